This design comes from an exercise in tuning for small area and a short achievable clock period on the open sky130 flow, not from production work.
At most, simulation tests tie the RTL to the original design; equivalence was not proved.
The runs stand in the order in which they began. Some may have run side by side, so a run need not build on the results above it, and the first need not be the original design.
The series may have gaps, and a smaller design here may also do less where the tests do not look.
No functional check of the RTL was part of runs 16, 22 to 24, 31, 32, 37 and 40 to 42.
Power and IR drop assume default switching activity.

--- flow/design.v ---
module FIR(Dout,
           Din,
           clk,
           reset);
    parameter b0 = 7;
    parameter b1 = 17;
    parameter b2 = 32;
    parameter b3 = 46;
    parameter b4 = 52;
    parameter b5 = 46;
    parameter b6 = 32;
    parameter b7 = 17;
    parameter b8 = 7;
    output	[17:0]	Dout;
    input 	[7:0] 	Din;
    input 		clk, reset;
    reg[17:0] cal_out[0:8];
    reg[7:0] shift_regs[0:7];
    integer reg_index;
    always @(posedge clk)
    begin
        for(reg_index = 0;reg_index < 8 ; reg_index = reg_index + 1)
        begin
            if (reset)
            begin
                shift_regs[reg_index] <= 'd0;
            end
            else
            begin
                if(reg_index == 0)
                    shift_regs[reg_index] <= Din;
                else
                    shift_regs[reg_index] <= shift_regs[reg_index-1];
            end
        end
    end
    assign Dout = (((Din * b0 + 'd0) + (shift_regs[0] * b1)) + (shift_regs[1] * b2) + (shift_regs[2] * b3)+(shift_regs[3]*b4)+
        (shift_regs[4]*b5)+(shift_regs[5]*b6) + (shift_regs[6]*b7) + (shift_regs[7]*b8));
endmodule
--- flow/config.mk ---
export PLATFORM = sky130hd
export DESIGN_NAME = FIR
export DESIGN_NICKNAME = FIR
export VERILOG_FILES = /design/flow/design.v
export SDC_FILE = /design/flow/constraint.sdc
export NUM_CORES = 4
export LEC_CHECK = 0
export CAP_MARGIN = 20
export CORE_MARGIN = 2
export CORE_UTILIZATION = 40
export SLEW_MARGIN = 20
--- flow/run.sh ---
#!/bin/bash
# synth_recipe.tcl (not shown) runs the flow's synth.tcl, then flattens the netlist and writes it again
# the make line also repeats each setting of config.mk as NAME=value (left out here)
make -C /OpenROAD-flow-scripts/flow DESIGN_CONFIG=/design/flow/config.mk WORK_HOME=/design/flow/orfs CLKGATE_MAP_FILE= SYNTH_SCRIPT=/design/flow/synth_recipe.tcl finish
--- flow/constraint.sdc ---
create_clock -name core_clock -period 12.0 [get_ports {clk}]
set_input_delay 2.4000 -clock core_clock [delete_from_list [all_inputs] [get_ports {clk}]]
set_output_delay 2.4000 -clock core_clock [all_outputs]
set_load 0.01 [all_outputs]
==> impl_metrics.csv, run 1 <==
group,metric,value,unit
outcome,outcome,"timing/DRC/antenna clean",
cells_and_area,diodes,0,
grt,grt_overflow,0,
setup_path,cp_slowest_cell,"clkdlybuf4s50_1",
synthesis,synth_warnings,2,
cells_and_area,nFillCells,1983,
clock_network,clock_latency,0.34,ns
timing,hold_violations,0,
clock_network,cts_resized,0,
cells_and_area,final_nets,1151,
clock_network,cts_tree,"built",
timing,max_freq,87.99,MHz
placed_design,dpl.hpwl,13830,um
placed_design,placed_area,8806,um2
drt,drtPass1Iterations,4,
grt,grt_util_met3,3.117,%
timing,drv_slew,0,
placed_design,place_inst,1114,
timing,finalClockSkew,0.005510,ns
setup_path,critPathMaxFanout,5,
floorplanning,rows,52,
setup_path,path_common_cell,"inv_1",
timing,post-route-period-util,94.71,%
clock_network,h-tree-depth,3,
timing,slew_headroom,55.65,%
drt,post_drt_wl_per_cell,13.91,um
timing,setup_viol,0,
placed_design,place_congestion,0.7689,
synthesis,synth_edf_count,0,
cells_and_area,reg_top3,"shift_regs (64)",
synthesis,ys_ff_latch,64,
synthesis,ys_types,46,
synthesis,syn_area_per_cell,9.975,um2
cells_and_area,stdcell_area,9110,um2
grt,grt_pass1_wl,26660,um
grt,grt_pass1_vias,5266,
floorplanning,initial_core_util,40.67,%
placed_design,io_buffers,27,
setup_path,critPathKind,"reg -> out",
clock_network,path_clk_slew,0.06,ns
timing,period_needed,11.37,ns
drt,drt_iter0_drc,163,
floorplanning,dieArea,21740,um2
clock_network,numClockSinks,64,
setup_path,cp-end-kind,"primary output",
flow_run,max_cap_violations,0,
grt,grt_antenna_before_repair,0,
grt,grt_most_used_layer,"met2",
setup_path,max_stage_delay,0.58,ns
timing,setup_tns,0,ns
grt,use_met2,25.91,%
clock_network,clockBufferDepth,2,
cells_and_area,drive_gt1_share,2.907,%
grt,grt_max_degree,65,
power_and_ir_drop,power.density,151.6,nW/um2
clock_network,post_cts_buffers,0,
floorplanning,ioPinCount,28,
power_and_ir_drop,finalPower,1.381,mW
floorplanning,die_y,147.4,um
grt,grtUsageTotal,15.88,%
setup_path,worstSetupStartpointType,"flip-flop",
drt,avgViaCountPerCell,4.578,
setup_path,crit_family,"adder cells",
cells_and_area,largest_register_ffs,64,
power_and_ir_drop,ir_drop,0.0002394,V
cells_and_area,final_cell_count_no_fill,1130,
clock_network,root_buffer,"clkbuf_16",
timing,hold_ws,0.4794,ns
floorplanning,die_x,147.4,um
drt,wl,15720,um
drt,remaining_drc_errors,0,
synthesis,synth_async_sr_flop_share,0,%
synthesis,synth_cells,825,
timing,tightestPinTransition,0.6549,ns
floorplanning,core,20230,um2
drt,ant_nets,0,
timing,rsz0062_at_grt,"no",
power_and_ir_drop,p_leak,4.911,nW
synthesis,ys.flop_type,"dfxtp_1",
setup_path,path_buf_inv,9,
setup_path,cp.required,9.60,ns
drt,num_vias,5173,
min_path,worstHoldPathType,"reg -> reg",
synthesis,yosysSeqAreaShare,15.57,%
clock_network,hold_buffers,0,
clock_network,cts_buffers,9,
setup_path,arrival,8.97,ns
cells_and_area,regMostFlops,"shift_regs",
cells_and_area,areaGrowthSynthToFinish,10.70,%
grt,use_met1,22.87,%
synthesis,syn-cell-area,8229,um2
-- worst min-delay path: cells and delay by family (launching register included) --
kind | cells | cell delay, ns
buf+inv | 1 | 0.08
flops | 1 | 0.30
simple gates | 1 | 0.05
-- stage by stage --
stage | setup slack [ns] | util, %
after floorplan | 2.095 | -
after detailed placement | 0.7990 | 43.52
after global routing | 0.04891 | 45.02
final | 0.6346 | 45.02
after CTS | 0.5596 | 45.02
after global placement | 0.8153 | 43.52
-- cells in the final DEF, fill, tap and decap left out, types with 2 or more instances in the layout --
cell               n
nand4_1            2
o21bai_1           5
a221o_1            2
nand2_1            9
xnor2_1           20
and3_1             5
a31oi_1            3
nand3_1            3
or2_2              3
a221oi_1           2
o211ai_1           2
fa_1             132
nand2b_1           2
and4_1             2
o31ai_1            2
inv_1            238
clkdlybuf4s50_1   26
a211oi_1           2
xor2_1            14
a21oi_1           22
ha_1             154
o21ai_1            5
dfxtp_1           64
inv_6              3
nor2b_1           47
o21ai_0            6
and2_1             4
nor2_1            33
clkbuf_16          9
nor3_1             6
o21a_1             3
a21o_1             8
-- path summary, 6_finish.rpt --
kind | start | to | slack (ns) | depth (start not counted)
setup / recovery | shift_regs[4][3] | Dout[15] | 0.63 | 31
hold / removal | shift_regs[1][4] | shift_regs[2][4] | 0.48 | 2
setup reg to reg | shift_regs[4][6] | shift_regs[5][6] | 11.21 | 2
hold reg to reg | shift_regs[1][4] | shift_regs[2][4] | 0.48 | 2
-- cell usage after synthesis, types with 6 or more instances --
cell / n / area [um2]
a21o_1: 8 / 60.06
nor3_1: 6 / 30.03
fa_1: 132 / 2643
xor2_1: 14 / 122.6
dfxtp_1: 64 / 1281
xnor2_1: 20 / 175.2
nor2_1: 33 / 123.9
ha_1: 154 / 1927
nand2_1: 9 / 33.78
inv_1: 238 / 893.4
o21ai_0: 6 / 30.03
a21oi_1: 22 / 110.1
nor2b_1: 47 / 294.0
clkbuf_1: 8 / 30.03
-- area by class of cell --
type	count	area (um2)	share of cell area, %
Multi-Input combinational cell	514	6022	66.10
Clock buffer	9	225.2	2.472
Inverter	238	893.4	9.806
Clock inverter	7	77.57	0.8515
Tap cell	270	337.8	3.708
Timing Repair Buffer	28	272.8	2.994
Sequential cell	64	1281	14.06
-- power breakdown --
group / internal (mW) / total, mW / switching, mW
logic: 0.442 / 0.888 / 0.446
registers: 0.217 / 0.223 / 0.00577
clock network: 0.163 / 0.270 / 0.107
total: 0.822 / 1.38 / 0.559
-- cell families (layout without fill, tap and decap cells) --
| logic type | count (synthesis) | count (layout) | synth area share, % |
|---|---|---|---|
| XOR/XNOR | 34 | 34 | 3.619 |
| AO/OA/AOI/OAI | 75 | 75 | 6.249 |
| buffers and inverters | 247 | 282 | 11.27 |
| multiplexers | 1 | 1 | 0.1216 |
| adder cells (fa/ha/maj) | 286 | 286 | 55.53 |
| flip-flops | 64 | 64 | 15.57 |
| AND/OR/NAND/NOR | 118 | 118 | 7.648 |
-- layer usage --
layer  up-vias  wire length, um
met5         -                0
met4         0               57
met3         6              405
met2        50             7540
met1      2516             7719
li1       2601                -
==> run 2, diff against run 1 <==
==> flow/design.v (replaced) <==
module FIR(Dout,
           Din,
           clk,
           reset);
    output  [17:0]  Dout;
    input   [7:0]   Din;
    input           clk, reset;
    reg [7:0]  x1, x2, x3, x4, x5, x6, x7;
    reg [15:0] acc;
    wire [15:0] acc_next = 17*Din + 32*x1 + 46*x2 + 52*x3 + 46*x4 + 32*x5 + 17*x6 + 7*x7;
    always @(posedge clk) begin
        if (reset) begin
            x1 <= 0; x2 <= 0; x3 <= 0; x4 <= 0; x5 <= 0; x6 <= 0; x7 <= 0;
            acc <= 0;
        end else begin
            x1 <= Din; x2 <= x1; x3 <= x2; x4 <= x3; x5 <= x4; x6 <= x5; x7 <= x6;
            acc <= acc_next;
        end
    end
    assign Dout = {2'b00, acc + 16'd7*Din};
endmodule
==> impl_metrics.csv, run 2 <==
group,metric,value,unit
outcome,outcome,"timing/DRC/antenna clean",
synthesis,ys_ff_latch,72,
clock_network,numClockSinks,72,
floorplanning,die_x,150.7,um
power_and_ir_drop,ir_drop,0.00007675,V
power_and_ir_drop,p_leak,4.960,nW
cells_and_area,regMostFlops,"acc",
min_path,holdPathEnd,"x6[0]",
clock_network,hold_buffers,0,
cells_and_area,largest_register_ffs,16,
placed_design,place_congestion,0.8055,
cells_and_area,final_common_cell,"inv_1",
synthesis,synth_edf_count,0,
timing,hold_ws,0.4666,ns
timing,period_needed,8.580,ns
cells_and_area,mostFrequentLayoutCells,"inv_1 (219), ha_1 (151), fa_1 (121)",
setup_path,cp_slowest_cell,"clkdlybuf4s50_1",
drt,met2WireLength,8380,um
min_path,worstHoldPathType,"reg -> reg",
cells_and_area,areaGrowthSynthToFinish,9.811,%
floorplanning,die_y,150.7,um
timing,tightestPinTransition,0.9020,ns
synthesis,synth_warnings,1,
synthesis,synth_most_common_cell,"inv_1",
flow_run,max_cap_violations,0,
setup_path,cp.required,9.60,ns
cells_and_area,drive_gt1_share,3.152,%
placed_design,dpl.hpwl,14880,um
synthesis,synth_async_sr_flop_share,0,%
synthesis,ys_types,54,
clock_network,path_clk_slew,0.06,ns
setup_path,arrival,6.18,ns
floorplanning,ioPinCount,28,
min_path,worstHoldPathCells,2,
drt,drt_iter0_drc,187,
cells_and_area,fin_util,44.83,%
clock_network,cts_tree,"built",
floorplanning,rows,53,
drt,drtPass1Iterations,4,
timing,rsz0062_at_grt,"no",
clock_network,clockBufferDepth,2,
cells_and_area,diodes,0,
synthesis,synthTopCellsByCount,"inv_1 (219), ha_1 (151), fa_1 (121)",
clock_network,cts_resized,0,
clock_network,post_cts_buffers,0,
synthesis,yosysSeqAreaShare,16.74,%
synthesis,synth_top_area_cell,"fa_1",
timing,slew_headroom,39.87,%
setup_path,path_common_cell,"fa_1",
drt,ant_nets,0,
cells_and_area,final_nets,1197,
synthesis,synth_area_leaders,"fa_1 (28%), ha_1 (22%), dfxtp_1 (17%), inv_1 (9.5%), nor2b_1 (3.7%)",
synthesis,syn_area_per_cell,9.683,um2
min_path,hp-start,"x5[0]",
drt,wl,17800,um
grt,grt_max_degree,82,
timing,setup_tns,0,ns
timing,fin_ws,3.420,ns
synthesis,syn-cell-area,8608,um2
floorplanning,core,21090,um2
timing,hold_violations,0,
grt,grt_antenna_before_repair,0,
timing,drv_slew,0,
drt,drt-met1-wl,8663,um
timing,finalClockSkew,0.005299,ns
power_and_ir_drop,power.density,149.2,nW/um2
placed_design,dpl_worst_slack,3.366,ns
drt,remaining_drc_errors,0,
setup_path,cp-end-kind,"primary output",
drt,post_drt_wl_per_cell,14.90,um
setup_path,critPathMaxFanout,6,
clock_network,h-tree-depth,3,
synthesis,synth_cells,889,
timing,post-route-period-util,71.50,%
clock_network,cts_buffers,9,
drt,met3_length,513,um
setup_path,worstSetupStartpointType,"primary input",
clock_network,clock_latency,0.35,ns
grt,grt_overflow,0,
setup_path,worst-r2r-cell-count,23,
setup_path,r2r_start,"x4[3]",
drt,top_layer,"met4",
drt,num_vias,5675,
synthesis,yosysTopAreaCellShare,28.14,%
grt,grtUsageTotal,16.83,%
drt,avgViaCountPerCell,4.749,
timing,max_freq,116.5,MHz
placed_design,io_buffers,25,
setup_path,r2r_setup_slack,4.70,ns
clock_network,root_buffer,"clkbuf_16",
setup_path,critPathKind,"in -> out",
setup_path,crit_chain,"clkdlybuf4s50_1 -> fa_1 -> inv_1 -> fa_1 -> inv_1 -> fa_1 -> a21o_2 -> a221oi_4 -> a2111oi_0 -> nor2_1 -> xnor2_1 -> clkdlybuf4s50_1",
timing,setup_viol,0,
floorplanning,initial_core_util,40.82,%
setup_path,max_stage_delay,0.60,ns
synthesis,ys.flop_type,"dfxtp_1",
grt,grt_pass1_wl,29110,um
setup_path,r2r_end,"acc[15]",
floorplanning,dieArea,22710,um2
grt,grt_pass1_vias,5824,
[run 2: cell types whose count changed after synthesis, moves of 4 or more]
cell,previous run,this run
xnor2_1,20,27
fa_1,132,121
nor3b_1,0,4
o21bai_1,5,1
nor2b_1,47,51
inv_1,238,219
a211oi_1,2,11
nor2_1,33,51
a21o_1,8,12
dfxtp_1,64,72
o21ai_0,6,24
a21oi_1,22,35
[run 2: cell families (layout without fill, tap and decap cells)]
group | Yosys count | in the layout | share of synthesized area (%)
compound gates | 119 | 119 | 9.434
fa+ha+maj | 272 | 272 | 50.09
buf+inv | 231 | 261 | 10.19
other cells | 1 | 2 | 0.04356
xor+xnor | 38 | 38 | 3.866
simple gates | 156 | 156 | 9.637
flops | 72 | 72 | 16.74
[run 2: area by class of cell]
cell class	instances	area, um2
Clock buffer	11	242.7
Clock inverter	5	56.30
Fill cell	2041	11630
Inverter	219	822.0
Multi-Input combinational cell	587	6294
Sequential cell	72	1441
Tap cell	275	344.1
Timing Repair Buffer	26	252.7
[run 2: worst max-delay path by stage]
stage | cells after the start | endpoint | startpoint | slack, ns
4_1_cts | 12 | Dout[13] | Din[1] | 3.37
5_1_grt | 12 | Dout[13] | Din[1] | 3.21
3_5_place_dp | 12 | Dout[13] | Din[1] | 3.37
2_1_floorplan | 10 | Dout[11] | Din[0] | 4.68
3_3_place_gp | 12 | Dout[13] | Din[1] | 3.39
6_report | 12 | Dout[13] | Din[1] | 3.42
[run 2: worst max-delay path: cells and delay by family]
family                     cells  cell delay, ns
adders and majority gates      3            1.47
and+or+nand+nor                1            0.17
AOI/OAI and AO/OA              3            0.73
buffers and inverters          4            1.27
xor gates and xnor gates       1            0.13
[run 2: layer usage]
layer / up-vias / global-route usage (%)
met1: 2724 / 22.72
met5: - / 0
met2: 72 / 28.43
met4: 0 / 4.159
li1: 2867 / -
met3: 12 / 2.515
[run 2: metrics by stage]
stage	std cells	total power, mW	instance area (um2)
floorplan	890	0.8966	8612
global placement	1179	1.140	9154
detailed placement	1179	1.147	9154
CTS	1195	1.436	9453
global route	1195	1.542	9453
finish	1195	1.410	9453
[run 2: report_power, final]
part	internal (mW)	leakage, nW	total (mW)	switching (mW)
clock network	0.166	0.145	0.276	0.110
logic	0.389	4.23	0.855	0.466
registers	0.262	0.589	0.279	0.0173
==> run 3, diff against run 2 <==
--- a/flow/config.mk
+++ b/flow/config.mk
@@ -8,4 +8,5 @@
 export CAP_MARGIN = 20
 export CORE_MARGIN = 2
 export CORE_UTILIZATION = 40
+export SETUP_SLACK_MARGIN = 5
 export SLEW_MARGIN = 20
==> impl_metrics.csv, run 3 <==
group,metric,value,unit
setup_path,r2r_setup_slack,5.25,ns
floorplanning,die_x,150.7,um
grt,grt_pass1_wl,30540,um
synthesis,synth_area_leaders,"fa_1 (28%), ha_1 (22%), dfxtp_1 (17%), inv_1 (9.5%), nor2b_1 (3.7%)",
clock_network,path_clk_slew,0.06,ns
min_path,holdPathEnd,"x6[2]",
timing,slew_headroom,40.42,%
clock_network,numClockSinks,72,
floorplanning,core,21090,um2
floorplanning,die_y,150.7,um
synthesis,yosysSeqAreaShare,16.74,%
timing,max_freq,132.1,MHz
synthesis,ys_types,54,
clock_network,cts_buffers,9,
drt,remaining_drc_errors,0,
timing,setup_viol,0,
synthesis,synth_cells,889,
cells_and_area,areaGrowthSynthToFinish,16.15,%
grt,grtUsageTotal,17.46,%
placed_design,placed_area,9169,um2
synthesis,synth_most_common_cell,"inv_1",
setup_path,worst-r2r-cell-count,22,
synthesis,synth_top_area_cell,"fa_1",
cells_and_area,fin_util,47.41,%
drt,ant_nets,0,
setup_path,worstSetupStartpointType,"primary input",
flow_run,max_cap_violations,0,
clock_network,root_buffer,"clkbuf_16",
clock_network,cts_tree,"built",
cells_and_area,largest_register_ffs,16,
power_and_ir_drop,p_leak,5.118,nW
floorplanning,dieArea,22710,um2
power_and_ir_drop,power.density,162.1,nW/um2
drt,num_vias,5791,
cells_and_area,regMostFlops,"acc",
timing,tightestPinTransition,0.8937,ns
grt,grt_antenna_before_repair,0,
setup_path,critPathMaxFanout,3,
synthesis,ys_ff_latch,72,
timing,period_needed,7.569,ns
floorplanning,rows,53,
synthesis,yosysTopAreaCellShare,28.14,%
placed_design,dpl_worst_slack,3.415,ns
synthesis,synth_edf_count,0,
placed_design,io_buffers,25,
cells_and_area,mostFrequentLayoutCells,"inv_1 (213), ha_1 (133), fa_1 (119)",
placed_design,place_congestion,0.8293,
grt,grt_max_degree,82,
timing,rsz0062_at_grt,"yes",
min_path,worstHoldPathCells,1,
setup_path,cp-end-kind,"primary output",
outcome,outcome,"timing/DRC/antenna clean",
grt,grt_overflow,0,
grt,grt_pass1_vias,6024,
synthesis,syn-cell-area,8608,um2
clock_network,clock_latency,0.34,ns
drt,avgViaCountPerCell,4.755,
timing,setup_tns,0,ns
setup_path,r2r_start,"x4[3]",
setup_path,critPathKind,"in -> out",
drt,wl,18420,um
floorplanning,ioPinCount,28,
power_and_ir_drop,finalPower,1.621,mW
timing,hold_violations,0,
timing,drv_slew,0,
setup_path,arrival,5.17,ns
cells_and_area,stdcell_area,9998,um2
synthesis,ys.flop_type,"dfxtp_1",
clock_network,hold_buffers,0,
synthesis,synth_async_sr_flop_share,0,%
placed_design,dpl.hpwl,14780,um
drt,post_drt_wl_per_cell,15.12,um
clock_network,clockBufferDepth,2,
timing,fin_ws,4.431,ns
timing,post-route-period-util,63.07,%
timing,finalClockSkew,0.007721,ns
power_and_ir_drop,ir_drop,0.00008018,V
drt,drt_iter0_drc,175,
cells_and_area,final_nets,1220,
setup_path,r2r_end,"acc[15]",
setup_path,cp.required,9.60,ns
min_path,hp-start,"x5[2]",
synthesis,syn_area_per_cell,9.683,um2
synthesis,synthTopCellsByCount,"inv_1 (219), ha_1 (151), fa_1 (121)",
cells_and_area,diodes,0,
cells_and_area,final_common_cell,"inv_1",
clock_network,h-tree-depth,3,
cells_and_area,drive_gt1_share,14.00,%
min_path,worstHoldPathType,"reg -> reg",
drt,drtPass1Iterations,4,
floorplanning,initial_core_util,40.82,%
synthesis,synth_warnings,1,
==> run 3: cell count changes in the layout (fill, tap and decap cells not counted), moves of 5 or more <==
cell	previous run	this run
dfxtp_4	0	5
a21oi_1	35	30
ha_1	151	133
inv_1	219	213
clkdlybuf4s50_1	24	2
buf_6	0	8
o21ai_2	1	6
inv_2	0	6
ha_4	0	15
buf_4	1	22
o21ai_0	24	19
buf_2	1	13
dfxtp_1	72	66
==> run 3: metal layers <==
layer  global-route usage, %  wire [um]  share of wire (%)
met1                   23.86       8815                 48
met2                   29.43       8890                 48
met3                   2.303        412                2.2
met4                   4.252        297                1.6
met5                       0          0                  0
==> run 3: worst max-delay path: stages <==
cell and delay (ns):
buf_12 0.10, fa_1 0.52, inv_1 0.05, fa_1 0.49
inv_2 0.05, fa_2 0.37, a21o_4 0.24, a221oi_4 0.29
buf_6 0.16, a2111oi_2 0.06, nor2_1 0.15, xnor2_1 0.13
buf_2 0.16
==> run 3: report_power, final <==
part / leakage (nW) / switching, mW / internal [mW] / total (mW)
clock network: 0.134 / 0.106 / 0.161 / 0.267
registers: 0.593 / 0.0182 / 0.261 / 0.279
logic: 4.39 / 0.567 / 0.508 / 1.07
total: 5.12 / 0.691 / 0.930 / 1.62
==> run 3: how the worst max path moves through the flow <==
stage           start       end  slack, ns  depth (start not counted)
5_1_grt        Din[1]  Dout[13]       4.30                         13
3_3_place_gp   Din[1]  Dout[15]       3.45                         12
2_1_floorplan  Din[0]  Dout[11]       4.75                         10
3_5_place_dp   Din[1]  Dout[15]       3.41                         12
6_report       Din[1]  Dout[13]       4.43                         13
4_1_cts        Din[1]  Dout[15]       4.42                         13
==> run 3: final cells by class <==
type	instances	area, um2
Multi-Input combinational cell	587	6694
Fill cell	1958	11090
Tap cell	275	344.1
Clock buffer	13	240.2
Sequential cell	72	1461
Timing Repair Buffer	49	394.1
Inverter	219	822.0
Clock inverter	3	42.54
==> run 3: per-stage QoR <==
stage | hold slack, ns | instances
floorplan | 0.4476 | 890
global placement | 0.4820 | 1179
detailed placement | 0.4855 | 1179
CTS | 0.4902 | 1210
global route | 0.5023 | 1218
finish | 0.4902 | 1218
==> run 3: timing repair <==
action,4_1_cts,5_1_grt
endpoints found under the setup margin,23,19
resized for setup,158,42
buffers inserted,15,8
pin swaps,42,35
==> run 3: cells by family (layout without fill, tap and decap cells) <==
family          after synthesis  after routing  synth area share [%]
other cells                   1              2               0.04356
fa+ha+maj                   272            272                 50.09
compound gates              119            119                 9.434
buf+inv                     231            284                 10.19
flops                        72             72                 16.74
simple gates                156            156                 9.637
xor+xnor                     38             38                 3.866
==> run 4, diff against run 3 <==
==> flow/design.v (replaced) <==
module FIR(Dout,
           Din,
           clk,
           reset);
    output  [17:0]  Dout;
    input   [7:0]   Din;
    input           clk, reset;
    reg [7:0]  x1, x2, x3, x4, x5, x6, x7;
    reg [15:0] S;
    wire s1, c2;
    ha u2 (x2[0], x4[0], s1, c2);
    wire s3, c4;
    fa u4 (x2[1], x4[1], c2, s3, c4);
    wire s5, c6;
    fa u6 (x2[2], x4[2], c4, s5, c6);
    wire s7, c8;
    fa u8 (x2[3], x4[3], c6, s7, c8);
    wire s9, c10;
    fa u10 (x2[4], x4[4], c8, s9, c10);
    wire s11, c12;
    fa u12 (x2[5], x4[5], c10, s11, c12);
    wire s13, c14;
    fa u14 (x2[6], x4[6], c12, s13, c14);
    wire s15, c16;
    fa u16 (x2[7], x4[7], c14, s15, c16);
    wire n17 = ~s1;
    wire n18 = ~s3;
    wire n19 = ~s5;
    wire n20 = ~s7;
    wire n21 = ~s9;
    wire n22 = ~s11;
    wire n23 = ~s13;
    wire n24 = ~s15;
    wire n25 = ~c16;
    wire n26 = ~x7[0];
    wire n27 = ~x7[1];
    wire n28 = ~x7[2];
    wire n29 = ~x7[3];
    wire n30 = ~x7[4];
    wire n31 = ~x7[5];
    wire n32 = ~x7[6];
    wire n33 = ~x7[7];
    wire s34, c35;
    fa u35 (x6[0], n26, Din[0], s34, c35);
    wire s36, c37;
    fa u37 (x6[1], n27, n17, s36, c37);
    wire s38, c39;
    fa u39 (s36, Din[1], c35, s38, c39);
    wire s40, c41;
    fa u41 (x6[2], x3[0], n28, s40, c41);
    wire s42, c43;
    fa u43 (s40, n18, c37, s42, c43);
    wire s44, c45;
    fa u45 (s42, Din[2], c39, s44, c45);
    wire n46 = ~s44;
    wire s47, c48;
    fa u48 (x6[3], x3[1], x7[0], s47, c48);
    wire s49, c50;
    fa u50 (n29, c41, s47, s49, c50);
    wire s51, c52;
    fa u52 (s49, n19, c43, s51, c52);
    wire s53, c54;
    fa u54 (s51, Din[3], c45, s53, c54);
    wire s55, c56;
    ha u56 (s44, s53, s55, c56);
    wire s57, c58;
    fa u58 (x6[0], x6[4], x3[0], s57, c58);
    wire s59, c60;
    fa u60 (x3[2], x7[1], n30, s59, c60);
    wire s61, c62;
    fa u62 (s1, c48, s57, s61, c62);
    wire s63, c64;
    fa u64 (s59, c50, s61, s63, c64);
    wire s65, c66;
    fa u66 (s63, n20, c52, s65, c66);
    wire s67, c68;
    fa u68 (Din[0], Din[4], s65, s67, c68);
    wire s69, c70;
    fa u70 (s67, c54, c56, s69, c70);
    wire s71, c72;
    fa u72 (x6[1], x6[5], x1[0], s71, c72);
    wire s73, c74;
    fa u74 (x5[0], x3[0], x3[1], s73, c74);
    wire s75, c76;
    fa u76 (x3[3], x7[2], n31, s75, c76);
    wire s77, c78;
    fa u78 (s1, c58, c60, s77, c78);
    wire s79, c80;
    fa u80 (s71, s73, s75, s79, c80);
    wire s81, c82;
    fa u82 (s3, c62, s77, s81, c82);
    wire s83, c84;
    fa u84 (s79, c64, s81, s83, c84);
    wire s85, c86;
    fa u86 (Din[1], Din[5], n21, s85, c86);
    wire s87, c88;
    fa u88 (c66, s83, s85, s87, c88);
    wire s89, c90;
    fa u90 (c68, s87, c70, s89, c90);
    wire s91, c92;
    fa u92 (x6[2], x6[6], x1[1], s91, c92);
    wire s93, c94;
    fa u94 (x5[1], x3[1], x3[2], s93, c94);
    wire s95, c96;
    fa u96 (x3[4], x7[3], n32, s95, c96);
    wire s97, c98;
    fa u98 (c72, c74, c76, s97, c98);
    wire s99, c100;
    fa u100 (s91, s93, s95, s99, c100);
    wire s101, c102;
    fa u102 (s3, c78, c80, s101, c102);
    wire s103, c104;
    fa u104 (s97, s99, s5, s103, c104);
    wire s105, c106;
    fa u106 (c82, s101, s103, s105, c106);
    wire s107, c108;
    fa u108 (c84, Din[2], Din[6], s107, c108);
    wire s109, c110;
    fa u110 (s105, n22, c86, s109, c110);
    wire s111, c112;
    fa u112 (s107, c88, s109, s111, c112);
    wire s113, c114;
    ha u114 (s111, c90, s113, c114);
    wire s115, c116;
    fa u116 (x6[3], x6[7], x1[2], s115, c116);
    wire s117, c118;
    fa u118 (x5[2], x3[2], x3[3], s117, c118);
    wire s119, c120;
    fa u120 (x3[5], x7[4], n33, s119, c120);
    wire s121, c122;
    fa u122 (c92, c94, c96, s121, c122);
    wire s123, c124;
    fa u124 (s115, s117, s119, s123, c124);
    wire s125, c126;
    fa u126 (c98, c100, s121, s125, c126);
    wire s127, c128;
    fa u128 (s123, s5, c102, s127, c128);
    wire s129, c130;
    fa u130 (s125, s7, c104, s129, c130);
    wire s131, c132;
    fa u132 (s127, Din[3], Din[7], s131, c132);
    wire s133, c134;
    fa u134 (c106, s129, c108, s133, c134);
    wire s135, c136;
    fa u136 (s131, n23, c110, s135, c136);
    wire s137, c138;
    fa u138 (s133, c112, s135, s137, c138);
    wire s139, c140;
    ha u140 (s137, c114, s139, c140);
    wire s141, c142;
    fa u142 (x6[4], x1[3], x5[3], s141, c142);
    wire s143, c144;
    fa u144 (x3[3], x3[4], x3[6], s143, c144);
    wire s145, c146;
    fa u146 (x7[5], c116, c118, s145, c146);
    wire s147, c148;
    fa u148 (c120, s141, s143, s147, c148);
    wire s149, c150;
    fa u150 (c122, s145, c124, s149, c150);
    wire s151, c152;
    fa u152 (s147, c126, s149, s151, c152);
    wire s153, c154;
    fa u154 (s7, c128, s9, s153, c154);
    wire s155, c156;
    fa u156 (c130, Din[4], s151, s155, c156);
    wire s157, c158;
    fa u158 (c132, s153, s155, s157, c158);
    wire s159, c160;
    fa u160 (c134, s157, n24, s159, c160);
    wire s161, c162;
    fa u162 (c136, c138, s159, s161, c162);
    wire s163, c164;
    ha u164 (s161, c140, s163, c164);
    wire s165, c166;
    fa u166 (x6[5], x1[4], x5[4], s165, c166);
    wire s167, c168;
    fa u168 (x3[4], x3[5], x3[7], s167, c168);
    wire s169, c170;
    fa u170 (x7[6], c142, c144, s169, c170);
    wire s171, c172;
    fa u172 (s165, s167, c146, s171, c172);
    wire s173, c174;
    fa u174 (c148, s169, s171, s173, c174);
    wire s175, c176;
    fa u176 (c150, s173, c152, s175, c176);
    wire s177, c178;
    fa u178 (s9, Din[5], s11, s177, c178);
    wire s179, c180;
    fa u180 (c154, c156, s175, s179, c180);
    wire s181, c182;
    fa u182 (s177, c158, s179, s181, c182);
    wire s183, c184;
    fa u184 (n25, s181, c160, s183, c184);
    wire s185, c186;
    fa u186 (s183, c162, c164, s185, c186);
    wire n187 = ~s185;
    wire s188, c189;
    fa u189 (x6[6], x1[5], x5[5], s188, c189);
    wire s190, c191;
    fa u191 (x3[5], x3[6], x7[7], s190, c191);
    wire s192, c193;
    fa u193 (c166, c168, s188, s192, c193);
    wire s194, c195;
    fa u195 (s190, c170, s192, s194, c195);
    wire s196, c197;
    fa u197 (c172, s194, c174, s196, c197);
    wire s198, c199;
    fa u199 (Din[6], s196, c176, s198, c199);
    wire s200, c201;
    fa u201 (s11, s13, c178, s200, c201);
    wire s202, c203;
    fa u203 (c180, s198, s200, s202, c203);
    wire s204, c205;
    fa u205 (c182, s202, c184, s204, c205);
    wire s206, c207;
    fa u207 (s204, c186, s185, s206, c207);
    wire s208, c209;
    fa u209 (x6[7], x1[6], x5[6], s208, c209);
    wire s210, c211;
    fa u211 (x3[6], x3[7], c189, s210, c211);
    wire s212, c213;
    fa u213 (c191, s208, c193, s212, c213);
    wire s214, c215;
    fa u215 (s210, c195, s212, s214, c215);
    wire s216, c217;
    fa u217 (Din[7], s214, c197, s216, c217);
    wire s218, c219;
    fa u219 (s216, c199, s13, s218, c219);
    wire s220, c221;
    fa u221 (s15, c201, s218, s220, c221);
    wire s222, c223;
    fa u223 (c203, s220, c205, s222, c223);
    wire s224 = ~(s222 ^ c207);
    wire c225 = s222 | c207;
    wire s226, c227;
    fa u227 (x1[7], x5[7], x3[7], s226, c227);
    wire s228, c229;
    fa u229 (c209, s226, c211, s228, c229);
    wire s230, c231;
    fa u231 (c213, s228, c215, s230, c231);
    wire s232, c233;
    fa u233 (s230, c217, c16, s232, c233);
    wire s234, c235;
    fa u235 (s15, c219, s232, s234, c235);
    wire s236, c237;
    fa u237 (c221, s234, c223, s236, c237);
    wire s238 = ~(s236 ^ c225);
    wire c239 = s236 | c225;
    wire s240, c241;
    fa u241 (c227, c229, c231, s240, c241);
    wire s242, c243;
    fa u243 (s240, c16, c233, s242, c243);
    wire s244, c245;
    fa u245 (c235, s242, c237, s244, c245);
    wire s246 = ~(s244 ^ c239);
    wire c247 = s244 | c239;
    wire s248, c249;
    fa u249 (c241, c243, c245, s248, c249);
    wire s250 = ~(s248 ^ c247);
    wire c251 = s248 | c247;
    wire s252 = ~(c249 ^ c251);
    wire c253 = c249 | c251;
    wire [15:0] S_next = {s252, s250, s246, s238, s224, s206, n187, s163, s139, s113, s89, s69, s55, n46, s38, s34};
    always @(posedge clk) begin
        if (reset) begin
            x1 <= 8'd0; x2 <= 8'd0; x3 <= 8'd0; x4 <= 8'd0;
            x5 <= 8'd0; x6 <= 8'd0; x7 <= 8'd0;
            S  <= 16'hFF01;
        end else begin
            x1 <= Din; x2 <= x1; x3 <= x2; x4 <= x3;
            x5 <= x4; x6 <= x5; x7 <= x6;
            S  <= S_next;
        end
    end
    wire [15:0] y;
    outadd ua (S, Din, 1'b0, y);
    assign Dout = {2'b00, y};
endmodule
module outadd(input [15:0] s, input [7:0] d, input [0:0] k, output [15:0] y);
    assign y = s + {5'd0, d, 3'd0} + {8'd0, ~d};
endmodule
module fa(input a, input b, input c, output s, output co);
    assign s = a ^ b ^ c;
    assign co = (a & b) | (a & c) | (b & c);
endmodule
module ha(input a, input b, output s, output co);
    assign s = a ^ b;
    assign co = a & b;
endmodule
--- a/flow/config.mk
+++ b/flow/config.mk
@@ -8,5 +8,7 @@
 export CAP_MARGIN = 20
 export CORE_MARGIN = 2
 export CORE_UTILIZATION = 40
-export SETUP_SLACK_MARGIN = 5
+export SETUP_SLACK_MARGIN = 3
 export SLEW_MARGIN = 20
+export SYNTH_HIERARCHICAL = 1
+export SYNTH_MINIMUM_KEEP_SIZE = 0
==> impl_metrics.csv, run 4 <==
group,metric,value,unit
setup_path,critPathKind,"in -> out",
power_and_ir_drop,switchingPower,0.4599,mW
synthesis,synth_area_leaders,"fa_1 (44%), dfxtp_1 (28%), nor2b_1 (7.7%), ha_1 (6.3%), inv_1 (2.3%)",
clock_network,root_buffer,"clkbuf_16",
synthesis,synth_most_common_cell,"fa_1",
setup_path,cp.required,9.60,ns
synthesis,synth_warnings,7,
drt,post_drt_wl_per_cell,14.71,um
synthesis,synthTopCellsByCount,"fa_1 (113), dfxtp_1 (72), nor2b_1 (63)",
placed_design,io_buffers,25,
placed_design,place_inst,589,
setup_path,arrival,5.66,ns
timing,hold_violations,0,
grt,grtUsageTotal,14.84,%
clock_network,clockBufferDepth,2,
cells_and_area,mostFrequentLayoutCells,"fa_1 (113), dfxtp_1 (72), nor2b_1 (63)",
power_and_ir_drop,power.density,211.2,nW/um2
timing,period_needed,8.057,ns
timing,max_freq,124.1,MHz
cells_and_area,drive_gt1_share,4.388,%
cells_and_area,largest_register_ffs,16,
drt,ant_nets,0,
cells_and_area,final_nets,577,
synthesis,syn_area_per_cell,12.79,um2
cells_and_area,diodes,0,
power_and_ir_drop,finalPower,1.226,mW
synthesis,synth_cells,402,
clock_network,clock_latency,0.34,ns
drt,drtPass1Iterations,4,
min_path,worstHoldPathType,"reg -> reg",
clock_network,numClockSinks,72,
power_and_ir_drop,p_int,0.7658,mW
timing,finalClockSkew,0.002081,ns
timing,slew_headroom,55.36,%
power_and_ir_drop,switching_share,37.52,%
timing,setup_viol,0,
outcome,outcome,"timing/DRC/antenna clean",
synthesis,yosysTopAreaCellShare,44.00,%
floorplanning,initial_core_util,40.91,%
timing,drv_slew,0,
cells_and_area,final_cell_count_no_fill,605,
timing,setup_tns,0,ns
cells_and_area,areaGrowthSynthToFinish,12.87,%
power_and_ir_drop,p_leak,2.523,nW
flow_run,max_cap_violations,0,
drt,avgViaCountPerCell,4.681,
timing,tightestPinTransition,0.6696,ns
synthesis,yosysSeqAreaShare,28.04,%
setup_path,worstSetupStartpointType,"primary input",
synthesis,ys_ff_latch,72,
power_and_ir_drop,p_comb_share,56.7,%
drt,drt_iter0_drc,158,
power_and_ir_drop,p_clk_share,19.9,%
synthesis,synth_edf_count,0,
synthesis,ys_types,38,
floorplanning,die_y,117.4,um
grt,grt_overflow,0,
cells_and_area,final_common_cell,"fa_1",
synthesis,synth_async_sr_flop_share,0,%
drt,wl,8902,um
clock_network,cts_resized,0,
grt,grt_pass1_vias,3125,
power_and_ir_drop,ir_drop,0.0001281,V
grt,grt_antenna_before_repair,0,
cells_and_area,regMostFlops,"S",
floorplanning,die_x,117.4,um
clock_network,path_clk_slew,0.05,ns
clock_network,cts_tree,"built",
grt,grt_max_degree,73,
power_and_ir_drop,seq_power_share,23.3,%
placed_design,place_congestion,0.8479,
placed_design,dpl.hpwl,7396,um
setup_path,critPathMaxFanout,6,
floorplanning,rows,41,
clock_network,h-tree-depth,3,
synthesis,ys.flop_type,"dfxtp_1",
clock_network,post_cts_buffers,0,
floorplanning,core,12570,um2
synthesis,synth_top_area_cell,"fa_1",
synthesis,syn-cell-area,5141,um2
grt,grt_pass1_wl,15700,um
setup_path,cp-end-kind,"primary output",
timing,post-route-period-util,67.14,%
floorplanning,ioPinCount,28,
drt,remaining_drc_errors,0,
floorplanning,dieArea,13780,um2
drt,num_vias,2832,
clock_network,hold_buffers,0,
clock_network,cts_buffers,9,
timing,rsz0062_at_grt,"no",
## run 4: cell count changes after synthesis, moves of 12 or more
cell | previous run | this run
inv_1 | 219 | 32
ha_1 | 151 | 26
nor2_1 | 51 | 7
a21oi_1 | 35 | 11
o21ai_0 | 24 | 1
xnor2_1 | 27 | 7
nor2b_1 | 51 | 63
## run 4: Yosys stat by module, one instance, submodules excluded
module	cells inside	copies in the design	flops+latches	area [um2]
FIR	182	1	72	2102
outadd	108	1	0	834.6
ha	1	5	0	12.51
fa	1	107	0	20.02
## run 4: metrics by stage
step | worst slack [ns] | cell area (um2) | util, % | hold slack (ns)
after global routing | 3.665 | 5803 | 46.17 | 0.4883
final | 3.943 | 5803 | 46.17 | 0.4740
after floorplan | 4.859 | 5145 | - | 0.4422
after detailed placement | 3.915 | 5530 | 44.00 | 0.4677
after CTS | 3.908 | 5803 | 46.17 | 0.4783
after global placement | 3.911 | 5530 | 44.00 | 0.4532
## run 4: final cells by class
| type | instances | area, um2 |
|---|---|---|
| Sequential cell | 72 | 1441 |
| Tap cell | 172 | 215.2 |
| Multi-Input combinational cell | 287 | 3501 |
| Inverter | 32 | 120.1 |
| Clock inverter | 7 | 47.55 |
| Fill cell | 1165 | 6765 |
| Clock buffer | 9 | 225.2 |
| Timing Repair Buffer | 26 | 252.7 |
## run 4: worst max-delay path: stages
cell             delay (ns)
clkdlybuf4s50_1        0.69
inv_1                  0.10
fa_1                   0.45
ha_1                   0.41
a21o_1                 0.14
a21oi_1                0.09
a21oi_1                0.42
nor3_1                 0.12
a211oi_1               0.24
clkdlybuf4s50_1        0.60
## run 4: power by group through the flow
stage | clock network (mW) | logic, mW | registers, mW
floorplan | 0 | 0.499 | 0.288
global placement | 0 | 0.695 | 0.292
detailed placement | 0 | 0.708 | 0.292
CTS | 0.252 | 0.713 | 0.287
global route | 0.262 | 0.804 | 0.290
finish | 0.244 | 0.696 | 0.286
## run 4: path summary, 6_finish.rpt
| path | from | to | slack (ns) | cells past startpoint |
|---|---|---|---|---|
| worst min-delay path | x4[0] | x5[0] | 0.47 | 1 |
| worst max register to register | x2[0] | S[15] | 4.95 | 20 |
| worst min register to register | x4[0] | x5[0] | 0.47 | 1 |
| worst max-delay path | Din[4] | Dout[12] | 3.94 | 10 |
## run 4: logic make-up after synthesis
family                     count (synthesis)  share of synthesized area, %
other                                      1                       0.07294
muxes                                      1                        0.1947
AOI/OAI and AO/OA                         29                         3.846
DFF                                       72                         28.04
xor gates and xnor gates                  10                         1.704
adders and majority gates                139                         50.33
buffers and inverters                     44                         3.942
and+or+nand+nor                          106                         11.88
## run 4: layer usage
metal  track usage, %  wire [um]  vias up
met5                0          0        -
met4            4.066         99        0
met3            5.058        376        8
met2            23.14       4382       40
met1            19.87       4042     1471
li1                 -          -     1313
==> run 5, diff against run 4 <==
--- a/flow/config.mk
+++ b/flow/config.mk
@@ -8,7 +8,7 @@
 export CAP_MARGIN = 20
 export CORE_MARGIN = 2
 export CORE_UTILIZATION = 40
-export SETUP_SLACK_MARGIN = 3
+export SETUP_SLACK_MARGIN = 5
 export SLEW_MARGIN = 20
 export SYNTH_HIERARCHICAL = 1
 export SYNTH_MINIMUM_KEEP_SIZE = 0
==> impl_metrics.csv, run 5 <==
group,metric,value,unit
outcome,outcome,"timing/DRC/antenna clean",
placed_design,dpl_worst_slack,3.941,ns
grt,grt_antenna_before_repair,0,
setup_path,arrival,4.56,ns
clock_network,h-tree-depth,3,
drt,avgViaCountPerCell,4.659,
cells_and_area,mostFrequentLayoutCells,"fa_1 (102), dfxtp_1 (72), nor2b_1 (63)",
setup_path,worst-r2r-cell-count,20,
grt,grt_max_degree,73,
placed_design,io_buffers,25,
power_and_ir_drop,finalPower,1.407,mW
drt,ant_nets,0,
power_and_ir_drop,power.density,231.6,nW/um2
clock_network,cts_buffers,9,
synthesis,synth_top_area_cell,"fa_1",
power_and_ir_drop,ir_drop,0.0001462,V
placed_design,place_congestion,0.8178,
timing,max_freq,143.7,MHz
drt,drtPass1Iterations,4,
min_path,worstHoldPathCells,1,
synthesis,yosysSeqAreaShare,28.04,%
timing,finalClockSkew,0.009873,ns
power_and_ir_drop,seq_power_share,20.3,%
cells_and_area,areaGrowthSynthToFinish,18.18,%
timing,setup_tns,0,ns
timing,drv_slew,0,
drt,wl,9030,um
power_and_ir_drop,switching_share,37.50,%
setup_path,critPathKind,"in -> out",
synthesis,ys_types,38,
floorplanning,rows,41,
synthesis,synth_edf_count,0,
floorplanning,die_y,117.4,um
synthesis,synth_most_common_cell,"fa_1",
power_and_ir_drop,p_comb_share,61.2,%
floorplanning,ioPinCount,28,
cells_and_area,multiInputGateArea,3711,um2
synthesis,syn_area_per_cell,12.79,um2
synthesis,ys.flop_type,"dfxtp_1",
synthesis,synthTopCellsByCount,"fa_1 (113), dfxtp_1 (72), nor2b_1 (63)",
timing,post-route-period-util,57.98,%
clock_network,clockBufferDepth,2,
floorplanning,initial_core_util,40.91,%
placed_design,dpl.hpwl,7313,um
power_and_ir_drop,p_int,0.8793,mW
flow_run,max_cap_violations,0,
floorplanning,core,12570,um2
timing,fin_ws,5.043,ns
clock_network,clock_latency,0.33,ns
grt,grt_pass1_wl,15290,um
setup_path,worstSetupStartpointType,"primary input",
timing,rsz0062_at_grt,"yes",
power_and_ir_drop,p_leak,2.600,nW
synthesis,synth_area_leaders,"fa_1 (44%), dfxtp_1 (28%), nor2b_1 (7.7%), ha_1 (6.3%), inv_1 (2.3%)",
floorplanning,die_x,117.4,um
setup_path,cp.required,9.60,ns
grt,grt_overflow,0,
synthesis,synth_cells,402,
drt,post_drt_wl_per_cell,14.68,um
cells_and_area,final_nets,587,
cells_and_area,final_common_cell,"fa_1",
drt,remaining_drc_errors,0,
grt,grtUsageTotal,14.26,%
timing,setup_viol,0,
min_path,worstHoldPathType,"reg -> reg",
timing,tightestPinTransition,0.6959,ns
clock_network,cts_tree,"built",
clock_network,root_buffer,"clkbuf_16",
cells_and_area,regArea,1441,um2
synthesis,synth_warnings,7,
grt,grt_pass1_vias,3038,
power_and_ir_drop,switchingPower,0.5275,mW
setup_path,cp-end-kind,"primary output",
cells_and_area,largest_register_ffs,16,
synthesis,synth_async_sr_flop_share,0,%
clock_network,path_clk_slew,0.06,ns
drt,drt_iter0_drc,133,
cells_and_area,regMostFlops,"S",
power_and_ir_drop,p_clk_share,18.5,%
timing,hold_violations,0,
setup_path,critPathMaxFanout,5,
synthesis,ys_ff_latch,72,
cells_and_area,drive_gt1_share,16.03,%
cells_and_area,nFillCells,1115,
synthesis,syn-cell-area,5141,um2
cells_and_area,diodes,0,
floorplanning,dieArea,13780,um2
synthesis,yosysTopAreaCellShare,44.00,%
drt,num_vias,2865,
timing,period_needed,6.957,ns
timing,slew_headroom,53.60,%
clock_network,numClockSinks,72,
[run 5: cell counts after synthesis]
Identical to the previous run, type by type.
[run 5: cell families (layout without fill, tap and decap cells)]
kind of cell | after synthesis | after routing | share of synthesized area, %
multiplexers | 1 | 1 | 0.1947
buffers and inverters | 44 | 84 | 3.942
other | 1 | 2 | 0.07294
XOR/XNOR | 10 | 10 | 1.704
AND/OR/NAND/NOR | 106 | 106 | 11.88
flip-flops | 72 | 72 | 28.04
AO/OA/AOI/OAI | 29 | 29 | 3.846
adder cells (fa/ha/maj) | 139 | 139 | 50.33
[run 5: timing repair]
action                     in CTS  in global routing
pin swaps                      12                 22
setup endpoints to repair      18                 11
cloned                          0                  0
setup buffers                   3                  7
gates resized for setup        76                 34
hold buffers                    0                  0
[run 5: layout make-up]
class | instances | share of cell area, %
well taps | 172 | 3.542
clock inverters | 4 | 0.9061
flip-flops and latches | 72 | 23.72
multi-input cells | 287 | 61.08
inverters | 32 | 1.977
repair buffers | 36 | 4.881
clock buffers | 12 | 3.892
[run 5: stage by stage]
stage | util [%] | std cells | cell area [um2] | hold WS (ns)
after global placement | 44.12 | 589 | 5545 | 0.4545
after detailed placement | 44.12 | 589 | 5545 | 0.4677
after CTS | 47.07 | 608 | 5916 | 0.4760
after floorplan | - | 403 | 5160 | 0.4422
after global routing | 48.34 | 615 | 6076 | 0.4893
final | 48.34 | 615 | 6076 | 0.4734
[run 5: layer usage]
layer,wire (um),global-route usage (%),vias up,part of all wire [%]
met1,4181,19.85,1484,46
met3,312,3.988,5,3.5
met5,0,0,-,0
met4,50,3.163,0,0.55
met2,4485,22.40,36,50
li1,-,-,1340,-
[run 5: path summary, 6_finish.rpt]
check,startpoint,endpoint,slack (ns)
max,Din[1],Dout[15],5.04
min,x2[0],x3[0],0.47
max reg2reg,x2[0],S[15],5.19
min reg2reg,x2[0],x3[0],0.47
[run 5: worst max-delay path: stages]
cell	delay (ns)
buf_4	0.14
inv_1	0.05
ha_1	0.27
ha_1	0.23
fa_2	0.36
a21o_1	0.21
a31o_4	0.25
and3_1	0.16
nor3_2	0.20
xnor2_1	0.14
clkbuf_2	0.15
[run 5: power groups by stage]
| stage | Clock [mW] | Combinational (mW) | Sequential, mW |
|---|---|---|---|
| 2_1_floorplan | 0 | 0.501 | 0.288 |
| 3_3_place_gp | 0 | 0.700 | 0.292 |
| 3_5_place_dp | 0 | 0.706 | 0.292 |
| 4_1_cts | 0.268 | 0.746 | 0.287 |
| 5_1_grt | 0.279 | 0.993 | 0.290 |
| 6_report | 0.260 | 0.861 | 0.286 |
[run 5: modules after synthesis, one instance, submodules excluded]
module | cell area [um2] | flops+latches
outadd | 834.6 | 0
ha | 12.51 | 0
FIR | 2102 | 72
fa | 20.02 | 0
==> run 6, diff against run 5 <==
==> flow/flow/run.sh (new file) <==
#!/bin/bash
set -euo pipefail
MARGIN=$(cat flow/margin.txt)
MAKELINE=$(grep '^make ' standard.sh | sed 's/"\${@:-finish}"//')
eval "$MAKELINE SETUP_SLACK_MARGIN=$MARGIN finish" > make_finish.log 2>&1
# everything is built: this only writes out/final.def from the final layout
bash standard.sh finish > make_def.log 2>&1
==> flow/flow/margin.txt (new file) <==
7
==> flow/standard.sh (new file) <==
#!/bin/bash
# synth_recipe.tcl (not shown) runs the flow's synth.tcl, then flattens the netlist and writes it again
# the make line also repeats each setting of config.mk as NAME=value (left out here)
make -C /OpenROAD-flow-scripts/flow DESIGN_CONFIG=/design/flow/config.mk WORK_HOME=/design/flow/orfs CLKGATE_MAP_FILE= SYNTH_SCRIPT=/design/flow/synth_recipe.tcl "${@:-finish}"
removed: flow/run.sh
==> impl_metrics.csv, run 6 <==
group,metric,value,unit
floorplanning,rows,41,
power_and_ir_drop,switchingPower,0.5624,mW
drt,post_drt_wl_per_cell,15.39,um
setup_path,crit_chain,"buf_12 -> fa_2 -> ha_4 -> a211o_1 -> a31o_4 -> and3_4 -> nor3_4 -> xnor2_1 -> buf_2",
drt,drt_iter0_drc,89,
clock_network,numClockSinks,72,
timing,post-route-period-util,56.86,%
synthesis,synth_warnings,7,
cells_and_area,regMostFlops,"S",
setup_path,max_stage_delay,0.59,ns
synthesis,synth_async_sr_flop_share,0,%
cells_and_area,largest_register_ffs,16,
floorplanning,die_x,117.4,um
power_and_ir_drop,ir_drop,0.0001301,V
floorplanning,core,12570,um2
synthesis,syn_area_per_cell,12.79,um2
timing,rsz0062_at_grt,"yes",
cells_and_area,diodes,0,
floorplanning,initial_core_util,40.91,%
timing,period_needed,6.823,ns
timing,hold_violations,0,
placed_design,place_congestion,0.8379,
timing,drv_slew,0,
synthesis,yosysSeqAreaShare,28.04,%
setup_path,arrival,4.42,ns
setup_path,cp_slowest_cell,"fa_2",
cells_and_area,final_nets,607,
timing,tightestPinTransition,0.6834,ns
clock_network,cts_tree,"built",
cells_and_area,areaGrowthSynthToFinish,29.52,%
synthesis,synth_cells,402,
drt,remaining_drc_errors,0,
setup_path,worstSetupStartpointType,"primary input",
timing,slew_headroom,54.44,%
setup_path,path_buf_inv,2,
clock_network,cts_buffers,9,
synthesis,synth_most_common_cell,"fa_1",
outcome,outcome,"timing/DRC/antenna clean",
placed_design,io_buffers,25,
timing,finalClockSkew,0.005695,ns
power_and_ir_drop,switching_share,36.56,%
clock_network,root_buffer,"clkbuf_16",
clock_network,path_clk_slew,0.06,ns
power_and_ir_drop,power.density,231.0,nW/um2
synthesis,synth_top_area_cell,"fa_1",
placed_design,dpl.hpwl,7650,um
floorplanning,dieArea,13780,um2
clock_network,clock_latency,0.34,ns
power_and_ir_drop,seq_power_share,18.7,%
cells_and_area,drive_gt1_share,32.18,%
timing,setup_tns,0,ns
synthesis,ys_ff_latch,72,
power_and_ir_drop,p_leak,2.811,nW
timing,setup_viol,0,
setup_path,crit_family,"adder cells",
power_and_ir_drop,p_clk_share,21.5,%
cells_and_area,final_common_cell,"fa_1",
synthesis,ys.flop_type,"dfxtp_1",
timing,max_freq,146.6,MHz
synthesis,synth_area_leaders,"fa_1 (44%), dfxtp_1 (28%), nor2b_1 (7.7%), ha_1 (6.3%), inv_1 (2.3%)",
floorplanning,ioPinCount,28,
drt,drtPass1Iterations,6,
drt,ant_nets,0,
synthesis,syn-cell-area,5141,um2
drt,num_vias,3009,
grt,grt_pass1_vias,3278,
grt,grt_pass1_wl,16620,um
setup_path,cp-end-kind,"primary output",
drt,wl,9770,um
grt,grt_antenna_before_repair,0,
synthesis,synthTopCellsByCount,"fa_1 (113), dfxtp_1 (72), nor2b_1 (63)",
grt,grt_max_degree,73,
synthesis,ys_types,38,
cells_and_area,fin_util,52.98,%
clock_network,h-tree-depth,3,
floorplanning,die_y,117.4,um
setup_path,critPathMaxFanout,3,
grt,grtUsageTotal,15.70,%
synthesis,yosysTopAreaCellShare,44.00,%
clock_network,clockBufferDepth,2,
min_path,worstHoldPathType,"reg -> reg",
flow_run,max_cap_violations,0,
grt,grt_overflow,0,
setup_path,critPathKind,"in -> out",
synthesis,synth_edf_count,0,
cells_and_area,mostFrequentLayoutCells,"fa_1 (97), nor2b_1 (63), dfxtp_1 (60)",
setup_path,cp.required,9.60,ns
power_and_ir_drop,p_comb_share,59.8,%
power_and_ir_drop,p_int,0.9757,mW
drt,avgViaCountPerCell,4.739,
==> run 6: cell counts after synthesis <==
No cell type changed its count.
==> run 6: path summary, 6_finish.rpt <==
| path | startpoint | endpoint | slack [ns] | cells after the start |
|---|---|---|---|---|
| max | Din[2] | Dout[15] | 5.18 | 9 |
| min | x4[0] | x5[0] | 0.46 | 1 |
| max reg2reg | x2[0] | S[15] | 5.34 | 20 |
| min reg2reg | x4[0] | x5[0] | 0.46 | 1 |
==> run 6: final cells by class <==
class | instances | area [um2]
clock buffer | 9 | 225.2
clock inverter | 7 | 142.6
fill | 1066 | 5909
inverter | 32 | 167.7
multi-input combinational | 287 | 3920
sequential | 72 | 1456
tap | 172 | 215.2
timing repair buffer | 56 | 531.8
==> run 6: per-layer routing <==
metal  track usage (%)  vias to the layer above  share of wire (%)
li1                  -                     1375                  -
met1             21.47                     1577                 44
met2             24.96                       46                 51
met3             4.280                       11                3.7
met4             3.991                        0                1.0
met5                 0                        -                  0
==> run 6: kinds of logic after synthesis <==
| family | count (synthesis) | synth area share (%) |
|---|---|---|
| adders and majority gates | 139 | 50.33 |
| and+or+nand+nor | 106 | 11.88 |
| DFF | 72 | 28.04 |
| buffers and inverters | 44 | 3.942 |
| AOI/OAI and AO/OA | 29 | 3.846 |
| xor gates and xnor gates | 10 | 1.704 |
| other | 1 | 0.07294 |
| muxes | 1 | 0.1947 |
==> run 6: stage by stage <==
| stage | setup slack, ns | power, mW | std cells | hold WS [ns] | area [um2] |
|---|---|---|---|---|---|
| after global routing | 5.144 | 1.704 | 635 | 0.4857 | 6659 |
| after CTS | 5.138 | 1.525 | 624 | 0.4690 | 6472 |
| after detailed placement | 3.925 | 1.176 | 589 | 0.4606 | 5869 |
| after global placement | 3.946 | 1.161 | 589 | 0.4616 | 5869 |
| final | 5.177 | 1.538 | 635 | 0.4649 | 6659 |
| after floorplan | 5.141 | 0.9461 | 403 | 0.4422 | 5484 |
==> run 6: power by group through the flow <==
stage                     registers, mW  clock network, mW  logic [mW]
after floorplan                   0.288                  0       0.658
after global placement            0.293                  0       0.869
after detailed placement          0.293                  0       0.883
after CTS                         0.288              0.338       0.900
after global routing              0.291              0.348        1.06
final                             0.288              0.330       0.921
==> run 6: Yosys stat by module, one instance, submodules excluded <==
module / cell area [um2] / cells inside / times used
outadd: 834.6 / 108 / 1
ha: 12.51 / 1 / 5
FIR: 2102 / 182 / 1
fa: 20.02 / 1 / 107
==> run 6: repair_timing <==
| item | CTS | global route |
|---|---|---|
| gates resized for setup | 157 | 20 |
| endpoints found under the setup margin | 29 | 26 |
| setup buffers | 19 | 11 |
| pin swaps | 28 | 18 |
| hold buffers | 0 | 0 |
==> run 7, diff against run 6 <==
==> flow/flow/margin.txt (replaced) <==
6
==> impl_metrics.csv, run 7 <==
group,metric,value,unit
setup_path,r2r_start,"x6[6]",
grt,grt_overflow,0,
floorplanning,core,12570,um2
synthesis,synth_top_area_cell,"fa_1",
drt,wl,9818,um
clock_network,numClockSinks,72,
placed_design,place_inst,589,
cells_and_area,final_cell_count_no_fill,630,
cells_and_area,diodes,0,
placed_design,io_buffers,25,
grt,grt_pass1_wl,16660,um
cells_and_area,mostFrequentLayoutCells,"fa_1 (94), dfxtp_1 (71), nor2b_1 (63)",
cells_and_area,largest_register_ffs,16,
outcome,outcome,"timing/DRC/antenna clean",
synthesis,syn_area_per_cell,12.79,um2
synthesis,synth_most_common_cell,"fa_1",
setup_path,arrival,4.38,ns
clock_network,cts_tree,"built",
drt,ant_nets,0,
cells_and_area,regMostFlops,"S",
clock_network,path_clk_slew,0.05,ns
clock_network,root_buffer,"clkbuf_16",
cells_and_area,areaGrowthSynthToFinish,25.87,%
drt,avgViaCountPerCell,4.671,
grt,grt_antenna_before_repair,0,
timing,finalClockSkew,0.007128,ns
setup_path,r2r_setup_slack,5.38,ns
timing,drv_slew,0,
synthesis,yosysSeqAreaShare,28.04,%
flow_run,max_cap_violations,0,
setup_path,worst-r2r-cell-count,17,
timing,tightestPinTransition,0.7048,ns
synthesis,ys_types,38,
grt,grt_max_degree,73,
clock_network,cts_buffers,9,
power_and_ir_drop,p_leak,2.720,nW
floorplanning,die_y,117.4,um
placed_design,place_congestion,0.8529,
synthesis,synth_cells,402,
timing,max_freq,147.6,MHz
min_path,worstHoldPathType,"reg -> reg",
setup_path,worstSetupStartpointType,"primary input",
clock_network,h-tree-depth,3,
cells_and_area,final_common_cell,"fa_1",
setup_path,crit_end,"Dout[15]",
synthesis,ys_ff_latch,72,
power_and_ir_drop,power.density,229.6,nW/um2
setup_path,cp.required,9.60,ns
synthesis,synth_async_sr_flop_share,0,%
grt,grt_pass1_vias,3212,
power_and_ir_drop,finalPower,1.486,mW
clock_network,clockBufferDepth,2,
timing,setup_viol,0,
drt,drt_iter0_drc,80,
setup_path,crit_start,"Din[3]",
power_and_ir_drop,ir_drop,0.0001355,V
placed_design,dpl.hpwl,7558,um
synthesis,syn-cell-area,5141,um2
setup_path,r2r_end,"S[15]",
drt,drtPass1Iterations,4,
grt,grtUsageTotal,15.67,%
floorplanning,rows,41,
timing,hold_violations,0,
floorplanning,ioPinCount,28,
floorplanning,dieArea,13780,um2
synthesis,yosysTopAreaCellShare,44.00,%
floorplanning,initial_core_util,40.91,%
timing,rsz0062_at_grt,"yes",
cells_and_area,drive_gt1_share,29.26,%
cells_and_area,final_nets,602,
setup_path,critPathMaxFanout,4,
setup_path,critPathKind,"in -> out",
drt,remaining_drc_errors,0,
floorplanning,die_x,117.4,um
setup_path,cp-end-kind,"primary output",
drt,num_vias,2943,
synthesis,synth_warnings,7,
timing,setup_tns,0,ns
drt,post_drt_wl_per_cell,15.58,um
synthesis,synthTopCellsByCount,"fa_1 (113), dfxtp_1 (72), nor2b_1 (63)",
timing,post-route-period-util,56.46,%
timing,period_needed,6.776,ns
synthesis,synth_edf_count,0,
timing,slew_headroom,53.01,%
synthesis,ys.flop_type,"dfxtp_1",
synthesis,synth_area_leaders,"fa_1 (44%), dfxtp_1 (28%), nor2b_1 (7.7%), ha_1 (6.3%), inv_1 (2.3%)",
clock_network,clock_latency,0.34,ns
[run 7: cell count changes in the layout (fill, tap and decap cells not counted), sizes merged]
cell / change
buf: -8
clkinvlp: +1
clkbuf: +3
clkdlybuf4s50: +2
bufinv: -3
inv: -1
clkinv: +1
[run 7: metrics by stage]
step / setup slack (ns) / area (um2) / util [%] / hold slack [ns]
floorplan: 5.141 / 5413 / - / 0.4422
global placement: 3.949 / 5798 / 46.13 / 0.4571
detailed placement: 3.890 / 5798 / 46.13 / 0.4607
CTS: 5.149 / 6307 / 50.18 / 0.4750
global route: 5.131 / 6471 / 51.49 / 0.4925
finish: 5.224 / 6471 / 51.49 / 0.4728
[run 7: timing repair]
item                       CTS  global route
setup buffers               13            12
pin swaps                   24            31
setup endpoints to repair   23            20
hold buffers                 0             0
cloned                       0             0
gates resized for setup    139            31
[run 7: power breakdown]
group / leakage, nW / switching [mW] / internal [mW]
logic: 1.98 / 0.446 / 0.482
registers: 0.590 / 0.0172 / 0.269
clock network: 0.145 / 0.105 / 0.166
total: 2.72 / 0.568 / 0.918
[run 7: routing by layer]
metal	wire [um]	part of all wire [%]	track usage, %	vias to the layer above
li1	-	-	-	1359
met1	4416	45	21.69	1540
met2	5006	51	24.85	36
met3	299	3.0	4.086	8
met4	96	0.98	3.765	0
met5	0	0	0	-
[run 7: cell type report]
| type | count | area, um2 |
|---|---|---|
| sequential | 72 | 1443 |
| tap | 172 | 215.2 |
| clock inverter | 5 | 56.30 |
| inverter | 32 | 150.1 |
| timing repair buffer | 51 | 459.2 |
| clock buffer | 11 | 242.7 |
| multi-input combinational | 287 | 3905 |
| fill | 1100 | 6097 |
[run 7: worst min path at each step]
| stage | slack, ns | startpoint | depth (start not counted) | endpoint |
|---|---|---|---|---|
| after floorplan | 0.44 | x4[0] | 1 | x5[0] |
| after global placement | 0.46 | x2[0] | 1 | x3[0] |
| after detailed placement | 0.46 | x2[0] | 1 | x3[0] |
| after CTS | 0.48 | x2[0] | 1 | x3[0] |
| after global routing | 0.49 | x2[5] | 1 | x3[5] |
| final | 0.47 | x4[0] | 1 | x5[0] |
[run 7: critical path, cell delays in order]
cell	delay, ns
buf_12	0.09
inv_4	0.03
fa_2	0.59
ha_4	0.22
a21o_1	0.21
a31o_4	0.28
and3_4	0.16
nor3_4	0.12
xnor2_1	0.13
buf_2	0.15
[run 7: cells by family after synthesis]
kind of cell               share of synthesized area [%]
buffers and inverters                              3.942
DFF                                                28.04
other                                            0.07294
adders and majority gates                          50.33
xor gates and xnor gates                           1.704
muxes                                             0.1947
AOI/OAI and AO/OA                                  3.846
and+or+nand+nor                                    11.88
[run 7: Yosys stat by module, one instance, submodules excluded]
module	flops+latches	times used
FIR	72	1
outadd	0	1
fa	0	107
ha	0	5
==> run 8, diff against run 7 <==
--- a/flow/design.v
+++ b/flow/design.v
@@ -58,7 +58,7 @@
     wire s49, c50;
     fa u50 (n29, c41, s47, s49, c50);
     wire s51, c52;
-    fa u52 (s49, n19, c43, s51, c52);
+    fa u52 (s49, c43, n19, s51, c52);
     wire s53, c54;
     fa u54 (s51, Din[3], c45, s53, c54);
     wire s55, c56;
@@ -114,7 +114,7 @@
     wire s105, c106;
     fa u106 (c82, s101, s103, s105, c106);
     wire s107, c108;
-    fa u108 (c84, Din[2], Din[6], s107, c108);
+    fa u108 (Din[2], Din[6], c84, s107, c108);
     wire s109, c110;
     fa u110 (s105, n22, c86, s109, c110);
     wire s111, c112;
@@ -138,7 +138,7 @@
     wire s129, c130;
     fa u130 (s125, s7, c104, s129, c130);
     wire s131, c132;
-    fa u132 (s127, Din[3], Din[7], s131, c132);
+    fa u132 (Din[3], Din[7], s127, s131, c132);
     wire s133, c134;
     fa u134 (c106, s129, c108, s133, c134);
     wire s135, c136;
@@ -160,9 +160,9 @@
     wire s151, c152;
     fa u152 (s147, c126, s149, s151, c152);
     wire s153, c154;
-    fa u154 (s7, c128, s9, s153, c154);
+    fa u154 (s7, c128, Din[4], s153, c154);
     wire s155, c156;
-    fa u156 (c130, Din[4], s151, s155, c156);
+    fa u156 (s9, c130, s151, s155, c156);
     wire s157, c158;
     fa u158 (c132, s153, s155, s157, c158);
     wire s159, c160;
@@ -182,17 +182,17 @@
     wire s173, c174;
     fa u174 (c148, s169, s171, s173, c174);
     wire s175, c176;
-    fa u176 (c150, s173, c152, s175, c176);
+    fa u176 (c150, s173, Din[5], s175, c176);
     wire s177, c178;
-    fa u178 (s9, Din[5], s11, s177, c178);
+    fa u178 (c152, s9, c154, s177, c178);
     wire s179, c180;
-    fa u180 (c154, c156, s175, s179, c180);
+    fa u180 (s11, c156, s175, s179, c180);
     wire s181, c182;
     fa u182 (s177, c158, s179, s181, c182);
     wire s183, c184;
     fa u184 (n25, s181, c160, s183, c184);
     wire s185, c186;
-    fa u186 (s183, c162, c164, s185, c186);
+    fa u186 (c162, s183, c164, s185, c186);
     wire n187 = ~s185;
     wire s188, c189;
     fa u189 (x6[6], x1[5], x5[5], s188, c189);
@@ -207,7 +207,7 @@
     wire s198, c199;
     fa u199 (Din[6], s196, c176, s198, c199);
     wire s200, c201;
-    fa u201 (s11, s13, c178, s200, c201);
+    fa u201 (s11, c178, s13, s200, c201);
     wire s202, c203;
     fa u203 (c180, s198, s200, s202, c203);
     wire s204, c205;
@@ -230,8 +230,8 @@
     fa u221 (s15, c201, s218, s220, c221);
     wire s222, c223;
     fa u223 (c203, s220, c205, s222, c223);
-    wire s224 = ~(s222 ^ c207);
-    wire c225 = s222 | c207;
+    wire w224 = ~(s222 ^ c207);
+    wire w225 = s222 | c207;
     wire s226, c227;
     fa u227 (x1[7], x5[7], x3[7], s226, c227);
     wire s228, c229;
@@ -244,23 +244,23 @@
     fa u235 (s15, c219, s232, s234, c235);
     wire s236, c237;
     fa u237 (c221, s234, c223, s236, c237);
-    wire s238 = ~(s236 ^ c225);
-    wire c239 = s236 | c225;
+    wire w238 = ~(s236 ^ w225);
+    wire w239 = s236 | w225;
     wire s240, c241;
     fa u241 (c227, c229, c231, s240, c241);
     wire s242, c243;
     fa u243 (s240, c16, c233, s242, c243);
     wire s244, c245;
-    fa u245 (c235, s242, c237, s244, c245);
-    wire s246 = ~(s244 ^ c239);
-    wire c247 = s244 | c239;
+    fa u245 (s242, c235, c237, s244, c245);
+    wire w246 = ~(s244 ^ w239);
+    wire w247 = s244 | w239;
     wire s248, c249;
     fa u249 (c241, c243, c245, s248, c249);
-    wire s250 = ~(s248 ^ c247);
-    wire c251 = s248 | c247;
-    wire s252 = ~(c249 ^ c251);
-    wire c253 = c249 | c251;
-    wire [15:0] S_next = {s252, s250, s246, s238, s224, s206, n187, s163, s139, s113, s89, s69, s55, n46, s38, s34};
+    wire w250 = ~(s248 ^ w247);
+    wire w251 = s248 | w247;
+    wire w252 = ~(c249 ^ w251);
+    wire w253 = c249 | w251;
+    wire [15:0] S_next = {w252, w250, w246, w238, w224, s206, n187, s163, s139, s113, s89, s69, s55, n46, s38, s34};
     always @(posedge clk) begin
         if (reset) begin
             x1 <= 8'd0; x2 <= 8'd0; x3 <= 8'd0; x4 <= 8'd0;
@@ -277,7 +277,128 @@
     assign Dout = {2'b00, y};
 endmodule
 module outadd(input [15:0] s, input [7:0] d, input [0:0] k, output [15:0] y);
-    assign y = s + {5'd0, d, 3'd0} + {8'd0, ~d};
+    wire o_w1 = ~d[0];
+    wire o_w2 = ~d[1];
+    wire o_w3 = ~d[2];
+    wire o_w4 = ~d[3];
+    wire o_w5 = ~d[4];
+    wire o_w6 = ~d[5];
+    wire o_w7 = ~d[6];
+    wire o_w8 = ~d[7];
+    wire o_s9, o_c10;
+    fa o_u10 (s[3], d[0], o_w4, o_s9, o_c10);
+    wire o_s11, o_c12;
+    fa o_u12 (s[4], d[1], o_w5, o_s11, o_c12);
+    wire o_s13, o_c14;
+    fa o_u14 (s[5], d[2], o_w6, o_s13, o_c14);
+    wire o_s15, o_c16;
+    fa o_u16 (s[6], d[3], o_w7, o_s15, o_c16);
+    wire o_s17, o_c18;
+    fa o_u18 (s[7], d[4], o_w8, o_s17, o_c18);
+    wire o_s19, o_c20;
+    ha o_u20 (s[8], d[5], o_s19, o_c20);
+    wire o_s21, o_c22;
+    ha o_u22 (s[9], d[6], o_s21, o_c22);
+    wire o_s23, o_c24;
+    ha o_u24 (s[10], d[7], o_s23, o_c24);
+    wire o_s25, o_c26;
+    ha o_u26 (s[0], o_w1, o_s25, o_c26);
+    wire o_s27, o_c28;
+    ha o_u28 (s[1], o_w2, o_s27, o_c28);
+    wire o_s29, o_c30;
+    ha o_u30 (s[2], o_w3, o_s29, o_c30);
+    wire o_s31, o_c32;
+    ha o_u32 (o_s11, o_c10, o_s31, o_c32);
+    wire o_s33, o_c34;
+    ha o_u34 (o_s13, o_c12, o_s33, o_c34);
+    wire o_s35, o_c36;
+    ha o_u36 (o_s15, o_c14, o_s35, o_c36);
+    wire o_s37, o_c38;
+    ha o_u38 (o_s17, o_c16, o_s37, o_c38);
+    wire o_s39, o_c40;
+    ha o_u40 (o_s19, o_c18, o_s39, o_c40);
+    wire o_s41, o_c42;
+    ha o_u42 (o_s21, o_c20, o_s41, o_c42);
+    wire o_s43, o_c44;
+    ha o_u44 (o_s23, o_c22, o_s43, o_c44);
+    wire o_s45, o_c46;
+    ha o_u46 (s[11], o_c24, o_s45, o_c46);
+    wire o_w47 = o_c28 | (o_s27 & o_c26);
+    wire o_w48 = o_s27 & o_s25;
+    wire o_w49 = (o_s9 & o_c30);
+    wire o_w50 = o_s9 & o_s29;
+    wire o_w51 = o_c34 | (o_s33 & o_c32);
+    wire o_w52 = o_s33 & o_s31;
+    wire o_w53 = o_c38 | (o_s37 & o_c36);
+    wire o_w54 = o_s37 & o_s35;
+    wire o_w55 = o_c42 | (o_s41 & o_c40);
+    wire o_w56 = o_s41 & o_s39;
+    wire o_w57 = o_c46 | (o_s45 & o_c44);
+    wire o_w58 = o_s45 & o_s43;
+    wire o_w59 = s[13] & s[12];
+    wire o_w60 = s[15] & s[14];
+    wire o_w61 = o_c30 | (o_s29 & o_w47);
+    wire o_w62 = o_s29 & o_w48;
+    wire o_w63 = o_w49 | (o_w50 & o_w47);
+    wire o_w64 = o_w50 & o_w48;
+    wire o_w65 = o_c36 | (o_s35 & o_w51);
+    wire o_w66 = o_s35 & o_w52;
+    wire o_w67 = o_w53 | (o_w54 & o_w51);
+    wire o_w68 = o_w54 & o_w52;
+    wire o_w69 = o_c44 | (o_s43 & o_w55);
+    wire o_w70 = o_s43 & o_w56;
+    wire o_w71 = o_w57 | (o_w58 & o_w55);
+    wire o_w72 = o_w58 & o_w56;
+    wire o_w73 = s[14] & o_w59;
+    wire o_w74 = o_w60 & o_w59;
+    wire o_w75 = o_c32 | (o_s31 & o_w63);
+    wire o_w76 = o_s31 & o_w64;
+    wire o_w77 = o_w51 | (o_w52 & o_w63);
+    wire o_w78 = o_w52 & o_w64;
+    wire o_w79 = o_w65 | (o_w66 & o_w63);
+    wire o_w80 = o_w66 & o_w64;
+    wire o_w81 = o_w67 | (o_w68 & o_w63);
+    wire o_w82 = o_w68 & o_w64;
+    wire o_w83 = (s[12] & o_w71);
+    wire o_w84 = s[12] & o_w72;
+    wire o_w85 = (o_w59 & o_w71);
+    wire o_w86 = o_w59 & o_w72;
+    wire o_w87 = (o_w73 & o_w71);
+    wire o_w88 = o_w73 & o_w72;
+    wire o_w89 = (o_w74 & o_w71);
+    wire o_w90 = o_w74 & o_w72;
+    wire o_w91 = o_c40 | (o_s39 & o_w81);
+    wire o_w92 = o_s39 & o_w82;
+    wire o_w93 = o_w55 | (o_w56 & o_w81);
+    wire o_w94 = o_w56 & o_w82;
+    wire o_w95 = o_w69 | (o_w70 & o_w81);
+    wire o_w96 = o_w70 & o_w82;
+    wire o_w97 = o_w71 | (o_w72 & o_w81);
+    wire o_w98 = o_w72 & o_w82;
+    wire o_w99 = o_w83 | (o_w84 & o_w81);
+    wire o_w100 = o_w84 & o_w82;
+    wire o_w101 = o_w85 | (o_w86 & o_w81);
+    wire o_w102 = o_w86 & o_w82;
+    wire o_w103 = o_w87 | (o_w88 & o_w81);
+    wire o_w104 = o_w88 & o_w82;
+    wire o_w105 = o_w89 | (o_w90 & o_w81);
+    wire o_w106 = o_w90 & o_w82;
+    wire o_w107 = o_s27 ^ o_c26;
+    wire o_w108 = o_s29 ^ o_w47;
+    wire o_w109 = o_s9 ^ o_w61;
+    wire o_w110 = o_s31 ^ o_w63;
+    wire o_w111 = o_s33 ^ o_w75;
+    wire o_w112 = o_s35 ^ o_w77;
+    wire o_w113 = o_s37 ^ o_w79;
+    wire o_w114 = o_s39 ^ o_w81;
+    wire o_w115 = o_s41 ^ o_w91;
+    wire o_w116 = o_s43 ^ o_w93;
+    wire o_w117 = o_s45 ^ o_w95;
+    wire o_w118 = s[12] ^ o_w97;
+    wire o_w119 = s[13] ^ o_w99;
+    wire o_w120 = s[14] ^ o_w101;
+    wire o_w121 = s[15] ^ o_w103;
+    assign y = {o_w121, o_w120, o_w119, o_w118, o_w117, o_w116, o_w115, o_w114, o_w113, o_w112, o_w111, o_w110, o_w109, o_w108, o_w107, o_s25};
 endmodule
 module fa(input a, input b, input c, output s, output co);
     assign s = a ^ b ^ c;
==> flow/run.sh (new file) <==
#!/bin/bash
# synth_recipe.tcl (not shown) runs the flow's synth.tcl, then flattens the netlist and writes it again
# the make line also repeats each setting of config.mk as NAME=value (left out here)
make -C /OpenROAD-flow-scripts/flow DESIGN_CONFIG=/design/flow/config.mk WORK_HOME=/design/flow/orfs CLKGATE_MAP_FILE= SYNTH_SCRIPT=/design/flow/synth_recipe.tcl finish
removed: flow/flow/run.sh
removed: flow/flow/margin.txt
removed: flow/standard.sh
==> impl_metrics.csv, run 8 <==
group,metric,value,unit
drt,remaining_drc_errors,0,
power_and_ir_drop,p_int,0.8828,mW
setup_path,cp.required,9.60,ns
synthesis,ys_ff_latch,72,
floorplanning,dieArea,13710,um2
grt,grt_max_degree,73,
setup_path,r2r_start,"x2[0]",
clock_network,clockBufferDepth,2,
drt,ant_nets,0,
synthesis,synth_cells,387,
grt,grt_pass1_vias,2917,
timing,hold_violations,0,
cells_and_area,drive_gt1_share,17.76,%
timing,slew_headroom,54.40,%
cells_and_area,final_nets,556,
clock_network,clock_latency,0.34,ns
timing,post-route-period-util,58.10,%
power_and_ir_drop,p_clk_share,20.2,%
flow_run,max_cap_violations,0,
timing,rsz0062_at_grt,"yes",
clock_network,cts_tree,"built",
drt,wl,8394,um
setup_path,worstSetupStartpointType,"primary input",
synthesis,ys_types,30,
clock_network,root_buffer,"clkbuf_16",
drt,drt_iter0_drc,106,
power_and_ir_drop,seq_power_share,20.9,%
setup_path,worst-r2r-cell-count,20,
synthesis,syn_area_per_cell,13.22,um2
grt,grt_antenna_before_repair,0,
clock_network,path_clk_slew,0.05,ns
setup_path,r2r_setup_slack,5.26,ns
grt,grt_overflow,0,
power_and_ir_drop,p_leak,2.527,nW
setup_path,crit_chain,"buf_4 -> fa_1 -> ha_4 -> a211oi_2 -> nor2_2 -> a21boi_4 -> a21oi_2 -> o21bai_1 -> ha_2 -> nor2_1 -> xnor2_1 -> buf_2",
cells_and_area,areaGrowthSynthToFinish,16.19,%
power_and_ir_drop,power.density,229.0,nW/um2
placed_design,dpl_worst_slack,3.900,ns
cells_and_area,final_cell_count_no_fill,583,
clock_network,numClockSinks,72,
clock_network,h-tree-depth,3,
timing,tightestPinTransition,0.6839,ns
floorplanning,die_y,117.1,um
timing,max_freq,143.4,MHz
timing,setup_viol,0,
synthesis,synth_top_area_cell,"fa_1",
synthesis,synth_edf_count,0,
power_and_ir_drop,switchingPower,0.4785,mW
drt,drtPass1Iterations,3,
floorplanning,die_x,117.1,um
timing,hold_ws,0.4737,ns
min_path,holdPathEnd,"x3[0]",
drt,avgViaCountPerCell,4.487,
min_path,worstHoldPathType,"reg -> reg",
synthesis,synth_warnings,7,
placed_design,place_congestion,0.8322,
drt,num_vias,2616,
timing,fin_ws,5.028,ns
setup_path,cp-end-kind,"primary output",
grt,grtUsageTotal,14.38,%
min_path,worstHoldPathCells,1,
floorplanning,initial_core_util,40.72,%
cells_and_area,mostFrequentLayoutCells,"fa_1 (103), dfxtp_1 (72), nor2b_1 (62)",
grt,grt_pass1_wl,14440,um
floorplanning,core,12570,um2
floorplanning,ioPinCount,28,
drt,post_drt_wl_per_cell,14.40,um
cells_and_area,regMostFlops,"S",
setup_path,cp_slowest_cell,"fa_1",
placed_design,io_buffers,25,
timing,period_needed,6.972,ns
setup_path,r2r_end,"S[15]",
synthesis,ys.flop_type,"dfxtp_1",
placed_design,place_inst,560,
timing,finalClockSkew,0.006549,ns
synthesis,syn-cell-area,5117,um2
synthesis,synthTopCellsByCount,"fa_1 (112), dfxtp_1 (72), nor2b_1 (62)",
power_and_ir_drop,ir_drop,0.0001159,V
clock_network,cts_buffers,9,
setup_path,critPathMaxFanout,5,
synthesis,synth_most_common_cell,"fa_1",
cells_and_area,stdcell_area,5946,um2
setup_path,arrival,4.57,ns
cells_and_area,final_common_cell,"fa_1",
outcome,outcome,"timing/DRC/antenna clean",
timing,drv_slew,0,
synthesis,synth_async_sr_flop_share,0,%
placed_design,dpl.hpwl,6838,um
power_and_ir_drop,switching_share,35.15,%
floorplanning,rows,41,
cells_and_area,diodes,0,
cells_and_area,largest_register_ffs,16,
synthesis,yosysTopAreaCellShare,43.81,%
timing,setup_tns,0,ns
placed_design,placed_area,5416,um2
clock_network,hold_buffers,0,
synthesis,yosysSeqAreaShare,28.17,%
min_path,hp-start,"x2[0]",
synthesis,synth_area_leaders,"fa_1 (44%), dfxtp_1 (28%), nor2b_1 (7.6%), ha_1 (6.6%), buf_4 (2.6%)",
setup_path,critPathKind,"in -> out",
power_and_ir_drop,p_comb_share,58.9,%
setup_path,max_stage_delay,0.55,ns
-- run 8: changes by cell type in the layout (fill, tap and decap cells not counted), moves of 6 or more --
cell | previous run | this run
buf_2 | 14 | 3
fa_2 | 19 | 9
fa_1 | 94 | 103
nand2_1 | 10 | 2
buf_4 | 20 | 14
buf_6 | 7 | 1
xnor2_1 | 3 | 9
-- run 8: per-stage QoR --
stage               utilization [%]  total power, mW
floorplan                         -           0.8220
global placement              43.10           0.9449
detailed placement            43.10           0.9542
CTS                           45.83            1.257
global route                  47.31            1.501
finish                        47.31            1.361
-- run 8: repair_timing --
action / in CTS / in global routing
buffers inserted: 3 / 5
gates resized for setup: 64 / 47
pin swaps: 7 / 25
endpoints found under the setup margin: 18 / 11
-- run 8: how the worst max path moves through the flow --
stage / startpoint / to / slack, ns / cells past startpoint
floorplan: Din[0] / S[15] / 5.00 / 19
finish: Din[1] / Dout[9] / 5.03 / 12
global placement: Din[5] / Dout[9] / 3.94 / 13
detailed placement: Din[4] / Dout[9] / 3.90 / 13
global route: Din[5] / Dout[9] / 4.87 / 13
CTS: Din[4] / Dout[9] / 4.82 / 13
-- run 8: cells by family (layout without fill, tap and decap cells) --
kind of cell | Yosys count | count (layout) | synth area share [%]
fa+ha+maj | 139 | 139 | 50.42
buf+inv | 59 | 82 | 6.088
flops | 72 | 72 | 28.17
simple gates | 85 | 85 | 10.12
compound gates | 19 | 19 | 3.080
xor+xnor | 12 | 12 | 2.054
other cells | 1 | 2 | 0.07328
-- run 8: power by group through the flow --
stage	Sequential [mW]	Clock, mW	Combinational [mW]
floorplan	0.286	0	0.536
global placement	0.289	0	0.656
detailed placement	0.290	0	0.665
CTS	0.284	0.284	0.689
global route	0.287	0.294	0.921
finish	0.284	0.276	0.802
-- run 8: metal layers --
layer / GRT usage, % / routed length, um / vias up / part of all wire (%)
li1: - / - / 1204 / -
met1: 19.10 / 3702 / 1366 / 44
met2: 22.89 / 4255 / 33 / 51
met3: 4.222 / 310 / 13 / 3.7
met4: 4.706 / 126 / 0 / 1.5
met5: 0 / 0 / - / 0
-- run 8: final cells by class --
class                           instances  area [um2]
Clock inverter                          4       70.07
Inverter                               33       123.9
Timing Repair Buffer                   34       299.0
Multi-Input combinational cell        257        3563
Sequential cell                        72        1441
Fill cell                            1126        6623
Clock buffer                           11       232.7
Tap cell                              172       215.2
-- run 8: Yosys stat by module (local to each module, per instance) --
module  times used  area [um2]  cells  flops+latches
outadd           1       535.5     74              0
ha              19       12.51      1              0
FIR              1        2102    182             72
fa             112       20.02      1              0
-- run 8: critical path, delay by kind of cell --
family	cells	cell delay, ns
XOR/XNOR	1	0.12
AND/OR/NAND/NOR	2	0.19
adder cells (fa/ha/maj)	3	0.93
AO/OA/AOI/OAI	4	0.64
buffers and inverters	2	0.29
==> run 9, diff against run 8 <==
--- a/flow/config.mk
+++ b/flow/config.mk
@@ -8,6 +8,9 @@
 export CAP_MARGIN = 20
 export CORE_MARGIN = 2
 export CORE_UTILIZATION = 40
+export CTS_BUF_LIST = sky130_fd_sc_hd__clkbuf_4
+export CTS_CLUSTER_DIAMETER = 60
+export CTS_CLUSTER_SIZE = 20
 export SETUP_SLACK_MARGIN = 5
 export SLEW_MARGIN = 20
 export SYNTH_HIERARCHICAL = 1
==> impl_metrics.csv, run 9 <==
group,metric,value,unit
grt,grt_pass1_vias,2907,
cells_and_area,nFillCells,1165,
power_and_ir_drop,ir_drop,0.00008036,V
clock_network,clockBufferDepth,2,
drt,avgViaCountPerCell,4.479,
timing,period_needed,6.956,ns
setup_path,cp_slowest_cell,"fa_1",
synthesis,ys_ff_latch,72,
synthesis,synth_warnings,7,
timing,setup_tns,0,ns
cells_and_area,final_common_cell,"fa_1",
cells_and_area,final_cell_count_no_fill,583,
setup_path,crit_family,"adder cells",
drt,num_vias,2611,
clock_network,numClockSinks,72,
setup_path,worstSetupStartpointType,"primary input",
synthesis,ys_types,30,
floorplanning,die_y,117.1,um
clock_network,cts_tree,"built",
clock_network,root_buffer,"clkbuf_4",
synthesis,syn_area_per_cell,13.22,um2
floorplanning,initial_core_util,40.72,%
synthesis,synth_cells,387,
grt,grt_overflow,0,
setup_path,critPathMaxFanout,4,
cells_and_area,diodes,0,
cells_and_area,regArea,1444,um2
synthesis,ys.flop_type,"dfxtp_1",
timing,drv_slew,0,
placed_design,dpl.hpwl,6838,um
grt,grtUsageTotal,14.08,%
drt,drt_iter0_drc,74,
cells_and_area,areaGrowthSynthToFinish,12.00,%
cells_and_area,regMostFlops,"S",
floorplanning,ioPinCount,28,
drt,ant_nets,0,
power_and_ir_drop,power.density,198.5,nW/um2
drt,wl,8233,um
floorplanning,die_x,117.1,um
setup_path,crit_chain,"buf_12 -> inv_4 -> fa_1 -> ha_4 -> a211oi_4 -> nor2_4 -> a21boi_4 -> a21oi_2 -> o21bai_1 -> ha_2 -> nor2_2 -> xnor2_1 -> buf_2",
synthesis,synth_area_leaders,"fa_1 (44%), dfxtp_1 (28%), nor2b_1 (7.6%), ha_1 (6.6%), buf_4 (2.6%)",
drt,remaining_drc_errors,0,
drt,drtPass1Iterations,4,
grt,grt_antenna_before_repair,0,
setup_path,cp.required,9.60,ns
synthesis,synthTopCellsByCount,"fa_1 (112), dfxtp_1 (72), nor2b_1 (62)",
timing,finalClockSkew,0.01637,ns
clock_network,cts_buffers,9,
drt,post_drt_wl_per_cell,14.12,um
synthesis,synth_async_sr_flop_share,0,%
synthesis,syn-cell-area,5117,um2
clock_network,clock_latency,0.43,ns
cells_and_area,drive_gt1_share,18.49,%
synthesis,synth_most_common_cell,"fa_1",
timing,post-route-period-util,57.96,%
timing,hold_violations,0,
timing,setup_viol,0,
setup_path,max_stage_delay,0.58,ns
clock_network,h-tree-depth,3,
power_and_ir_drop,p_leak,2.447,nW
timing,slew_headroom,54.17,%
cells_and_area,largest_register_ffs,16,
setup_path,path_buf_inv,3,
flow_run,max_cap_violations,0,
timing,rsz0062_at_grt,"yes",
clock_network,path_clk_slew,0.10,ns
timing,max_freq,143.8,MHz
synthesis,synth_edf_count,0,
placed_design,place_inst,560,
min_path,worstHoldPathType,"reg -> reg",
cells_and_area,final_nets,556,
grt,grt_pass1_wl,14250,um
floorplanning,dieArea,13710,um2
setup_path,cp-end-kind,"primary output",
floorplanning,core,12570,um2
setup_path,critPathKind,"in -> out",
synthesis,yosysTopAreaCellShare,43.81,%
grt,grt_max_degree,73,
synthesis,synth_top_area_cell,"fa_1",
setup_path,arrival,4.56,ns
cells_and_area,multiInputGateArea,3506,um2
floorplanning,rows,41,
timing,tightestPinTransition,0.6875,ns
synthesis,yosysSeqAreaShare,28.17,%
placed_design,place_congestion,0.8322,
cells_and_area,mostFrequentLayoutCells,"fa_1 (101), dfxtp_1 (70), nor2b_1 (62)",
placed_design,io_buffers,25,
outcome,outcome,"timing/DRC/antenna clean",
==> run 9: cell counts after synthesis <==
No cell type changed its count.
==> run 9: layout make-up <==
cell class | instances | share of cell area (%)
clock buffer | 11 | 1.441
clock inverter | 4 | 1.222
inverter | 33 | 2.205
multi-input combinational | 257 | 61.17
sequential | 72 | 25.19
tap | 172 | 3.755
timing repair buffer | 34 | 5.021
==> run 9: cell families after synthesis <==
logic type | share of synthesized area, %
DFF | 28.17
other | 0.07328
buffers and inverters | 6.088
adders and majority gates | 50.42
xor gates and xnor gates | 2.054
AOI/OAI and AO/OA | 3.080
and+or+nand+nor | 10.12
==> run 9: where the power goes <==
part	internal, mW	switching (mW)
combinational	0.361	0.324
clock	0.0875	0.0817
sequential	0.269	0.0144
total	0.717	0.420
==> run 9: worst reg2reg max path: stages, from the launching register on <==
cell      delay, ns
dfxtp_1        0.54
fa_1           0.51
fa_1           0.42
fa_1           0.51
fa_1           0.43
fa_1           0.40
fa_1           0.53
fa_1           0.43
fa_1           0.41
fa_1           0.38
fa_1           0.38
fa_1           0.38
fa_1           0.38
fa_1           0.48
inv_1          0.04
ha_2           0.17
xnor2_1        0.12
nand2b_1       0.06
==> run 9: final timing paths <==
path | start | to | slack, ns | cells past startpoint
max | Din[4] | Dout[9] | 5.04 | 13
min | x4[0] | x5[0] | 0.48 | 1
max reg2reg | x3[3] | S[15] | 5.31 | 17
min reg2reg | x4[0] | x5[0] | 0.48 | 1
==> run 9: layer usage <==
layer	routed length, um	vias to the layer above	GRT usage [%]
met2	4216	36	22.89
met4	110	0	4.235
li1	-	1203	-
met5	0	-	0
met3	262	9	3.708
met1	3644	1363	18.71
==> run 9: metrics by stage <==
step | cell area, um2 | total power [mW] | hold slack [ns] | util (%) | setup WS, ns
floorplan | 5136 | 0.8220 | 0.4422 | - | 5.001
global placement | 5416 | 0.9449 | 0.4582 | 43.10 | 3.936
detailed placement | 5416 | 0.9542 | 0.4645 | 43.10 | 3.900
CTS | 5600 | 1.132 | 0.4858 | 44.56 | 4.821
global route | 5732 | 1.269 | 0.5040 | 45.60 | 4.940
finish | 5732 | 1.138 | 0.4815 | 45.60 | 5.044
==> run 9: what timing repair did <==
action	CTS	global route
resized for setup	63	42
pin swaps	5	14
setup buffers	2	6
endpoints found under the setup margin	18	12
hold buffers	0	0
==> run 9: modules after synthesis, one instance, submodules excluded <==
module | cells | copies in the design | area (um2) | flops+latches
FIR | 182 | 1 | 2102 | 72
fa | 1 | 112 | 20.02 | 0
ha | 1 | 19 | 12.51 | 0
outadd | 74 | 1 | 535.5 | 0
==> run 10, diff against run 9 <==
==> flow/flow/run.sh (new file) <==
#!/bin/bash
# Own layout flow: the standard ORFS flow (standard.sh's make command and
# synthesis, unchanged), with these changes after synthesis:
#  - timing repair aims at a setup slack margin of $MARGIN ns,
#  - port buffers are buf_2 cells (ORFS's default pick is a delay cell),
#  - clock tree: clkbuf_8 buffers, larger sink clusters, no dummy loads.
# ORFS writes each tool's log under orfs/logs/; make's output goes to
# make_*.log in this folder.
set -euo pipefail
MARGIN=5
MAKELINE=$(grep '^make ' standard.sh | sed 's/"\${@:-finish}"//')
run_make() { eval "$MAKELINE"' "$@"'; }
run_make synth > make_synth.log 2>&1
run_make "SETUP_SLACK_MARGIN=$MARGIN" \
  "BUFFER_PORTS_ARGS=-buffer_cell sky130_fd_sc_hd__buf_2" \
  "CTS_ARGS=-sink_clustering_enable -repair_clock_nets -dont_use_dummy_load -buf_list sky130_fd_sc_hd__clkbuf_8 -sink_clustering_size 30 -sink_clustering_max_diameter 100" \
  finish > make_finish.log 2>&1
# everything is built: this only writes out/final.def from the final layout
bash standard.sh finish > make_def.log 2>&1
==> flow/standard.sh (new file) <==
#!/bin/bash
# synth_recipe.tcl (not shown) runs the flow's synth.tcl, then flattens the netlist and writes it again
# the make line also repeats each setting of config.mk as NAME=value (left out here)
make -C /OpenROAD-flow-scripts/flow DESIGN_CONFIG=/design/flow/config.mk WORK_HOME=/design/flow/orfs CLKGATE_MAP_FILE= SYNTH_SCRIPT=/design/flow/synth_recipe.tcl "${@:-finish}"
--- a/flow/config.mk
+++ b/flow/config.mk
@@ -8,9 +8,6 @@
 export CAP_MARGIN = 20
 export CORE_MARGIN = 2
 export CORE_UTILIZATION = 40
-export CTS_BUF_LIST = sky130_fd_sc_hd__clkbuf_4
-export CTS_CLUSTER_DIAMETER = 60
-export CTS_CLUSTER_SIZE = 20
 export SETUP_SLACK_MARGIN = 5
 export SLEW_MARGIN = 20
 export SYNTH_HIERARCHICAL = 1
removed: flow/run.sh
==> impl_metrics.csv, run 10 <==
group,metric,value,unit
outcome,outcome,"timing/DRC/antenna clean",
cells_and_area,final_cell_count_no_fill,575,
power_and_ir_drop,ir_drop,0.0001221,V
setup_path,path_buf_inv,2,
grt,grt_overflow,0,
synthesis,ys_ff_latch,72,
placed_design,place_congestion,0.8097,
drt,num_vias,2582,
setup_path,critPathMaxFanout,4,
timing,setup_tns,0,ns
setup_path,r2r_start,"x2[0]",
timing,fin_ws,5.022,ns
min_path,hp-start,"x5[5]",
placed_design,dpl.hpwl,6731,um
synthesis,yosysTopAreaCellShare,43.81,%
floorplanning,rows,41,
timing,setup_viol,0,
clock_network,cts_buffers,9,
grt,grt_pass1_vias,2862,
synthesis,synth_top_area_cell,"fa_1",
clock_network,h-tree-depth,3,
placed_design,io_buffers,25,
min_path,holdPathEnd,"x6[5]",
synthesis,synth_area_leaders,"fa_1 (44%), dfxtp_1 (28%), nor2b_1 (7.6%), ha_1 (6.6%), buf_4 (2.6%)",
cells_and_area,fin_util,45.04,%
setup_path,worst-r2r-cell-count,20,
grt,grt_most_used_layer,"met2",
synthesis,ys.flop_type,"dfxtp_1",
synthesis,yosysSeqAreaShare,28.17,%
cells_and_area,final_nets,554,
synthesis,synth_warnings,7,
clock_network,root_buffer,"clkbuf_8",
synthesis,synthAdderAreaFrac,50.42,%
synthesis,synth_async_sr_flop_share,0,%
drt,drtPass1Iterations,4,
setup_path,r2r_setup_slack,5.19,ns
placed_design,place_inst,560,
floorplanning,core,12570,um2
synthesis,ys_types,30,
timing,tightestPinTransition,0.6729,ns
drt,drt_iter0_drc,92,
drt,remaining_drc_errors,0,
setup_path,crit_chain,"buf_12 -> fa_2 -> fa_2 -> fa_2 -> fa_1 -> ha_2 -> fa_2 -> fa_2 -> ha_4 -> ha_4 -> ha_4 -> fa_1 -> fa_2 -> inv_2 -> ha_4 -> ha_4 -> ha_4 -> ha_4 -> xnor2_2 -> nand2b_1",
setup_path,max_stage_delay,0.49,ns
setup_path,r2r_end,"S[15]",
grt,use_met2,22.27,%
clock_network,numClockSinks,72,
drt,post_drt_wl_per_cell,14.03,um
synthesis,syn-cell-area,5117,um2
synthesis,synth_xor_area_share,2.054,%
timing,hold_violations,0,
synthesis,synth.area.mux_share,0,%
grt,grt_pass1_wl,13760,um
synthesis,synthTopCellsByCount,"fa_1 (112), dfxtp_1 (72), nor2b_1 (62)",
setup_path,worstSetupStartpointType,"primary input",
drt,wl,8070,um
setup_path,cp-end-kind,"flip-flop",
flow_run,max_cap_violations,0,
power_and_ir_drop,p_leak,2.405,nW
min_path,worstHoldPathCells,1,
floorplanning,ioPinCount,28,
grt,grt_antenna_before_repair,0,
setup_path,arrival,7.21,ns
timing,period_needed,6.978,ns
grt,grt_util_met3,3.296,%
timing,max_freq,143.3,MHz
timing,drv_slew,0,
clock_network,path_clk_slew,0.07,ns
cells_and_area,diodes,0,
floorplanning,initial_core_util,40.72,%
drt,ant_nets,0,
timing,slew_headroom,55.14,%
drt,avgViaCountPerCell,4.490,
cells_and_area,regMostFlops,"S",
clock_network,clockBufferDepth,2,
setup_path,cp_slowest_cell,"fa_1",
setup_path,path_common_cell,"ha_4",
synthesis,syn_area_per_cell,13.22,um2
floorplanning,die_y,117.1,um
synthesis,synthSimpleGateAreaFrac,10.12,%
grt,grtUsageTotal,13.66,%
cells_and_area,areaGrowthSynthToFinish,10.61,%
timing,post-route-period-util,58.15,%
synthesis,synth_top_family_by_area,"adder cells",
synthesis,synth_edf_count,0,
cells_and_area,drive_gt1_share,18.86,%
clock_network,cts_tree,"built",
cells_and_area,largest_register_ffs,16,
setup_path,critPathKind,"in -> reg",
setup_path,cp.required,12.23,ns
synthesis,synth_compound_area_share,3.081,%
cells_and_area,mostFrequentLayoutCells,"fa_1 (103), dfxtp_1 (72), nor2b_1 (62)",
power_and_ir_drop,power.density,205.4,nW/um2
floorplanning,dieArea,13710,um2
cells_and_area,final_common_cell,"fa_1",
placed_design,dpl_worst_slack,4.665,ns
clock_network,clock_latency,0.36,ns
min_path,worstHoldPathType,"reg -> reg",
synthesis,synth_cells,387,
timing,finalClockSkew,0.01741,ns
grt,grt_max_degree,73,
setup_path,crit_family,"adder cells",
grt,use_met1,17.86,%
synthesis,synth_most_common_cell,"fa_1",
floorplanning,die_x,117.1,um
timing,rsz0062_at_grt,"yes",
run 10: cell counts after synthesis:
No cell type changed its count.
run 10: final cells by class:
class / instances / area (um2)
Inverter: 33 / 123.9
Fill cell: 1151 / 6908
Multi-Input combinational cell: 257 / 3538
Sequential cell: 72 / 1441
Clock buffer: 9 / 123.9
Timing Repair Buffer: 32 / 217.7
Tap cell: 172 / 215.2
run 10: how the worst max path moves through the flow:
stage                      start  endpoint  cells past startpoint
after floorplan           Din[0]     S[15]                     19
after global placement    Din[0]     S[15]                     20
after detailed placement  Din[0]     S[15]                     20
after CTS                 Din[4]   Dout[9]                     13
after global routing      Din[5]   Dout[9]                     13
final                     Din[0]     S[15]                     20
run 10: where the power goes:
group	total [mW]	switching [mW]	internal, mW
clock	0.143	0.0767	0.0668
combinational	0.736	0.354	0.382
sequential	0.283	0.0142	0.269
total	1.16	0.445	0.718
run 10: logic make-up after synthesis:
group	Yosys count
buf+inv	59
other cells	1
fa+ha+maj	139
xor+xnor	12
simple gates	85
flops	72
compound gates	19
run 10: layer usage:
layer | share of wire, % | wire length [um]
met3 | 3.1 | 254
met1 | 45 | 3596
met4 | 1.3 | 104
met2 | 51 | 4116
met5 | 0 | 0
run 10: Yosys stat by module (local to each module, per instance):
module  cell area (um2)  flip-flops and latches
outadd            535.5                       0
FIR                2102                      72
ha                12.51                       0
fa                20.02                       0
run 10: through the flow:
stage                     instance area (um2)  total power, mW  hold slack [ns]
after floorplan                          5136           0.8220           0.4422
after global placement                   5296           0.8885           0.4565
after detailed placement                 5296           0.8960           0.4611
after CTS                                5463            1.055           0.4705
after global routing                     5660            1.307           0.4847
final                                    5660            1.163           0.4649
run 10: timing repair:
action / in CTS / in global routing
buffers inserted: 2 / 4
gates resized for setup: 7 / 35
pin swaps: 4 / 26
hold buffers: 0 / 0
endpoints found under the setup margin: 3 / 5
==> run 11, diff against run 10 <==
==> flow/run.sh (new file) <==
#!/bin/bash
# synth_recipe.tcl (not shown) runs the flow's synth.tcl, then flattens the netlist and writes it again
# the make line also repeats each setting of config.mk as NAME=value (left out here)
make -C /OpenROAD-flow-scripts/flow DESIGN_CONFIG=/design/flow/config.mk WORK_HOME=/design/flow/orfs CLKGATE_MAP_FILE= SYNTH_SCRIPT=/design/flow/synth_recipe.tcl finish
--- a/flow/config.mk
+++ b/flow/config.mk
@@ -8,6 +8,9 @@
 export CAP_MARGIN = 20
 export CORE_MARGIN = 2
 export CORE_UTILIZATION = 40
+export CTS_BUF_LIST = sky130_fd_sc_hd__clkbuf_8
+export CTS_CLUSTER_DIAMETER = 100
+export CTS_CLUSTER_SIZE = 30
 export SETUP_SLACK_MARGIN = 5
 export SLEW_MARGIN = 20
 export SYNTH_HIERARCHICAL = 1
removed: flow/flow/run.sh
removed: flow/standard.sh
==> impl_metrics.csv, run 11 <==
group,metric,value,unit
setup_path,arrival,4.59,ns
drt,ant_nets,0,
clock_network,clockBufferDepth,2,
setup_path,cp.required,9.60,ns
grt,grt_util_met3,3.862,%
grt,grt_pass1_wl,14280,um
synthesis,syn_area_per_cell,13.22,um2
timing,post-route-period-util,58.24,%
cells_and_area,largest_register_ffs,16,
setup_path,critPathKind,"in -> out",
synthesis,synth_xor_area_share,2.054,%
timing,tightestPinTransition,0.6739,ns
synthesis,synth_top_family_by_area,"adder cells",
synthesis,synthAdderAreaFrac,50.42,%
cells_and_area,mostFrequentLayoutCells,"fa_1 (103), dfxtp_1 (71), nor2b_1 (62)",
timing,rsz0062_at_grt,"yes",
setup_path,max_stage_delay,0.54,ns
setup_path,cp-end-kind,"primary output",
grt,use_met2,22.85,%
floorplanning,die_x,117.1,um
setup_path,path_buf_inv,2,
placed_design,io_buffers,25,
outcome,outcome,"timing/DRC/antenna clean",
clock_network,h-tree-depth,3,
grt,grt_pass1_vias,2904,
timing,hold_ws,0.4771,ns
cells_and_area,nFillCells,1159,
synthesis,synth_warnings,7,
timing,hold_violations,0,
synthesis,synth_area_leaders,"fa_1 (44%), dfxtp_1 (28%), nor2b_1 (7.6%), ha_1 (6.6%), buf_4 (2.6%)",
cells_and_area,multiInputGateArea,3506,um2
synthesis,synth_top_area_cell,"fa_1",
cells_and_area,regArea,1443,um2
synthesis,synthTopCellsByCount,"fa_1 (112), dfxtp_1 (72), nor2b_1 (62)",
timing,drv_slew,0,
floorplanning,die_y,117.1,um
cells_and_area,final_nets,555,
timing,finalClockSkew,0.01040,ns
clock_network,path_clk_slew,0.07,ns
drt,drt_iter0_drc,89,
min_path,worstHoldPathType,"reg -> reg",
drt,avgViaCountPerCell,4.471,
setup_path,crit_chain,"buf_4 -> fa_1 -> ha_4 -> a211oi_2 -> nor2_2 -> a21boi_4 -> a21oi_2 -> o21bai_1 -> ha_1 -> nor2_1 -> xnor2_1 -> buf_2",
synthesis,yosysTopAreaCellShare,43.81,%
synthesis,synth_compound_area_share,3.081,%
drt,drtPass1Iterations,4,
setup_path,cp_slowest_cell,"fa_1",
timing,max_freq,143.1,MHz
flow_run,max_cap_violations,0,
synthesis,ys_types,30,
floorplanning,dieArea,13710,um2
synthesis,ys_ff_latch,72,
setup_path,worstSetupStartpointType,"primary input",
synthesis,yosysSeqAreaShare,28.17,%
setup_path,critPathMaxFanout,5,
synthesis,synth_most_common_cell,"fa_1",
grt,grt_antenna_before_repair,0,
timing,fin_ws,5.011,ns
grt,grtUsageTotal,14.15,%
synthesis,synthSimpleGateAreaFrac,10.12,%
cells_and_area,drive_gt1_share,16.59,%
cells_and_area,diodes,0,
synthesis,synth_cells,387,
placed_design,place_congestion,0.8322,
power_and_ir_drop,ir_drop,0.00009445,V
cells_and_area,final_common_cell,"fa_1",
floorplanning,rows,41,
synthesis,synth_edf_count,0,
floorplanning,initial_core_util,40.72,%
clock_network,clock_latency,0.35,ns
grt,grt_most_used_layer,"met2",
placed_design,dpl_worst_slack,3.900,ns
clock_network,cts_buffers,9,
drt,post_drt_wl_per_cell,14.06,um
grt,grt_max_degree,73,
clock_network,numClockSinks,72,
clock_network,cts_tree,"built",
synthesis,syn-cell-area,5117,um2
drt,remaining_drc_errors,0,
setup_path,crit_family,"adder cells",
synthesis,synth.area.mux_share,0,%
grt,use_met1,18.88,%
placed_design,dpl.hpwl,6838,um
timing,slew_headroom,55.07,%
drt,num_vias,2602,
clock_network,root_buffer,"clkbuf_8",
floorplanning,core,12570,um2
power_and_ir_drop,power.density,209.1,nW/um2
cells_and_area,areaGrowthSynthToFinish,12.54,%
cells_and_area,regMostFlops,"S",
synthesis,synth_async_sr_flop_share,0,%
drt,wl,8182,um
power_and_ir_drop,p_leak,2.477,nW
clock_network,hold_buffers,0,
floorplanning,ioPinCount,28,
timing,setup_viol,0,
synthesis,ys.flop_type,"dfxtp_1",
timing,period_needed,6.989,ns
timing,setup_tns,0,ns
grt,grt_overflow,0,
==> run 11: cell counts after synthesis <==
Identical to the previous run, type by type.
==> run 11: metrics by stage <==
| stage | total power [mW] | cell area [um2] | std cells | utilization [%] |
|---|---|---|---|---|
| after floorplan | 0.8220 | 5136 | 388 | - |
| after global placement | 0.9449 | 5416 | 560 | 43.10 |
| after detailed placement | 0.9542 | 5416 | 560 | 43.10 |
| after CTS | 1.163 | 5652 | 577 | 44.97 |
| after global routing | 1.339 | 5759 | 582 | 45.82 |
| final | 1.204 | 5759 | 582 | 45.82 |
==> run 11: report_power, final <==
| part | switching (mW) | internal (mW) | total, mW |
|---|---|---|---|
| Clock | 0.0867 | 0.114 | 0.200 |
| Sequential | 0.0145 | 0.269 | 0.284 |
| Combinational | 0.333 | 0.387 | 0.720 |
==> run 11: area by class of cell <==
type                    instances  share of cell area [%]
clock inverters                 6                   1.347
clock buffers                   9                   2.151
flip-flops and latches         72                   25.05
repair buffers                 33                   4.693
inverters                      33                   2.151
multi-input cells             257                   60.87
well taps                     172                   3.737
==> run 11: layer usage <==
metal	part of all wire [%]	vias to the layer above
li1	-	1201
met1	44	1354
met2	51	37
met3	3.7	10
met4	1.3	0
met5	0	-
==> run 11: worst reg2reg max path: stages, from the launching register on <==
cell	delay, ns
dfxtp_1	0.31
ha_1	0.21
fa_1	0.39
fa_1	0.39
fa_1	0.39
fa_1	0.39
fa_2	0.36
fa_2	0.36
fa_2	0.57
inv_1	0.07
fa_1	0.38
fa_1	0.39
fa_1	0.38
fa_1	0.38
fa_1	0.38
fa_1	0.38
fa_1	0.48
inv_1	0.06
ha_4	0.16
xnor2_2	0.11
nand2b_1	0.06
==> run 11: kinds of logic after synthesis <==
kind of cell               count (synthesis)
xor gates and xnor gates                  12
adders and majority gates                139
buffers and inverters                     59
AOI/OAI and AO/OA                         19
and+or+nand+nor                           85
DFF                                       72
other                                      1
==> run 11: modules after synthesis, one instance, submodules excluded <==
| module | cells | area, um2 | times used |
|---|---|---|---|
| FIR | 182 | 2102 | 1 |
| ha | 1 | 12.51 | 19 |
| fa | 1 | 20.02 | 112 |
| outadd | 74 | 535.5 | 1 |
==> run 11: final timing paths <==
| path | from | to | slack, ns | cells after the start |
|---|---|---|---|---|
| min | x2[0] | x3[0] | 0.48 | 1 |
| max reg2reg | x2[0] | S[15] | 5.27 | 20 |
| min reg2reg | x2[0] | x3[0] | 0.48 | 1 |
| max | Din[1] | Dout[9] | 5.01 | 12 |
==> run 11: what timing repair did <==
item	4_1_cts	5_1_grt
endpoints found under the setup margin	18	11
pin swaps	6	13
buffers inserted	2	5
resized for setup	64	32
==> run 12, diff against run 11 <==
==> flow/flow/run.sh (new file) <==
#!/bin/bash
# Own layout flow: the standard ORFS flow (standard.sh's make command and
# synthesis, unchanged), with these changes after synthesis:
#  - timing repair aims at a setup slack margin of $MARGIN ns,
#  - port buffers are buf_2 cells (ORFS's default pick is a delay cell),
#  - clock tree: clkbuf_8 buffers, larger sink clusters, no dummy loads.
# ORFS writes each tool's log under orfs/logs/; make's output goes to
# make_*.log in this folder.
set -euo pipefail
MARGIN=5.5
MAKELINE=$(grep '^make ' standard.sh | sed 's/"\${@:-finish}"//')
run_make() { eval "$MAKELINE"' "$@"'; }
run_make synth > make_synth.log 2>&1
run_make "SETUP_SLACK_MARGIN=$MARGIN" \
  "BUFFER_PORTS_ARGS=-buffer_cell sky130_fd_sc_hd__buf_2" \
  "CTS_ARGS=-sink_clustering_enable -repair_clock_nets -dont_use_dummy_load -buf_list sky130_fd_sc_hd__clkbuf_8 -sink_clustering_size 30 -sink_clustering_max_diameter 100" \
  finish > make_finish.log 2>&1
# everything is built: this only writes out/final.def from the final layout
bash standard.sh finish > make_def.log 2>&1
==> flow/standard.sh (new file) <==
#!/bin/bash
# synth_recipe.tcl (not shown) runs the flow's synth.tcl, then flattens the netlist and writes it again
# the make line also repeats each setting of config.mk as NAME=value (left out here)
make -C /OpenROAD-flow-scripts/flow DESIGN_CONFIG=/design/flow/config.mk WORK_HOME=/design/flow/orfs CLKGATE_MAP_FILE= SYNTH_SCRIPT=/design/flow/synth_recipe.tcl "${@:-finish}"
--- a/flow/config.mk
+++ b/flow/config.mk
@@ -8,9 +8,6 @@
 export CAP_MARGIN = 20
 export CORE_MARGIN = 2
 export CORE_UTILIZATION = 40
-export CTS_BUF_LIST = sky130_fd_sc_hd__clkbuf_8
-export CTS_CLUSTER_DIAMETER = 100
-export CTS_CLUSTER_SIZE = 30
 export SETUP_SLACK_MARGIN = 5
 export SLEW_MARGIN = 20
 export SYNTH_HIERARCHICAL = 1
removed: flow/run.sh
==> impl_metrics.csv, run 12 <==
group,metric,value,unit
cells_and_area,mostFrequentLayoutCells,"fa_1 (94), dfxtp_1 (68), nor2b_1 (62)",
timing,period_needed,6.898,ns
setup_path,worstSetupStartpointType,"primary input",
drt,ant_nets,0,
clock_network,root_buffer,"clkbuf_8",
floorplanning,die_x,117.1,um
drt,wl,8366,um
timing,finalClockSkew,0.01384,ns
setup_path,crit_chain,"buf_12 -> buf_4 -> fa_1 -> ha_4 -> nand4_1 -> a21oi_2 -> a21oi_4 -> a211o_1 -> xnor2_2 -> buf_2",
power_and_ir_drop,ir_drop,0.0001062,V
cells_and_area,largest_register_ffs,16,
floorplanning,die_y,117.1,um
placed_design,dpl.hpwl,6953,um
cells_and_area,final_nets,562,
cells_and_area,diodes,0,
grt,grt_pass1_vias,2847,
timing,hold_ws,0.4695,ns
grt,grtUsageTotal,14.10,%
grt,grt_antenna_before_repair,0,
cells_and_area,regArea,1446,um2
synthesis,synth_most_common_cell,"fa_1",
synthesis,synth_edf_count,0,
clock_network,numClockSinks,72,
drt,drtPass1Iterations,4,
cells_and_area,nFillCells,1154,
floorplanning,core,12570,um2
placed_design,dpl_worst_slack,4.832,ns
grt,use_met2,22.43,%
power_and_ir_drop,power.density,209.6,nW/um2
grt,grt_most_used_layer,"met2",
setup_path,critPathKind,"in -> out",
clock_network,cts_buffers,9,
synthesis,synth_area_leaders,"fa_1 (44%), dfxtp_1 (28%), nor2b_1 (7.6%), ha_1 (6.6%), buf_4 (2.6%)",
min_path,hp-start,"x2[0]",
grt,grt_max_degree,73,
synthesis,synth_top_area_cell,"fa_1",
cells_and_area,regMostFlops,"S",
synthesis,ys_ff_latch,72,
clock_network,path_clk_slew,0.06,ns
setup_path,cp-end-kind,"primary output",
outcome,outcome,"timing/DRC/antenna clean",
timing,setup_tns,0,ns
timing,slew_headroom,53.17,%
timing,fin_ws,5.102,ns
timing,hold_violations,0,
cells_and_area,areaGrowthSynthToFinish,14.30,%
cells_and_area,multiInputGateArea,3618,um2
floorplanning,initial_core_util,40.72,%
placed_design,io_buffers,25,
setup_path,arrival,4.50,ns
synthesis,synth_warnings,7,
cells_and_area,drive_gt1_share,25.30,%
flow_run,max_cap_violations,0,
synthesis,synth_cells,387,
timing,setup_viol,0,
drt,remaining_drc_errors,0,
clock_network,clockBufferDepth,2,
setup_path,critPathMaxFanout,4,
synthesis,yosysTopAreaCellShare,43.81,%
floorplanning,rows,41,
drt,drt_iter0_drc,69,
synthesis,syn_area_per_cell,13.22,um2
placed_design,placed_area,5399,um2
synthesis,yosysSeqAreaShare,28.17,%
drt,avgViaCountPerCell,4.489,
timing,post-route-period-util,57.48,%
setup_path,cp_slowest_cell,"fa_1",
timing,drv_slew,0,
drt,post_drt_wl_per_cell,14.35,um
cells_and_area,stdcell_area,5849,um2
synthesis,synthTopCellsByCount,"fa_1 (112), dfxtp_1 (72), nor2b_1 (62)",
floorplanning,ioPinCount,28,
drt,num_vias,2617,
cells_and_area,final_common_cell,"fa_1",
grt,use_met1,18.54,%
synthesis,syn-cell-area,5117,um2
synthesis,ys.flop_type,"dfxtp_1",
grt,grt_util_met3,4.068,%
timing,max_freq,145.0,MHz
timing,tightestPinTransition,0.7025,ns
grt,grt_pass1_wl,14030,um
synthesis,ys_types,30,
grt,grt_overflow,0,
clock_network,clock_latency,0.35,ns
placed_design,place_congestion,0.8401,
power_and_ir_drop,finalPower,1.226,mW
min_path,worstHoldPathType,"reg -> reg",
clock_network,cts_tree,"built",
power_and_ir_drop,p_leak,2.456,nW
setup_path,max_stage_delay,0.50,ns
timing,rsz0062_at_grt,"yes",
clock_network,h-tree-depth,3,
setup_path,cp.required,9.60,ns
setup_path,crit_start,"Din[4]",
setup_path,r2r_start,"x2[0]",
floorplanning,dieArea,13710,um2
setup_path,r2r_setup_slack,5.44,ns
synthesis,synth_async_sr_flop_share,0,%
-- run 12: cell counts after synthesis --
No cell type changed its count.
-- run 12: path summary, 6_finish.rpt --
kind                                 end  cells after the start
worst max register to register     S[15]                     20
worst min-delay path               x3[0]                      1
worst max-delay path            Dout[15]                     10
worst min register to register     x3[0]                      1
-- run 12: area by class of cell --
class	count	area share [%]
repair buffers	40	5.326
flip-flops and latches	72	24.73
clock buffers	9	2.118
inverters	33	2.289
multi-input cells	257	61.86
well taps	172	3.679
-- run 12: per-layer routing --
layer / vias up / wire length, um
met2: 41 / 4198
li1: 1211 / -
met4: 0 / 154
met3: 12 / 245
met1: 1353 / 3767
met5: - / 0
-- run 12: power breakdown --
| part | internal (mW) | leakage [nW] | total [mW] | switching [mW] |
|---|---|---|---|---|
| clock network | 0.0668 | 0.0647 | 0.145 | 0.0781 |
| logic | 0.427 | 1.80 | 0.797 | 0.370 |
| registers | 0.269 | 0.591 | 0.284 | 0.0145 |
| total | 0.763 | 2.46 | 1.23 | 0.463 |
-- run 12: cells by family (layout without fill, tap and decap cells) --
logic type	count (synthesis)	in the layout	synth area share, %
DFF	72	72	28.17
and+or+nand+nor	85	85	10.12
xor gates and xnor gates	12	12	2.054
AOI/OAI and AO/OA	19	19	3.080
other	1	2	0.07328
adders and majority gates	139	139	50.42
buffers and inverters	59	82	6.088
-- run 12: repair_timing --
| item | 4_1_cts | 5_1_grt |
|---|---|---|
| buffers inserted | 6 | 8 |
| hold buffers | 0 | 0 |
| pin swaps | 15 | 20 |
| gates resized for setup | 41 | 12 |
| endpoints found under the setup margin | 14 | 14 |
-- run 12: stage by stage --
step | instances | utilization, %
floorplan | 388 | -
global placement | 560 | 42.96
detailed placement | 560 | 42.96
CTS | 575 | 45.59
global route | 583 | 46.54
finish | 583 | 46.54
-- run 12: critical path, delay by kind of cell --
family | cells | cell delay, ns
fa+ha+maj | 2 | 0.80
compound gates | 3 | 0.61
buf+inv | 3 | 0.42
xor+xnor | 1 | 0.15
simple gates | 1 | 0.11
-- run 12: Yosys stat by module (local to each module, per instance) --
module  times used  cells inside
FIR              1           182
fa             112             1
ha              19             1
outadd           1            74
==> run 13, diff against run 12 <==
--- a/flow/flow/run.sh
+++ b/flow/flow/run.sh
@@ -7,7 +7,7 @@
 # ORFS writes each tool's log under orfs/logs/; make's output goes to
 # make_*.log in this folder.
 set -euo pipefail
-MARGIN=5.5
+MARGIN=6
 MAKELINE=$(grep '^make ' standard.sh | sed 's/"\${@:-finish}"//')
 run_make() { eval "$MAKELINE"' "$@"'; }
 run_make synth > make_synth.log 2>&1
==> impl_metrics.csv, run 13 <==
group,metric,value,unit
drt,avgViaCountPerCell,4.509,
timing,period_needed,6.851,ns
floorplanning,dieArea,13710,um2
cells_and_area,nFillCells,1107,
power_and_ir_drop,p_clk_share,11.8,%
clock_network,cts_tree,"built",
synthesis,synth_most_common_cell,"fa_1",
synthesis,ys_types,30,
grt,grt_pass1_vias,2983,
synthesis,synth_top_area_cell,"fa_1",
placed_design,place_congestion,0.8021,
drt,remaining_drc_errors,0,
cells_and_area,regMostFlops,"S",
floorplanning,die_x,117.1,um
setup_path,worstSetupStartpointType,"primary input",
synthesis,synthAdderAreaFrac,50.42,%
timing,finalClockSkew,0.01331,ns
power_and_ir_drop,p_leak,2.505,nW
setup_path,cp.required,9.60,ns
setup_path,max_stage_delay,0.54,ns
clock_network,cts_buffers,9,
setup_path,critPathKind,"in -> out",
power_and_ir_drop,switchingPower,0.4646,mW
synthesis,ys_ff_latch,72,
floorplanning,rows,41,
synthesis,synth_top_family_by_area,"adder cells",
power_and_ir_drop,ir_drop,0.00008790,V
floorplanning,core,12570,um2
grt,grt_pass1_wl,14700,um
synthesis,synth_compound_area_share,3.081,%
floorplanning,ioPinCount,28,
synthesis,yosysTopAreaCellShare,43.81,%
timing,rsz0062_at_grt,"yes",
cells_and_area,final_common_cell,"fa_1",
drt,ant_nets,0,
clock_network,numClockSinks,72,
synthesis,synth_async_sr_flop_share,0,%
power_and_ir_drop,p_int,0.7606,mW
synthesis,synth_cells,387,
setup_path,critPathMaxFanout,3,
grt,grt_antenna_before_repair,0,
setup_path,cp_slowest_cell,"fa_1",
drt,drtPass1Iterations,4,
synthesis,synth_edf_count,0,
timing,setup_viol,0,
cells_and_area,diodes,0,
clock_network,clock_latency,0.34,ns
timing,hold_violations,0,
timing,post-route-period-util,57.09,%
cells_and_area,areaGrowthSynthToFinish,17.38,%
cells_and_area,drive_gt1_share,28.67,%
synthesis,ys.flop_type,"dfxtp_1",
synthesis,synth.area.mux_share,0,%
cells_and_area,regArea,1453,um2
setup_path,cp-end-kind,"primary output",
outcome,outcome,"timing/DRC/antenna clean",
cells_and_area,mostFrequentLayoutCells,"fa_1 (96), dfxtp_1 (63), nor2b_1 (62)",
timing,max_freq,146.0,MHz
synthesis,yosysSeqAreaShare,28.17,%
floorplanning,die_y,117.1,um
clock_network,hold_buffers,0,
power_and_ir_drop,seq_power_share,23.3,%
synthesis,synthSimpleGateAreaFrac,10.12,%
drt,wl,8588,um
synthesis,synthTopCellsByCount,"fa_1 (112), dfxtp_1 (72), nor2b_1 (62)",
setup_path,crit_chain,"buf_12 -> inv_8 -> fa_1 -> ha_4 -> a211oi_2 -> nor2_2 -> a21boi_4 -> a21oi_2 -> o21bai_1 -> ha_2 -> nor2_2 -> xnor2_1 -> buf_2",
synthesis,synth_xor_area_share,2.054,%
synthesis,synth_area_leaders,"fa_1 (44%), dfxtp_1 (28%), nor2b_1 (7.6%), ha_1 (6.6%), buf_4 (2.6%)",
synthesis,syn-cell-area,5117,um2
synthesis,synth_warnings,7,
timing,slew_headroom,54.81,%
timing,tightestPinTransition,0.6779,ns
drt,post_drt_wl_per_cell,14.63,um
timing,drv_slew,0,
cells_and_area,multiInputGateArea,3682,um2
clock_network,path_clk_slew,0.07,ns
setup_path,arrival,4.45,ns
clock_network,root_buffer,"clkbuf_8",
cells_and_area,largest_register_ffs,16,
drt,num_vias,2647,
cells_and_area,final_nets,566,
setup_path,path_common_cell,"nor2_2",
grt,grt_overflow,0,
drt,drt_iter0_drc,73,
timing,setup_tns,0,ns
synthesis,syn_area_per_cell,13.22,um2
min_path,worstHoldPathType,"reg -> reg",
placed_design,io_buffers,25,
power_and_ir_drop,finalPower,1.225,mW
placed_design,dpl.hpwl,6946,um
power_and_ir_drop,power.density,204.0,nW/um2
grt,grtUsageTotal,14.52,%
power_and_ir_drop,switching_share,37.92,%
power_and_ir_drop,p_comb_share,64.9,%
floorplanning,initial_core_util,40.72,%
cells_and_area,fin_util,47.79,%
setup_path,r2r_setup_slack,5.43,ns
flow_run,max_cap_violations,0,
clock_network,h-tree-depth,3,
clock_network,clockBufferDepth,2,
grt,grt_max_degree,73,
run 13: cell count changes in the layout (fill, tap and decap cells not counted), moves of 3 or more:
cell / before / now
buf_12: 2 / 5
ha_4: 12 / 16
ha_1: 13 / 9
dfxtp_2: 4 / 9
dfxtp_1: 68 / 63
buf_6: 5 / 9
run 13: path summary, 6_finish.rpt:
| check | from | end | cells past startpoint |
|---|---|---|---|
| worst max-delay path | Din[4] | Dout[9] | 13 |
| worst min-delay path | x4[0] | x5[0] | 1 |
| worst max register to register | x6[2] | S[15] | 17 |
| worst min register to register | x4[0] | x5[0] | 1 |
run 13: area by class of cell:
type	instances	area share (%)
multi-input cells	257	61.30
flip-flops and latches	72	24.18
repair buffers	44	6.644
inverters	33	2.229
well taps	172	3.583
clock buffers	9	2.062
run 13: repair_timing:
item	in CTS	in global routing
endpoints found under the setup margin	20	20
setup buffers	11	7
pin swaps	13	11
gates cloned	0	0
resized for setup	54	13
run 13: metrics by stage:
| stage | instance area (um2) | setup WS (ns) | instances | hold slack, ns |
|---|---|---|---|---|
| after floorplan | 5326 | 5.141 | 388 | 0.4422 |
| after global placement | 5483 | 4.905 | 560 | 0.4520 |
| after detailed placement | 5483 | 4.837 | 560 | 0.4618 |
| after CTS | 5908 | 5.139 | 580 | 0.4720 |
| after global routing | 6007 | 5.008 | 587 | 0.4925 |
| final | 6007 | 5.149 | 587 | 0.4706 |
run 13: modules after synthesis (local to each module, per instance):
module | flops+latches | times used
FIR | 72 | 1
outadd | 0 | 1
fa | 0 | 112
ha | 0 | 19
run 13: worst max-delay path: cells and delay by family:
kind                     cells  cell delay (ns)
adder cells (fa/ha/maj)      3             0.92
buffers and inverters        3             0.26
AO/OA/AOI/OAI                4             0.59
XOR/XNOR                     1             0.11
AND/OR/NAND/NOR              2             0.15
run 13: cell families (layout without fill, tap and decap cells):
family	count (synthesis)	count (layout)
flip-flops	72	72
XOR/XNOR	12	12
adder cells (fa/ha/maj)	139	139
AND/OR/NAND/NOR	85	85
other	1	2
buffers and inverters	59	86
AO/OA/AOI/OAI	19	19
run 13: metal layers:
metal / up-vias / share of wire (%) / GRT usage (%)
met5: - / 0 / 0
met4: 0 / 1.2 / 4.235
met3: 10 / 3.0 / 3.605
met2: 28 / 51 / 23.39
met1: 1395 / 45 / 19.70
li1: 1214 / - / -
run 13: power groups by stage:
stage               combinational (mW)  clock, mW  sequential [mW]
detailed placement               0.742          0            0.290
CTS                              0.798      0.152            0.285
global route                     0.917      0.162            0.289
global placement                 0.729          0            0.289
floorplan                        0.659          0            0.286
finish                           0.796      0.144            0.285
==> run 14, diff against run 13 <==
--- a/flow/flow/run.sh
+++ b/flow/flow/run.sh
@@ -7,7 +7,7 @@
 # ORFS writes each tool's log under orfs/logs/; make's output goes to
 # make_*.log in this folder.
 set -euo pipefail
-MARGIN=6
+MARGIN=5
 MAKELINE=$(grep '^make ' standard.sh | sed 's/"\${@:-finish}"//')
 run_make() { eval "$MAKELINE"' "$@"'; }
 run_make synth > make_synth.log 2>&1
--- a/flow/config.mk
+++ b/flow/config.mk
@@ -7,7 +7,8 @@
 export LEC_CHECK = 0
 export CAP_MARGIN = 20
 export CORE_MARGIN = 2
-export CORE_UTILIZATION = 40
+export CORE_UTILIZATION = 60
+export PLACE_DENSITY = 0.7
 export SETUP_SLACK_MARGIN = 5
 export SLEW_MARGIN = 20
 export SYNTH_HIERARCHICAL = 1
==> impl_metrics.csv, run 14 <==
group,metric,value,unit
outcome,outcome,"timing/DRC/antenna clean",
placed_design,io_buffers,25,
clock_network,clockBufferDepth,2,
synthesis,synth_warnings,7,
grt,grt_pass1_wl,14150,um
power_and_ir_drop,ir_drop,0.0002229,V
grt,grt_max_degree,73,
synthesis,synth_top_family_by_area,"adder cells",
cells_and_area,nFillCells,637,
timing,setup_viol,0,
synthesis,syn_area_per_cell,13.22,um2
floorplanning,core,8258,um2
synthesis,syn-cell-area,5117,um2
grt,grt_overflow,0,
drt,ant_nets,0,
setup_path,arrival,4.53,ns
setup_path,cp.required,9.60,ns
power_and_ir_drop,p_leak,2.442,nW
timing,rsz0062_at_grt,"yes",
floorplanning,dieArea,9283,um2
clock_network,h-tree-depth,3,
synthesis,ys.flop_type,"dfxtp_1",
synthesis,synth_edf_count,0,
power_and_ir_drop,power.density,210.5,nW/um2
setup_path,r2r_end,"S[15]",
floorplanning,rows,33,
placed_design,dpl.hpwl,6739,um
synthesis,synth_area_leaders,"fa_1 (44%), dfxtp_1 (28%), nor2b_1 (7.6%), ha_1 (6.6%), buf_4 (2.6%)",
placed_design,place_congestion,0.8090,
drt,post_drt_wl_per_cell,16.23,um
setup_path,critPathMaxFanout,5,
cells_and_area,fin_util,67.97,%
drt,avgViaCountPerCell,5.194,
synthesis,synth.area.mux_share,0,%
synthesis,ys_ff_latch,72,
setup_path,max_stage_delay,0.43,ns
synthesis,synthTopCellsByCount,"fa_1 (112), dfxtp_1 (72), nor2b_1 (62)",
setup_path,crit_family,"adder cells",
setup_path,crit_chain,"buf_2 -> inv_1 -> fa_1 -> ha_1 -> nand4_1 -> a21oi_2 -> a21oi_4 -> a211o_1 -> xnor2_1 -> buf_2",
floorplanning,die_y,96.35,um
cells_and_area,regMostFlops,"S",
synthesis,synthSimpleGateAreaFrac,10.12,%
timing,max_freq,144.3,MHz
synthesis,yosysSeqAreaShare,28.17,%
setup_path,cp-end-kind,"primary output",
timing,finalClockSkew,0.01875,ns
drt,num_vias,2675,
setup_path,worst-path-stages,10,
setup_path,path_common_cell,"buf_2",
timing,setup_tns,0,ns
synthesis,synth_most_common_cell,"fa_1",
setup_path,worstSetupStartpointType,"primary input",
timing,drv_slew,0,
clock_network,numClockSinks,72,
floorplanning,die_x,96.35,um
drt,remaining_drc_errors,0,
setup_path,crit_start,"Din[7]",
clock_network,root_buffer,"clkbuf_8",
setup_path,path_buf_inv,3,
cells_and_area,mostFrequentLayoutCells,"fa_1 (102), dfxtp_1 (72), nor2b_1 (62)",
cells_and_area,regArea,1441,um2
cells_and_area,drive_gt1_share,20.24,%
drt,drtPass1Iterations,4,
timing,post-route-period-util,57.74,%
setup_path,worst-r2r-cell-count,20,
synthesis,synth_top_area_cell,"fa_1",
grt,grt_pass1_vias,2918,
timing,hold_violations,0,
setup_path,crit_end,"Dout[15]",
flow_run,max_cap_violations,0,
drt,wl,8359,um
min_path,worstHoldPathType,"reg -> reg",
cells_and_area,final_nets,561,
timing,period_needed,6.929,ns
clock_network,cts_buffers,9,
floorplanning,initial_core_util,61.97,%
synthesis,synth_cells,387,
clock_network,cts_tree,"built",
drt,drt_iter0_drc,41,
placed_design,dpl_worst_slack,4.626,ns
synthesis,ys_types,30,
cells_and_area,areaGrowthSynthToFinish,9.682,%
cells_and_area,largest_register_ffs,16,
clock_network,clock_latency,0.34,ns
setup_path,r2r_start,"x2[0]",
grt,grtUsageTotal,21.22,%
clock_network,path_clk_slew,0.07,ns
floorplanning,ioPinCount,28,
grt,grt_antenna_before_repair,0,
timing,hold_ws,0.4761,ns
clock_network,hold_buffers,0,
synthesis,synthAdderAreaFrac,50.42,%
setup_path,cp_slowest_cell,"fa_1",
synthesis,yosysTopAreaCellShare,43.81,%
synthesis,synth_xor_area_share,2.054,%
setup_path,critPathKind,"in -> out",
timing,slew_headroom,53.90,%
setup_path,r2r_setup_slack,5.24,ns
synthesis,synth_async_sr_flop_share,0,%
cells_and_area,multiInputGateArea,3518,um2
timing,tightestPinTransition,0.6915,ns
cells_and_area,diodes,0,
timing,fin_ws,5.071,ns
synthesis,synth_compound_area_share,3.081,%
cells_and_area,final_common_cell,"fa_1",
-- run 14: cell types whose count changed in the layout (fill, tap and decap cells not counted), moves of 5 or more --
cell,previous run,this run
buf_2,14,19
buf_6,9,1
dfxtp_1,63,72
dfxtp_2,9,0
fa_1,96,102
fa_2,16,10
ha_1,9,16
ha_4,16,6
-- run 14: cell type report --
cell class,count,area share (%)
inverters,33,2.207
repair buffers,39,4.882
clock buffers,9,2.207
multi-input cells,257,62.68
flip-flops and latches,72,25.68
well taps,105,2.341
-- run 14: per-module statistics from Yosys (local to each module, per instance) --
| module | cells inside | flops+latches | area, um2 | copies in the design |
|---|---|---|---|---|
| ha | 1 | 0 | 12.51 | 19 |
| fa | 1 | 0 | 20.02 | 112 |
| outadd | 74 | 0 | 535.5 | 1 |
| FIR | 182 | 72 | 2102 | 1 |
-- run 14: how the worst min path moves through the flow --
stage	start	to	slack (ns)	depth (start not counted)
2_1_floorplan	x4[0]	x5[0]	0.44	1
3_3_place_gp	x4[0]	x5[0]	0.45	1
3_5_place_dp	x4[0]	x5[0]	0.47	1
4_1_cts	x4[0]	x5[0]	0.48	1
5_1_grt	x2[0]	x3[0]	0.49	1
6_report	x1[6]	x2[6]	0.48	1
-- run 14: power breakdown --
group          switching, mW  internal [mW]  total (mW)
combinational          0.365          0.389       0.754
clock                 0.0763         0.0669       0.143
sequential            0.0154          0.269       0.285
total                  0.457          0.725        1.18
-- run 14: worst reg2reg max path: cells and delay by family, from the launching register on --
family,cells,cell delay [ns]
xor gates and xnor gates,1,0.11
buffers and inverters,2,0.12
adders and majority gates,16,6.02
DFF,1,0.31
and+or+nand+nor,1,0.06
-- run 14: layer usage --
metal | part of all wire (%) | global-route usage, % | wire, um
met1 | 43 | 27.87 | 3592
met2 | 54 | 36.34 | 4520
met3 | 2.1 | 3.524 | 173
met4 | 0.86 | 6.690 | 72
met5 | 0 | 0 | 0
-- run 14: per-stage QoR --
step                      power (mW)  cell area (um2)  instances
after CTS                      1.068             5396        506
after detailed placement      0.8973             5213        493
after global placement        0.8829             5213        493
after global routing           1.307             5613        515
after floorplan               0.8220             5136        388
final                          1.181             5613        515
-- run 14: what timing repair did --
| action | CTS | global route |
|---|---|---|
| buffers inserted | 4 | 9 |
| pin swaps | 8 | 20 |
| setup endpoints to repair | 3 | 7 |
| gates resized for setup | 7 | 36 |
-- run 14: cell families after synthesis --
logic type                 Yosys count
and+or+nand+nor                     85
xor gates and xnor gates            12
buffers and inverters               59
adders and majority gates          139
DFF                                 72
AOI/OAI and AO/OA                   19
other                                1
==> run 15, diff against run 14 <==
--- a/flow/config.mk
+++ b/flow/config.mk
@@ -7,8 +7,8 @@
 export LEC_CHECK = 0
 export CAP_MARGIN = 20
 export CORE_MARGIN = 2
-export CORE_UTILIZATION = 60
-export PLACE_DENSITY = 0.7
+export CORE_UTILIZATION = 75
+export PLACE_DENSITY = 0.85
 export SETUP_SLACK_MARGIN = 5
 export SLEW_MARGIN = 20
 export SYNTH_HIERARCHICAL = 1
==> impl_metrics.csv, run 15 <==
group,metric,value,unit
outcome,outcome,"timing/DRC/antenna clean",
clock_network,cts_tree,"built",
clock_network,path_clk_slew,0.08,ns
synthesis,yosysTopAreaCellShare,43.81,%
cells_and_area,stdcell_area,5538,um2
timing,post-route-period-util,58.79,%
cells_and_area,final_nets,553,
floorplanning,rows,30,
cells_and_area,final_common_cell,"fa_1",
drt,avgViaCountPerCell,5.627,
grt,grtUsageTotal,28.20,%
timing,rsz0062_at_grt,"yes",
placed_design,place_inst,467,
synthesis,ys_ff_latch,72,
cells_and_area,drive_gt1_share,18.66,%
clock_network,cts_buffers,9,
flow_run,max_cap_violations,0,
floorplanning,initial_core_util,76.59,%
cells_and_area,regMostFlops,"S",
timing,tightestPinTransition,0.6948,ns
setup_path,max_stage_delay,0.52,ns
setup_path,crit_family,"adder cells",
timing,drv_slew,0,
grt,grt_antenna_before_repair,0,
floorplanning,die_x,86.60,um
setup_path,critPathKind,"in -> reg",
grt,grt_overflow,0,
floorplanning,dieArea,7500,um2
drt,ant_nets,0,
timing,setup_viol,0,
synthesis,ys_types,30,
cells_and_area,mostFrequentLayoutCells,"fa_1 (102), dfxtp_1 (72), nor2b_1 (62)",
grt,grt_max_degree,73,
synthesis,syn-cell-area,5117,um2
setup_path,cp.required,12.25,ns
timing,period_needed,7.055,ns
clock_network,numClockSinks,72,
placed_design,io_buffers,25,
clock_network,clock_latency,0.35,ns
setup_path,critPathMaxFanout,5,
setup_path,cp_slowest_cell,"fa_1",
timing,hold_violations,0,
power_and_ir_drop,p_leak,2.396,nW
drt,post_drt_wl_per_cell,19.37,um
timing,finalClockSkew,0.02136,ns
synthesis,syn_area_per_cell,13.22,um2
synthesis,synth_cells,387,
synthesis,yosysSeqAreaShare,28.17,%
placed_design,place_congestion,0.8597,
timing,setup_tns,0,ns
power_and_ir_drop,power.density,229.3,nW/um2
min_path,worstHoldPathType,"reg -> reg",
clock_network,clockBufferDepth,2,
drt,remaining_drc_errors,0,
synthesis,synth_edf_count,0,
floorplanning,core,6681,um2
synthesis,ys.flop_type,"dfxtp_1",
timing,max_freq,141.8,MHz
setup_path,crit_chain,"buf_12 -> fa_2 -> fa_2 -> fa_2 -> fa_1 -> ha_2 -> fa_2 -> fa_2 -> ha_4 -> ha_4 -> ha_4 -> fa_1 -> fa_2 -> inv_2 -> ha_4 -> ha_4 -> ha_4 -> ha_4 -> xnor2_2 -> nand2b_1",
power_and_ir_drop,ir_drop,0.0002802,V
clock_network,hold_buffers,0,
synthesis,synthTopCellsByCount,"fa_1 (112), dfxtp_1 (72), nor2b_1 (62)",
cells_and_area,largest_register_ffs,16,
grt,grt_pass1_wl,15400,um
cells_and_area,nFillCells,350,
floorplanning,die_y,86.60,um
synthesis,synth_warnings,7,
drt,num_vias,2712,
setup_path,arrival,7.31,ns
cells_and_area,final_cell_count_no_fill,482,
clock_network,h-tree-depth,3,
clock_network,root_buffer,"clkbuf_8",
placed_design,placed_area,5174,um2
grt,grt_pass1_vias,3231,
cells_and_area,diodes,0,
drt,drt_iter0_drc,86,
setup_path,path_common_cell,"ha_4",
placed_design,dpl.hpwl,6960,um
synthesis,synth_most_common_cell,"fa_1",
drt,wl,9336,um
floorplanning,ioPinCount,28,
drt,drtPass1Iterations,4,
synthesis,synth_top_area_cell,"fa_1",
synthesis,synth_area_leaders,"fa_1 (44%), dfxtp_1 (28%), nor2b_1 (7.6%), ha_1 (6.6%), buf_4 (2.6%)",
setup_path,path_buf_inv,2,
cells_and_area,areaGrowthSynthToFinish,8.215,%
synthesis,synth_async_sr_flop_share,0,%
setup_path,cp-end-kind,"flip-flop",
timing,slew_headroom,53.68,%
setup_path,worstSetupStartpointType,"primary input",
## run 15: cells by family (layout without fill, tap and decap cells)
logic type,Yosys count,in the layout,synth area share [%]
flops,72,72,28.17
other cells,1,2,0.07328
simple gates,85,85,10.12
buf+inv,59,73,6.088
compound gates,19,19,3.080
xor+xnor,12,12,2.054
fa+ha+maj,139,139,50.42
## run 15: area by class of cell
cell class | instances | area, um2 | area share, %
multi-input combinational | 257 | 3541 | 63.94
sequential | 72 | 1441 | 26.03
timing repair buffer | 31 | 207.7 | 3.751
clock buffer | 9 | 123.9 | 2.237
inverter | 33 | 123.9 | 2.237
tap | 80 | 100.1 | 1.808
## run 15: modules after synthesis, one instance, submodules excluded
module	area (um2)	flip-flops and latches
fa	20.02	0
ha	12.51	0
FIR	2102	72
outadd	535.5	0
## run 15: worst paths after layout
path,to,slack [ns],cells after the start,start
hold reg to reg,x3[0],0.47,1,x2[0]
hold / removal,x3[0],0.47,1,x2[0]
setup / recovery,S[15],4.95,20,Din[0]
setup reg to reg,S[15],5.11,20,x4[0]
## run 15: per-stage QoR
step / power (mW) / setup slack [ns] / hold WS, ns / util [%]
after global routing: 1.387 / 4.807 / 0.4821 / 82.88
final: 1.270 / 4.945 / 0.4730 / 82.88
after CTS: 1.081 / 4.985 / 0.4745 / 80.21
after detailed placement: 0.9103 / 4.586 / 0.4668 / 77.43
after floorplan: 0.8220 / 5.001 / 0.4422 / -
after global placement: 0.8782 / 4.710 / 0.4460 / 77.43
## run 15: timing repair
| action | 4_1_cts | 5_1_grt |
|---|---|---|
| buffers inserted | 3 | 3 |
| pin swaps | 8 | 22 |
| resized for setup | 11 | 30 |
| endpoints found under the setup margin | 4 | 7 |
## run 15: routing by layer
metal / share of wire, % / global-route usage (%)
met4: 3.4 / 12.50
met3: 2.7 / 5.238
met2: 55 / 48.04
met1: 39 / 35.55
met5: 0 / 0
## run 15: worst reg2reg max path, delay by kind of cell, from the launching register on
kind / cells / cell delay (ns)
buffers and inverters: 2 / 0.12
flip-flops: 1 / 0.31
XOR/XNOR: 1 / 0.14
AND/OR/NAND/NOR: 1 / 0.06
adder cells (fa/ha/maj): 16 / 6.14
## run 15: power by group
part | switching [mW] | internal [mW]
Clock | 0.0805 | 0.0669
Sequential | 0.0163 | 0.269
Combinational | 0.411 | 0.427
==> run 16, diff against run 15 <==
--- a/flow/design.v
+++ b/flow/design.v
@@ -277,6 +277,9 @@
     assign Dout = {2'b00, y};
 endmodule
 module outadd(input [15:0] s, input [7:0] d, input [0:0] k, output [15:0] y);
+    wire [4:0] px, po, pn;
+    dpx upx (d, px);
+    dpon upo (d, po, pn);
     wire o_w1 = ~d[0];
     wire o_w2 = ~d[1];
     wire o_w3 = ~d[2];
@@ -285,16 +288,16 @@
     wire o_w6 = ~d[5];
     wire o_w7 = ~d[6];
     wire o_w8 = ~d[7];
-    wire o_s9, o_c10;
-    fa o_u10 (s[3], d[0], o_w4, o_s9, o_c10);
-    wire o_s11, o_c12;
-    fa o_u12 (s[4], d[1], o_w5, o_s11, o_c12);
-    wire o_s13, o_c14;
-    fa o_u14 (s[5], d[2], o_w6, o_s13, o_c14);
-    wire o_s15, o_c16;
-    fa o_u16 (s[6], d[3], o_w7, o_s15, o_c16);
-    wire o_s17, o_c18;
-    fa o_u18 (s[7], d[4], o_w8, o_s17, o_c18);
+    wire o_w9 = s[3] ^ px[0];
+    wire o_w10 = s[3] ? po[0] : pn[0];
+    wire o_w11 = s[4] ^ px[1];
+    wire o_w12 = s[4] ? po[1] : pn[1];
+    wire o_w13 = s[5] ^ px[2];
+    wire o_w14 = s[5] ? po[2] : pn[2];
+    wire o_w15 = s[6] ^ px[3];
+    wire o_w16 = s[6] ? po[3] : pn[3];
+    wire o_w17 = s[7] ^ px[4];
+    wire o_w18 = s[7] ? po[4] : pn[4];
     wire o_s19, o_c20;
     ha o_u20 (s[8], d[5], o_s19, o_c20);
     wire o_s21, o_c22;
@@ -308,15 +311,15 @@
     wire o_s29, o_c30;
     ha o_u30 (s[2], o_w3, o_s29, o_c30);
     wire o_s31, o_c32;
-    ha o_u32 (o_s11, o_c10, o_s31, o_c32);
+    ha o_u32 (o_w11, o_w10, o_s31, o_c32);
     wire o_s33, o_c34;
-    ha o_u34 (o_s13, o_c12, o_s33, o_c34);
+    ha o_u34 (o_w13, o_w12, o_s33, o_c34);
     wire o_s35, o_c36;
-    ha o_u36 (o_s15, o_c14, o_s35, o_c36);
+    ha o_u36 (o_w15, o_w14, o_s35, o_c36);
     wire o_s37, o_c38;
-    ha o_u38 (o_s17, o_c16, o_s37, o_c38);
+    ha o_u38 (o_w17, o_w16, o_s37, o_c38);
     wire o_s39, o_c40;
-    ha o_u40 (o_s19, o_c18, o_s39, o_c40);
+    ha o_u40 (o_s19, o_w18, o_s39, o_c40);
     wire o_s41, o_c42;
     ha o_u42 (o_s21, o_c20, o_s41, o_c42);
     wire o_s43, o_c44;
@@ -325,8 +328,8 @@
     ha o_u46 (s[11], o_c24, o_s45, o_c46);
     wire o_w47 = o_c28 | (o_s27 & o_c26);
     wire o_w48 = o_s27 & o_s25;
-    wire o_w49 = (o_s9 & o_c30);
-    wire o_w50 = o_s9 & o_s29;
+    wire o_w49 = (o_w9 & o_c30);
+    wire o_w50 = o_w9 & o_s29;
     wire o_w51 = o_c34 | (o_s33 & o_c32);
     wire o_w52 = o_s33 & o_s31;
     wire o_w53 = o_c38 | (o_s37 & o_c36);
@@ -385,7 +388,7 @@
     wire o_w106 = o_w90 & o_w82;
     wire o_w107 = o_s27 ^ o_c26;
     wire o_w108 = o_s29 ^ o_w47;
-    wire o_w109 = o_s9 ^ o_w61;
+    wire o_w109 = o_w9 ^ o_w61;
     wire o_w110 = o_s31 ^ o_w63;
     wire o_w111 = o_s33 ^ o_w75;
     wire o_w112 = o_s35 ^ o_w77;
@@ -400,6 +403,25 @@
     wire o_w121 = s[15] ^ o_w103;
     assign y = {o_w121, o_w120, o_w119, o_w118, o_w117, o_w116, o_w115, o_w114, o_w113, o_w112, o_w111, o_w110, o_w109, o_w108, o_w107, o_s25};
 endmodule
+module dpx(input [7:0] d, output [4:0] x);
+    assign x[0] = ~(d[0] ^ d[3]);   
+    assign x[1] = ~(d[1] ^ d[4]);   
+    assign x[2] = ~(d[2] ^ d[5]);   
+    assign x[3] = ~(d[3] ^ d[6]);   
+    assign x[4] = ~(d[4] ^ d[7]);   
+endmodule
+module dpon(input [7:0] d, output [4:0] o, output [4:0] n);
+    assign o[0] = d[0] | ~d[3];   
+    assign n[0] = d[0] & ~d[3];
+    assign o[1] = d[1] | ~d[4];   
+    assign n[1] = d[1] & ~d[4];
+    assign o[2] = d[2] | ~d[5];   
+    assign n[2] = d[2] & ~d[5];
+    assign o[3] = d[3] | ~d[6];   
+    assign n[3] = d[3] & ~d[6];
+    assign o[4] = d[4] | ~d[7];   
+    assign n[4] = d[4] & ~d[7];
+endmodule
 module fa(input a, input b, input c, output s, output co);
     assign s = a ^ b ^ c;
     assign co = (a & b) | (a & c) | (b & c);
--- a/flow/config.mk
+++ b/flow/config.mk
@@ -7,8 +7,7 @@
 export LEC_CHECK = 0
 export CAP_MARGIN = 20
 export CORE_MARGIN = 2
-export CORE_UTILIZATION = 75
-export PLACE_DENSITY = 0.85
+export CORE_UTILIZATION = 40
 export SETUP_SLACK_MARGIN = 5
 export SLEW_MARGIN = 20
 export SYNTH_HIERARCHICAL = 1
==> impl_metrics.csv, run 16 <==
group,metric,value,unit
outcome,outcome,"timing/DRC/antenna clean",
cells_and_area,mostFrequentLayoutCells,"fa_1 (96), dfxtp_1 (71), nor2b_1 (65)",
synthesis,ys_ff_latch,72,
timing,post-route-period-util,57.64,%
timing,max_freq,144.6,MHz
cells_and_area,drive_gt1_share,21.40,%
grt,grt_pass1_wl,15460,um
timing,hold_violations,0,
drt,avgViaCountPerCell,4.643,
synthesis,yosysTopAreaCellShare,40.94,%
synthesis,synthAdderAreaFrac,47.39,%
synthesis,synth_async_sr_flop_share,0,%
grt,grt_antenna_before_repair,0,
synthesis,ys_types,33,
synthesis,syn-cell-area,5233,um2
setup_path,crit_chain,"buf_4 -> nand2b_1 -> mux2_2 -> ha_4 -> a21oi_4 -> o21ai_2 -> a41oi_4 -> nor3_2 -> or4b_1 -> buf_2",
drt,remaining_drc_errors,0,
floorplanning,ioPinCount,28,
synthesis,yosysSeqAreaShare,27.55,%
setup_path,arrival,4.52,ns
synthesis,synthTopCellsByCount,"fa_1 (107), dfxtp_1 (72), nor2b_1 (66)",
drt,ant_nets,0,
setup_path,cp-end-kind,"primary output",
power_and_ir_drop,p_clk_share,11.8,%
cells_and_area,regMostFlops,"S",
timing,slew_headroom,54.62,%
timing,period_needed,6.916,ns
power_and_ir_drop,p_leak,2.467,nW
min_path,worstHoldPathType,"reg -> reg",
timing,rsz0062_at_grt,"no",
synthesis,ys.flop_type,"dfxtp_1",
floorplanning,rows,41,
synthesis,synth.area.mux_share,1.076,%
grt,grt_pass1_vias,3089,
placed_design,io_buffers,25,
clock_network,h-tree-depth,3,
power_and_ir_drop,finalPower,1.214,mW
floorplanning,core,12670,um2
clock_network,clock_latency,0.35,ns
power_and_ir_drop,switching_share,39.87,%
power_and_ir_drop,switchingPower,0.4839,mW
synthesis,synth_most_common_cell,"fa_1",
floorplanning,dieArea,14010,um2
placed_design,place_congestion,0.8311,
setup_path,worstSetupStartpointType,"primary input",
timing,setup_viol,0,
drt,drt_iter0_drc,91,
floorplanning,initial_core_util,41.30,%
timing,drv_slew,0,
synthesis,synth_xor_area_share,3.348,%
drt,post_drt_wl_per_cell,14.99,um
drt,num_vias,2795,
synthesis,syn_area_per_cell,12.64,um2
synthesis,synth_area_leaders,"fa_1 (41%), dfxtp_1 (28%), nor2b_1 (7.9%), ha_1 (6.5%), buf_4 (2.6%)",
synthesis,synth_warnings,7,
cells_and_area,final_common_cell,"fa_1",
grt,grt_max_degree,73,
floorplanning,die_y,118.4,um
timing,finalClockSkew,0.01977,ns
synthesis,synth_top_area_cell,"fa_1",
clock_network,numClockSinks,72,
clock_network,cts_tree,"built",
power_and_ir_drop,p_comb_share,64.3,%
power_and_ir_drop,p_int,0.7296,mW
power_and_ir_drop,ir_drop,0.0001057,V
setup_path,critPathKind,"in -> out",
synthesis,synth_cells,414,
synthesis,synthSimpleGateAreaFrac,11.98,%
cells_and_area,largest_register_ffs,16,
power_and_ir_drop,seq_power_share,23.9,%
synthesis,synth_edf_count,0,
clock_network,cts_buffers,9,
grt,grt_overflow,0,
setup_path,cp_slowest_cell,"or4b_1",
setup_path,cp.required,9.60,ns
cells_and_area,diodes,0,
clock_network,path_clk_slew,0.06,ns
clock_network,hold_buffers,0,
synthesis,synth_compound_area_share,2.846,%
cells_and_area,areaGrowthSynthToFinish,12.08,%
timing,tightestPinTransition,0.6806,ns
clock_network,clockBufferDepth,2,
floorplanning,die_x,118.4,um
power_and_ir_drop,power.density,206.9,nW/um2
cells_and_area,final_nets,576,
clock_network,root_buffer,"clkbuf_8",
timing,setup_tns,0,ns
flow_run,max_cap_violations,0,
synthesis,synth_top_family_by_area,"adder cells",
drt,wl,9025,um
setup_path,max_stage_delay,0.50,ns
grt,grtUsageTotal,14.22,%
placed_design,dpl.hpwl,7226,um
setup_path,critPathMaxFanout,7,
drt,drtPass1Iterations,4,
[run 16: metrics by stage]
stage / util [%] / instances / setup WS [ns] / hold WS (ns) / area (um2)
after CTS: 44.58 / 599 / 5.004 / 0.4755 / 5649
final: 46.28 / 602 / 5.084 / 0.4754 / 5864
after floorplan: - / 415 / 5.001 / 0.4422 / 5251
after global routing: 46.28 / 602 / 4.980 / 0.4772 / 5864
after detailed placement: 42.71 / 587 / 4.567 / 0.4685 / 5411
after global placement: 42.71 / 587 / 4.708 / 0.4577 / 5411
[run 16: final timing paths]
| check | from | to | slack [ns] | depth (start not counted) |
|---|---|---|---|---|
| worst max-delay path | Din[1] | Dout[11] | 5.08 | 10 |
| worst min-delay path | x2[0] | x3[0] | 0.48 | 1 |
| worst max register to register | x2[0] | S[15] | 5.22 | 20 |
| worst min register to register | x2[0] | x3[0] | 0.48 | 1 |
[run 16: power by group through the flow]
stage / Sequential, mW / Combinational [mW] / Clock [mW]
after global routing: 0.293 / 0.903 / 0.160
after floorplan: 0.288 / 0.550 / 0
after CTS: 0.288 / 0.664 / 0.152
after global placement: 0.292 / 0.613 / 0
after detailed placement: 0.294 / 0.634 / 0
final: 0.290 / 0.781 / 0.143
[run 16: repair_timing]
| action | CTS | global route |
|---|---|---|
| setup endpoints to repair | 8 | 9 |
| pin swaps | 10 | 16 |
| setup buffers | 3 | 3 |
| resized for setup | 21 | 36 |
[run 16: logic make-up (layout without fill, tap and decap cells)]
| logic type | after synthesis | after routing |
|---|---|---|
| adders and majority gates | 134 | 134 |
| and+or+nand+nor | 105 | 105 |
| DFF | 72 | 72 |
| buffers and inverters | 56 | 71 |
| AOI/OAI and AO/OA | 21 | 21 |
| xor gates and xnor gates | 20 | 20 |
| muxes | 5 | 5 |
| other | 1 | 2 |
[run 16: per-module statistics from Yosys, one instance, submodules excluded]
module	times used	flip-flops and latches	cells
FIR	1	72	182
outadd	1	0	91
dpon	1	0	10
dpx	1	0	5
fa	107	0	1
ha	19	0	1
[run 16: metal layers]
layer | GRT usage (%) | routed length (um) | vias up
li1 | - | - | 1288
met5 | 0 | 0 | -
met3 | 4.006 | 320 | 8
met1 | 18.20 | 3878 | 1453
met2 | 23.52 | 4699 | 46
met4 | 4.315 | 127 | 0
[run 16: area by class of cell]
cell class / count / area [um2]
fillers: 1178 / 6807
well taps: 172 / 215.2
repair buffers: 32 / 205.2
clock buffers: 9 / 123.9
flip-flops and latches: 72 / 1443
inverters: 30 / 112.6
multi-input cells: 287 / 3765
[run 16: critical path, delay by kind of cell]
| kind | cells | cell delay (ns) |
|---|---|---|
| fa+ha+maj | 1 | 0.27 |
| compound gates | 3 | 0.54 |
| buf+inv | 2 | 0.30 |
| mux | 1 | 0.29 |
| simple gates | 3 | 0.71 |
==> run 17, diff against run 16 <==
==> flow/design.v: back to that of run 8 <==
--- a/flow/flow/run.sh
+++ b/flow/flow/run.sh
@@ -13,7 +13,7 @@
 run_make synth > make_synth.log 2>&1
 run_make "SETUP_SLACK_MARGIN=$MARGIN" \
   "BUFFER_PORTS_ARGS=-buffer_cell sky130_fd_sc_hd__buf_2" \
-  "CTS_ARGS=-sink_clustering_enable -repair_clock_nets -dont_use_dummy_load -buf_list sky130_fd_sc_hd__clkbuf_8 -sink_clustering_size 30 -sink_clustering_max_diameter 100" \
+  "CTS_ARGS=-sink_clustering_enable -repair_clock_nets -dont_use_dummy_load -buf_list sky130_fd_sc_hd__clkbuf_16 -sink_clustering_size 40 -sink_clustering_max_diameter 300 -distance_between_buffers 200" \
   finish > make_finish.log 2>&1
 # everything is built: this only writes out/final.def from the final layout
 bash standard.sh finish > make_def.log 2>&1
==> impl_metrics.csv, run 17 <==
group,metric,value,unit
timing,post-route-period-util,58.25,%
synthesis,yosysSeqAreaShare,28.17,%
timing,fin_ws,5.010,ns
floorplanning,core,12570,um2
cells_and_area,nFillCells,1135,
synthesis,synth_top_family_by_area,"adder cells",
clock_network,h-tree-depth,3,
drt,remaining_drc_errors,0,
synthesis,synth_area_leaders,"fa_1 (44%), dfxtp_1 (28%), nor2b_1 (7.6%), ha_1 (6.6%), buf_4 (2.6%)",
timing,setup_viol,0,
setup_path,critPathMaxFanout,4,
outcome,outcome,"timing/DRC/antenna clean",
synthesis,yosysTopAreaCellShare,43.81,%
grt,grt_pass1_vias,2846,
setup_path,cp_slowest_cell,"fa_1",
placed_design,dpl.hpwl,6731,um
setup_path,worstSetupStartpointType,"primary input",
cells_and_area,mostFrequentLayoutCells,"fa_1 (104), dfxtp_1 (72), nor2b_1 (62)",
timing,rsz0062_at_grt,"yes",
synthesis,syn-cell-area,5117,um2
synthesis,synthSimpleGateAreaFrac,10.12,%
setup_path,arrival,7.20,ns
timing,slew_headroom,55.37,%
setup_path,cp-end-kind,"flip-flop",
cells_and_area,diodes,0,
clock_network,numClockSinks,72,
grt,grtUsageTotal,13.61,%
cells_and_area,drive_gt1_share,18.61,%
synthesis,synth_edf_count,0,
placed_design,dpl_worst_slack,4.665,ns
grt,grt_overflow,0,
synthesis,synth_async_sr_flop_share,0,%
drt,wl,8090,um
power_and_ir_drop,p_leak,2.454,nW
synthesis,ys.flop_type,"dfxtp_1",
cells_and_area,regMostFlops,"S",
placed_design,placed_area,5296,um2
drt,ant_nets,0,
placed_design,place_congestion,0.8097,
synthesis,synth.area.mux_share,0,%
flow_run,max_cap_violations,0,
drt,post_drt_wl_per_cell,14.07,um
synthesis,synth_warnings,7,
floorplanning,dieArea,13710,um2
grt,grt_antenna_before_repair,0,
drt,drtPass1Iterations,4,
min_path,hp-start,"x5[5]",
timing,drv_slew,0,
cells_and_area,final_common_cell,"fa_1",
placed_design,place_inst,560,
setup_path,crit_chain,"buf_12 -> fa_2 -> fa_2 -> fa_2 -> fa_1 -> ha_2 -> fa_2 -> fa_2 -> ha_4 -> ha_4 -> ha_4 -> fa_1 -> fa_2 -> inv_2 -> ha_4 -> ha_4 -> ha_4 -> ha_4 -> xnor2_2 -> nand2b_1",
synthesis,synthTopCellsByCount,"fa_1 (112), dfxtp_1 (72), nor2b_1 (62)",
setup_path,cp.required,12.21,ns
synthesis,synth_most_common_cell,"fa_1",
synthesis,synth_cells,387,
clock_network,clock_latency,0.33,ns
setup_path,r2r_start,"x2[0]",
synthesis,syn_area_per_cell,13.22,um2
synthesis,synthAdderAreaFrac,50.42,%
cells_and_area,final_nets,554,
cells_and_area,largest_register_ffs,16,
synthesis,ys_ff_latch,72,
timing,hold_violations,0,
cells_and_area,stdcell_area,5759,um2
grt,grt_max_degree,73,
clock_network,path_clk_slew,0.05,ns
synthesis,ys_types,30,
floorplanning,rows,41,
timing,period_needed,6.990,ns
synthesis,synth_top_area_cell,"fa_1",
cells_and_area,areaGrowthSynthToFinish,12.54,%
power_and_ir_drop,power.density,214.4,nW/um2
drt,drt_iter0_drc,85,
floorplanning,die_y,117.1,um
setup_path,r2r_setup_slack,5.13,ns
floorplanning,initial_core_util,40.72,%
timing,max_freq,143.1,MHz
setup_path,critPathKind,"in -> reg",
cells_and_area,final_cell_count_no_fill,575,
timing,finalClockSkew,0.01028,ns
power_and_ir_drop,finalPower,1.235,mW
setup_path,max_stage_delay,0.55,ns
placed_design,io_buffers,25,
min_path,worstHoldPathType,"reg -> reg",
synthesis,synth_compound_area_share,3.081,%
timing,tightestPinTransition,0.6694,ns
clock_network,cts_buffers,9,
cells_and_area,multiInputGateArea,3536,um2
floorplanning,ioPinCount,28,
floorplanning,die_x,117.1,um
cells_and_area,regArea,1441,um2
synthesis,synth_xor_area_share,2.054,%
setup_path,path_common_cell,"ha_4",
drt,num_vias,2601,
clock_network,cts_tree,"built",
timing,setup_tns,0,ns
drt,avgViaCountPerCell,4.523,
setup_path,crit_start,"Din[0]",
clock_network,clockBufferDepth,2,
grt,grt_pass1_wl,13770,um
clock_network,root_buffer,"clkbuf_16",
power_and_ir_drop,ir_drop,0.0001122,V
==> run 17: changes by cell type in the layout (fill, tap and decap cells not counted), sizes merged, moves of 5 or more <==
cell    before  now
nor2b       68   62
xor2         8    2
mux2         5    0
o21ai        6    1
nand2        7    2
fa         107  112
nand2b      12    6
==> run 17: power breakdown <==
| group | switching (mW) | leakage (nW) | internal, mW | total (mW) |
|---|---|---|---|---|
| logic | 0.354 | 1.75 | 0.380 | 0.734 |
| clock network | 0.0859 | 0.111 | 0.131 | 0.217 |
| registers | 0.0142 | 0.590 | 0.270 | 0.284 |
==> run 17: metrics by stage <==
stage	utilization, %	hold slack, ns
global placement	42.14	0.4565
CTS	44.27	0.4685
floorplan	-	0.4422
global route	45.82	0.4821
detailed placement	42.14	0.4611
finish	45.82	0.4666
==> run 17: path summary, 6_finish.rpt <==
path / endpoint / depth (start not counted)
worst min register to register: x6[5] / 1
worst min-delay path: x6[5] / 1
worst max-delay path: S[15] / 20
worst max register to register: S[15] / 20
==> run 17: timing repair <==
item                       4_1_cts  5_1_grt
setup endpoints to repair        3        5
hold buffers                     0        0
buffers inserted                 2        4
resized for setup                7       34
pin swaps                        6       23
==> run 17: final cells by class <==
| cell class | count | area share, % |
|---|---|---|
| multi-input cells | 257 | 61.39 |
| flip-flops and latches | 72 | 25.03 |
| clock buffers | 9 | 3.910 |
| repair buffers | 32 | 3.780 |
| well taps | 172 | 3.737 |
| inverters | 33 | 2.151 |
==> run 17: per-layer routing <==
metal / global-route usage [%] / vias to the layer above / part of all wire (%)
li1: - / 1189 / -
met1: 17.93 / 1368 / 45
met2: 22.24 / 36 / 51
met3: 3.605 / 8 / 3.2
met4: 4.235 / 0 / 1.3
met5: 0 / - / 0
==> run 17: kinds of logic after synthesis <==
| family | count (synthesis) |
|---|---|
| AOI/OAI and AO/OA | 19 |
| xor gates and xnor gates | 12 |
| adders and majority gates | 139 |
| buffers and inverters | 59 |
| DFF | 72 |
| other | 1 |
| and+or+nand+nor | 85 |
==> run 17: modules after synthesis (local to each module, per instance) <==
module,flip-flops and latches,area (um2),cells inside,copies in the design
outadd,0,535.5,74,1
FIR,72,2102,182,1
ha,0,12.51,1,19
fa,0,20.02,1,112
==> run 17: critical path: cells and delay by family <==
kind / cells / cell delay [ns]
fa+ha+maj: 16 / 4.44
buf+inv: 2 / 0.15
xor+xnor: 1 / 0.14
simple gates: 1 / 0.06
==> run 18, diff against run 17 <==
--- a/flow/flow/run.sh
+++ b/flow/flow/run.sh
@@ -13,7 +13,7 @@
 run_make synth > make_synth.log 2>&1
 run_make "SETUP_SLACK_MARGIN=$MARGIN" \
   "BUFFER_PORTS_ARGS=-buffer_cell sky130_fd_sc_hd__buf_2" \
-  "CTS_ARGS=-sink_clustering_enable -repair_clock_nets -dont_use_dummy_load -buf_list sky130_fd_sc_hd__clkbuf_16 -sink_clustering_size 40 -sink_clustering_max_diameter 300 -distance_between_buffers 200" \
+  "CTS_ARGS=-sink_clustering_enable -repair_clock_nets -dont_use_dummy_load -buf_list sky130_fd_sc_hd__clkbuf_8 -sink_clustering_size 36 -sink_clustering_max_diameter 300 -sink_clustering_levels 1" \
   finish > make_finish.log 2>&1
 # everything is built: this only writes out/final.def from the final layout
 bash standard.sh finish > make_def.log 2>&1
==> impl_metrics.csv, run 18 <==
group,metric,value,unit
synthesis,synth_async_sr_flop_share,0,%
power_and_ir_drop,p_leak,2.405,nW
power_and_ir_drop,ir_drop,0.0001221,V
timing,max_freq,143.3,MHz
setup_path,cp-end-kind,"flip-flop",
floorplanning,dieArea,13710,um2
setup_path,critPathKind,"in -> reg",
setup_path,worst-r2r-cell-count,20,
drt,num_vias,2582,
grt,grt_pass1_wl,13760,um
clock_network,hold_buffers,0,
setup_path,arrival,7.21,ns
clock_network,cts_buffers,9,
synthesis,synth_top_family_by_area,"adder cells",
power_and_ir_drop,finalPower,1.163,mW
clock_network,numClockSinks,72,
placed_design,dpl.hpwl,6731,um
synthesis,ys_types,30,
grt,grt_pass1_vias,2862,
cells_and_area,regMostFlops,"S",
drt,drt_iter0_drc,92,
min_path,worstHoldPathCells,1,
setup_path,r2r_start,"x2[0]",
drt,avgViaCountPerCell,4.490,
clock_network,root_buffer,"clkbuf_8",
cells_and_area,stdcell_area,5660,um2
min_path,holdPathEnd,"x6[5]",
placed_design,place_congestion,0.8097,
timing,tightestPinTransition,0.6729,ns
placed_design,io_buffers,25,
drt,drtPass1Iterations,4,
timing,setup_tns,0,ns
cells_and_area,areaGrowthSynthToFinish,10.61,%
power_and_ir_drop,power.density,205.4,nW/um2
synthesis,synth_area_leaders,"fa_1 (44%), dfxtp_1 (28%), nor2b_1 (7.6%), ha_1 (6.6%), buf_4 (2.6%)",
placed_design,placed_area,5296,um2
timing,period_needed,6.978,ns
floorplanning,die_x,117.1,um
setup_path,worstSetupStartpointType,"primary input",
synthesis,synthTopCellsByCount,"fa_1 (112), dfxtp_1 (72), nor2b_1 (62)",
synthesis,synth_top_area_cell,"fa_1",
grt,grt_max_degree,73,
floorplanning,die_y,117.1,um
synthesis,syn_area_per_cell,13.22,um2
clock_network,clock_latency,0.36,ns
synthesis,yosysSeqAreaShare,28.17,%
synthesis,yosysTopAreaCellShare,43.81,%
floorplanning,ioPinCount,28,
synthesis,synth_most_common_cell,"fa_1",
clock_network,clockBufferDepth,2,
synthesis,ys_ff_latch,72,
timing,hold_violations,0,
synthesis,synth.area.mux_share,0,%
timing,post-route-period-util,58.15,%
floorplanning,initial_core_util,40.72,%
cells_and_area,mostFrequentLayoutCells,"fa_1 (103), dfxtp_1 (72), nor2b_1 (62)",
timing,drv_slew,0,
floorplanning,rows,41,
clock_network,cts_tree,"built",
cells_and_area,final_common_cell,"fa_1",
grt,grtUsageTotal,13.66,%
drt,wl,8070,um
synthesis,synth_warnings,7,
cells_and_area,fin_util,45.04,%
timing,rsz0062_at_grt,"yes",
timing,setup_viol,0,
cells_and_area,drive_gt1_share,18.86,%
synthesis,ys.flop_type,"dfxtp_1",
setup_path,r2r_setup_slack,5.19,ns
clock_network,h-tree-depth,3,
timing,finalClockSkew,0.01741,ns
grt,grt_antenna_before_repair,0,
flow_run,max_cap_violations,0,
synthesis,synthAdderAreaFrac,50.42,%
clock_network,path_clk_slew,0.07,ns
outcome,outcome,"timing/DRC/antenna clean",
synthesis,synth_compound_area_share,3.081,%
setup_path,cp.required,12.23,ns
drt,post_drt_wl_per_cell,14.03,um
cells_and_area,diodes,0,
drt,ant_nets,0,
setup_path,critPathMaxFanout,4,
min_path,worstHoldPathType,"reg -> reg",
floorplanning,core,12570,um2
cells_and_area,final_nets,554,
synthesis,synthSimpleGateAreaFrac,10.12,%
setup_path,r2r_end,"S[15]",
min_path,hp-start,"x5[5]",
synthesis,syn-cell-area,5117,um2
grt,grt_overflow,0,
drt,remaining_drc_errors,0,
synthesis,synth_edf_count,0,
synthesis,synth_cells,387,
timing,slew_headroom,55.14,%
cells_and_area,largest_register_ffs,16,
synthesis,synth_xor_area_share,2.054,%
run 18: cell types whose count changed in the layout (fill, tap and decap cells not counted):
cell       before  now
fa_1          104  103
clkbuf_16       9    0
fa_2            8    9
clkbuf_8        0    9
run 18: routing by layer:
layer | wire, um | global-route usage, % | part of all wire, %
met4 | 104 | 5.176 | 1.3
met3 | 254 | 3.296 | 3.1
met2 | 4116 | 22.27 | 51
met5 | 0 | 0 | 0
met1 | 3596 | 17.86 | 45
run 18: logic make-up (layout without fill, tap and decap cells):
group                      count (synthesis)  after routing
adders and majority gates                139            139
and+or+nand+nor                           85             85
DFF                                       72             72
buffers and inverters                     59             74
AOI/OAI and AO/OA                         19             19
xor gates and xnor gates                  12             12
other                                      1              2
run 18: power breakdown:
group | leakage [nW] | internal [mW] | total, mW | switching, mW
clock network | 0.0647 | 0.0668 | 0.143 | 0.0767
logic | 1.75 | 0.382 | 0.736 | 0.354
registers | 0.590 | 0.269 | 0.283 | 0.0142
run 18: stage by stage:
stage / cells / hold WS [ns] / worst slack, ns
after global routing: 575 / 0.4847 / 4.870
final: 575 / 0.4649 / 5.022
after detailed placement: 560 / 0.4611 / 4.665
after global placement: 560 / 0.4565 / 4.716
after CTS: 571 / 0.4705 / 4.978
after floorplan: 388 / 0.4422 / 5.001
run 18: worst max-delay path, stage by stage:
cell and delay [ns]:
buf_12 0.11, fa_2 0.36, fa_2 0.40, fa_2 0.40
fa_1 0.49, ha_2 0.20, fa_2 0.36, fa_2 0.38
ha_4 0.18, ha_4 0.16, ha_4 0.15, fa_1 0.48
fa_2 0.37, inv_2 0.07, ha_4 0.13, ha_4 0.13
ha_4 0.14, ha_4 0.13, xnor2_2 0.10, nand2b_1 0.06
run 18: area by class of cell:
class	instances	area [um2]
clock buffers	9	123.9
fillers	1151	6908
inverters	33	123.9
multi-input cells	257	3538
flip-flops and latches	72	1441
well taps	172	215.2
repair buffers	32	217.7
run 18: Yosys stat by module (local to each module, per instance):
module,cell area (um2),cells inside
fa,20.02,1
outadd,535.5,74
FIR,2102,182
ha,12.51,1
run 18: what timing repair did:
action	4_1_cts	5_1_grt
endpoints found under the setup margin	3	5
buffers inserted	2	4
endpoints found under the hold margin	0	0
gates resized for setup	7	35
gates cloned	0	0
pin swaps	4	26
run 18: worst max path at each step:
stage                          to  slack [ns]   start  cells after the start
after floorplan             S[15]        5.00  Din[0]                     19
after global placement      S[15]        4.72  Din[0]                     20
after detailed placement    S[15]        4.67  Din[0]                     20
after CTS                 Dout[9]        4.98  Din[4]                     13
after global routing      Dout[9]        4.87  Din[5]                     13
final                       S[15]        5.02  Din[0]                     20
==> run 19, diff against run 18 <==
==> flow/design.v (replaced) <==
module FIR(Dout,
           Din,
           clk,
           reset);
    output  [17:0]  Dout;
    input   [7:0]   Din;
    input           clk, reset;
    reg [7:0]  x1, x2n, x3, x4n, x5, x6n, x7;
    reg [15:0] S;
    wire       rn;       
    rinv ur (reset, rn);
    wire s1, c2;
    fa u2 (x2n[0], x4n[0], 1'b1, s1, c2);
    wire s3, c4;
    fa u4 (x2n[1], x4n[1], c2, s3, c4);
    wire s5, c6;
    fa u6 (x2n[2], x4n[2], c4, s5, c6);
    wire s7, c8;
    fa u8 (x2n[3], x4n[3], c6, s7, c8);
    wire s9, c10;
    fa u10 (x2n[4], x4n[4], c8, s9, c10);
    wire s11, c12;
    fa u12 (x2n[5], x4n[5], c10, s11, c12);
    wire s13, c14;
    fa u14 (x2n[6], x4n[6], c12, s13, c14);
    wire s15, c16;
    fa u16 (x2n[7], x4n[7], c14, s15, c16);
    wire n17 = ~x6n[0];
    wire n18 = ~x6n[1];
    wire n19 = ~x6n[2];
    wire n20 = ~x6n[3];
    wire n21 = ~x6n[4];
    wire n22 = ~x6n[5];
    wire n23 = ~x6n[6];
    wire n24 = ~x6n[7];
    wire n25 = ~s1;
    wire n26 = ~s3;
    wire n27 = ~s5;
    wire n28 = ~s7;
    wire n29 = ~s9;
    wire n30 = ~s11;
    wire n31 = ~s13;
    wire n32 = ~s15;
    wire n33 = ~c16;
    wire n34 = ~x7[0];
    wire n35 = ~x7[1];
    wire n36 = ~x7[2];
    wire n37 = ~x7[3];
    wire n38 = ~x7[4];
    wire n39 = ~x7[5];
    wire n40 = ~x7[6];
    wire n41 = ~x7[7];
    wire s42, c43;
    fa u43 (n17, n34, Din[0], s42, c43);
    wire s44, c45;
    fa u45 (n18, n35, s1, s44, c45);
    wire s46, c47;
    fa u47 (s44, Din[1], c43, s46, c47);
    wire s48, c49;
    fa u49 (x3[0], n19, n36, s48, c49);
    wire s50, c51;
    fa u51 (s48, s3, c45, s50, c51);
    wire s52, c53;
    fa u53 (s50, Din[2], c47, s52, c53);
    wire n54 = ~s52;
    wire s55, c56;
    fa u56 (x3[1], x7[0], n20, s55, c56);
    wire s57, c58;
    fa u58 (n37, c49, s55, s57, c58);
    wire s59, c60;
    fa u60 (s57, s5, c51, s59, c60);
    wire s61, c62;
    fa u62 (s59, Din[3], c53, s61, c62);
    wire s63, c64;
    ha u64 (s52, s61, s63, c64);
    wire s65, c66;
    fa u66 (x3[0], x3[2], x7[1], s65, c66);
    wire s67, c68;
    fa u68 (n17, n21, n38, s67, c68);
    wire s69, c70;
    fa u70 (c56, s65, n25, s69, c70);
    wire s71, c72;
    fa u72 (s67, c58, s69, s71, c72);
    wire s73, c74;
    fa u74 (s71, s7, c60, s73, c74);
    wire s75, c76;
    fa u76 (Din[0], Din[4], s73, s75, c76);
    wire s77, c78;
    fa u78 (s75, c62, c64, s77, c78);
    wire s79, c80;
    fa u80 (x1[0], x5[0], x3[0], s79, c80);
    wire s81, c82;
    fa u82 (x3[1], x3[3], x7[2], s81, c82);
    wire s83, c84;
    fa u84 (n18, n22, n39, s83, c84);
    wire s85, c86;
    fa u86 (c66, c68, s79, s85, c86);
    wire s87, c88;
    fa u88 (s81, n25, s83, s87, c88);
    wire s89, c90;
    fa u90 (n26, c70, s85, s89, c90);
    wire s91, c92;
    fa u92 (s87, c72, s89, s91, c92);
    wire s93, c94;
    fa u94 (Din[1], Din[5], s91, s93, c94);
    wire s95, c96;
    fa u96 (s9, c74, s93, s95, c96);
    wire s97, c98;
    fa u98 (c76, s95, c78, s97, c98);
    wire s99, c100;
    fa u100 (x1[1], x5[1], x3[1], s99, c100);
    wire s101, c102;
    fa u102 (x3[2], x3[4], x7[3], s101, c102);
    wire s103, c104;
    fa u104 (n19, n23, n40, s103, c104);
    wire s105, c106;
    fa u106 (c80, c82, c84, s105, c106);
    wire s107, c108;
    fa u108 (s99, s101, s103, s107, c108);
    wire s109, c110;
    fa u110 (c86, n26, c88, s109, c110);
    wire s111, c112;
    fa u112 (s105, s107, n27, s111, c112);
    wire s113, c114;
    fa u114 (c90, s109, s111, s113, c114);
    wire s115, c116;
    fa u116 (Din[2], Din[6], c92, s115, c116);
    wire s117, c118;
    fa u118 (s113, c94, s115, s117, c118);
    wire s119, c120;
    fa u120 (s11, c96, s117, s119, c120);
    wire s121, c122;
    ha u122 (s119, c98, s121, c122);
    wire s123, c124;
    fa u124 (x1[2], x5[2], x3[2], s123, c124);
    wire s125, c126;
    fa u126 (x3[3], x3[5], x7[4], s125, c126);
    wire s127, c128;
    fa u128 (n20, n24, n41, s127, c128);
    wire s129, c130;
    fa u130 (c100, c102, c104, s129, c130);
    wire s131, c132;
    fa u132 (s123, s125, s127, s131, c132);
    wire s133, c134;
    fa u134 (c106, c108, s129, s133, c134);
    wire s135, c136;
    fa u136 (s131, n27, c110, s135, c136);
    wire s137, c138;
    fa u138 (s133, n28, c112, s137, c138);
    wire s139, c140;
    fa u140 (Din[3], Din[7], s135, s139, c140);
    wire s141, c142;
    fa u142 (c114, s137, c116, s141, c142);
    wire s143, c144;
    fa u144 (s139, c118, s141, s143, c144);
    wire s145, c146;
    fa u146 (s13, c120, s143, s145, c146);
    wire s147, c148;
    ha u148 (s145, c122, s147, c148);
    wire s149, c150;
    fa u150 (x1[3], x5[3], x3[3], s149, c150);
    wire s151, c152;
    fa u152 (x3[4], x3[6], x7[5], s151, c152);
    wire s153, c154;
    fa u154 (n21, c124, c126, s153, c154);
    wire s155, c156;
    fa u156 (c128, s149, s151, s155, c156);
    wire s157, c158;
    fa u158 (c130, s153, c132, s157, c158);
    wire s159, c160;
    fa u160 (s155, c134, s157, s159, c160);
    wire s161, c162;
    fa u162 (n28, c136, Din[4], s161, c162);
    wire s163, c164;
    fa u164 (s159, n29, c138, s163, c164);
    wire s165, c166;
    fa u166 (c140, s161, s163, s165, c166);
    wire s167, c168;
    fa u168 (c142, s165, c144, s167, c168);
    wire s169, c170;
    fa u170 (s15, s167, c146, s169, c170);
    wire s171, c172;
    ha u172 (s169, c148, s171, c172);
    wire s173, c174;
    fa u174 (x1[4], x5[4], x3[4], s173, c174);
    wire s175, c176;
    fa u176 (x3[5], x3[7], x7[6], s175, c176);
    wire s177, c178;
    fa u178 (n22, c150, c152, s177, c178);
    wire s179, c180;
    fa u180 (s173, s175, c154, s179, c180);
    wire s181, c182;
    fa u182 (c156, s177, s179, s181, c182);
    wire s183, c184;
    fa u184 (c158, s181, Din[5], s183, c184);
    wire s185, c186;
    fa u186 (c160, n29, c162, s185, c186);
    wire s187, c188;
    fa u188 (s183, n30, c164, s187, c188);
    wire s189, c190;
    fa u190 (s185, c166, s187, s189, c190);
    wire s191, c192;
    fa u192 (c16, s189, c168, s191, c192);
    wire s193, c194;
    fa u194 (s191, c170, c172, s193, c194);
    wire n195 = ~s193;
    wire s196, c197;
    fa u197 (x1[5], x5[5], x3[5], s196, c197);
    wire s198, c199;
    fa u199 (x3[6], x7[7], n23, s198, c199);
    wire s200, c201;
    fa u201 (c174, c176, s196, s200, c201);
    wire s202, c203;
    fa u203 (s198, c178, s200, s202, c203);
    wire s204, c205;
    fa u205 (c180, s202, c182, s204, c205);
    wire s206, c207;
    fa u207 (Din[6], s204, c184, s206, c207);
    wire s208, c209;
    fa u209 (n30, c186, s206, s208, c209);
    wire s210, c211;
    fa u211 (n31, c188, s208, s210, c211);
    wire s212, c213;
    fa u213 (c190, s210, c192, s212, c213);
    wire s214, c215;
    fa u215 (s212, c194, s193, s214, c215);
    wire s216, c217;
    fa u217 (x1[6], x5[6], x3[6], s216, c217);
    wire s218, c219;
    fa u219 (x3[7], n24, c197, s218, c219);
    wire s220, c221;
    fa u221 (c199, s216, c201, s220, c221);
    wire s222, c223;
    fa u223 (s218, c203, s220, s222, c223);
    wire s224, c225;
    fa u225 (Din[7], s222, c205, s224, c225);
    wire s226, c227;
    fa u227 (s224, c207, n31, s226, c227);
    wire s228, c229;
    fa u229 (c209, n32, s226, s228, c229);
    wire s230, c231;
    fa u231 (c211, s228, c213, s230, c231);
    wire w232 = ~(s230 ^ c215);
    wire w233 = s230 | c215;
    wire s234, c235;
    fa u235 (x1[7], x5[7], x3[7], s234, c235);
    wire s236, c237;
    fa u237 (c217, s234, c219, s236, c237);
    wire s238, c239;
    fa u239 (c221, s236, c223, s238, c239);
    wire s240, c241;
    fa u241 (s238, c225, n33, s240, c241);
    wire s242, c243;
    fa u243 (n32, c227, s240, s242, c243);
    wire s244, c245;
    fa u245 (c229, s242, c231, s244, c245);
    wire w246 = ~(s244 ^ w233);
    wire w247 = s244 | w233;
    wire s248, c249;
    fa u249 (c235, c237, c239, s248, c249);
    wire s250, c251;
    fa u251 (s248, n33, c241, s250, c251);
    wire s252, c253;
    fa u253 (c243, s250, c245, s252, c253);
    wire w254 = ~(s252 ^ w247);
    wire w255 = s252 | w247;
    wire s256, c257;
    fa u257 (c249, c251, c253, s256, c257);
    wire w258 = ~(s256 ^ w255);
    wire w259 = s256 | w255;
    wire w260 = ~(c257 ^ w259);
    wire w261 = c257 | w259;
    wire [15:0] S_next = {w260, w258, w254, w246, w232, s214, n195, s171, s147, s121, s97, s77, s63, n54, s46, s42};
    always @(posedge clk) begin
        x1  <= Din & {8{rn}};
        x2n <= ~(x1 & {8{rn}});
        x3  <= ~(x2n | {8{reset}});
        x4n <= ~(x3 & {8{rn}});
        x5  <= ~(x4n | {8{reset}});
        x6n <= ~(x5 & {8{rn}});
        x7  <= ~(x6n | {8{reset}});
    end
    always @(posedge clk) begin
        if (reset) begin
            S  <= 16'hFF01;
        end else begin
            S  <= S_next;
        end
    end
    wire [15:0] y;
    outadd ua (S, Din, 1'b0, y);
    assign Dout = {2'b00, y};
endmodule
module outadd(input [15:0] s, input [7:0] d, input [0:0] k, output [15:0] y);
    wire o_w1 = ~d[0];
    wire o_w2 = ~d[1];
    wire o_w3 = ~d[2];
    wire o_w4 = ~d[3];
    wire o_w5 = ~d[4];
    wire o_w6 = ~d[5];
    wire o_w7 = ~d[6];
    wire o_w8 = ~d[7];
    wire o_s9, o_c10;
    fa o_u10 (s[3], d[0], o_w4, o_s9, o_c10);
    wire o_s11, o_c12;
    fa o_u12 (s[4], d[1], o_w5, o_s11, o_c12);
    wire o_s13, o_c14;
    fa o_u14 (s[5], d[2], o_w6, o_s13, o_c14);
    wire o_s15, o_c16;
    fa o_u16 (s[6], d[3], o_w7, o_s15, o_c16);
    wire o_s17, o_c18;
    fa o_u18 (s[7], d[4], o_w8, o_s17, o_c18);
    wire o_s19, o_c20;
    ha o_u20 (s[8], d[5], o_s19, o_c20);
    wire o_s21, o_c22;
    ha o_u22 (s[9], d[6], o_s21, o_c22);
    wire o_s23, o_c24;
    ha o_u24 (s[10], d[7], o_s23, o_c24);
    wire o_s25, o_c26;
    ha o_u26 (s[0], o_w1, o_s25, o_c26);
    wire o_s27, o_c28;
    ha o_u28 (s[1], o_w2, o_s27, o_c28);
    wire o_s29, o_c30;
    ha o_u30 (s[2], o_w3, o_s29, o_c30);
    wire o_s31, o_c32;
    ha o_u32 (o_s11, o_c10, o_s31, o_c32);
    wire o_s33, o_c34;
    ha o_u34 (o_s13, o_c12, o_s33, o_c34);
    wire o_s35, o_c36;
    ha o_u36 (o_s15, o_c14, o_s35, o_c36);
    wire o_s37, o_c38;
    ha o_u38 (o_s17, o_c16, o_s37, o_c38);
    wire o_s39, o_c40;
    ha o_u40 (o_s19, o_c18, o_s39, o_c40);
    wire o_s41, o_c42;
    ha o_u42 (o_s21, o_c20, o_s41, o_c42);
    wire o_s43, o_c44;
    ha o_u44 (o_s23, o_c22, o_s43, o_c44);
    wire o_s45, o_c46;
    ha o_u46 (s[11], o_c24, o_s45, o_c46);
    wire o_w47 = o_c28 | (o_s27 & o_c26);
    wire o_w48 = o_s27 & o_s25;
    wire o_w49 = (o_s9 & o_c30);
    wire o_w50 = o_s9 & o_s29;
    wire o_w51 = o_c34 | (o_s33 & o_c32);
    wire o_w52 = o_s33 & o_s31;
    wire o_w53 = o_c38 | (o_s37 & o_c36);
    wire o_w54 = o_s37 & o_s35;
    wire o_w55 = o_c42 | (o_s41 & o_c40);
    wire o_w56 = o_s41 & o_s39;
    wire o_w57 = o_c46 | (o_s45 & o_c44);
    wire o_w58 = o_s45 & o_s43;
    wire o_w59 = s[13] & s[12];
    wire o_w60 = s[15] & s[14];
    wire o_w61 = o_c30 | (o_s29 & o_w47);
    wire o_w62 = o_s29 & o_w48;
    wire o_w63 = o_w49 | (o_w50 & o_w47);
    wire o_w64 = o_w50 & o_w48;
    wire o_w65 = o_c36 | (o_s35 & o_w51);
    wire o_w66 = o_s35 & o_w52;
    wire o_w67 = o_w53 | (o_w54 & o_w51);
    wire o_w68 = o_w54 & o_w52;
    wire o_w69 = o_c44 | (o_s43 & o_w55);
    wire o_w70 = o_s43 & o_w56;
    wire o_w71 = o_w57 | (o_w58 & o_w55);
    wire o_w72 = o_w58 & o_w56;
    wire o_w73 = s[14] & o_w59;
    wire o_w74 = o_w60 & o_w59;
    wire o_w75 = o_c32 | (o_s31 & o_w63);
    wire o_w76 = o_s31 & o_w64;
    wire o_w77 = o_w51 | (o_w52 & o_w63);
    wire o_w78 = o_w52 & o_w64;
    wire o_w79 = o_w65 | (o_w66 & o_w63);
    wire o_w80 = o_w66 & o_w64;
    wire o_w81 = o_w67 | (o_w68 & o_w63);
    wire o_w82 = o_w68 & o_w64;
    wire o_w83 = (s[12] & o_w71);
    wire o_w84 = s[12] & o_w72;
    wire o_w85 = (o_w59 & o_w71);
    wire o_w86 = o_w59 & o_w72;
    wire o_w87 = (o_w73 & o_w71);
    wire o_w88 = o_w73 & o_w72;
    wire o_w89 = (o_w74 & o_w71);
    wire o_w90 = o_w74 & o_w72;
    wire o_w91 = o_c40 | (o_s39 & o_w81);
    wire o_w92 = o_s39 & o_w82;
    wire o_w93 = o_w55 | (o_w56 & o_w81);
    wire o_w94 = o_w56 & o_w82;
    wire o_w95 = o_w69 | (o_w70 & o_w81);
    wire o_w96 = o_w70 & o_w82;
    wire o_w97 = o_w71 | (o_w72 & o_w81);
    wire o_w98 = o_w72 & o_w82;
    wire o_w99 = o_w83 | (o_w84 & o_w81);
    wire o_w100 = o_w84 & o_w82;
    wire o_w101 = o_w85 | (o_w86 & o_w81);
    wire o_w102 = o_w86 & o_w82;
    wire o_w103 = o_w87 | (o_w88 & o_w81);
    wire o_w104 = o_w88 & o_w82;
    wire o_w105 = o_w89 | (o_w90 & o_w81);
    wire o_w106 = o_w90 & o_w82;
    wire o_w107 = o_s27 ^ o_c26;
    wire o_w108 = o_s29 ^ o_w47;
    wire o_w109 = o_s9 ^ o_w61;
    wire o_w110 = o_s31 ^ o_w63;
    wire o_w111 = o_s33 ^ o_w75;
    wire o_w112 = o_s35 ^ o_w77;
    wire o_w113 = o_s37 ^ o_w79;
    wire o_w114 = o_s39 ^ o_w81;
    wire o_w115 = o_s41 ^ o_w91;
    wire o_w116 = o_s43 ^ o_w93;
    wire o_w117 = o_s45 ^ o_w95;
    wire o_w118 = s[12] ^ o_w97;
    wire o_w119 = s[13] ^ o_w99;
    wire o_w120 = s[14] ^ o_w101;
    wire o_w121 = s[15] ^ o_w103;
    assign y = {o_w121, o_w120, o_w119, o_w118, o_w117, o_w116, o_w115, o_w114, o_w113, o_w112, o_w111, o_w110, o_w109, o_w108, o_w107, o_s25};
endmodule
module rinv(input r, output rn);
    assign rn = ~r;
endmodule
module fa(input a, input b, input c, output s, output co);
    assign s = a ^ b ^ c;
    assign co = (a & b) | (a & c) | (b & c);
endmodule
module ha(input a, input b, output s, output co);
    assign s = a ^ b;
    assign co = a & b;
endmodule
--- a/flow/flow/run.sh
+++ b/flow/flow/run.sh
@@ -13,7 +13,7 @@
 run_make synth > make_synth.log 2>&1
 run_make "SETUP_SLACK_MARGIN=$MARGIN" \
   "BUFFER_PORTS_ARGS=-buffer_cell sky130_fd_sc_hd__buf_2" \
-  "CTS_ARGS=-sink_clustering_enable -repair_clock_nets -dont_use_dummy_load -buf_list sky130_fd_sc_hd__clkbuf_8 -sink_clustering_size 36 -sink_clustering_max_diameter 300 -sink_clustering_levels 1" \
+  "CTS_ARGS=-sink_clustering_enable -repair_clock_nets -dont_use_dummy_load -buf_list sky130_fd_sc_hd__clkbuf_8 -sink_clustering_size 30 -sink_clustering_max_diameter 100" \
   finish > make_finish.log 2>&1
 # everything is built: this only writes out/final.def from the final layout
 bash standard.sh finish > make_def.log 2>&1
==> impl_metrics.csv, run 19 <==
group,metric,value,unit
floorplanning,dieArea,13470,um2
synthesis,synth_cells,396,
setup_path,critPathKind,"in -> out",
cells_and_area,final_common_cell,"fa_1",
drt,drt_iter0_drc,46,
synthesis,syn_area_per_cell,12.69,um2
synthesis,ys_types,30,
timing,finalClockSkew,0.02360,ns
cells_and_area,regMostFlops,"S",
grt,grt_pass1_wl,14500,um
grt,grtUsageTotal,14.70,%
synthesis,synth_edf_count,0,
clock_network,clock_latency,0.35,ns
timing,hold_violations,0,
synthesis,synthTopCellsByCount,"fa_1 (113), dfxtp_1 (72), inv_1 (42)",
setup_path,cp-end-kind,"primary output",
drt,avgViaCountPerCell,4.611,
placed_design,io_buffers,25,
clock_network,hold_buffers,0,
synthesis,ys_ff_latch,72,
clock_network,clockBufferDepth,2,
synthesis,ys.flop_type,"dfxtp_1",
cells_and_area,diodes,0,
cells_and_area,drive_gt1_share,22.09,%
outcome,outcome,"timing/DRC/antenna clean",
floorplanning,die_y,116.1,um
synthesis,yosysSeqAreaShare,28.69,%
power_and_ir_drop,finalPower,1.289,mW
placed_design,dpl_worst_slack,4.669,ns
timing,rsz0062_at_grt,"yes",
clock_network,cts_tree,"built",
cells_and_area,largest_register_ffs,16,
floorplanning,core,12160,um2
cells_and_area,mostFrequentLayoutCells,"fa_1 (96), dfxtp_1 (72), inv_1 (39)",
clock_network,h-tree-depth,3,
setup_path,worstSetupStartpointType,"primary input",
grt,grt_max_degree,42,
synthesis,synth_top_area_cell,"fa_1",
drt,ant_nets,0,
drt,remaining_drc_errors,0,
timing,period_needed,6.990,ns
placed_design,dpl.hpwl,7118,um
drt,drtPass1Iterations,4,
floorplanning,initial_core_util,41.32,%
flow_run,max_cap_violations,0,
timing,setup_tns,0,ns
grt,grt_overflow,0,
timing,fin_ws,5.010,ns
synthesis,synth_async_sr_flop_share,0,%
timing,max_freq,143.1,MHz
power_and_ir_drop,p_leak,2.486,nW
cells_and_area,final_nets,572,
min_path,worstHoldPathType,"reg -> reg",
setup_path,critPathMaxFanout,5,
timing,setup_viol,0,
synthesis,synth_warnings,7,
floorplanning,rows,40,
cells_and_area,areaGrowthSynthToFinish,12.33,%
drt,post_drt_wl_per_cell,14.71,um
drt,wl,8662,um
clock_network,numClockSinks,72,
timing,drv_slew,0,
grt,grt_antenna_before_repair,0,
grt,grt_pass1_vias,2989,
clock_network,root_buffer,"clkbuf_8",
power_and_ir_drop,power.density,228.4,nW/um2
synthesis,synth_area_leaders,"fa_1 (45%), dfxtp_1 (29%), ha_1 (6.5%), inv_1 (3.1%), buf_4 (2.7%)",
cells_and_area,final_cell_count_no_fill,589,
clock_network,path_clk_slew,0.07,ns
drt,num_vias,2716,
timing,post-route-period-util,58.25,%
synthesis,synth_most_common_cell,"fa_1",
setup_path,cp.required,9.60,ns
floorplanning,die_x,116.1,um
power_and_ir_drop,ir_drop,0.0001384,V
synthesis,syn-cell-area,5025,um2
floorplanning,ioPinCount,28,
placed_design,place_inst,567,
clock_network,cts_buffers,9,
synthesis,yosysTopAreaCellShare,45.02,%
setup_path,arrival,4.59,ns
placed_design,place_congestion,0.8593,
## run 19: cell families after synthesis
kind of cell / count (synthesis) / synth area share (%)
xor gates and xnor gates: 12 / 2.092
AOI/OAI and AO/OA: 19 / 3.137
adders and majority gates: 139 / 51.49
buffers and inverters: 67 / 6.524
other: 2 / 0.1495
and+or+nand+nor: 85 / 7.919
DFF: 72 / 28.69
## run 19: power by group
part	switching [mW]	total, mW	internal, mW
logic	0.411	0.862	0.451
registers	0.0150	0.286	0.271
clock network	0.0745	0.141	0.0666
## run 19: repair_timing
action                                  in CTS  in global routing
gates resized for setup                     16                 32
pin swaps                                   13                 24
setup buffers                                7                  6
endpoints found under the setup margin       4                  6
## run 19: final timing paths
check,start,end,slack (ns),depth (start not counted)
worst max register to register,x3[0],S[15],5.14,18
worst min register to register,x6n[2],x7[2],0.41,1
worst max-delay path,Din[4],Dout[9],5.01,13
worst min-delay path,x6n[2],x7[2],0.41,1
## run 19: cell type report
class	count	area (um2)
inverter	42	160.2
tap	168	210.2
multi-input combinational	258	3440
clock buffer	9	123.9
fill	1134	6518
timing repair buffer	40	269.0
sequential	72	1441
## run 19: routing by layer
| layer | up-vias | global-route usage (%) | share of wire, % |
|---|---|---|---|
| li1 | 1231 | - | - |
| met1 | 1441 | 19.20 | 45 |
| met2 | 36 | 24.17 | 51 |
| met3 | 8 | 4.079 | 2.5 |
| met4 | 0 | 4.286 | 1.2 |
| met5 | - | 0 | 0 |
## run 19: modules after synthesis (local to each module, per instance)
module	flip-flops and latches	area [um2]	cells inside	times used
rinv	0	3.754	1	1
fa	0	20.02	1	113
ha	0	12.51	1	18
FIR	72	1998	190	1
outadd	0	535.5	74	1
## run 19: stage by stage
stage	hold slack (ns)	utilization, %	instance area (um2)
detailed placement	0.3948	42.95	5224
finish	0.4058	46.41	5644
global route	0.4053	46.41	5644
CTS	0.4028	44.80	5449
floorplan	0.3856	-	5044
global placement	0.3926	42.95	5224
## run 19: critical path, cell delays in order
cell	delay (ns)
buf_12	0.10
inv_4	0.03
fa_1	0.58
ha_4	0.22
a211oi_2	0.23
nor2_2	0.07
a21boi_4	0.14
a21oi_2	0.18
o21bai_1	0.10
ha_2	0.18
nor2_2	0.11
xnor2_1	0.11
buf_2	0.14
==> run 20, diff against run 19 <==
--- a/flow/config.mk
+++ b/flow/config.mk
@@ -5,10 +5,10 @@
 export SDC_FILE = /design/flow/constraint.sdc
 export NUM_CORES = 4
 export LEC_CHECK = 0
-export CAP_MARGIN = 20
+export CAP_MARGIN = 0
 export CORE_MARGIN = 2
 export CORE_UTILIZATION = 40
 export SETUP_SLACK_MARGIN = 5
-export SLEW_MARGIN = 20
+export SLEW_MARGIN = 0
 export SYNTH_HIERARCHICAL = 1
 export SYNTH_MINIMUM_KEEP_SIZE = 0
==> impl_metrics.csv, run 20 <==
group,metric,value,unit
outcome,outcome,"timing/DRC/antenna clean",
drt,num_vias,2716,
clock_network,numClockSinks,72,
clock_network,cts_buffers,9,
synthesis,synth_async_sr_flop_share,0,%
cells_and_area,diodes,0,
floorplanning,core,12160,um2
synthesis,synth_area_leaders,"fa_1 (45%), dfxtp_1 (29%), ha_1 (6.5%), inv_1 (3.1%), buf_4 (2.7%)",
drt,ant_nets,0,
setup_path,critPathMaxFanout,5,
synthesis,syn-cell-area,5025,um2
grt,grt_pass1_vias,2989,
placed_design,place_congestion,0.8593,
placed_design,dpl.hpwl,7118,um
cells_and_area,final_common_cell,"fa_1",
floorplanning,die_x,116.1,um
power_and_ir_drop,p_leak,2.486,nW
setup_path,cp-end-kind,"primary output",
synthesis,synthTopCellsByCount,"fa_1 (113), dfxtp_1 (72), inv_1 (42)",
timing,setup_viol,0,
synthesis,synth_most_common_cell,"fa_1",
setup_path,max_stage_delay,0.58,ns
setup_path,worstSetupStartpointType,"primary input",
drt,avgViaCountPerCell,4.611,
clock_network,h-tree-depth,3,
clock_network,cts_tree,"built",
min_path,holdPathEnd,"x7[2]",
clock_network,clockBufferDepth,2,
flow_run,max_cap_violations,0,
setup_path,r2r_setup_slack,5.14,ns
cells_and_area,mostFrequentLayoutCells,"fa_1 (96), dfxtp_1 (72), inv_1 (39)",
placed_design,io_buffers,25,
min_path,worstHoldPathCells,1,
drt,remaining_drc_errors,0,
timing,setup_tns,0,ns
timing,fin_ws,5.010,ns
synthesis,ys_ff_latch,72,
synthesis,synth_cells,396,
setup_path,r2r_end,"S[15]",
synthesis,synth_top_area_cell,"fa_1",
cells_and_area,fin_util,46.41,%
synthesis,ys_types,30,
grt,grtUsageTotal,14.70,%
drt,wl,8662,um
floorplanning,ioPinCount,28,
cells_and_area,areaGrowthSynthToFinish,12.33,%
floorplanning,initial_core_util,41.32,%
cells_and_area,drive_gt1_share,22.09,%
setup_path,path_buf_inv,3,
setup_path,crit_family,"adder cells",
synthesis,synth_edf_count,0,
floorplanning,dieArea,13470,um2
synthesis,yosysSeqAreaShare,28.69,%
grt,grt_overflow,0,
clock_network,clock_latency,0.35,ns
timing,max_freq,143.1,MHz
setup_path,r2r_start,"x3[0]",
setup_path,worst-r2r-cell-count,18,
cells_and_area,largest_register_ffs,16,
cells_and_area,regMostFlops,"S",
synthesis,synth_warnings,7,
placed_design,dpl_worst_slack,4.669,ns
min_path,hp-start,"x6n[2]",
timing,rsz0062_at_grt,"yes",
grt,grt_pass1_wl,14500,um
clock_network,root_buffer,"clkbuf_8",
floorplanning,die_y,116.1,um
setup_path,critPathKind,"in -> out",
setup_path,arrival,4.59,ns
timing,drv_slew,0,
min_path,worstHoldPathType,"reg -> reg",
timing,finalClockSkew,0.02360,ns
setup_path,cp.required,9.60,ns
grt,grt_antenna_before_repair,0,
drt,drt_iter0_drc,46,
setup_path,path_common_cell,"nor2_2",
timing,post-route-period-util,58.25,%
setup_path,cp_slowest_cell,"fa_1",
drt,drtPass1Iterations,4,
grt,grt_max_degree,42,
synthesis,syn_area_per_cell,12.69,um2
drt,post_drt_wl_per_cell,14.71,um
timing,hold_violations,0,
power_and_ir_drop,power.density,228.4,nW/um2
setup_path,crit_chain,"buf_12 -> inv_4 -> fa_1 -> ha_4 -> a211oi_2 -> nor2_2 -> a21boi_4 -> a21oi_2 -> o21bai_1 -> ha_2 -> nor2_2 -> xnor2_1 -> buf_2",
floorplanning,rows,40,
power_and_ir_drop,ir_drop,0.0001384,V
clock_network,path_clk_slew,0.07,ns
synthesis,ys.flop_type,"dfxtp_1",
timing,period_needed,6.990,ns
synthesis,yosysTopAreaCellShare,45.02,%
cells_and_area,final_nets,572,
==> run 20: Yosys stat by module, one instance, submodules excluded <==
| module | cell area (um2) | flops+latches | cells inside |
|---|---|---|---|
| outadd | 535.5 | 0 | 74 |
| fa | 20.02 | 0 | 1 |
| rinv | 3.754 | 0 | 1 |
| ha | 12.51 | 0 | 1 |
| FIR | 1998 | 72 | 190 |
==> run 20: cell type report <==
class,count,area [um2]
fillers,1134,6518
multi-input cells,258,3440
flip-flops and latches,72,1441
repair buffers,40,269.0
well taps,168,210.2
inverters,42,160.2
clock buffers,9,123.9
==> run 20: per-stage QoR <==
stage / std cells / hold WS [ns] / cell area (um2) / power, mW
floorplan: 397 / 0.3856 / 5044 / 0.8761
global placement: 567 / 0.3926 / 5224 / 0.9629
detailed placement: 567 / 0.3948 / 5224 / 0.9661
CTS: 583 / 0.4028 / 5449 / 1.135
global route: 589 / 0.4053 / 5644 / 1.450
finish: 589 / 0.4058 / 5644 / 1.289
==> run 20: worst max-delay path by stage <==
| stage | to | depth (start not counted) | slack (ns) | from |
|---|---|---|---|---|
| after floorplan | S[15] | 19 | 5.00 | Din[0] |
| after global placement | S[15] | 20 | 4.72 | Din[0] |
| after detailed placement | S[15] | 20 | 4.67 | Din[0] |
| after CTS | Dout[9] | 13 | 5.01 | Din[4] |
| after global routing | Dout[9] | 13 | 4.86 | Din[4] |
| final | Dout[9] | 13 | 5.01 | Din[4] |
==> run 20: kinds of logic after synthesis <==
logic type      count (synthesis)  synth area share (%)
fa+ha+maj                     139                 51.49
simple gates                   85                 7.919
flops                          72                 28.69
buf+inv                        67                 6.524
compound gates                 19                 3.137
xor+xnor                       12                 2.092
other cells                     2                0.1495
==> run 20: routing by layer <==
metal | wire length [um] | global-route usage, % | vias to the layer above
li1 | - | - | 1231
met1 | 3935 | 19.20 | 1441
met2 | 4401 | 24.17 | 36
met3 | 219 | 4.079 | 8
met4 | 105 | 4.286 | 0
met5 | 0 | 0 | -
==> run 20: where the power goes <==
| part | leakage (nW) | internal, mW | switching [mW] |
|---|---|---|---|
| registers | 0.591 | 0.271 | 0.0150 |
| logic | 1.83 | 0.451 | 0.411 |
| clock network | 0.0647 | 0.0666 | 0.0745 |
==> run 20: timing repair <==
action                     in CTS  in global routing
buffers inserted                7                  6
gates cloned                    0                  0
setup endpoints to repair       4                  6
resized for setup              16                 32
pin swaps                      13                 24
hold buffers                    0                  0
==> run 21, diff against run 20 <==
==> flow/design.v (replaced) <==
module FIR(Dout,
           Din,
           clk,
           reset);
    output  [17:0]  Dout;
    input   [7:0]   Din;
    input           clk, reset;
    reg [7:0]  x1, x2n, x3, x4n, x5, x6n, x7;
    reg [15:0] S;
    wire       rn;       
    rinv ur (reset, rn);
    wire s1, c2;
    fa u2 (x2n[0], x4n[0], 1'b1, s1, c2);
    wire s3, c4;
    fa u4 (x2n[1], x4n[1], c2, s3, c4);
    wire s5, c6;
    fa u6 (x2n[2], x4n[2], c4, s5, c6);
    wire s7, c8;
    fa u8 (x2n[3], x4n[3], c6, s7, c8);
    wire s9, c10;
    fa u10 (x2n[4], x4n[4], c8, s9, c10);
    wire s11, c12;
    fa u12 (x2n[5], x4n[5], c10, s11, c12);
    wire s13, c14;
    fa u14 (x2n[6], x4n[6], c12, s13, c14);
    wire s15, c16;
    fa u16 (x2n[7], x4n[7], c14, s15, c16);
    wire n17 = ~x6n[0];
    wire n18 = ~x6n[1];
    wire n19 = ~x6n[2];
    wire n20 = ~x6n[3];
    wire n21 = ~x6n[4];
    wire n22 = ~x6n[5];
    wire n23 = ~x6n[6];
    wire n24 = ~x6n[7];
    wire n25 = ~s1;
    wire n26 = ~s3;
    wire n27 = ~s5;
    wire n28 = ~s7;
    wire n29 = ~s9;
    wire n30 = ~s11;
    wire n31 = ~s13;
    wire n32 = ~s15;
    wire n33 = ~c16;
    wire n34 = ~x7[0];
    wire n35 = ~x7[1];
    wire n36 = ~x7[2];
    wire n37 = ~x7[3];
    wire n38 = ~x7[4];
    wire n39 = ~x7[5];
    wire n40 = ~x7[6];
    wire n41 = ~x7[7];
    wire s42, c43;
    fa u43 (n17, n34, Din[0], s42, c43);
    wire s44, c45;
    fa u45 (n18, n35, s1, s44, c45);
    wire s46, c47;
    fa u47 (s44, Din[1], c43, s46, c47);
    wire s48, c49;
    fa u49 (x3[0], n19, n36, s48, c49);
    wire s50, c51;
    fa u51 (s48, s3, c45, s50, c51);
    wire s52, c53;
    fa u53 (s50, Din[2], c47, s52, c53);
    wire s54, c55;
    fa u55 (x3[1], x7[0], n20, s54, c55);
    wire s56, c57;
    fa u57 (n37, c49, s54, s56, c57);
    wire s58, c59;
    fa u59 (s56, s5, c51, s58, c59);
    wire s60, c61;
    fa u61 (s58, Din[3], c53, s60, c61);
    wire s62, c63;
    fa u63 (x3[0], x3[2], x7[1], s62, c63);
    wire s64, c65;
    fa u65 (n17, n21, n38, s64, c65);
    wire s66, c67;
    fa u67 (c55, s62, n25, s66, c67);
    wire s68, c69;
    fa u69 (s64, c57, s66, s68, c69);
    wire s70, c71;
    fa u71 (s68, s7, c59, s70, c71);
    wire s72, c73;
    fa u73 (Din[0], Din[4], s70, s72, c73);
    wire s74, c75;
    fa u75 (x1[0], x5[0], x3[0], s74, c75);
    wire s76, c77;
    fa u77 (x3[1], x3[3], x7[2], s76, c77);
    wire s78, c79;
    fa u79 (n18, n22, n39, s78, c79);
    wire s80, c81;
    fa u81 (c63, c65, s74, s80, c81);
    wire s82, c83;
    fa u83 (s76, n25, s78, s82, c83);
    wire s84, c85;
    fa u85 (n26, c67, s80, s84, c85);
    wire s86, c87;
    fa u87 (s82, c69, s84, s86, c87);
    wire s88, c89;
    fa u89 (Din[1], Din[5], s86, s88, c89);
    wire s90, c91;
    fa u91 (s9, c71, s88, s90, c91);
    wire s92, c93;
    fa u93 (x1[1], x5[1], x3[1], s92, c93);
    wire s94, c95;
    fa u95 (x3[2], x3[4], x7[3], s94, c95);
    wire s96, c97;
    fa u97 (n19, n23, n40, s96, c97);
    wire s98, c99;
    fa u99 (c75, c77, c79, s98, c99);
    wire s100, c101;
    fa u101 (s92, s94, s96, s100, c101);
    wire s102, c103;
    fa u103 (c81, n26, c83, s102, c103);
    wire s104, c105;
    fa u105 (s98, s100, n27, s104, c105);
    wire s106, c107;
    fa u107 (c85, s102, s104, s106, c107);
    wire s108, c109;
    fa u109 (Din[2], Din[6], c87, s108, c109);
    wire s110, c111;
    fa u111 (s106, c89, s108, s110, c111);
    wire s112, c113;
    fa u113 (s11, c91, s110, s112, c113);
    wire s114, c115;
    fa u115 (x1[2], x5[2], x3[2], s114, c115);
    wire s116, c117;
    fa u117 (x3[3], x3[5], x7[4], s116, c117);
    wire s118, c119;
    fa u119 (n20, n24, n41, s118, c119);
    wire s120, c121;
    fa u121 (c93, c95, c97, s120, c121);
    wire s122, c123;
    fa u123 (s114, s116, s118, s122, c123);
    wire s124, c125;
    fa u125 (c99, c101, s120, s124, c125);
    wire s126, c127;
    fa u127 (s122, n27, c103, s126, c127);
    wire s128, c129;
    fa u129 (s124, n28, c105, s128, c129);
    wire s130, c131;
    fa u131 (Din[3], Din[7], s126, s130, c131);
    wire s132, c133;
    fa u133 (c107, s128, c109, s132, c133);
    wire s134, c135;
    fa u135 (s130, c111, s132, s134, c135);
    wire s136, c137;
    fa u137 (s13, c113, s134, s136, c137);
    wire s138, c139;
    fa u139 (x1[3], x5[3], x3[3], s138, c139);
    wire s140, c141;
    fa u141 (x3[4], x3[6], x7[5], s140, c141);
    wire s142, c143;
    fa u143 (n21, c115, c117, s142, c143);
    wire s144, c145;
    fa u145 (c119, s138, s140, s144, c145);
    wire s146, c147;
    fa u147 (c121, s142, c123, s146, c147);
    wire s148, c149;
    fa u149 (s144, c125, s146, s148, c149);
    wire s150, c151;
    fa u151 (n28, c127, Din[4], s150, c151);
    wire s152, c153;
    fa u153 (s148, n29, c129, s152, c153);
    wire s154, c155;
    fa u155 (c131, s150, s152, s154, c155);
    wire s156, c157;
    fa u157 (c133, s154, c135, s156, c157);
    wire s158, c159;
    fa u159 (s15, s156, c137, s158, c159);
    wire s160, c161;
    fa u161 (x1[4], x5[4], x3[4], s160, c161);
    wire s162, c163;
    fa u163 (x3[5], x3[7], x7[6], s162, c163);
    wire s164, c165;
    fa u165 (n22, c139, c141, s164, c165);
    wire s166, c167;
    fa u167 (s160, s162, c143, s166, c167);
    wire s168, c169;
    fa u169 (c145, s164, s166, s168, c169);
    wire s170, c171;
    fa u171 (c147, s168, Din[5], s170, c171);
    wire s172, c173;
    fa u173 (c149, n29, c151, s172, c173);
    wire s174, c175;
    fa u175 (s170, n30, c153, s174, c175);
    wire s176, c177;
    fa u177 (s172, c155, s174, s176, c177);
    wire s178, c179;
    fa u179 (c16, s176, c157, s178, c179);
    wire w180 = ~(s178 ^ c159);
    wire w181 = s178 | c159;
    wire s182, c183;
    fa u183 (x1[5], x5[5], x3[5], s182, c183);
    wire s184, c185;
    fa u185 (x3[6], x7[7], n23, s184, c185);
    wire s186, c187;
    fa u187 (c161, c163, s182, s186, c187);
    wire s188, c189;
    fa u189 (s184, c165, s186, s188, c189);
    wire s190, c191;
    fa u191 (c167, s188, c169, s190, c191);
    wire s192, c193;
    fa u193 (Din[6], s190, c171, s192, c193);
    wire s194, c195;
    fa u195 (n30, c173, s192, s194, c195);
    wire s196, c197;
    fa u197 (n31, c175, s194, s196, c197);
    wire s198, c199;
    fa u199 (c177, s196, c179, s198, c199);
    wire s200, c201;
    fa u201 (x1[6], x5[6], x3[6], s200, c201);
    wire s202, c203;
    fa u203 (x3[7], n24, c183, s202, c203);
    wire s204, c205;
    fa u205 (c185, s200, c187, s204, c205);
    wire s206, c207;
    fa u207 (s202, c189, s204, s206, c207);
    wire s208, c209;
    fa u209 (Din[7], s206, c191, s208, c209);
    wire s210, c211;
    fa u211 (s208, c193, n31, s210, c211);
    wire s212, c213;
    fa u213 (c195, n32, s210, s212, c213);
    wire s214, c215;
    fa u215 (c197, s212, c199, s214, c215);
    wire s216, c217;
    fa u217 (x1[7], x5[7], x3[7], s216, c217);
    wire s218, c219;
    fa u219 (c201, s216, c203, s218, c219);
    wire s220, c221;
    fa u221 (c205, s218, c207, s220, c221);
    wire s222, c223;
    fa u223 (s220, c209, n33, s222, c223);
    wire s224, c225;
    fa u225 (n32, c211, s222, s224, c225);
    wire s226, c227;
    fa u227 (c213, s224, c215, s226, c227);
    wire s228, c229;
    fa u229 (c217, c219, c221, s228, c229);
    wire s230, c231;
    fa u231 (s228, n33, c223, s230, c231);
    wire s232, c233;
    fa u233 (c225, s230, c227, s232, c233);
    wire s234, c235;
    fa u235 (c229, c231, c233, s234, c235);
    wire n236 = ~s52;
    wire s237, c238;
    ha u238 (s60, s52, s237, c238);
    wire s239, c240;
    fa u240 (c61, s72, c238, s239, c240);
    wire s241, c242;
    fa u242 (c73, s90, c240, s241, c242);
    wire s243, c244;
    ha u244 (s112, c242, s243, c244);
    wire s245, c246;
    ha u246 (s136, c244, s245, c246);
    wire s247, c248;
    ha u248 (s158, c246, s247, c248);
    wire s249, c250;
    ha u250 (w180, c248, s249, c250);
    wire s251, c252;
    fa u252 (w181, s198, c250, s251, c252);
    wire w253 = ~(s214 ^ c252);
    wire w254 = s214 | c252;
    wire w255 = ~(s226 ^ w254);
    wire w256 = s226 | w254;
    wire w257 = ~(s232 ^ w256);
    wire w258 = s232 | w256;
    wire w259 = ~(s234 ^ w258);
    wire w260 = s234 | w258;
    wire w261 = ~(c235 ^ w260);
    wire w262 = c235 | w260;
    wire [15:0] S_next = {w261, w259, w257, w255, w253, s251, s249, s247, s245, s243, s241, s239, s237, n236, s46, s42};
    always @(posedge clk) begin
        x1  <= Din & {8{rn}};
        x2n <= ~(x1 & {8{rn}});
        x3  <= ~(x2n | {8{reset}});
        x4n <= ~(x3 & {8{rn}});
        x5  <= ~(x4n | {8{reset}});
        x6n <= ~(x5 & {8{rn}});
        x7  <= ~(x6n | {8{reset}});
    end
    always @(posedge clk) begin
        if (reset) begin
            S  <= 16'hFF01;
        end else begin
            S  <= S_next;
        end
    end
    wire [15:0] y;
    outadd ua (S, Din, 1'b0, y);
    assign Dout = {2'b00, y};
endmodule
module outadd(input [15:0] s, input [7:0] d, input [0:0] k, output [15:0] y);
    wire o_w1 = ~d[0];
    wire o_w2 = ~d[1];
    wire o_w3 = ~d[2];
    wire o_w4 = ~d[3];
    wire o_w5 = ~d[4];
    wire o_w6 = ~d[5];
    wire o_w7 = ~d[6];
    wire o_w8 = ~d[7];
    wire o_s9, o_c10;
    fa o_u10 (s[3], d[0], o_w4, o_s9, o_c10);
    wire o_s11, o_c12;
    fa o_u12 (s[4], d[1], o_w5, o_s11, o_c12);
    wire o_s13, o_c14;
    fa o_u14 (s[5], d[2], o_w6, o_s13, o_c14);
    wire o_s15, o_c16;
    fa o_u16 (s[6], d[3], o_w7, o_s15, o_c16);
    wire o_s17, o_c18;
    fa o_u18 (s[7], d[4], o_w8, o_s17, o_c18);
    wire o_s19, o_c20;
    ha o_u20 (s[8], d[5], o_s19, o_c20);
    wire o_s21, o_c22;
    ha o_u22 (s[9], d[6], o_s21, o_c22);
    wire o_s23, o_c24;
    ha o_u24 (s[10], d[7], o_s23, o_c24);
    wire o_s25, o_c26;
    ha o_u26 (s[0], o_w1, o_s25, o_c26);
    wire o_s27, o_c28;
    ha o_u28 (s[1], o_w2, o_s27, o_c28);
    wire o_s29, o_c30;
    ha o_u30 (s[2], o_w3, o_s29, o_c30);
    wire o_s31, o_c32;
    ha o_u32 (o_s11, o_c10, o_s31, o_c32);
    wire o_s33, o_c34;
    ha o_u34 (o_s13, o_c12, o_s33, o_c34);
    wire o_s35, o_c36;
    ha o_u36 (o_s15, o_c14, o_s35, o_c36);
    wire o_s37, o_c38;
    ha o_u38 (o_s17, o_c16, o_s37, o_c38);
    wire o_s39, o_c40;
    ha o_u40 (o_s19, o_c18, o_s39, o_c40);
    wire o_s41, o_c42;
    ha o_u42 (o_s21, o_c20, o_s41, o_c42);
    wire o_s43, o_c44;
    ha o_u44 (o_s23, o_c22, o_s43, o_c44);
    wire o_s45, o_c46;
    ha o_u46 (s[11], o_c24, o_s45, o_c46);
    wire o_w47 = o_c28 | (o_s27 & o_c26);
    wire o_w48 = o_s27 & o_s25;
    wire o_w49 = (o_s9 & o_c30);
    wire o_w50 = o_s9 & o_s29;
    wire o_w51 = o_c34 | (o_s33 & o_c32);
    wire o_w52 = o_s33 & o_s31;
    wire o_w53 = o_c38 | (o_s37 & o_c36);
    wire o_w54 = o_s37 & o_s35;
    wire o_w55 = o_c42 | (o_s41 & o_c40);
    wire o_w56 = o_s41 & o_s39;
    wire o_w57 = o_c46 | (o_s45 & o_c44);
    wire o_w58 = o_s45 & o_s43;
    wire o_w59 = s[13] & s[12];
    wire o_w60 = s[15] & s[14];
    wire o_w61 = o_c30 | (o_s29 & o_w47);
    wire o_w62 = o_s29 & o_w48;
    wire o_w63 = o_w49 | (o_w50 & o_w47);
    wire o_w64 = o_w50 & o_w48;
    wire o_w65 = o_c36 | (o_s35 & o_w51);
    wire o_w66 = o_s35 & o_w52;
    wire o_w67 = o_w53 | (o_w54 & o_w51);
    wire o_w68 = o_w54 & o_w52;
    wire o_w69 = o_c44 | (o_s43 & o_w55);
    wire o_w70 = o_s43 & o_w56;
    wire o_w71 = o_w57 | (o_w58 & o_w55);
    wire o_w72 = o_w58 & o_w56;
    wire o_w73 = s[14] & o_w59;
    wire o_w74 = o_w60 & o_w59;
    wire o_w75 = o_c32 | (o_s31 & o_w63);
    wire o_w76 = o_s31 & o_w64;
    wire o_w77 = o_w51 | (o_w52 & o_w63);
    wire o_w78 = o_w52 & o_w64;
    wire o_w79 = o_w65 | (o_w66 & o_w63);
    wire o_w80 = o_w66 & o_w64;
    wire o_w81 = o_w67 | (o_w68 & o_w63);
    wire o_w82 = o_w68 & o_w64;
    wire o_w83 = (s[12] & o_w71);
    wire o_w84 = s[12] & o_w72;
    wire o_w85 = (o_w59 & o_w71);
    wire o_w86 = o_w59 & o_w72;
    wire o_w87 = (o_w73 & o_w71);
    wire o_w88 = o_w73 & o_w72;
    wire o_w89 = (o_w74 & o_w71);
    wire o_w90 = o_w74 & o_w72;
    wire o_w91 = o_c40 | (o_s39 & o_w81);
    wire o_w92 = o_s39 & o_w82;
    wire o_w93 = o_w55 | (o_w56 & o_w81);
    wire o_w94 = o_w56 & o_w82;
    wire o_w95 = o_w69 | (o_w70 & o_w81);
    wire o_w96 = o_w70 & o_w82;
    wire o_w97 = o_w71 | (o_w72 & o_w81);
    wire o_w98 = o_w72 & o_w82;
    wire o_w99 = o_w83 | (o_w84 & o_w81);
    wire o_w100 = o_w84 & o_w82;
    wire o_w101 = o_w85 | (o_w86 & o_w81);
    wire o_w102 = o_w86 & o_w82;
    wire o_w103 = o_w87 | (o_w88 & o_w81);
    wire o_w104 = o_w88 & o_w82;
    wire o_w105 = o_w89 | (o_w90 & o_w81);
    wire o_w106 = o_w90 & o_w82;
    wire o_w107 = o_s27 ^ o_c26;
    wire o_w108 = o_s29 ^ o_w47;
    wire o_w109 = o_s9 ^ o_w61;
    wire o_w110 = o_s31 ^ o_w63;
    wire o_w111 = o_s33 ^ o_w75;
    wire o_w112 = o_s35 ^ o_w77;
    wire o_w113 = o_s37 ^ o_w79;
    wire o_w114 = o_s39 ^ o_w81;
    wire o_w115 = o_s41 ^ o_w91;
    wire o_w116 = o_s43 ^ o_w93;
    wire o_w117 = o_s45 ^ o_w95;
    wire o_w118 = s[12] ^ o_w97;
    wire o_w119 = s[13] ^ o_w99;
    wire o_w120 = s[14] ^ o_w101;
    wire o_w121 = s[15] ^ o_w103;
    assign y = {o_w121, o_w120, o_w119, o_w118, o_w117, o_w116, o_w115, o_w114, o_w113, o_w112, o_w111, o_w110, o_w109, o_w108, o_w107, o_s25};
endmodule
module rinv(input r, output rn);
    assign rn = ~r;
endmodule
module fa(input a, input b, input c, output s, output co);
    assign s = a ^ b ^ c;
    assign co = (a & b) | (a & c) | (b & c);
endmodule
module ha(input a, input b, output s, output co);
    assign s = a ^ b;
    assign co = a & b;
endmodule
--- a/flow/config.mk
+++ b/flow/config.mk
@@ -5,10 +5,10 @@
 export SDC_FILE = /design/flow/constraint.sdc
 export NUM_CORES = 4
 export LEC_CHECK = 0
-export CAP_MARGIN = 0
+export CAP_MARGIN = 20
 export CORE_MARGIN = 2
 export CORE_UTILIZATION = 40
 export SETUP_SLACK_MARGIN = 5
-export SLEW_MARGIN = 0
+export SLEW_MARGIN = 20
 export SYNTH_HIERARCHICAL = 1
 export SYNTH_MINIMUM_KEEP_SIZE = 0
==> impl_metrics.csv, run 21 <==
group,metric,value,unit
outcome,outcome,"timing/DRC/antenna clean",
cells_and_area,nFillCells,1165,
setup_path,worst-r2r-cell-count,19,
synthesis,synthTopCellsByCount,"fa_1 (112), dfxtp_1 (72), inv_1 (46)",
clock_network,numClockSinks,72,
cells_and_area,final_nets,574,
timing,setup_tns,0,ns
power_and_ir_drop,p_int,0.6661,mW
drt,avgViaCountPerCell,4.483,
drt,num_vias,2663,
timing,slew_headroom,35.96,%
cells_and_area,diodes,0,
synthesis,yosysTopAreaCellShare,44.44,%
timing,max_freq,143.7,MHz
floorplanning,rows,41,
power_and_ir_drop,p_comb_share,60.6,%
synthesis,synth_area_leaders,"fa_1 (44%), dfxtp_1 (29%), ha_1 (6.9%), inv_1 (3.4%), buf_4 (2.7%)",
setup_path,r2r_end,"S[15]",
setup_path,crit_end,"Dout[9]",
synthesis,synth_cells,401,
placed_design,io_buffers,25,
drt,drtPass1Iterations,4,
timing,fin_ws,5.040,ns
placed_design,place_inst,574,
synthesis,synth_most_common_cell,"fa_1",
clock_network,path_clk_slew,0.07,ns
synthesis,syn_area_per_cell,12.58,um2
setup_path,critPathMaxFanout,3,
setup_path,cp.required,9.60,ns
timing,rsz0062_at_grt,"yes",
setup_path,critPathKind,"in -> out",
setup_path,cp_slowest_cell,"fa_1",
setup_path,crit_chain,"buf_12 -> fa_1 -> ha_4 -> a211oi_2 -> nor2_2 -> a21boi_4 -> a21oi_2 -> o21bai_1 -> ha_2 -> nor2_2 -> xnor2_1 -> buf_2",
grt,grt_pass1_vias,2970,
floorplanning,dieArea,13530,um2
synthesis,ys.flop_type,"dfxtp_1",
floorplanning,die_y,116.3,um
synthesis,syn-cell-area,5045,um2
cells_and_area,regMostFlops,"S",
synthesis,yosysSeqAreaShare,28.57,%
power_and_ir_drop,power.density,195.3,nW/um2
synthesis,synth_async_sr_flop_share,0,%
flow_run,max_cap_violations,0,
setup_path,max_stage_delay,0.55,ns
grt,grtUsageTotal,13.73,%
floorplanning,initial_core_util,40.47,%
timing,setup_viol,0,
power_and_ir_drop,seq_power_share,26.2,%
setup_path,r2r_setup_slack,5.22,ns
placed_design,place_congestion,0.8478,
power_and_ir_drop,p_leak,2.507,nW
timing,post-route-period-util,58.00,%
cells_and_area,stdcell_area,5553,um2
cells_and_area,mostFrequentLayoutCells,"fa_1 (94), dfxtp_1 (72), inv_1 (45)",
cells_and_area,final_cell_count_no_fill,594,
setup_path,worstSetupStartpointType,"primary input",
floorplanning,core,12470,um2
grt,grt_overflow,0,
cells_and_area,final_common_cell,"fa_1",
timing,drv_slew,0,
setup_path,cp-end-kind,"primary output",
timing,finalClockSkew,0.02824,ns
clock_network,h-tree-depth,3,
placed_design,dpl_worst_slack,4.722,ns
setup_path,r2r_start,"x2n[0]",
placed_design,dpl.hpwl,7029,um
timing,period_needed,6.960,ns
power_and_ir_drop,switchingPower,0.4186,mW
drt,drt_iter0_drc,69,
timing,tightestPinTransition,0.9595,ns
drt,post_drt_wl_per_cell,14.09,um
synthesis,synth_warnings,7,
grt,grt_pass1_wl,13900,um
setup_path,crit_start,"Din[1]",
setup_path,arrival,4.56,ns
cells_and_area,largest_register_ffs,16,
min_path,worstHoldPathType,"reg -> reg",
setup_path,path_common_cell,"nor2_2",
synthesis,synth_edf_count,0,
clock_network,cts_buffers,9,
clock_network,clockBufferDepth,2,
clock_network,cts_tree,"built",
timing,hold_violations,0,
grt,grt_max_degree,42,
cells_and_area,areaGrowthSynthToFinish,10.07,%
drt,remaining_drc_errors,0,
drt,wl,8372,um
clock_network,clock_latency,0.35,ns
cells_and_area,drive_gt1_share,18.48,%
drt,ant_nets,0,
power_and_ir_drop,ir_drop,0.00007891,V
floorplanning,die_x,116.3,um
synthesis,ys_ff_latch,72,
synthesis,synth_top_area_cell,"fa_1",
grt,grt_antenna_before_repair,0,
synthesis,ys_types,30,
clock_network,root_buffer,"clkbuf_8",
power_and_ir_drop,p_clk_share,13.2,%
placed_design,placed_area,5219,um2
clock_network,hold_buffers,0,
power_and_ir_drop,switching_share,38.59,%
floorplanning,ioPinCount,28,
[run 21: changes by cell type in the layout (fill, tap and decap cells not counted), moves of 2 or more]
| cell | before | now |
|---|---|---|
| buf_4 | 17 | 12 |
| inv_2 | 2 | 0 |
| clkbuf_4 | 2 | 0 |
| ha_2 | 3 | 1 |
| fa_1 | 96 | 94 |
| inv_1 | 39 | 45 |
| ha_4 | 9 | 2 |
| ha_1 | 14 | 25 |
| buf_2 | 19 | 21 |
[run 21: cell type report]
class	instances	area (um2)	share of cell area, %
Tap cell	172	215.2	3.876
Clock buffer	9	123.9	2.231
Timing Repair Buffer	36	250.2	4.507
Sequential cell	72	1441	25.96
Inverter	46	175.2	3.155
Multi-Input combinational cell	259	3347	60.27
[run 21: kinds of logic after synthesis]
group	after synthesis	share of synthesized area (%)
simple gates	85	7.887
compound gates	19	3.125
xor+xnor	12	2.083
fa+ha+maj	140	51.39
flops	72	28.57
other cells	2	0.1489
buf+inv	71	6.796
[run 21: critical path: cells and delay by family]
kind	cells	cell delay (ns)
AOI/OAI and AO/OA	4	0.66
xor gates and xnor gates	1	0.12
adders and majority gates	3	0.96
buffers and inverters	2	0.25
and+or+nand+nor	2	0.18
[run 21: power by group through the flow]
| stage | sequential [mW] | clock, mW | combinational, mW |
|---|---|---|---|
| 2_1_floorplan | 0.287 | 0 | 0.549 |
| 3_3_place_gp | 0.289 | 0 | 0.622 |
| 3_5_place_dp | 0.290 | 0 | 0.623 |
| 4_1_cts | 0.284 | 0.149 | 0.650 |
| 5_1_grt | 0.287 | 0.160 | 0.771 |
| 6_report | 0.284 | 0.144 | 0.657 |
[run 21: per-stage QoR]
step / util [%] / power, mW / hold WS, ns
2_1_floorplan: - / 0.8351 / 0.3856
3_3_place_gp: 41.86 / 0.9110 / 0.3899
3_5_place_dp: 41.86 / 0.9128 / 0.3928
4_1_cts: 43.43 / 1.083 / 0.3905
5_1_grt: 44.54 / 1.218 / 0.4139
6_report: 44.54 / 1.085 / 0.3858
[run 21: how the worst min path moves through the flow]
stage,start,depth (start not counted),slack (ns),to
floorplan,x6n[0],1,0.39,x7[0]
global route,x6n[0],1,0.41,x7[0]
finish,x6n[0],1,0.39,x7[0]
global placement,x6n[2],1,0.39,x7[2]
detailed placement,x6n[3],1,0.39,x7[3]
CTS,x6n[0],1,0.39,x7[0]
[run 21: what timing repair did]
item / in CTS / in global routing
resized for setup: 12 / 27
endpoints found under the setup margin: 4 / 3
setup buffers: 4 / 7
pin swaps: 8 / 19
[run 21: Yosys stat by module (local to each module, per instance)]
module | cells | flops+latches | times used | area, um2
ha | 1 | 0 | 19 | 12.51
outadd | 74 | 0 | 1 | 535.5
FIR | 195 | 72 | 1 | 2026
fa | 1 | 0 | 112 | 20.02
rinv | 1 | 0 | 1 | 3.754
[run 21: layer usage]
metal	GRT usage (%)	up-vias	part of all wire [%]
li1	-	1229	-
met1	18.35	1381	46
met2	22.71	42	49
met3	2.802	11	3.7
met4	4.286	0	1.4
met5	0	-	0
==> run 22, diff against run 21 <==
--- a/flow/design.v
+++ b/flow/design.v
@@ -293,6 +293,9 @@
     assign Dout = {2'b00, y};
 endmodule
 module outadd(input [15:0] s, input [7:0] d, input [0:0] k, output [15:0] y);
+    wire [4:0] px, po, pn;
+    dpx upx (d, px);
+    dpon upo (d, po, pn);
     wire o_w1 = ~d[0];
     wire o_w2 = ~d[1];
     wire o_w3 = ~d[2];
@@ -301,16 +304,16 @@
     wire o_w6 = ~d[5];
     wire o_w7 = ~d[6];
     wire o_w8 = ~d[7];
-    wire o_s9, o_c10;
-    fa o_u10 (s[3], d[0], o_w4, o_s9, o_c10);
-    wire o_s11, o_c12;
-    fa o_u12 (s[4], d[1], o_w5, o_s11, o_c12);
-    wire o_s13, o_c14;
-    fa o_u14 (s[5], d[2], o_w6, o_s13, o_c14);
-    wire o_s15, o_c16;
-    fa o_u16 (s[6], d[3], o_w7, o_s15, o_c16);
-    wire o_s17, o_c18;
-    fa o_u18 (s[7], d[4], o_w8, o_s17, o_c18);
+    wire o_w9 = s[3] ^ px[0];
+    wire o_w10 = s[3] ? po[0] : pn[0];
+    wire o_w11 = s[4] ^ px[1];
+    wire o_w12 = s[4] ? po[1] : pn[1];
+    wire o_w13 = s[5] ^ px[2];
+    wire o_w14 = s[5] ? po[2] : pn[2];
+    wire o_w15 = s[6] ^ px[3];
+    wire o_w16 = s[6] ? po[3] : pn[3];
+    wire o_w17 = s[7] ^ px[4];
+    wire o_w18 = s[7] ? po[4] : pn[4];
     wire o_s19, o_c20;
     ha o_u20 (s[8], d[5], o_s19, o_c20);
     wire o_s21, o_c22;
@@ -324,15 +327,15 @@
     wire o_s29, o_c30;
     ha o_u30 (s[2], o_w3, o_s29, o_c30);
     wire o_s31, o_c32;
-    ha o_u32 (o_s11, o_c10, o_s31, o_c32);
+    ha o_u32 (o_w11, o_w10, o_s31, o_c32);
     wire o_s33, o_c34;
-    ha o_u34 (o_s13, o_c12, o_s33, o_c34);
+    ha o_u34 (o_w13, o_w12, o_s33, o_c34);
     wire o_s35, o_c36;
-    ha o_u36 (o_s15, o_c14, o_s35, o_c36);
+    ha o_u36 (o_w15, o_w14, o_s35, o_c36);
     wire o_s37, o_c38;
-    ha o_u38 (o_s17, o_c16, o_s37, o_c38);
+    ha o_u38 (o_w17, o_w16, o_s37, o_c38);
     wire o_s39, o_c40;
-    ha o_u40 (o_s19, o_c18, o_s39, o_c40);
+    ha o_u40 (o_s19, o_w18, o_s39, o_c40);
     wire o_s41, o_c42;
     ha o_u42 (o_s21, o_c20, o_s41, o_c42);
     wire o_s43, o_c44;
@@ -341,8 +344,8 @@
     ha o_u46 (s[11], o_c24, o_s45, o_c46);
     wire o_w47 = o_c28 | (o_s27 & o_c26);
     wire o_w48 = o_s27 & o_s25;
-    wire o_w49 = (o_s9 & o_c30);
-    wire o_w50 = o_s9 & o_s29;
+    wire o_w49 = (o_w9 & o_c30);
+    wire o_w50 = o_w9 & o_s29;
     wire o_w51 = o_c34 | (o_s33 & o_c32);
     wire o_w52 = o_s33 & o_s31;
     wire o_w53 = o_c38 | (o_s37 & o_c36);
@@ -401,7 +404,7 @@
     wire o_w106 = o_w90 & o_w82;
     wire o_w107 = o_s27 ^ o_c26;
     wire o_w108 = o_s29 ^ o_w47;
-    wire o_w109 = o_s9 ^ o_w61;
+    wire o_w109 = o_w9 ^ o_w61;
     wire o_w110 = o_s31 ^ o_w63;
     wire o_w111 = o_s33 ^ o_w75;
     wire o_w112 = o_s35 ^ o_w77;
@@ -416,6 +419,25 @@
     wire o_w121 = s[15] ^ o_w103;
     assign y = {o_w121, o_w120, o_w119, o_w118, o_w117, o_w116, o_w115, o_w114, o_w113, o_w112, o_w111, o_w110, o_w109, o_w108, o_w107, o_s25};
 endmodule
+module dpx(input [7:0] d, output [4:0] x);
+    assign x[0] = ~(d[0] ^ d[3]);   
+    assign x[1] = ~(d[1] ^ d[4]);   
+    assign x[2] = ~(d[2] ^ d[5]);   
+    assign x[3] = ~(d[3] ^ d[6]);   
+    assign x[4] = ~(d[4] ^ d[7]);   
+endmodule
+module dpon(input [7:0] d, output [4:0] o, output [4:0] n);
+    assign o[0] = d[0] | ~d[3];   
+    assign n[0] = d[0] & ~d[3];
+    assign o[1] = d[1] | ~d[4];   
+    assign n[1] = d[1] & ~d[4];
+    assign o[2] = d[2] | ~d[5];   
+    assign n[2] = d[2] & ~d[5];
+    assign o[3] = d[3] | ~d[6];   
+    assign n[3] = d[3] & ~d[6];
+    assign o[4] = d[4] | ~d[7];   
+    assign n[4] = d[4] & ~d[7];
+endmodule
 module rinv(input r, output rn);
     assign rn = ~r;
 endmodule
==> impl_metrics.csv, run 22 <==
group,metric,value,unit
outcome,outcome,"timing/DRC/antenna clean",
placed_design,place_congestion,0.8225,
timing,period_needed,6.949,ns
cells_and_area,multiInputGateArea,3585,um2
cells_and_area,diodes,0,
drt,drt_iter0_drc,80,
clock_network,clock_latency,0.35,ns
synthesis,ys.flop_type,"dfxtp_1",
drt,ant_nets,0,
cells_and_area,regArea,1444,um2
timing,finalClockSkew,0.01408,ns
floorplanning,core,12620,um2
cells_and_area,drive_gt1_share,19.46,%
timing,drv_slew,0,
timing,rsz0062_at_grt,"no",
power_and_ir_drop,power.density,199.3,nW/um2
clock_network,cts_buffers,9,
timing,setup_viol,0,
setup_path,path_buf_inv,2,
grt,grtUsageTotal,14.27,%
setup_path,max_stage_delay,0.55,ns
flow_run,max_cap_violations,0,
synthesis,syn_area_per_cell,12.06,um2
synthesis,synth_edf_count,0,
drt,num_vias,2889,
cells_and_area,largest_register_ffs,16,
grt,grt_pass1_wl,15310,um
drt,wl,8877,um
cells_and_area,fin_util,45.58,%
cells_and_area,areaGrowthSynthToFinish,11.47,%
floorplanning,rows,41,
floorplanning,initial_core_util,40.89,%
synthesis,yosysTopAreaCellShare,41.51,%
synthesis,synth_async_sr_flop_share,0,%
clock_network,path_clk_slew,0.06,ns
timing,max_freq,143.9,MHz
synthesis,synth_most_common_cell,"fa_1",
grt,grt_max_degree,42,
clock_network,root_buffer,"clkbuf_8",
floorplanning,ioPinCount,28,
grt,grt_pass1_vias,3138,
synthesis,yosysSeqAreaShare,27.93,%
clock_network,h-tree-depth,3,
synthesis,synth_warnings,7,
setup_path,critPathMaxFanout,7,
setup_path,worstSetupStartpointType,"primary input",
setup_path,cp_slowest_cell,"or4b_4",
synthesis,synth_cells,428,
placed_design,io_buffers,25,
drt,drtPass1Iterations,4,
floorplanning,die_x,117.6,um
drt,avgViaCountPerCell,4.667,
setup_path,crit_chain,"buf_4 -> xnor2_1 -> xor2_1 -> ha_4 -> a21oi_2 -> o21ai_2 -> a41oi_4 -> nor3_1 -> or4b_4 -> buf_6",
floorplanning,dieArea,13820,um2
drt,remaining_drc_errors,0,
synthesis,synth_top_area_cell,"fa_1",
floorplanning,die_y,117.6,um
timing,tightestPinTransition,0.9933,ns
cells_and_area,nFillCells,1179,
setup_path,critPathKind,"in -> out",
clock_network,numClockSinks,72,
setup_path,arrival,4.55,ns
cells_and_area,regMostFlops,"S",
synthesis,synth_area_leaders,"fa_1 (42%), dfxtp_1 (28%), ha_1 (6.8%), inv_1 (3.1%), buf_4 (2.6%)",
synthesis,synthTopCellsByCount,"fa_1 (107), dfxtp_1 (72), inv_1 (43)",
setup_path,cp-end-kind,"primary output",
drt,post_drt_wl_per_cell,14.34,um
synthesis,ys_types,33,
clock_network,cts_tree,"built",
setup_path,cp.required,9.60,ns
placed_design,dpl.hpwl,7197,um
timing,hold_violations,0,
setup_path,crit_family,"simple AND/OR/NAND/NOR gates",
cells_and_area,final_common_cell,"fa_1",
synthesis,ys_ff_latch,72,
power_and_ir_drop,p_leak,2.552,nW
synthesis,syn-cell-area,5160,um2
cells_and_area,mostFrequentLayoutCells,"fa_1 (91), dfxtp_1 (70), inv_1 (41)",
timing,post-route-period-util,57.91,%
power_and_ir_drop,ir_drop,0.00008895,V
timing,setup_tns,0,ns
min_path,worstHoldPathType,"reg -> reg",
clock_network,clockBufferDepth,2,
grt,grt_overflow,0,
timing,slew_headroom,33.71,%
grt,grt_antenna_before_repair,0,
cells_and_area,final_nets,594,
[run 22: path summary, 6_finish.rpt]
path          start  endpoint  slack, ns  cells after the start
max          Din[7]  Dout[11]       5.05                     10
min          x6n[3]     x7[3]       0.40                      1
max reg2reg  x2n[0]     S[15]       5.20                     19
min reg2reg  x6n[3]     x7[3]       0.40                      1
[run 22: power breakdown]
part,total [mW],internal (mW),switching (mW)
clock network,0.142,0.0667,0.0755
logic,0.716,0.353,0.364
registers,0.288,0.269,0.0191
[run 22: timing repair]
action,in CTS,in global routing
pin swaps,12,12
hold buffers,0,0
endpoints found under the hold margin,0,0
endpoints found under the setup margin,8,9
setup buffers,6,2
gates resized for setup,24,32
[run 22: cell families after synthesis]
kind of cell               after synthesis  share of synthesized area [%]
muxes                                    5                          1.091
adders and majority gates              135                          48.30
buffers and inverters                   68                          6.426
xor gates and xnor gates                20                          3.395
and+or+nand+nor                        105                          9.821
DFF                                     72                          27.93
AOI/OAI and AO/OA                       21                          2.886
other                                    2                         0.1455
[run 22: modules after synthesis, one instance, submodules excluded]
| module | area, um2 | copies in the design | cells |
|---|---|---|---|
| fa | 20.02 | 107 | 1 |
| ha | 12.51 | 19 | 1 |
| dpon | 67.56 | 1 | 10 |
| outadd | 639.4 | 1 | 91 |
| FIR | 2026 | 1 | 195 |
| rinv | 3.754 | 1 | 1 |
| dpx | 43.79 | 1 | 5 |
[run 22: per-stage QoR]
stage | std cells | hold slack (ns) | cell area (um2) | setup slack (ns) | power [mW]
after floorplan | 429 | 0.3856 | 5164 | 5.025 | 0.8505
after detailed placement | 602 | 0.3909 | 5341 | 4.666 | 0.9399
after CTS | 617 | 0.3985 | 5618 | 4.977 | 1.122
after global routing | 619 | 0.4098 | 5752 | 4.976 | 1.289
final | 619 | 0.3995 | 5752 | 5.051 | 1.147
after global placement | 602 | 0.3904 | 5341 | 4.722 | 0.9226
[run 22: final cells by class]
cell class	instances	area share (%)
clock buffers	9	2.154
inverters	43	2.806
multi-input cells	289	62.32
flip-flops and latches	72	25.10
well taps	172	3.742
repair buffers	34	3.872
[run 22: routing by layer]
layer / global-route usage [%] / share of wire [%]
met5: 0 / 0
met4: 3.840 / 1.2
met3: 4.070 / 3.8
met2: 22.55 / 50
met1: 19.41 / 45
==> run 23, diff against run 22 <==
--- a/flow/flow/run.sh
+++ b/flow/flow/run.sh
@@ -7,7 +7,7 @@
 # ORFS writes each tool's log under orfs/logs/; make's output goes to
 # make_*.log in this folder.
 set -euo pipefail
-MARGIN=5
+MARGIN=5.5
 MAKELINE=$(grep '^make ' standard.sh | sed 's/"\${@:-finish}"//')
 run_make() { eval "$MAKELINE"' "$@"'; }
 run_make synth > make_synth.log 2>&1
==> impl_metrics.csv, run 23 <==
group,metric,value,unit
outcome,outcome,"timing/DRC/antenna clean",
setup_path,worst-r2r-cell-count,19,
synthesis,synth_top_area_cell,"fa_1",
min_path,worstHoldPathType,"reg -> reg",
setup_path,cp.required,9.60,ns
clock_network,hold_buffers,0,
floorplanning,rows,41,
timing,finalClockSkew,0.01676,ns
cells_and_area,mostFrequentLayoutCells,"fa_1 (78), dfxtp_1 (68), inv_1 (34)",
cells_and_area,drive_gt1_share,31.51,%
cells_and_area,final_cell_count_no_fill,629,
drt,remaining_drc_errors,0,
floorplanning,dieArea,13820,um2
cells_and_area,areaGrowthSynthToFinish,19.25,%
min_path,hp-start,"x6n[1]",
floorplanning,core,12620,um2
setup_path,arrival,4.39,ns
cells_and_area,largest_register_ffs,16,
timing,setup_viol,0,
drt,post_drt_wl_per_cell,14.80,um
setup_path,critPathKind,"in -> out",
placed_design,place_congestion,0.8141,
min_path,holdPathEnd,"x7[1]",
clock_network,clock_latency,0.36,ns
synthesis,ys.flop_type,"dfxtp_1",
synthesis,syn_area_per_cell,12.06,um2
drt,drt_iter0_drc,79,
drt,ant_nets,0,
setup_path,cp_slowest_cell,"or4b_1",
drt,wl,9307,um
synthesis,syn-cell-area,5160,um2
synthesis,synth_cells,428,
grt,grt_antenna_before_repair,0,
cells_and_area,fin_util,48.76,%
clock_network,cts_buffers,9,
floorplanning,die_x,117.6,um
placed_design,io_buffers,25,
synthesis,yosysTopAreaCellShare,41.51,%
timing,max_freq,147.2,MHz
setup_path,crit_start,"Din[0]",
grt,grt_pass1_vias,3156,
power_and_ir_drop,p_leak,2.630,nW
synthesis,synth_edf_count,0,
synthesis,ys_ff_latch,72,
clock_network,numClockSinks,72,
clock_network,path_clk_slew,0.07,ns
power_and_ir_drop,ir_drop,0.00009701,V
synthesis,synth_most_common_cell,"fa_1",
synthesis,ys_types,33,
grt,grt_pass1_wl,15720,um
cells_and_area,regMostFlops,"S",
timing,post-route-period-util,56.61,%
timing,setup_tns,0,ns
timing,rsz0062_at_grt,"yes",
timing,drv_slew,0,
clock_network,root_buffer,"clkbuf_8",
timing,hold_violations,0,
cells_and_area,final_common_cell,"fa_1",
synthesis,yosysSeqAreaShare,27.93,%
min_path,worstHoldPathCells,1,
synthesis,synthTopCellsByCount,"fa_1 (107), dfxtp_1 (72), inv_1 (43)",
grt,grt_max_degree,42,
floorplanning,die_y,117.6,um
timing,tightestPinTransition,1.010,ns
drt,avgViaCountPerCell,4.652,
floorplanning,initial_core_util,40.89,%
timing,period_needed,6.793,ns
clock_network,h-tree-depth,3,
grt,grtUsageTotal,14.65,%
setup_path,r2r_setup_slack,5.49,ns
floorplanning,ioPinCount,28,
placed_design,place_inst,602,
setup_path,cp-end-kind,"primary output",
flow_run,max_cap_violations,0,
clock_network,clockBufferDepth,2,
timing,slew_headroom,32.56,%
synthesis,synth_area_leaders,"fa_1 (42%), dfxtp_1 (28%), ha_1 (6.8%), inv_1 (3.1%), buf_4 (2.6%)",
grt,grt_overflow,0,
timing,hold_ws,0.3848,ns
placed_design,dpl.hpwl,7323,um
setup_path,r2r_end,"S[15]",
synthesis,synth_async_sr_flop_share,0,%
setup_path,r2r_start,"x2n[0]",
cells_and_area,final_nets,604,
drt,num_vias,2926,
setup_path,crit_chain,"buf_12 -> nor2b_1 -> mux2_4 -> ha_4 -> inv_4 -> a211oi_4 -> a41oi_4 -> o2111ai_1 -> or4b_1 -> buf_2",
setup_path,critPathMaxFanout,5,
setup_path,max_stage_delay,0.43,ns
clock_network,cts_tree,"built",
setup_path,worstSetupStartpointType,"primary input",
power_and_ir_drop,power.density,214.8,nW/um2
cells_and_area,diodes,0,
drt,drtPass1Iterations,4,
synthesis,synth_warnings,7,
==> run 23: cell counts after synthesis <==
Identical to the previous run, type by type.
==> run 23: worst max-delay path, delay by kind of cell <==
family                     cells  cell delay [ns]
AOI/OAI and AO/OA              3             0.60
muxes                          1             0.28
and+or+nand+nor                2             0.55
adders and majority gates      1             0.28
buffers and inverters          3             0.28
==> run 23: metrics by stage <==
step           setup slack (ns)  area, um2  power, mW
4_1_cts                   5.160       5943      1.207
5_1_grt                   5.117       6153      1.464
2_1_floorplan             5.322       5248     0.8787
3_3_place_gp              4.977       5425     0.9614
6_report                  5.207       6153      1.322
3_5_place_dp              4.873       5425     0.9720
==> run 23: layer usage <==
metal | up-vias | wire, um | GRT usage [%]
met5 | - | 0 | 0
met4 | 0 | 126 | 4.744
met3 | 11 | 247 | 3.488
met2 | 34 | 4842 | 23.87
met1 | 1531 | 4091 | 19.41
li1 | 1350 | - | -
==> run 23: cells by family (layout without fill, tap and decap cells) <==
kind of cell	after synthesis	after routing	share of synthesized area [%]
muxes	5	5	1.091
and+or+nand+nor	105	105	9.821
adders and majority gates	135	135	48.30
DFF	72	72	27.93
AOI/OAI and AO/OA	21	21	2.886
other	2	3	0.1455
buffers and inverters	68	96	6.426
xor gates and xnor gates	20	20	3.395
==> run 23: area by class of cell <==
type                       instances  area, um2
sequential                        72       1446
multi-input combinational        289       3831
fill                            1166       6466
inverter                          43      166.4
clock buffer                       9      123.9
tap                              172      215.2
timing repair buffer              44      370.4
==> run 23: how the worst max path moves through the flow <==
stage,to,slack (ns),depth (start not counted)
after global placement,Dout[11],4.98,10
after detailed placement,Dout[11],4.87,10
after floorplan,Dout[11],5.32,9
final,Dout[11],5.21,10
after global routing,Dout[11],5.12,10
after CTS,Dout[11],5.16,10
==> run 23: Yosys stat by module, one instance, submodules excluded <==
module / copies in the design / cells inside / cell area (um2)
fa: 107 / 1 / 20.02
outadd: 1 / 91 / 639.4
rinv: 1 / 1 / 3.754
dpon: 1 / 10 / 67.56
FIR: 1 / 195 / 2026
ha: 19 / 1 / 12.51
dpx: 1 / 5 / 43.79
==> run 23: power breakdown <==
group          leakage (nW)  total (mW)  internal [mW]  switching (mW)
sequential            0.592       0.289          0.269          0.0202
clock                0.0647       0.146         0.0668          0.0787
combinational          1.97       0.887          0.454           0.433
total                  2.63        1.32          0.790           0.532
==> run 23: repair_timing <==
item / in CTS / in global routing
pin swaps: 34 / 25
setup buffers: 15 / 3
resized for setup: 73 / 41
endpoints found under the setup margin: 14 / 13
==> run 24, diff against run 23 <==
--- a/flow/design.v
+++ b/flow/design.v
@@ -9,6 +9,7 @@
     reg [15:0] S;
     wire       rn;       
     rinv ur (reset, rn);
+    reg [3:0] K;    
     wire s1, c2;
     fa u2 (x2n[0], x4n[0], 1'b1, s1, c2);
     wire s3, c4;
@@ -258,20 +259,16 @@
     wire s247, c248;
     ha u248 (s158, c246, s247, c248);
     wire s249, c250;
-    ha u250 (w180, c248, s249, c250);
-    wire s251, c252;
-    fa u252 (w181, s198, c250, s251, c252);
-    wire w253 = ~(s214 ^ c252);
-    wire w254 = s214 | c252;
-    wire w255 = ~(s226 ^ w254);
-    wire w256 = s226 | w254;
-    wire w257 = ~(s232 ^ w256);
-    wire w258 = s232 | w256;
-    wire w259 = ~(s234 ^ w258);
-    wire w260 = s234 | w258;
-    wire w261 = ~(c235 ^ w260);
-    wire w262 = c235 | w260;
-    wire [15:0] S_next = {w261, w259, w257, w255, w253, s251, s249, s247, s245, s243, s241, s239, s237, n236, s46, s42};
+    ha u250 (w181, s198, s249, c250);
+    wire n251 = ~s214;
+    wire w252 = ~(s226 ^ s214);
+    wire w253 = s226 | s214;
+    wire n254 = ~s232;
+    wire w255 = ~(s234 ^ s232);
+    wire w256 = s234 | s232;
+    wire n257 = ~c235;
+    wire [15:0] S_next = {n257, w255, n254, w252, n251, s249, w180, s247, s245, s243, s241, s239, s237, n236, s46, s42};
+    wire [3:0] K_next = {w256, w253, c250, c248};
     always @(posedge clk) begin
         x1  <= Din & {8{rn}};
         x2n <= ~(x1 & {8{rn}});
@@ -284,18 +281,17 @@
     always @(posedge clk) begin
         if (reset) begin
             S  <= 16'hFF01;
+            K  <= 4'd0;
         end else begin
             S  <= S_next;
+            K  <= K_next;
         end
     end
     wire [15:0] y;
-    outadd ua (S, Din, 1'b0, y);
+    outadd ua (S, Din, K, y);
     assign Dout = {2'b00, y};
 endmodule
-module outadd(input [15:0] s, input [7:0] d, input [0:0] k, output [15:0] y);
-    wire [4:0] px, po, pn;
-    dpx upx (d, px);
-    dpon upo (d, po, pn);
+module outadd(input [15:0] s, input [7:0] d, input [3:0] k, output [15:0] y);
     wire o_w1 = ~d[0];
     wire o_w2 = ~d[1];
     wire o_w3 = ~d[2];
@@ -304,139 +300,131 @@
     wire o_w6 = ~d[5];
     wire o_w7 = ~d[6];
     wire o_w8 = ~d[7];
-    wire o_w9 = s[3] ^ px[0];
-    wire o_w10 = s[3] ? po[0] : pn[0];
-    wire o_w11 = s[4] ^ px[1];
-    wire o_w12 = s[4] ? po[1] : pn[1];
-    wire o_w13 = s[5] ^ px[2];
-    wire o_w14 = s[5] ? po[2] : pn[2];
-    wire o_w15 = s[6] ^ px[3];
-    wire o_w16 = s[6] ? po[3] : pn[3];
-    wire o_w17 = s[7] ^ px[4];
-    wire o_w18 = s[7] ? po[4] : pn[4];
+    wire o_s9, o_c10;
+    fa o_u10 (s[3], d[0], o_w4, o_s9, o_c10);
+    wire o_s11, o_c12;
+    fa o_u12 (s[4], d[1], o_w5, o_s11, o_c12);
+    wire o_s13, o_c14;
+    fa o_u14 (s[5], d[2], o_w6, o_s13, o_c14);
+    wire o_s15, o_c16;
+    fa o_u16 (s[6], d[3], o_w7, o_s15, o_c16);
+    wire o_s17, o_c18;
+    fa o_u18 (s[7], d[4], o_w8, o_s17, o_c18);
     wire o_s19, o_c20;
     ha o_u20 (s[8], d[5], o_s19, o_c20);
     wire o_s21, o_c22;
-    ha o_u22 (s[9], d[6], o_s21, o_c22);
+    fa o_u22 (s[9], d[6], k[0], o_s21, o_c22);
     wire o_s23, o_c24;
     ha o_u24 (s[10], d[7], o_s23, o_c24);
     wire o_s25, o_c26;
-    ha o_u26 (s[0], o_w1, o_s25, o_c26);
+    ha o_u26 (s[11], k[1], o_s25, o_c26);
     wire o_s27, o_c28;
-    ha o_u28 (s[1], o_w2, o_s27, o_c28);
+    ha o_u28 (s[0], o_w1, o_s27, o_c28);
     wire o_s29, o_c30;
-    ha o_u30 (s[2], o_w3, o_s29, o_c30);
+    ha o_u30 (s[1], o_w2, o_s29, o_c30);
     wire o_s31, o_c32;
-    ha o_u32 (o_w11, o_w10, o_s31, o_c32);
+    ha o_u32 (s[2], o_w3, o_s31, o_c32);
     wire o_s33, o_c34;
-    ha o_u34 (o_w13, o_w12, o_s33, o_c34);
+    ha o_u34 (o_s11, o_c10, o_s33, o_c34);
     wire o_s35, o_c36;
-    ha o_u36 (o_w15, o_w14, o_s35, o_c36);
+    ha o_u36 (o_s13, o_c12, o_s35, o_c36);
     wire o_s37, o_c38;
-    ha o_u38 (o_w17, o_w16, o_s37, o_c38);
+    ha o_u38 (o_s15, o_c14, o_s37, o_c38);
     wire o_s39, o_c40;
-    ha o_u40 (o_s19, o_w18, o_s39, o_c40);
+    ha o_u40 (o_s17, o_c16, o_s39, o_c40);
     wire o_s41, o_c42;
-    ha o_u42 (o_s21, o_c20, o_s41, o_c42);
+    ha o_u42 (o_s19, o_c18, o_s41, o_c42);
     wire o_s43, o_c44;
-    ha o_u44 (o_s23, o_c22, o_s43, o_c44);
+    ha o_u44 (o_s21, o_c20, o_s43, o_c44);
     wire o_s45, o_c46;
-    ha o_u46 (s[11], o_c24, o_s45, o_c46);
-    wire o_w47 = o_c28 | (o_s27 & o_c26);
-    wire o_w48 = o_s27 & o_s25;
-    wire o_w49 = (o_w9 & o_c30);
-    wire o_w50 = o_w9 & o_s29;
-    wire o_w51 = o_c34 | (o_s33 & o_c32);
-    wire o_w52 = o_s33 & o_s31;
-    wire o_w53 = o_c38 | (o_s37 & o_c36);
-    wire o_w54 = o_s37 & o_s35;
-    wire o_w55 = o_c42 | (o_s41 & o_c40);
-    wire o_w56 = o_s41 & o_s39;
-    wire o_w57 = o_c46 | (o_s45 & o_c44);
-    wire o_w58 = o_s45 & o_s43;
-    wire o_w59 = s[13] & s[12];
-    wire o_w60 = s[15] & s[14];
-    wire o_w61 = o_c30 | (o_s29 & o_w47);
-    wire o_w62 = o_s29 & o_w48;
-    wire o_w63 = o_w49 | (o_w50 & o_w47);
-    wire o_w64 = o_w50 & o_w48;
-    wire o_w65 = o_c36 | (o_s35 & o_w51);
-    wire o_w66 = o_s35 & o_w52;
-    wire o_w67 = o_w53 | (o_w54 & o_w51);
-    wire o_w68 = o_w54 & o_w52;
-    wire o_w69 = o_c44 | (o_s43 & o_w55);
-    wire o_w70 = o_s43 & o_w56;
-    wire o_w71 = o_w57 | (o_w58 & o_w55);
-    wire o_w72 = o_w58 & o_w56;
-    wire o_w73 = s[14] & o_w59;
-    wire o_w74 = o_w60 & o_w59;
-    wire o_w75 = o_c32 | (o_s31 & o_w63);
-    wire o_w76 = o_s31 & o_w64;
-    wire o_w77 = o_w51 | (o_w52 & o_w63);
-    wire o_w78 = o_w52 & o_w64;
-    wire o_w79 = o_w65 | (o_w66 & o_w63);
-    wire o_w80 = o_w66 & o_w64;
-    wire o_w81 = o_w67 | (o_w68 & o_w63);
-    wire o_w82 = o_w68 & o_w64;
-    wire o_w83 = (s[12] & o_w71);
-    wire o_w84 = s[12] & o_w72;
-    wire o_w85 = (o_w59 & o_w71);
-    wire o_w86 = o_w59 & o_w72;
-    wire o_w87 = (o_w73 & o_w71);
-    wire o_w88 = o_w73 & o_w72;
-    wire o_w89 = (o_w74 & o_w71);
-    wire o_w90 = o_w74 & o_w72;
-    wire o_w91 = o_c40 | (o_s39 & o_w81);
-    wire o_w92 = o_s39 & o_w82;
-    wire o_w93 = o_w55 | (o_w56 & o_w81);
-    wire o_w94 = o_w56 & o_w82;
-    wire o_w95 = o_w69 | (o_w70 & o_w81);
-    wire o_w96 = o_w70 & o_w82;
-    wire o_w97 = o_w71 | (o_w72 & o_w81);
-    wire o_w98 = o_w72 & o_w82;
-    wire o_w99 = o_w83 | (o_w84 & o_w81);
-    wire o_w100 = o_w84 & o_w82;
-    wire o_w101 = o_w85 | (o_w86 & o_w81);
-    wire o_w102 = o_w86 & o_w82;
-    wire o_w103 = o_w87 | (o_w88 & o_w81);
-    wire o_w104 = o_w88 & o_w82;
-    wire o_w105 = o_w89 | (o_w90 & o_w81);
-    wire o_w106 = o_w90 & o_w82;
-    wire o_w107 = o_s27 ^ o_c26;
-    wire o_w108 = o_s29 ^ o_w47;
-    wire o_w109 = o_w9 ^ o_w61;
-    wire o_w110 = o_s31 ^ o_w63;
-    wire o_w111 = o_s33 ^ o_w75;
-    wire o_w112 = o_s35 ^ o_w77;
-    wire o_w113 = o_s37 ^ o_w79;
-    wire o_w114 = o_s39 ^ o_w81;
-    wire o_w115 = o_s41 ^ o_w91;
-    wire o_w116 = o_s43 ^ o_w93;
-    wire o_w117 = o_s45 ^ o_w95;
-    wire o_w118 = s[12] ^ o_w97;
-    wire o_w119 = s[13] ^ o_w99;
-    wire o_w120 = s[14] ^ o_w101;
-    wire o_w121 = s[15] ^ o_w103;
-    assign y = {o_w121, o_w120, o_w119, o_w118, o_w117, o_w116, o_w115, o_w114, o_w113, o_w112, o_w111, o_w110, o_w109, o_w108, o_w107, o_s25};
-endmodule
-module dpx(input [7:0] d, output [4:0] x);
-    assign x[0] = ~(d[0] ^ d[3]);   
-    assign x[1] = ~(d[1] ^ d[4]);   
-    assign x[2] = ~(d[2] ^ d[5]);   
-    assign x[3] = ~(d[3] ^ d[6]);   
-    assign x[4] = ~(d[4] ^ d[7]);   
-endmodule
-module dpon(input [7:0] d, output [4:0] o, output [4:0] n);
-    assign o[0] = d[0] | ~d[3];   
-    assign n[0] = d[0] & ~d[3];
-    assign o[1] = d[1] | ~d[4];   
-    assign n[1] = d[1] & ~d[4];
-    assign o[2] = d[2] | ~d[5];   
-    assign n[2] = d[2] & ~d[5];
-    assign o[3] = d[3] | ~d[6];   
-    assign n[3] = d[3] & ~d[6];
-    assign o[4] = d[4] | ~d[7];   
-    assign n[4] = d[4] & ~d[7];
+    ha o_u46 (o_s23, o_c22, o_s45, o_c46);
+    wire o_s47, o_c48;
+    ha o_u48 (o_s25, o_c24, o_s47, o_c48);
+    wire o_s49, o_c50;
+    ha o_u50 (s[12], o_c26, o_s49, o_c50);
+    wire o_s51, o_c52;
+    ha o_u52 (s[13], k[2], o_s51, o_c52);
+    wire o_s53, o_c54;
+    ha o_u54 (s[15], k[3], o_s53, o_c54);
+    wire o_w55 = o_c30 | (o_s29 & o_c28);
+    wire o_w56 = o_s29 & o_s27;
+    wire o_w57 = (o_s9 & o_c32);
+    wire o_w58 = o_s9 & o_s31;
+    wire o_w59 = o_c36 | (o_s35 & o_c34);
+    wire o_w60 = o_s35 & o_s33;
+    wire o_w61 = o_c40 | (o_s39 & o_c38);
+    wire o_w62 = o_s39 & o_s37;
+    wire o_w63 = o_c44 | (o_s43 & o_c42);
+    wire o_w64 = o_s43 & o_s41;
+    wire o_w65 = o_c48 | (o_s47 & o_c46);
+    wire o_w66 = o_s47 & o_s45;
+    wire o_w67 = o_c52 | (o_s51 & o_c50);
+    wire o_w68 = o_s51 & o_s49;
+    wire o_w69 = o_s53 & s[14];
+    wire o_w70 = o_c32 | (o_s31 & o_w55);
+    wire o_w71 = o_s31 & o_w56;
+    wire o_w72 = o_w57 | (o_w58 & o_w55);
+    wire o_w73 = o_w58 & o_w56;
+    wire o_w74 = o_c38 | (o_s37 & o_w59);
+    wire o_w75 = o_s37 & o_w60;
+    wire o_w76 = o_w61 | (o_w62 & o_w59);
+    wire o_w77 = o_w62 & o_w60;
+    wire o_w78 = o_c46 | (o_s45 & o_w63);
+    wire o_w79 = o_s45 & o_w64;
+    wire o_w80 = o_w65 | (o_w66 & o_w63);
+    wire o_w81 = o_w66 & o_w64;
+    wire o_w82 = (s[14] & o_w67);
+    wire o_w83 = s[14] & o_w68;
+    wire o_w84 = o_c54 | (o_w69 & o_w67);
+    wire o_w85 = o_w69 & o_w68;
+    wire o_w86 = o_c34 | (o_s33 & o_w72);
+    wire o_w87 = o_s33 & o_w73;
+    wire o_w88 = o_w59 | (o_w60 & o_w72);
+    wire o_w89 = o_w60 & o_w73;
+    wire o_w90 = o_w74 | (o_w75 & o_w72);
+    wire o_w91 = o_w75 & o_w73;
+    wire o_w92 = o_w76 | (o_w77 & o_w72);
+    wire o_w93 = o_w77 & o_w73;
+    wire o_w94 = o_c50 | (o_s49 & o_w80);
+    wire o_w95 = o_s49 & o_w81;
+    wire o_w96 = o_w67 | (o_w68 & o_w80);
+    wire o_w97 = o_w68 & o_w81;
+    wire o_w98 = o_w82 | (o_w83 & o_w80);
+    wire o_w99 = o_w83 & o_w81;
+    wire o_w100 = o_w84 | (o_w85 & o_w80);
+    wire o_w101 = o_w85 & o_w81;
+    wire o_w102 = o_c42 | (o_s41 & o_w92);
+    wire o_w103 = o_s41 & o_w93;
+    wire o_w104 = o_w63 | (o_w64 & o_w92);
+    wire o_w105 = o_w64 & o_w93;
+    wire o_w106 = o_w78 | (o_w79 & o_w92);
+    wire o_w107 = o_w79 & o_w93;
+    wire o_w108 = o_w80 | (o_w81 & o_w92);
+    wire o_w109 = o_w81 & o_w93;
+    wire o_w110 = o_w94 | (o_w95 & o_w92);
+    wire o_w111 = o_w95 & o_w93;
+    wire o_w112 = o_w96 | (o_w97 & o_w92);
+    wire o_w113 = o_w97 & o_w93;
+    wire o_w114 = o_w98 | (o_w99 & o_w92);
+    wire o_w115 = o_w99 & o_w93;
+    wire o_w116 = o_w100 | (o_w101 & o_w92);
+    wire o_w117 = o_w101 & o_w93;
+    wire o_w118 = o_s29 ^ o_c28;
+    wire o_w119 = o_s31 ^ o_w55;
+    wire o_w120 = o_s9 ^ o_w70;
+    wire o_w121 = o_s33 ^ o_w72;
+    wire o_w122 = o_s35 ^ o_w86;
+    wire o_w123 = o_s37 ^ o_w88;
+    wire o_w124 = o_s39 ^ o_w90;
+    wire o_w125 = o_s41 ^ o_w92;
+    wire o_w126 = o_s43 ^ o_w102;
+    wire o_w127 = o_s45 ^ o_w104;
+    wire o_w128 = o_s47 ^ o_w106;
+    wire o_w129 = o_s49 ^ o_w108;
+    wire o_w130 = o_s51 ^ o_w110;
+    wire o_w131 = s[14] ^ o_w112;
+    wire o_w132 = o_s53 ^ o_w114;
+    assign y = {o_w132, o_w131, o_w130, o_w129, o_w128, o_w127, o_w126, o_w125, o_w124, o_w123, o_w122, o_w121, o_w120, o_w119, o_w118, o_s27};
 endmodule
 module rinv(input r, output rn);
     assign rn = ~r;
--- a/flow/flow/run.sh
+++ b/flow/flow/run.sh
@@ -7,7 +7,7 @@
 # ORFS writes each tool's log under orfs/logs/; make's output goes to
 # make_*.log in this folder.
 set -euo pipefail
-MARGIN=5.5
+MARGIN=5
 MAKELINE=$(grep '^make ' standard.sh | sed 's/"\${@:-finish}"//')
 run_make() { eval "$MAKELINE"' "$@"'; }
 run_make synth > make_synth.log 2>&1
==> impl_metrics.csv, run 24 <==
group,metric,value,unit
cells_and_area,areaGrowthSynthToFinish,10.19,%
clock_network,root_buffer,"clkbuf_8",
cells_and_area,diodes,0,
floorplanning,rows,41,
timing,period_needed,6.921,ns
timing,setup_viol,0,
floorplanning,core,12670,um2
synthesis,synthTopCellsByCount,"fa_1 (112), dfxtp_1 (76), inv_1 (43)",
setup_path,worstSetupStartpointType,"primary input",
setup_path,cp_slowest_cell,"fa_1",
grt,grt_pass1_wl,14970,um
clock_network,path_clk_slew,0.08,ns
flow_run,max_cap_violations,0,
synthesis,synth_warnings,7,
clock_network,cts_tree,"built",
clock_network,clock_latency,0.36,ns
timing,max_freq,144.5,MHz
timing,hold_violations,0,
synthesis,synth_top_area_cell,"fa_1",
min_path,worstHoldPathType,"reg -> reg",
synthesis,syn-cell-area,5204,um2
drt,num_vias,2767,
timing,fin_ws,5.079,ns
placed_design,io_buffers,25,
floorplanning,dieArea,13940,um2
setup_path,max_stage_delay,0.48,ns
clock_network,clockBufferDepth,2,
timing,drv_slew,0,
timing,tightestPinTransition,0.9227,ns
grt,grt_overflow,0,
synthesis,ys_types,36,
power_and_ir_drop,power.density,206.4,nW/um2
synthesis,synth_edf_count,0,
cells_and_area,final_nets,588,
synthesis,syn_area_per_cell,12.48,um2
grt,grt_max_degree,46,
drt,ant_nets,0,
cells_and_area,multiInputGateArea,3502,um2
cells_and_area,regMostFlops,"S",
grt,grt_antenna_before_repair,0,
clock_network,numClockSinks,76,
timing,slew_headroom,38.42,%
floorplanning,die_y,118.1,um
setup_path,critPathKind,"in -> out",
synthesis,yosysSeqAreaShare,29.24,%
power_and_ir_drop,ir_drop,0.00006905,V
drt,post_drt_wl_per_cell,14.33,um
grt,grt_pass1_vias,3141,
synthesis,synth_cells,417,
floorplanning,die_x,118.1,um
synthesis,ys.flop_type,"dfxtp_1",
drt,remaining_drc_errors,0,
placed_design,dpl_worst_slack,4.787,ns
setup_path,crit_chain,"buf_4 -> inv_1 -> fa_1 -> ha_4 -> a21o_1 -> a21oi_4 -> or3_1 -> a31o_1 -> xnor2_1 -> buf_2",
timing,rsz0062_at_grt,"yes",
synthesis,synth_async_sr_flop_share,0,%
drt,drt_iter0_drc,70,
cells_and_area,largest_register_ffs,16,
placed_design,dpl.hpwl,7226,um
setup_path,critPathMaxFanout,5,
synthesis,yosysTopAreaCellShare,43.09,%
clock_network,hold_buffers,0,
synthesis,synth_area_leaders,"fa_1 (43%), dfxtp_1 (29%), ha_1 (7.0%), inv_1 (3.1%), buf_4 (2.6%)",
drt,wl,8701,um
timing,setup_tns,0,ns
cells_and_area,drive_gt1_share,17.24,%
floorplanning,initial_core_util,41.07,%
cells_and_area,mostFrequentLayoutCells,"fa_1 (99), dfxtp_1 (75), inv_1 (43)",
placed_design,place_congestion,0.8336,
cells_and_area,nFillCells,1208,
drt,drtPass1Iterations,4,
setup_path,cp.required,9.60,ns
cells_and_area,final_common_cell,"fa_1",
cells_and_area,regArea,1523,um2
floorplanning,ioPinCount,28,
timing,post-route-period-util,57.68,%
synthesis,ys_ff_latch,76,
outcome,outcome,"timing/DRC/antenna clean",
setup_path,cp-end-kind,"primary output",
drt,avgViaCountPerCell,4.558,
synthesis,synth_most_common_cell,"fa_1",
timing,finalClockSkew,0.02313,ns
clock_network,cts_buffers,9,
grt,grtUsageTotal,13.97,%
setup_path,arrival,4.52,ns
clock_network,h-tree-depth,3,
power_and_ir_drop,p_leak,2.556,nW
==> run 24: cell types whose count changed in the layout (fill, tap and decap cells not counted), sizes merged, moves of 5 or more <==
cell	before	now
mux2	5	0
fa	107	112
xor2	8	1
o21ai	6	0
buf	44	32
a21o	0	5
==> run 24: logic make-up (layout without fill, tap and decap cells) <==
group | after synthesis | after routing | synth area share, %
and+or+nand+nor | 101 | 101 | 9.377
DFF | 76 | 76 | 29.24
buffers and inverters | 69 | 86 | 6.708
xor gates and xnor gates | 10 | 10 | 1.683
adders and majority gates | 141 | 141 | 50.06
other | 2 | 3 | 0.1443
AOI/OAI and AO/OA | 18 | 18 | 2.789
==> run 24: metal layers <==
metal / vias to the layer above / wire (um) / global-route usage, %
li1: 1288 / - / -
met1: 1436 / 3996 / 17.84
met5: - / 0 / 0
met3: 8 / 363 / 4.554
met2: 35 / 4230 / 22.83
met4: 0 / 111 / 3.840
==> run 24: critical path, delay by kind of cell <==
family	cells	cell delay, ns
buffers and inverters	3	0.37
AOI/OAI and AO/OA	3	0.46
adders and majority gates	2	0.78
xor gates and xnor gates	1	0.12
and+or+nand+nor	1	0.37
==> run 24: layout make-up <==
cell class	instances	share of cell area [%]
multi-input cells	273	61.07
flip-flops and latches	76	26.55
well taps	172	3.753
repair buffers	34	3.644
inverters	43	2.815
clock buffers	9	2.160
==> run 24: timing repair <==
action | in CTS | in global routing
gates resized for setup | 13 | 25
endpoints found under the hold margin | 0 | 0
pin swaps | 4 | 17
setup buffers | 3 | 5
endpoints found under the setup margin | 10 | 9
==> run 24: path summary, 6_finish.rpt <==
kind / slack, ns / endpoint / from / depth (start not counted)
hold reg to reg: 0.38 / x7[5] / x6n[5] / 1
setup reg to reg: 5.25 / S[14] / x2n[0] / 18
setup / recovery: 5.08 / Dout[13] / Din[4] / 10
hold / removal: 0.38 / x7[5] / x6n[5] / 1
==> run 24: stage by stage <==
step,power [mW],cell area (um2),utilization [%],cells,hold WS (ns)
after floorplan,0.8917,5207,-,418,0.3856
after global placement,0.9525,5368,42.36,590,0.3909
after detailed placement,0.9703,5368,42.36,590,0.3941
after CTS,1.152,5577,44.01,602,0.3861
after global routing,1.310,5734,45.26,607,0.4047
final,1.183,5734,45.26,607,0.3829
==> run 24: Yosys stat by module (local to each module, per instance) <==
module,cells,flops+latches,copies in the design,area (um2)
fa,1,0,112,20.02
outadd,83,0,1,580.6
FIR,199,76,1,2102
rinv,1,0,1,3.754
ha,1,0,22,12.51
==> run 24: report_power, final <==
part           internal (mW)  switching, mW
combinational          0.373          0.365
clock                 0.0668         0.0799
sequential             0.284         0.0148
total                  0.724          0.459
==> run 25, diff against run 24 <==
==> flow/design.v: back to that of run 21 <==
--- a/flow/flow/run.sh
+++ b/flow/flow/run.sh
@@ -7,7 +7,7 @@
 # ORFS writes each tool's log under orfs/logs/; make's output goes to
 # make_*.log in this folder.
 set -euo pipefail
-MARGIN=5
+MARGIN=5.3
 MAKELINE=$(grep '^make ' standard.sh | sed 's/"\${@:-finish}"//')
 run_make() { eval "$MAKELINE"' "$@"'; }
 run_make synth > make_synth.log 2>&1
--- a/flow/config.mk
+++ b/flow/config.mk
@@ -5,6 +5,7 @@
 export SDC_FILE = /design/flow/constraint.sdc
 export NUM_CORES = 4
 export LEC_CHECK = 0
+export ABC_AREA = 1
 export CAP_MARGIN = 20
 export CORE_MARGIN = 2
 export CORE_UTILIZATION = 40
==> impl_metrics.csv, run 25 <==
group,metric,value,unit
synthesis,synth_area_leaders,"fa_1 (43%), dfxtp_1 (28%), ha_1 (6.8%), inv_1 (5.7%), nand2_1 (5.1%)",
synthesis,yosysTopAreaCellShare,43.20,%
timing,finalClockSkew,0.02435,ns
setup_path,arrival,4.24,ns
min_path,worstHoldPathType,"reg -> reg",
timing,setup_tns,0,ns
setup_path,path_common_cell,"nand2_4",
grt,grt_max_degree,38,
synthesis,synthSimpleGateAreaFrac,10.46,%
timing,hold_violations,0,
setup_path,crit_end,"Dout[9]",
clock_network,path_clk_slew,0.07,ns
timing,slew_headroom,33.44,%
clock_network,clock_latency,0.36,ns
clock_network,numClockSinks,72,
setup_path,r2r_end,"S[14]",
floorplanning,initial_core_util,41.13,%
synthesis,synth_edf_count,0,
timing,max_freq,150.6,MHz
synthesis,yosysSeqAreaShare,27.77,%
clock_network,hold_buffers,0,
setup_path,r2r_setup_slack,5.49,ns
setup_path,worst-path-stages,12,
setup_path,critPathKind,"in -> out",
timing,tightestPinTransition,0.9973,ns
synthesis,synth.area.mux_share,0,%
synthesis,synthAdderAreaFrac,49.95,%
synthesis,ys_ff_latch,72,
clock_network,clockBufferDepth,2,
setup_path,cp.required,9.60,ns
drt,post_drt_wl_per_cell,13.82,um
timing,hold_ws,0.4011,ns
cells_and_area,drive_gt1_share,24.02,%
drt,avgViaCountPerCell,4.466,
synthesis,synth_cells,464,
setup_path,max_stage_delay,0.59,ns
synthesis,synth_compound_area_share,1.061,%
cells_and_area,diodes,0,
floorplanning,core,12620,um2
cells_and_area,nFillCells,1177,
floorplanning,die_y,117.9,um
setup_path,crit_family,"adder cells",
flow_run,max_cap_violations,0,
clock_network,h-tree-depth,3,
drt,drtPass1Iterations,4,
synthesis,ys_types,21,
setup_path,worstSetupStartpointType,"primary input",
grt,use_met1,18.40,%
floorplanning,die_x,117.9,um
placed_design,io_buffers,25,
drt,ant_nets,0,
synthesis,syn_area_per_cell,11.19,um2
outcome,outcome,"timing/DRC/antenna clean",
setup_path,crit_chain,"buf_12 -> clkinv_4 -> fa_2 -> ha_4 -> nand2_4 -> nand2_4 -> a21oi_4 -> nand2_4 -> ha_4 -> nor2_4 -> xnor2_2 -> buf_2",
power_and_ir_drop,ir_drop,0.00006940,V
synthesis,synth_async_sr_flop_share,0,%
setup_path,crit_start,"Din[5]",
power_and_ir_drop,power.density,203.7,nW/um2
drt,num_vias,2943,
setup_path,path_buf_inv,3,
timing,period_needed,6.641,ns
synthesis,synthTopCellsByCount,"fa_1 (112), inv_1 (79), dfxtp_1 (72)",
cells_and_area,largest_register_ffs,16,
timing,drv_slew,0,
setup_path,r2r_start,"x6n[0]",
setup_path,cp_slowest_cell,"fa_2",
drt,wl,9105,um
placed_design,dpl.hpwl,7441,um
grt,grt_pass1_wl,15910,um
synthesis,synth_top_family_by_area,"adder cells",
grt,grt_antenna_before_repair,0,
cells_and_area,mostFrequentLayoutCells,"fa_1 (84), inv_1 (72), dfxtp_1 (69)",
clock_network,cts_tree,"built",
drt,drt_iter0_drc,138,
grt,grt_util_met3,4.118,%
synthesis,synth_warnings,7,
grt,use_met2,24.96,%
synthesis,synth_xor_area_share,0.8438,%
cells_and_area,areaGrowthSynthToFinish,12.39,%
drt,remaining_drc_errors,0,
floorplanning,dieArea,13900,um2
cells_and_area,final_nets,639,
timing,post-route-period-util,55.34,%
setup_path,cp-end-kind,"primary output",
synthesis,synth_most_common_cell,"fa_1",
placed_design,place_congestion,0.8614,
power_and_ir_drop,p_leak,2.778,nW
setup_path,worst-r2r-cell-count,18,
grt,grt_overflow,0,
setup_path,critPathMaxFanout,5,
floorplanning,ioPinCount,28,
timing,rsz0062_at_grt,"yes",
synthesis,syn-cell-area,5190,um2
clock_network,root_buffer,"clkbuf_8",
clock_network,cts_buffers,9,
synthesis,ys.flop_type,"dfxtp_1",
synthesis,synth_top_area_cell,"fa_1",
cells_and_area,final_common_cell,"fa_1",
grt,grt_pass1_vias,3348,
timing,setup_viol,0,
grt,grtUsageTotal,14.86,%
cells_and_area,regMostFlops,"S",
floorplanning,rows,41,
grt,grt_most_used_layer,"met2",
## run 25: how the worst min path moves through the flow
stage | start | endpoint | slack [ns] | cells past startpoint
2_1_floorplan | x6n[0] | x7[0] | 0.39 | 1
3_3_place_gp | x6n[2] | x7[2] | 0.39 | 1
3_5_place_dp | x6n[2] | x7[2] | 0.39 | 1
4_1_cts | x6n[2] | x7[2] | 0.41 | 1
5_1_grt | x6n[3] | x7[3] | 0.42 | 1
6_report | x6n[4] | x7[4] | 0.40 | 1
## run 25: worst reg2reg max path: stages (launching register included)
cell	delay, ns
dfxtp_1	0.33
inv_1	0.10
fa_1	0.47
fa_1	0.55
fa_1	0.45
fa_1	0.39
fa_1	0.38
fa_1	0.46
fa_2	0.35
fa_2	0.35
fa_2	0.36
fa_2	0.34
fa_2	0.34
fa_2	0.34
fa_2	0.34
fa_1	0.48
inv_1	0.07
ha_4	0.25
nand2_1	0.04
## run 25: cell families (layout without fill, tap and decap cells)
| family | Yosys count | after routing |
|---|---|---|
| adders and majority gates | 140 | 140 |
| and+or+nand+nor | 133 | 133 |
| buffers and inverters | 104 | 126 |
| DFF | 72 | 72 |
| AOI/OAI and AO/OA | 8 | 8 |
| xor gates and xnor gates | 5 | 5 |
| other | 2 | 3 |
## run 25: stage by stage
step / area, um2 / worst slack (ns) / power (mW) / std cells / utilization, %
floorplan: 5219 / 5.312 / 0.8473 / 465 / -
global placement: 5349 / 4.979 / 0.9189 / 637 / 42.39
detailed placement: 5349 / 4.922 / 0.9342 / 637 / 42.39
CTS: 5607 / 5.305 / 1.111 / 651 / 44.43
global route: 5833 / 5.279 / 1.336 / 659 / 46.22
finish: 5833 / 5.359 / 1.188 / 659 / 46.22
## run 25: per-module statistics from Yosys, one instance, submodules excluded
module / flops+latches / cells / times used
FIR: 72 / 213 / 1
fa: 0 / 1 / 112
outadd: 0 / 119 / 1
rinv: 0 / 1 / 1
ha: 0 / 1 / 19
## run 25: repair_timing
action,in CTS,in global routing
pin swaps,18,29
gates resized for setup,26,53
setup endpoints to repair,10,9
buffers inserted,5,8
endpoints found under the hold margin,0,0
## run 25: routing by layer
layer	vias to the layer above	wire length (um)
met4	0	227
li1	1377	-
met1	1506	3845
met3	19	347
met2	41	4685
met5	-	0
## run 25: area by class of cell
class,count,area (um2),share of cell area (%)
Tap cell,172,215.2,3.689
Clock buffer,9,123.9,2.124
Multi-Input combinational cell,289,3468,59.46
Timing Repair Buffer,38,279.0,4.783
Sequential cell,72,1445,24.77
Inverter,79,301.5,5.169
## run 25: power by group
| part | internal (mW) | switching [mW] | total [mW] |
|---|---|---|---|
| Clock | 0.0668 | 0.0789 | 0.146 |
| Sequential | 0.269 | 0.0150 | 0.284 |
| Combinational | 0.369 | 0.390 | 0.759 |
| Total | 0.705 | 0.484 | 1.19 |
==> run 26, diff against run 25 <==
--- a/flow/flow/run.sh
+++ b/flow/flow/run.sh
@@ -7,7 +7,7 @@
 # ORFS writes each tool's log under orfs/logs/; make's output goes to
 # make_*.log in this folder.
 set -euo pipefail
-MARGIN=5.3
+MARGIN=5.6
 MAKELINE=$(grep '^make ' standard.sh | sed 's/"\${@:-finish}"//')
 run_make() { eval "$MAKELINE"' "$@"'; }
 run_make synth > make_synth.log 2>&1
==> impl_metrics.csv, run 26 <==
group,metric,value,unit
outcome,outcome,"timing/DRC/antenna clean",
drt,met2WireLength,4879,um
synthesis,synth_most_common_cell,"fa_1",
floorplanning,core,12620,um2
setup_path,crit_start,"Din[4]",
synthesis,synth_top_area_cell,"fa_1",
power_and_ir_drop,ir_drop,0.0001113,V
timing,drv_slew,0,
synthesis,synth_async_sr_flop_share,0,%
cells_and_area,final_nets,650,
drt,post_drt_wl_per_cell,14.16,um
setup_path,critPathKind,"in -> out",
cells_and_area,largest_register_ffs,16,
synthesis,yosysTopAreaCellShare,43.20,%
clock_network,path_clk_slew,0.08,ns
timing,finalClockSkew,0.02659,ns
timing,tightestPinTransition,0.7319,ns
clock_network,cts_tree,"built",
setup_path,cp-end-kind,"primary output",
drt,ant_nets,0,
drt,wl,9484,um
clock_network,clockBufferDepth,2,
min_path,hp-start,"x5[4]",
timing,post-route-period-util,55.02,%
drt,avgViaCountPerCell,4.464,
clock_network,cts_buffers,9,
setup_path,arrival,4.20,ns
synthesis,ys.flop_type,"dfxtp_1",
timing,setup_viol,0,
clock_network,h-tree-depth,3,
synthesis,yosysSeqAreaShare,27.77,%
drt,drtPass1Iterations,4,
drt,drt_iter0_drc,116,
timing,setup_tns,0,ns
timing,hold_violations,0,
synthesis,ys_ff_latch,72,
floorplanning,die_y,117.9,um
timing,slew_headroom,51.21,%
placed_design,dpl.hpwl,7399,um
floorplanning,initial_core_util,41.13,%
cells_and_area,areaGrowthSynthToFinish,18.78,%
cells_and_area,mostFrequentLayoutCells,"fa_1 (81), dfxtp_1 (68), inv_1 (68)",
cells_and_area,diodes,0,
cells_and_area,final_common_cell,"fa_1",
grt,grtUsageTotal,15.10,%
synthesis,syn-cell-area,5190,um2
placed_design,placed_area,5431,um2
min_path,worstHoldPathType,"reg -> reg",
power_and_ir_drop,finalPower,1.328,mW
power_and_ir_drop,power.density,215.5,nW/um2
synthesis,syn_area_per_cell,11.19,um2
setup_path,critPathMaxFanout,4,
synthesis,ys_types,21,
clock_network,numClockSinks,72,
grt,grt_pass1_vias,3340,
cells_and_area,regMostFlops,"S",
drt,top_layer,"met4",
drt,met3_length,272,um
synthesis,synth_area_leaders,"fa_1 (43%), dfxtp_1 (28%), ha_1 (6.8%), inv_1 (5.7%), nand2_1 (5.1%)",
grt,grt_pass1_wl,16100,um
setup_path,cp.required,9.60,ns
setup_path,r2r_start,"x6n[0]",
grt,grt_max_degree,38,
cells_and_area,drive_gt1_share,30.32,%
synthesis,synth_warnings,7,
power_and_ir_drop,p_leak,2.901,nW
cells_and_area,stdcell_area,6165,um2
floorplanning,die_x,117.9,um
placed_design,place_congestion,0.8448,
clock_network,root_buffer,"clkbuf_8",
setup_path,worstSetupStartpointType,"primary input",
clock_network,clock_latency,0.36,ns
flow_run,max_cap_violations,0,
placed_design,io_buffers,25,
drt,remaining_drc_errors,0,
synthesis,synth_cells,464,
synthesis,synthTopCellsByCount,"fa_1 (112), inv_1 (79), dfxtp_1 (72)",
timing,max_freq,151.5,MHz
synthesis,synth_edf_count,0,
timing,period_needed,6.602,ns
timing,rsz0062_at_grt,"yes",
floorplanning,rows,41,
floorplanning,dieArea,13900,um2
grt,grt_overflow,0,
drt,num_vias,2991,
cells_and_area,nFillCells,1148,
drt,drt-met1-wl,4286,um
grt,grt_antenna_before_repair,0,
floorplanning,ioPinCount,28,
==> run 26: cell types whose count changed in the layout (fill, tap and decap cells not counted), sizes merged <==
| cell | previous run | this run |
|---|---|---|
| buf | 36 | 49 |
| clkbuf | 11 | 9 |
| clkinv | 1 | 0 |
| inv | 78 | 79 |
==> run 26: kinds of logic (layout without fill, tap and decap cells) <==
group                      count (synthesis)  count (layout)  share of synthesized area, %
AOI/OAI and AO/OA                          8               8                         1.061
xor gates and xnor gates                   5               5                        0.8437
adders and majority gates                140             140                         49.95
buffers and inverters                    104             137                         9.764
DFF                                       72              72                         27.77
other                                      2               3                        0.1447
and+or+nand+nor                          133             133                         10.46
==> run 26: worst paths after layout <==
path                                 to  slack (ns)  cells past startpoint
worst max register to register    S[14]        5.48                     18
worst min-delay path             x6n[4]        0.40                      1
worst min register to register   x6n[4]        0.40                      1
worst max-delay path            Dout[9]        5.40                     11
==> run 26: repair_timing <==
action,4_1_cts,5_1_grt
hold buffers,0,0
setup endpoints to repair,14,14
setup buffers,13,10
resized for setup,61,55
pin swaps,28,46
==> run 26: metal layers <==
metal	vias up	track usage, %
met5	-	0
met2	37	25.84
met3	5	3.682
met4	0	3.389
li1	1404	-
met1	1545	19.43
==> run 26: layout make-up <==
| type | instances | area (um2) | area share, % |
|---|---|---|---|
| inverter | 79 | 309.0 | 5.013 |
| multi-input combinational | 289 | 3617 | 58.68 |
| sequential | 72 | 1446 | 23.46 |
| timing repair buffer | 49 | 452.9 | 7.347 |
| clock buffer | 9 | 123.9 | 2.009 |
| tap | 172 | 215.2 | 3.491 |
==> run 26: power breakdown <==
part           switching (mW)  internal [mW]
Clock                  0.0787         0.0668
Sequential             0.0146          0.269
Combinational           0.447          0.452
==> run 26: worst max-delay path, stage by stage <==
cell and delay, ns:
buf_12 0.11, fa_1 0.57, ha_4 0.23, nand2_4 0.09
inv_2 0.04, a21oi_4 0.13, nand2_4 0.11, ha_4 0.18
nor2_4 0.07, xnor2_1 0.11, buf_2 0.15
==> run 26: per-module statistics from Yosys, one instance, submodules excluded <==
module / cell area (um2) / cells / flops+latches
FIR: 2082 / 213 / 72
rinv: 3.754 / 1 / 0
ha: 12.51 / 1 / 0
fa: 20.02 / 1 / 0
outadd: 624.3 / 119 / 0
==> run 26: per-stage QoR <==
| stage | utilization [%] | cells | hold slack, ns | worst slack (ns) |
|---|---|---|---|---|
| 2_1_floorplan | - | 465 | 0.3856 | 5.387 |
| 3_3_place_gp | 43.04 | 637 | 0.3930 | 5.055 |
| 3_5_place_dp | 43.04 | 637 | 0.3943 | 5.026 |
| 4_1_cts | 46.41 | 659 | 0.4000 | 5.323 |
| 5_1_grt | 48.85 | 670 | 0.4110 | 5.314 |
| 6_report | 48.85 | 670 | 0.3963 | 5.398 |
==> run 27, diff against run 26 <==
--- a/flow/flow/run.sh
+++ b/flow/flow/run.sh
@@ -7,7 +7,7 @@
 # ORFS writes each tool's log under orfs/logs/; make's output goes to
 # make_*.log in this folder.
 set -euo pipefail
-MARGIN=5.6
+MARGIN=5
 MAKELINE=$(grep '^make ' standard.sh | sed 's/"\${@:-finish}"//')
 run_make() { eval "$MAKELINE"' "$@"'; }
 run_make synth > make_synth.log 2>&1
--- a/flow/config.mk
+++ b/flow/config.mk
@@ -5,7 +5,7 @@
 export SDC_FILE = /design/flow/constraint.sdc
 export NUM_CORES = 4
 export LEC_CHECK = 0
-export ABC_AREA = 1
+export ABC_CLOCK_PERIOD_IN_PS = 1500
 export CAP_MARGIN = 20
 export CORE_MARGIN = 2
 export CORE_UTILIZATION = 40
==> impl_metrics.csv, run 27 <==
group,metric,value,unit
outcome,outcome,"timing/DRC/antenna clean",
clock_network,cts_tree,"built",
floorplanning,die_x,116.3,um
synthesis,ys_ff_latch,72,
floorplanning,dieArea,13530,um2
floorplanning,ioPinCount,28,
cells_and_area,mostFrequentLayoutCells,"fa_1 (94), dfxtp_1 (72), inv_1 (45)",
cells_and_area,final_nets,574,
floorplanning,die_y,116.3,um
setup_path,worstSetupStartpointType,"primary input",
min_path,worstHoldPathType,"reg -> reg",
placed_design,place_inst,574,
timing,max_freq,143.7,MHz
setup_path,critPathKind,"in -> out",
power_and_ir_drop,ir_drop,0.00007891,V
clock_network,clock_latency,0.35,ns
flow_run,max_cap_violations,0,
synthesis,synth_cells,401,
cells_and_area,final_cell_count_no_fill,594,
timing,setup_tns,0,ns
drt,drt_iter0_drc,69,
power_and_ir_drop,p_int,0.6661,mW
timing,post-route-period-util,58.00,%
floorplanning,initial_core_util,40.47,%
synthesis,synthTopCellsByCount,"fa_1 (112), dfxtp_1 (72), inv_1 (46)",
drt,drtPass1Iterations,4,
power_and_ir_drop,power.density,195.3,nW/um2
synthesis,synth_async_sr_flop_share,0,%
clock_network,root_buffer,"clkbuf_8",
setup_path,cp.required,9.60,ns
synthesis,synth_most_common_cell,"fa_1",
clock_network,h-tree-depth,3,
timing,slew_headroom,35.96,%
setup_path,worst-r2r-cell-count,19,
drt,post_drt_wl_per_cell,14.09,um
setup_path,critPathMaxFanout,3,
cells_and_area,final_common_cell,"fa_1",
cells_and_area,diodes,0,
timing,drv_slew,0,
timing,tightestPinTransition,0.9595,ns
power_and_ir_drop,p_leak,2.507,nW
clock_network,hold_buffers,0,
clock_network,path_clk_slew,0.07,ns
floorplanning,rows,41,
setup_path,crit_chain,"buf_12 -> fa_1 -> ha_4 -> a211oi_2 -> nor2_2 -> a21boi_4 -> a21oi_2 -> o21bai_1 -> ha_2 -> nor2_2 -> xnor2_1 -> buf_2",
timing,setup_viol,0,
drt,remaining_drc_errors,0,
cells_and_area,largest_register_ffs,16,
timing,hold_violations,0,
power_and_ir_drop,switchingPower,0.4186,mW
power_and_ir_drop,p_clk_share,13.2,%
synthesis,ys.flop_type,"dfxtp_1",
timing,period_needed,6.960,ns
synthesis,syn_area_per_cell,12.58,um2
power_and_ir_drop,seq_power_share,26.2,%
setup_path,cp_slowest_cell,"fa_1",
placed_design,io_buffers,25,
synthesis,yosysSeqAreaShare,28.57,%
clock_network,clockBufferDepth,2,
cells_and_area,regMostFlops,"S",
power_and_ir_drop,switching_share,38.59,%
drt,num_vias,2663,
setup_path,max_stage_delay,0.55,ns
placed_design,dpl.hpwl,7029,um
grt,grt_pass1_vias,2970,
synthesis,synth_warnings,7,
timing,rsz0062_at_grt,"yes",
clock_network,cts_buffers,9,
grt,grt_antenna_before_repair,0,
setup_path,arrival,4.56,ns
drt,wl,8372,um
synthesis,syn-cell-area,5045,um2
cells_and_area,drive_gt1_share,18.48,%
power_and_ir_drop,p_comb_share,60.6,%
grt,grtUsageTotal,13.73,%
power_and_ir_drop,finalPower,1.085,mW
grt,grt_pass1_wl,13900,um
synthesis,synth_area_leaders,"fa_1 (44%), dfxtp_1 (29%), ha_1 (6.9%), inv_1 (3.4%), buf_4 (2.7%)",
grt,grt_overflow,0,
synthesis,yosysTopAreaCellShare,44.44,%
placed_design,place_congestion,0.8478,
drt,avgViaCountPerCell,4.483,
drt,ant_nets,0,
cells_and_area,areaGrowthSynthToFinish,10.07,%
grt,grt_max_degree,42,
cells_and_area,nFillCells,1165,
setup_path,cp-end-kind,"primary output",
min_path,worstHoldPathCells,1,
floorplanning,core,12470,um2
synthesis,synth_top_area_cell,"fa_1",
synthesis,ys_types,30,
synthesis,synth_edf_count,0,
setup_path,path_common_cell,"nor2_2",
clock_network,numClockSinks,72,
timing,finalClockSkew,0.02824,ns
-- run 27: changes by cell type after synthesis, sizes merged, moves of 3 or more --
cell	change
nor2	-11
a211o	+3
inv	-33
nor2b	+6
xnor2	+6
nand2	-52
clkbuf	-3
nand2b	+4
nand3	-6
and2	+8
buf	+3
-- run 27: final timing paths --
check	from	to	slack [ns]
worst max-delay path	Din[1]	Dout[9]	5.04
worst min-delay path	x6n[0]	x7[0]	0.39
worst min register to register	x6n[0]	x7[0]	0.39
worst max register to register	x2n[0]	S[15]	5.22
-- run 27: final cells by class --
class / count / area, um2 / area share (%)
inverter: 46 / 175.2 / 3.155
tap: 172 / 215.2 / 3.876
multi-input combinational: 259 / 3347 / 60.27
timing repair buffer: 36 / 250.2 / 4.507
sequential: 72 / 1441 / 25.96
clock buffer: 9 / 123.9 / 2.231
-- run 27: Yosys stat by module, one instance, submodules excluded --
module | flops+latches | times used
FIR | 72 | 1
outadd | 0 | 1
fa | 0 | 112
ha | 0 | 19
rinv | 0 | 1
-- run 27: logic make-up (layout without fill, tap and decap cells) --
family	count (synthesis)	after routing	synth area share, %
buffers and inverters	71	91	6.796
AND/OR/NAND/NOR	85	85	7.887
adder cells (fa/ha/maj)	140	140	51.39
other	2	3	0.1489
flip-flops	72	72	28.57
AO/OA/AOI/OAI	19	19	3.125
XOR/XNOR	12	12	2.083
-- run 27: repair_timing --
action	4_1_cts	5_1_grt
endpoints found under the setup margin	4	3
setup buffers	4	7
gates resized for setup	12	27
hold endpoints to repair	0	0
pin swaps	8	19
-- run 27: critical path, delay by kind of cell --
kind,cells,cell delay (ns)
simple gates,2,0.18
buf+inv,2,0.25
xor+xnor,1,0.12
compound gates,4,0.66
fa+ha+maj,3,0.96
-- run 27: metrics by stage --
stage               setup slack, ns  util, %  hold WS (ns)  area (um2)
global route                  4.946    44.54        0.4139        5553
global placement              4.779    41.86        0.3899        5219
detailed placement            4.722    41.86        0.3928        5219
CTS                           4.986    43.43        0.3905        5414
floorplan                     5.025        -        0.3856        5049
finish                        5.040    44.54        0.3858        5553
-- run 27: power by group through the flow --
| stage | Clock (mW) | Combinational [mW] | Sequential [mW] |
|---|---|---|---|
| 3_5_place_dp | 0 | 0.623 | 0.290 |
| 3_3_place_gp | 0 | 0.622 | 0.289 |
| 2_1_floorplan | 0 | 0.549 | 0.287 |
| 6_report | 0.144 | 0.657 | 0.284 |
| 5_1_grt | 0.160 | 0.771 | 0.287 |
| 4_1_cts | 0.149 | 0.650 | 0.284 |
-- run 27: routing by layer --
metal / part of all wire [%] / GRT usage (%) / vias up
li1: - / - / 1229
met1: 46 / 18.35 / 1381
met2: 49 / 22.71 / 42
met3: 3.7 / 2.802 / 11
met4: 1.4 / 4.286 / 0
met5: 0 / 0 / -
==> run 28, diff against run 27 <==
--- a/flow/config.mk
+++ b/flow/config.mk
@@ -5,7 +5,7 @@
 export SDC_FILE = /design/flow/constraint.sdc
 export NUM_CORES = 4
 export LEC_CHECK = 0
-export ABC_CLOCK_PERIOD_IN_PS = 1500
+export ABC_AREA = 1
 export CAP_MARGIN = 20
 export CORE_MARGIN = 2
 export CORE_UTILIZATION = 40
==> impl_metrics.csv, run 28 <==
group,metric,value,unit
synthesis,synth_async_sr_flop_share,0,%
drt,avgViaCountPerCell,4.440,
cells_and_area,drive_gt1_share,14.37,%
synthesis,ys_types,21,
drt,wl,8729,um
timing,setup_tns,0,ns
floorplanning,core,12620,um2
timing,hold_violations,0,
grt,grtUsageTotal,14.53,%
drt,num_vias,2895,
clock_network,root_buffer,"clkbuf_8",
clock_network,cts_tree,"built",
clock_network,clockBufferDepth,2,
power_and_ir_drop,p_leak,2.735,nW
synthesis,yosysSeqAreaShare,27.77,%
cells_and_area,largest_register_ffs,16,
synthesis,syn_area_per_cell,11.19,um2
drt,drtPass1Iterations,4,
floorplanning,initial_core_util,41.13,%
cells_and_area,nFillCells,1234,
setup_path,cp-end-kind,"primary output",
placed_design,io_buffers,25,
floorplanning,die_y,117.9,um
setup_path,max_stage_delay,0.59,ns
setup_path,crit_chain,"buf_4 -> inv_1 -> fa_1 -> ha_4 -> nand2_1 -> nand2_2 -> a21oi_4 -> nand2_4 -> ha_1 -> nor2_2 -> xnor2_1 -> buf_2",
setup_path,arrival,4.47,ns
setup_path,cp_slowest_cell,"fa_1",
grt,grt_max_degree,38,
timing,period_needed,6.867,ns
power_and_ir_drop,ir_drop,0.00006921,V
timing,rsz0062_at_grt,"no",
synthesis,synthTopCellsByCount,"fa_1 (112), inv_1 (79), dfxtp_1 (72)",
clock_network,path_clk_slew,0.07,ns
floorplanning,die_x,117.9,um
synthesis,ys_ff_latch,72,
cells_and_area,final_common_cell,"fa_1",
timing,finalClockSkew,0.01116,ns
power_and_ir_drop,power.density,193.7,nW/um2
timing,max_freq,145.6,MHz
setup_path,critPathMaxFanout,7,
synthesis,synth_warnings,7,
timing,tightestPinTransition,1.014,ns
floorplanning,rows,41,
synthesis,yosysTopAreaCellShare,43.20,%
synthesis,synth_cells,464,
setup_path,critPathKind,"in -> out",
clock_network,cts_buffers,9,
cells_and_area,final_cell_count_no_fill,652,
floorplanning,dieArea,13900,um2
drt,remaining_drc_errors,0,
synthesis,synth_most_common_cell,"fa_1",
setup_path,cp.required,9.60,ns
min_path,worstHoldPathType,"reg -> reg",
synthesis,ys.flop_type,"dfxtp_1",
placed_design,dpl.hpwl,7284,um
floorplanning,ioPinCount,28,
cells_and_area,areaGrowthSynthToFinish,7.425,%
grt,grt_antenna_before_repair,0,
synthesis,syn-cell-area,5190,um2
cells_and_area,mostFrequentLayoutCells,"fa_1 (99), inv_1 (77), dfxtp_1 (72)",
timing,post-route-period-util,57.23,%
timing,drv_slew,0,
grt,grt_overflow,0,
setup_path,worstSetupStartpointType,"primary input",
grt,grt_pass1_wl,15620,um
drt,ant_nets,0,
synthesis,synth_top_area_cell,"fa_1",
clock_network,h-tree-depth,3,
placed_design,place_inst,638,
clock_network,numClockSinks,72,
timing,setup_viol,0,
grt,grt_pass1_vias,3279,
timing,slew_headroom,32.33,%
drt,drt_iter0_drc,112,
outcome,outcome,"timing/DRC/antenna clean",
clock_network,clock_latency,0.36,ns
synthesis,synth_area_leaders,"fa_1 (43%), dfxtp_1 (28%), ha_1 (6.8%), inv_1 (5.7%), nand2_1 (5.1%)",
synthesis,synth_edf_count,0,
flow_run,max_cap_violations,0,
cells_and_area,diodes,0,
placed_design,place_congestion,0.8381,
cells_and_area,final_nets,632,
cells_and_area,regMostFlops,"S",
drt,post_drt_wl_per_cell,13.39,um
[run 28: cell types whose count changed after synthesis, sizes merged, moves of 3 or more]
cell and change:
nand2 +52, inv +33, nor2 +11, and2 -8, nand3 +6, nor2b -6, xnor2 -6, nand2b -4
a211o -3, buf -3, clkbuf +3
[run 28: routing by layer]
layer	track usage, %	part of all wire, %
met1	18.78	46
met2	24.53	50
met3	3.924	3.6
met4	3.163	0.68
met5	0	0
[run 28: cell type report]
| class | count | area, um2 | share of cell area (%) |
|---|---|---|---|
| inverters | 79 | 296.5 | 5.319 |
| well taps | 172 | 215.2 | 3.860 |
| repair buffers | 31 | 177.7 | 3.187 |
| multi-input cells | 289 | 3321 | 59.56 |
| clock buffers | 9 | 123.9 | 2.222 |
| flip-flops and latches | 72 | 1441 | 25.85 |
[run 28: final timing paths]
check / start / to / slack (ns) / depth (start not counted)
min reg2reg: x6n[4] / x7[4] / 0.40 / 1
max: Din[5] / Dout[9] / 5.13 / 12
min: x6n[4] / x7[4] / 0.40 / 1
max reg2reg: x2n[0] / S[15] / 5.23 / 19
[run 28: worst max-delay path, delay by kind of cell]
kind	cells	cell delay, ns
fa+ha+maj	3	1.02
buf+inv	3	0.38
simple gates	4	0.37
compound gates	1	0.17
xor+xnor	1	0.11
[run 28: logic make-up after synthesis]
group                    after synthesis  share of synthesized area, %
adder cells (fa/ha/maj)              140                         49.95
AND/OR/NAND/NOR                      133                         10.46
buffers and inverters                104                         9.764
flip-flops                            72                         27.77
AO/OA/AOI/OAI                          8                         1.061
XOR/XNOR                               5                        0.8437
other                                  2                        0.1447
[run 28: per-module statistics from Yosys (local to each module, per instance)]
module	flip-flops and latches	cell area [um2]	times used	cells
FIR	72	2082	1	213
outadd	0	624.3	1	119
rinv	0	3.754	1	1
ha	0	12.51	19	1
fa	0	20.02	112	1
[run 28: what timing repair did]
action / 4_1_cts / 5_1_grt
buffers inserted: 3 / 2
pin swaps: 3 / 9
gates resized for setup: 6 / 18
hold endpoints to repair: 0 / 0
hold buffers: 0 / 0
endpoints found under the setup margin: 2 / 3
[run 28: where the power goes]
part	total, mW	internal (mW)	leakage, nW	switching [mW]
Combinational	0.648	0.300	2.08	0.348
Sequential	0.284	0.269	0.591	0.0146
Clock	0.148	0.0669	0.0647	0.0814
[run 28: metrics by stage]
stage	utilization [%]	instance area [um2]	total power, mW	setup slack [ns]	hold slack, ns
5_1_grt	44.18	5575	1.229	4.982	0.4167
2_1_floorplan	-	5194	0.8390	5.110	0.3856
6_report	44.18	5575	1.080	5.133	0.4023
3_3_place_gp	42.25	5331	0.9146	4.851	0.3917
4_1_cts	43.53	5493	1.084	5.043	0.4001
3_5_place_dp	42.25	5331	0.9310	4.783	0.3935
==> run 29, diff against run 28 <==
--- a/flow/flow/run.sh
+++ b/flow/flow/run.sh
@@ -11,7 +11,7 @@
 MAKELINE=$(grep '^make ' standard.sh | sed 's/"\${@:-finish}"//')
 run_make() { eval "$MAKELINE"' "$@"'; }
 run_make synth > make_synth.log 2>&1
-run_make "SETUP_SLACK_MARGIN=$MARGIN" \
+run_make "SETUP_SLACK_MARGIN=$MARGIN" "MATCH_CELL_FOOTPRINT=0" \
   "BUFFER_PORTS_ARGS=-buffer_cell sky130_fd_sc_hd__buf_2" \
   "CTS_ARGS=-sink_clustering_enable -repair_clock_nets -dont_use_dummy_load -buf_list sky130_fd_sc_hd__clkbuf_8 -sink_clustering_size 30 -sink_clustering_max_diameter 100" \
   finish > make_finish.log 2>&1
==> impl_metrics.csv, run 29 <==
group,metric,value,unit
clock_network,path_clk_slew,0.07,ns
grt,grtUsageTotal,14.53,%
cells_and_area,fin_util,44.18,%
grt,grt_max_degree,38,
timing,slew_headroom,32.33,%
cells_and_area,mostFrequentLayoutCells,"fa_1 (99), inv_1 (77), dfxtp_1 (72)",
timing,rsz0062_at_grt,"no",
drt,drtPass1Iterations,4,
synthesis,synth_async_sr_flop_share,0,%
synthesis,yosysTopAreaCellShare,43.20,%
cells_and_area,final_common_cell,"fa_1",
timing,max_freq,145.6,MHz
setup_path,max_stage_delay,0.59,ns
clock_network,hold_buffers,0,
timing,hold_violations,0,
synthesis,ys_types,21,
power_and_ir_drop,power.density,193.7,nW/um2
setup_path,arrival,4.47,ns
drt,post_drt_wl_per_cell,13.39,um
drt,avgViaCountPerCell,4.440,
setup_path,worstSetupStartpointType,"primary input",
placed_design,io_buffers,25,
drt,wl,8729,um
drt,ant_nets,0,
timing,setup_viol,0,
synthesis,synth_warnings,7,
synthesis,synth_cells,464,
clock_network,clockBufferDepth,2,
timing,hold_ws,0.4023,ns
synthesis,syn-cell-area,5190,um2
floorplanning,rows,41,
timing,finalClockSkew,0.01116,ns
placed_design,place_inst,638,
setup_path,cp.required,9.60,ns
clock_network,numClockSinks,72,
flow_run,max_cap_violations,0,
drt,num_vias,2895,
power_and_ir_drop,finalPower,1.080,mW
setup_path,crit_family,"adder cells",
timing,post-route-period-util,57.23,%
timing,period_needed,6.867,ns
synthesis,synth_edf_count,0,
cells_and_area,largest_register_ffs,16,
cells_and_area,final_nets,632,
placed_design,dpl.hpwl,7284,um
setup_path,cp_slowest_cell,"fa_1",
clock_network,h-tree-depth,3,
floorplanning,die_y,117.9,um
floorplanning,dieArea,13900,um2
clock_network,clock_latency,0.36,ns
grt,grt_antenna_before_repair,0,
synthesis,synth_area_leaders,"fa_1 (43%), dfxtp_1 (28%), ha_1 (6.8%), inv_1 (5.7%), nand2_1 (5.1%)",
grt,grt_pass1_vias,3279,
synthesis,synth_top_area_cell,"fa_1",
cells_and_area,regMostFlops,"S",
setup_path,cp-end-kind,"primary output",
floorplanning,die_x,117.9,um
setup_path,critPathKind,"in -> out",
cells_and_area,final_cell_count_no_fill,652,
clock_network,cts_tree,"built",
synthesis,syn_area_per_cell,11.19,um2
clock_network,cts_buffers,9,
grt,grt_pass1_wl,15620,um
power_and_ir_drop,ir_drop,0.00006921,V
min_path,worstHoldPathType,"reg -> reg",
setup_path,path_buf_inv,3,
timing,drv_slew,0,
setup_path,crit_chain,"buf_4 -> inv_1 -> fa_1 -> ha_4 -> nand2_1 -> nand2_2 -> a21oi_4 -> nand2_4 -> ha_1 -> nor2_2 -> xnor2_1 -> buf_2",
timing,tightestPinTransition,1.014,ns
synthesis,yosysSeqAreaShare,27.77,%
floorplanning,ioPinCount,28,
floorplanning,core,12620,um2
synthesis,ys_ff_latch,72,
synthesis,synthTopCellsByCount,"fa_1 (112), inv_1 (79), dfxtp_1 (72)",
placed_design,place_congestion,0.8381,
synthesis,synth_most_common_cell,"fa_1",
floorplanning,initial_core_util,41.13,%
grt,grt_overflow,0,
timing,setup_tns,0,ns
cells_and_area,multiInputGateArea,3321,um2
cells_and_area,diodes,0,
drt,remaining_drc_errors,0,
cells_and_area,areaGrowthSynthToFinish,7.425,%
setup_path,critPathMaxFanout,7,
drt,drt_iter0_drc,112,
power_and_ir_drop,p_leak,2.735,nW
cells_and_area,regArea,1441,um2
synthesis,ys.flop_type,"dfxtp_1",
cells_and_area,drive_gt1_share,14.37,%
cells_and_area,nFillCells,1234,
outcome,outcome,"timing/DRC/antenna clean",
clock_network,root_buffer,"clkbuf_8",
-- run 29: kinds of logic after synthesis --
| kind of cell | after synthesis | share of synthesized area, % |
|---|---|---|
| flops | 72 | 27.77 |
| buf+inv | 104 | 9.764 |
| simple gates | 133 | 10.46 |
| compound gates | 8 | 1.061 |
| xor+xnor | 5 | 0.8437 |
| other cells | 2 | 0.1447 |
| fa+ha+maj | 140 | 49.95 |
-- run 29: report_power, final --
part | internal (mW) | switching (mW) | total [mW]
clock network | 0.0669 | 0.0814 | 0.148
registers | 0.269 | 0.0146 | 0.284
logic | 0.300 | 0.348 | 0.648
-- run 29: what timing repair did --
action	in CTS	in global routing
pin swaps	3	9
endpoints found under the setup margin	2	3
setup buffers	3	2
cloned	0	0
hold endpoints to repair	0	0
resized for setup	6	18
-- run 29: per-stage QoR --
stage / instance area (um2) / setup WS, ns
5_1_grt: 5575 / 4.982
3_5_place_dp: 5331 / 4.783
4_1_cts: 5493 / 5.043
3_3_place_gp: 5331 / 4.851
2_1_floorplan: 5194 / 5.110
6_report: 5575 / 5.133
-- run 29: cell type report --
type                       instances  share of cell area [%]
tap                              172                   3.860
clock buffer                       9                   2.222
multi-input combinational        289                   59.56
timing repair buffer              31                   3.187
inverter                          79                   5.319
sequential                        72                   25.85
-- run 29: worst register-to-register path, delay by kind of cell, from the launching register on --
| family | cells | cell delay, ns |
|---|---|---|
| AND/OR/NAND/NOR | 2 | 0.12 |
| adder cells (fa/ha/maj) | 15 | 6.07 |
| buffers and inverters | 2 | 0.12 |
| flip-flops | 1 | 0.33 |
-- run 29: final timing paths --
path	startpoint	endpoint	slack [ns]	cells past startpoint
setup / recovery	Din[5]	Dout[9]	5.13	12
hold / removal	x6n[4]	x7[4]	0.40	1
setup reg to reg	x2n[0]	S[15]	5.23	19
hold reg to reg	x6n[4]	x7[4]	0.40	1
-- run 29: metal layers --
layer  vias to the layer above  GRT usage (%)  wire length [um]
li1                       1364              -                 -
met1                      1484          18.78              3973
met2                        41          24.53              4381
met3                         6          3.924               314
met4                         0          3.163                59
met5                         -              0                 0
-- run 29: per-module statistics from Yosys (local to each module, per instance) --
module	flip-flops and latches	cells inside	cell area (um2)
fa	0	1	20.02
outadd	0	119	624.3
FIR	72	213	2082
rinv	0	1	3.754
ha	0	1	12.51
==> run 30, diff against run 29 <==
--- a/flow/flow/run.sh
+++ b/flow/flow/run.sh
@@ -11,7 +11,7 @@
 MAKELINE=$(grep '^make ' standard.sh | sed 's/"\${@:-finish}"//')
 run_make() { eval "$MAKELINE"' "$@"'; }
 run_make synth > make_synth.log 2>&1
-run_make "SETUP_SLACK_MARGIN=$MARGIN" "MATCH_CELL_FOOTPRINT=0" \
+run_make "SETUP_SLACK_MARGIN=$MARGIN" "RECOVER_POWER=100" \
   "BUFFER_PORTS_ARGS=-buffer_cell sky130_fd_sc_hd__buf_2" \
   "CTS_ARGS=-sink_clustering_enable -repair_clock_nets -dont_use_dummy_load -buf_list sky130_fd_sc_hd__clkbuf_8 -sink_clustering_size 30 -sink_clustering_max_diameter 100" \
   finish > make_finish.log 2>&1
==> impl_metrics.csv, run 30 <==
group,metric,value,unit
cells_and_area,nFillCells,1248,
min_path,hp-start,"x6n[4]",
grt,grt_overflow,0,
clock_network,cts_tree,"built",
power_and_ir_drop,switching_share,41.47,%
synthesis,syn-cell-area,5190,um2
drt,avgViaCountPerCell,4.429,
setup_path,path_buf_inv,3,
placed_design,io_buffers,25,
setup_path,r2r_setup_slack,5.23,ns
power_and_ir_drop,seq_power_share,26.6,%
power_and_ir_drop,p_comb_share,59.5,%
timing,fin_ws,4.929,ns
floorplanning,initial_core_util,41.13,%
timing,rsz0062_at_grt,"no",
grt,grt_most_used_layer,"met2",
grt,grt_util_met3,3.924,%
placed_design,dpl.hpwl,7284,um
power_and_ir_drop,finalPower,1.065,mW
setup_path,arrival,4.67,ns
grt,use_met1,18.78,%
clock_network,path_clk_slew,0.07,ns
timing,slew_headroom,-13.25,%
power_and_ir_drop,p_int,0.6236,mW
synthesis,yosysSeqAreaShare,27.77,%
grt,grtUsageTotal,14.53,%
setup_path,max_stage_delay,0.54,ns
placed_design,place_congestion,0.8381,
power_and_ir_drop,p_clk_share,13.9,%
synthesis,syn_area_per_cell,11.19,um2
setup_path,r2r_start,"x2n[0]",
timing,period_needed,7.071,ns
cells_and_area,diodes,0,
drt,remaining_drc_errors,0,
clock_network,clock_latency,0.36,ns
cells_and_area,regMostFlops,"S",
synthesis,synth_cells,464,
synthesis,synth_top_area_cell,"fa_1",
power_and_ir_drop,power.density,192.4,nW/um2
setup_path,cp-end-kind,"primary output",
synthesis,synth_area_leaders,"fa_1 (43%), dfxtp_1 (28%), ha_1 (6.8%), inv_1 (5.7%), nand2_1 (5.1%)",
min_path,worstHoldPathType,"reg -> reg",
setup_path,cp_slowest_cell,"fa_1",
timing,post-route-period-util,58.93,%
floorplanning,die_y,117.9,um
synthesis,synth_most_common_cell,"fa_1",
synthesis,synthTopCellsByCount,"fa_1 (112), inv_1 (79), dfxtp_1 (72)",
outcome,outcome,"finished with violations",
grt,grt_max_degree,38,
drt,drtPass1Iterations,4,
floorplanning,dieArea,13900,um2
grt,use_met2,24.53,%
grt,grt_antenna_before_repair,0,
synthesis,synth_edf_count,0,
setup_path,cp.required,9.60,ns
cells_and_area,fin_util,43.88,%
drt,num_vias,2888,
outcome,so_faults,"max-capacitance violations, max-slew violations",
placed_design,dpl_worst_slack,4.783,ns
timing,tightestPinTransition,1.699,ns
floorplanning,ioPinCount,28,
setup_path,worst-r2r-cell-count,19,
floorplanning,core,12620,um2
timing,hold_ws,0.4038,ns
timing,setup_viol,0,
clock_network,root_buffer,"clkbuf_8",
synthesis,synth_async_sr_flop_share,0,%
timing,hold_violations,0,
setup_path,crit_family,"adder cells",
timing,finalClockSkew,0.01088,ns
power_and_ir_drop,ir_drop,0.00006893,V
min_path,worstHoldPathCells,1,
cells_and_area,final_common_cell,"fa_1",
cells_and_area,regArea,1441,um2
timing,setup_tns,0,ns
clock_network,clockBufferDepth,2,
cells_and_area,drive_gt1_share,10.42,%
grt,grt_pass1_wl,15620,um
floorplanning,die_x,117.9,um
setup_path,r2r_end,"S[15]",
setup_path,critPathMaxFanout,7,
synthesis,ys_ff_latch,72,
cells_and_area,mostFrequentLayoutCells,"fa_1 (100), inv_1 (77), nand2_1 (74)",
grt,grt_pass1_vias,3279,
timing,drv_slew,38,
cells_and_area,largest_register_ffs,16,
cells_and_area,final_nets,632,
drt,drt_iter0_drc,108,
setup_path,worstSetupStartpointType,"primary input",
cells_and_area,areaGrowthSynthToFinish,6.702,%
drt,post_drt_wl_per_cell,13.40,um
min_path,holdPathEnd,"x7[4]",
drt,wl,8737,um
floorplanning,rows,41,
clock_network,numClockSinks,72,
clock_network,h-tree-depth,3,
drt,ant_nets,0,
synthesis,ys.flop_type,"dfxtp_1",
setup_path,critPathKind,"in -> out",
synthesis,yosysTopAreaCellShare,43.20,%
power_and_ir_drop,switchingPower,0.4418,mW
power_and_ir_drop,p_leak,2.695,nW
flow_run,max_cap_violations,1,
clock_network,cts_buffers,9,
synthesis,synth_warnings,7,
timing,max_freq,141.4,MHz
synthesis,ys_types,21,
setup_path,crit_chain,"clkbuf_1 -> fa_1 -> ha_4 -> nand2_1 -> inv_1 -> a21oi_4 -> nand2_1 -> ha_1 -> nor2_2 -> xnor2_1 -> clkbuf_1",
cells_and_area,multiInputGateArea,3303,um2
==> run 30: cell counts after synthesis <==
No cell type changed its count.
==> run 30: how the worst max path moves through the flow <==
stage	start	end	slack, ns	cells past startpoint
final	Din[3]	Dout[9]	4.93	11
after global routing	Din[3]	Dout[9]	4.70	11
after floorplan	Din[2]	S[15]	5.11	14
after detailed placement	Din[2]	S[15]	4.78	15
after global placement	Din[2]	S[15]	4.85	15
after CTS	Din[5]	Dout[9]	5.04	12
==> run 30: cell type report <==
class                   count  share of cell area [%]
well taps                 172                   3.886
inverters                  79                   5.355
flip-flops and latches     72                   26.03
repair buffers             31                   2.847
multi-input cells         289                   59.65
clock buffers               9                   2.237
==> run 30: per-layer routing <==
metal | wire length (um) | vias up | part of all wire (%)
met5 | 0 | - | 0
met4 | 59 | 0 | 0.68
met3 | 316 | 6 | 3.6
met2 | 4361 | 43 | 50
met1 | 3999 | 1475 | 46
li1 | - | 1364 | -
==> run 30: kinds of logic (layout without fill, tap and decap cells) <==
family                     after synthesis  count (layout)  synth area share, %
DFF                                     72              72                27.77
AOI/OAI and AO/OA                        8               8                1.061
xor gates and xnor gates                 5               5               0.8437
and+or+nand+nor                        133             133                10.46
adders and majority gates              140             140                49.95
buffers and inverters                  104             119                9.764
other                                    2               3               0.1447
==> run 30: worst reg2reg max path, cell delays in order (launching register included) <==
cell     delay [ns]
dfxtp_1        0.33
fa_2           0.39
fa_2           0.36
fa_2           0.61
inv_1          0.08
fa_1           0.46
fa_1           0.44
fa_1           0.50
fa_1           0.40
fa_1           0.39
fa_1           0.39
fa_2           0.35
fa_2           0.34
fa_1           0.38
fa_1           0.38
fa_1           0.49
inv_1          0.04
ha_1           0.20
nand2_1        0.07
nand3_1        0.05
==> run 30: Yosys stat by module, one instance, submodules excluded <==
module / cells / times used / area, um2
ha: 1 / 19 / 12.51
fa: 1 / 112 / 20.02
outadd: 119 / 1 / 624.3
FIR: 213 / 1 / 2082
rinv: 1 / 1 / 3.754
==> run 30: what timing repair did <==
item                                    in CTS  in global routing
hold buffers                                 0                  0
gates cloned                                 0                  0
endpoints found under the setup margin       2                  3
gates resized for setup                      6                 18
hold endpoints to repair                     0                  0
buffers inserted                             3                  2
pin swaps                                    3                  9
==> run 30: power groups by stage <==
stage | clock network (mW) | logic, mW | registers, mW
global placement | 0 | 0.626 | 0.289
detailed placement | 0 | 0.641 | 0.290
floorplan | 0 | 0.553 | 0.286
global route | 0.163 | 0.764 | 0.287
CTS | 0.155 | 0.645 | 0.284
finish | 0.148 | 0.633 | 0.284
==> run 30: per-stage QoR <==
stage | instance area, um2 | instances
floorplan | 5194 | 465
global placement | 5331 | 638
detailed placement | 5331 | 638
CTS | 5493 | 650
global route | 5538 | 652
finish | 5538 | 652
==> run 31, diff against run 30 <==
--- a/flow/design.v
+++ b/flow/design.v
@@ -188,8 +188,9 @@
     fa u177 (s172, c155, s174, s176, c177);
     wire s178, c179;
     fa u179 (c16, s176, c157, s178, c179);
-    wire w180 = ~(s178 ^ c159);
-    wire w181 = s178 | c159;
+    wire s180, c181;
+    xnor1 x181 (s178, c159, s180);
+    or1 o181 (s178, c159, c181);
     wire s182, c183;
     fa u183 (x1[5], x5[5], x3[5], s182, c183);
     wire s184, c185;
@@ -258,20 +259,25 @@
     wire s247, c248;
     ha u248 (s158, c246, s247, c248);
     wire s249, c250;
-    ha u250 (w180, c248, s249, c250);
+    ha u250 (s180, c248, s249, c250);
     wire s251, c252;
-    fa u252 (w181, s198, c250, s251, c252);
-    wire w253 = ~(s214 ^ c252);
-    wire w254 = s214 | c252;
-    wire w255 = ~(s226 ^ w254);
-    wire w256 = s226 | w254;
-    wire w257 = ~(s232 ^ w256);
-    wire w258 = s232 | w256;
-    wire w259 = ~(s234 ^ w258);
-    wire w260 = s234 | w258;
-    wire w261 = ~(c235 ^ w260);
-    wire w262 = c235 | w260;
-    wire [15:0] S_next = {w261, w259, w257, w255, w253, s251, s249, s247, s245, s243, s241, s239, s237, n236, s46, s42};
+    fa u252 (c181, s198, c250, s251, c252);
+    wire s253, c254;
+    xnor1 x254 (s214, c252, s253);
+    or1 o254 (s214, c252, c254);
+    wire s255, c256;
+    xnor1 x256 (s226, c254, s255);
+    or1 o256 (s226, c254, c256);
+    wire s257, c258;
+    xnor1 x258 (s232, c256, s257);
+    or1 o258 (s232, c256, c258);
+    wire s259, c260;
+    xnor1 x260 (s234, c258, s259);
+    or1 o260 (s234, c258, c260);
+    wire s261, c262;
+    xnor1 x262 (c235, c260, s261);
+    or1 o262 (c235, c260, c262);
+    wire [15:0] S_next = {s261, s259, s257, s255, s253, s251, s249, s247, s245, s243, s241, s239, s237, n236, s46, s42};
     always @(posedge clk) begin
         x1  <= Din & {8{rn}};
         x2n <= ~(x1 & {8{rn}});
@@ -419,6 +425,12 @@
 module rinv(input r, output rn);
     assign rn = ~r;
 endmodule
+module xnor1(input a, input b, output y);
+    assign y = ~(a ^ b);
+endmodule
+module or1(input a, input b, output y);
+    assign y = a | b;
+endmodule
 module fa(input a, input b, input c, output s, output co);
     assign s = a ^ b ^ c;
     assign co = (a & b) | (a & c) | (b & c);
--- a/flow/flow/run.sh
+++ b/flow/flow/run.sh
@@ -11,7 +11,7 @@
 MAKELINE=$(grep '^make ' standard.sh | sed 's/"\${@:-finish}"//')
 run_make() { eval "$MAKELINE"' "$@"'; }
 run_make synth > make_synth.log 2>&1
-run_make "SETUP_SLACK_MARGIN=$MARGIN" "RECOVER_POWER=100" \
+run_make "SETUP_SLACK_MARGIN=$MARGIN" \
   "BUFFER_PORTS_ARGS=-buffer_cell sky130_fd_sc_hd__buf_2" \
   "CTS_ARGS=-sink_clustering_enable -repair_clock_nets -dont_use_dummy_load -buf_list sky130_fd_sc_hd__clkbuf_8 -sink_clustering_size 30 -sink_clustering_max_diameter 100" \
   finish > make_finish.log 2>&1
--- a/flow/config.mk
+++ b/flow/config.mk
@@ -5,7 +5,7 @@
 export SDC_FILE = /design/flow/constraint.sdc
 export NUM_CORES = 4
 export LEC_CHECK = 0
-export ABC_AREA = 1
+export ABC_AREA = 0
 export CAP_MARGIN = 20
 export CORE_MARGIN = 2
 export CORE_UTILIZATION = 40
==> impl_metrics.csv, run 31 <==
group,metric,value,unit
clock_network,clock_latency,0.34,ns
cells_and_area,final_cell_count_no_fill,592,
timing,setup_tns,0,ns
synthesis,synth_most_common_cell,"fa_1",
timing,setup_viol,0,
setup_path,worstSetupStartpointType,"flip-flop",
drt,ant_nets,0,
grt,grt_overflow,0,
setup_path,cp.required,12.22,ns
cells_and_area,regMostFlops,"S",
synthesis,synth_edf_count,0,
drt,drt_iter0_drc,57,
placed_design,io_buffers,25,
placed_design,place_congestion,0.8316,
synthesis,synth_warnings,7,
synthesis,synth_top_area_cell,"fa_1",
clock_network,h-tree-depth,3,
synthesis,yosysTopAreaCellShare,44.63,%
grt,grt_max_degree,42,
floorplanning,core,12110,um2
setup_path,critPathKind,"reg -> reg",
power_and_ir_drop,p_int,0.7263,mW
power_and_ir_drop,seq_power_share,24.7,%
setup_path,cp-end-kind,"flip-flop",
clock_network,path_clk_slew,0.07,ns
drt,remaining_drc_errors,0,
timing,rsz0062_at_grt,"yes",
drt,post_drt_wl_per_cell,14.44,um
synthesis,ys.flop_type,"dfxtp_1",
placed_design,place_inst,567,
drt,avgViaCountPerCell,4.481,
grt,grt_pass1_wl,14180,um
clock_network,clockBufferDepth,2,
power_and_ir_drop,switchingPower,0.4259,mW
setup_path,r2r_start,"x3[2]",
setup_path,critPathMaxFanout,4,
cells_and_area,final_common_cell,"fa_1",
synthesis,yosysSeqAreaShare,28.69,%
synthesis,synthTopCellsByCount,"fa_1 (112), dfxtp_1 (72), inv_1 (37)",
timing,hold_violations,0,
outcome,outcome,"timing/DRC/antenna clean",
power_and_ir_drop,p_comb_share,62.9,%
timing,drv_slew,0,
floorplanning,die_y,116.1,um
synthesis,ys_types,29,
cells_and_area,areaGrowthSynthToFinish,11.61,%
setup_path,r2r_end,"S[15]",
timing,tightestPinTransition,0.7299,ns
drt,drtPass1Iterations,4,
clock_network,cts_buffers,9,
grt,grt_pass1_vias,2970,
timing,finalClockSkew,0.01530,ns
synthesis,synth_cells,397,
cells_and_area,drive_gt1_share,22.17,%
drt,wl,8548,um
min_path,worstHoldPathCells,1,
clock_network,hold_buffers,0,
timing,hold_ws,0.3965,ns
flow_run,max_cap_violations,0,
clock_network,cts_tree,"built",
power_and_ir_drop,ir_drop,0.0001075,V
timing,post-route-period-util,58.05,%
clock_network,root_buffer,"clkbuf_8",
placed_design,dpl.hpwl,7084,um
cells_and_area,fin_util,46.29,%
cells_and_area,final_nets,571,
cells_and_area,mostFrequentLayoutCells,"fa_1 (92), dfxtp_1 (71), inv_1 (35)",
power_and_ir_drop,power.density,205.5,nW/um2
power_and_ir_drop,switching_share,36.96,%
floorplanning,ioPinCount,28,
floorplanning,die_x,116.1,um
min_path,hp-start,"x5[6]",
timing,max_freq,143.5,MHz
grt,grtUsageTotal,14.19,%
timing,slew_headroom,51.34,%
setup_path,r2r_setup_slack,5.03,ns
grt,grt_antenna_before_repair,0,
floorplanning,initial_core_util,41.48,%
power_and_ir_drop,p_leak,2.459,nW
power_and_ir_drop,p_clk_share,12.4,%
min_path,worstHoldPathType,"reg -> reg",
floorplanning,dieArea,13470,um2
drt,num_vias,2653,
synthesis,ys_ff_latch,72,
synthesis,synth_area_leaders,"fa_1 (45%), dfxtp_1 (29%), ha_1 (5.7%), inv_1 (2.8%), buf_4 (2.7%)",
clock_network,numClockSinks,72,
floorplanning,rows,40,
min_path,holdPathEnd,"x6n[6]",
setup_path,arrival,7.19,ns
synthesis,synth_async_sr_flop_share,0,%
synthesis,syn-cell-area,5024,um2
timing,period_needed,6.966,ns
setup_path,worst-r2r-cell-count,17,
synthesis,syn_area_per_cell,12.65,um2
cells_and_area,largest_register_ffs,16,
cells_and_area,diodes,0,
==> run 31: kinds of logic after synthesis <==
logic type | synth area share (%)
fa+ha+maj | 50.36
simple gates | 8.543
flops | 28.69
buf+inv | 6.152
compound gates | 3.138
xor+xnor | 2.964
other cells | 0.1495
==> run 31: power groups by stage <==
stage / logic, mW / clock network (mW) / registers [mW]
detailed placement: 0.660 / 0 / 0.290
floorplan: 0.590 / 0 / 0.287
global route: 0.832 / 0.160 / 0.287
finish: 0.725 / 0.143 / 0.284
CTS: 0.699 / 0.150 / 0.284
global placement: 0.656 / 0 / 0.289
==> run 31: critical path: stages (launching register included) <==
cell     delay (ns)
dfxtp_1        0.49
fa_1           0.49
fa_1           0.43
fa_1           0.54
fa_1           0.43
fa_2           0.36
fa_1           0.42
fa_1           0.42
fa_2           0.35
fa_2           0.34
fa_1           0.38
fa_1           0.39
fa_1           0.39
fa_2           0.35
fa_1           0.49
or2_1          0.25
xnor2_1        0.12
or2_1          0.20
==> run 31: through the flow <==
stage          area (um2)  total power [mW]  setup WS, ns
3_5_place_dp         5220            0.9501         4.590
6_report             5607             1.152         5.034
5_1_grt              5607             1.280         4.856
3_3_place_gp         5220            0.9458         4.623
4_1_cts              5454             1.134         4.947
2_1_floorplan        5047            0.8769         4.898
==> run 31: repair_timing <==
item | CTS | global route
resized for setup | 19 | 24
pin swaps | 19 | 20
buffers inserted | 7 | 9
endpoints found under the hold margin | 0 | 0
endpoints found under the setup margin | 4 | 6
==> run 31: routing by layer <==
metal	part of all wire, %	global-route usage, %
met1	46	19.00
met2	49	23.39
met3	4.1	3.504
met4	0.77	3.571
met5	0	0
==> run 31: worst max path at each step <==
stage            from  depth (start not counted)  slack, ns     to
2_1_floorplan  Din[0]                         18       4.90  S[15]
3_3_place_gp   Din[0]                         19       4.62  S[15]
3_5_place_dp   Din[0]                         19       4.59  S[15]
4_1_cts        Din[0]                         19       4.95  S[15]
5_1_grt         x3[2]                         17       4.86  S[15]
6_report        x3[2]                         17       5.03  S[15]
==> run 31: layout make-up <==
class                           count  area (um2)
Timing Repair Buffer               42       299.0
Clock buffer                        9       123.9
Inverter                           37       141.4
Fill cell                        1151        6505
Sequential cell                    72        1443
Multi-Input combinational cell    264        3390
Tap cell                          168       210.2
==> run 31: modules after synthesis (local to each module, per instance) <==
module	times used	cells inside	flops+latches
FIR	1	180	72
fa	112	1	0
ha	19	1	0
or1	5	1	0
outadd	1	74	0
rinv	1	1	0
xnor1	6	1	0
==> run 32, diff against run 31 <==
--- a/flow/config.mk
+++ b/flow/config.mk
@@ -5,7 +5,7 @@
 export SDC_FILE = /design/flow/constraint.sdc
 export NUM_CORES = 4
 export LEC_CHECK = 0
-export ABC_AREA = 0
+export ABC_AREA = 1
 export CAP_MARGIN = 20
 export CORE_MARGIN = 2
 export CORE_UTILIZATION = 40
==> impl_metrics.csv, run 32 <==
group,metric,value,unit
synthesis,synth_edf_count,0,
cells_and_area,final_common_cell,"nand2_1",
cells_and_area,mostFrequentLayoutCells,"nand2_1 (97), fa_1 (96), inv_1 (95)",
synthesis,ys_types,20,
synthesis,synth_most_common_cell,"fa_1",
drt,avgViaCountPerCell,4.459,
drt,drt_iter0_drc,129,
power_and_ir_drop,power.density,209.0,nW/um2
clock_network,hold_buffers,0,
drt,ant_nets,0,
cells_and_area,multiInputGateArea,3328,um2
clock_network,h-tree-depth,3,
drt,post_drt_wl_per_cell,13.37,um
grt,grt_pass1_wl,15410,um
setup_path,arrival,4.47,ns
floorplanning,core,12720,um2
placed_design,dpl_worst_slack,4.774,ns
setup_path,critPathKind,"in -> out",
setup_path,max_stage_delay,0.55,ns
setup_path,crit_family,"adder cells",
floorplanning,ioPinCount,28,
floorplanning,die_x,118.6,um
floorplanning,rows,41,
clock_network,clock_latency,0.35,ns
synthesis,yosysTopAreaCellShare,42.70,%
setup_path,cp.required,9.60,ns
grt,grt_pass1_vias,3173,
timing,tightestPinTransition,1.014,ns
timing,rsz0062_at_grt,"yes",
cells_and_area,diodes,0,
synthesis,synthTopCellsByCount,"fa_1 (112), inv_1 (98), nand2_1 (97)",
timing,setup_viol,0,
setup_path,cp-end-kind,"primary output",
setup_path,cp_slowest_cell,"fa_1",
synthesis,synth_warnings,7,
synthesis,synth_cells,499,
clock_network,cts_tree,"built",
drt,remaining_drc_errors,0,
placed_design,dpl.hpwl,7633,um
timing,fin_ws,5.129,ns
timing,drv_slew,0,
cells_and_area,areaGrowthSynthToFinish,7.744,%
clock_network,cts_buffers,9,
timing,setup_tns,0,ns
cells_and_area,nFillCells,1236,
grt,grt_antenna_before_repair,0,
timing,period_needed,6.871,ns
timing,finalClockSkew,0.01257,ns
setup_path,crit_chain,"buf_2 -> inv_1 -> fa_1 -> ha_4 -> nand2_1 -> inv_1 -> a21oi_4 -> nand2_4 -> ha_1 -> nor2_1 -> xnor2_1 -> buf_2",
timing,slew_headroom,31.96,%
synthesis,synth_top_area_cell,"fa_1",
synthesis,synth_async_sr_flop_share,0,%
outcome,outcome,"timing/DRC/antenna clean",
min_path,worstHoldPathType,"reg -> reg",
cells_and_area,regMostFlops,"S",
power_and_ir_drop,ir_drop,0.00008637,V
timing,hold_violations,0,
placed_design,io_buffers,25,
synthesis,yosysSeqAreaShare,27.45,%
power_and_ir_drop,finalPower,1.183,mW
clock_network,root_buffer,"clkbuf_8",
timing,post-route-period-util,57.26,%
drt,drtPass1Iterations,4,
timing,max_freq,145.5,MHz
synthesis,ys.flop_type,"dfxtp_1",
floorplanning,initial_core_util,41.28,%
clock_network,numClockSinks,72,
cells_and_area,drive_gt1_share,14.15,%
synthesis,syn_area_per_cell,10.52,um2
setup_path,path_buf_inv,4,
setup_path,critPathMaxFanout,7,
drt,num_vias,3068,
synthesis,syn-cell-area,5251,um2
clock_network,path_clk_slew,0.07,ns
flow_run,max_cap_violations,0,
clock_network,clockBufferDepth,2,
grt,grt_max_degree,34,
floorplanning,dieArea,14060,um2
placed_design,place_congestion,0.8601,
drt,wl,9197,um
floorplanning,die_y,118.6,um
power_and_ir_drop,p_leak,2.872,nW
synthesis,synth_area_leaders,"fa_1 (43%), dfxtp_1 (27%), inv_1 (7.0%), nand2_1 (6.9%), ha_1 (5.5%)",
grt,grtUsageTotal,14.34,%
cells_and_area,regArea,1444,um2
synthesis,ys_ff_latch,72,
cells_and_area,largest_register_ffs,16,
setup_path,worstSetupStartpointType,"primary input",
grt,grt_overflow,0,
cells_and_area,final_nets,663,
## run 32: final timing paths
| check | from | end | slack, ns | cells past startpoint |
|---|---|---|---|---|
| max | Din[6] | Dout[9] | 5.13 | 12 |
| min | x5[4] | x6n[4] | 0.39 | 1 |
| min reg2reg | x5[4] | x6n[4] | 0.39 | 1 |
| max reg2reg | x2n[0] | S[15] | 5.24 | 22 |
## run 32: logic make-up after synthesis
family,synth area share [%]
adder cells (fa/ha/maj),48.18
AO/OA/AOI/OAI,1.048
flip-flops,27.45
XOR/XNOR,0.8339
buffers and inverters,10.72
other,0.1430
AND/OR/NAND/NOR,11.63
## run 32: stage by stage
| step | utilization, % | std cells | instance area [um2] | hold slack [ns] |
|---|---|---|---|---|
| detailed placement | 42.48 | 673 | 5404 | 0.3928 |
| global route | 44.47 | 688 | 5658 | 0.4177 |
| global placement | 42.48 | 673 | 5404 | 0.3922 |
| floorplan | - | 500 | 5255 | 0.3850 |
| CTS | 43.69 | 684 | 5558 | 0.3969 |
| finish | 44.47 | 688 | 5658 | 0.3942 |
## run 32: where the power goes
part / internal [mW] / leakage [nW] / switching, mW
combinational: 0.336 / 2.22 / 0.415
clock: 0.0669 / 0.0647 / 0.0803
sequential: 0.269 / 0.591 / 0.0154
total: 0.672 / 2.87 / 0.511
## run 32: repair_timing
item | CTS | global route
setup endpoints to repair | 1 | 3
pin swaps | 2 | 10
setup buffers | 2 | 4
resized for setup | 6 | 19
## run 32: cell type report
class,instances,area share [%]
Multi-Input combinational cell,305,58.82
Sequential cell,72,25.52
Inverter,99,6.568
Tap cell,172,3.804
Timing Repair Buffer,31,3.096
Clock buffer,9,2.189
## run 32: Yosys stat by module (local to each module, per instance), excerpt
module  flops+latches  cell area, um2  cells  times used
or1                 0           11.26      3           5
ha                  0           12.51      1          19
rinv                0           3.754      1           1
FIR                72            1974    203           1
xnor1               0           18.77      5           6
fa                  0           20.02      1         112
## run 32: layer usage
metal | global-route usage (%) | wire (um)
met1 | 18.82 | 4172
met2 | 23.74 | 4664
met3 | 3.427 | 242
met4 | 4.018 | 119
met5 | 0 | 0
==> run 33, diff against run 32 <==
--- a/flow/design.v
+++ b/flow/design.v
@@ -188,9 +188,8 @@
     fa u177 (s172, c155, s174, s176, c177);
     wire s178, c179;
     fa u179 (c16, s176, c157, s178, c179);
-    wire s180, c181;
-    xnor1 x181 (s178, c159, s180);
-    or1 o181 (s178, c159, c181);
+    wire w180 = ~(s178 ^ c159);
+    wire w181 = s178 | c159;
     wire s182, c183;
     fa u183 (x1[5], x5[5], x3[5], s182, c183);
     wire s184, c185;
@@ -259,25 +258,20 @@
     wire s247, c248;
     ha u248 (s158, c246, s247, c248);
     wire s249, c250;
-    ha u250 (s180, c248, s249, c250);
+    ha u250 (w180, c248, s249, c250);
     wire s251, c252;
-    fa u252 (c181, s198, c250, s251, c252);
-    wire s253, c254;
-    xnor1 x254 (s214, c252, s253);
-    or1 o254 (s214, c252, c254);
-    wire s255, c256;
-    xnor1 x256 (s226, c254, s255);
-    or1 o256 (s226, c254, c256);
-    wire s257, c258;
-    xnor1 x258 (s232, c256, s257);
-    or1 o258 (s232, c256, c258);
-    wire s259, c260;
-    xnor1 x260 (s234, c258, s259);
-    or1 o260 (s234, c258, c260);
-    wire s261, c262;
-    xnor1 x262 (c235, c260, s261);
-    or1 o262 (c235, c260, c262);
-    wire [15:0] S_next = {s261, s259, s257, s255, s253, s251, s249, s247, s245, s243, s241, s239, s237, n236, s46, s42};
+    fa u252 (w181, s198, c250, s251, c252);
+    wire w253 = ~(s214 ^ c252);
+    wire w254 = s214 | c252;
+    wire w255 = ~(s226 ^ w254);
+    wire w256 = s226 | w254;
+    wire w257 = ~(s232 ^ w256);
+    wire w258 = s232 | w256;
+    wire w259 = ~(s234 ^ w258);
+    wire w260 = s234 | w258;
+    wire w261 = ~(c235 ^ w260);
+    wire w262 = c235 | w260;
+    wire [15:0] S_next = {w261, w259, w257, w255, w253, s251, s249, s247, s245, s243, s241, s239, s237, n236, s46, s42};
     always @(posedge clk) begin
         x1  <= Din & {8{rn}};
         x2n <= ~(x1 & {8{rn}});
@@ -425,12 +419,6 @@
 module rinv(input r, output rn);
     assign rn = ~r;
 endmodule
-module xnor1(input a, input b, output y);
-    assign y = ~(a ^ b);
-endmodule
-module or1(input a, input b, output y);
-    assign y = a | b;
-endmodule
 module fa(input a, input b, input c, output s, output co);
     assign s = a ^ b ^ c;
     assign co = (a & b) | (a & c) | (b & c);
--- a/flow/flow/run.sh
+++ b/flow/flow/run.sh
@@ -7,11 +7,11 @@
 # ORFS writes each tool's log under orfs/logs/; make's output goes to
 # make_*.log in this folder.
 set -euo pipefail
-MARGIN=5
+MARGIN=5.3
 MAKELINE=$(grep '^make ' standard.sh | sed 's/"\${@:-finish}"//')
 run_make() { eval "$MAKELINE"' "$@"'; }
 run_make synth > make_synth.log 2>&1
-run_make "SETUP_SLACK_MARGIN=$MARGIN" \
+run_make "SETUP_SLACK_MARGIN=$MARGIN" "MATCH_CELL_FOOTPRINT=0" \
   "BUFFER_PORTS_ARGS=-buffer_cell sky130_fd_sc_hd__buf_2" \
   "CTS_ARGS=-sink_clustering_enable -repair_clock_nets -dont_use_dummy_load -buf_list sky130_fd_sc_hd__clkbuf_8 -sink_clustering_size 30 -sink_clustering_max_diameter 100" \
   finish > make_finish.log 2>&1
==> impl_metrics.csv, run 33 <==
group,metric,value,unit
setup_path,path_buf_inv,3,
setup_path,cp-end-kind,"primary output",
clock_network,path_clk_slew,0.07,ns
placed_design,place_inst,637,
setup_path,crit_chain,"buf_12 -> clkinv_4 -> fa_2 -> ha_4 -> nand2_4 -> nand2_4 -> a21oi_4 -> nand2_4 -> ha_4 -> nor2_4 -> xnor2_2 -> buf_2",
drt,ant_nets,0,
synthesis,synth_area_leaders,"fa_1 (43%), dfxtp_1 (28%), ha_1 (6.8%), inv_1 (5.7%), nand2_1 (5.1%)",
clock_network,cts_buffers,9,
setup_path,worst-path-stages,12,
clock_network,h-tree-depth,3,
synthesis,synth_top_area_cell,"fa_1",
outcome,outcome,"timing/DRC/antenna clean",
cells_and_area,mostFrequentLayoutCells,"fa_1 (86), inv_1 (73), dfxtp_1 (70)",
placed_design,place_congestion,0.8614,
cells_and_area,nFillCells,1179,
flow_run,max_cap_violations,0,
drt,remaining_drc_errors,0,
setup_path,worstSetupStartpointType,"primary input",
floorplanning,die_y,117.9,um
min_path,worstHoldPathCells,1,
power_and_ir_drop,seq_power_share,24.0,%
synthesis,synth_warnings,7,
cells_and_area,stdcell_area,5814,um2
synthesis,ys_ff_latch,72,
placed_design,dpl.hpwl,7441,um
floorplanning,die_x,117.9,um
cells_and_area,final_nets,638,
synthesis,syn-cell-area,5190,um2
cells_and_area,regArea,1444,um2
timing,period_needed,6.630,ns
power_and_ir_drop,ir_drop,0.00006934,V
cells_and_area,regMostFlops,"S",
grt,grtUsageTotal,14.83,%
drt,drtPass1Iterations,4,
synthesis,ys.flop_type,"dfxtp_1",
grt,grt_antenna_before_repair,0,
timing,finalClockSkew,0.02296,ns
timing,drv_slew,0,
grt,grt_max_degree,38,
power_and_ir_drop,p_clk_share,12.3,%
setup_path,worst-r2r-cell-count,17,
power_and_ir_drop,p_leak,2.771,nW
clock_network,clockBufferDepth,2,
timing,slew_headroom,33.51,%
clock_network,numClockSinks,72,
cells_and_area,diodes,0,
cells_and_area,drive_gt1_share,22.63,%
power_and_ir_drop,switching_share,40.55,%
power_and_ir_drop,p_comb_share,63.7,%
timing,hold_violations,0,
floorplanning,dieArea,13900,um2
cells_and_area,final_cell_count_no_fill,658,
timing,post-route-period-util,55.25,%
synthesis,synth_edf_count,0,
synthesis,synth_most_common_cell,"fa_1",
min_path,worstHoldPathType,"reg -> reg",
drt,post_drt_wl_per_cell,13.77,um
floorplanning,rows,41,
placed_design,placed_area,5349,um2
setup_path,max_stage_delay,0.59,ns
setup_path,arrival,4.23,ns
timing,tightestPinTransition,0.9963,ns
drt,avgViaCountPerCell,4.477,
timing,max_freq,150.8,MHz
drt,num_vias,2946,
floorplanning,initial_core_util,41.13,%
power_and_ir_drop,power.density,203.7,nW/um2
synthesis,ys_types,21,
power_and_ir_drop,switchingPower,0.4803,mW
placed_design,io_buffers,25,
drt,drt_iter0_drc,122,
clock_network,cts_tree,"built",
drt,wl,9062,um
timing,rsz0062_at_grt,"yes",
grt,grt_pass1_wl,15880,um
setup_path,cp.required,9.60,ns
floorplanning,ioPinCount,28,
power_and_ir_drop,p_int,0.7041,mW
cells_and_area,areaGrowthSynthToFinish,12.03,%
synthesis,synth_async_sr_flop_share,0,%
cells_and_area,largest_register_ffs,16,
clock_network,root_buffer,"clkbuf_8",
synthesis,yosysTopAreaCellShare,43.20,%
timing,setup_tns,0,ns
cells_and_area,final_common_cell,"fa_1",
cells_and_area,multiInputGateArea,3463,um2
synthesis,syn_area_per_cell,11.19,um2
setup_path,critPathMaxFanout,5,
grt,grt_pass1_vias,3351,
timing,hold_ws,0.4009,ns
setup_path,crit_family,"adder cells",
grt,grt_overflow,0,
synthesis,synth_cells,464,
timing,setup_viol,0,
synthesis,synthTopCellsByCount,"fa_1 (112), inv_1 (79), dfxtp_1 (72)",
setup_path,critPathKind,"in -> out",
clock_network,clock_latency,0.35,ns
setup_path,path_common_cell,"nand2_4",
setup_path,cp_slowest_cell,"fa_2",
floorplanning,core,12620,um2
synthesis,yosysSeqAreaShare,27.77,%
## run 33: worst paths after layout
kind / slack (ns) / endpoint / start
worst max-delay path: 5.37 / Dout[9] / Din[5]
worst min-delay path: 0.40 / x7[4] / x6n[4]
worst max register to register: 5.51 / S[14] / x3[0]
worst min register to register: 0.40 / x7[4] / x6n[4]
## run 33: cells by family after synthesis
kind of cell / count (synthesis) / synth area share [%]
adder cells (fa/ha/maj): 140 / 49.95
AND/OR/NAND/NOR: 133 / 10.46
buffers and inverters: 104 / 9.764
flip-flops: 72 / 27.77
AO/OA/AOI/OAI: 8 / 1.061
XOR/XNOR: 5 / 0.8437
other: 2 / 0.1447
## run 33: what timing repair did
| action | 4_1_cts | 5_1_grt |
|---|---|---|
| resized for setup | 31 | 45 |
| endpoints found under the setup margin | 10 | 9 |
| pin swaps | 19 | 26 |
| hold buffers | 0 | 0 |
| setup buffers | 5 | 7 |
## run 33: per-module statistics from Yosys, one instance, submodules excluded
module  area [um2]  times used
fa           20.02         112
FIR           2082           1
ha           12.51          19
outadd       624.3           1
rinv         3.754           1
## run 33: metrics by stage
| stage | worst slack (ns) | power (mW) | util (%) |
|---|---|---|---|
| 3_3_place_gp | 4.979 | 0.9189 | 42.39 |
| 3_5_place_dp | 4.922 | 0.9342 | 42.39 |
| 2_1_floorplan | 5.312 | 0.8473 | - |
| 6_report | 5.370 | 1.184 | 46.07 |
| 4_1_cts | 5.286 | 1.111 | 44.46 |
| 5_1_grt | 5.289 | 1.333 | 46.07 |
## run 33: power groups by stage
stage | Combinational (mW) | Sequential [mW] | Clock, mW
2_1_floorplan | 0.561 | 0.286 | 0
3_3_place_gp | 0.630 | 0.289 | 0
3_5_place_dp | 0.644 | 0.290 | 0
4_1_cts | 0.675 | 0.284 | 0.152
5_1_grt | 0.884 | 0.288 | 0.161
6_report | 0.755 | 0.284 | 0.145
## run 33: cell type report
type / instances / area share [%]
timing repair buffer: 37 / 4.584
clock buffer: 9 / 2.130
inverter: 79 / 5.186
tap: 172 / 3.701
multi-input combinational: 289 / 59.57
sequential: 72 / 24.83
## run 33: per-layer routing
metal / wire length, um / vias up / part of all wire (%) / global-route usage (%)
met5: 0 / - / 0 / 0
met4: 222 / 0 / 2.4 / 5.271
met3: 323 / 18 / 3.6 / 4.118
met2: 4613 / 43 / 51 / 24.93
met1: 3902 / 1508 / 43 / 18.34
li1: - / 1377 / - / -
==> run 34, diff against run 33 <==
--- a/flow/flow/run.sh
+++ b/flow/flow/run.sh
@@ -7,7 +7,7 @@
 # ORFS writes each tool's log under orfs/logs/; make's output goes to
 # make_*.log in this folder.
 set -euo pipefail
-MARGIN=5.3
+MARGIN=5.6
 MAKELINE=$(grep '^make ' standard.sh | sed 's/"\${@:-finish}"//')
 run_make() { eval "$MAKELINE"' "$@"'; }
 run_make synth > make_synth.log 2>&1
==> impl_metrics.csv, run 34 <==
group,metric,value,unit
outcome,outcome,"timing/DRC/antenna clean",
cells_and_area,final_common_cell,"fa_1",
drt,avgViaCountPerCell,4.454,
power_and_ir_drop,ir_drop,0.0001113,V
floorplanning,die_x,117.9,um
floorplanning,initial_core_util,41.13,%
min_path,worstHoldPathType,"reg -> reg",
cells_and_area,stdcell_area,6157,um2
setup_path,critPathKind,"in -> out",
clock_network,cts_tree,"built",
grt,grt_max_degree,38,
synthesis,synth_warnings,7,
power_and_ir_drop,p_int,0.7880,mW
cells_and_area,diodes,0,
synthesis,synthSimpleGateAreaFrac,10.46,%
min_path,worstHoldPathCells,1,
timing,period_needed,6.595,ns
min_path,holdPathEnd,"x6n[4]",
min_path,hp-start,"x5[4]",
drt,wl,9458,um
power_and_ir_drop,seq_power_share,21.4,%
setup_path,cp-end-kind,"primary output",
timing,hold_violations,0,
clock_network,path_clk_slew,0.08,ns
timing,max_freq,151.6,MHz
power_and_ir_drop,p_leak,2.895,nW
drt,top_layer,"met4",
setup_path,max_stage_delay,0.57,ns
synthesis,ys_types,21,
clock_network,root_buffer,"clkbuf_8",
cells_and_area,nFillCells,1146,
timing,setup_tns,0,ns
placed_design,placed_area,5431,um2
setup_path,r2r_start,"x6n[0]",
power_and_ir_drop,switching_share,40.69,%
setup_path,cp.required,9.60,ns
synthesis,synth_most_common_cell,"fa_1",
grt,grt_antenna_before_repair,0,
clock_network,numClockSinks,72,
timing,tightestPinTransition,0.7400,ns
placed_design,dpl_worst_slack,5.026,ns
cells_and_area,areaGrowthSynthToFinish,18.64,%
floorplanning,dieArea,13900,um2
grt,grt_pass1_wl,16080,um
drt,drtPass1Iterations,4,
power_and_ir_drop,switchingPower,0.5405,mW
setup_path,worstSetupStartpointType,"primary input",
power_and_ir_drop,power.density,215.8,nW/um2
setup_path,r2r_end,"S[14]",
synthesis,synthTopCellsByCount,"fa_1 (112), inv_1 (79), dfxtp_1 (72)",
setup_path,arrival,4.19,ns
power_and_ir_drop,p_comb_share,67.7,%
setup_path,crit_family,"adder cells",
drt,drt-met1-wl,4277,um
floorplanning,die_y,117.9,um
timing,post-route-period-util,54.96,%
timing,fin_ws,5.405,ns
setup_path,worst-r2r-cell-count,18,
drt,num_vias,2980,
synthesis,synth.area.mux_share,0,%
setup_path,critPathMaxFanout,5,
flow_run,max_cap_violations,0,
synthesis,yosysSeqAreaShare,27.77,%
synthesis,synth_xor_area_share,0.8438,%
cells_and_area,largest_register_ffs,16,
timing,rsz0062_at_grt,"yes",
floorplanning,rows,41,
drt,met2WireLength,4843,um
timing,drv_slew,0,
synthesis,synthAdderAreaFrac,49.95,%
floorplanning,core,12620,um2
timing,setup_viol,0,
cells_and_area,final_cell_count_no_fill,669,
cells_and_area,regMostFlops,"S",
grt,grt_pass1_vias,3342,
synthesis,synth_compound_area_share,1.061,%
synthesis,synth_cells,464,
synthesis,synth_top_area_cell,"fa_1",
power_and_ir_drop,p_clk_share,11.0,%
synthesis,yosysTopAreaCellShare,43.20,%
synthesis,synth_async_sr_flop_share,0,%
floorplanning,ioPinCount,28,
clock_network,clockBufferDepth,2,
placed_design,io_buffers,25,
clock_network,clock_latency,0.36,ns
drt,drt_iter0_drc,113,
synthesis,syn-cell-area,5190,um2
timing,finalClockSkew,0.02650,ns
setup_path,crit_chain,"buf_12 -> inv_2 -> fa_1 -> ha_4 -> nand2_4 -> inv_2 -> a21oi_4 -> nand2_4 -> ha_4 -> nor2_4 -> xnor2_1 -> buf_2",
placed_design,dpl.hpwl,7399,um
cells_and_area,mostFrequentLayoutCells,"fa_1 (81), dfxtp_1 (68), inv_1 (67)",
synthesis,ys.flop_type,"dfxtp_1",
placed_design,place_congestion,0.8448,
synthesis,synth_edf_count,0,
setup_path,path_buf_inv,4,
grt,grt_overflow,0,
drt,post_drt_wl_per_cell,14.14,um
setup_path,r2r_setup_slack,5.48,ns
clock_network,cts_buffers,9,
synthesis,synth_top_family_by_area,"adder cells",
placed_design,place_inst,637,
clock_network,h-tree-depth,3,
grt,grtUsageTotal,15.07,%
synthesis,syn_area_per_cell,11.19,um2
cells_and_area,final_nets,649,
synthesis,synth_area_leaders,"fa_1 (43%), dfxtp_1 (28%), ha_1 (6.8%), inv_1 (5.7%), nand2_1 (5.1%)",
timing,slew_headroom,50.66,%
cells_and_area,drive_gt1_share,30.38,%
power_and_ir_drop,finalPower,1.329,mW
drt,ant_nets,0,
setup_path,cp_slowest_cell,"fa_1",
drt,remaining_drc_errors,0,
drt,met3_length,290,um
synthesis,ys_ff_latch,72,
==> run 34: per-stage QoR <==
step	utilization, %	hold WS [ns]
floorplan	-	0.3856
global placement	43.04	0.3930
detailed placement	43.04	0.3943
CTS	46.37	0.4000
global route	48.79	0.4110
finish	48.79	0.3965
==> run 34: logic make-up after synthesis <==
logic type / count (synthesis)
flops: 72
xor+xnor: 5
simple gates: 133
fa+ha+maj: 140
compound gates: 8
other cells: 2
buf+inv: 104
==> run 34: how the worst max path moves through the flow <==
stage | startpoint | endpoint | slack (ns) | cells after the start
3_5_place_dp | Din[2] | S[14] | 5.03 | 14
2_1_floorplan | Din[0] | S[15] | 5.39 | 20
6_report | Din[6] | Dout[9] | 5.41 | 12
3_3_place_gp | Din[0] | S[15] | 5.05 | 21
4_1_cts | x2n[0] | S[14] | 5.32 | 18
5_1_grt | x6n[0] | S[14] | 5.31 | 18
==> run 34: worst reg2reg max path: stages (launching register included) <==
cell and delay [ns]:
dfxtp_1 0.33, inv_1 0.11, fa_1 0.49, fa_1 0.55
fa_1 0.43, fa_2 0.35, fa_1 0.39, fa_1 0.48
fa_2 0.36, fa_2 0.35, fa_2 0.36, fa_2 0.35
fa_2 0.35, fa_2 0.34, fa_2 0.35, fa_1 0.48
inv_1 0.06, ha_4 0.25, nand2_1 0.05
==> run 34: metal layers <==
metal,vias up,GRT usage [%]
li1,1403,-
met1,1528,19.40
met3,5,3.634
met4,0,3.389
met5,-,0
met2,44,25.80
==> run 34: power groups by stage <==
| stage | logic, mW | clock network [mW] | registers (mW) |
|---|---|---|---|
| floorplan | 0.587 | 0 | 0.286 |
| CTS | 0.762 | 0.153 | 0.284 |
| finish | 0.899 | 0.145 | 0.284 |
| global route | 1.04 | 0.162 | 0.288 |
| detailed placement | 0.676 | 0 | 0.289 |
| global placement | 0.657 | 0 | 0.289 |
==> run 34: final cells by class <==
| cell class | count | area, um2 | share of cell area (%) |
|---|---|---|---|
| clock buffers | 9 | 123.9 | 2.012 |
| well taps | 172 | 215.2 | 3.495 |
| flip-flops and latches | 72 | 1446 | 23.49 |
| repair buffers | 48 | 445.4 | 7.234 |
| inverters | 79 | 309.0 | 5.019 |
| multi-input cells | 289 | 3617 | 58.75 |
==> run 34: timing repair <==
item	in CTS	in global routing
gates resized for setup	66	58
buffers inserted	13	9
endpoints found under the setup margin	14	14
hold buffers	0	0
gates cloned	0	0
pin swaps	28	47
==> run 34: Yosys stat by module (local to each module, per instance) <==
module,flip-flops and latches,cells
rinv,0,1
fa,0,1
ha,0,1
FIR,72,213
outadd,0,119
==> run 35, diff against run 34 <==
--- a/flow/flow/run.sh
+++ b/flow/flow/run.sh
@@ -7,13 +7,13 @@
 # ORFS writes each tool's log under orfs/logs/; make's output goes to
 # make_*.log in this folder.
 set -euo pipefail
-MARGIN=5.6
+MARGIN=5
 MAKELINE=$(grep '^make ' standard.sh | sed 's/"\${@:-finish}"//')
 run_make() { eval "$MAKELINE"' "$@"'; }
 run_make synth > make_synth.log 2>&1
-run_make "SETUP_SLACK_MARGIN=$MARGIN" "MATCH_CELL_FOOTPRINT=0" \
+run_make "SETUP_SLACK_MARGIN=$MARGIN" \
   "BUFFER_PORTS_ARGS=-buffer_cell sky130_fd_sc_hd__buf_2" \
-  "CTS_ARGS=-sink_clustering_enable -repair_clock_nets -dont_use_dummy_load -buf_list sky130_fd_sc_hd__clkbuf_8 -sink_clustering_size 30 -sink_clustering_max_diameter 100" \
+  "CTS_ARGS=-sink_clustering_enable -repair_clock_nets -dont_use_dummy_load -buf_list sky130_fd_sc_hd__clkbuf_4 -sink_clustering_size 10 -sink_clustering_max_diameter 50" \
   finish > make_finish.log 2>&1
 # everything is built: this only writes out/final.def from the final layout
 bash standard.sh finish > make_def.log 2>&1
==> impl_metrics.csv, run 35 <==
group,metric,value,unit
timing,hold_violations,0,
clock_network,hold_buffers,0,
floorplanning,initial_core_util,41.13,%
power_and_ir_drop,switchingPower,0.4398,mW
cells_and_area,mostFrequentLayoutCells,"fa_1 (100), inv_1 (77), dfxtp_1 (70), nand2_1 (70), nor2_1 (42)",
clock_network,cts_buffers,9,
setup_path,r2r_start,"x2n[0]",
placed_design,placed_area,5331,um2
power_and_ir_drop,seq_power_share,27.2,%
synthesis,ys_types,21,
timing,finalClockSkew,0.02094,ns
cells_and_area,diodes,0,
setup_path,arrival,4.47,ns
synthesis,ys.flop_type,"dfxtp_1",
cells_and_area,final_cell_count_no_fill,652,
timing,rsz0062_at_grt,"no",
drt,avgViaCountPerCell,4.457,
synthesis,yosysTopAreaCellShare,43.20,%
setup_path,worst-r2r-cell-count,19,
floorplanning,dieArea,13900,um2
cells_and_area,drive_gt1_share,14.58,%
cells_and_area,final_nets,632,
drt,remaining_drc_errors,0,
setup_path,critPathKind,"in -> out",
synthesis,synthTopCellsByCount,"fa_1 (112), inv_1 (79), dfxtp_1 (72)",
synthesis,synth_most_common_cell,"fa_1",
cells_and_area,final_common_cell,"fa_1",
setup_path,worstSetupStartpointType,"primary input",
placed_design,dpl.hpwl,7284,um
synthesis,synth_edf_count,0,
min_path,worstHoldPathType,"reg -> reg",
clock_network,cts_tree,"built",
synthesis,synth_warnings,7,
cells_and_area,nFillCells,1236,
flow_run,max_cap_violations,0,
timing,fin_ws,5.133,ns
floorplanning,core,12620,um2
floorplanning,die_y,117.9,um
setup_path,cp.required,9.60,ns
power_and_ir_drop,finalPower,1.043,mW
placed_design,io_buffers,25,
floorplanning,die_x,117.9,um
drt,wl,8749,um
setup_path,max_stage_delay,0.59,ns
clock_network,root_buffer,"clkbuf_4",
synthesis,synth_area_leaders,"fa_1 (43%), dfxtp_1 (28%), ha_1 (6.8%), inv_1 (5.7%), nand2_1 (5.1%)",
cells_and_area,regMostFlops,"S",
drt,post_drt_wl_per_cell,13.42,um
power_and_ir_drop,p_leak,2.713,nW
setup_path,cp_slowest_cell,"fa_1",
min_path,hp-start,"x5[5]",
power_and_ir_drop,power.density,189.0,nW/um2
drt,ant_nets,0,
drt,drtPass1Iterations,4,
setup_path,r2r_setup_slack,5.22,ns
placed_design,dpl_worst_slack,4.783,ns
clock_network,h-tree-depth,3,
grt,grt_overflow,0,
synthesis,syn-cell-area,5190,um2
power_and_ir_drop,p_comb_share,62.1,%
setup_path,cp-end-kind,"primary output",
drt,num_vias,2906,
min_path,worstHoldPathCells,1,
setup_path,critPathMaxFanout,7,
cells_and_area,largest_register_ffs,16,
setup_path,r2r_end,"S[15]",
synthesis,synth_top_area_cell,"fa_1",
outcome,outcome,"timing/DRC/antenna clean",
timing,slew_headroom,32.57,%
drt,drt_iter0_drc,107,
timing,setup_viol,0,
timing,max_freq,145.6,MHz
floorplanning,ioPinCount,28,
grt,grt_pass1_vias,3312,
cells_and_area,areaGrowthSynthToFinish,6.340,%
power_and_ir_drop,ir_drop,0.00006921,V
synthesis,syn_area_per_cell,11.19,um2
timing,post-route-period-util,57.23,%
power_and_ir_drop,switching_share,42.17,%
clock_network,path_clk_slew,0.10,ns
clock_network,numClockSinks,72,
cells_and_area,stdcell_area,5519,um2
clock_network,clockBufferDepth,2,
synthesis,yosysSeqAreaShare,27.77,%
synthesis,ys_ff_latch,72,
timing,period_needed,6.867,ns
timing,tightestPinTransition,1.010,ns
synthesis,synth_cells,464,
grt,grt_pass1_wl,15660,um
grt,grt_max_degree,38,
power_and_ir_drop,p_clk_share,10.7,%
grt,grt_antenna_before_repair,0,
min_path,holdPathEnd,"x6n[5]",
setup_path,crit_chain,"buf_4 -> inv_1 -> fa_1 -> ha_4 -> nand2_1 -> nand2_2 -> a21oi_4 -> nand2_4 -> ha_1 -> nor2_2 -> xnor2_1 -> buf_2",
placed_design,place_inst,638,
power_and_ir_drop,p_int,0.6033,mW
grt,grtUsageTotal,14.55,%
timing,drv_slew,0,
timing,setup_tns,0,ns
placed_design,place_congestion,0.8381,
clock_network,clock_latency,0.43,ns
floorplanning,rows,41,
synthesis,synth_async_sr_flop_share,0,%
==> run 35: cell counts after synthesis <==
Identical to the previous run, type by type.
==> run 35: per-module statistics from Yosys (local to each module, per instance) <==
module	flops+latches	area (um2)
FIR	72	2082
ha	0	12.51
outadd	0	624.3
rinv	0	3.754
fa	0	20.02
==> run 35: logic make-up (layout without fill, tap and decap cells) <==
logic type,Yosys count,in the layout,share of synthesized area [%]
adders and majority gates,140,140,49.95
DFF,72,72,27.77
AOI/OAI and AO/OA,8,8,1.061
other,2,3,0.1447
and+or+nand+nor,133,133,10.46
buffers and inverters,104,119,9.764
xor gates and xnor gates,5,5,0.8437
==> run 35: worst max path at each step <==
stage	from	depth (start not counted)	end
final	Din[5]	12	Dout[9]
after global routing	Din[5]	12	Dout[9]
after CTS	x2n[0]	19	S[15]
after detailed placement	Din[2]	15	S[15]
after global placement	Din[2]	15	S[15]
after floorplan	Din[2]	14	S[15]
==> run 35: routing by layer <==
layer	track usage, %	wire, um	vias to the layer above
met5	0	0	-
li1	-	-	1366
met2	24.20	4304	47
met4	4.819	156	0
met1	18.75	4020	1479
met3	3.440	269	14
==> run 35: metrics by stage <==
stage	utilization (%)	hold slack (ns)
floorplan	-	0.3856
global placement	42.25	0.3917
detailed placement	42.25	0.3935
CTS	43.08	0.4003
global route	43.73	0.4200
finish	43.73	0.4009
==> run 35: power groups by stage <==
stage,registers [mW],clock network [mW],logic [mW]
3_5_place_dp,0.290,0,0.641
3_3_place_gp,0.289,0,0.626
2_1_floorplan,0.286,0,0.553
4_1_cts,0.284,0.117,0.645
6_report,0.283,0.112,0.648
5_1_grt,0.287,0.126,0.779
==> run 35: what timing repair did <==
action | 4_1_cts | 5_1_grt
gates cloned | 0 | 0
pin swaps | 3 | 9
resized for setup | 6 | 19
endpoints found under the setup margin | 2 | 3
buffers inserted | 3 | 2
==> run 35: final cells by class <==
cell class / instances / area, um2 / area share [%]
clock buffers: 9 / 67.56 / 1.224
well taps: 172 / 215.2 / 3.899
inverters: 79 / 296.5 / 5.373
flip-flops and latches: 72 / 1444 / 26.16
repair buffers: 31 / 177.7 / 3.219
multi-input cells: 289 / 3318 / 60.12
==> run 35: critical path, delay by kind of cell <==
family / cells / cell delay (ns)
xor+xnor: 1 / 0.11
fa+ha+maj: 3 / 1.02
compound gates: 1 / 0.17
buf+inv: 3 / 0.38
simple gates: 4 / 0.37
==> run 36, diff against run 35 <==
--- a/flow/flow/run.sh
+++ b/flow/flow/run.sh
@@ -13,7 +13,7 @@
 run_make synth > make_synth.log 2>&1
 run_make "SETUP_SLACK_MARGIN=$MARGIN" \
   "BUFFER_PORTS_ARGS=-buffer_cell sky130_fd_sc_hd__buf_2" \
-  "CTS_ARGS=-sink_clustering_enable -repair_clock_nets -dont_use_dummy_load -buf_list sky130_fd_sc_hd__clkbuf_4 -sink_clustering_size 10 -sink_clustering_max_diameter 50" \
+  "CTS_ARGS=-sink_clustering_enable -repair_clock_nets -dont_use_dummy_load -buf_list sky130_fd_sc_hd__clkbuf_16 -root_buf sky130_fd_sc_hd__clkbuf_16 -sink_clustering_size 50 -sink_clustering_max_diameter 500" \
   finish > make_finish.log 2>&1
 # everything is built: this only writes out/final.def from the final layout
 bash standard.sh finish > make_def.log 2>&1
==> impl_metrics.csv, run 36 <==
group,metric,value,unit
floorplanning,die_x,117.9,um
grt,grt_max_degree,38,
synthesis,synth_warnings,7,
synthesis,yosysSeqAreaShare,27.77,%
drt,drtPass1Iterations,4,
synthesis,synth_compound_area_share,1.061,%
clock_network,cts_buffers,9,
timing,slew_headroom,33.90,%
drt,remaining_drc_errors,0,
drt,post_drt_wl_per_cell,13.43,um
drt,num_vias,2898,
floorplanning,initial_core_util,41.13,%
synthesis,synth_area_leaders,"fa_1 (43%), dfxtp_1 (28%), ha_1 (6.8%), inv_1 (5.7%), nand2_1 (5.1%)",
setup_path,critPathKind,"in -> out",
power_and_ir_drop,power.density,203.1,nW/um2
cells_and_area,areaGrowthSynthToFinish,9.402,%
synthesis,ys.flop_type,"dfxtp_1",
clock_network,hold_buffers,0,
timing,setup_viol,0,
clock_network,numClockSinks,72,
min_path,hp-start,"x6n[4]",
drt,wl,8754,um
synthesis,synth_cells,464,
grt,grt_pass1_vias,3275,
cells_and_area,fin_util,44.99,%
floorplanning,ioPinCount,28,
synthesis,synth_edf_count,0,
placed_design,dpl.hpwl,7284,um
timing,hold_violations,0,
setup_path,crit_family,"adder cells",
synthesis,yosysTopAreaCellShare,43.20,%
synthesis,synth.area.mux_share,0,%
min_path,worstHoldPathCells,1,
drt,drt_iter0_drc,107,
clock_network,clock_latency,0.33,ns
setup_path,cp.required,9.60,ns
cells_and_area,mostFrequentLayoutCells,"fa_1 (99), inv_1 (77), dfxtp_1 (71)",
flow_run,max_cap_violations,0,
setup_path,worst-r2r-cell-count,19,
timing,finalClockSkew,0.006736,ns
setup_path,r2r_end,"S[15]",
floorplanning,core,12620,um2
synthesis,ys_ff_latch,72,
timing,post-route-period-util,57.25,%
setup_path,cp-end-kind,"primary output",
setup_path,critPathMaxFanout,7,
cells_and_area,final_common_cell,"fa_1",
synthesis,syn_area_per_cell,11.19,um2
power_and_ir_drop,ir_drop,0.00008054,V
setup_path,arrival,4.47,ns
timing,rsz0062_at_grt,"no",
setup_path,path_buf_inv,3,
setup_path,cp_slowest_cell,"fa_1",
clock_network,root_buffer,"clkbuf_16",
synthesis,syn-cell-area,5190,um2
timing,drv_slew,0,
cells_and_area,final_nets,632,
setup_path,max_stage_delay,0.60,ns
setup_path,worstSetupStartpointType,"primary input",
placed_design,place_congestion,0.8381,
synthesis,ys_types,21,
placed_design,place_inst,638,
grt,grt_antenna_before_repair,0,
timing,setup_tns,0,ns
grt,grt_pass1_wl,15640,um
floorplanning,rows,41,
cells_and_area,nFillCells,1218,
placed_design,io_buffers,25,
cells_and_area,diodes,0,
synthesis,synth_top_area_cell,"fa_1",
drt,avgViaCountPerCell,4.445,
clock_network,clockBufferDepth,2,
power_and_ir_drop,p_leak,2.782,nW
setup_path,r2r_start,"x2n[0]",
synthesis,synth_xor_area_share,0.8438,%
synthesis,synthSimpleGateAreaFrac,10.46,%
grt,grt_overflow,0,
grt,grtUsageTotal,14.57,%
min_path,worstHoldPathType,"reg -> reg",
floorplanning,dieArea,13900,um2
floorplanning,die_y,117.9,um
cells_and_area,drive_gt1_share,14.58,%
clock_network,cts_tree,"built",
cells_and_area,multiInputGateArea,3321,um2
outcome,outcome,"timing/DRC/antenna clean",
synthesis,synthTopCellsByCount,"fa_1 (112), inv_1 (79), dfxtp_1 (72)",
timing,period_needed,6.871,ns
clock_network,h-tree-depth,3,
cells_and_area,final_cell_count_no_fill,652,
cells_and_area,regArea,1443,um2
min_path,holdPathEnd,"x7[4]",
setup_path,r2r_setup_slack,5.24,ns
synthesis,synth_most_common_cell,"fa_1",
cells_and_area,regMostFlops,"S",
synthesis,synth_top_family_by_area,"adder cells",
drt,ant_nets,0,
clock_network,path_clk_slew,0.05,ns
timing,max_freq,145.5,MHz
cells_and_area,largest_register_ffs,16,
synthesis,synth_async_sr_flop_share,0,%
timing,tightestPinTransition,0.9904,ns
setup_path,crit_chain,"buf_4 -> inv_1 -> fa_1 -> ha_4 -> nand2_1 -> nand2_2 -> a21oi_4 -> nand2_4 -> ha_1 -> nor2_2 -> xnor2_1 -> buf_2",
synthesis,synthAdderAreaFrac,49.95,%
run 36: logic make-up after synthesis:
family | after synthesis
DFF | 72
other | 2
buffers and inverters | 104
xor gates and xnor gates | 5
AOI/OAI and AO/OA | 8
and+or+nand+nor | 133
adders and majority gates | 140
run 36: metrics by stage:
stage	setup slack [ns]	hold WS [ns]	area, um2	total power, mW
final	5.129	0.4011	5678	1.153
after global routing	4.982	0.4144	5678	1.302
after CTS	5.043	0.3984	5594	1.158
after detailed placement	4.783	0.3935	5331	0.9310
after global placement	4.851	0.3917	5331	0.9146
after floorplan	5.110	0.3856	5194	0.8390
run 36: worst max-delay path by stage:
stage | startpoint | endpoint | slack (ns) | depth (start not counted)
finish | Din[5] | Dout[9] | 5.13 | 12
global route | Din[5] | Dout[9] | 4.98 | 12
CTS | Din[5] | Dout[9] | 5.04 | 12
detailed placement | Din[2] | S[15] | 4.78 | 15
global placement | Din[2] | S[15] | 4.85 | 15
floorplan | Din[2] | S[15] | 5.11 | 14
run 36: repair_timing:
item                                   CTS  global route
setup buffers                            3             2
pin swaps                                3             9
setup endpoints to repair                2             3
resized for setup                        6            19
endpoints found under the hold margin    0             0
run 36: cell type report:
| cell class | count | area share [%] |
|---|---|---|
| clock buffer | 9 | 3.967 |
| inverter | 79 | 5.223 |
| multi-input combinational | 289 | 58.48 |
| sequential | 72 | 25.41 |
| tap | 172 | 3.790 |
| timing repair buffer | 31 | 3.129 |
run 36: Yosys stat by module (local to each module, per instance):
module  cells  times used  flip-flops and latches
FIR       213           1                      72
fa          1         112                       0
ha          1          19                       0
outadd    119           1                       0
rinv        1           1                       0
run 36: where the power goes:
group | internal [mW] | switching (mW)
Sequential | 0.269 | 0.0147
Clock | 0.131 | 0.0893
Combinational | 0.300 | 0.349
Total | 0.701 | 0.453
run 36: metal layers:
| layer | wire (um) | global-route usage (%) | vias up |
|---|---|---|---|
| met3 | 289 | 3.682 | 9 |
| li1 | - | - | 1365 |
| met5 | 0 | 0 | - |
| met1 | 3960 | 18.82 | 1483 |
| met4 | 117 | 3.690 | 0 |
| met2 | 4387 | 24.53 | 41 |
==> run 37, diff against run 36 <==
--- a/flow/design.v
+++ b/flow/design.v
@@ -301,124 +301,295 @@
     wire o_w6 = ~d[5];
     wire o_w7 = ~d[6];
     wire o_w8 = ~d[7];
-    wire o_s9, o_c10;
-    fa o_u10 (s[3], d[0], o_w4, o_s9, o_c10);
-    wire o_s11, o_c12;
-    fa o_u12 (s[4], d[1], o_w5, o_s11, o_c12);
-    wire o_s13, o_c14;
-    fa o_u14 (s[5], d[2], o_w6, o_s13, o_c14);
-    wire o_s15, o_c16;
-    fa o_u16 (s[6], d[3], o_w7, o_s15, o_c16);
-    wire o_s17, o_c18;
-    fa o_u18 (s[7], d[4], o_w8, o_s17, o_c18);
-    wire o_s19, o_c20;
-    ha o_u20 (s[8], d[5], o_s19, o_c20);
-    wire o_s21, o_c22;
-    ha o_u22 (s[9], d[6], o_s21, o_c22);
-    wire o_s23, o_c24;
-    ha o_u24 (s[10], d[7], o_s23, o_c24);
-    wire o_s25, o_c26;
-    ha o_u26 (s[0], o_w1, o_s25, o_c26);
-    wire o_s27, o_c28;
-    ha o_u28 (s[1], o_w2, o_s27, o_c28);
-    wire o_s29, o_c30;
-    ha o_u30 (s[2], o_w3, o_s29, o_c30);
-    wire o_s31, o_c32;
-    ha o_u32 (o_s11, o_c10, o_s31, o_c32);
-    wire o_s33, o_c34;
-    ha o_u34 (o_s13, o_c12, o_s33, o_c34);
-    wire o_s35, o_c36;
-    ha o_u36 (o_s15, o_c14, o_s35, o_c36);
-    wire o_s37, o_c38;
-    ha o_u38 (o_s17, o_c16, o_s37, o_c38);
-    wire o_s39, o_c40;
-    ha o_u40 (o_s19, o_c18, o_s39, o_c40);
-    wire o_s41, o_c42;
-    ha o_u42 (o_s21, o_c20, o_s41, o_c42);
-    wire o_s43, o_c44;
-    ha o_u44 (o_s23, o_c22, o_s43, o_c44);
-    wire o_s45, o_c46;
-    ha o_u46 (s[11], o_c24, o_s45, o_c46);
-    wire o_w47 = o_c28 | (o_s27 & o_c26);
-    wire o_w48 = o_s27 & o_s25;
-    wire o_w49 = (o_s9 & o_c30);
-    wire o_w50 = o_s9 & o_s29;
-    wire o_w51 = o_c34 | (o_s33 & o_c32);
-    wire o_w52 = o_s33 & o_s31;
-    wire o_w53 = o_c38 | (o_s37 & o_c36);
-    wire o_w54 = o_s37 & o_s35;
-    wire o_w55 = o_c42 | (o_s41 & o_c40);
-    wire o_w56 = o_s41 & o_s39;
-    wire o_w57 = o_c46 | (o_s45 & o_c44);
-    wire o_w58 = o_s45 & o_s43;
-    wire o_w59 = s[13] & s[12];
-    wire o_w60 = s[15] & s[14];
-    wire o_w61 = o_c30 | (o_s29 & o_w47);
-    wire o_w62 = o_s29 & o_w48;
-    wire o_w63 = o_w49 | (o_w50 & o_w47);
-    wire o_w64 = o_w50 & o_w48;
-    wire o_w65 = o_c36 | (o_s35 & o_w51);
-    wire o_w66 = o_s35 & o_w52;
-    wire o_w67 = o_w53 | (o_w54 & o_w51);
-    wire o_w68 = o_w54 & o_w52;
-    wire o_w69 = o_c44 | (o_s43 & o_w55);
-    wire o_w70 = o_s43 & o_w56;
-    wire o_w71 = o_w57 | (o_w58 & o_w55);
-    wire o_w72 = o_w58 & o_w56;
-    wire o_w73 = s[14] & o_w59;
-    wire o_w74 = o_w60 & o_w59;
-    wire o_w75 = o_c32 | (o_s31 & o_w63);
-    wire o_w76 = o_s31 & o_w64;
-    wire o_w77 = o_w51 | (o_w52 & o_w63);
-    wire o_w78 = o_w52 & o_w64;
-    wire o_w79 = o_w65 | (o_w66 & o_w63);
-    wire o_w80 = o_w66 & o_w64;
-    wire o_w81 = o_w67 | (o_w68 & o_w63);
-    wire o_w82 = o_w68 & o_w64;
-    wire o_w83 = (s[12] & o_w71);
-    wire o_w84 = s[12] & o_w72;
-    wire o_w85 = (o_w59 & o_w71);
-    wire o_w86 = o_w59 & o_w72;
-    wire o_w87 = (o_w73 & o_w71);
-    wire o_w88 = o_w73 & o_w72;
-    wire o_w89 = (o_w74 & o_w71);
-    wire o_w90 = o_w74 & o_w72;
-    wire o_w91 = o_c40 | (o_s39 & o_w81);
-    wire o_w92 = o_s39 & o_w82;
-    wire o_w93 = o_w55 | (o_w56 & o_w81);
-    wire o_w94 = o_w56 & o_w82;
-    wire o_w95 = o_w69 | (o_w70 & o_w81);
-    wire o_w96 = o_w70 & o_w82;
-    wire o_w97 = o_w71 | (o_w72 & o_w81);
-    wire o_w98 = o_w72 & o_w82;
-    wire o_w99 = o_w83 | (o_w84 & o_w81);
-    wire o_w100 = o_w84 & o_w82;
-    wire o_w101 = o_w85 | (o_w86 & o_w81);
-    wire o_w102 = o_w86 & o_w82;
-    wire o_w103 = o_w87 | (o_w88 & o_w81);
-    wire o_w104 = o_w88 & o_w82;
-    wire o_w105 = o_w89 | (o_w90 & o_w81);
-    wire o_w106 = o_w90 & o_w82;
-    wire o_w107 = o_s27 ^ o_c26;
-    wire o_w108 = o_s29 ^ o_w47;
-    wire o_w109 = o_s9 ^ o_w61;
-    wire o_w110 = o_s31 ^ o_w63;
-    wire o_w111 = o_s33 ^ o_w75;
-    wire o_w112 = o_s35 ^ o_w77;
-    wire o_w113 = o_s37 ^ o_w79;
-    wire o_w114 = o_s39 ^ o_w81;
-    wire o_w115 = o_s41 ^ o_w91;
-    wire o_w116 = o_s43 ^ o_w93;
-    wire o_w117 = o_s45 ^ o_w95;
-    wire o_w118 = s[12] ^ o_w97;
-    wire o_w119 = s[13] ^ o_w99;
-    wire o_w120 = s[14] ^ o_w101;
-    wire o_w121 = s[15] ^ o_w103;
-    assign y = {o_w121, o_w120, o_w119, o_w118, o_w117, o_w116, o_w115, o_w114, o_w113, o_w112, o_w111, o_w110, o_w109, o_w108, o_w107, o_s25};
+    wire o_w9;
+    g_xnor2 o_g9 (d[0], d[3], o_w9);
+    wire o_w10;
+    g_xor2 o_g10 (s[3], o_w9, o_w10);
+    wire o_w11;
+    g_or2b o_g11 (d[0], d[3], o_w11);
+    wire o_w12;
+    g_and2b o_g12 (d[0], d[3], o_w12);
+    wire o_w13;
+    g_ao21 o_g13 (s[3], o_w11, o_w12, o_w13);
+    wire o_w14;
+    g_xnor2 o_g14 (d[1], d[4], o_w14);
+    wire o_w15;
+    g_xor2 o_g15 (s[4], o_w14, o_w15);
+    wire o_w16;
+    g_or2b o_g16 (d[1], d[4], o_w16);
+    wire o_w17;
+    g_and2b o_g17 (d[1], d[4], o_w17);
+    wire o_w18;
+    g_ao21 o_g18 (s[4], o_w16, o_w17, o_w18);
+    wire o_w19;
+    g_xnor2 o_g19 (d[2], d[5], o_w19);
+    wire o_w20;
+    g_xor2 o_g20 (s[5], o_w19, o_w20);
+    wire o_w21;
+    g_or2b o_g21 (d[2], d[5], o_w21);
+    wire o_w22;
+    g_and2b o_g22 (d[2], d[5], o_w22);
+    wire o_w23;
+    g_ao21 o_g23 (s[5], o_w21, o_w22, o_w23);
+    wire o_w24;
+    g_xnor2 o_g24 (d[3], d[6], o_w24);
+    wire o_w25;
+    g_xor2 o_g25 (s[6], o_w24, o_w25);
+    wire o_w26;
+    g_or2b o_g26 (d[3], d[6], o_w26);
+    wire o_w27;
+    g_and2b o_g27 (d[3], d[6], o_w27);
+    wire o_w28;
+    g_ao21 o_g28 (s[6], o_w26, o_w27, o_w28);
+    wire o_w29;
+    g_xnor2 o_g29 (d[4], d[7], o_w29);
+    wire o_w30;
+    g_xor2 o_g30 (s[7], o_w29, o_w30);
+    wire o_w31;
+    g_or2b o_g31 (d[4], d[7], o_w31);
+    wire o_w32;
+    g_and2b o_g32 (d[4], d[7], o_w32);
+    wire o_w33;
+    g_ao21 o_g33 (s[7], o_w31, o_w32, o_w33);
+    wire o_s34, o_c35;
+    ha o_u35 (s[8], d[5], o_s34, o_c35);
+    wire o_s36, o_c37;
+    ha o_u37 (s[9], d[6], o_s36, o_c37);
+    wire o_s38, o_c39;
+    ha o_u39 (s[10], d[7], o_s38, o_c39);
+    wire o_s40, o_c41;
+    ha o_u41 (s[0], o_w1, o_s40, o_c41);
+    wire o_s42, o_c43;
+    ha o_u43 (s[1], o_w2, o_s42, o_c43);
+    wire o_s44, o_c45;
+    ha o_u45 (s[2], o_w3, o_s44, o_c45);
+    wire o_s46, o_c47;
+    ha o_u47 (o_w15, o_w13, o_s46, o_c47);
+    wire o_s48, o_c49;
+    ha o_u49 (o_w20, o_w18, o_s48, o_c49);
+    wire o_s50, o_c51;
+    ha o_u51 (o_w25, o_w23, o_s50, o_c51);
+    wire o_s52, o_c53;
+    ha o_u53 (o_w30, o_w28, o_s52, o_c53);
+    wire o_s54, o_c55;
+    ha o_u55 (o_s34, o_w33, o_s54, o_c55);
+    wire o_s56, o_c57;
+    ha o_u57 (o_s36, o_c35, o_s56, o_c57);
+    wire o_s58, o_c59;
+    ha o_u59 (o_s38, o_c37, o_s58, o_c59);
+    wire o_s60, o_c61;
+    ha o_u61 (s[11], o_c39, o_s60, o_c61);
+    wire o_w62;
+    g_aoi21 o_g62 (o_s42, o_c41, o_c43, o_w62);
+    wire o_w63;
+    g_nand2 o_g63 (o_s42, o_s40, o_w63);
+    wire o_w64;
+    g_nand2 o_g64 (o_w10, o_c45, o_w64);
+    wire o_w65;
+    g_nand2 o_g65 (o_w10, o_s44, o_w65);
+    wire o_w66;
+    g_aoi21 o_g66 (o_s48, o_c47, o_c49, o_w66);
+    wire o_w67;
+    g_nand2 o_g67 (o_s48, o_s46, o_w67);
+    wire o_w68;
+    g_aoi21 o_g68 (o_s52, o_c51, o_c53, o_w68);
+    wire o_w69;
+    g_nand2 o_g69 (o_s52, o_s50, o_w69);
+    wire o_w70;
+    g_aoi21 o_g70 (o_s56, o_c55, o_c57, o_w70);
+    wire o_w71;
+    g_nand2 o_g71 (o_s56, o_s54, o_w71);
+    wire o_w72;
+    g_aoi21 o_g72 (o_s60, o_c59, o_c61, o_w72);
+    wire o_w73;
+    g_nand2 o_g73 (o_s60, o_s58, o_w73);
+    wire o_w74;
+    g_nand2 o_g74 (s[13], s[12], o_w74);
+    wire o_w75;
+    g_nand2 o_g75 (s[15], s[14], o_w75);
+    wire o_w76;
+    g_inv o_g76 (o_w62, o_w76);
+    wire o_w77;
+    g_aoi21 o_g77 (o_s44, o_w76, o_c45, o_w77);
+    wire o_w78;
+    g_inv o_g78 (o_w63, o_w78);
+    wire o_w79;
+    g_nand2 o_g79 (o_s44, o_w78, o_w79);
+    wire o_w80;
+    g_oai21 o_g80 (o_w65, o_w62, o_w64, o_w80);
+    wire o_w81;
+    g_nor2 o_g81 (o_w65, o_w63, o_w81);
+    wire o_w82;
+    g_inv o_g82 (o_w66, o_w82);
+    wire o_w83;
+    g_aoi21 o_g83 (o_s50, o_w82, o_c51, o_w83);
+    wire o_w84;
+    g_inv o_g84 (o_w67, o_w84);
+    wire o_w85;
+    g_nand2 o_g85 (o_s50, o_w84, o_w85);
+    wire o_w86;
+    g_oai21 o_g86 (o_w69, o_w66, o_w68, o_w86);
+    wire o_w87;
+    g_nor2 o_g87 (o_w69, o_w67, o_w87);
+    wire o_w88;
+    g_inv o_g88 (o_w70, o_w88);
+    wire o_w89;
+    g_aoi21 o_g89 (o_s58, o_w88, o_c59, o_w89);
+    wire o_w90;
+    g_inv o_g90 (o_w71, o_w90);
+    wire o_w91;
+    g_nand2 o_g91 (o_s58, o_w90, o_w91);
+    wire o_w92;
+    g_oai21 o_g92 (o_w73, o_w70, o_w72, o_w92);
+    wire o_w93;
+    g_nor2 o_g93 (o_w73, o_w71, o_w93);
+    wire o_w94;
+    g_inv o_g94 (o_w74, o_w94);
+    wire o_w95;
+    g_nand2 o_g95 (s[14], o_w94, o_w95);
+    wire o_w96;
+    g_nor2 o_g96 (o_w75, o_w74, o_w96);
+    wire o_w97;
+    g_aoi21 o_g97 (o_s46, o_w80, o_c47, o_w97);
+    wire o_w98;
+    g_nand2 o_g98 (o_s46, o_w81, o_w98);
+    wire o_w99;
+    g_inv o_g99 (o_w80, o_w99);
+    wire o_w100;
+    g_oai21 o_g100 (o_w67, o_w99, o_w66, o_w100);
+    wire o_w101;
+    g_inv o_g101 (o_w81, o_w101);
+    wire o_w102;
+    g_nor2 o_g102 (o_w67, o_w101, o_w102);
+    wire o_w103;
+    g_oai21 o_g103 (o_w85, o_w99, o_w83, o_w103);
+    wire o_w104;
+    g_nor2 o_g104 (o_w85, o_w101, o_w104);
+    wire o_w105;
+    g_aoi21 o_g105 (o_w87, o_w80, o_w86, o_w105);
+    wire o_w106;
+    g_nand2 o_g106 (o_w87, o_w81, o_w106);
+    wire o_w107;
+    g_nand2 o_g107 (s[12], o_w92, o_w107);
+    wire o_w108;
+    g_nand2 o_g108 (s[12], o_w93, o_w108);
+    wire o_w109;
+    g_inv o_g109 (o_w92, o_w109);
+    wire o_w110;
+    g_nor2 o_g110 (o_w74, o_w109, o_w110);
+    wire o_w111;
+    g_inv o_g111 (o_w93, o_w111);
+    wire o_w112;
+    g_nor2 o_g112 (o_w74, o_w111, o_w112);
+    wire o_w113;
+    g_nor2 o_g113 (o_w95, o_w109, o_w113);
+    wire o_w114;
+    g_nor2 o_g114 (o_w95, o_w111, o_w114);
+    wire o_w115;
+    g_nand2 o_g115 (o_w96, o_w92, o_w115);
+    wire o_w116;
+    g_nand2 o_g116 (o_w96, o_w93, o_w116);
+    wire o_w117;
+    g_inv o_g117 (o_w105, o_w117);
+    wire o_w118;
+    g_aoi21 o_g118 (o_s54, o_w117, o_c55, o_w118);
+    wire o_w119;
+    g_inv o_g119 (o_w106, o_w119);
+    wire o_w120;
+    g_nand2 o_g120 (o_s54, o_w119, o_w120);
+    wire o_w121;
+    g_oai21 o_g121 (o_w71, o_w105, o_w70, o_w121);
+    wire o_w122;
+    g_nor2 o_g122 (o_w71, o_w106, o_w122);
+    wire o_w123;
+    g_oai21 o_g123 (o_w91, o_w105, o_w89, o_w123);
+    wire o_w124;
+    g_nor2 o_g124 (o_w91, o_w106, o_w124);
+    wire o_w125;
+    g_aoi21 o_g125 (o_w93, o_w117, o_w92, o_w125);
+    wire o_w126;
+    g_nand2 o_g126 (o_w93, o_w119, o_w126);
+    wire o_w127;
+    g_oai21 o_g127 (o_w108, o_w105, o_w107, o_w127);
+    wire o_w128;
+    g_nor2 o_g128 (o_w108, o_w106, o_w128);
+    wire o_w129;
+    g_aoi21 o_g129 (o_w112, o_w117, o_w110, o_w129);
+    wire o_w130;
+    g_nand2 o_g130 (o_w112, o_w119, o_w130);
+    wire o_w131;
+    g_aoi21 o_g131 (o_w114, o_w117, o_w113, o_w131);
+    wire o_w132;
+    g_nand2 o_g132 (o_w114, o_w119, o_w132);
+    wire o_w133;
+    g_oai21 o_g133 (o_w116, o_w105, o_w115, o_w133);
+    wire o_w134;
+    g_nor2 o_g134 (o_w116, o_w106, o_w134);
+    wire o_w135;
+    g_xor2 o_g135 (o_s42, o_c41, o_w135);
+    wire o_w136;
+    g_xnor2 o_g136 (o_s44, o_w62, o_w136);
+    wire o_w137;
+    g_xnor2 o_g137 (o_w10, o_w77, o_w137);
+    wire o_w138;
+    g_xor2 o_g138 (o_s46, o_w80, o_w138);
+    wire o_w139;
+    g_xnor2 o_g139 (o_s48, o_w97, o_w139);
+    wire o_w140;
+    g_xor2 o_g140 (o_s50, o_w100, o_w140);
+    wire o_w141;
+    g_xor2 o_g141 (o_s52, o_w103, o_w141);
+    wire o_w142;
+    g_xnor2 o_g142 (o_s54, o_w105, o_w142);
+    wire o_w143;
+    g_xnor2 o_g143 (o_s56, o_w118, o_w143);
+    wire o_w144;
+    g_xor2 o_g144 (o_s58, o_w121, o_w144);
+    wire o_w145;
+    g_xor2 o_g145 (o_s60, o_w123, o_w145);
+    wire o_w146;
+    g_xnor2 o_g146 (s[12], o_w125, o_w146);
+    wire o_w147;
+    g_xor2 o_g147 (s[13], o_w127, o_w147);
+    wire o_w148;
+    g_xnor2 o_g148 (s[14], o_w129, o_w148);
+    wire o_w149;
+    g_xnor2 o_g149 (s[15], o_w131, o_w149);
+    assign y = {o_w149, o_w148, o_w147, o_w146, o_w145, o_w144, o_w143, o_w142, o_w141, o_w140, o_w139, o_w138, o_w137, o_w136, o_w135, o_s40};
 endmodule
 module rinv(input r, output rn);
     assign rn = ~r;
 endmodule
+module g_and2b(input a, bn, output y);
+    assign y = a & ~bn;
+endmodule
+module g_ao21(input a1, a2, b1, output y);
+    assign y = (a1 & a2) | b1;
+endmodule
+module g_aoi21(input a1, a2, b1, output y);
+    assign y = ~((a1 & a2) | b1);
+endmodule
+module g_inv(input a, output y);
+    assign y = ~a;
+endmodule
+module g_nand2(input a, b, output y);
+    assign y = ~(a & b);
+endmodule
+module g_nor2(input a, b, output y);
+    assign y = ~(a | b);
+endmodule
+module g_oai21(input a1, a2, b1, output y);
+    assign y = ~((a1 | a2) & b1);
+endmodule
+module g_or2b(input a, bn, output y);
+    assign y = a | ~bn;
+endmodule
+module g_xnor2(input a, b, output y);
+    assign y = ~(a ^ b);
+endmodule
+module g_xor2(input a, b, output y);
+    assign y = a ^ b;
+endmodule
 module fa(input a, input b, input c, output s, output co);
     assign s = a ^ b ^ c;
     assign co = (a & b) | (a & c) | (b & c);
--- a/flow/flow/run.sh
+++ b/flow/flow/run.sh
@@ -13,7 +13,7 @@
 run_make synth > make_synth.log 2>&1
 run_make "SETUP_SLACK_MARGIN=$MARGIN" \
   "BUFFER_PORTS_ARGS=-buffer_cell sky130_fd_sc_hd__buf_2" \
-  "CTS_ARGS=-sink_clustering_enable -repair_clock_nets -dont_use_dummy_load -buf_list sky130_fd_sc_hd__clkbuf_16 -root_buf sky130_fd_sc_hd__clkbuf_16 -sink_clustering_size 50 -sink_clustering_max_diameter 500" \
+  "CTS_ARGS=-sink_clustering_enable -repair_clock_nets -dont_use_dummy_load -buf_list sky130_fd_sc_hd__clkbuf_8 -sink_clustering_size 30 -sink_clustering_max_diameter 100" \
   finish > make_finish.log 2>&1
 # everything is built: this only writes out/final.def from the final layout
 bash standard.sh finish > make_def.log 2>&1
--- a/flow/config.mk
+++ b/flow/config.mk
@@ -5,7 +5,6 @@
 export SDC_FILE = /design/flow/constraint.sdc
 export NUM_CORES = 4
 export LEC_CHECK = 0
-export ABC_AREA = 1
 export CAP_MARGIN = 20
 export CORE_MARGIN = 2
 export CORE_UTILIZATION = 40
==> impl_metrics.csv, run 37 <==
group,metric,value,unit
power_and_ir_drop,p_int,0.6442,mW
timing,period_needed,6.866,ns
floorplanning,rows,41,
timing,finalClockSkew,0.01775,ns
clock_network,h-tree-depth,3,
floorplanning,initial_core_util,40.93,%
setup_path,critPathMaxFanout,7,
clock_network,numClockSinks,72,
setup_path,r2r_start,"x2n[0]",
timing,max_freq,145.7,MHz
cells_and_area,mostFrequentLayoutCells,"fa_1 (93), dfxtp_1 (72), inv_1 (47)",
placed_design,place_congestion,0.8365,
power_and_ir_drop,p_clk_share,13.5,%
setup_path,cp_slowest_cell,"fa_1",
clock_network,hold_buffers,0,
power_and_ir_drop,finalPower,1.076,mW
synthesis,synth_cells,431,
cells_and_area,final_cell_count_no_fill,620,
setup_path,arrival,7.11,ns
drt,num_vias,2796,
cells_and_area,areaGrowthSynthToFinish,7.510,%
min_path,hp-start,"x5[5]",
synthesis,ys_types,19,
setup_path,cp-end-kind,"flip-flop",
synthesis,synth_edf_count,0,
synthesis,synth_warnings,7,
timing,fin_ws,5.135,ns
clock_network,clock_latency,0.36,ns
grt,grt_pass1_wl,14570,um
synthesis,synth_area_leaders,"fa_1 (41%), dfxtp_1 (28%), ha_1 (5.8%), inv_1 (3.5%), buf_4 (2.6%)",
timing,setup_viol,0,
floorplanning,die_x,117.6,um
setup_path,crit_chain,"buf_2 -> fa_1 -> fa_2 -> fa_1 -> fa_1 -> fa_2 -> fa_1 -> fa_1 -> fa_1 -> fa_1 -> fa_1 -> inv_1 -> ha_1 -> xnor2_1 -> nand2b_1",
setup_path,worstSetupStartpointType,"primary input",
clock_network,root_buffer,"clkbuf_8",
synthesis,yosysTopAreaCellShare,41.47,%
floorplanning,die_y,117.6,um
flow_run,max_cap_violations,0,
timing,hold_ws,0.3990,ns
clock_network,clockBufferDepth,2,
placed_design,dpl.hpwl,7095,um
synthesis,synth_async_sr_flop_share,0,%
outcome,outcome,"timing/DRC/antenna clean",
placed_design,io_buffers,25,
power_and_ir_drop,seq_power_share,26.5,%
cells_and_area,largest_register_ffs,16,
timing,post-route-period-util,57.21,%
setup_path,crit_family,"adder cells",
synthesis,syn-cell-area,5165,um2
drt,remaining_drc_errors,0,
timing,drv_slew,0,
grt,grt_antenna_before_repair,0,
cells_and_area,regArea,1441,um2
synthesis,ys.flop_type,"dfxtp_1",
grt,grt_pass1_vias,3022,
timing,rsz0062_at_grt,"yes",
drt,wl,8377,um
drt,avgViaCountPerCell,4.510,
power_and_ir_drop,power.density,193.7,nW/um2
cells_and_area,regMostFlops,"S",
synthesis,ys_ff_latch,72,
synthesis,syn_area_per_cell,11.98,um2
synthesis,yosysSeqAreaShare,27.91,%
cells_and_area,diodes,0,
timing,hold_violations,0,
power_and_ir_drop,switching_share,40.12,%
synthesis,synthTopCellsByCount,"fa_1 (107), dfxtp_1 (72), inv_1 (48)",
setup_path,path_buf_inv,2,
drt,ant_nets,0,
timing,setup_tns,0,ns
cells_and_area,final_common_cell,"fa_1",
clock_network,path_clk_slew,0.07,ns
clock_network,cts_buffers,9,
grt,grtUsageTotal,13.59,%
floorplanning,dieArea,13840,um2
grt,grt_max_degree,42,
cells_and_area,nFillCells,1214,
cells_and_area,final_nets,591,
cells_and_area,multiInputGateArea,3412,um2
setup_path,critPathKind,"in -> reg",
timing,slew_headroom,37.09,%
timing,tightestPinTransition,0.9426,ns
drt,post_drt_wl_per_cell,13.51,um
power_and_ir_drop,switchingPower,0.4316,mW
floorplanning,core,12620,um2
synthesis,synth_most_common_cell,"fa_1",
clock_network,cts_tree,"built",
placed_design,place_inst,605,
drt,drtPass1Iterations,4,
min_path,worstHoldPathType,"reg -> reg",
floorplanning,ioPinCount,28,
setup_path,max_stage_delay,0.49,ns
setup_path,path_common_cell,"fa_1",
grt,grt_overflow,0,
setup_path,crit_start,"Din[6]",
placed_design,dpl_worst_slack,4.624,ns
drt,drt_iter0_drc,86,
power_and_ir_drop,p_comb_share,60.0,%
synthesis,synth_top_area_cell,"fa_1",
setup_path,cp.required,12.25,ns
cells_and_area,drive_gt1_share,16.74,%
power_and_ir_drop,p_leak,2.550,nW
power_and_ir_drop,ir_drop,0.00008096,V
## run 37: changes by cell type in the layout (fill, tap and decap cells not counted), moves of 7 or more
cell       delta
clkbuf_8      +9
xnor2_1      +10
inv_1        -30
nand2b_1      +9
a21oi_2      +13
nand3_1       -7
nor2_1       -11
nand2_2       -7
xor2_1       +11
clkbuf_16     -9
o21ai_1       +7
and2_1        +8
nand2_1      -34
## run 37: logic make-up (layout without fill, tap and decap cells)
family | count (synthesis) | count (layout) | share of synthesized area (%)
AOI/OAI and AO/OA | 27 | 27 | 3.876
xor gates and xnor gates | 26 | 26 | 4.409
adders and majority gates | 131 | 131 | 47.29
buffers and inverters | 73 | 89 | 6.783
DFF | 72 | 72 | 27.91
other | 2 | 3 | 0.1454
and+or+nand+nor | 100 | 100 | 9.593
## run 37: final timing paths
kind	end	slack [ns]	cells past startpoint
worst max register to register	S[15]	5.14	19
worst min-delay path	x6n[5]	0.40	1
worst min register to register	x6n[5]	0.40	1
worst max-delay path	S[15]	5.13	15
## run 37: layer usage
layer | track usage, % | up-vias | wire length (um)
met5 | 0 | - | 0
met1 | 17.75 | 1436 | 3804
met4 | 4.443 | 0 | 132
li1 | - | 1307 | -
met2 | 22.02 | 42 | 4120
met3 | 3.682 | 11 | 320
## run 37: timing repair
item | 4_1_cts | 5_1_grt
pin swaps | 5 | 2
setup endpoints to repair | 2 | 6
buffers inserted | 5 | 1
gates resized for setup | 8 | 8
## run 37: area by class of cell
| cell class | count | area share, % |
|---|---|---|
| Inverter | 48 | 3.245 |
| Timing Repair Buffer | 32 | 3.245 |
| Tap cell | 172 | 3.876 |
| Multi-Input combinational cell | 287 | 61.45 |
| Clock buffer | 9 | 2.231 |
| Sequential cell | 72 | 25.96 |
## run 37: power by group through the flow
stage,Sequential [mW],Combinational [mW],Clock [mW]
2_1_floorplan,0.287,0.570,0
3_3_place_gp,0.290,0.639,0
3_5_place_dp,0.291,0.647,0
4_1_cts,0.285,0.658,0.153
5_1_grt,0.288,0.759,0.161
6_report,0.285,0.645,0.146
## run 37: Yosys stat by module (local to each module, per instance), excerpt
module / cell area [um2] / flops+latches / copies in the design
g_or2b: 6.256 / 0 / 5
g_and2b: 13.76 / 0 / 5
g_ao21: 7.507 / 0 / 5
g_inv: 3.754 / 0 / 10
ha: 12.51 / 0 / 19
FIR: 2026 / 72 / 1
outadd: 131.4 / 0 / 1
rinv: 3.754 / 0 / 1
g_nand2: 3.754 / 0 / 12
g_xor2: 8.758 / 0 / 12
g_nor2: 3.754 / 0 / 6
fa: 20.02 / 0 / 107
## run 37: stage by stage
step                utilization, %  cell area [um2]
global placement             42.37             5346
floorplan                        -             5169
global route                 44.00             5553
CTS                          43.80             5528
finish                       44.00             5553
detailed placement           42.37             5346
## run 37: worst register-to-register path, stage by stage, from the launching register on
cell and delay (ns):
dfxtp_1 0.33, fa_2 0.40, fa_2 0.37, fa_2 0.37, fa_2 0.56, inv_1 0.09, fa_1 0.41, fa_2 0.55
fa_2 0.44, fa_1 0.41, fa_2 0.34, fa_1 0.38, fa_1 0.39, fa_1 0.39, fa_1 0.38, fa_1 0.49
inv_1 0.04, ha_1 0.19, xnor2_1 0.16, nand2b_1 0.06
## Run 38: large edit since run 37, in outline
flow/design.v: 600 -> 551 lines; modules unchanged: 11
  outadd: edited, 265 -> 225 lines, shown in part
  removed: g_and2b, g_ao21, g_or2b
==> module outadd as of run 38, first 56 of 225 lines <==
module outadd(input [15:0] s, input [7:0] d, input [0:0] k, output [15:0] y);
    wire o_w1 = ~d[0];
    wire o_w2 = ~d[1];
    wire o_w3 = ~d[2];
    wire o_w4 = ~d[3];
    wire o_w5 = ~d[4];
    wire o_w6 = ~d[5];
    wire o_w7 = ~d[6];
    wire o_w8 = ~d[7];
    wire o_s9, o_c10;
    fa o_u10 (s[3], d[0], o_w4, o_s9, o_c10);
    wire o_s11, o_c12;
    fa o_u12 (s[4], d[1], o_w5, o_s11, o_c12);
    wire o_s13, o_c14;
    fa o_u14 (s[5], d[2], o_w6, o_s13, o_c14);
    wire o_s15, o_c16;
    fa o_u16 (s[6], d[3], o_w7, o_s15, o_c16);
    wire o_s17, o_c18;
    fa o_u18 (s[7], d[4], o_w8, o_s17, o_c18);
    wire o_s19, o_c20;
    ha o_u20 (s[8], d[5], o_s19, o_c20);
    wire o_s21, o_c22;
    ha o_u22 (s[9], d[6], o_s21, o_c22);
    wire o_s23, o_c24;
    ha o_u24 (s[10], d[7], o_s23, o_c24);
    wire o_s25, o_c26;
    ha o_u26 (s[0], o_w1, o_s25, o_c26);
    wire o_s27, o_c28;
    ha o_u28 (s[1], o_w2, o_s27, o_c28);
    wire o_s29, o_c30;
    ha o_u30 (s[2], o_w3, o_s29, o_c30);
    wire o_s31, o_c32;
    ha o_u32 (o_s11, o_c10, o_s31, o_c32);
    wire o_s33, o_c34;
    ha o_u34 (o_s13, o_c12, o_s33, o_c34);
    wire o_s35, o_c36;
    ha o_u36 (o_s15, o_c14, o_s35, o_c36);
    wire o_s37, o_c38;
    ha o_u38 (o_s17, o_c16, o_s37, o_c38);
    wire o_s39, o_c40;
    ha o_u40 (o_s19, o_c18, o_s39, o_c40);
    wire o_s41, o_c42;
    ha o_u42 (o_s21, o_c20, o_s41, o_c42);
    wire o_s43, o_c44;
    ha o_u44 (o_s23, o_c22, o_s43, o_c44);
    wire o_s45, o_c46;
    ha o_u46 (s[11], o_c24, o_s45, o_c46);
    wire o_w47;
    g_aoi21 o_g47 (o_s27, o_c26, o_c28, o_w47);
    wire o_w48;
    g_nand2 o_g48 (o_s27, o_s25, o_w48);
    wire o_w49;
    g_nand2 o_g49 (o_s9, o_c30, o_w49);
    wire o_w50;
    g_nand2 o_g50 (o_s9, o_s29, o_w50);
    wire o_w51;
==> impl_metrics.csv, run 38 <==
group,metric,value,unit
drt,met2WireLength,4543,um
setup_path,r2r_start,"x2n[0]",
clock_network,clockBufferDepth,2,
setup_path,max_stage_delay,0.53,ns
drt,drt-met1-wl,3875,um
synthesis,ys.flop_type,"dfxtp_1",
setup_path,crit_chain,"clkbuf_4 -> inv_1 -> fa_1 -> ha_4 -> a21oi_2 -> o21ai_1 -> a21oi_2 -> buf_4 -> o21ai_1 -> xor2_1 -> buf_2",
setup_path,cp-end-kind,"primary output",
drt,drt_iter0_drc,60,
clock_network,hold_buffers,0,
synthesis,syn_area_per_cell,12.16,um2
synthesis,ys_types,17,
floorplanning,die_x,116.5,um
floorplanning,dieArea,13560,um2
drt,remaining_drc_errors,0,
setup_path,worstSetupStartpointType,"primary input",
drt,drtPass1Iterations,4,
clock_network,cts_buffers,9,
flow_run,max_cap_violations,0,
timing,period_needed,6.912,ns
grt,grt_pass1_wl,14660,um
setup_path,critPathKind,"in -> out",
outcome,outcome,"timing/DRC/antenna clean",
floorplanning,die_y,116.5,um
clock_network,cts_tree,"built",
timing,drv_slew,0,
setup_path,worst-r2r-cell-count,19,
synthesis,synth_top_area_cell,"fa_1",
setup_path,crit_start,"Din[5]",
drt,num_vias,2688,
setup_path,arrival,4.51,ns
synthesis,synth_async_sr_flop_share,0,%
timing,tightestPinTransition,0.9682,ns
power_and_ir_drop,ir_drop,0.00008042,V
timing,post-route-period-util,57.60,%
synthesis,synthTopCellsByCount,"fa_1 (112), dfxtp_1 (72), inv_1 (53)",
timing,setup_tns,0,ns
synthesis,synth_edf_count,0,
drt,top_layer,"met4",
setup_path,cp_slowest_cell,"fa_1",
setup_path,r2r_end,"S[15]",
floorplanning,initial_core_util,40.58,%
floorplanning,ioPinCount,28,
clock_network,clock_latency,0.34,ns
synthesis,synth_warnings,7,
setup_path,crit_family,"adder cells",
grt,grt_antenna_before_repair,0,
setup_path,critPathMaxFanout,5,
synthesis,ys_ff_latch,72,
clock_network,numClockSinks,72,
timing,slew_headroom,35.38,%
drt,met3_length,245,um
power_and_ir_drop,p_leak,2.497,nW
timing,max_freq,144.7,MHz
grt,grt_overflow,0,
timing,rsz0062_at_grt,"no",
setup_path,r2r_setup_slack,5.21,ns
synthesis,synth_most_common_cell,"fa_1",
clock_network,root_buffer,"clkbuf_8",
drt,post_drt_wl_per_cell,14.44,um
timing,hold_violations,0,
drt,ant_nets,0,
setup_path,worst-path-stages,11,
synthesis,synth_cells,416,
timing,finalClockSkew,0.01081,ns
cells_and_area,final_common_cell,"fa_1",
clock_network,h-tree-depth,3,
cells_and_area,areaGrowthSynthToFinish,8.533,%
placed_design,place_congestion,0.8430,
setup_path,cp.required,9.60,ns
grt,grtUsageTotal,14.57,%
cells_and_area,regMostFlops,"S",
cells_and_area,drive_gt1_share,17.97,%
setup_path,path_buf_inv,4,
setup_path,crit_end,"Dout[13]",
timing,setup_viol,0,
clock_network,path_clk_slew,0.07,ns
cells_and_area,diodes,0,
synthesis,yosysTopAreaCellShare,44.32,%
min_path,worstHoldPathType,"reg -> reg",
floorplanning,rows,41,
grt,grt_max_degree,42,
power_and_ir_drop,power.density,199.0,nW/um2
placed_design,io_buffers,25,
timing,hold_ws,0.4006,ns
grt,grt_pass1_vias,3048,
floorplanning,core,12470,um2
cells_and_area,mostFrequentLayoutCells,"fa_1 (97), dfxtp_1 (70), inv_1 (51)",
cells_and_area,final_nets,582,
drt,wl,8752,um
synthesis,syn-cell-area,5059,um2
synthesis,synth_area_leaders,"fa_1 (44%), dfxtp_1 (28%), ha_1 (5.9%), inv_1 (3.9%), buf_4 (2.7%)",
placed_design,dpl.hpwl,7256,um
drt,avgViaCountPerCell,4.436,
power_and_ir_drop,finalPower,1.093,mW
cells_and_area,largest_register_ffs,16,
synthesis,yosysSeqAreaShare,28.49,%
## run 38: cell types whose count changed after synthesis, sizes merged
cell,delta
nand2b,-5
nor2b,-5
a21o,-5
inv,+5
xor2,-5
fa,+5
xnor2,-5
## run 38: layout make-up
cell class	count	area [um2]
Multi-Input combinational cell	267	3318
Timing Repair Buffer	33	190.2
Fill cell	1159	6975
Tap cell	172	215.2
Inverter	53	198.9
Sequential cell	72	1444
Clock buffer	9	123.9
## run 38: Yosys stat by module, one instance, submodules excluded
module	copies in the design	flip-flops and latches	cell area, um2
outadd	1	0	150.1
g_xor2	7	0	8.758
ha	19	0	12.51
FIR	1	72	2026
g_nor2	6	0	3.754
g_oai21	8	0	5.005
g_nand2	12	0	3.754
fa	112	0	20.02
g_xnor2	8	0	8.758
g_aoi21	14	0	8.758
rinv	1	0	3.754
g_inv	10	0	3.754
## run 38: timing repair
item,in CTS,in global routing
pin swaps,5,3
gates cloned,0,0
resized for setup,11,13
setup buffers,6,1
setup endpoints to repair,6,9
## run 38: kinds of logic after synthesis
| kind of cell | after synthesis | share of synthesized area (%) |
|---|---|---|
| other | 2 | 0.1485 |
| AND/OR/NAND/NOR | 90 | 7.816 |
| AO/OA/AOI/OAI | 22 | 3.216 |
| flip-flops | 72 | 28.49 |
| XOR/XNOR | 16 | 2.770 |
| adder cells (fa/ha/maj) | 136 | 50.26 |
| buffers and inverters | 78 | 7.296 |
## run 38: worst register-to-register path, stage by stage (launching register included)
cell and delay [ns]:
dfxtp_2 0.34, fa_2 0.39, fa_2 0.38, fa_2 0.41
fa_2 0.60, inv_1 0.09, fa_1 0.41, fa_2 0.55
fa_2 0.44, fa_2 0.37, fa_2 0.34, fa_1 0.39
fa_2 0.36, fa_2 0.34, fa_2 0.35, fa_1 0.49
inv_1 0.04, ha_1 0.19, xnor2_1 0.13, nand2b_1 0.07
## run 38: how the worst min path moves through the flow
stage | endpoint | cells past startpoint | startpoint
global route | x7[3] | 1 | x6n[3]
finish | x7[6] | 1 | x6n[6]
detailed placement | x7[3] | 1 | x6n[3]
CTS | x7[1] | 1 | x6n[1]
global placement | x7[2] | 1 | x6n[2]
floorplan | x7[0] | 1 | x6n[0]
## run 38: power by group
group          internal (mW)  leakage [nW]  total [mW]  switching (mW)
sequential             0.269         0.591       0.284          0.0151
clock                 0.0670        0.0647       0.148          0.0811
combinational          0.318          1.84       0.661           0.343
## run 38: per-stage QoR
step / util [%] / worst slack, ns / area [um2] / instances
detailed placement: 42.04 / 4.669 / 5240 / 590
global route: 44.04 / 5.006 / 5490 / 606
floorplan: - / 5.025 / 5062 / 417
finish: 44.04 / 5.088 / 5490 / 606
global placement: 42.04 / 4.784 / 5240 / 590
CTS: 43.58 / 5.002 / 5433 / 605
## run 38: routing by layer
layer,GRT usage (%),vias to the layer above
li1,-,1253
met5,0,-
met2,24.96,32
met3,3.425,7
met1,18.61,1396
met4,4.048,0
## Run 39: large edit since run 38, in outline
flow/design.v: 551 -> 579 lines; modules unchanged: 10
  FIR: edited, 294 -> 289 lines
  outadd: edited, 225 -> 255 lines, shown in part
  g_and2b: new, 3 lines
==> module FIR, changes in run 39 <==
@@ -6,7 +6,7 @@
     input   [7:0]   Din;
     input           clk, reset;
     reg [7:0]  x1, x2n, x3, x4n, x5, x6n, x7;
-    reg [15:0] S;
+    reg [15:0] Sn;       
     wire       rn;       
     rinv ur (reset, rn);
     wire s1, c2;
@@ -281,14 +281,9 @@
         x6n <= ~(x5 & {8{rn}});
         x7  <= ~(x6n | {8{reset}});
     end
-    always @(posedge clk) begin
-        if (reset) begin
-            S  <= 16'hFF01;
-        end else begin
-            S  <= S_next;
-        end
-    end
+    always @(posedge clk)
+        Sn <= (~(S_next & {{16{{rn}}}}) & 16'h00FE) | (~(S_next | {{16{{reset}}}}) & 16'hFF01);
     wire [15:0] y;
-    outadd ua (S, Din, 1'b0, y);
+    outadd ua (Sn, Din, 1'b0, y);
     assign Dout = {2'b00, y};
 endmodule
==> module outadd, changes in run 39, first 56 of 387 lines <==
@@ -1,225 +1,255 @@
-module outadd(input [15:0] s, input [7:0] d, input [0:0] k, output [15:0] y);
-    wire o_w1 = ~d[0];
-    wire o_w2 = ~d[1];
-    wire o_w3 = ~d[2];
-    wire o_w4 = ~d[3];
-    wire o_w5 = ~d[4];
-    wire o_w6 = ~d[5];
-    wire o_w7 = ~d[6];
-    wire o_w8 = ~d[7];
-    wire o_s9, o_c10;
-    fa o_u10 (s[3], d[0], o_w4, o_s9, o_c10);
+module outadd(input [15:0] sn, input [7:0] d, input [0:0] k, output [15:0] y);
+    wire o_w1;
+    g_inv o_g1 (d[0], o_w1);
+    wire o_s2, o_c3;
+    fa o_u3 (sn[3], o_w1, d[3], o_s2, o_c3);
+    wire o_w4;
+    g_inv o_g4 (d[1], o_w4);
+    wire o_s5, o_c6;
+    fa o_u6 (sn[4], o_w4, d[4], o_s5, o_c6);
+    wire o_w7;
+    g_inv o_g7 (d[2], o_w7);
+    wire o_s8, o_c9;
+    fa o_u9 (sn[5], o_w7, d[5], o_s8, o_c9);
+    wire o_w10;
+    g_inv o_g10 (d[3], o_w10);
     wire o_s11, o_c12;
-    fa o_u12 (s[4], d[1], o_w5, o_s11, o_c12);
-    wire o_s13, o_c14;
-    fa o_u14 (s[5], d[2], o_w6, o_s13, o_c14);
-    wire o_s15, o_c16;
-    fa o_u16 (s[6], d[3], o_w7, o_s15, o_c16);
+    fa o_u12 (sn[6], o_w10, d[6], o_s11, o_c12);
+    wire o_w13;
+    g_inv o_g13 (d[4], o_w13);
+    wire o_s14, o_c15;
+    fa o_u15 (sn[7], o_w13, d[7], o_s14, o_c15);
+    wire o_w16;
+    g_inv o_g16 (sn[8], o_w16);
     wire o_s17, o_c18;
-    fa o_u18 (s[7], d[4], o_w8, o_s17, o_c18);
-    wire o_s19, o_c20;
-    ha o_u20 (s[8], d[5], o_s19, o_c20);
-    wire o_s21, o_c22;
-    ha o_u22 (s[9], d[6], o_s21, o_c22);
+    ha o_u18 (o_w16, d[5], o_s17, o_c18);
+    wire o_w19;
+    g_inv o_g19 (sn[9], o_w19);
+    wire o_s20, o_c21;
+    ha o_u21 (o_w19, d[6], o_s20, o_c21);
+    wire o_w22;
+    g_inv o_g22 (sn[10], o_w22);
     wire o_s23, o_c24;
-    ha o_u24 (s[10], d[7], o_s23, o_c24);
-    wire o_s25, o_c26;
==> module g_and2b as of run 39 <==
module g_and2b(input a, bn, output y);
    assign y = a & ~bn;
endmodule
==> impl_metrics.csv, run 39 <==
group,metric,value,unit
placed_design,place_inst,601,
power_and_ir_drop,ir_drop,0.00006623,V
clock_network,root_buffer,"clkbuf_8",
drt,num_vias,2706,
synthesis,synth_async_sr_flop_share,0,%
setup_path,cp-end-kind,"primary output",
floorplanning,dieArea,13630,um2
power_and_ir_drop,p_comb_share,61.3,%
drt,ant_nets,0,
cells_and_area,fin_util,43.99,%
synthesis,yosysSeqAreaShare,28.35,%
drt,post_drt_wl_per_cell,13.99,um
cells_and_area,diodes,0,
floorplanning,rows,41,
timing,period_needed,6.879,ns
synthesis,ys.flop_type,"dfxtp_1",
floorplanning,die_y,116.7,um
synthesis,syn-cell-area,5084,um2
grt,grt_max_degree,40,
timing,rsz0062_at_grt,"yes",
grt,grt_antenna_before_repair,0,
timing,finalClockSkew,0.01905,ns
synthesis,synth_top_area_cell,"fa_1",
timing,hold_violations,0,
cells_and_area,nFillCells,1177,
clock_network,clockBufferDepth,2,
grt,grt_pass1_wl,14210,um
power_and_ir_drop,p_int,0.6581,mW
setup_path,max_stage_delay,0.52,ns
synthesis,synth_warnings,7,
cells_and_area,drive_gt1_share,18.69,%
timing,slew_headroom,56.41,%
setup_path,critPathMaxFanout,6,
clock_network,cts_tree,"built",
power_and_ir_drop,p_leak,2.493,nW
cells_and_area,final_cell_count_no_fill,616,
power_and_ir_drop,power.density,200.8,nW/um2
outcome,outcome,"timing/DRC/antenna clean",
setup_path,crit_chain,"clkbuf_4 -> inv_1 -> fa_1 -> xor2_2 -> a21oi_2 -> o21ai_1 -> a21oi_4 -> inv_2 -> a21oi_2 -> xor2_1 -> buf_2",
setup_path,cp_slowest_cell,"fa_1",
clock_network,hold_buffers,0,
cells_and_area,regMostFlops,"Sn",
synthesis,yosysTopAreaCellShare,44.11,%
synthesis,synth_most_common_cell,"fa_1",
synthesis,synth_area_leaders,"fa_1 (44%), dfxtp_1 (28%), inv_1 (4.1%), ha_1 (3.7%), buf_4 (3.2%)",
placed_design,io_buffers,25,
synthesis,synth_edf_count,0,
grt,grt_pass1_vias,2985,
placed_design,place_congestion,0.8145,
clock_network,clock_latency,0.34,ns
timing,drv_slew,0,
timing,post-route-period-util,57.32,%
setup_path,arrival,4.48,ns
setup_path,critPathKind,"in -> out",
min_path,worstHoldPathType,"reg -> reg",
floorplanning,die_x,116.7,um
synthesis,synthTopCellsByCount,"fa_1 (112), dfxtp_1 (72), inv_1 (55)",
drt,wl,8619,um
grt,grtUsageTotal,14.03,%
clock_network,numClockSinks,72,
drt,drtPass1Iterations,6,
timing,setup_viol,0,
power_and_ir_drop,finalPower,1.106,mW
flow_run,max_cap_violations,0,
clock_network,cts_buffers,9,
timing,tightestPinTransition,0.6538,ns
synthesis,ys_ff_latch,72,
cells_and_area,final_nets,583,
power_and_ir_drop,seq_power_share,25.9,%
drt,drt_iter0_drc,74,
cells_and_area,areaGrowthSynthToFinish,8.319,%
synthesis,ys_types,18,
synthesis,syn_area_per_cell,11.91,um2
floorplanning,core,12520,um2
drt,avgViaCountPerCell,4.393,
drt,remaining_drc_errors,0,
power_and_ir_drop,p_clk_share,12.9,%
power_and_ir_drop,switchingPower,0.4475,mW
setup_path,worstSetupStartpointType,"primary input",
clock_network,h-tree-depth,3,
clock_network,path_clk_slew,0.07,ns
floorplanning,initial_core_util,40.61,%
power_and_ir_drop,switching_share,40.48,%
grt,grt_overflow,0,
cells_and_area,final_common_cell,"fa_1",
synthesis,synth_cells,427,
setup_path,path_common_cell,"a21oi_2",
timing,max_freq,145.4,MHz
cells_and_area,mostFrequentLayoutCells,"fa_1 (97), dfxtp_1 (70), inv_1 (53)",
floorplanning,ioPinCount,28,
placed_design,dpl.hpwl,7183,um
setup_path,cp.required,9.60,ns
cells_and_area,largest_register_ffs,16,
timing,setup_tns,0,ns
-- run 39: changes by cell type in the layout (fill, tap and decap cells not counted), sizes merged --
cell,change
inv,+2
xor2,+9
nand2b,-4
ha,-9
buf,-1
nor2,+13
nand2,+4
or2,-4
-- run 39: cell type report --
| type | count | area, um2 | area share (%) |
|---|---|---|---|
| repair buffers | 32 | 182.7 | 3.317 |
| inverters | 55 | 206.4 | 3.749 |
| well taps | 172 | 215.2 | 3.908 |
| multi-input cells | 276 | 3334 | 60.55 |
| clock buffers | 9 | 123.9 | 2.249 |
| flip-flops and latches | 72 | 1444 | 26.22 |
-- run 39: path summary, 6_finish.rpt --
path                              from  endpoint  slack, ns  cells after the start
worst min-delay path             x5[0]    x6n[0]       0.39                      1
worst min register to register   x5[0]    x6n[0]       0.39                      1
worst max-delay path            Din[2]  Dout[13]       5.12                     11
worst max register to register  x2n[0]    Sn[14]       5.19                     18
-- run 39: worst max-delay path, delay by kind of cell --
family	cells	cell delay [ns]
buf+inv	4	0.51
xor+xnor	2	0.35
compound gates	4	0.70
fa+ha+maj	1	0.52
-- run 39: modules after synthesis, one instance, submodules excluded, a selection --
module,flops+latches,cells inside,times used
fa,0,1,112
g_nor2,0,1,15
ha,0,1,10
g_and2b,0,1,2
rinv,0,1,1
FIR,72,195,1
g_inv,0,1,20
g_aoi21,0,1,14
g_xnor2,0,1,9
g_nand2,0,1,10
g_oai21,0,1,8
outadd,0,16,1
-- run 39: cell families after synthesis --
| kind of cell | share of synthesized area [%] |
|---|---|
| other | 0.1477 |
| AND/OR/NAND/NOR | 8.344 |
| AO/OA/AOI/OAI | 3.200 |
| adder cells (fa/ha/maj) | 47.80 |
| XOR/XNOR | 4.307 |
| buffers and inverters | 7.851 |
| flip-flops | 28.35 |
-- run 39: repair_timing --
| action | CTS | global route |
|---|---|---|
| pin swaps | 2 | 6 |
| resized for setup | 10 | 19 |
| buffers inserted | 0 | 6 |
| hold endpoints to repair | 0 | 0 |
| endpoints found under the setup margin | 5 | 9 |
-- run 39: power by group through the flow --
stage / combinational, mW / sequential, mW / clock (mW)
2_1_floorplan: 0.569 / 0.288 / 0
3_3_place_gp: 0.640 / 0.291 / 0
3_5_place_dp: 0.647 / 0.292 / 0
4_1_cts: 0.667 / 0.286 / 0.148
5_1_grt: 0.789 / 0.289 / 0.157
6_report: 0.678 / 0.286 / 0.142
-- run 39: metal layers --
layer	part of all wire, %	vias up	global-route usage [%]
met5	0	-	0
met4	1.1	0	4.235
met3	2.1	7	2.647
met2	50	38	23.12
met1	47	1391	19.00
li1	-	1270	-
-- run 39: metrics by stage --
stage / setup WS, ns / cell area [um2] / hold slack, ns
after floorplan: 5.036 / 5087 / 0.3856
after global placement: 4.745 / 5243 / 0.3904
after detailed placement: 4.697 / 5243 / 0.3921
after CTS: 4.995 / 5406 / 0.3912
after global routing: 4.993 / 5507 / 0.4051
final: 5.121 / 5507 / 0.3886
==> run 40, diff against run 39 <==
--- a/flow/design.v
+++ b/flow/design.v
@@ -188,8 +188,10 @@
     fa u177 (s172, c155, s174, s176, c177);
     wire s178, c179;
     fa u179 (c16, s176, c157, s178, c179);
-    wire w180 = ~(s178 ^ c159);
-    wire w181 = s178 | c159;
+    wire w180;
+    g_xnor2 g180 (s178, c159, w180);
+    wire w181;
+    g_or2 g181 (s178, c159, w181);
     wire s182, c183;
     fa u183 (x1[5], x5[5], x3[5], s182, c183);
     wire s184, c185;
@@ -261,16 +263,24 @@
     ha u250 (w180, c248, s249, c250);
     wire s251, c252;
     fa u252 (w181, s198, c250, s251, c252);
-    wire w253 = ~(s214 ^ c252);
-    wire w254 = s214 | c252;
-    wire w255 = ~(s226 ^ w254);
-    wire w256 = s226 | w254;
-    wire w257 = ~(s232 ^ w256);
-    wire w258 = s232 | w256;
-    wire w259 = ~(s234 ^ w258);
-    wire w260 = s234 | w258;
-    wire w261 = ~(c235 ^ w260);
-    wire w262 = c235 | w260;
+    wire w253;
+    g_xnor2 g253 (s214, c252, w253);
+    wire w254;
+    g_or2 g254 (s214, c252, w254);
+    wire w255;
+    g_xnor2 g255 (s226, w254, w255);
+    wire w256;
+    g_or2 g256 (s226, w254, w256);
+    wire w257;
+    g_xnor2 g257 (s232, w256, w257);
+    wire w258;
+    g_or2 g258 (s232, w256, w258);
+    wire w259;
+    g_xnor2 g259 (s234, w258, w259);
+    wire w260;
+    g_or2 g260 (s234, w258, w260);
+    wire w261;
+    g_xnor2 g261 (c235, w260, w261);
     wire [15:0] S_next = {w261, w259, w257, w255, w253, s251, s249, s247, s245, s243, s241, s239, s237, n236, s46, s42};
     always @(posedge clk) begin
         x1  <= Din & {8{rn}};
@@ -563,6 +573,9 @@
 module g_oai21(input a1, a2, b1, output y);
     assign y = ~((a1 | a2) & b1);
 endmodule
+module g_or2(input a, b, output y);
+    assign y = a | b;
+endmodule
 module g_xnor2(input a, b, output y);
     assign y = ~(a ^ b);
 endmodule
==> impl_metrics.csv, run 40 <==
group,metric,value,unit
outcome,outcome,"timing/DRC/antenna clean",
clock_network,clockBufferDepth,2,
synthesis,synth_xor_area_share,5.170,%
drt,ant_nets,0,
synthesis,synthAdderAreaFrac,46.58,%
clock_network,numClockSinks,72,
synthesis,synth_top_area_cell,"fa_1",
synthesis,syn_area_per_cell,11.99,um2
placed_design,io_buffers,25,
cells_and_area,largest_register_ffs,16,
drt,wl,8622,um
timing,setup_tns,0,ns
setup_path,path_buf_inv,1,
grt,grt_antenna_before_repair,0,
timing,setup_viol,0,
synthesis,synthSimpleGateAreaFrac,8.912,%
timing,finalClockSkew,0.02108,ns
drt,drt-met1-wl,4077,um
synthesis,syn-cell-area,5082,um2
power_and_ir_drop,ir_drop,0.00007591,V
clock_network,path_clk_slew,0.07,ns
floorplanning,dieArea,13620,um2
drt,avgViaCountPerCell,4.419,
synthesis,synth_async_sr_flop_share,0,%
placed_design,place_congestion,0.8159,
flow_run,max_cap_violations,0,
clock_network,cts_tree,"built",
drt,drtPass1Iterations,4,
grt,grtUsageTotal,13.94,%
grt,grt_overflow,0,
synthesis,synth_most_common_cell,"fa_1",
placed_design,dpl.hpwl,7098,um
drt,met3_length,286,um
cells_and_area,nFillCells,1171,
setup_path,r2r_setup_slack,5.08,ns
floorplanning,initial_core_util,40.60,%
setup_path,arrival,7.17,ns
synthesis,ys.flop_type,"dfxtp_1",
floorplanning,die_y,116.7,um
setup_path,cp.required,12.19,ns
synthesis,synth_cells,424,
setup_path,critPathKind,"in -> reg",
setup_path,crit_family,"adder cells",
timing,period_needed,6.987,ns
cells_and_area,final_common_cell,"fa_1",
floorplanning,rows,41,
timing,rsz0062_at_grt,"yes",
drt,top_layer,"met4",
cells_and_area,regMostFlops,"Sn",
min_path,worstHoldPathType,"reg -> reg",
synthesis,yosysTopAreaCellShare,44.12,%
setup_path,max_stage_delay,0.44,ns
cells_and_area,regArea,1441,um2
timing,post-route-period-util,58.22,%
synthesis,synth_compound_area_share,3.200,%
clock_network,hold_buffers,0,
setup_path,worstSetupStartpointType,"primary input",
drt,post_drt_wl_per_cell,14.11,um
synthesis,synth_area_leaders,"fa_1 (44%), dfxtp_1 (28%), inv_1 (3.4%), nor2_1 (3.3%), nand2_1 (3.0%)",
clock_network,h-tree-depth,3,
power_and_ir_drop,power.density,207.5,nW/um2
drt,remaining_drc_errors,0,
setup_path,cp-end-kind,"flip-flop",
synthesis,synth_warnings,7,
synthesis,synth_edf_count,0,
floorplanning,core,12520,um2
cells_and_area,fin_util,43.77,%
cells_and_area,areaGrowthSynthToFinish,7.804,%
power_and_ir_drop,p_leak,2.416,nW
drt,met2WireLength,4126,um
synthesis,ys_ff_latch,72,
grt,grt_max_degree,40,
timing,tightestPinTransition,0.7217,ns
timing,slew_headroom,51.89,%
timing,hold_violations,0,
timing,max_freq,143.1,MHz
timing,drv_slew,0,
synthesis,ys_types,19,
cells_and_area,mostFrequentLayoutCells,"fa_1 (97), dfxtp_1 (72), inv_1 (45)",
grt,grt_pass1_vias,2909,
clock_network,clock_latency,0.34,ns
cells_and_area,final_nets,573,
setup_path,path_common_cell,"fa_2",
synthesis,synthTopCellsByCount,"fa_1 (112), dfxtp_1 (72), inv_1 (46)",
setup_path,cp_slowest_cell,"fa_1",
clock_network,cts_buffers,9,
cells_and_area,drive_gt1_share,18.91,%
setup_path,crit_chain,"clkbuf_4 -> fa_2 -> fa_2 -> fa_2 -> fa_1 -> ha_2 -> fa_2 -> fa_2 -> ha_1 -> ha_1 -> ha_1 -> ha_1 -> fa_2 -> or2_1 -> or2_1 -> or2_1 -> or2_1 -> xnor2_1 -> nor2_1",
synthesis,synth_top_family_by_area,"adder cells",
synthesis,synth.area.mux_share,0,%
grt,grt_pass1_wl,14060,um
clock_network,root_buffer,"clkbuf_8",
floorplanning,ioPinCount,28,
drt,num_vias,2700,
floorplanning,die_x,116.7,um
setup_path,critPathMaxFanout,6,
cells_and_area,diodes,0,
synthesis,yosysSeqAreaShare,28.36,%
cells_and_area,multiInputGateArea,3348,um2
drt,drt_iter0_drc,79,
run 40: cell count changes after synthesis, moves of 4 or more:
| cell | previous run | this run |
|---|---|---|
| ha_1 | 15 | 10 |
| or2_1 | 0 | 5 |
| xnor2_1 | 9 | 15 |
| nor2b_1 | 4 | 0 |
| buf_6 | 2 | 6 |
| inv_1 | 55 | 46 |
run 40: cell type report:
cell class / instances / share of cell area (%)
multi-input combinational: 281 / 61.11
sequential: 72 / 26.31
tap: 172 / 3.928
timing repair buffer: 31 / 3.243
inverter: 46 / 3.151
clock buffer: 9 / 2.261
run 40: power breakdown:
part	switching, mW	internal (mW)
combinational	0.363	0.343
clock	0.0797	0.0670
sequential	0.0161	0.269
run 40: path summary, 6_finish.rpt:
path                              from      to  depth (start not counted)
worst max-delay path            Din[0]  Sn[15]                         19
worst min-delay path             x5[6]  x6n[6]                          1
worst max register to register  x2n[0]  Sn[15]                         18
worst min register to register   x5[6]  x6n[6]                          1
run 40: repair_timing:
| item | CTS | global route |
|---|---|---|
| setup buffers | 1 | 4 |
| gates resized for setup | 6 | 17 |
| endpoints found under the setup margin | 5 | 9 |
| pin swaps | 3 | 8 |
run 40: cell families after synthesis:
family,count (synthesis)
compound gates,22
buf+inv,72
xor+xnor,30
other cells,2
simple gates,104
flops,72
fa+ha+maj,122
run 40: stage by stage:
step | worst slack (ns) | cells | power [mW] | cell area, um2 | hold slack, ns
floorplan | 5.007 | 425 | 0.9000 | 5101 | 0.3856
global placement | 4.656 | 597 | 0.9635 | 5234 | 0.3929
detailed placement | 4.630 | 597 | 0.9710 | 5234 | 0.3969
CTS | 4.936 | 607 | 1.127 | 5385 | 0.4062
global route | 4.840 | 611 | 1.249 | 5479 | 0.4132
finish | 5.013 | 611 | 1.137 | 5479 | 0.4003
run 40: worst reg2reg max path, cell delays in order, from the launching register on:
cell,delay [ns]
dfxtp_1,0.33
fa_2,0.40
fa_2,0.37
fa_2,0.58
inv_1,0.09
fa_1,0.51
fa_1,0.44
fa_1,0.45
fa_1,0.42
fa_1,0.39
fa_1,0.40
fa_2,0.36
fa_1,0.39
fa_2,0.35
fa_2,0.35
fa_1,0.50
or2_1,0.24
xnor2_1,0.13
nor2_1,0.05
run 40: per-module statistics from Yosys, one instance, submodules excluded:
module   flip-flops and latches  cells
g_xnor2                       0      1
ha                            0      1
outadd                        0     16
fa                            0      1
rinv                          0      1
g_or2                         0      1
g_aoi21                       0      1
g_and2b                       0      1
g_oai21                       0      1
g_nor2                        0      1
FIR                          72    181
g_inv                         0      1
g_nand2                       0      1
g_xor2                        0      1
run 40: routing by layer:
layer / up-vias / track usage [%]
met3: 10 / 2.543
met5: - / 0
met1: 1396 / 18.65
met2: 35 / 22.93
met4: 0 / 4.941
li1: 1259 / -
==> run 41, diff against run 40 <==
--- a/flow/flow/run.sh
+++ b/flow/flow/run.sh
@@ -7,7 +7,7 @@
 # ORFS writes each tool's log under orfs/logs/; make's output goes to
 # make_*.log in this folder.
 set -euo pipefail
-MARGIN=5
+MARGIN=5.15
 MAKELINE=$(grep '^make ' standard.sh | sed 's/"\${@:-finish}"//')
 run_make() { eval "$MAKELINE"' "$@"'; }
 run_make synth > make_synth.log 2>&1
==> impl_metrics.csv, run 41 <==
group,metric,value,unit
setup_path,critPathMaxFanout,6,
clock_network,clock_latency,0.34,ns
synthesis,yosysSeqAreaShare,28.36,%
synthesis,syn-cell-area,5082,um2
grt,grt_pass1_vias,3015,
drt,avgViaCountPerCell,4.436,
drt,drtPass1Iterations,4,
power_and_ir_drop,ir_drop,0.00007820,V
cells_and_area,drive_gt1_share,22.60,%
synthesis,synthTopCellsByCount,"fa_1 (112), dfxtp_1 (72), inv_1 (46)",
drt,ant_nets,0,
grt,grt_max_degree,38,
synthesis,synth_most_common_cell,"fa_1",
drt,post_drt_wl_per_cell,14.02,um
timing,max_freq,143.8,MHz
clock_network,clockBufferDepth,2,
timing,hold_violations,0,
synthesis,ys_ff_latch,72,
cells_and_area,diodes,0,
setup_path,critPathKind,"in -> reg",
synthesis,synth_top_area_cell,"fa_1",
placed_design,io_buffers,25,
setup_path,worst-r2r-cell-count,18,
setup_path,cp-end-kind,"flip-flop",
synthesis,synth_cells,424,
grt,grt_pass1_wl,14230,um
placed_design,dpl_worst_slack,4.658,ns
synthesis,ys.flop_type,"dfxtp_1",
floorplanning,core,12520,um2
synthesis,yosysTopAreaCellShare,44.12,%
clock_network,cts_buffers,9,
cells_and_area,final_common_cell,"fa_1",
timing,rsz0062_at_grt,"yes",
min_path,worstHoldPathType,"reg -> reg",
synthesis,ys_types,19,
grt,grt_antenna_before_repair,0,
synthesis,syn_area_per_cell,11.99,um2
synthesis,synth_async_sr_flop_share,0,%
setup_path,worstSetupStartpointType,"primary input",
synthesis,synth_area_leaders,"fa_1 (44%), dfxtp_1 (28%), inv_1 (3.4%), nor2_1 (3.3%), nand2_1 (3.0%)",
cells_and_area,mostFrequentLayoutCells,"fa_1 (93), dfxtp_1 (72), inv_1 (45)",
drt,wl,8681,um
timing,setup_viol,0,
clock_network,cts_tree,"built",
timing,setup_tns,0,ns
timing,drv_slew,0,
timing,period_needed,6.954,ns
clock_network,numClockSinks,72,
drt,remaining_drc_errors,0,
synthesis,synth_edf_count,0,
clock_network,h-tree-depth,3,
floorplanning,die_y,116.7,um
floorplanning,initial_core_util,40.60,%
timing,finalClockSkew,0.01549,ns
min_path,worstHoldPathCells,1,
grt,grt_overflow,0,
cells_and_area,final_nets,581,
clock_network,root_buffer,"clkbuf_8",
placed_design,place_congestion,0.8144,
power_and_ir_drop,p_leak,2.457,nW
placed_design,dpl.hpwl,7107,um
cells_and_area,areaGrowthSynthToFinish,9.577,%
floorplanning,rows,41,
drt,drt_iter0_drc,71,
clock_network,path_clk_slew,0.07,ns
timing,post-route-period-util,57.95,%
setup_path,arrival,7.15,ns
timing,slew_headroom,53.47,%
timing,tightestPinTransition,0.6980,ns
floorplanning,dieArea,13620,um2
timing,fin_ws,5.046,ns
grt,grtUsageTotal,14.06,%
clock_network,hold_buffers,0,
synthesis,synth_warnings,7,
outcome,outcome,"timing/DRC/antenna clean",
power_and_ir_drop,power.density,208.8,nW/um2
flow_run,max_cap_violations,0,
drt,num_vias,2746,
setup_path,cp.required,12.20,ns
cells_and_area,regMostFlops,"Sn",
cells_and_area,largest_register_ffs,16,
floorplanning,ioPinCount,28,
floorplanning,die_x,116.7,um
## run 41: changes by cell type in the layout (fill, tap and decap cells not counted), sizes merged
cell	change
buf	+8
## run 41: final cells by class
type	count	area, um2
clock buffer	9	123.9
sequential	72	1441
inverter	46	172.7
multi-input combinational	281	3369
timing repair buffer	39	246.5
fill	1162	6948
tap	172	215.2
## run 41: metal layers
layer | GRT usage, % | share of wire (%) | vias up
li1 | - | - | 1277
met1 | 18.75 | 46 | 1413
met2 | 22.89 | 49 | 43
met3 | 2.958 | 3.4 | 13
met4 | 5.020 | 1.6 | 0
met5 | 0 | 0 | -
## run 41: power breakdown
part / internal, mW / switching (mW) / leakage (nW)
clock: 0.0670 / 0.0805 / 0.0647
combinational: 0.357 / 0.372 / 1.80
sequential: 0.269 / 0.0165 / 0.591
total: 0.693 / 0.469 / 2.46
## run 41: critical path: stages
cell,delay [ns]
buf_4,0.14
fa_2,0.34
fa_2,0.37
fa_2,0.37
fa_1,0.44
ha_2,0.19
fa_2,0.33
fa_2,0.34
ha_1,0.19
ha_1,0.18
ha_1,0.18
ha_2,0.18
fa_2,0.36
or2_1,0.23
or2_1,0.24
or2_1,0.24
or2_1,0.22
xnor2_1,0.14
nor2_1,0.05
## run 41: Yosys stat by module, one instance, submodules excluded
module / flops+latches / cells inside / times used / cell area, um2
ha: 0 / 1 / 10 / 12.51
g_inv: 0 / 1 / 20 / 3.754
fa: 0 / 1 / 112 / 20.02
rinv: 0 / 1 / 1 / 3.754
g_nand2: 0 / 1 / 10 / 3.754
g_nor2: 0 / 1 / 15 / 3.754
g_xor2: 0 / 1 / 15 / 8.758
g_aoi21: 0 / 1 / 14 / 8.758
g_xnor2: 0 / 1 / 15 / 8.758
g_oai21: 0 / 1 / 8 / 5.005
g_or2: 0 / 1 / 5 / 6.256
FIR: 72 / 181 / 1 / 1938
g_and2b: 0 / 1 / 2 / 13.76
outadd: 0 / 16 / 1 / 120.1
## run 41: cell families after synthesis
logic type	Yosys count	share of synthesized area (%)
AOI/OAI and AO/OA	22	3.200
xor gates and xnor gates	30	5.170
adders and majority gates	122	46.58
buffers and inverters	72	7.632
DFF	72	28.36
other	2	0.1478
and+or+nand+nor	104	8.912
## run 41: final timing paths
check / from / to / slack [ns]
min: x6n[3] / x7[3] / 0.39
max: Din[0] / Sn[15] / 5.05
max reg2reg: x4n[0] / Sn[15] / 5.14
min reg2reg: x6n[3] / x7[3] / 0.39
## run 41: repair_timing
action / CTS / global route
endpoints found under the setup margin: 9 / 9
setup buffers: 9 / 4
pin swaps: 9 / 11
resized for setup: 16 / 18
## run 41: metrics by stage
step	cell area, um2	util (%)	instances	power, mW	hold slack, ns
2_1_floorplan	5106	-	425	0.9006	0.3856
3_3_place_gp	5239	41.85	597	0.9666	0.3904
3_5_place_dp	5239	41.85	597	0.9726	0.3932
4_1_cts	5495	43.90	615	1.159	0.3870
5_1_grt	5569	44.49	619	1.278	0.3994
6_report	5569	44.49	619	1.163	0.3890
==> run 42, diff against run 41 <==
--- a/flow/flow/run.sh
+++ b/flow/flow/run.sh
@@ -7,7 +7,7 @@
 # ORFS writes each tool's log under orfs/logs/; make's output goes to
 # make_*.log in this folder.
 set -euo pipefail
-MARGIN=5.15
+MARGIN=5.3
 MAKELINE=$(grep '^make ' standard.sh | sed 's/"\${@:-finish}"//')
 run_make() { eval "$MAKELINE"' "$@"'; }
 run_make synth > make_synth.log 2>&1
==> impl_metrics.csv, run 42 <==
group,metric,value,unit
synthesis,synth_warnings,7,
cells_and_area,final_nets,583,
clock_network,clockBufferDepth,2,
cells_and_area,drive_gt1_share,28.29,%
drt,ant_nets,0,
placed_design,dpl.hpwl,7273,um
synthesis,ys_ff_latch,72,
setup_path,worstSetupStartpointType,"primary input",
timing,hold_violations,0,
setup_path,cp-end-kind,"flip-flop",
synthesis,synth_area_leaders,"fa_1 (44%), dfxtp_1 (28%), inv_1 (3.4%), nor2_1 (3.3%), nand2_1 (3.0%)",
outcome,outcome,"timing/DRC/antenna clean",
clock_network,h-tree-depth,3,
power_and_ir_drop,power.density,219.9,nW/um2
setup_path,arrival,7.03,ns
grt,grt_overflow,0,
clock_network,cts_buffers,9,
timing,finalClockSkew,0.03017,ns
synthesis,syn-cell-area,5082,um2
cells_and_area,nFillCells,1145,
drt,num_vias,2792,
floorplanning,initial_core_util,40.60,%
timing,rsz0062_at_grt,"yes",
timing,setup_tns,0,ns
floorplanning,die_y,116.7,um
cells_and_area,largest_register_ffs,16,
timing,slew_headroom,53.15,%
timing,period_needed,6.834,ns
cells_and_area,multiInputGateArea,3480,um2
floorplanning,rows,41,
grt,grt_antenna_before_repair,0,
synthesis,syn_area_per_cell,11.99,um2
synthesis,synth_cells,424,
clock_network,root_buffer,"clkbuf_8",
drt,remaining_drc_errors,0,
grt,grt_pass1_wl,15150,um
clock_network,path_clk_slew,0.09,ns
setup_path,critPathMaxFanout,6,
synthesis,synth_top_area_cell,"fa_1",
setup_path,critPathKind,"in -> reg",
placed_design,io_buffers,25,
power_and_ir_drop,p_leak,2.486,nW
floorplanning,dieArea,13620,um2
flow_run,max_cap_violations,0,
synthesis,synth_most_common_cell,"fa_1",
floorplanning,die_x,116.7,um
synthesis,synthTopCellsByCount,"fa_1 (112), dfxtp_1 (72), inv_1 (46)",
cells_and_area,regMostFlops,"Sn",
synthesis,synth_async_sr_flop_share,0,%
cells_and_area,areaGrowthSynthToFinish,13.54,%
cells_and_area,mostFrequentLayoutCells,"fa_1 (83), dfxtp_1 (71), nor2_1 (41)",
cells_and_area,final_common_cell,"fa_1",
placed_design,place_congestion,0.8122,
cells_and_area,diodes,0,
grt,grtUsageTotal,15.06,%
drt,post_drt_wl_per_cell,14.39,um
clock_network,cts_tree,"built",
min_path,worstHoldPathType,"reg -> reg",
grt,grt_pass1_vias,3143,
clock_network,clock_latency,0.35,ns
setup_path,cp.required,12.20,ns
drt,drt_iter0_drc,51,
clock_network,numClockSinks,72,
timing,post-route-period-util,56.95,%
timing,drv_slew,0,
floorplanning,ioPinCount,28,
synthesis,yosysSeqAreaShare,28.36,%
floorplanning,core,12520,um2
synthesis,ys.flop_type,"dfxtp_1",
synthesis,synth_edf_count,0,
power_and_ir_drop,ir_drop,0.0001169,V
synthesis,yosysTopAreaCellShare,44.12,%
timing,tightestPinTransition,0.7027,ns
timing,fin_ws,5.166,ns
placed_design,dpl_worst_slack,4.723,ns
timing,max_freq,146.3,MHz
grt,grt_max_degree,35,
synthesis,ys_types,19,
drt,wl,8934,um
drt,avgViaCountPerCell,4.496,
timing,setup_viol,0,
cells_and_area,regArea,1443,um2
drt,drtPass1Iterations,4,
run 42: cell counts after synthesis:
No cell type changed its count.
run 42: power by group:
group / leakage (nW) / switching, mW / internal (mW)
Sequential: 0.591 / 0.0168 / 0.269
Combinational: 1.83 / 0.411 / 0.425
Clock: 0.0647 / 0.0795 / 0.0669
run 42: what timing repair did:
item	4_1_cts	5_1_grt
setup endpoints to repair	10	9
resized for setup	40	35
setup buffers	10	5
hold buffers	0	0
pin swaps	20	24
run 42: final timing paths:
path | from | to | slack [ns] | cells after the start
max | Din[0] | Sn[15] | 5.17 | 19
min | x6n[2] | x7[2] | 0.37 | 1
max reg2reg | x4n[0] | Sn[15] | 5.28 | 18
min reg2reg | x6n[2] | x7[2] | 0.37 | 1
run 42: cell families after synthesis:
| kind of cell | share of synthesized area (%) |
|---|---|
| xor gates and xnor gates | 5.170 |
| and+or+nand+nor | 8.912 |
| buffers and inverters | 7.632 |
| DFF | 28.36 |
| adders and majority gates | 46.58 |
| other | 0.1478 |
| AOI/OAI and AO/OA | 3.200 |
run 42: cell type report:
type	count	share of cell area, %
repair buffers	41	5.703
clock buffers	9	2.147
well taps	172	3.729
flip-flops and latches	72	25.00
multi-input cells	281	60.30
inverters	46	3.122
run 42: modules after synthesis, one instance, submodules excluded, a selection:
| module | flip-flops and latches | cell area [um2] | times used |
|---|---|---|---|
| g_or2 | 0 | 6.256 | 5 |
| g_oai21 | 0 | 5.005 | 8 |
| rinv | 0 | 3.754 | 1 |
| g_xnor2 | 0 | 8.758 | 15 |
| g_nand2 | 0 | 3.754 | 10 |
| outadd | 0 | 120.1 | 1 |
run 42: layer usage:
| layer | part of all wire (%) | global-route usage [%] | wire (um) | vias to the layer above |
|---|---|---|---|---|
| li1 | - | - | - | 1284 |
| met1 | 45 | 19.37 | 3993 | 1455 |
| met2 | 52 | 26.05 | 4603 | 44 |
| met3 | 2.6 | 2.647 | 234 | 9 |
| met4 | 1.1 | 4.706 | 102 | 0 |
| met5 | 0 | 0 | 0 | - |
run 42: per-stage QoR:
| stage | util, % | cell area (um2) | std cells | total power [mW] | hold slack (ns) |
|---|---|---|---|---|---|
| after CTS | 44.77 | 5604 | 616 | 1.212 | 0.3768 |
| final | 46.10 | 5771 | 621 | 1.269 | 0.3713 |
| after detailed placement | 42.11 | 5271 | 597 | 1.012 | 0.3918 |
| after global routing | 46.10 | 5771 | 621 | 1.402 | 0.4047 |
| after global placement | 42.11 | 5271 | 597 | 0.9939 | 0.3892 |
| after floorplan | - | 5139 | 425 | 0.9313 | 0.3856 |
run 42: critical path: stages:
cell and delay (ns):
buf_6 0.12, fa_2 0.33, fa_2 0.34, fa_2 0.34, fa_1 0.44, ha_2 0.19, fa_2 0.34, fa_2 0.37
ha_2 0.19, ha_4 0.16, ha_4 0.15, ha_4 0.15, fa_2 0.34, or2_4 0.24, or2_4 0.23, or2_4 0.26
or2_1 0.22, xnor2_1 0.16, nor2_1 0.05

-- afterwards: timing with drivers on the ports --
The results above use ideal ports. As a check the final layouts listed here were re-extracted and re-timed, cells and wires unchanged. Step 1 (the two cells are an assumption about what drives the block):
set clk [get_ports {clk}]
set_driving_cell -lib_cell sky130_fd_sc_hd__clkbuf_16 $clk
set_driving_cell -lib_cell sky130_fd_sc_hd__buf_2 [delete_from_list [all_inputs] $clk]
Step 2 also shifts input and output timing later by t, the mid clock arrival at the registers, as if the neighbouring blocks saw the same clock. Slacks: ideal / step 1 / step 2; pairs: ideal / step 1.
run | t, ns | slack for setup (ns) | worst setup path after step 2 | latest minus earliest clock arrival (ns) | slew at the worst register clock pin (ns)
run 1 | 0.371 | 0.635 / 0.598 / 0.733 | input to output | 0.007 / 0.007 | 0.06 / 0.06
run 2 | 0.390 | 3.420 / 3.393 / 3.393 | input to output | 0.006 / 0.006 | 0.06 / 0.06
run 3 | 0.383 | 4.431 / 4.382 / 4.382 | input to output | 0.008 / 0.008 | 0.06 / 0.06
run 4 | 0.378 | 3.943 / 3.903 / 3.903 | input to output | 0.003 / 0.003 | 0.06 / 0.06
run 5 | 0.364 | 5.043 / 5.000 / 4.670 | input to register | 0.010 / 0.010 | 0.06 / 0.06
run 6 | 0.368 | 5.177 / 5.128 / 4.887 | input to register | 0.006 / 0.006 | 0.06 / 0.06
run 7 | 0.367 | 5.224 / 5.149 / 4.887 | input to register | 0.007 / 0.007 | 0.06 / 0.06
run 8 | 0.368 | 5.028 / 4.972 / 4.693 | input to register | 0.007 / 0.007 | 0.06 / 0.06
run 9 | 0.445 | 5.044 / 4.976 / 4.762 | input to register | 0.016 / 0.017 | 0.12 / 0.12
run 10 | 0.378 | 5.022 / 4.997 / 4.625 | input to register | 0.020 / 0.020 | 0.08 / 0.08
run 11 | 0.377 | 5.011 / 4.986 / 4.760 | input to register | 0.011 / 0.011 | 0.08 / 0.08
run 12 | 0.378 | 5.102 / 5.054 / 4.899 | input to register | 0.019 / 0.019 | 0.07 / 0.07
run 13 | 0.369 | 5.149 / 5.082 / 4.908 | input to register | 0.014 / 0.013 | 0.07 / 0.07
run 14 | 0.361 | 5.071 / 5.033 / 4.764 | input to register | 0.019 / 0.019 | 0.08 / 0.08
run 15 | 0.370 | 4.945 / 4.919 / 4.549 | input to register | 0.021 / 0.021 | 0.08 / 0.08
run 16 | 0.371 | 5.084 / 5.055 / 4.736 | input to register | 0.021 / 0.021 | 0.08 / 0.08
run 17 | 0.360 | 5.010 / 4.976 / 4.634 | input to register | 0.014 / 0.013 | 0.06 / 0.06
run 18 | 0.378 | 5.022 / 4.997 / 4.625 | input to register | 0.020 / 0.020 | 0.08 / 0.08
run 19 | 0.372 | 5.010 / 4.950 / 4.662 | input to register | 0.023 / 0.023 | 0.07 / 0.07
run 20 | 0.372 | 5.010 / 4.950 / 4.662 | input to register | 0.023 / 0.023 | 0.07 / 0.07
run 21 | 0.365 | 5.040 / 4.983 / 4.827 | input to register | 0.028 / 0.028 | 0.08 / 0.08
run 22 | 0.376 | 5.051 / 5.022 / 4.844 | input to register | 0.014 / 0.015 | 0.07 / 0.07
run 23 | 0.378 | 5.207 / 5.158 / 5.003 | input to register | 0.017 / 0.016 | 0.08 / 0.08
run 24 | 0.381 | 5.079 / 5.055 / 5.004 | input to register | 0.023 / 0.023 | 0.08 / 0.08
run 25 | 0.376 | 5.359 / 5.297 / 5.108 | input to register | 0.024 / 0.024 | 0.08 / 0.08
run 26 | 0.373 | 5.398 / 5.339 / 5.024 | input to register | 0.027 / 0.027 | 0.08 / 0.08
run 27 | 0.365 | 5.040 / 4.983 / 4.827 | input to register | 0.028 / 0.028 | 0.08 / 0.08
run 28 | 0.381 | 5.133 / 5.110 / 4.891 | input to register | 0.015 / 0.014 | 0.07 / 0.07
run 29 | 0.381 | 5.133 / 5.110 / 4.891 | input to register | 0.015 / 0.014 | 0.07 / 0.07
run 30 | 0.382 | 4.929 / 4.904 / 4.789 | input to register | 0.014 / 0.015 | 0.07 / 0.07
run 31 | 0.362 | 5.034 / 4.999 / 4.692 | input to register | 0.016 / 0.015 | 0.07 / 0.07
run 32 | 0.377 | 5.129 / 5.109 / 4.891 | input to register | 0.016 / 0.016 | 0.07 / 0.07
run 33 | 0.373 | 5.370 / 5.308 / 5.110 | input to register | 0.023 / 0.023 | 0.07 / 0.07
run 34 | 0.373 | 5.405 / 5.340 / 5.024 | input to register | 0.026 / 0.026 | 0.08 / 0.08
run 35 | 0.446 | 5.133 / 5.110 / 4.840 | input to register | 0.027 / 0.027 | 0.12 / 0.12
run 36 | 0.361 | 5.129 / 5.107 / 4.888 | input to register | 0.008 / 0.008 | 0.05 / 0.05
run 37 | 0.386 | 5.135 / 5.141 / 4.760 | input to register | 0.018 / 0.018 | 0.07 / 0.07
run 38 | 0.370 | 5.088 / 5.067 / 4.824 | input to register | 0.012 / 0.012 | 0.07 / 0.07
run 39 | 0.360 | 5.121 / 5.089 / 4.818 | input to register | 0.019 / 0.019 | 0.07 / 0.07
run 40 | 0.365 | 5.013 / 5.023 / 4.657 | input to register | 0.021 / 0.021 | 0.08 / 0.08
run 41 | 0.368 | 5.046 / 5.053 / 4.685 | input to register | 0.015 / 0.016 | 0.07 / 0.07
run 42 | 0.369 | 5.166 / 5.159 / 4.790 | input to register | 0.031 / 0.030 | 0.09 / 0.09
